Context: an optimization exercise on an open-source flow, tuned for small area. The choices shown serve that exercise and are no tape-out recipe. At most, simulation tests tie the RTL to the original design; equivalence was not proved. Order is by start time. A run may have started before the one above it ended, and the first run may already hold edits. Not every run is shown, and edits may drop behaviour that the tests do not exercise. Only the layout flow was run in runs 4, 11 and 12; the RTL was not checked for function there. The clock port is modelled as an ideal driver; clocking choices that lean on that would not hold on a real chip.

===== config.mk =====
export PLATFORM = sky130hd
export DESIGN_NAME = layer_1
export DESIGN_NICKNAME = layer_1
export VERILOG_FILES = /design/flow/design.v
export SDC_FILE = /design/flow/constraint.sdc
export NUM_CORES = 4
export LEC_CHECK = 0
export CAP_MARGIN = 20
export CORE_MARGIN = 2
export CORE_UTILIZATION = 40
export SLEW_MARGIN = 20

===== constraint.sdc =====
create_clock -name core_clock -period 12.0 [get_ports {clk}]
set_input_delay 2.4000 -clock core_clock [delete_from_list [all_inputs] [get_ports {clk}]]
set_output_delay 2.4000 -clock core_clock [all_outputs]
set_load 0.01 [all_outputs]

===== design.v =====
module layer_1(
  input clk,
  input reset,
  input in_valid,
  input [7:0] pxl_in,
  output [8:0] pool_out,
  output out_valid
);
  reg [1063:0] sh;
  always @(posedge clk)
    if (in_valid) sh <= {sh[1055:0], pxl_in};
  reg [4:0] row, col;
  always @(posedge clk or posedge reset)
    if (reset) begin
      row <= 5'd0; col <= 5'd0;
    end else if (in_valid) begin
      col <= col + 5'd1;
      if (col == 5'd31) row <= row + 5'd1;
    end
  reg v0, v1, v2, vo;
  reg xo0, yo0, xo1, yo1, xo2, yo2;
  always @(posedge clk or posedge reset)
    if (reset) begin
      v0 <= 1'b0; v1 <= 1'b0; v2 <= 1'b0; vo <= 1'b0;
    end else begin
      v0 <= in_valid && row >= 5'd4 && col >= 5'd4;
      v1 <= v0;
      v2 <= v1;
      vo <= v2 && xo2 && yo2;
    end
  always @(posedge clk) begin
    xo0 <= col[0]; yo0 <= row[0];
    xo1 <= xo0; yo1 <= yo0;
    xo2 <= xo1; yo2 <= yo1;
  end
  wire t1 = sh[1059] ^ sh[1057] ^ sh[1050];
  wire t2 = (sh[1059] & sh[1057]) | (sh[1050] & (sh[1059] ^ sh[1057]));
  wire t3 = sh[1048] ^ ~sh[1043] ^ sh[1033];
  wire t4 = (sh[1048] & ~sh[1043]) | (sh[1033] & (sh[1048] ^ ~sh[1043]));
  wire t5 = sh[1027] ^ ~sh[1024] ^ ~sh[802];
  wire t6 = (sh[1027] & ~sh[1024]) | (~sh[802] & (sh[1027] ^ ~sh[1024]));
  wire t7 = ~sh[795] ^ sh[793];
  wire t8 = ~sh[795] & sh[793];
  wire t9 = sh[1060] ^ sh[1058] ^ sh[1051];
  wire t10 = (sh[1060] & sh[1058]) | (sh[1051] & (sh[1060] ^ sh[1058]));
  wire t11 = sh[1049] ^ ~sh[1044] ^ sh[1040];
  wire t12 = (sh[1049] & ~sh[1044]) | (sh[1040] & (sh[1049] ^ ~sh[1044]));
  wire t13 = sh[1034] ^ sh[1032] ^ sh[1028];
  wire t14 = (sh[1034] & sh[1032]) | (sh[1028] & (sh[1034] ^ sh[1032]));
  wire t15 = ~sh[1025] ^ ~sh[803] ^ ~sh[796];
  wire t16 = (~sh[1025] & ~sh[803]) | (~sh[796] & (~sh[1025] ^ ~sh[803]));
  wire t17 = sh[794] ^ sh[785] ^ sh[780];
  wire t18 = (sh[794] & sh[785]) | (sh[780] & (sh[794] ^ sh[785]));
  wire t19 = ~sh[778] ^ ~sh[776] ^ sh[772];
  wire t20 = (~sh[778] & ~sh[776]) | (sh[772] & (~sh[778] ^ ~sh[776]));
  wire t21 = sh[770] ^ ~sh[549] ^ ~sh[547];
  wire t22 = (sh[770] & ~sh[549]) | (~sh[547] & (sh[770] ^ ~sh[549]));
  wire t23 = sh[545] ^ ~sh[539] ^ sh[537];
  wire t24 = (sh[545] & ~sh[539]) | (sh[537] & (sh[545] ^ ~sh[539]));
  wire t25 = sh[533] ^ ~sh[531] ^ sh[529];
  wire t26 = (sh[533] & ~sh[531]) | (sh[529] & (sh[533] ^ ~sh[531]));
  wire t27 = sh[1061] ^ sh[1059] ^ sh[1052];
  wire t28 = (sh[1061] & sh[1059]) | (sh[1052] & (sh[1061] ^ sh[1059]));
  wire t29 = sh[1050] ^ ~sh[1045] ^ sh[1041];
  wire t30 = (sh[1050] & ~sh[1045]) | (sh[1041] & (sh[1050] ^ ~sh[1045]));
  wire t31 = sh[1035] ^ sh[1033] ^ sh[1029];
  wire t32 = (sh[1035] & sh[1033]) | (sh[1029] & (sh[1035] ^ sh[1033]));
  wire t33 = ~sh[1026] ^ sh[1024] ^ ~sh[804];
  wire t34 = (~sh[1026] & sh[1024]) | (~sh[804] & (~sh[1026] ^ sh[1024]));
  wire t35 = sh[800] ^ ~sh[797] ^ sh[795];
  wire t36 = (sh[800] & ~sh[797]) | (sh[795] & (sh[800] ^ ~sh[797]));
  wire t37 = sh[792] ^ sh[786] ^ sh[784];
  wire t38 = (sh[792] & sh[786]) | (sh[784] & (sh[792] ^ sh[786]));
  wire t39 = sh[781] ^ ~sh[779] ^ ~sh[777];
  wire t40 = (sh[781] & ~sh[779]) | (~sh[777] & (sh[781] ^ ~sh[779]));
  wire t41 = sh[773] ^ sh[771] ^ ~sh[550];
  wire t42 = (sh[773] & sh[771]) | (~sh[550] & (sh[773] ^ sh[771]));
  wire t43 = ~sh[548] ^ sh[546] ^ ~sh[540];
  wire t44 = (~sh[548] & sh[546]) | (~sh[540] & (~sh[548] ^ sh[546]));
  wire t45 = sh[538] ^ sh[534] ^ ~sh[532];
  wire t46 = (sh[538] & sh[534]) | (~sh[532] & (sh[538] ^ sh[534]));
  wire t47 = sh[530] ^ ~sh[525] ^ sh[522];
  wire t48 = (sh[530] & ~sh[525]) | (sh[522] & (sh[530] ^ ~sh[525]));
  wire t49 = ~sh[518] ^ sh[514] ^ sh[290];
  wire t50 = (~sh[518] & sh[514]) | (sh[290] & (~sh[518] ^ sh[514]));
  wire t51 = sh[286] ^ sh[282] ^ sh[277];
  wire t52 = (sh[286] & sh[282]) | (sh[277] & (sh[286] ^ sh[282]));
  wire t53 = sh[274] ^ ~sh[270];
  wire t54 = sh[274] & ~sh[270];
  wire t55 = sh[1062] ^ sh[1060] ^ sh[1053];
  wire t56 = (sh[1062] & sh[1060]) | (sh[1053] & (sh[1062] ^ sh[1060]));
  wire t57 = sh[1051] ^ ~sh[1046] ^ sh[1042];
  wire t58 = (sh[1051] & ~sh[1046]) | (sh[1042] & (sh[1051] ^ ~sh[1046]));
  wire t59 = sh[1036] ^ sh[1034] ^ sh[1030];
  wire t60 = (sh[1036] & sh[1034]) | (sh[1030] & (sh[1036] ^ sh[1034]));
  wire t61 = ~sh[1027] ^ sh[1025] ^ ~sh[805];
  wire t62 = (~sh[1027] & sh[1025]) | (~sh[805] & (~sh[1027] ^ sh[1025]));
  wire t63 = sh[801] ^ ~sh[798] ^ sh[796];
  wire t64 = (sh[801] & ~sh[798]) | (sh[796] & (sh[801] ^ ~sh[798]));
  wire t65 = sh[793] ^ sh[787] ^ sh[785];
  wire t66 = (sh[793] & sh[787]) | (sh[785] & (sh[793] ^ sh[787]));
  wire t67 = sh[782] ^ ~sh[780] ^ ~sh[778];
  wire t68 = (sh[782] & ~sh[780]) | (~sh[778] & (sh[782] ^ ~sh[780]));
  wire t69 = sh[776] ^ sh[774] ^ sh[772];
  wire t70 = (sh[776] & sh[774]) | (sh[772] & (sh[776] ^ sh[774]));
  wire t71 = ~sh[551] ^ ~sh[549] ^ sh[547];
  wire t72 = (~sh[551] & ~sh[549]) | (sh[547] & (~sh[551] ^ ~sh[549]));
  wire t73 = ~sh[541] ^ sh[539] ^ sh[535];
  wire t74 = (~sh[541] & sh[539]) | (sh[535] & (~sh[541] ^ sh[539]));
  wire t75 = ~sh[533] ^ sh[531] ^ ~sh[526];
  wire t76 = (~sh[533] & sh[531]) | (~sh[526] & (~sh[533] ^ sh[531]));
  wire t77 = sh[523] ^ ~sh[519] ^ sh[515];
  wire t78 = (sh[523] & ~sh[519]) | (sh[515] & (sh[523] ^ ~sh[519]));
  wire t79 = sh[291] ^ sh[287] ^ sh[283];
  wire t80 = (sh[291] & sh[287]) | (sh[283] & (sh[291] ^ sh[287]));
  wire t81 = sh[278] ^ sh[275] ^ ~sh[271];
  wire t82 = (sh[278] & sh[275]) | (~sh[271] & (sh[278] ^ sh[275]));
  wire t83 = sh[269] ^ sh[267] ^ sh[261];
  wire t84 = (sh[269] & sh[267]) | (sh[261] & (sh[269] ^ sh[267]));
  wire t85 = sh[259] ^ sh[39] ^ sh[37];
  wire t86 = (sh[259] & sh[39]) | (sh[37] & (sh[259] ^ sh[39]));
  wire t87 = sh[1063] ^ sh[1061] ^ sh[1054];
  wire t88 = (sh[1063] & sh[1061]) | (sh[1054] & (sh[1063] ^ sh[1061]));
  wire t89 = sh[1052] ^ ~sh[1047] ^ sh[1043];
  wire t90 = (sh[1052] & ~sh[1047]) | (sh[1043] & (sh[1052] ^ ~sh[1047]));
  wire t91 = sh[1037] ^ sh[1035] ^ sh[1031];
  wire t92 = (sh[1037] & sh[1035]) | (sh[1031] & (sh[1037] ^ sh[1035]));
  wire t93 = ~sh[1028] ^ sh[1026] ^ ~sh[806];
  wire t94 = (~sh[1028] & sh[1026]) | (~sh[806] & (~sh[1028] ^ sh[1026]));
  wire t95 = sh[802] ^ ~sh[799] ^ sh[797];
  wire t96 = (sh[802] & ~sh[799]) | (sh[797] & (sh[802] ^ ~sh[799]));
  wire t97 = sh[794] ^ sh[788] ^ sh[786];
  wire t98 = (sh[794] & sh[788]) | (sh[786] & (sh[794] ^ sh[788]));
  wire t99 = sh[783] ^ ~sh[781] ^ ~sh[779];
  wire t100 = (sh[783] & ~sh[781]) | (~sh[779] & (sh[783] ^ ~sh[781]));
  wire t101 = sh[777] ^ sh[775] ^ sh[773];
  wire t102 = (sh[777] & sh[775]) | (sh[773] & (sh[777] ^ sh[775]));
  wire t103 = ~sh[550] ^ sh[548] ^ ~sh[542];
  wire t104 = (~sh[550] & sh[548]) | (~sh[542] & (~sh[550] ^ sh[548]));
  wire t105 = sh[540] ^ ~sh[534] ^ sh[532];
  wire t106 = (sh[540] & ~sh[534]) | (sh[532] & (sh[540] ^ ~sh[534]));
  wire t107 = ~sh[527] ^ sh[524] ^ sh[516];
  wire t108 = (~sh[527] & sh[524]) | (sh[516] & (~sh[527] ^ sh[524]));
  wire t109 = sh[292] ^ sh[284] ^ sh[279];
  wire t110 = (sh[292] & sh[284]) | (sh[279] & (sh[292] ^ sh[284]));
  wire t111 = sh[276] ^ sh[270] ^ sh[268];
  wire t112 = (sh[276] & sh[270]) | (sh[268] & (sh[276] ^ sh[270]));
  wire t113 = sh[1062] ^ sh[1055] ^ sh[1053];
  wire t114 = (sh[1062] & sh[1055]) | (sh[1053] & (sh[1062] ^ sh[1055]));
  wire t115 = sh[1044] ^ sh[1038] ^ sh[1036];
  wire t116 = (sh[1044] & sh[1038]) | (sh[1036] & (sh[1044] ^ sh[1038]));
  wire t117 = ~sh[1029] ^ sh[1027] ^ ~sh[807];
  wire t118 = (~sh[1029] & sh[1027]) | (~sh[807] & (~sh[1029] ^ sh[1027]));
  wire t119 = sh[803] ^ sh[798] ^ sh[795];
  wire t120 = (sh[803] & sh[798]) | (sh[795] & (sh[803] ^ sh[798]));
  wire t121 = sh[789] ^ sh[787] ^ ~sh[782];
  wire t122 = (sh[789] & sh[787]) | (~sh[782] & (sh[789] ^ sh[787]));
  wire t123 = ~sh[780] ^ sh[778] ^ sh[774];
  wire t124 = (~sh[780] & sh[778]) | (sh[774] & (~sh[780] ^ sh[778]));
  wire t125 = ~sh[551] ^ sh[549] ^ ~sh[543];
  wire t126 = (~sh[551] & sh[549]) | (~sh[543] & (~sh[551] ^ sh[549]));
  wire t127 = sh[1063] ^ sh[1054];
  wire t128 = sh[1063] & sh[1054];
  wire t129 = sh[1058] ^ sh[1056] ^ sh[1049];
  wire t130 = (sh[1058] & sh[1056]) | (sh[1049] & (sh[1058] ^ sh[1056]));
  wire t131 = ~sh[1042] ^ sh[1032] ^ sh[1026];
  wire t132 = (~sh[1042] & sh[1032]) | (sh[1026] & (~sh[1042] ^ sh[1032]));
  wire t133 = ~sh[801] ^ ~sh[794] ^ sh[792];
  wire t134 = (~sh[801] & ~sh[794]) | (sh[792] & (~sh[801] ^ ~sh[794]));
  wire t135 = t1 ^ t3 ^ t5;
  wire t136 = (t1 & t3) | (t5 & (t1 ^ t3));
  wire t137 = t7 ^ sh[784] ^ sh[779];
  wire t138 = (t7 & sh[784]) | (sh[779] & (t7 ^ sh[784]));
  wire t139 = ~sh[777] ^ sh[771] ^ sh[769];
  wire t140 = (~sh[777] & sh[771]) | (sh[769] & (~sh[777] ^ sh[771]));
  wire t141 = ~sh[548] ^ ~sh[546] ^ sh[544];
  wire t142 = (~sh[548] & ~sh[546]) | (sh[544] & (~sh[548] ^ ~sh[546]));
  wire t143 = ~sh[538] ^ sh[536] ^ sh[532];
  wire t144 = (~sh[538] & sh[536]) | (sh[532] & (~sh[538] ^ sh[536]));
  wire t145 = ~sh[530] ^ sh[528] ^ ~sh[523];
  wire t146 = (~sh[530] & sh[528]) | (~sh[523] & (~sh[530] ^ sh[528]));
  wire t147 = sh[520] ^ ~sh[516] ^ sh[512];
  wire t148 = (sh[520] & ~sh[516]) | (sh[512] & (sh[520] ^ ~sh[516]));
  wire t149 = sh[288] ^ sh[284] ^ sh[280];
  wire t150 = (sh[288] & sh[284]) | (sh[280] & (sh[288] ^ sh[284]));
  wire t151 = sh[275] ^ sh[272];
  wire t152 = sh[275] & sh[272];
  wire t153 = t2 ^ t4 ^ t6;
  wire t154 = (t2 & t4) | (t6 & (t2 ^ t4));
  wire t155 = t8 ^ t9 ^ t11;
  wire t156 = (t8 & t9) | (t11 & (t8 ^ t9));
  wire t157 = t13 ^ t15 ^ t17;
  wire t158 = (t13 & t15) | (t17 & (t13 ^ t15));
  wire t159 = t19 ^ t21 ^ t23;
  wire t160 = (t19 & t21) | (t23 & (t19 ^ t21));
  wire t161 = t25 ^ ~sh[524] ^ sh[521];
  wire t162 = (t25 & ~sh[524]) | (sh[521] & (t25 ^ ~sh[524]));
  wire t163 = ~sh[517] ^ sh[513] ^ sh[289];
  wire t164 = (~sh[517] & sh[513]) | (sh[289] & (~sh[517] ^ sh[513]));
  wire t165 = sh[285] ^ sh[281] ^ sh[276];
  wire t166 = (sh[285] & sh[281]) | (sh[276] & (sh[285] ^ sh[281]));
  wire t167 = sh[273] ^ ~sh[269] ^ sh[267];
  wire t168 = (sh[273] & ~sh[269]) | (sh[267] & (sh[273] ^ ~sh[269]));
  wire t169 = sh[265] ^ sh[259] ^ sh[257];
  wire t170 = (sh[265] & sh[259]) | (sh[257] & (sh[265] ^ sh[259]));
  wire t171 = sh[37] ^ sh[35] ^ sh[33];
  wire t172 = (sh[37] & sh[35]) | (sh[33] & (sh[37] ^ sh[35]));
  wire t173 = ~sh[28] ^ ~sh[26] ^ sh[24];
  wire t174 = (~sh[28] & ~sh[26]) | (sh[24] & (~sh[28] ^ ~sh[26]));
  wire t175 = ~sh[21] ^ ~sh[18];
  wire t176 = ~sh[21] & ~sh[18];
  wire t177 = t10 ^ t12 ^ t14;
  wire t178 = (t10 & t12) | (t14 & (t10 ^ t12));
  wire t179 = t16 ^ t18 ^ t20;
  wire t180 = (t16 & t18) | (t20 & (t16 ^ t18));
  wire t181 = t22 ^ t24 ^ t26;
  wire t182 = (t22 & t24) | (t26 & (t22 ^ t24));
  wire t183 = t27 ^ t29 ^ t31;
  wire t184 = (t27 & t29) | (t31 & (t27 ^ t29));
  wire t185 = t33 ^ t35 ^ t37;
  wire t186 = (t33 & t35) | (t37 & (t33 ^ t35));
  wire t187 = t39 ^ t41 ^ t43;
  wire t188 = (t39 & t41) | (t43 & (t39 ^ t41));
  wire t189 = t45 ^ t47 ^ t49;
  wire t190 = (t45 & t47) | (t49 & (t45 ^ t47));
  wire t191 = t51 ^ t53 ^ sh[268];
  wire t192 = (t51 & t53) | (sh[268] & (t51 ^ t53));
  wire t193 = sh[266] ^ sh[260] ^ sh[258];
  wire t194 = (sh[266] & sh[260]) | (sh[258] & (sh[266] ^ sh[260]));
  wire t195 = sh[38] ^ sh[36] ^ sh[34];
  wire t196 = (sh[38] & sh[36]) | (sh[34] & (sh[38] ^ sh[36]));
  wire t197 = ~sh[29] ^ ~sh[27] ^ sh[25];
  wire t198 = (~sh[29] & ~sh[27]) | (sh[25] & (~sh[29] ^ ~sh[27]));
  wire t199 = ~sh[22] ^ ~sh[19] ^ sh[17];
  wire t200 = (~sh[22] & ~sh[19]) | (sh[17] & (~sh[22] ^ ~sh[19]));
  wire t201 = ~sh[11] ^ sh[9] ^ sh[6];
  wire t202 = (~sh[11] & sh[9]) | (sh[6] & (~sh[11] ^ sh[9]));
  wire t203 = t28 ^ t30 ^ t32;
  wire t204 = (t28 & t30) | (t32 & (t28 ^ t30));
  wire t205 = t34 ^ t36 ^ t38;
  wire t206 = (t34 & t36) | (t38 & (t34 ^ t36));
  wire t207 = t40 ^ t42 ^ t44;
  wire t208 = (t40 & t42) | (t44 & (t40 ^ t42));
  wire t209 = t46 ^ t48 ^ t50;
  wire t210 = (t46 & t48) | (t50 & (t46 ^ t48));
  wire t211 = t52 ^ t54 ^ t55;
  wire t212 = (t52 & t54) | (t55 & (t52 ^ t54));
  wire t213 = t57 ^ t59 ^ t61;
  wire t214 = (t57 & t59) | (t61 & (t57 ^ t59));
  wire t215 = t63 ^ t65 ^ t67;
  wire t216 = (t63 & t65) | (t67 & (t63 ^ t65));
  wire t217 = t69 ^ t71 ^ t73;
  wire t218 = (t69 & t71) | (t73 & (t69 ^ t71));
  wire t219 = t75 ^ t77 ^ t79;
  wire t220 = (t75 & t77) | (t79 & (t75 ^ t77));
  wire t221 = t81 ^ t83 ^ t85;
  wire t222 = (t81 & t83) | (t85 & (t81 ^ t83));
  wire t223 = sh[35] ^ ~sh[30] ^ ~sh[28];
  wire t224 = (sh[35] & ~sh[30]) | (~sh[28] & (sh[35] ^ ~sh[30]));
  wire t225 = sh[26] ^ ~sh[23] ^ ~sh[20];
  wire t226 = (sh[26] & ~sh[23]) | (~sh[20] & (sh[26] ^ ~sh[23]));
  wire t227 = sh[18] ^ ~sh[12] ^ sh[10];
  wire t228 = (sh[18] & ~sh[12]) | (sh[10] & (sh[18] ^ ~sh[12]));
  wire t229 = sh[7] ^ ~sh[4];
  wire t230 = sh[7] & ~sh[4];
  wire t231 = t56 ^ t58 ^ t60;
  wire t232 = (t56 & t58) | (t60 & (t56 ^ t58));
  wire t233 = t62 ^ t64 ^ t66;
  wire t234 = (t62 & t64) | (t66 & (t62 ^ t64));
  wire t235 = t68 ^ t70 ^ t72;
  wire t236 = (t68 & t70) | (t72 & (t68 ^ t70));
  wire t237 = t74 ^ t76 ^ t78;
  wire t238 = (t74 & t76) | (t78 & (t74 ^ t76));
  wire t239 = t80 ^ t82 ^ t84;
  wire t240 = (t80 & t82) | (t84 & (t80 ^ t82));
  wire t241 = t86 ^ t87 ^ t89;
  wire t242 = (t86 & t87) | (t89 & (t86 ^ t87));
  wire t243 = t91 ^ t93 ^ t95;
  wire t244 = (t91 & t93) | (t95 & (t91 ^ t93));
  wire t245 = t97 ^ t99 ^ t101;
  wire t246 = (t97 & t99) | (t101 & (t97 ^ t99));
  wire t247 = t103 ^ t105 ^ t107;
  wire t248 = (t103 & t105) | (t107 & (t103 ^ t105));
  wire t249 = t109 ^ t111 ^ sh[262];
  wire t250 = (t109 & t111) | (sh[262] & (t109 ^ t111));
  wire t251 = sh[260] ^ sh[38] ^ sh[36];
  wire t252 = (sh[260] & sh[38]) | (sh[36] & (sh[260] ^ sh[38]));
  wire t253 = ~sh[31] ^ ~sh[29] ^ sh[27];
  wire t254 = (~sh[31] & ~sh[29]) | (sh[27] & (~sh[31] ^ ~sh[29]));
  wire t255 = ~sh[21] ^ sh[19] ^ ~sh[13];
  wire t256 = (~sh[21] & sh[19]) | (~sh[13] & (~sh[21] ^ sh[19]));
  wire t257 = sh[11] ^ ~sh[5] ^ sh[3];
  wire t258 = (sh[11] & ~sh[5]) | (sh[3] & (sh[11] ^ ~sh[5]));
  wire t259 = t88 ^ t90 ^ t92;
  wire t260 = (t88 & t90) | (t92 & (t88 ^ t90));
  wire t261 = t94 ^ t96 ^ t98;
  wire t262 = (t94 & t96) | (t98 & (t94 ^ t96));
  wire t263 = t100 ^ t102 ^ t104;
  wire t264 = (t100 & t102) | (t104 & (t100 ^ t102));
  wire t265 = t106 ^ t108 ^ t110;
  wire t266 = (t106 & t108) | (t110 & (t106 ^ t108));
  wire t267 = t112 ^ t113 ^ t115;
  wire t268 = (t112 & t113) | (t115 & (t112 ^ t113));
  wire t269 = t117 ^ t119 ^ t121;
  wire t270 = (t117 & t119) | (t121 & (t117 ^ t119));
  wire t271 = t123 ^ t125 ^ sh[541];
  wire t272 = (t123 & t125) | (sh[541] & (t123 ^ t125));
  wire t273 = ~sh[535] ^ sh[533] ^ sh[525];
  wire t274 = (~sh[535] & sh[533]) | (sh[525] & (~sh[535] ^ sh[533]));
  wire t275 = sh[517] ^ sh[293] ^ sh[285];
  wire t276 = (sh[517] & sh[293]) | (sh[285] & (sh[517] ^ sh[293]));
  wire t277 = sh[277] ^ sh[271] ^ sh[269];
  wire t278 = (sh[277] & sh[271]) | (sh[269] & (sh[277] ^ sh[271]));
  wire t279 = sh[263] ^ sh[261] ^ sh[39];
  wire t280 = (sh[263] & sh[261]) | (sh[39] & (sh[263] ^ sh[261]));
  wire t281 = sh[37] ^ ~sh[30] ^ sh[28];
  wire t282 = (sh[37] & ~sh[30]) | (sh[28] & (sh[37] ^ ~sh[30]));
  wire t283 = ~sh[22] ^ sh[20] ^ ~sh[14];
  wire t284 = (~sh[22] & sh[20]) | (~sh[14] & (~sh[22] ^ sh[20]));
  wire t285 = sh[12] ^ ~sh[6] ^ sh[4];
  wire t286 = (sh[12] & ~sh[6]) | (sh[4] & (sh[12] ^ ~sh[6]));
  wire t287 = t114 ^ t116 ^ t118;
  wire t288 = (t114 & t116) | (t118 & (t114 ^ t116));
  wire t289 = t120 ^ t122 ^ t124;
  wire t290 = (t120 & t122) | (t124 & (t120 ^ t122));
  wire t291 = t126 ^ t127 ^ sh[1045];
  wire t292 = (t126 & t127) | (sh[1045] & (t126 ^ t127));
  wire t293 = sh[1039] ^ sh[1037] ^ ~sh[1030];
  wire t294 = (sh[1039] & sh[1037]) | (~sh[1030] & (sh[1039] ^ sh[1037]));
  wire t295 = sh[1028] ^ sh[804] ^ sh[799];
  wire t296 = (sh[1028] & sh[804]) | (sh[799] & (sh[1028] ^ sh[804]));
  wire t297 = sh[796] ^ sh[790] ^ sh[788];
  wire t298 = (sh[796] & sh[790]) | (sh[788] & (sh[796] ^ sh[790]));
  wire t299 = ~sh[783] ^ ~sh[781] ^ sh[779];
  wire t300 = (~sh[783] & ~sh[781]) | (sh[779] & (~sh[783] ^ ~sh[781]));
  wire t301 = sh[775] ^ sh[550] ^ sh[542];
  wire t302 = (sh[775] & sh[550]) | (sh[542] & (sh[775] ^ sh[550]));
  wire t303 = sh[534] ^ sh[526] ^ sh[518];
  wire t304 = (sh[534] & sh[526]) | (sh[518] & (sh[534] ^ sh[526]));
  wire t305 = sh[294] ^ sh[286] ^ sh[278];
  wire t306 = (sh[294] & sh[286]) | (sh[278] & (sh[294] ^ sh[286]));
  wire t307 = sh[270] ^ sh[262] ^ sh[38];
  wire t308 = (sh[270] & sh[262]) | (sh[38] & (sh[270] ^ sh[262]));
  wire t309 = ~sh[31] ^ sh[29] ^ ~sh[23];
  wire t310 = (~sh[31] & sh[29]) | (~sh[23] & (~sh[31] ^ sh[29]));
  wire t311 = sh[21] ^ ~sh[15] ^ sh[13];
  wire t312 = (sh[21] & ~sh[15]) | (sh[13] & (sh[21] ^ ~sh[15]));
  wire t313 = ~sh[7] ^ sh[5] ^ 1'b1;
  wire t314 = (~sh[7] & sh[5]) | (1'b1 & (~sh[7] ^ sh[5]));
  wire t315 = t128 ^ sh[1055] ^ sh[1046];
  wire t316 = (t128 & sh[1055]) | (sh[1046] & (t128 ^ sh[1055]));
  wire t317 = sh[1038] ^ ~sh[1031] ^ sh[1029];
  wire t318 = (sh[1038] & ~sh[1031]) | (sh[1029] & (sh[1038] ^ ~sh[1031]));
  wire t319 = sh[805] ^ sh[797] ^ sh[791];
  wire t320 = (sh[805] & sh[797]) | (sh[791] & (sh[805] ^ sh[797]));
  wire t321 = sh[789] ^ ~sh[782] ^ sh[780];
  wire t322 = (sh[789] & ~sh[782]) | (sh[780] & (sh[789] ^ ~sh[782]));
  wire t323 = sh[551] ^ sh[543] ^ sh[535];
  wire t324 = (sh[551] & sh[543]) | (sh[535] & (sh[551] ^ sh[543]));
  wire t325 = sh[527] ^ sh[519] ^ sh[295];
  wire t326 = (sh[527] & sh[519]) | (sh[295] & (sh[527] ^ sh[519]));
  wire t327 = sh[287] ^ sh[279] ^ sh[271];
  wire t328 = (sh[287] & sh[279]) | (sh[271] & (sh[287] ^ sh[279]));
  wire t329 = sh[1057] ^ sh[1048] ^ ~sh[1041];
  wire t330 = (sh[1057] & sh[1048]) | (~sh[1041] & (sh[1057] ^ sh[1048]));
  wire t331 = sh[1025] ^ ~sh[800] ^ ~sh[793];
  wire t332 = (sh[1025] & ~sh[800]) | (~sh[793] & (sh[1025] ^ ~sh[800]));
  wire t333 = sh[777] ^ sh[769] ^ ~sh[546];
  wire t334 = (sh[777] & sh[769]) | (~sh[546] & (sh[777] ^ sh[769]));
  wire t335 = ~sh[544] ^ ~sh[536];
  wire t336 = ~sh[544] & ~sh[536];
  wire t337 = t129 ^ t131 ^ t133;
  wire t338 = (t129 & t131) | (t133 & (t129 ^ t131));
  wire t339 = sh[778] ^ ~sh[776] ^ sh[770];
  wire t340 = (sh[778] & ~sh[776]) | (sh[770] & (sh[778] ^ ~sh[776]));
  wire t341 = sh[768] ^ ~sh[547] ^ ~sh[545];
  wire t342 = (sh[768] & ~sh[547]) | (~sh[545] & (sh[768] ^ ~sh[547]));
  wire t343 = ~sh[537] ^ sh[531] ^ ~sh[529];
  wire t344 = (~sh[537] & sh[531]) | (~sh[529] & (~sh[537] ^ sh[531]));
  wire t345 = ~sh[522] ^ ~sh[515] ^ sh[283];
  wire t346 = (~sh[522] & ~sh[515]) | (sh[283] & (~sh[522] ^ ~sh[515]));
  wire t347 = sh[274] ^ ~sh[267] ^ sh[265];
  wire t348 = (sh[274] & ~sh[267]) | (sh[265] & (sh[274] ^ ~sh[267]));
  wire t349 = sh[257] ^ sh[35];
  wire t350 = sh[257] & sh[35];
  wire t351 = t130 ^ t132 ^ t134;
  wire t352 = (t130 & t132) | (t134 & (t130 ^ t132));
  wire t353 = t135 ^ t137 ^ t139;
  wire t354 = (t135 & t137) | (t139 & (t135 ^ t137));
  wire t355 = t141 ^ t143 ^ t145;
  wire t356 = (t141 & t143) | (t145 & (t141 ^ t143));
  wire t357 = t147 ^ t149 ^ t151;
  wire t358 = (t147 & t149) | (t151 & (t147 ^ t149));
  wire t359 = ~sh[268] ^ sh[266] ^ sh[264];
  wire t360 = (~sh[268] & sh[266]) | (sh[264] & (~sh[268] ^ sh[266]));
  wire t361 = sh[258] ^ sh[256] ^ sh[36];
  wire t362 = (sh[258] & sh[256]) | (sh[36] & (sh[258] ^ sh[256]));
  wire t363 = sh[34] ^ sh[32] ^ ~sh[27];
  wire t364 = (sh[34] & sh[32]) | (~sh[27] & (sh[34] ^ sh[32]));
  wire t365 = ~sh[25] ^ ~sh[20] ^ ~sh[17];
  wire t366 = (~sh[25] & ~sh[20]) | (~sh[17] & (~sh[25] ^ ~sh[20]));
  wire t367 = t136 ^ t138 ^ t140;
  wire t368 = (t136 & t138) | (t140 & (t136 ^ t138));
  wire t369 = t142 ^ t144 ^ t146;
  wire t370 = (t142 & t144) | (t146 & (t142 ^ t144));
  wire t371 = t148 ^ t150 ^ t152;
  wire t372 = (t148 & t150) | (t152 & (t148 ^ t150));
  wire t373 = t153 ^ t155 ^ t157;
  wire t374 = (t153 & t155) | (t157 & (t153 ^ t155));
  wire t375 = t159 ^ t161 ^ t163;
  wire t376 = (t159 & t161) | (t163 & (t159 ^ t161));
  wire t377 = t165 ^ t167 ^ t169;
  wire t378 = (t165 & t167) | (t169 & (t165 ^ t167));
  wire t379 = t171 ^ t173 ^ t175;
  wire t380 = (t171 & t173) | (t175 & (t171 ^ t173));
  wire t381 = sh[16] ^ ~sh[10] ^ sh[8];
  wire t382 = (sh[16] & ~sh[10]) | (sh[8] & (sh[16] ^ ~sh[10]));
  wire t383 = sh[5] ^ ~sh[2];
  wire t384 = sh[5] & ~sh[2];
  wire t385 = t154 ^ t156 ^ t158;
  wire t386 = (t154 & t156) | (t158 & (t154 ^ t156));
  wire t387 = t160 ^ t162 ^ t164;
  wire t388 = (t160 & t162) | (t164 & (t160 ^ t162));
  wire t389 = t166 ^ t168 ^ t170;
  wire t390 = (t166 & t168) | (t170 & (t166 ^ t168));
  wire t391 = t172 ^ t174 ^ t176;
  wire t392 = (t172 & t174) | (t176 & (t172 ^ t174));
  wire t393 = t177 ^ t179 ^ t181;
  wire t394 = (t177 & t179) | (t181 & (t177 ^ t179));
  wire t395 = t183 ^ t185 ^ t187;
  wire t396 = (t183 & t185) | (t187 & (t183 ^ t185));
  wire t397 = t189 ^ t191 ^ t193;
  wire t398 = (t189 & t191) | (t193 & (t189 ^ t191));
  wire t399 = t195 ^ t197 ^ t199;
  wire t400 = (t195 & t197) | (t199 & (t195 ^ t197));
  wire t401 = t201 ^ ~sh[3] ^ sh[1];
  wire t402 = (t201 & ~sh[3]) | (sh[1] & (t201 ^ ~sh[3]));
  wire t403 = t178 ^ t180 ^ t182;
  wire t404 = (t178 & t180) | (t182 & (t178 ^ t180));
  wire t405 = t184 ^ t186 ^ t188;
  wire t406 = (t184 & t186) | (t188 & (t184 ^ t186));
  wire t407 = t190 ^ t192 ^ t194;
  wire t408 = (t190 & t192) | (t194 & (t190 ^ t192));
  wire t409 = t196 ^ t198 ^ t200;
  wire t410 = (t196 & t198) | (t200 & (t196 ^ t198));
  wire t411 = t202 ^ t203 ^ t205;
  wire t412 = (t202 & t203) | (t205 & (t202 ^ t203));
  wire t413 = t207 ^ t209 ^ t211;
  wire t414 = (t207 & t209) | (t211 & (t207 ^ t209));
  wire t415 = t213 ^ t215 ^ t217;
  wire t416 = (t213 & t215) | (t217 & (t213 ^ t215));
  wire t417 = t219 ^ t221 ^ t223;
  wire t418 = (t219 & t221) | (t223 & (t219 ^ t221));
  wire t419 = t225 ^ t227 ^ t229;
  wire t420 = (t225 & t227) | (t229 & (t225 ^ t227));
  wire t421 = t204 ^ t206 ^ t208;
  wire t422 = (t204 & t206) | (t208 & (t204 ^ t206));
  wire t423 = t210 ^ t212 ^ t214;
  wire t424 = (t210 & t212) | (t214 & (t210 ^ t212));
  wire t425 = t216 ^ t218 ^ t220;
  wire t426 = (t216 & t218) | (t220 & (t216 ^ t218));
  wire t427 = t222 ^ t224 ^ t226;
  wire t428 = (t222 & t224) | (t226 & (t222 ^ t224));
  wire t429 = t228 ^ t230 ^ t231;
  wire t430 = (t228 & t230) | (t231 & (t228 ^ t230));
  wire t431 = t233 ^ t235 ^ t237;
  wire t432 = (t233 & t235) | (t237 & (t233 ^ t235));
  wire t433 = t239 ^ t241 ^ t243;
  wire t434 = (t239 & t241) | (t243 & (t239 ^ t241));
  wire t435 = t245 ^ t247 ^ t249;
  wire t436 = (t245 & t247) | (t249 & (t245 ^ t247));
  wire t437 = t251 ^ t253 ^ t255;
  wire t438 = (t251 & t253) | (t255 & (t251 ^ t253));
  wire t439 = t232 ^ t234 ^ t236;
  wire t440 = (t232 & t234) | (t236 & (t232 ^ t234));
  wire t441 = t238 ^ t240 ^ t242;
  wire t442 = (t238 & t240) | (t242 & (t238 ^ t240));
  wire t443 = t244 ^ t246 ^ t248;
  wire t444 = (t244 & t246) | (t248 & (t244 ^ t246));
  wire t445 = t250 ^ t252 ^ t254;
  wire t446 = (t250 & t252) | (t254 & (t250 ^ t252));
  wire t447 = t256 ^ t258 ^ t259;
  wire t448 = (t256 & t258) | (t259 & (t256 ^ t258));
  wire t449 = t261 ^ t263 ^ t265;
  wire t450 = (t261 & t263) | (t265 & (t261 ^ t263));
  wire t451 = t267 ^ t269 ^ t271;
  wire t452 = (t267 & t269) | (t271 & (t267 ^ t269));
  wire t453 = t273 ^ t275 ^ t277;
  wire t454 = (t273 & t275) | (t277 & (t273 ^ t275));
  wire t455 = t279 ^ t281 ^ t283;
  wire t456 = (t279 & t281) | (t283 & (t279 ^ t281));
  wire t457 = t260 ^ t262 ^ t264;
  wire t458 = (t260 & t262) | (t264 & (t260 ^ t262));
  wire t459 = t266 ^ t268 ^ t270;
  wire t460 = (t266 & t268) | (t270 & (t266 ^ t268));
  wire t461 = t272 ^ t274 ^ t276;
  wire t462 = (t272 & t274) | (t276 & (t272 ^ t274));
  wire t463 = t278 ^ t280 ^ t282;
  wire t464 = (t278 & t280) | (t282 & (t278 ^ t280));
  wire t465 = t284 ^ t286 ^ t287;
  wire t466 = (t284 & t286) | (t287 & (t284 ^ t286));
  wire t467 = t289 ^ t291 ^ t293;
  wire t468 = (t289 & t291) | (t293 & (t289 ^ t291));
  wire t469 = t295 ^ t297 ^ t299;
  wire t470 = (t295 & t297) | (t299 & (t295 ^ t297));
  wire t471 = t301 ^ t303 ^ t305;
  wire t472 = (t301 & t303) | (t305 & (t301 ^ t303));
  wire t473 = t307 ^ t309 ^ t311;
  wire t474 = (t307 & t309) | (t311 & (t307 ^ t309));
  wire t475 = t288 ^ t290 ^ t292;
  wire t476 = (t288 & t290) | (t292 & (t288 ^ t290));
  wire t477 = t294 ^ t296 ^ t298;
  wire t478 = (t294 & t296) | (t298 & (t294 ^ t296));
  wire t479 = t300 ^ t302 ^ t304;
  wire t480 = (t300 & t302) | (t304 & (t300 ^ t302));
  wire t481 = t306 ^ t308 ^ t310;
  wire t482 = (t306 & t308) | (t310 & (t306 ^ t308));
  wire t483 = t312 ^ t314 ^ t315;
  wire t484 = (t312 & t314) | (t315 & (t312 ^ t314));
  wire t485 = t317 ^ t319 ^ t321;
  wire t486 = (t317 & t319) | (t321 & (t317 ^ t319));
  wire t487 = t323 ^ t325 ^ t327;
  wire t488 = (t323 & t325) | (t327 & (t323 ^ t325));
  wire t489 = sh[263] ^ sh[39] ^ sh[30];
  wire t490 = (sh[263] & sh[39]) | (sh[30] & (sh[263] ^ sh[39]));
  wire t491 = sh[22] ^ sh[14] ^ sh[6];
  wire t492 = (sh[22] & sh[14]) | (sh[6] & (sh[22] ^ sh[14]));
  wire t493 = t316 ^ t318 ^ t320;
  wire t494 = (t316 & t318) | (t320 & (t316 ^ t318));
  wire t495 = t322 ^ t324 ^ t326;
  wire t496 = (t322 & t324) | (t326 & (t322 ^ t324));
  wire t497 = t328 ^ sh[1047] ^ sh[1039];
  wire t498 = (t328 & sh[1047]) | (sh[1039] & (t328 ^ sh[1047]));
  wire t499 = sh[1030] ^ sh[806] ^ sh[798];
  wire t500 = (sh[1030] & sh[806]) | (sh[798] & (sh[1030] ^ sh[806]));
  wire t501 = sh[790] ^ ~sh[783];
  wire t502 = sh[790] & ~sh[783];
  wire t503 = sh[1056] ^ ~sh[1040] ^ sh[1024];
  wire t504 = (sh[1056] & ~sh[1040]) | (sh[1024] & (sh[1056] ^ ~sh[1040]));
  wire t505 = ~sh[792] ^ sh[776] ^ sh[768];
  wire t506 = (~sh[792] & sh[776]) | (sh[768] & (~sh[792] ^ sh[776]));
  wire t507 = t329 ^ t331 ^ t333;
  wire t508 = (t329 & t331) | (t333 & (t329 ^ t331));
  wire t509 = t335 ^ sh[530] ^ ~sh[528];
  wire t510 = (t335 & sh[530]) | (~sh[528] & (t335 ^ sh[530]));
  wire t511 = ~sh[521] ^ ~sh[514] ^ sh[282];
  wire t512 = (~sh[521] & ~sh[514]) | (sh[282] & (~sh[521] ^ ~sh[514]));
  wire t513 = sh[273] ^ ~sh[266] ^ sh[264];
  wire t514 = (sh[273] & ~sh[266]) | (sh[264] & (sh[273] ^ ~sh[266]));
  wire t515 = t330 ^ t332 ^ t334;
  wire t516 = (t330 & t332) | (t334 & (t330 ^ t332));
  wire t517 = t336 ^ t337 ^ t339;
  wire t518 = (t336 & t337) | (t339 & (t336 ^ t337));
  wire t519 = t341 ^ t343 ^ t345;
  wire t520 = (t341 & t343) | (t345 & (t341 ^ t343));
  wire t521 = t347 ^ t349 ^ sh[33];
  wire t522 = (t347 & t349) | (sh[33] & (t347 ^ t349));
  wire t523 = ~sh[26] ^ ~sh[24] ^ ~sh[19];
  wire t524 = (~sh[26] & ~sh[24]) | (~sh[19] & (~sh[26] ^ ~sh[24]));
  wire t525 = t338 ^ t340 ^ t342;
  wire t526 = (t338 & t340) | (t342 & (t338 ^ t340));
  wire t527 = t344 ^ t346 ^ t348;
  wire t528 = (t344 & t346) | (t348 & (t344 ^ t346));
  wire t529 = t350 ^ t351 ^ t353;
  wire t530 = (t350 & t351) | (t353 & (t350 ^ t351));
  wire t531 = t355 ^ t357 ^ t359;
  wire t532 = (t355 & t357) | (t359 & (t355 ^ t357));
  wire t533 = t361 ^ t363 ^ t365;
  wire t534 = (t361 & t363) | (t365 & (t361 ^ t363));
  wire t535 = ~sh[9] ^ sh[4];
  wire t536 = ~sh[9] & sh[4];
  wire t537 = t352 ^ t354 ^ t356;
  wire t538 = (t352 & t354) | (t356 & (t352 ^ t354));
  wire t539 = t358 ^ t360 ^ t362;
  wire t540 = (t358 & t360) | (t362 & (t358 ^ t360));
  wire t541 = t364 ^ t366 ^ t367;
  wire t542 = (t364 & t366) | (t367 & (t364 ^ t366));
  wire t543 = t369 ^ t371 ^ t373;
  wire t544 = (t369 & t371) | (t373 & (t369 ^ t371));
  wire t545 = t375 ^ t377 ^ t379;
  wire t546 = (t375 & t377) | (t379 & (t375 ^ t377));
  wire t547 = t381 ^ t383 ^ sh[0];
  wire t548 = (t381 & t383) | (sh[0] & (t381 ^ t383));
  wire t549 = t368 ^ t370 ^ t372;
  wire t550 = (t368 & t370) | (t372 & (t368 ^ t370));
  wire t551 = t374 ^ t376 ^ t378;
  wire t552 = (t374 & t376) | (t378 & (t374 ^ t376));
  wire t553 = t380 ^ t382 ^ t384;
  wire t554 = (t380 & t382) | (t384 & (t380 ^ t382));
  wire t555 = t385 ^ t387 ^ t389;
  wire t556 = (t385 & t387) | (t389 & (t385 ^ t387));
  wire t557 = t391 ^ t393 ^ t395;
  wire t558 = (t391 & t393) | (t395 & (t391 ^ t393));
  wire t559 = t397 ^ t399 ^ t401;
  wire t560 = (t397 & t399) | (t401 & (t397 ^ t399));
  wire t561 = t386 ^ t388 ^ t390;
  wire t562 = (t386 & t388) | (t390 & (t386 ^ t388));
  wire t563 = t392 ^ t394 ^ t396;
  wire t564 = (t392 & t394) | (t396 & (t392 ^ t394));
  wire t565 = t398 ^ t400 ^ t402;
  wire t566 = (t398 & t400) | (t402 & (t398 ^ t400));
  wire t567 = t403 ^ t405 ^ t407;
  wire t568 = (t403 & t405) | (t407 & (t403 ^ t405));
  wire t569 = t409 ^ t411 ^ t413;
  wire t570 = (t409 & t411) | (t413 & (t409 ^ t411));
  wire t571 = t415 ^ t417 ^ t419;
  wire t572 = (t415 & t417) | (t419 & (t415 ^ t417));
  wire t573 = t404 ^ t406 ^ t408;
  wire t574 = (t404 & t406) | (t408 & (t404 ^ t406));
  wire t575 = t410 ^ t412 ^ t414;
  wire t576 = (t410 & t412) | (t414 & (t410 ^ t412));
  wire t577 = t416 ^ t418 ^ t420;
  wire t578 = (t416 & t418) | (t420 & (t416 ^ t418));
  wire t579 = t421 ^ t423 ^ t425;
  wire t580 = (t421 & t423) | (t425 & (t421 ^ t423));
  wire t581 = t427 ^ t429 ^ t431;
  wire t582 = (t427 & t429) | (t431 & (t427 ^ t429));
  wire t583 = t433 ^ t435 ^ t437;
  wire t584 = (t433 & t435) | (t437 & (t433 ^ t435));
  wire t585 = t422 ^ t424 ^ t426;
  wire t586 = (t422 & t424) | (t426 & (t422 ^ t424));
  wire t587 = t428 ^ t430 ^ t432;
  wire t588 = (t428 & t430) | (t432 & (t428 ^ t430));
  wire t589 = t434 ^ t436 ^ t438;
  wire t590 = (t434 & t436) | (t438 & (t434 ^ t436));
  wire t591 = t439 ^ t441 ^ t443;
  wire t592 = (t439 & t441) | (t443 & (t439 ^ t441));
  wire t593 = t445 ^ t447 ^ t449;
  wire t594 = (t445 & t447) | (t449 & (t445 ^ t447));
  wire t595 = t451 ^ t453 ^ t455;
  wire t596 = (t451 & t453) | (t455 & (t451 ^ t453));
  wire t597 = t440 ^ t442 ^ t444;
  wire t598 = (t440 & t442) | (t444 & (t440 ^ t442));
  wire t599 = t446 ^ t448 ^ t450;
  wire t600 = (t446 & t448) | (t450 & (t446 ^ t448));
  wire t601 = t452 ^ t454 ^ t456;
  wire t602 = (t452 & t454) | (t456 & (t452 ^ t454));
  wire t603 = t457 ^ t459 ^ t461;
  wire t604 = (t457 & t459) | (t461 & (t457 ^ t459));
  wire t605 = t463 ^ t465 ^ t467;
  wire t606 = (t463 & t465) | (t467 & (t463 ^ t465));
  wire t607 = t469 ^ t471 ^ t473;
  wire t608 = (t469 & t471) | (t473 & (t469 ^ t471));
  wire t609 = t458 ^ t460 ^ t462;
  wire t610 = (t458 & t460) | (t462 & (t458 ^ t460));
  wire t611 = t464 ^ t466 ^ t468;
  wire t612 = (t464 & t466) | (t468 & (t464 ^ t466));
  wire t613 = t470 ^ t472 ^ t474;
  wire t614 = (t470 & t472) | (t474 & (t470 ^ t472));
  wire t615 = t475 ^ t477 ^ t479;
  wire t616 = (t475 & t477) | (t479 & (t475 ^ t477));
  wire t617 = t481 ^ t483 ^ t485;
  wire t618 = (t481 & t483) | (t485 & (t481 ^ t483));
  wire t619 = t487 ^ t489 ^ t491;
  wire t620 = (t487 & t489) | (t491 & (t487 ^ t489));
  wire t621 = t476 ^ t478 ^ t480;
  wire t622 = (t476 & t478) | (t480 & (t476 ^ t478));
  wire t623 = t482 ^ t484 ^ t486;
  wire t624 = (t482 & t484) | (t486 & (t482 ^ t484));
  wire t625 = t488 ^ t490 ^ t492;
  wire t626 = (t488 & t490) | (t492 & (t488 ^ t490));
  wire t627 = t493 ^ t495 ^ t497;
  wire t628 = (t493 & t495) | (t497 & (t493 ^ t495));
  wire t629 = t499 ^ t501 ^ sh[781];
  wire t630 = (t499 & t501) | (sh[781] & (t499 ^ t501));
  wire t631 = sh[31] ^ sh[23] ^ sh[15];
  wire t632 = (sh[31] & sh[23]) | (sh[15] & (sh[31] ^ sh[23]));
  wire t633 = t494 ^ t496 ^ t498;
  wire t634 = (t494 & t496) | (t498 & (t494 ^ t496));
  wire t635 = t500 ^ t502;
  wire t636 = t500 & t502;
  wire t637 = t503 ^ t505 ^ ~sh[545];
  wire t638 = (t503 & t505) | (~sh[545] & (t503 ^ t505));
  wire t639 = sh[529] ^ ~sh[520] ^ ~sh[513];
  wire t640 = (sh[529] & ~sh[520]) | (~sh[513] & (sh[529] ^ ~sh[520]));
  wire t641 = t504 ^ t506 ^ t507;
  wire t642 = (t504 & t506) | (t507 & (t504 ^ t506));
  wire t643 = t509 ^ t511 ^ t513;
  wire t644 = (t509 & t511) | (t513 & (t509 ^ t511));
  wire t645 = sh[256] ^ sh[34] ^ sh[32];
  wire t646 = (sh[256] & sh[34]) | (sh[32] & (sh[256] ^ sh[34]));
  wire t647 = t508 ^ t510 ^ t512;
  wire t648 = (t508 & t510) | (t512 & (t508 ^ t510));
  wire t649 = t514 ^ t515 ^ t517;
  wire t650 = (t514 & t515) | (t517 & (t514 ^ t515));
  wire t651 = t519 ^ t521 ^ t523;
  wire t652 = (t519 & t521) | (t523 & (t519 ^ t521));
  wire t653 = ~sh[16] ^ ~sh[8];
  wire t654 = ~sh[16] & ~sh[8];
  wire t655 = t516 ^ t518 ^ t520;
  wire t656 = (t516 & t518) | (t520 & (t516 ^ t518));
  wire t657 = t522 ^ t524 ^ t525;
  wire t658 = (t522 & t524) | (t525 & (t522 ^ t524));
  wire t659 = t527 ^ t529 ^ t531;
  wire t660 = (t527 & t529) | (t531 & (t527 ^ t529));
  wire t661 = t533 ^ t535 ^ ~sh[1];
  wire t662 = (t533 & t535) | (~sh[1] & (t533 ^ t535));
  wire t663 = t526 ^ t528 ^ t530;
  wire t664 = (t526 & t528) | (t530 & (t526 ^ t528));
  wire t665 = t532 ^ t534 ^ t536;
  wire t666 = (t532 & t534) | (t536 & (t532 ^ t534));
  wire t667 = t537 ^ t539 ^ t541;
  wire t668 = (t537 & t539) | (t541 & (t537 ^ t539));
  wire t669 = t543 ^ t545 ^ t547;
  wire t670 = (t543 & t545) | (t547 & (t543 ^ t545));
  wire t671 = t538 ^ t540 ^ t542;
  wire t672 = (t538 & t540) | (t542 & (t538 ^ t540));
  wire t673 = t544 ^ t546 ^ t548;
  wire t674 = (t544 & t546) | (t548 & (t544 ^ t546));
  wire t675 = t549 ^ t551 ^ t553;
  wire t676 = (t549 & t551) | (t553 & (t549 ^ t551));
  wire t677 = t555 ^ t557 ^ t559;
  wire t678 = (t555 & t557) | (t559 & (t555 ^ t557));
  wire t679 = t550 ^ t552 ^ t554;
  wire t680 = (t550 & t552) | (t554 & (t550 ^ t552));
  wire t681 = t556 ^ t558 ^ t560;
  wire t682 = (t556 & t558) | (t560 & (t556 ^ t558));
  wire t683 = t561 ^ t563 ^ t565;
  wire t684 = (t561 & t563) | (t565 & (t561 ^ t563));
  wire t685 = t567 ^ t569 ^ t571;
  wire t686 = (t567 & t569) | (t571 & (t567 ^ t569));
  wire t687 = t562 ^ t564 ^ t566;
  wire t688 = (t562 & t564) | (t566 & (t562 ^ t564));
  wire t689 = t568 ^ t570 ^ t572;
  wire t690 = (t568 & t570) | (t572 & (t568 ^ t570));
  wire t691 = t573 ^ t575 ^ t577;
  wire t692 = (t573 & t575) | (t577 & (t573 ^ t575));
  wire t693 = t579 ^ t581 ^ t583;
  wire t694 = (t579 & t581) | (t583 & (t579 ^ t581));
  wire t695 = t574 ^ t576 ^ t578;
  wire t696 = (t574 & t576) | (t578 & (t574 ^ t576));
  wire t697 = t580 ^ t582 ^ t584;
  wire t698 = (t580 & t582) | (t584 & (t580 ^ t582));
  wire t699 = t585 ^ t587 ^ t589;
  wire t700 = (t585 & t587) | (t589 & (t585 ^ t587));
  wire t701 = t591 ^ t593 ^ t595;
  wire t702 = (t591 & t593) | (t595 & (t591 ^ t593));
  wire t703 = t586 ^ t588 ^ t590;
  wire t704 = (t586 & t588) | (t590 & (t586 ^ t588));
  wire t705 = t592 ^ t594 ^ t596;
  wire t706 = (t592 & t594) | (t596 & (t592 ^ t594));
  wire t707 = t597 ^ t599 ^ t601;
  wire t708 = (t597 & t599) | (t601 & (t597 ^ t599));
  wire t709 = t603 ^ t605 ^ t607;
  wire t710 = (t603 & t605) | (t607 & (t603 ^ t605));
  wire t711 = t598 ^ t600 ^ t602;
  wire t712 = (t598 & t600) | (t602 & (t598 ^ t600));
  wire t713 = t604 ^ t606 ^ t608;
  wire t714 = (t604 & t606) | (t608 & (t604 ^ t606));
  wire t715 = t609 ^ t611 ^ t613;
  wire t716 = (t609 & t611) | (t613 & (t609 ^ t611));
  wire t717 = t615 ^ t617 ^ t619;
  wire t718 = (t615 & t617) | (t619 & (t615 ^ t617));
  wire t719 = t610 ^ t612 ^ t614;
  wire t720 = (t610 & t612) | (t614 & (t610 ^ t612));
  wire t721 = t616 ^ t618 ^ t620;
  wire t722 = (t616 & t618) | (t620 & (t616 ^ t618));
  wire t723 = t621 ^ t623 ^ t625;
  wire t724 = (t621 & t623) | (t625 & (t621 ^ t623));
  wire t725 = t627 ^ t629 ^ t631;
  wire t726 = (t627 & t629) | (t631 & (t627 ^ t629));
  wire t727 = t622 ^ t624 ^ t626;
  wire t728 = (t622 & t624) | (t626 & (t622 ^ t624));
  wire t729 = t628 ^ t630 ^ t632;
  wire t730 = (t628 & t630) | (t632 & (t628 ^ t630));
  wire t731 = t633 ^ t635 ^ sh[1031];
  wire t732 = (t633 & t635) | (sh[1031] & (t633 ^ t635));
  wire t733 = sh[807] ^ sh[799] ^ sh[791];
  wire t734 = (sh[807] & sh[799]) | (sh[791] & (sh[807] ^ sh[799]));
  wire t735 = ~sh[544] ^ sh[528] ^ ~sh[512];
  wire t736 = (~sh[544] & sh[528]) | (~sh[512] & (~sh[544] ^ sh[528]));
  wire t737 = t637 ^ t639 ^ sh[281];
  wire t738 = (t637 & t639) | (sh[281] & (t637 ^ t639));
  wire t739 = sh[272] ^ ~sh[265] ^ sh[33];
  wire t740 = (sh[272] & ~sh[265]) | (sh[33] & (sh[272] ^ ~sh[265]));
  wire t741 = t638 ^ t640 ^ t641;
  wire t742 = (t638 & t640) | (t641 & (t638 ^ t640));
  wire t743 = t643 ^ t645 ^ ~sh[25];
  wire t744 = (t643 & t645) | (~sh[25] & (t643 ^ t645));
  wire t745 = ~sh[18] ^ sh[2];
  wire t746 = ~sh[18] & sh[2];
  wire t747 = t642 ^ t644 ^ t646;
  wire t748 = (t642 & t644) | (t646 & (t642 ^ t644));
  wire t749 = t647 ^ t649 ^ t651;
  wire t750 = (t647 & t649) | (t651 & (t647 ^ t649));
  wire t751 = t653 ^ sh[3] ^ ~sh[0];
  wire t752 = (t653 & sh[3]) | (~sh[0] & (t653 ^ sh[3]));
  wire t753 = t648 ^ t650 ^ t652;
  wire t754 = (t648 & t650) | (t652 & (t648 ^ t650));
  wire t755 = t654 ^ t655 ^ t657;
  wire t756 = (t654 & t655) | (t657 & (t654 ^ t655));
  wire t757 = t659 ^ t661 ^ 1'b1;
  wire t758 = (t659 & t661) | (1'b1 & (t659 ^ t661));
  wire t759 = t656 ^ t658 ^ t660;
  wire t760 = (t656 & t658) | (t660 & (t656 ^ t658));
  wire t761 = t662 ^ t663 ^ t665;
  wire t762 = (t662 & t663) | (t665 & (t662 ^ t663));
  wire t763 = t667 ^ t669 ^ 1'b1;
  wire t764 = (t667 & t669) | (1'b1 & (t667 ^ t669));
  wire t765 = t664 ^ t666 ^ t668;
  wire t766 = (t664 & t666) | (t668 & (t664 ^ t666));
  wire t767 = t670 ^ t671 ^ t673;
  wire t768 = (t670 & t671) | (t673 & (t670 ^ t671));
  wire t769 = t675 ^ t677 ^ 1'b1;
  wire t770 = (t675 & t677) | (1'b1 & (t675 ^ t677));
  wire t771 = t672 ^ t674 ^ t676;
  wire t772 = (t672 & t674) | (t676 & (t672 ^ t674));
  wire t773 = t678 ^ t679 ^ t681;
  wire t774 = (t678 & t679) | (t681 & (t678 ^ t679));
  wire t775 = t683 ^ t685 ^ sh[2];
  wire t776 = (t683 & t685) | (sh[2] & (t683 ^ t685));
  wire t777 = t680 ^ t682 ^ t684;
  wire t778 = (t680 & t682) | (t684 & (t680 ^ t682));
  wire t779 = t686 ^ t687 ^ t689;
  wire t780 = (t686 & t687) | (t689 & (t686 ^ t687));
  wire t781 = t691 ^ t693 ^ t257;
  wire t782 = (t691 & t693) | (t257 & (t691 ^ t693));
  wire t783 = t688 ^ t690 ^ t692;
  wire t784 = (t688 & t690) | (t692 & (t688 ^ t690));
  wire t785 = t694 ^ t695 ^ t697;
  wire t786 = (t694 & t695) | (t697 & (t694 ^ t695));
  wire t787 = t699 ^ t701 ^ t285;
  wire t788 = (t699 & t701) | (t285 & (t699 ^ t701));
  wire t789 = t696 ^ t698 ^ t700;
  wire t790 = (t696 & t698) | (t700 & (t696 ^ t698));
  wire t791 = t702 ^ t703 ^ t705;
  wire t792 = (t702 & t703) | (t705 & (t702 ^ t703));
  wire t793 = t707 ^ t709 ^ t313;
  wire t794 = (t707 & t709) | (t313 & (t707 ^ t709));
  wire t795 = t704 ^ t706 ^ t708;
  wire t796 = (t704 & t706) | (t708 & (t704 ^ t706));
  wire t797 = t710 ^ t711 ^ t713;
  wire t798 = (t710 & t711) | (t713 & (t710 ^ t711));
  wire t799 = t715 ^ t717 ^ 1'b1;
  wire t800 = (t715 & t717) | (1'b1 & (t715 ^ t717));
  wire t801 = t712 ^ t714 ^ t716;
  wire t802 = (t712 & t714) | (t716 & (t712 ^ t714));
  wire t803 = t718 ^ t719 ^ t721;
  wire t804 = (t718 & t719) | (t721 & (t718 ^ t719));
  wire t805 = t723 ^ t725 ^ sh[7];
  wire t806 = (t723 & t725) | (sh[7] & (t723 ^ t725));
  wire t807 = t720 ^ t722 ^ t724;
  wire t808 = (t720 & t722) | (t724 & (t720 ^ t722));
  wire t809 = t726 ^ t727 ^ t729;
  wire t810 = (t726 & t727) | (t729 & (t726 ^ t727));
  wire t811 = t731 ^ t733 ^ sh[782];
  wire t812 = (t731 & t733) | (sh[782] & (t731 ^ t733));
  wire t813 = t728 ^ t730 ^ t732;
  wire t814 = (t728 & t730) | (t732 & (t728 ^ t730));
  wire t815 = t734 ^ t634 ^ t636;
  wire t816 = (t734 & t634) | (t636 & (t734 ^ t634));
  wire t817 = t735 ^ sh[280] ^ ~sh[264];
  wire t818 = (t735 & sh[280]) | (~sh[264] & (t735 ^ sh[280]));
  wire t819 = t736 ^ t737 ^ t739;
  wire t820 = (t736 & t737) | (t739 & (t736 ^ t737));
  wire t821 = ~sh[24] ^ ~sh[17];
  wire t822 = ~sh[24] & ~sh[17];
  wire t823 = t738 ^ t740 ^ t741;
  wire t824 = (t738 & t740) | (t741 & (t738 ^ t740));
  wire t825 = t743 ^ t745 ^ 1'b1;
  wire t826 = (t743 & t745) | (1'b1 & (t743 ^ t745));
  wire t827 = t742 ^ t744 ^ t746;
  wire t828 = (t742 & t744) | (t746 & (t742 ^ t744));
  wire t829 = t747 ^ t749 ^ t751;
  wire t830 = (t747 & t749) | (t751 & (t747 ^ t749));
  wire t831 = t748 ^ t750 ^ t752;
  wire t832 = (t748 & t750) | (t752 & (t748 ^ t750));
  wire t833 = t753 ^ t755 ^ t757;
  wire t834 = (t753 & t755) | (t757 & (t753 ^ t755));
  wire t835 = t754 ^ t756 ^ t758;
  wire t836 = (t754 & t756) | (t758 & (t754 ^ t756));
  wire t837 = t759 ^ t761 ^ t763;
  wire t838 = (t759 & t761) | (t763 & (t759 ^ t761));
  wire t839 = t760 ^ t762 ^ t764;
  wire t840 = (t760 & t762) | (t764 & (t760 ^ t762));
  wire t841 = t765 ^ t767 ^ t769;
  wire t842 = (t765 & t767) | (t769 & (t765 ^ t767));
  wire t843 = t766 ^ t768 ^ t770;
  wire t844 = (t766 & t768) | (t770 & (t766 ^ t768));
  wire t845 = t771 ^ t773 ^ t775;
  wire t846 = (t771 & t773) | (t775 & (t771 ^ t773));
  wire t847 = t772 ^ t774 ^ t776;
  wire t848 = (t772 & t774) | (t776 & (t772 ^ t774));
  wire t849 = t777 ^ t779 ^ t781;
  wire t850 = (t777 & t779) | (t781 & (t777 ^ t779));
  wire t851 = t778 ^ t780 ^ t782;
  wire t852 = (t778 & t780) | (t782 & (t778 ^ t780));
  wire t853 = t783 ^ t785 ^ t787;
  wire t854 = (t783 & t785) | (t787 & (t783 ^ t785));
  wire t855 = t784 ^ t786 ^ t788;
  wire t856 = (t784 & t786) | (t788 & (t784 ^ t786));
  wire t857 = t789 ^ t791 ^ t793;
  wire t858 = (t789 & t791) | (t793 & (t789 ^ t791));
  wire t859 = t790 ^ t792 ^ t794;
  wire t860 = (t790 & t792) | (t794 & (t790 ^ t792));
  wire t861 = t795 ^ t797 ^ t799;
  wire t862 = (t795 & t797) | (t799 & (t795 ^ t797));
  wire t863 = t796 ^ t798 ^ t800;
  wire t864 = (t796 & t798) | (t800 & (t796 ^ t798));
  wire t865 = t801 ^ t803 ^ t805;
  wire t866 = (t801 & t803) | (t805 & (t801 ^ t803));
  wire t867 = t802 ^ t804 ^ t806;
  wire t868 = (t802 & t804) | (t806 & (t802 ^ t804));
  wire t869 = t807 ^ t809 ^ t811;
  wire t870 = (t807 & t809) | (t811 & (t807 ^ t809));
  wire t871 = t808 ^ t810 ^ t812;
  wire t872 = (t808 & t810) | (t812 & (t808 ^ t810));
  wire t873 = t813 ^ t815 ^ sh[783];
  wire t874 = (t813 & t815) | (sh[783] & (t813 ^ t815));
  wire t875 = t814 ^ t816;
  wire t876 = t814 & t816;
  wire t877 = t817 ^ sh[32];
  wire t878 = t817 & sh[32];
  wire t879 = t818 ^ t819 ^ t821;
  wire t880 = (t818 & t819) | (t821 & (t818 ^ t819));
  wire t881 = t820 ^ t822 ^ t823;
  wire t882 = (t820 & t822) | (t823 & (t820 ^ t822));
  wire t883 = t824 ^ t826 ^ t827;
  wire t884 = (t824 & t826) | (t827 & (t824 ^ t826));
  wire t885 = t828 ^ t830 ^ t831;
  wire t886 = (t828 & t830) | (t831 & (t828 ^ t830));
  wire t887 = t832 ^ t834 ^ t835;
  wire t888 = (t832 & t834) | (t835 & (t832 ^ t834));
  wire t889 = t836 ^ t838 ^ t839;
  wire t890 = (t836 & t838) | (t839 & (t836 ^ t838));
  wire t891 = t840 ^ t842 ^ t843;
  wire t892 = (t840 & t842) | (t843 & (t840 ^ t842));
  wire t893 = t844 ^ t846 ^ t847;
  wire t894 = (t844 & t846) | (t847 & (t844 ^ t846));
  wire t895 = t848 ^ t850 ^ t851;
  wire t896 = (t848 & t850) | (t851 & (t848 ^ t850));
  wire t897 = t852 ^ t854 ^ t855;
  wire t898 = (t852 & t854) | (t855 & (t852 ^ t854));
  wire t899 = t856 ^ t858 ^ t859;
  wire t900 = (t856 & t858) | (t859 & (t856 ^ t858));
  wire t901 = t860 ^ t862 ^ t863;
  wire t902 = (t860 & t862) | (t863 & (t860 ^ t862));
  wire t903 = t864 ^ t866 ^ t867;
  wire t904 = (t864 & t866) | (t867 & (t864 ^ t866));
  wire t905 = t868 ^ t870 ^ t871;
  wire t906 = (t868 & t870) | (t871 & (t868 ^ t870));
  wire t907 = t872 ^ t874 ^ t875;
  wire t908 = (t872 & t874) | (t875 & (t872 ^ t874));
  wire t909 = t877 ^ ~sh[16];
  wire t910 = t877 & ~sh[16];
  wire t911 = t878 ^ t879 ^ sh[1];
  wire t912 = (t878 & t879) | (sh[1] & (t878 ^ t879));
  wire t913 = t880 ^ t881 ^ t825;
  wire t914 = (t880 & t881) | (t825 & (t880 ^ t881));
  wire t915 = t882 ^ t883 ^ t829;
  wire t916 = (t882 & t883) | (t829 & (t882 ^ t883));
  wire t917 = t884 ^ t885 ^ t833;
  wire t918 = (t884 & t885) | (t833 & (t884 ^ t885));
  wire t919 = t886 ^ t887 ^ t837;
  wire t920 = (t886 & t887) | (t837 & (t886 ^ t887));
  wire t921 = t888 ^ t889 ^ t841;
  wire t922 = (t888 & t889) | (t841 & (t888 ^ t889));
  wire t923 = t890 ^ t891 ^ t845;
  wire t924 = (t890 & t891) | (t845 & (t890 ^ t891));
  wire t925 = t892 ^ t893 ^ t849;
  wire t926 = (t892 & t893) | (t849 & (t892 ^ t893));
  wire t927 = t894 ^ t895 ^ t853;
  wire t928 = (t894 & t895) | (t853 & (t894 ^ t895));
  wire t929 = t896 ^ t897 ^ t857;
  wire t930 = (t896 & t897) | (t857 & (t896 ^ t897));
  wire t931 = t898 ^ t899 ^ t861;
  wire t932 = (t898 & t899) | (t861 & (t898 ^ t899));
  wire t933 = t900 ^ t901 ^ t865;
  wire t934 = (t900 & t901) | (t865 & (t900 ^ t901));
  wire t935 = t902 ^ t903 ^ t869;
  wire t936 = (t902 & t903) | (t869 & (t902 ^ t903));
  wire t937 = t904 ^ t905 ^ t873;
  wire t938 = (t904 & t905) | (t873 & (t904 ^ t905));
  wire t939 = t906 ^ t907 ^ 1'b1;
  wire t940 = (t906 & t907) | (1'b1 & (t906 ^ t907));
  wire t941 = t908 ^ t876 ^ 1'b1;
  wire t942 = (t908 & t876) | (1'b1 & (t908 ^ t876));
  wire t943 = t909 ^ sh[0];
  wire t944 = t909 & sh[0];
  wire t945 = t910 ^ t911 ^ t944;
  wire t946 = (t910 & t911) | (t944 & (t910 ^ t911));
  wire t947 = t912 ^ t913 ^ t946;
  wire t948 = (t912 & t913) | (t946 & (t912 ^ t913));
  wire t949 = t914 ^ t915 ^ t948;
  wire t950 = (t914 & t915) | (t948 & (t914 ^ t915));
  wire t951 = t916 ^ t917 ^ t950;
  wire t952 = (t916 & t917) | (t950 & (t916 ^ t917));
  wire t953 = t918 ^ t919 ^ t952;
  wire t954 = (t918 & t919) | (t952 & (t918 ^ t919));
  wire t955 = t920 ^ t921 ^ t954;
  wire t956 = (t920 & t921) | (t954 & (t920 ^ t921));
  wire t957 = t922 ^ t923 ^ t956;
  wire t958 = (t922 & t923) | (t956 & (t922 ^ t923));
  wire t959 = t924 ^ t925 ^ t958;
  wire t960 = (t924 & t925) | (t958 & (t924 ^ t925));
  wire t961 = t926 ^ t927 ^ t960;
  wire t962 = (t926 & t927) | (t960 & (t926 ^ t927));
  wire t963 = t928 ^ t929 ^ t962;
  wire t964 = (t928 & t929) | (t962 & (t928 ^ t929));
  wire t965 = t930 ^ t931 ^ t964;
  wire t966 = (t930 & t931) | (t964 & (t930 ^ t931));
  wire t967 = t932 ^ t933 ^ t966;
  wire t968 = (t932 & t933) | (t966 & (t932 ^ t933));
  wire t969 = t934 ^ t935 ^ t968;
  wire t970 = (t934 & t935) | (t968 & (t934 ^ t935));
  wire t971 = t936 ^ t937 ^ t970;
  wire t972 = (t936 & t937) | (t970 & (t936 ^ t937));
  wire t973 = t938 ^ t939 ^ t972;
  wire t974 = (t938 & t939) | (t972 & (t938 ^ t939));
  wire t975 = t940 ^ t941 ^ t974;
  wire t976 = (t940 & t941) | (t974 & (t940 ^ t941));
  wire t977 = t942 ^ 1'b1 ^ t976;
  wire [17:0] a_sum = {t977, t975, t973, t971, t969, t967, t965, t963, t961, t959, t957, t955, t953, t951, t949, t947, t945, t943};
  wire nz = (|sh[1063:1056]) | (|sh[1055:1048]) | (|sh[1047:1040]) | (|sh[1039:1032]) | (|sh[807:800]) | (|sh[799:792]) | (|sh[791:784]) | (|sh[783:776]) | (|sh[775:768]) | (|sh[551:544]) | (|sh[543:536]) | (|sh[535:528]) | (|sh[527:520]) | (|sh[519:512]) | (|sh[295:288]) | (|sh[287:280]) | (|sh[279:272]) | (|sh[271:264]) | (|sh[263:256]) | (|sh[39:32]) | (|sh[31:24]) | (|sh[23:16]) | (|sh[15:8]);
  reg [17:0] a_r;
  reg nz1;
  always @(posedge clk) begin
    a_r <= a_sum;
    nz1 <= nz;
  end
  wire d1 = ~a_r[14] ^ ~a_r[11];
  wire d2 = ~a_r[14] & ~a_r[11];
  wire d3 = ~a_r[15] ^ ~a_r[12] ^ ~a_r[10];
  wire d4 = (~a_r[15] & ~a_r[12]) | (~a_r[10] & (~a_r[15] ^ ~a_r[12]));
  wire d5 = ~a_r[16] ^ ~a_r[13] ^ ~a_r[11];
  wire d6 = (~a_r[16] & ~a_r[13]) | (~a_r[11] & (~a_r[16] ^ ~a_r[13]));
  wire d7 = a_r[6] ^ a_r[3];
  wire d8 = a_r[6] & a_r[3];
  wire d9 = ~a_r[17] ^ ~a_r[14] ^ ~a_r[12];
  wire d10 = (~a_r[17] & ~a_r[14]) | (~a_r[12] & (~a_r[17] ^ ~a_r[14]));
  wire d11 = a_r[7] ^ a_r[4] ^ a_r[2];
  wire d12 = (a_r[7] & a_r[4]) | (a_r[2] & (a_r[7] ^ a_r[4]));
  wire d13 = ~a_r[15] ^ ~a_r[13] ^ a_r[8];
  wire d14 = (~a_r[15] & ~a_r[13]) | (a_r[8] & (~a_r[15] ^ ~a_r[13]));
  wire d15 = a_r[5] ^ a_r[3] ^ 1'b1;
  wire d16 = (a_r[5] & a_r[3]) | (1'b1 & (a_r[5] ^ a_r[3]));
  wire d17 = ~a_r[16] ^ ~a_r[14] ^ a_r[9];
  wire d18 = (~a_r[16] & ~a_r[14]) | (a_r[9] & (~a_r[16] ^ ~a_r[14]));
  wire d19 = a_r[6] ^ a_r[4] ^ 1'b1;
  wire d20 = (a_r[6] & a_r[4]) | (1'b1 & (a_r[6] ^ a_r[4]));
  wire d21 = ~a_r[17] ^ ~a_r[15] ^ a_r[10];
  wire d22 = (~a_r[17] & ~a_r[15]) | (a_r[10] & (~a_r[17] ^ ~a_r[15]));
  wire d23 = a_r[7] ^ a_r[5] ^ 1'b1;
  wire d24 = (a_r[7] & a_r[5]) | (1'b1 & (a_r[7] ^ a_r[5]));
  wire d25 = ~a_r[16] ^ a_r[11] ^ a_r[8];
  wire d26 = (~a_r[16] & a_r[11]) | (a_r[8] & (~a_r[16] ^ a_r[11]));
  wire d27 = ~a_r[17] ^ a_r[12] ^ a_r[9];
  wire d28 = (~a_r[17] & a_r[12]) | (a_r[9] & (~a_r[17] ^ a_r[12]));
  wire d29 = ~a_r[11] ^ ~a_r[8];
  wire d30 = ~a_r[11] & ~a_r[8];
  wire d31 = ~a_r[12] ^ ~a_r[9] ^ ~a_r[7];
  wire d32 = (~a_r[12] & ~a_r[9]) | (~a_r[7] & (~a_r[12] ^ ~a_r[9]));
  wire d33 = ~a_r[13] ^ ~a_r[10] ^ ~a_r[8];
  wire d34 = (~a_r[13] & ~a_r[10]) | (~a_r[8] & (~a_r[13] ^ ~a_r[10]));
  wire d35 = d1 ^ ~a_r[9] ^ a_r[4];
  wire d36 = (d1 & ~a_r[9]) | (a_r[4] & (d1 ^ ~a_r[9]));
  wire d37 = d2 ^ d3 ^ a_r[5];
  wire d38 = (d2 & d3) | (a_r[5] & (d2 ^ d3));
  wire d39 = d4 ^ d5 ^ d7;
  wire d40 = (d4 & d5) | (d7 & (d4 ^ d5));
  wire d41 = d6 ^ d8 ^ d9;
  wire d42 = (d6 & d8) | (d9 & (d6 ^ d8));
  wire d43 = d10 ^ d12 ^ d13;
  wire d44 = (d10 & d12) | (d13 & (d10 ^ d12));
  wire d45 = d14 ^ d16 ^ d17;
  wire d46 = (d14 & d16) | (d17 & (d14 ^ d16));
  wire d47 = d18 ^ d20 ^ d21;
  wire d48 = (d18 & d20) | (d21 & (d18 ^ d20));
  wire d49 = d22 ^ d24 ^ d25;
  wire d50 = (d22 & d24) | (d25 & (d22 ^ d24));
  wire d51 = d26 ^ d27 ^ a_r[7];
  wire d52 = (d26 & d27) | (a_r[7] & (d26 ^ d27));
  wire d53 = d28 ^ a_r[13] ^ a_r[10];
  wire d54 = (d28 & a_r[13]) | (a_r[10] & (d28 ^ a_r[13]));
  wire d55 = a_r[14] ^ a_r[11] ^ a_r[9];
  wire d56 = (a_r[14] & a_r[11]) | (a_r[9] & (a_r[14] ^ a_r[11]));
  wire d57 = a_r[15] ^ a_r[12] ^ a_r[10];
  wire d58 = (a_r[15] & a_r[12]) | (a_r[10] & (a_r[15] ^ a_r[12]));
  wire d59 = a_r[16] ^ a_r[13] ^ a_r[11];
  wire d60 = (a_r[16] & a_r[13]) | (a_r[11] & (a_r[16] ^ a_r[13]));
  wire d61 = a_r[17] ^ a_r[14] ^ a_r[12];
  wire d62 = (a_r[17] & a_r[14]) | (a_r[12] & (a_r[17] ^ a_r[14]));
  wire d63 = a_r[15] ^ a_r[13];
  wire d64 = a_r[15] & a_r[13];
  wire d65 = a_r[16] ^ a_r[14];
  wire d66 = a_r[16] & a_r[14];
  wire d67 = a_r[17] ^ a_r[15];
  wire d68 = a_r[17] & a_r[15];
  wire d69 = ~a_r[6] ^ ~a_r[3];
  wire d70 = ~a_r[6] & ~a_r[3];
  wire d71 = ~a_r[7] ^ ~a_r[4] ^ ~a_r[2];
  wire d72 = (~a_r[7] & ~a_r[4]) | (~a_r[2] & (~a_r[7] ^ ~a_r[4]));
  wire d73 = ~a_r[8] ^ ~a_r[5] ^ ~a_r[3];
  wire d74 = (~a_r[8] & ~a_r[5]) | (~a_r[3] & (~a_r[8] ^ ~a_r[5]));
  wire d75 = ~a_r[9] ^ ~a_r[6] ^ ~a_r[4];
  wire d76 = (~a_r[9] & ~a_r[6]) | (~a_r[4] & (~a_r[9] ^ ~a_r[6]));
  wire d77 = ~a_r[10] ^ ~a_r[7] ^ ~a_r[5];
  wire d78 = (~a_r[10] & ~a_r[7]) | (~a_r[5] & (~a_r[10] ^ ~a_r[7]));
  wire d79 = d29 ^ ~a_r[6] ^ 1'b1;
  wire d80 = (d29 & ~a_r[6]) | (1'b1 & (d29 ^ ~a_r[6]));
  wire d81 = d30 ^ d31 ^ a_r[2];
  wire d82 = (d30 & d31) | (a_r[2] & (d30 ^ d31));
  wire d83 = d32 ^ d33 ^ a_r[3];
  wire d84 = (d32 & d33) | (a_r[3] & (d32 ^ d33));
  wire d85 = d34 ^ d35 ^ 1'b1;
  wire d86 = (d34 & d35) | (1'b1 & (d34 ^ d35));
  wire d87 = d36 ^ d37 ^ a_r[2];
  wire d88 = (d36 & d37) | (a_r[2] & (d36 ^ d37));
  wire d89 = d38 ^ d39 ^ 1'b1;
  wire d90 = (d38 & d39) | (1'b1 & (d38 ^ d39));
  wire d91 = d40 ^ d41 ^ d11;
  wire d92 = (d40 & d41) | (d11 & (d40 ^ d41));
  wire d93 = d42 ^ d43 ^ d15;
  wire d94 = (d42 & d43) | (d15 & (d42 ^ d43));
  wire d95 = d44 ^ d45 ^ d19;
  wire d96 = (d44 & d45) | (d19 & (d44 ^ d45));
  wire d97 = d46 ^ d47 ^ d23;
  wire d98 = (d46 & d47) | (d23 & (d46 ^ d47));
  wire d99 = d48 ^ d49 ^ a_r[6];
  wire d100 = (d48 & d49) | (a_r[6] & (d48 ^ d49));
  wire d101 = d50 ^ d51 ^ 1'b1;
  wire d102 = (d50 & d51) | (1'b1 & (d50 ^ d51));
  wire d103 = d52 ^ d53 ^ a_r[8];
  wire d104 = (d52 & d53) | (a_r[8] & (d52 ^ d53));
  wire d105 = d54 ^ d55 ^ 1'b1;
  wire d106 = (d54 & d55) | (1'b1 & (d54 ^ d55));
  wire d107 = d56 ^ d57 ^ 1'b1;
  wire d108 = (d56 & d57) | (1'b1 & (d56 ^ d57));
  wire d109 = d58 ^ d59 ^ 1'b1;
  wire d110 = (d58 & d59) | (1'b1 & (d58 ^ d59));
  wire d111 = d60 ^ d61 ^ 1'b1;
  wire d112 = (d60 & d61) | (1'b1 & (d60 ^ d61));
  wire d113 = d62 ^ d63 ^ 1'b1;
  wire d114 = (d62 & d63) | (1'b1 & (d62 ^ d63));
  wire d115 = d64 ^ d65 ^ 1'b1;
  wire d116 = (d64 & d65) | (1'b1 & (d64 ^ d65));
  wire d117 = d66 ^ d67 ^ 1'b1;
  wire d118 = (d66 & d67) | (1'b1 & (d66 ^ d67));
  wire d119 = ~a_r[4] ^ 1'b1;
  wire d120 = ~a_r[4] & 1'b1;
  wire d121 = ~a_r[5] ^ ~a_r[2] ^ d120;
  wire d122 = (~a_r[5] & ~a_r[2]) | (d120 & (~a_r[5] ^ ~a_r[2]));
  wire d123 = d69 ^ 1'b1 ^ d122;
  wire d124 = (d69 & 1'b1) | (d122 & (d69 ^ 1'b1));
  wire d125 = d70 ^ d71 ^ d124;
  wire d126 = (d70 & d71) | (d124 & (d70 ^ d71));
  wire d127 = d72 ^ d73 ^ d126;
  wire d128 = (d72 & d73) | (d126 & (d72 ^ d73));
  wire d129 = d74 ^ d75 ^ d128;
  wire d130 = (d74 & d75) | (d128 & (d74 ^ d75));
  wire d131 = d76 ^ d77 ^ d130;
  wire d132 = (d76 & d77) | (d130 & (d76 ^ d77));
  wire d133 = d78 ^ d79 ^ d132;
  wire d134 = (d78 & d79) | (d132 & (d78 ^ d79));
  wire d135 = d80 ^ d81 ^ d134;
  wire d136 = (d80 & d81) | (d134 & (d80 ^ d81));
  wire d137 = d82 ^ d83 ^ d136;
  wire d138 = (d82 & d83) | (d136 & (d82 ^ d83));
  wire d139 = d84 ^ d85 ^ d138;
  wire d140 = (d84 & d85) | (d138 & (d84 ^ d85));
  wire d141 = d86 ^ d87 ^ d140;
  wire d142 = (d86 & d87) | (d140 & (d86 ^ d87));
  wire d143 = d88 ^ d89 ^ d142;
  wire d144 = (d88 & d89) | (d142 & (d88 ^ d89));
  wire d145 = d90 ^ d91 ^ d144;
  wire d146 = (d90 & d91) | (d144 & (d90 ^ d91));
  wire d147 = d92 ^ d93 ^ d146;
  wire d148 = (d92 & d93) | (d146 & (d92 ^ d93));
  wire d149 = d94 ^ d95 ^ d148;
  wire d150 = (d94 & d95) | (d148 & (d94 ^ d95));
  wire d151 = d96 ^ d97 ^ d150;
  wire d152 = (d96 & d97) | (d150 & (d96 ^ d97));
  wire d153 = d98 ^ d99 ^ d152;
  wire d154 = (d98 & d99) | (d152 & (d98 ^ d99));
  wire d155 = d100 ^ d101 ^ d154;
  wire d156 = (d100 & d101) | (d154 & (d100 ^ d101));
  wire d157 = d102 ^ d103 ^ d156;
  wire d158 = (d102 & d103) | (d156 & (d102 ^ d103));
  wire d159 = d104 ^ d105 ^ d158;
  wire d160 = (d104 & d105) | (d158 & (d104 ^ d105));
  wire d161 = d106 ^ d107 ^ d160;
  wire d162 = (d106 & d107) | (d160 & (d106 ^ d107));
  wire d163 = d108 ^ d109 ^ d162;
  wire d164 = (d108 & d109) | (d162 & (d108 ^ d109));
  wire d165 = d110 ^ d111 ^ d164;
  wire d166 = (d110 & d111) | (d164 & (d110 ^ d111));
  wire d167 = d112 ^ d113 ^ d166;
  wire d168 = (d112 & d113) | (d166 & (d112 ^ d113));
  wire d169 = d114 ^ d115 ^ d168;
  wire d170 = (d114 & d115) | (d168 & (d114 ^ d115));
  wire d171 = d116 ^ d117 ^ d170;
  wire [28:0] prod = {d171, d169, d167, d165, d163, d161, d159, d157, d155, d153, d151, d149, d147, d145, d143, d141, d139, d137, d135, d133, d131, d129, d127, d125, d123, d121, d119, ~a_r[3], ~a_r[2]};
  reg [8:0] q_r;
  reg rz2, nz2;
  always @(posedge clk) begin
    q_r <= prod[28:20];
    rz2 <= prod[19:15] == 5'd0 && a_r[1:0] == 2'd0;
    nz2 <= nz1;
  end
  wire [8:0] c9 = q_r - {8'd0, rz2 & nz2};
  wire [7:0] f = c9[8] ? 8'd0 : c9[7:0];
  reg [7:0] hm;
  reg [111:0] pb;
  wire [7:0] up = yo2 ? pb[111:104] : 8'd0;
  wire [7:0] m0 = f > up ? f : up;
  wire [7:0] m1 = f > hm ? f : hm;
  always @(posedge clk) begin
    if (v2 && !xo2) hm <= m0;
    if (v2 && xo2) pb <= {pb[103:0], m1};
  end
  assign pool_out = {1'b0, pb[7:0]};
  assign out_valid = vo;
endmodule

===== run.sh =====
#!/bin/bash
# synth_recipe.tcl (not shown) runs the flow's synth.tcl, then flattens the netlist and writes it again
# the make line also repeats each setting of config.mk as NAME=value (left out here)
make -C /OpenROAD-flow-scripts/flow DESIGN_CONFIG=/design/flow/config.mk WORK_HOME=/design/flow/orfs CLKGATE_MAP_FILE= SYNTH_SCRIPT=/design/flow/synth_recipe.tcl finish

==> results_dict.tcl, run 1 <==
set metrics [dict create \
    outcome "no timing/DRC/antenna violations" \
    drt_pre_antenna_iters 5 \
    finClkSkew_ns 0.0341 \
    cp_slowest_stage_delay_ns 0.57 \
    cp_max_fo 5 \
    ant_nets 0 \
    hold_violations 0 \
    crit_path_end_kind "flip-flop" \
    layout_commonest_cell "edfxtp_1" \
    syn_nets 3183 \
    synthFlopType "edfxtp_1" \
    die-area_mm2 0.131 \
    layout_common_cells "edfxtp_1 (1184), inv_1 (546), fa_1 (512)" \
    max-cap-violations 0 \
    clk_latency_ns 0.77 \
    grt_use_total_pct 17.4 \
    hold_class "reg2reg" \
    port_buffers 19 \
    vias 21200 \
    clk_pin_slew_worst_paths_ns 0.06 \
    grt_pass1_wl_mm 162 \
    drv_slew 0 \
    fin_nets 3337 \
    antenna_cells 0 \
    drtIter0Drc 2037 \
    yosysSeqAreaShare_pct 71.4 \
    rsz0062_at_grt "no" \
    tightest_slew_ns 1.22 \
    synth_cell_types 43 \
    relSlewSlack_pct 18.0 \
    setup_viol 0 \
    syn_inst 2577 \
    synth_compound_area_share_pct 0.537 \
    die_h_um 362 \
    area_growth_pct 13.2 \
    max_freq_ghz 0.0972 \
    io_pins 21 \
    routed_wl_mm 110 \
    synth-adder-area-share_pct 22.0 \
    coreArea_mm2 0.127 \
    fp-row-count 131 \
    ys_seq_elements 1234 \
    cts.hold.buffers_added 0 \
    viasPerCell 4.72 \
    synth_edf_count 1184 \
    dp.final_hpwl_mm 78.7 \
    syn_avg_cell_area_um2 19.9 \
    synth_area_mm2 0.0513 \
    routabilityCongestion 0.941 \
    cts_setup_buffers 0 \
    period_share_pct 85.7 \
    initial_core_util_pct 40.3 \
    antenna_found_initial 4 \
    start_kind "flip-flop" \
    synthMuxAreaShare_pct 0.215 \
    worstPathArrival_ns 10.98 \
    critPathKind "reg2reg" \
    die_w_um 362 \
    clk_path_buf_depth 3 \
    synth-xor-area-share_pct 0.327 \
    cts.sinks 1234 \
    cpMostUsedCell "fa_1" \
    grt_max_degree 175 \
    cts_buffers 133 \
    cts_max_level 4 \
    final_util_pct 45.6 \
    yosys.area_share.simple_pct 1.31 \
    grt_pass1_vias 23300 \
    drive_gt1_share_pct 7.96 \
    setup-tns-final_ns 0 \
    synthArstFlopShare_pct 1.13 \
    cts_root_buf "clkbuf_16" \
    gr-total-overflow 0 \
    synth_top_family_by_area "adder cells" \
    drcViolationCount 0 \
    cp_slowest_cell "fa_1" \
    crit_required_ns 12.69 \
    wl_per_cell_um 24.5 \
    cts_tree "built" \
    cts_resized 0 \
    min_period_ns 10.29 \
    rrSetupSlack_ns 1.71 \
    synth_warnings 1 \
]
==> worst paths after layout <==
kind / start / to / cells after the start
max in group asynchronous: reset / row[1] / 2
worst min-delay path: nz1 / nz2 / 0
min in group asynchronous: reset / vo / 2
worst min register to register: nz1 / nz2 / 0
worst max-delay path: sh[776] / a_r[16] / 28
worst max register to register: sh[776] / a_r[16] / 28
==> area by class of cell <==
type | instances | area (um2)
fillers | 10700 | 69300
flip-flops and latches | 1234 | 36600
multi-input cells | 783 | 12500
clock buffers | 158 | 3440
well taps | 1662 | 2080
inverters | 546 | 2050
clock inverters | 86 | 951
repair buffers | 33 | 363
==> registers in the layout, summed over array words and instances, names as in the netlist <==
signal  cells
pb        112
nz2         1
xo0         1
row         5
yo1         1
sh       1064
v1          1
q_r         9
vo          1
nz1         1
yo2         1
v0          1
a_r        18
col         5
hm          8
xo2         1
xo1         1
rz2         1
yo0         1
v2          1
==> critical path, delay by kind of cell (launching register included) <==
kind	cells	cell delay, ns
fa+ha+maj	22	9.25
buf+inv	6	0.44
flops	1	0.52
==> metal layers <==
layer  global-route usage (%)  routed length (um)
met1                     24.5               50700
met2                     27.8               52700
met3                     3.25                4190
met4                     5.23                2750
met5                        0                  13
==> kinds of logic after synthesis <==
| logic type | Yosys count |
|---|---|
| flip-flops | 1234 |
| adder cells (fa/ha/maj) | 595 |
| buffers and inverters | 560 |
| AND/OR/NAND/NOR | 119 |
| AO/OA/AOI/OAI | 41 |
| XOR/XNOR | 17 |
| multiplexers | 10 |
| other | 1 |
==> synthesized netlist by cell type, drive strengths merged (2+ instances only) <==
library cell,number,area share (%)
and2,3,0.037
and3,2,0.024
a21o,4,0.059
dfrtp,14,0.68
xor2,3,0.051
clkbuf,5,0.037
nor2,14,0.10
nand3,6,0.059
a221oi,2,0.034
o21ai,5,0.049
buf,9,0.13
a31o,7,0.12
a21oi,13,0.13
nand2,16,0.12
nor4,50,0.61
edfxtp,1184,69
nand4,14,0.17
nor2b,2,0.024
fa,512,20
o21a,2,0.029
inv,546,4.0
a32oi,2,0.034
mux2i,2,0.039
xnor2,14,0.28
dfxtp,36,1.4
mux2,8,0.18
ha,83,2.0
nor3,3,0.029
nand2b,3,0.037
==> metrics by stage <==
stage          instances  hold WS, ns  setup WS (ns)  cell area, um2
4_1_cts             4501        0.325           1.60           58000
3_5_place_dp        4257        0.312           1.63           53600
3_3_place_gp        4257        0.313           1.63           53600
2_1_floorplan       2577        0.310           2.38           51300
5_1_grt             4502        0.336           1.34           58000
6_report            4502        0.324           1.71           58000
Power of run 1 is not shown: default switching activity piles up to over one toggle a cycle in this logic, so the estimate is an artifact.
==> run 2: changes to the inputs <==
--- a/config.mk
+++ b/config.mk
@@ -8,4 +8,6 @@
 export CAP_MARGIN = 20
 export CORE_MARGIN = 2
 export CORE_UTILIZATION = 40
+export CTS_BUF_LIST = sky130_fd_sc_hd__clkbuf_8
+export CTS_CLUSTER_SIZE = 30
 export SLEW_MARGIN = 20
==> run 2 against run 1 <==
  * Area after synthesis stayed put
  * Die area stayed put
  * Register-to-register slack worse by 0.02 ns
  * Non-clock buffer count is 1 higher
  * Wire length is 0.80% higher
  * Utilization is 0.19 points lower
  * Still clean
  * Setup slack worse by 0.025 ns
  * Count of clock-buffer cells in the layout is 46 higher
  * Worst hold slack worse by 0.013 ns
==> results_dict.tcl, run 2 <==
set metrics [dict create \
    outcome "no timing/DRC/antenna violations" \
    top_regs "sh: 1064 flops, pb: 112 flops, a_r: 18 flops" \
    syn_inst 2577 \
    max_freq_ghz 0.0970 \
    dp.final_hpwl_mm 78.7 \
    drt_pre_antenna_iters 5 \
    port_buffers 19 \
    critPathKind "reg2reg" \
    vias 21600 \
    setup_viol 0 \
    grt_pass1_vias 23800 \
    synth_cell_types 43 \
    synthMuxAreaShare_pct 0.215 \
    cp_max_fo 5 \
    min_period_ns 10.31 \
    synth-adder-area-share_pct 22.0 \
    drv_slew 0 \
    tightest_slew_ns 1.22 \
    grt_pass1_wl_mm 163 \
    crit_required_ns 12.84 \
    drcViolationCount 0 \
    die_w_um 362 \
    max-cap-violations 0 \
    synth_top_cells_by_count "edfxtp_1 (1184), inv_1 (546), fa_1 (512), ha_1 (83), nor4_1 (50)" \
    hold_class "reg2reg" \
    largest_register_ffs 1064 \
    multi_input_area_mm2 0.0125 \
    initial_core_util_pct 40.3 \
    fin_nets 3405 \
    area_growth_pct 12.7 \
    layout_commonest_cell "edfxtp_1" \
    crit_path_end_kind "flip-flop" \
    yosysTopAreaCell "edfxtp_1" \
    cts_max_level 4 \
    die-area_mm2 0.131 \
    wl_per_cell_um 24.0 \
    antenna_found_initial 5 \
    clk_path_buf_depth 3 \
    place_ws_ns 1.63 \
    period_share_pct 85.9 \
    die_h_um 362 \
    cts_resized 0 \
    synth_area_leaders "edfxtp_1 (69%), fa_1 (20%), inv_1 (4.0%)" \
    routed_wl_mm 111 \
    cts_root_buf "clkbuf_8" \
    yosysMostFrequentCell "edfxtp_1" \
    routabilityCongestion 0.941 \
    grt_max_degree 175 \
    syn_nets 3183 \
    cts_buffers 200 \
    coreArea_mm2 0.127 \
    synth_warnings 1 \
    synthArstFlopShare_pct 1.13 \
    ant_nets 0 \
    seqCellArea_mm2 0.0366 \
    yosysSeqAreaShare_pct 71.4 \
    drive_gt1_share_pct 9.91 \
    cts_setup_buffers 0 \
    drtIter0Drc 1856 \
    worst_slack_ns 1.69 \
    clk_latency_ns 0.92 \
    yosysTopAreaCellShare_pct 69.3 \
    cts.sinks 1234 \
    n_fill_cell 10800 \
    setup-tns-final_ns 0 \
    start_kind "flip-flop" \
    rsz0062_at_grt "no" \
    cts_tree "built" \
    top_register "sh" \
    cp_slowest_stage_delay_ns 0.58 \
    gr-total-overflow 0 \
    cp_slowest_cell "fa_1" \
    viasPerCell 4.66 \
    yosys.area_share.simple_pct 1.31 \
    ys_seq_elements 1234 \
    relSlewSlack_pct 17.9 \
    finClkSkew_ns 0.0644 \
    synth_edf_count 1184 \
    io_pins 21 \
    synth_compound_area_share_pct 0.537 \
    fp-row-count 131 \
    synthFlopType "edfxtp_1" \
    hold_violations 0 \
    worstPathArrival_ns 11.15 \
    synth_area_mm2 0.0513 \
    cts.hold.buffers_added 0 \
    synth_top_family_by_area "adder cells" \
    layout_common_cells "edfxtp_1 (1184), inv_1 (603), fa_1 (512)" \
    cpMostUsedCell "fa_1" \
    synth-xor-area-share_pct 0.327 \
    clk_pin_slew_worst_paths_ns 0.07 \
    syn_avg_cell_area_um2 19.9 \
    grt_use_total_pct 17.5 \
]
## run 2: cell count changes in the layout (fill, tap and decap cells not counted), sizes merged
cell,change
bufinv,+8
clkinvlp,-11
buf,+1
clkbuf,+46
diode,+3
inv,+60
clkinv,+22
## run 2: routing by layer
metal / routed length [um] / share of wire, % / track usage [%] / up-vias
met3: 4710 / 4.2 / 3.43 / 154
met4: 2480 / 2.2 / 5.24 / 0
met2: 53400 / 48 / 27.9 / 477
met5: 0 / 0 / 0 / -
li1: - / - / - / 9298
met1: 50600 / 45 / 24.5 / 11700
## run 2: stage by stage
stage / cells / instance area, um2 / util (%) / hold WS (ns)
3_5_place_dp: 4257 / 53600 / 42.1 / 0.312
6_report: 4631 / 57800 / 45.4 / 0.310
3_3_place_gp: 4257 / 53600 / 42.1 / 0.313
5_1_grt: 4630 / 57800 / 45.4 / 0.327
2_1_floorplan: 2577 / 51300 / - / 0.310
4_1_cts: 4626 / 57700 / 45.3 / 0.311
## run 2: path summary, 6_finish.rpt
| kind | start | depth (start not counted) | slack, ns | end |
|---|---|---|---|---|
| setup / recovery | sh[776] | 28 | 1.69 | a_r[16] |
| hold / removal | nz1 | 0 | 0.31 | nz2 |
| setup reg to reg | sh[776] | 28 | 1.69 | a_r[16] |
| hold reg to reg | nz1 | 0 | 0.31 | nz2 |
| max in group asynchronous | reset | 2 | 9.67 | col[0] |
| min in group asynchronous | reset | 2 | 1.92 | vo |
## run 2: cell type report
class / instances / share of cell area (%)
clock buffer: 204 / 4.86
inverter: 546 / 3.55
sequential: 1234 / 63.4
clock inverter: 165 / 2.27
timing repair buffer: 34 / 0.676
tap: 1662 / 3.60
antenna: 3 / 0.0130
multi-input combinational: 783 / 21.7
## run 2: cells by family after synthesis
kind of cell	count (synthesis)
buffers and inverters	560
multiplexers	10
flip-flops	1234
AO/OA/AOI/OAI	41
AND/OR/NAND/NOR	119
adder cells (fa/ha/maj)	595
XOR/XNOR	17
other	1
## run 2: worst max-delay path, delay by kind of cell, from the launching register on
family / cells / cell delay [ns]
buffers and inverters: 6 / 0.46
DFF: 1 / 0.52
adders and majority gates: 22 / 9.27
Power of run 2 is left out for the same reason.
==> run 3: changes to the inputs <==
--- a/config.mk
+++ b/config.mk
@@ -8,6 +8,6 @@
 export CAP_MARGIN = 20
 export CORE_MARGIN = 2
 export CORE_UTILIZATION = 40
-export CTS_BUF_LIST = sky130_fd_sc_hd__clkbuf_8
+export CTS_CLUSTER_DIAMETER = 100
 export CTS_CLUSTER_SIZE = 30
 export SLEW_MARGIN = 20
==> run 3 against run 2 <==
  * Wire length decreased by 3.2%
  * First-iteration DRC count decreased by 1.8%
  * Non-clock buffer count unchanged
  * Fmax increased by 0.45%
  * Cell count decreased by 6.3%
  * Largest cell class unchanged
==> results_dict.tcl, run 3 <==
set metrics [dict create \
    outcome "no timing/DRC/antenna violations" \
    syn_avg_cell_area_um2 19.9 \
    period_share_pct 85.6 \
    grt_use_total_pct 16.8 \
    cts_buffers 54 \
    top_register "sh" \
    hold_class "reg2reg" \
    cts_resized 0 \
    drive_gt1_share_pct 4.15 \
    placed_area_mm2 0.0536 \
    cpMostUsedCell "fa_1" \
    cts_tree "built" \
    crit_required_ns 12.64 \
    max-cap-violations 0 \
    top_regs "sh: 1064 flops, pb: 112 flops, a_r: 18 flops" \
    syn_inst 2577 \
    cp_slowest_cell "fa_1" \
    io_pins 21 \
    vias 20600 \
    crit_path_start "sh[776]" \
    cts_setup_buffers 0 \
    hold_violations 0 \
    r2r-start "sh[776]" \
    port_buffers 19 \
    cts.sinks 1234 \
    ant_nets 0 \
    drv_slew 0 \
    initial_core_util_pct 40.3 \
    layout_common_cells "edfxtp_1 (1184), inv_1 (546), fa_1 (512)" \
    die_w_um 362 \
    drt_pre_antenna_iters 5 \
    synth_top_cells_by_count "edfxtp_1 (1184), inv_1 (546), fa_1 (512), ha_1 (83), nor4_1 (50)" \
    ys_seq_elements 1234 \
    layout_commonest_cell "edfxtp_1" \
    fp-row-count 131 \
    worstPathArrival_ns 10.91 \
    yosysTopAreaCellShare_pct 69.3 \
    dp.final_hpwl_mm 78.7 \
    rsz0062_at_grt "no" \
    grt_pass1_wl_mm 158 \
    clk_latency_ns 0.70 \
    worst_slack_ns 1.73 \
    min_period_ns 10.27 \
    tightest_slew_ns 1.04 \
    clk_pin_slew_worst_paths_ns 0.11 \
    setup_viol 0 \
    synth_area_mm2 0.0513 \
    gr-total-overflow 0 \
    yosysTopAreaCell "edfxtp_1" \
    relSlewSlack_pct 30.2 \
    critPathKind "reg2reg" \
    coreArea_mm2 0.127 \
    viasPerCell 4.74 \
    place_ws_ns 1.63 \
    largest_register_ffs 1064 \
    grt_max_degree 175 \
    synth_warnings 1 \
    antenna_found_initial 3 \
    routabilityCongestion 0.941 \
    synthArstFlopShare_pct 1.13 \
    max_freq_ghz 0.0974 \
    yosysSeqAreaShare_pct 71.4 \
    stdcell_area_mm2 0.0554 \
    finClkSkew_ns 0.0283 \
    fin_nets 3259 \
    synth_edf_count 1184 \
    rrSetupSlack_ns 1.73 \
    cp_max_fo 5 \
    synthFlopType "edfxtp_1" \
    drcViolationCount 0 \
    routed_wl_mm 108 \
    drtIter0Drc 1823 \
    crit_path_end_kind "flip-flop" \
    die-area_mm2 0.131 \
    cts_max_level 2 \
    syn_nets 3183 \
    clk_path_buf_depth 3 \
    setup-tns-final_ns 0 \
    yosysMostFrequentCell "edfxtp_1" \
    r2r-end "a_r[16]" \
    start_kind "flip-flop" \
    r2r_cells 28 \
    cts_root_buf "clkbuf_16" \
    synth_cell_types 43 \
    grt_pass1_vias 22300 \
    die_h_um 362 \
    wl_per_cell_um 24.8 \
    synth_area_leaders "edfxtp_1 (69%), fa_1 (20%), inv_1 (4.0%)" \
    cp_slowest_stage_delay_ns 0.57 \
    cts.hold.buffers_added 0 \
    final_util_pct 43.5 \
    area_growth_pct 8.01 \
    crit_path_end "a_r[16]" \
]
-- run 3: cell count changes in the layout (fill, tap and decap cells not counted), moves of 4 or more --
cell       before  now
inv_1         603  546
clkbuf_1        0    4
clkbuf_16       0   56
bufinv_16      18    0
clkinv_2       20    0
clkinv_1       54    1
inv_6           1    5
clkbuf_8      204    0
-- run 3: how the worst min path moves through the flow --
stage,from,to,slack [ns],cells after the start
after floorplan,nz1,nz2,0.31,0
after global placement,yo1,yo2,0.31,0
after detailed placement,yo0,yo1,0.31,0
after CTS,yo0,yo1,0.34,0
after global routing,yo0,yo1,0.35,0
final,yo0,yo1,0.34,0
-- run 3: final cells by class --
cell class              count  area [um2]
diodes                      2        5.00
clock buffers              60        1420
clock inverters            20         300
fillers                 10900       72000
inverters                 546        2050
multi-input cells         783       12500
flip-flops and latches   1234       36600
well taps                1662        2080
repair buffers             34         390
-- run 3: kinds of logic (layout without fill, tap and decap cells) --
logic type / Yosys count / after routing / synth area share, %
adders and majority gates: 595 / 595 / 22.0
DFF: 1234 / 1234 / 71.4
other: 1 / 3 / 0.00731
muxes: 10 / 10 / 0.215
AOI/OAI and AO/OA: 41 / 41 / 0.537
and+or+nand+nor: 119 / 119 / 1.31
xor gates and xnor gates: 17 / 17 / 0.327
buffers and inverters: 560 / 660 / 4.17
-- run 3: worst max-delay path: cells and delay by family (launching register included) --
kind                       cells  cell delay (ns)
adders and majority gates     22             9.24
DFF                            1             0.52
buffers and inverters          6             0.44
-- run 3: through the flow --
step                      hold WS (ns)  cells
after floorplan                  0.310   2577
after global routing             0.349   4339
final                            0.337   4341
after global placement           0.313   4257
after detailed placement         0.312   4257
after CTS                        0.339   4337
-- run 3: routing by layer --
metal | up-vias | GRT usage (%) | part of all wire, % | routed length, um
met1 | 11300 | 24.1 | 46 | 49500
li1 | 8878 | - | - | -
met4 | 2 | 3.77 | 2.1 | 2290
met2 | 297 | 27.7 | 49 | 52300
met5 | - | 0 | 0.010 | 11
met3 | 97 | 2.03 | 3.4 | 3670
Power of run 3 is left out for the same reason.
==> run 4: changes to the inputs <==
==> design.v (replaced) <==
module layer_1(
  input clk,
  input reset,
  input in_valid,
  input [7:0] pxl_in,
  output [8:0] pool_out,
  output out_valid
);
  reg [7:0] pd;
  reg ivd;
  always @(posedge clk) begin
    pd <= pxl_in;
    ivd <= in_valid;
  end
  reg [1023:0] ch;
  always @(posedge clk)
    if (ivd) ch <= {ch[1015:0], pd};
  reg [4:0] row, col;
  always @(posedge clk or posedge reset)
    if (reset) begin
      row <= 5'd0; col <= 5'd0;
    end else if (in_valid) begin
      col <= col + 5'd1;
      if (col == 5'd31) row <= row + 5'd1;
    end
  reg v0, v1, v2, vo;
  reg xo0, yo0, xo1, yo1, xo2, yo2;
  always @(posedge clk or posedge reset)
    if (reset) begin
      v0 <= 1'b0; v1 <= 1'b0; v2 <= 1'b0; vo <= 1'b0;
    end else begin
      v0 <= in_valid && row >= 5'd4 && col >= 5'd4;
      v1 <= v0;
      v2 <= v1;
      vo <= v2 && xo2 && yo2;
    end
  always @(posedge clk) begin
    xo0 <= col[0]; yo0 <= row[0];
    xo1 <= xo0; yo1 <= yo0;
    xo2 <= xo1; yo2 <= yo1;
  end
  reg [14:0] a1;
  reg [16:0] a2, a3;
  reg [17:0] a4;
  reg [3:0] nzh;
  wire n1 = ch[1019] ^ ch[1017];
  wire n2 = ch[1019] & ch[1017];
  wire n3s, n3c;
  fadd un3 (ch[1020], ch[1018], ch[505], n3s, n3c);
  wire n4s, n4c;
  fadd un4 (ch[1021], ch[1019], ch[760], n4s, n4c);
  wire n5 = ch[506] ^ ch[250];
  wire n6 = ch[506] & ch[250];
  wire n7s, n7c;
  fadd un7 (ch[1022], ch[1020], ch[761], n7s, n7c);
  wire n8s, n8c;
  fadd un8 (ch[507], ch[251], pd[7], n8s, n8c);
  wire n9s, n9c;
  fadd un9 (ch[1023], ch[1021], ch[762], n9s, n9c);
  wire n10s, n10c;
  fadd un10 (ch[1022], ch[763], ch[509], n10s, n10c);
  wire n11s, n11c;
  fadd un11 (ch[1018], ch[1016], pd[3], n11s, n11c);
  wire n12s, n12c;
  fadd un12 (n1, ch[504], ch[248], n12s, n12c);
  wire n13s, n13c;
  fadd un13 (pd[4], pd[2], pd[0], n13s, n13c);
  wire n14s, n14c;
  fadd un14 (n2, n3s, ch[249], n14s, n14c);
  wire n15s, n15c;
  fadd un15 (pd[5], pd[3], pd[1], n15s, n15c);
  wire n16 = ch[763] ^ ch[509];
  wire n17 = ch[763] | ch[509];
  wire n18s, n18c;
  fadd un18 (n3c, n4s, n5, n18s, n18c);
  wire n19s, n19c;
  fadd un19 (pd[6], pd[4], pd[2], n19s, n19c);
  wire n20s, n20c;
  fadd un20 (ch[764], ch[510], ch[508], n20s, n20c);
  wire n21s, n21c;
  fadd un21 (n4c, n6, n7s, n21s, n21c);
  wire n22s, n22c;
  fadd un22 (n8s, pd[5], pd[3], n22s, n22c);
  wire n23s, n23c;
  fadd un23 (ch[765], ch[511], ch[509], n23s, n23c);
  wire n24s, n24c;
  fadd un24 (n7c, n8c, n9s, n24s, n24c);
  wire n25s, n25c;
  fadd un25 (ch[252], pd[6], pd[4], n25s, n25c);
  wire n26s, n26c;
  fadd un26 (ch[508], ch[766], ch[510], n26s, n26c);
  wire n27s, n27c;
  fadd un27 (n9c, ch[508], n10s, n27s, n27c);
  wire n28s, n28c;
  fadd un28 (ch[253], pd[7], pd[5], n28s, n28c);
  wire n29 = ch[767] ^ ch[511];
  wire n30 = ch[767] & ch[511];
  wire n31s, n31c;
  fadd un31 (n10c, ch[1023], ch[764], n31s, n31c);
  wire n32s, n32c;
  fadd un32 (ch[510], ch[254], pd[6], n32s, n32c);
  wire n33s, n33c;
  fadd un33 (ch[1017], pd[2], pd[0], n33s, n33c);
  wire n34s, n34c;
  fadd un34 (ch[761], ch[507], ch[505], n34s, n34c);
  wire n35s, n35c;
  fadd un35 (n11c, n12s, n13s, n35s, n35c);
  wire n36s, n36c;
  fadd un36 (ch[762], ch[508], ch[506], n36s, n36c);
  wire n37s, n37c;
  fadd un37 (n12c, n13c, n14s, n37s, n37c);
  wire n38s, n38c;
  fadd un38 (n15s, n16, ~ch[507], n38s, n38c);
  wire n39s, n39c;
  fadd un39 (n14c, n15c, n18s, n39s, n39c);
  wire n40s, n40c;
  fadd un40 (~n19s, n17, n20s, n40s, n40c);
  wire n41s, n41c;
  fadd un41 (n18c, n19c, n21s, n41s, n41c);
  wire n42s, n42c;
  fadd un42 (~n22s, n20c, n23s, n42s, n42c);
  wire n43s, n43c;
  fadd un43 (n21c, n22c, n24s, n43s, n43c);
  wire n44s, n44c;
  fadd un44 (~n25s, n23c, n26s, n44s, n44c);
  wire n45s, n45c;
  fadd un45 (n24c, n25c, n27s, n45s, n45c);
  wire n46s, n46c;
  fadd un46 (~n28s, n26c, n29, n46s, n46c);
  wire n47s, n47c;
  fadd un47 (n27c, n28c, n31s, n47s, n47c);
  wire n48 = n32s ^ n30;
  wire n49 = n32s | ~n30;
  wire n50s, n50c;
  fadd un50 (n31c, n32c, ch[765], n50s, n50c);
  wire n51s, n51c;
  fadd un51 (ch[511], ch[255], pd[7], n51s, n51c);
  wire n52 = ch[760] ^ ch[506];
  wire n53 = ch[760] | ch[506];
  wire n54s, n54c;
  fadd un54 (n33c, pd[1], ~n34s, n54s, n54c);
  wire n55s, n55c;
  fadd un55 (n11s, n35s, ~n34c, n55s, n55c);
  wire n56s, n56c;
  fadd un56 (n35c, n37s, n38s, n56s, n56c);
  wire n57s, n57c;
  fadd un57 (n37c, n38c, n39s, n57s, n57c);
  wire n58s, n58c;
  fadd un58 (n39c, n41s, ~n40c, n58s, n58c);
  wire n59s, n59c;
  fadd un59 (n41c, n43s, ~n42c, n59s, n59c);
  wire n60s, n60c;
  fadd un60 (n43c, n45s, ~n44c, n60s, n60c);
  wire n61s, n61c;
  fadd un61 (n45c, n47s, n48, n61s, n61c);
  wire n62s, n62c;
  fadd un62 (n47c, n49, n50s, n62s, n62c);
  wire n63s, n63c;
  fadd un63 (n50c, n51c, ch[766], n63s, n63c);
  wire n64s, n64c;
  fadd un64 (ch[1016], pd[1], ~ch[505], n64s, n64c);
  wire n65s, n65c;
  fadd un65 (n52, n33s, ~ch[504], n65s, n65c);
  wire n66s, n66c;
  fadd un66 (~n54s, n53, n11s, n66s, n66c);
  wire n67s, n67c;
  fadd un67 (n54c, n55s, ~n36s, n67s, n67c);
  wire n68s, n68c;
  fadd un68 (n55c, n56s, ~n36c, n68s, n68c);
  wire n69s, n69c;
  fadd un69 (n56c, n57s, ~n40s, n69s, n69c);
  wire n70s, n70c;
  fadd un70 (n57c, n58s, ~n42s, n70s, n70c);
  wire n71s, n71c;
  fadd un71 (n58c, n59s, ~n44s, n71s, n71c);
  wire n72s, n72c;
  fadd un72 (n59c, n60s, ~n46s, n72s, n72c);
  wire n73s, n73c;
  fadd un73 (n60c, n61s, ~n46c, n73s, n73c);
  wire n74s, n74c;
  fadd un74 (n61c, n62s, n51s, n74s, n74c);
  wire n75 = n62c ^ n63s;
  wire n76 = n62c | n63s;
  wire n77 = n63c ^ ch[767];
  wire n78 = n63c | ch[767];
  wire n79 = pd[0] ^ ch[504];
  wire n80 = pd[0] | ch[504];
  wire n81s, n81c;
  fadd un81 (pd[0], n64s, ~n80, n81s, n81c);
  wire n82s, n82c;
  fadd un82 (n64c, n65s, n81c, n82s, n82c);
  wire n83s, n83c;
  fadd un83 (n65c, ~n66s, n82c, n83s, n83c);
  wire n84s, n84c;
  fadd un84 (~n66c, n67s, n83c, n84s, n84c);
  wire n85s, n85c;
  fadd un85 (n67c, n68s, n84c, n85s, n85c);
  wire n86s, n86c;
  fadd un86 (n68c, n69s, n85c, n86s, n86c);
  wire n87s, n87c;
  fadd un87 (n69c, n70s, n86c, n87s, n87c);
  wire n88s, n88c;
  fadd un88 (n70c, n71s, n87c, n88s, n88c);
  wire n89s, n89c;
  fadd un89 (n71c, n72s, n88c, n89s, n89c);
  wire n90s, n90c;
  fadd un90 (n72c, n73s, n89c, n90s, n90c);
  wire n91s, n91c;
  fadd un91 (n73c, n74s, n90c, n91s, n91c);
  wire n92s, n92c;
  fadd un92 (n74c, ~n75, n91c, n92s, n92c);
  wire n93s, n93c;
  fadd un93 (n76, ~n77, n92c, n93s, n93c);
  wire n94 = n78 ^ n93c;
  wire [14:0] base = {n94, n93s, n92s, n91s, n90s, n89s, n88s, n87s, n86s, n85s, n84s, n83s, n82s, n81s, n79};
  wire n95 = ch[1018] ^ ch[1016];
  wire n96 = ch[1018] & ch[1016];
  wire n97s, n97c;
  fadd un97 (ch[1019], ch[1017], ch[763], n97s, n97c);
  wire n98s, n98c;
  fadd un98 (ch[1020], ch[1018], ch[764], n98s, n98c);
  wire n99s, n99c;
  fadd un99 (ch[1021], ch[1019], ch[765], n99s, n99c);
  wire n100s, n100c;
  fadd un100 (ch[1022], ch[1020], ch[766], n100s, n100c);
  wire n101 = ch[1016] ^ ch[760];
  wire n102 = ch[1016] & ch[760];
  wire n103s, n103c;
  fadd un103 (ch[1017], ch[761], ch[506], n103s, n103c);
  wire n104s, n104c;
  fadd un104 (n95, ch[762], ch[760], n104s, n104c);
  wire n105 = ch[507] ^ ch[251];
  wire n106 = ch[507] & ch[251];
  wire n107s, n107c;
  fadd un107 (n96, n97s, ch[761], n107s, n107c);
  wire n108s, n108c;
  fadd un108 (ch[508], ch[252], pd[4], n108s, n108c);
  wire n109s, n109c;
  fadd un109 (n97c, n98s, ch[762], n109s, n109c);
  wire n110s, n110c;
  fadd un110 (ch[509], ch[253], pd[5], n110s, n110c);
  wire n111s, n111c;
  fadd un111 (n98c, n99s, ch[763], n111s, n111c);
  wire n112s, n112c;
  fadd un112 (ch[510], ch[254], pd[6], n112s, n112c);
  wire n113s, n113c;
  fadd un113 (n99c, n100s, ch[764], n113s, n113c);
  wire n114s, n114c;
  fadd un114 (ch[511], ch[255], pd[7], n114s, n114c);
  wire n115s, n115c;
  fadd un115 (n100c, ch[1023], ch[1021], n115s, n115c);
  wire n116 = ch[767] ^ ch[765];
  wire n117 = ch[767] & ch[765];
  wire n118 = n101 ^ ch[505];
  wire n119 = n101 & ch[505];
  wire n120s, n120c;
  fadd un120 (n102, n103s, ch[250], n120s, n120c);
  wire n121s, n121c;
  fadd un121 (n103c, n104s, n105, n121s, n121c);
  wire n122s, n122c;
  fadd un122 (n104c, n106, n107s, n122s, n122c);
  wire n123s, n123c;
  fadd un123 (n107c, n108c, n109s, n123s, n123c);
  wire n124s, n124c;
  fadd un124 (n109c, n110c, n111s, n124s, n124c);
  wire n125s, n125c;
  fadd un125 (n111c, n112c, n113s, n125s, n125c);
  wire n126s, n126c;
  fadd un126 (n113c, n114c, n115s, n126s, n126c);
  wire n127s, n127c;
  fadd un127 (n115c, n117, ch[1022], n127s, n127c);
  wire n128 = ch[504] ^ ch[248];
  wire n129 = ch[504] & ch[248];
  wire n130s, n130c;
  fadd un130 (n118, ch[249], pd[1], n130s, n130c);
  wire n131s, n131c;
  fadd un131 (n119, n120s, pd[2], n131s, n131c);
  wire n132s, n132c;
  fadd un132 (n120c, n121s, pd[3], n132s, n132c);
  wire n133s, n133c;
  fadd un133 (n121c, n122s, n108s, n133s, n133c);
  wire n134s, n134c;
  fadd un134 (n122c, n123s, n110s, n134s, n134c);
  wire n135s, n135c;
  fadd un135 (n123c, n124s, n112s, n135s, n135c);
  wire n136s, n136c;
  fadd un136 (n124c, n125s, n114s, n136s, n136c);
  wire n137s, n137c;
  fadd un137 (n125c, n126s, n116, n137s, n137c);
  wire n138s, n138c;
  fadd un138 (n126c, n127s, ch[766], n138s, n138c);
  wire n139s, n139c;
  fadd un139 (n127c, ch[1023], ch[767], n139s, n139c);
  wire n140 = n128 ^ pd[0];
  wire n141 = n128 & pd[0];
  wire n142s, n142c;
  fadd un142 (n129, n130s, n141, n142s, n142c);
  wire n143s, n143c;
  fadd un143 (n130c, n131s, n142c, n143s, n143c);
  wire n144s, n144c;
  fadd un144 (n131c, n132s, n143c, n144s, n144c);
  wire n145s, n145c;
  fadd un145 (n132c, n133s, n144c, n145s, n145c);
  wire n146s, n146c;
  fadd un146 (n133c, n134s, n145c, n146s, n146c);
  wire n147s, n147c;
  fadd un147 (n134c, n135s, n146c, n147s, n147c);
  wire n148s, n148c;
  fadd un148 (n135c, n136s, n147c, n148s, n148c);
  wire n149s, n149c;
  fadd un149 (n136c, n137s, n148c, n149s, n149c);
  wire n150s, n150c;
  fadd un150 (n137c, n138s, n149c, n150s, n150c);
  wire n151s, n151c;
  fadd un151 (n138c, n139s, n150c, n151s, n151c);
  wire n152 = n139c ^ n151c;
  wire n153 = n139c & n151c;
  wire [12:0] dsum = {n153, n152, n151s, n150s, n149s, n148s, n147s, n146s, n145s, n144s, n143s, n142s, n140};
  wire n154 = dsum[1] ^ dsum[0];
  wire n155 = dsum[1] & dsum[0];
  wire n156s, n156c;
  fadd un156 (dsum[2], dsum[1], n155, n156s, n156c);
  wire n157s, n157c;
  fadd un157 (dsum[3], dsum[2], n156c, n157s, n157c);
  wire n158s, n158c;
  fadd un158 (dsum[4], dsum[3], n157c, n158s, n158c);
  wire n159s, n159c;
  fadd un159 (dsum[5], dsum[4], n158c, n159s, n159c);
  wire n160s, n160c;
  fadd un160 (dsum[6], dsum[5], n159c, n160s, n160c);
  wire n161s, n161c;
  fadd un161 (dsum[7], dsum[6], n160c, n161s, n161c);
  wire n162s, n162c;
  fadd un162 (dsum[8], dsum[7], n161c, n162s, n162c);
  wire n163s, n163c;
  fadd un163 (dsum[9], dsum[8], n162c, n163s, n163c);
  wire n164s, n164c;
  fadd un164 (dsum[10], dsum[9], n163c, n164s, n164c);
  wire n165s, n165c;
  fadd un165 (dsum[11], dsum[10], n164c, n165s, n165c);
  wire n166s, n166c;
  fadd un166 (dsum[12], dsum[11], n165c, n166s, n166c);
  wire n167 = dsum[12] ^ n166c;
  wire n168 = dsum[12] & n166c;
  wire [14:0] d3 = {n168, n167, n166s, n165s, n164s, n163s, n162s, n161s, n160s, n159s, n158s, n157s, n156s, n154, dsum[0]};
  wire n169 = a1[0] ^ base[0];
  wire n170 = a1[0] & base[0];
  wire n171s, n171c;
  fadd un171 (a1[1], base[1], dsum[1], n171s, n171c);
  wire n172s, n172c;
  fadd un172 (a1[2], base[2], dsum[2], n172s, n172c);
  wire n173s, n173c;
  fadd un173 (a1[3], base[3], dsum[3], n173s, n173c);
  wire n174s, n174c;
  fadd un174 (a1[4], base[4], dsum[4], n174s, n174c);
  wire n175s, n175c;
  fadd un175 (a1[5], base[5], dsum[5], n175s, n175c);
  wire n176s, n176c;
  fadd un176 (a1[6], base[6], dsum[6], n176s, n176c);
  wire n177s, n177c;
  fadd un177 (a1[7], base[7], dsum[7], n177s, n177c);
  wire n178s, n178c;
  fadd un178 (a1[8], base[8], dsum[8], n178s, n178c);
  wire n179s, n179c;
  fadd un179 (a1[9], base[9], dsum[9], n179s, n179c);
  wire n180s, n180c;
  fadd un180 (a1[10], base[10], dsum[10], n180s, n180c);
  wire n181s, n181c;
  fadd un181 (a1[11], base[11], dsum[11], n181s, n181c);
  wire n182s, n182c;
  fadd un182 (a1[12], base[12], dsum[12], n182s, n182c);
  wire n183 = a1[13] ^ base[13];
  wire n184 = a1[13] & base[13];
  wire n185 = a1[14] ^ base[14];
  wire n186 = a1[14] | base[14];
  wire n187 = n169 ^ dsum[0];
  wire n188 = n169 & dsum[0];
  wire n189s, n189c;
  fadd un189 (n170, n171s, n188, n189s, n189c);
  wire n190s, n190c;
  fadd un190 (n171c, n172s, n189c, n190s, n190c);
  wire n191s, n191c;
  fadd un191 (n172c, n173s, n190c, n191s, n191c);
  wire n192s, n192c;
  fadd un192 (n173c, n174s, n191c, n192s, n192c);
  wire n193s, n193c;
  fadd un193 (n174c, n175s, n192c, n193s, n193c);
  wire n194s, n194c;
  fadd un194 (n175c, n176s, n193c, n194s, n194c);
  wire n195s, n195c;
  fadd un195 (n176c, n177s, n194c, n195s, n195c);
  wire n196s, n196c;
  fadd un196 (n177c, n178s, n195c, n196s, n196c);
  wire n197s, n197c;
  fadd un197 (n178c, n179s, n196c, n197s, n197c);
  wire n198s, n198c;
  fadd un198 (n179c, n180s, n197c, n198s, n198c);
  wire n199s, n199c;
  fadd un199 (n180c, n181s, n198c, n199s, n199c);
  wire n200s, n200c;
  fadd un200 (n181c, n182s, n199c, n200s, n200c);
  wire n201s, n201c;
  fadd un201 (n182c, n183, n200c, n201s, n201c);
  wire n202s, n202c;
  fadd un202 (n184, n185, n201c, n202s, n202c);
  wire n203 = n186 ^ n202c;
  wire n204 = ~n186 & n202c;
  wire n205 = a2[1] ^ base[1];
  wire n206 = a2[1] & base[1];
  wire n207s, n207c;
  fadd un207 (a2[2], base[2], dsum[1], n207s, n207c);
  wire n208s, n208c;
  fadd un208 (a2[3], base[3], dsum[2], n208s, n208c);
  wire n209s, n209c;
  fadd un209 (a2[4], base[4], dsum[3], n209s, n209c);
  wire n210s, n210c;
  fadd un210 (a2[5], base[5], dsum[4], n210s, n210c);
  wire n211s, n211c;
  fadd un211 (a2[6], base[6], dsum[5], n211s, n211c);
  wire n212s, n212c;
  fadd un212 (a2[7], base[7], dsum[6], n212s, n212c);
  wire n213s, n213c;
  fadd un213 (a2[8], base[8], dsum[7], n213s, n213c);
  wire n214s, n214c;
  fadd un214 (a2[9], base[9], dsum[8], n214s, n214c);
  wire n215s, n215c;
  fadd un215 (a2[10], base[10], dsum[9], n215s, n215c);
  wire n216s, n216c;
  fadd un216 (a2[11], base[11], dsum[10], n216s, n216c);
  wire n217s, n217c;
  fadd un217 (a2[12], base[12], dsum[11], n217s, n217c);
  wire n218s, n218c;
  fadd un218 (a2[13], base[13], dsum[12], n218s, n218c);
  wire n219 = a2[14] ^ base[14];
  wire n220 = a2[14] & ~base[14];
  wire n221 = a2[0] ^ base[0];
  wire n222 = a2[0] & base[0];
  wire n223s, n223c;
  fadd un223 (n205, dsum[0], n222, n223s, n223c);
  wire n224s, n224c;
  fadd un224 (n206, n207s, n223c, n224s, n224c);
  wire n225s, n225c;
  fadd un225 (n207c, n208s, n224c, n225s, n225c);
  wire n226s, n226c;
  fadd un226 (n208c, n209s, n225c, n226s, n226c);
  wire n227s, n227c;
  fadd un227 (n209c, n210s, n226c, n227s, n227c);
  wire n228s, n228c;
  fadd un228 (n210c, n211s, n227c, n228s, n228c);
  wire n229s, n229c;
  fadd un229 (n211c, n212s, n228c, n229s, n229c);
  wire n230s, n230c;
  fadd un230 (n212c, n213s, n229c, n230s, n230c);
  wire n231s, n231c;
  fadd un231 (n213c, n214s, n230c, n231s, n231c);
  wire n232s, n232c;
  fadd un232 (n214c, n215s, n231c, n232s, n232c);
  wire n233s, n233c;
  fadd un233 (n215c, n216s, n232c, n233s, n233c);
  wire n234s, n234c;
  fadd un234 (n216c, n217s, n233c, n234s, n234c);
  wire n235s, n235c;
  fadd un235 (n217c, n218s, n234c, n235s, n235c);
  wire n236s, n236c;
  fadd un236 (n218c, ~n219, n235c, n236s, n236c);
  wire n237s, n237c;
  fadd un237 (n220, ~a2[15], n236c, n237s, n237c);
  wire n238 = a2[16] ^ n237c;
  wire n239 = a3[0] ^ base[0];
  wire n240 = a3[0] & base[0];
  wire n241s, n241c;
  fadd un241 (a3[1], base[1], d3[1], n241s, n241c);
  wire n242s, n242c;
  fadd un242 (a3[2], base[2], d3[2], n242s, n242c);
  wire n243s, n243c;
  fadd un243 (a3[3], base[3], d3[3], n243s, n243c);
  wire n244s, n244c;
  fadd un244 (a3[4], base[4], d3[4], n244s, n244c);
  wire n245s, n245c;
  fadd un245 (a3[5], base[5], d3[5], n245s, n245c);
  wire n246s, n246c;
  fadd un246 (a3[6], base[6], d3[6], n246s, n246c);
  wire n247s, n247c;
  fadd un247 (a3[7], base[7], d3[7], n247s, n247c);
  wire n248s, n248c;
  fadd un248 (a3[8], base[8], d3[8], n248s, n248c);
  wire n249s, n249c;
  fadd un249 (a3[9], base[9], d3[9], n249s, n249c);
  wire n250s, n250c;
  fadd un250 (a3[10], base[10], d3[10], n250s, n250c);
  wire n251s, n251c;
  fadd un251 (a3[11], base[11], d3[11], n251s, n251c);
  wire n252s, n252c;
  fadd un252 (a3[12], base[12], d3[12], n252s, n252c);
  wire n253s, n253c;
  fadd un253 (a3[13], base[13], d3[13], n253s, n253c);
  wire n254s, n254c;
  fadd un254 (a3[14], d3[14], ~base[14], n254s, n254c);
  wire n255 = n239 ^ d3[0];
  wire n256 = n239 & d3[0];
  wire n257s, n257c;
  fadd un257 (n240, n241s, n256, n257s, n257c);
  wire n258s, n258c;
  fadd un258 (n241c, n242s, n257c, n258s, n258c);
  wire n259s, n259c;
  fadd un259 (n242c, n243s, n258c, n259s, n259c);
  wire n260s, n260c;
  fadd un260 (n243c, n244s, n259c, n260s, n260c);
  wire n261s, n261c;
  fadd un261 (n244c, n245s, n260c, n261s, n261c);
  wire n262s, n262c;
  fadd un262 (n245c, n246s, n261c, n262s, n262c);
  wire n263s, n263c;
  fadd un263 (n246c, n247s, n262c, n263s, n263c);
  wire n264s, n264c;
  fadd un264 (n247c, n248s, n263c, n264s, n264c);
  wire n265s, n265c;
  fadd un265 (n248c, n249s, n264c, n265s, n265c);
  wire n266s, n266c;
  fadd un266 (n249c, n250s, n265c, n266s, n266c);
  wire n267s, n267c;
  fadd un267 (n250c, n251s, n266c, n267s, n267c);
  wire n268s, n268c;
  fadd un268 (n251c, n252s, n267c, n268s, n268c);
  wire n269s, n269c;
  fadd un269 (n252c, n253s, n268c, n269s, n269c);
  wire n270s, n270c;
  fadd un270 (n253c, n254s, n269c, n270s, n270c);
  wire n271s, n271c;
  fadd un271 (n254c, a3[15], n270c, n271s, n271c);
  wire n272 = a3[16] ^ n271c;
  wire n273 = a3[16] & n271c;
  wire n274s, n274c;
  fadd un274 (a4[7], base[7], dsum[5], n274s, n274c);
  wire n275s, n275c;
  fadd un275 (a4[8], base[8], dsum[6], n275s, n275c);
  wire n276s, n276c;
  fadd un276 (a4[9], base[9], dsum[7], n276s, n276c);
  wire n277s, n277c;
  fadd un277 (a4[10], base[10], dsum[8], n277s, n277c);
  wire n278 = a4[3] ^ base[3];
  wire n279 = a4[3] & base[3];
  wire n280s, n280c;
  fadd un280 (a4[4], base[4], dsum[2], n280s, n280c);
  wire n281s, n281c;
  fadd un281 (a4[5], base[5], dsum[3], n281s, n281c);
  wire n282 = ch[762] ^ ch[760];
  wire n283 = ch[762] & ch[760];
  wire n284s, n284c;
  fadd un284 (a4[6], base[6], dsum[4], n284s, n284c);
  wire n285s, n285c;
  fadd un285 (ch[763], ch[761], ~ch[765], n285s, n285c);
  wire n286s, n286c;
  fadd un286 (n274s, ch[764], ch[762], n286s, n286c);
  wire n287 = ch[766] ^ ch[760];
  wire n288 = ch[766] & ch[760];
  wire n289s, n289c;
  fadd un289 (n274c, n275s, ch[765], n289s, n289c);
  wire n290s, n290c;
  fadd un290 (~ch[763], ch[767], ch[761], n290s, n290c);
  wire n291s, n291c;
  fadd un291 (n275c, n276s, ch[766], n291s, n291c);
  wire n292 = ch[764] ^ ch[762];
  wire n293 = ch[764] | ~ch[762];
  wire n294s, n294c;
  fadd un294 (n276c, n277s, ch[767], n294s, n294c);
  wire n295 = ch[765] ^ ch[763];
  wire n296 = ch[765] | ~ch[763];
  wire n297s, n297c;
  fadd un297 (n277c, base[11], dsum[9], n297s, n297c);
  wire n298s, n298c;
  fadd un298 (~ch[766], a4[11], ch[764], n298s, n298c);
  wire n299s, n299c;
  fadd un299 (a4[11], base[12], dsum[10], n299s, n299c);
  wire n300s, n300c;
  fadd un300 (~ch[767], a4[12], ch[765], n300s, n300c);
  wire n301s, n301c;
  fadd un301 (a4[12], a4[13], base[13], n301s, n301c);
  wire n302 = dsum[11] ^ ch[766];
  wire n303 = dsum[11] | ~ch[766];
  wire n304 = a4[14] ^ dsum[12];
  wire n305 = a4[14] | dsum[12];
  wire n306 = base[14] ^ ch[767];
  wire n307 = base[14] | ch[767];
  wire n308s, n308c;
  fadd un308 (a4[2], base[2], dsum[0], n308s, n308c);
  wire n309s, n309c;
  fadd un309 (n278, dsum[1], ch[760], n309s, n309c);
  wire n310s, n310c;
  fadd un310 (n279, n280s, ch[761], n310s, n310c);
  wire n311s, n311c;
  fadd un311 (n280c, n281s, n282, n311s, n311c);
  wire n312s, n312c;
  fadd un312 (n281c, n283, n284s, n312s, n312c);
  wire n313s, n313c;
  fadd un313 (n284c, n285c, n286s, n313s, n313c);
  wire n314s, n314c;
  fadd un314 (n286c, n289s, ~n288, n314s, n314c);
  wire n315s, n315c;
  fadd un315 (n289c, n291s, n292, n315s, n315c);
  wire n316s, n316c;
  fadd un316 (n291c, n293, n294s, n316s, n316c);
  wire n317s, n317c;
  fadd un317 (n294c, n296, n297s, n317s, n317c);
  wire n318s, n318c;
  fadd un318 (n297c, n299s, ~n298c, n318s, n318c);
  wire n319s, n319c;
  fadd un319 (n299c, n301s, n302, n319s, n319c);
  wire n320s, n320c;
  fadd un320 (n301c, n303, n306, n320s, n320c);
  wire n321 = n305 ^ a4[15];
  wire n322 = n305 & a4[15];
  wire n323 = a4[1] ^ ch[760];
  wire n324 = a4[1] | ch[760];
  wire n325s, n325c;
  fadd un325 (a4[1], n308s, ~ch[761], n325s, n325c);
  wire n326s, n326c;
  fadd un326 (n308c, n309s, ~ch[762], n326s, n326c);
  wire n327s, n327c;
  fadd un327 (n309c, n310s, ~ch[763], n327s, n327c);
  wire n328s, n328c;
  fadd un328 (n310c, n311s, ~ch[764], n328s, n328c);
  wire n329s, n329c;
  fadd un329 (n311c, n312s, n285s, n329s, n329c);
  wire n330s, n330c;
  fadd un330 (n312c, n313s, ~n287, n330s, n330c);
  wire n331s, n331c;
  fadd un331 (n313c, n314s, ~n290s, n331s, n331c);
  wire n332s, n332c;
  fadd un332 (n314c, n315s, ~n290c, n332s, n332c);
  wire n333s, n333c;
  fadd un333 (n315c, n316s, n295, n333s, n333c);
  wire n334s, n334c;
  fadd un334 (n316c, n317s, ~n298s, n334s, n334c);
  wire n335s, n335c;
  fadd un335 (n317c, n318s, ~n300s, n335s, n335c);
  wire n336s, n336c;
  fadd un336 (n318c, n319s, ~n300c, n336s, n336c);
  wire n337s, n337c;
  fadd un337 (n319c, n320s, ~n304, n337s, n337c);
  wire n338s, n338c;
  fadd un338 (n320c, n321, ~n307, n338s, n338c);
  wire n339 = n322 ^ a4[16];
  wire n340 = n322 | a4[16];
  wire n341 = a4[0] ^ base[0];
  wire n342 = a4[0] & base[0];
  wire n343s, n343c;
  fadd un343 (n323, base[1], n342, n343s, n343c);
  wire n344s, n344c;
  fadd un344 (~n324, n325s, n343c, n344s, n344c);
  wire n345s, n345c;
  fadd un345 (n325c, n326s, n344c, n345s, n345c);
  wire n346s, n346c;
  fadd un346 (n326c, n327s, n345c, n346s, n346c);
  wire n347s, n347c;
  fadd un347 (n327c, n328s, n346c, n347s, n347c);
  wire n348s, n348c;
  fadd un348 (n328c, n329s, n347c, n348s, n348c);
  wire n349s, n349c;
  fadd un349 (n329c, n330s, n348c, n349s, n349c);
  wire n350s, n350c;
  fadd un350 (n330c, n331s, n349c, n350s, n350c);
  wire n351s, n351c;
  fadd un351 (n331c, n332s, n350c, n351s, n351c);
  wire n352s, n352c;
  fadd un352 (n332c, n333s, n351c, n352s, n352c);
  wire n353s, n353c;
  fadd un353 (n333c, n334s, n352c, n353s, n353c);
  wire n354s, n354c;
  fadd un354 (n334c, n335s, n353c, n354s, n354c);
  wire n355s, n355c;
  fadd un355 (n335c, n336s, n354c, n355s, n355c);
  wire n356s, n356c;
  fadd un356 (n336c, n337s, n355c, n356s, n356c);
  wire n357s, n357c;
  fadd un357 (n337c, n338s, n356c, n357s, n357c);
  wire n358s, n358c;
  fadd un358 (n338c, ~n339, n357c, n358s, n358c);
  wire n359 = n340 ^ a4[17] ^ n358c;
  wire [14:0] a1_n = {base[14], base[13], base[12], base[11], base[10], base[9], base[8], base[7], base[6], base[5], base[4], base[3], base[2], base[1], base[0]};
  wire [16:0] a2_n = {n204, n203, n202s, n201s, n200s, n199s, n198s, n197s, n196s, n195s, n194s, n193s, n192s, n191s, n190s, n189s, n187};
  wire [16:0] a3_n = {n238, n237s, n236s, n235s, n234s, n233s, n232s, n231s, n230s, n229s, n228s, n227s, n226s, n225s, n224s, n223s, n221};
  wire [17:0] a4_n = {n273, n272, n271s, n270s, n269s, n268s, n267s, n266s, n265s, n264s, n263s, n262s, n261s, n260s, n259s, n258s, n257s, n255};
  wire [17:0] a_sum = {n359, n358s, n357s, n356s, n355s, n354s, n353s, n352s, n351s, n350s, n349s, n348s, n347s, n346s, n345s, n344s, n343s, n341};
  wire n360 = a_r[5] ^ a_r[2];
  wire n361 = a_r[5] & a_r[2];
  wire n362s, n362c;
  fadd un362 (a_r[16], a_r[13], a_r[11], n362s, n362c);
  wire n363s, n363c;
  fadd un363 (a_r[7], a_r[4], a_r[2], n363s, n363c);
  wire n364 = a_r[17] ^ a_r[14];
  wire n365 = a_r[17] | a_r[14];
  wire n366s, n366c;
  fadd un366 (a_r[17], a_r[5], a_r[3], n366s, n366c);
  wire n367s, n367c;
  fadd un367 (a_r[8], a_r[15], a_r[13], n367s, n367c);
  wire n368s, n368c;
  fadd un368 (a_r[8], a_r[6], a_r[4], n368s, n368c);
  wire n369s, n369c;
  fadd un369 (a_r[9], a_r[16], a_r[14], n369s, n369c);
  wire n370s, n370c;
  fadd un370 (a_r[9], a_r[10], a_r[7], n370s, n370c);
  wire n371s, n371c;
  fadd un371 (~a_r[5], a_r[17], a_r[15], n371s, n371c);
  wire n372s, n372c;
  fadd un372 (a_r[17], a_r[11], a_r[8], n372s, n372c);
  wire n373 = a_r[6] ^ a_r[16];
  wire n374 = a_r[6] & ~a_r[16];
  wire n375s, n375c;
  fadd un375 (a_r[17], a_r[12], a_r[9], n375s, n375c);
  wire n376 = a_r[13] ^ a_r[10];
  wire n377 = a_r[13] & a_r[10];
  wire n378 = a_r[15] ^ a_r[12];
  wire n379 = a_r[15] | a_r[12];
  wire n380s, n380c;
  fadd un380 (n361, a_r[6], a_r[3], n380s, n380c);
  wire n381s, n381c;
  fadd un381 (n363s, n364, ~n362c, n381s, n381c);
  wire n382s, n382c;
  fadd un382 (n363c, n366s, ~n365, n382s, n382c);
  wire n383s, n383c;
  fadd un383 (n366c, n368s, ~n367c, n383s, n383c);
  wire n384s, n384c;
  fadd un384 (n368c, n370s, ~n369c, n384s, n384c);
  wire n385s, n385c;
  fadd un385 (n370c, n372s, ~n371c, n385s, n385c);
  wire n386s, n386c;
  fadd un386 (n372c, n374, n375s, n386s, n386c);
  wire n387s, n387c;
  fadd un387 (n375c, a_r[7], n376, n387s, n387c);
  wire n388s, n388c;
  fadd un388 (n377, a_r[11], a_r[9], n388s, n388c);
  wire n389s, n389c;
  fadd un389 (a_r[14], a_r[12], a_r[10], n389s, n389c);
  wire n390s, n390c;
  fadd un390 (a_r[15], a_r[13], a_r[11], n390s, n390c);
  wire n391s, n391c;
  fadd un391 (a_r[16], a_r[12], ~a_r[14], n391s, n391c);
  wire n392s, n392c;
  fadd un392 (a_r[14], a_r[15], a_r[13], n392s, n392c);
  wire n393 = n378 ^ n360;
  wire n394 = n378 & n360;
  wire n395s, n395c;
  fadd un395 (~n380s, n379, n362s, n395s, n395c);
  wire n396s, n396c;
  fadd un396 (n380c, n381s, ~a_r[12], n396s, n396c);
  wire n397s, n397c;
  fadd un397 (n381c, n382s, ~n367s, n397s, n397c);
  wire n398s, n398c;
  fadd un398 (n382c, n383s, ~n369s, n398s, n398c);
  wire n399s, n399c;
  fadd un399 (n383c, n384s, ~n371s, n399s, n399c);
  wire n400s, n400c;
  fadd un400 (n384c, n385s, ~n373, n400s, n400c);
  wire n401s, n401c;
  fadd un401 (n385c, n386s, ~a_r[7], n401s, n401c);
  wire n402s, n402c;
  fadd un402 (n386c, n387s, a_r[8], n402s, n402c);
  wire n403s, n403c;
  fadd un403 (n387c, n388s, ~a_r[14], n403s, n403c);
  wire n404s, n404c;
  fadd un404 (n388c, n389s, ~a_r[15], n404s, n404c);
  wire n405s, n405c;
  fadd un405 (n389c, n390s, ~a_r[16], n405s, n405c);
  wire n406s, n406c;
  fadd un406 (n390c, n391s, ~a_r[17], n406s, n406c);
  wire n407 = n391c ^ n392s;
  wire n408 = n391c | n392s;
  wire n409s, n409c;
  fadd un409 (n392c, a_r[14], ~a_r[16], n409s, n409c);
  wire n410s, n410c;
  fadd un410 (~a_r[16], a_r[15], a_r[17], n410s, n410c);
  wire n411 = n393 ^ a_r[10];
  wire n412 = n393 & ~a_r[10];
  wire n413s, n413c;
  fadd un413 (n394, ~n395s, n412, n413s, n413c);
  wire n414s, n414c;
  fadd un414 (~n395c, n396s, n413c, n414s, n414c);
  wire n415s, n415c;
  fadd un415 (n396c, n397s, n414c, n415s, n415c);
  wire n416s, n416c;
  fadd un416 (n397c, n398s, n415c, n416s, n416c);
  wire n417s, n417c;
  fadd un417 (n398c, n399s, n416c, n417s, n417c);
  wire n418s, n418c;
  fadd un418 (n399c, n400s, n417c, n418s, n418c);
  wire n419s, n419c;
  fadd un419 (n400c, n401s, n418c, n419s, n419c);
  wire n420s, n420c;
  fadd un420 (n401c, n402s, n419c, n420s, n420c);
  wire n421s, n421c;
  fadd un421 (n402c, n403s, n420c, n421s, n421c);
  wire n422s, n422c;
  fadd un422 (n403c, n404s, n421c, n422s, n422c);
  wire n423s, n423c;
  fadd un423 (n404c, n405s, n422c, n423s, n423c);
  wire n424s, n424c;
  fadd un424 (n405c, n406s, n423c, n424s, n424c);
  wire n425s, n425c;
  fadd un425 (n406c, ~n407, n424c, n425s, n425c);
  wire n426s, n426c;
  fadd un426 (n408, n409s, n425c, n426s, n426c);
  wire n427 = n409c ^ n410s ^ n426c;
  wire [28:0] prod = {n427, n426s, n425s, n424s, n423s, n422s, n421s, n420s, n419s, n418s, n417s, n416s, n415s, n414s, n413s, n411, 1'b0, 1'b0, 1'b0, 1'b0, 1'b0, 1'b0, 1'b0, 1'b0, 1'b0, 1'b0, 1'b0, 1'b0, 1'b0};
  wire nz_col = (|ch[1023:1016]) | (|ch[767:760]) | (|ch[511:504]) | (|ch[255:248]) | (|pd[7:0]);
  wire nz = (|nzh) | (|ch[767:760]) | (|ch[511:504]) | (|ch[255:248]);
  always @(posedge clk)
    if (ivd) begin
      a1 <= a1_n; a2 <= a2_n; a3 <= a3_n; a4 <= a4_n;
      nzh <= {nzh[2:0], nz_col};
    end
  reg [17:0] a_r;
  reg nz1;
  always @(posedge clk) begin
    a_r <= a_sum;
    nz1 <= nz;
  end
  reg [8:0] q_r;
  reg rz2, nz2;
  wire [28:0] prod_t = {~prod[28], prod[27], prod[26], prod[25], prod[24], prod[23], prod[22], prod[21], prod[20], prod[19], prod[18], prod[17], prod[16], prod[15], prod[14], ~prod[13], prod[12], prod[11], prod[10], prod[9], prod[8], prod[7], prod[6], prod[5], prod[4], prod[3], prod[2], prod[1], prod[0]};
  wire [1:0] a_lo = {a_r[1], a_r[0]};
  always @(posedge clk) begin
    q_r <= prod_t[28:20];
    rz2 <= prod_t[19:15] == 5'd0 && a_lo == 2'd0;
    nz2 <= nz1;
  end
  wire [8:0] c9 = q_r - {8'd0, rz2 & nz2};
  wire [7:0] f = c9[8] ? 8'd0 : c9[7:0];
  reg [7:0] hm;
  reg [111:0] pb;
  wire [7:0] up = yo2 ? pb[111:104] : 8'd0;
  wire [7:0] m0 = f > up ? f : up;
  wire [7:0] m1 = f > hm ? f : hm;
  always @(posedge clk) begin
    if (v2 && !xo2) hm <= m0;
    if (v2 && xo2) pb <= {pb[103:0], m1};
  end
  assign pool_out = {1'b0, pb[7:0]};
  assign out_valid = vo;
endmodule
module fadd(input a, input b, input c, output s, output co);
  assign s = a ^ b ^ c;
  assign co = (a & b) | (a & c) | (b & c);
endmodule
--- a/config.mk
+++ b/config.mk
@@ -11,3 +11,5 @@
 export CTS_CLUSTER_DIAMETER = 100
 export CTS_CLUSTER_SIZE = 30
 export SLEW_MARGIN = 20
+export SYNTH_HIERARCHICAL = 1
+export SYNTH_MINIMUM_KEEP_SIZE = 0
==> run 4 against run 3 <==
  * Worst hold slack gained 0.0018 ns
  * Clock skew is 0.012 ns higher
  * Global-route usage down 6.1 points
  * Design area decreased by 9.1%
  * Via count decreased by 21%
  * Wire length is 42% lower
  * Register-to-register slack got worse by 0.90 ns
==> results_dict.tcl, run 4 <==
set metrics [dict create \
    viasPerCell 4.56 \
    yosys.area_share.simple_pct 0.944 \
    synth_warnings 7 \
    wl_met3_mm 1.92 \
    cts_setup_buffers 0 \
    ant_nets 0 \
    syn_avg_cell_area_um2 24.0 \
    yosysMostFrequentCell "edfxtp_1" \
    grt_pass1_vias 17300 \
    tightest_slew_ns 1.19 \
    cts_buffers 51 \
    io_pins 21 \
    clk_latency_ns 0.69 \
    top_layer_used "met4" \
    hp-start "yo1" \
    crit_path_end_kind "flip-flop" \
    synth-xor-area-share_pct 0.357 \
    drtIter0Drc 1308 \
    clk_pin_slew_worst_paths_ns 0.11 \
    synth_top_family_by_area "adder cells" \
    setup-tns-final_ns 0 \
    routed_wl_mm 62.5 \
    crit_required_ns 12.58 \
    cts_max_level 2 \
    die_w_um 345 \
    grt_max_degree 202 \
    setup_viol 0 \
    synthArstFlopShare_pct 1.10 \
    routed-wl-met2_mm 28.2 \
    antenna_found_initial 0 \
    yosysSeqAreaShare_pct 80.9 \
    met1_length_mm 31.2 \
    r2r-end "a_r[17]" \
    drv_slew 0 \
    n_fill_cell 9657 \
    r2r-start "ch[1017]" \
    max-cap-violations 0 \
    finClkSkew_ns 0.0400 \
    critPathKind "reg2reg" \
    rsz0062_at_grt "no" \
    die-area_mm2 0.119 \
    period_share_pct 93.0 \
    cts_tree "built" \
    top_regs "ch: 1024 flops, pb: 112 flops" \
    grt_pass1_wl_mm 102 \
    vias 16300 \
    coreArea_mm2 0.116 \
    min_period_ns 11.17 \
    area_growth_pct 7.94 \
    port_buffers 19 \
    cts.sinks 1274 \
    routabilityCongestion 0.781 \
    gr-total-overflow 0 \
    synth_edf_count 1215 \
    die_h_um 345 \
    hold_depth 0 \
    synth_cell_types 49 \
    start_kind "flip-flop" \
    drcViolationCount 0 \
    largest_register_ffs 1024 \
    fin_nets 2421 \
    synth_top_cells_by_count "edfxtp_1 (1215), fa_1 (323), inv_1 (119), ha_1 (70), dfxtp_1 (45)" \
    cts_resized 0 \
    multi_input_area_mm2 0.00837 \
    synth_area_mm2 0.0466 \
    syn_nets 2347 \
    layout_commonest_cell "edfxtp_1" \
    synthMuxAreaShare_pct 0.456 \
    worstPathArrival_ns 11.75 \
    antenna_cells 0 \
    dp.final_hpwl_mm 37.5 \
    grt_use_total_pct 10.7 \
    r2r_cells 25 \
    fp-row-count 125 \
    yosysTopAreaCell "edfxtp_1" \
    drive_gt1_share_pct 4.78 \
    syn_inst 1943 \
    synth-adder-area-share_pct 15.7 \
    synth_compound_area_share_pct 0.429 \
    cp_max_fo 5 \
    yosysTopAreaCellShare_pct 78.2 \
    synth_area_leaders "edfxtp_1 (78%), fa_1 (14%), dfxtp_1 (1.9%)" \
    seqCellArea_mm2 0.0377 \
    drt_pre_antenna_iters 4 \
    wl_per_cell_um 17.5 \
    clk_path_buf_depth 3 \
    layout_common_cells "edfxtp_1 (1215), fa_1 (323), inv_1 (119)" \
    relSlewSlack_pct 20.9 \
    hold_class "reg2reg" \
    cts.hold.buffers_added 0 \
    ys_seq_elements 1274 \
    cts_root_buf "clkbuf_16" \
    initial_core_util_pct 40.2 \
    hold_violations 0 \
    top_register "ch" \
    rrSetupSlack_ns 0.83 \
    max_freq_ghz 0.0896 \
    holdPathEnd "yo2" \
    outcome "no timing/DRC/antenna violations" \
    synthFlopType "edfxtp_1" \
]
## run 4: cell types whose count changed after synthesis, sizes merged, moves of 8 or more
cell / delta
ha: -13
nand2: +8
a21oi: -8
nor4: -36
inv: -427
nand4: -11
fa: -189
dfxtp: +9
edfxtp: +31
## run 4: layout make-up
cell class	instances	share of cell area [%]
well taps	1524	3.79
clock inverters	12	0.365
multi-input cells	537	16.6
inverters	119	0.887
clock buffers	73	2.70
flip-flops and latches	1274	75.0
repair buffers	34	0.691
## run 4: worst max-delay path by stage
stage | start | end | slack (ns) | cells past startpoint
final | ch[1017] | a_r[17] | 0.83 | 25
after detailed placement | ch[1017] | a_r[17] | 0.72 | 25
after CTS | ch[1017] | a_r[17] | 0.70 | 25
after floorplan | ch[1017] | a_r[17] | 1.20 | 25
after global placement | ch[1017] | a_r[17] | 0.77 | 25
after global routing | ch[1017] | a_r[17] | 0.47 | 25
## run 4: cell families (layout without fill, tap and decap cells)
kind of cell               Yosys count  count (layout)
AOI/OAI and AO/OA                   28              28
xor gates and xnor gates            19              19
adders and majority gates          393             393
buffers and inverters              132             238
and+or+nand+nor                     80              80
other                                1               1
muxes                               16              16
DFF                               1274            1274
## run 4: Yosys stat by module, one instance, submodules excluded
module	cells	flip-flops and latches	area [um2]	copies in the design
fadd	1	0	20.0	323
layer_1	1620	1274	40200	1
## run 4: metal layers
layer / GRT usage [%] / vias up
met5: 0 / -
met2: 15.6 / 162
met1: 16.9 / 8776
met3: 1.82 / 78
met4: 2.57 / 0
li1: - / 7289
## run 4: metrics by stage
step | instances | setup slack, ns | util (%) | hold slack [ns] | area [um2]
2_1_floorplan | 1943 | 1.20 | - | 0.310 | 46600
3_3_place_gp | 3488 | 0.774 | 42.1 | 0.313 | 48800
3_5_place_dp | 3488 | 0.717 | 42.1 | 0.316 | 48800
4_1_cts | 3573 | 0.704 | 43.4 | 0.343 | 50300
5_1_grt | 3573 | 0.469 | 43.4 | 0.353 | 50400
6_report | 3573 | 0.834 | 43.4 | 0.339 | 50400
## run 4: worst max-delay path, stage by stage, from the launching register on
cell      delay (ns)
edfxtp_1        0.56
ha_1            0.39
fa_1            0.57
fa_1            0.45
fa_1            0.54
fa_1            0.44
fa_1            0.42
fa_1            0.39
fa_1            0.42
fa_1            0.42
fa_1            0.41
fa_1            0.70
fa_1            0.49
fa_1            0.51
fa_1            0.55
fa_1            0.44
fa_1            0.41
fa_1            0.39
fa_1            0.39
fa_1            0.39
fa_1            0.39
fa_1            0.38
fa_1            0.38
fa_1            0.38
xor2_1          0.16
xnor2_1         0.12
Power of run 4 is left out for the same reason.
==> run 5: changes to the inputs <==
--- a/design.v
+++ b/design.v
@@ -23,26 +23,26 @@
       col <= col + 5'd1;
       if (col == 5'd31) row <= row + 5'd1;
     end
-  reg v0, v1, v2, vo;
-  reg xo0, yo0, xo1, yo1, xo2, yo2;
+  reg v0, v1, vo;
+  reg xo0, yo0, xo1, yo1;
   always @(posedge clk or posedge reset)
     if (reset) begin
-      v0 <= 1'b0; v1 <= 1'b0; v2 <= 1'b0; vo <= 1'b0;
+      v0 <= 1'b0; v1 <= 1'b0; vo <= 1'b0;
     end else begin
       v0 <= in_valid && row >= 5'd4 && col >= 5'd4;
       v1 <= v0;
-      v2 <= v1;
-      vo <= v2 && xo2 && yo2;
+      vo <= v1 && xo1 && yo1;
     end
   always @(posedge clk) begin
     xo0 <= col[0]; yo0 <= row[0];
     xo1 <= xo0; yo1 <= yo0;
-    xo2 <= xo1; yo2 <= yo1;
   end
   reg [14:0] a1;
   reg [16:0] a2, a3;
   reg [17:0] a4;
   reg [3:0] nzh;
+  wire nz_col = (|ch[1023:1016]) | (|ch[767:760]) | (|ch[511:504]) | (|ch[255:248]) | (|pd[7:0]);
+  wire nz = (|nzh) | (|ch[767:760]) | (|ch[511:504]) | (|ch[255:248]);
   wire n1 = ch[1019] ^ ch[1017];
   wire n2 = ch[1019] & ch[1017];
   wire n3s, n3c;
@@ -582,76 +582,74 @@
   wire n305 = a4[14] | dsum[12];
   wire n306 = base[14] ^ ch[767];
   wire n307 = base[14] | ch[767];
-  wire n308s, n308c;
-  fadd un308 (a4[2], base[2], dsum[0], n308s, n308c);
-  wire n309s, n309c;
-  fadd un309 (n278, dsum[1], ch[760], n309s, n309c);
+  wire n308 = a4[1] ^ base[1];
+  wire n309 = a4[1] & base[1];
   wire n310s, n310c;
-  fadd un310 (n279, n280s, ch[761], n310s, n310c);
+  fadd un310 (a4[2], base[2], dsum[0], n310s, n310c);
   wire n311s, n311c;
-  fadd un311 (n280c, n281s, n282, n311s, n311c);
+  fadd un311 (n278, dsum[1], ch[760], n311s, n311c);
   wire n312s, n312c;
-  fadd un312 (n281c, n283, n284s, n312s, n312c);
+  fadd un312 (n279, n280s, ch[761], n312s, n312c);
   wire n313s, n313c;
-  fadd un313 (n284c, n285c, n286s, n313s, n313c);
+  fadd un313 (n280c, n281s, n282, n313s, n313c);
   wire n314s, n314c;
-  fadd un314 (n286c, n289s, ~n288, n314s, n314c);
+  fadd un314 (n281c, n283, n284s, n314s, n314c);
   wire n315s, n315c;
-  fadd un315 (n289c, n291s, n292, n315s, n315c);
+  fadd un315 (n284c, n285c, n286s, n315s, n315c);
   wire n316s, n316c;
-  fadd un316 (n291c, n293, n294s, n316s, n316c);
+  fadd un316 (n286c, n289s, ~n288, n316s, n316c);
   wire n317s, n317c;
-  fadd un317 (n294c, n296, n297s, n317s, n317c);
+  fadd un317 (n289c, n291s, n292, n317s, n317c);
   wire n318s, n318c;
-  fadd un318 (n297c, n299s, ~n298c, n318s, n318c);
+  fadd un318 (n291c, n293, n294s, n318s, n318c);
   wire n319s, n319c;
-  fadd un319 (n299c, n301s, n302, n319s, n319c);
+  fadd un319 (n294c, n296, n297s, n319s, n319c);
   wire n320s, n320c;
-  fadd un320 (n301c, n303, n306, n320s, n320c);
-  wire n321 = n305 ^ a4[15];
-  wire n322 = n305 & a4[15];
-  wire n323 = a4[1] ^ ch[760];
-  wire n324 = a4[1] | ch[760];
-  wire n325s, n325c;
-  fadd un325 (a4[1], n308s, ~ch[761], n325s, n325c);
-  wire n326s, n326c;
-  fadd un326 (n308c, n309s, ~ch[762], n326s, n326c);
+  fadd un320 (n297c, n299s, ~n298c, n320s, n320c);
+  wire n321s, n321c;
+  fadd un321 (n299c, n301s, n302, n321s, n321c);
+  wire n322s, n322c;
+  fadd un322 (n301c, n303, n306, n322s, n322c);
+  wire n323 = n305 ^ a4[15];
+  wire n324 = n305 & a4[15];
+  wire n325 = a4[0] ^ nz;
+  wire n326 = a4[0] | nz;
   wire n327s, n327c;
-  fadd un327 (n309c, n310s, ~ch[763], n327s, n327c);
+  fadd un327 (a4[0], n308, ~ch[760], n327s, n327c);
   wire n328s, n328c;
-  fadd un328 (n310c, n311s, ~ch[764], n328s, n328c);
+  fadd un328 (n309, n310s, ~ch[761], n328s, n328c);
   wire n329s, n329c;
-  fadd un329 (n311c, n312s, n285s, n329s, n329c);
+  fadd un329 (n310c, n311s, ~ch[762], n329s, n329c);
   wire n330s, n330c;
-  fadd un330 (n312c, n313s, ~n287, n330s, n330c);
+  fadd un330 (n311c, n312s, ~ch[763], n330s, n330c);
   wire n331s, n331c;
-  fadd un331 (n313c, n314s, ~n290s, n331s, n331c);
+  fadd un331 (n312c, n313s, ~ch[764], n331s, n331c);
   wire n332s, n332c;
-  fadd un332 (n314c, n315s, ~n290c, n332s, n332c);
+  fadd un332 (n313c, n314s, n285s, n332s, n332c);
   wire n333s, n333c;
-  fadd un333 (n315c, n316s, n295, n333s, n333c);
+  fadd un333 (n314c, n315s, ~n287, n333s, n333c);
   wire n334s, n334c;
-  fadd un334 (n316c, n317s, ~n298s, n334s, n334c);
+  fadd un334 (n315c, n316s, ~n290s, n334s, n334c);
   wire n335s, n335c;
-  fadd un335 (n317c, n318s, ~n300s, n335s, n335c);
+  fadd un335 (n316c, n317s, ~n290c, n335s, n335c);
   wire n336s, n336c;
-  fadd un336 (n318c, n319s, ~n300c, n336s, n336c);
+  fadd un336 (n317c, n318s, n295, n336s, n336c);
   wire n337s, n337c;
-  fadd un337 (n319c, n320s, ~n304, n337s, n337c);
+  fadd un337 (n318c, n319s, ~n298s, n337s, n337c);
   wire n338s, n338c;
-  fadd un338 (n320c, n321, ~n307, n338s, n338c);
-  wire n339 = n322 ^ a4[16];
-  wire n340 = n322 | a4[16];
-  wire n341 = a4[0] ^ base[0];
-  wire n342 = a4[0] & base[0];
-  wire n343s, n343c;
-  fadd un343 (n323, base[1], n342, n343s, n343c);
-  wire n344s, n344c;
-  fadd un344 (~n324, n325s, n343c, n344s, n344c);
-  wire n345s, n345c;
-  fadd un345 (n325c, n326s, n344c, n345s, n345c);
+  fadd un338 (n319c, n320s, ~n300s, n338s, n338c);
+  wire n339s, n339c;
+  fadd un339 (n320c, n321s, ~n300c, n339s, n339c);
+  wire n340s, n340c;
+  fadd un340 (n321c, n322s, ~n304, n340s, n340c);
+  wire n341s, n341c;
+  fadd un341 (n322c, n323, ~n307, n341s, n341c);
+  wire n342 = n324 ^ a4[16];
+  wire n343 = n324 | a4[16];
+  wire n344 = n325 ^ base[0];
+  wire n345 = n325 & base[0];
   wire n346s, n346c;
-  fadd un346 (n326c, n327s, n345c, n346s, n346c);
+  fadd un346 (~n326, n327s, n345, n346s, n346c);
   wire n347s, n347c;
   fadd un347 (n327c, n328s, n346c, n347s, n347c);
   wire n348s, n348c;
@@ -675,113 +673,113 @@
   wire n357s, n357c;
   fadd un357 (n337c, n338s, n356c, n357s, n357c);
   wire n358s, n358c;
-  fadd un358 (n338c, ~n339, n357c, n358s, n358c);
-  wire n359 = n340 ^ a4[17] ^ n358c;
+  fadd un358 (n338c, n339s, n357c, n358s, n358c);
+  wire n359s, n359c;
+  fadd un359 (n339c, n340s, n358c, n359s, n359c);
+  wire n360s, n360c;
+  fadd un360 (n340c, n341s, n359c, n360s, n360c);
+  wire n361s, n361c;
+  fadd un361 (n341c, ~n342, n360c, n361s, n361c);
+  wire n362 = n343 ^ a4[17] ^ n361c;
   wire [14:0] a1_n = {base[14], base[13], base[12], base[11], base[10], base[9], base[8], base[7], base[6], base[5], base[4], base[3], base[2], base[1], base[0]};
   wire [16:0] a2_n = {n204, n203, n202s, n201s, n200s, n199s, n198s, n197s, n196s, n195s, n194s, n193s, n192s, n191s, n190s, n189s, n187};
   wire [16:0] a3_n = {n238, n237s, n236s, n235s, n234s, n233s, n232s, n231s, n230s, n229s, n228s, n227s, n226s, n225s, n224s, n223s, n221};
   wire [17:0] a4_n = {n273, n272, n271s, n270s, n269s, n268s, n267s, n266s, n265s, n264s, n263s, n262s, n261s, n260s, n259s, n258s, n257s, n255};
-  wire [17:0] a_sum = {n359, n358s, n357s, n356s, n355s, n354s, n353s, n352s, n351s, n350s, n349s, n348s, n347s, n346s, n345s, n344s, n343s, n341};
-  wire n360 = a_r[5] ^ a_r[2];
-  wire n361 = a_r[5] & a_r[2];
-  wire n362s, n362c;
-  fadd un362 (a_r[16], a_r[13], a_r[11], n362s, n362c);
-  wire n363s, n363c;
-  fadd un363 (a_r[7], a_r[4], a_r[2], n363s, n363c);
-  wire n364 = a_r[17] ^ a_r[14];
-  wire n365 = a_r[17] | a_r[14];
+  wire [17:0] a_sum = {n362, n361s, n360s, n359s, n358s, n357s, n356s, n355s, n354s, n353s, n352s, n351s, n350s, n349s, n348s, n347s, n346s, n344};
+  wire n363 = a_r[5] ^ a_r[2];
+  wire n364 = a_r[5] & a_r[2];
+  wire n365s, n365c;
+  fadd un365 (a_r[16], a_r[13], a_r[11], n365s, n365c);
   wire n366s, n366c;
-  fadd un366 (a_r[17], a_r[5], a_r[3], n366s, n366c);
-  wire n367s, n367c;
-  fadd un367 (a_r[8], a_r[15], a_r[13], n367s, n367c);
-  wire n368s, n368c;
-  fadd un368 (a_r[8], a_r[6], a_r[4], n368s, n368c);
+  fadd un366 (a_r[7], a_r[4], a_r[2], n366s, n366c);
+  wire n367 = a_r[17] ^ a_r[14];
+  wire n368 = a_r[17] | a_r[14];
   wire n369s, n369c;
-  fadd un369 (a_r[9], a_r[16], a_r[14], n369s, n369c);
+  fadd un369 (a_r[17], a_r[5], a_r[3], n369s, n369c);
   wire n370s, n370c;
-  fadd un370 (a_r[9], a_r[10], a_r[7], n370s, n370c);
+  fadd un370 (a_r[8], a_r[15], a_r[13], n370s, n370c);
   wire n371s, n371c;
-  fadd un371 (~a_r[5], a_r[17], a_r[15], n371s, n371c);
+  fadd un371 (a_r[8], a_r[6], a_r[4], n371s, n371c);
   wire n372s, n372c;
-  fadd un372 (a_r[17], a_r[11], a_r[8], n372s, n372c);
-  wire n373 = a_r[6] ^ a_r[16];
-  wire n374 = a_r[6] & ~a_r[16];
+  fadd un372 (a_r[9], a_r[16], a_r[14], n372s, n372c);
+  wire n373s, n373c;
+  fadd un373 (a_r[9], a_r[10], a_r[7], n373s, n373c);
+  wire n374s, n374c;
+  fadd un374 (~a_r[5], a_r[17], a_r[15], n374s, n374c);
   wire n375s, n375c;
-  fadd un375 (a_r[17], a_r[12], a_r[9], n375s, n375c);
-  wire n376 = a_r[13] ^ a_r[10];
-  wire n377 = a_r[13] & a_r[10];
-  wire n378 = a_r[15] ^ a_r[12];
-  wire n379 = a_r[15] | a_r[12];
-  wire n380s, n380c;
-  fadd un380 (n361, a_r[6], a_r[3], n380s, n380c);
-  wire n381s, n381c;
-  fadd un381 (n363s, n364, ~n362c, n381s, n381c);
-  wire n382s, n382c;
-  fadd un382 (n363c, n366s, ~n365, n382s, n382c);
+  fadd un375 (a_r[17], a_r[11], a_r[8], n375s, n375c);
+  wire n376 = a_r[6] ^ a_r[16];
+  wire n377 = a_r[6] & ~a_r[16];
+  wire n378s, n378c;
+  fadd un378 (a_r[17], a_r[12], a_r[9], n378s, n378c);
+  wire n379 = a_r[13] ^ a_r[10];
+  wire n380 = a_r[13] & a_r[10];
+  wire n381 = a_r[15] ^ a_r[12];
+  wire n382 = a_r[15] | a_r[12];
   wire n383s, n383c;
-  fadd un383 (n366c, n368s, ~n367c, n383s, n383c);
+  fadd un383 (n364, a_r[6], a_r[3], n383s, n383c);
   wire n384s, n384c;
-  fadd un384 (n368c, n370s, ~n369c, n384s, n384c);
+  fadd un384 (n366s, n367, ~n365c, n384s, n384c);
   wire n385s, n385c;
-  fadd un385 (n370c, n372s, ~n371c, n385s, n385c);
+  fadd un385 (n366c, n369s, ~n368, n385s, n385c);
   wire n386s, n386c;
-  fadd un386 (n372c, n374, n375s, n386s, n386c);
+  fadd un386 (n369c, n371s, ~n370c, n386s, n386c);
   wire n387s, n387c;
-  fadd un387 (n375c, a_r[7], n376, n387s, n387c);
+  fadd un387 (n371c, n373s, ~n372c, n387s, n387c);
   wire n388s, n388c;
-  fadd un388 (n377, a_r[11], a_r[9], n388s, n388c);
+  fadd un388 (n373c, n375s, ~n374c, n388s, n388c);
   wire n389s, n389c;
-  fadd un389 (a_r[14], a_r[12], a_r[10], n389s, n389c);
+  fadd un389 (n375c, n377, n378s, n389s, n389c);
   wire n390s, n390c;
-  fadd un390 (a_r[15], a_r[13], a_r[11], n390s, n390c);
+  fadd un390 (n378c, a_r[7], n379, n390s, n390c);
   wire n391s, n391c;
-  fadd un391 (a_r[16], a_r[12], ~a_r[14], n391s, n391c);
+  fadd un391 (n380, a_r[11], a_r[9], n391s, n391c);
   wire n392s, n392c;
-  fadd un392 (a_r[14], a_r[15], a_r[13], n392s, n392c);
-  wire n393 = n378 ^ n360;
-  wire n394 = n378 & n360;
+  fadd un392 (a_r[14], a_r[12], a_r[10], n392s, n392c);
+  wire n393s, n393c;
+  fadd un393 (a_r[15], a_r[13], a_r[11], n393s, n393c);
+  wire n394s, n394c;
+  fadd un394 (a_r[16], a_r[12], ~a_r[14], n394s, n394c);
   wire n395s, n395c;
-  fadd un395 (~n380s, n379, n362s, n395s, n395c);
-  wire n396s, n396c;
-  fadd un396 (n380c, n381s, ~a_r[12], n396s, n396c);
-  wire n397s, n397c;
-  fadd un397 (n381c, n382s, ~n367s, n397s, n397c);
+  fadd un395 (a_r[14], a_r[15], a_r[13], n395s, n395c);
+  wire n396 = n381 ^ n363;
+  wire n397 = n381 & n363;
   wire n398s, n398c;
-  fadd un398 (n382c, n383s, ~n369s, n398s, n398c);
+  fadd un398 (~n383s, n382, n365s, n398s, n398c);
   wire n399s, n399c;
-  fadd un399 (n383c, n384s, ~n371s, n399s, n399c);
+  fadd un399 (n383c, n384s, ~a_r[12], n399s, n399c);
   wire n400s, n400c;
-  fadd un400 (n384c, n385s, ~n373, n400s, n400c);
+  fadd un400 (n384c, n385s, ~n370s, n400s, n400c);
   wire n401s, n401c;
-  fadd un401 (n385c, n386s, ~a_r[7], n401s, n401c);
+  fadd un401 (n385c, n386s, ~n372s, n401s, n401c);
   wire n402s, n402c;
-  fadd un402 (n386c, n387s, a_r[8], n402s, n402c);
+  fadd un402 (n386c, n387s, ~n374s, n402s, n402c);
   wire n403s, n403c;
-  fadd un403 (n387c, n388s, ~a_r[14], n403s, n403c);
+  fadd un403 (n387c, n388s, ~n376, n403s, n403c);
   wire n404s, n404c;
-  fadd un404 (n388c, n389s, ~a_r[15], n404s, n404c);
+  fadd un404 (n388c, n389s, ~a_r[7], n404s, n404c);
   wire n405s, n405c;
-  fadd un405 (n389c, n390s, ~a_r[16], n405s, n405c);
+  fadd un405 (n389c, n390s, a_r[8], n405s, n405c);
   wire n406s, n406c;
-  fadd un406 (n390c, n391s, ~a_r[17], n406s, n406c);
-  wire n407 = n391c ^ n392s;
-  wire n408 = n391c | n392s;
+  fadd un406 (n390c, n391s, ~a_r[14], n406s, n406c);
+  wire n407s, n407c;
+  fadd un407 (n391c, n392s, ~a_r[15], n407s, n407c);
+  wire n408s, n408c;
+  fadd un408 (n392c, n393s, ~a_r[16], n408s, n408c);
   wire n409s, n409c;
-  fadd un409 (n392c, a_r[14], ~a_r[16], n409s, n409c);
-  wire n410s, n410c;
-  fadd un410 (~a_r[16], a_r[15], a_r[17], n410s, n410c);
-  wire n411 = n393 ^ a_r[10];
-  wire n412 = n393 & ~a_r[10];
+  fadd un409 (n393c, n394s, ~a_r[17], n409s, n409c);
+  wire n410 = n394c ^ n395s;
+  wire n411 = n394c | n395s;
+  wire n412s, n412c;
+  fadd un412 (n395c, a_r[14], ~a_r[16], n412s, n412c);
   wire n413s, n413c;
-  fadd un413 (n394, ~n395s, n412, n413s, n413c);
-  wire n414s, n414c;
-  fadd un414 (~n395c, n396s, n413c, n414s, n414c);
-  wire n415s, n415c;
-  fadd un415 (n396c, n397s, n414c, n415s, n415c);
+  fadd un413 (~a_r[16], a_r[15], a_r[17], n413s, n413c);
+  wire n414 = n396 ^ a_r[10];
+  wire n415 = n396 & ~a_r[10];
   wire n416s, n416c;
-  fadd un416 (n397c, n398s, n415c, n416s, n416c);
+  fadd un416 (n397, ~n398s, n415, n416s, n416c);
   wire n417s, n417c;
-  fadd un417 (n398c, n399s, n416c, n417s, n417c);
+  fadd un417 (~n398c, n399s, n416c, n417s, n417c);
   wire n418s, n418c;
   fadd un418 (n399c, n400s, n417c, n418s, n418c);
   wire n419s, n419c;
@@ -797,43 +795,35 @@
   wire n424s, n424c;
   fadd un424 (n405c, n406s, n423c, n424s, n424c);
   wire n425s, n425c;
-  fadd un425 (n406c, ~n407, n424c, n425s, n425c);
+  fadd un425 (n406c, n407s, n424c, n425s, n425c);
   wire n426s, n426c;
-  fadd un426 (n408, n409s, n425c, n426s, n426c);
-  wire n427 = n409c ^ n410s ^ n426c;
-  wire [28:0] prod = {n427, n426s, n425s, n424s, n423s, n422s, n421s, n420s, n419s, n418s, n417s, n416s, n415s, n414s, n413s, n411, 1'b0, 1'b0, 1'b0, 1'b0, 1'b0, 1'b0, 1'b0, 1'b0, 1'b0, 1'b0, 1'b0, 1'b0, 1'b0};
-  wire nz_col = (|ch[1023:1016]) | (|ch[767:760]) | (|ch[511:504]) | (|ch[255:248]) | (|pd[7:0]);
-  wire nz = (|nzh) | (|ch[767:760]) | (|ch[511:504]) | (|ch[255:248]);
+  fadd un426 (n407c, n408s, n425c, n426s, n426c);
+  wire n427s, n427c;
+  fadd un427 (n408c, n409s, n426c, n427s, n427c);
+  wire n428s, n428c;
+  fadd un428 (n409c, ~n410, n427c, n428s, n428c);
+  wire n429s, n429c;
+  fadd un429 (n411, n412s, n428c, n429s, n429c);
+  wire n430 = n412c ^ n413s ^ n429c;
+  wire [28:0] prod = {n430, n429s, n428s, n427s, n426s, n425s, n424s, n423s, n422s, n421s, n420s, n419s, n418s, n417s, n416s, n414, 1'b0, 1'b0, 1'b0, 1'b0, 1'b0, 1'b0, 1'b0, 1'b0, 1'b0, 1'b0, 1'b0, 1'b0, 1'b0};
   always @(posedge clk)
     if (ivd) begin
       a1 <= a1_n; a2 <= a2_n; a3 <= a3_n; a4 <= a4_n;
       nzh <= {nzh[2:0], nz_col};
     end
   reg [17:0] a_r;
-  reg nz1;
-  always @(posedge clk) begin
+  always @(posedge clk)
     a_r <= a_sum;
-    nz1 <= nz;
-  end
-  reg [8:0] q_r;
-  reg rz2, nz2;
-  wire [28:0] prod_t = {~prod[28], prod[27], prod[26], prod[25], prod[24], prod[23], prod[22], prod[21], prod[20], prod[19], prod[18], prod[17], prod[16], prod[15], prod[14], ~prod[13], prod[12], prod[11], prod[10], prod[9], prod[8], prod[7], prod[6], prod[5], prod[4], prod[3], prod[2], prod[1], prod[0]};
-  wire [1:0] a_lo = {a_r[1], a_r[0]};
-  always @(posedge clk) begin
-    q_r <= prod_t[28:20];
-    rz2 <= prod_t[19:15] == 5'd0 && a_lo == 2'd0;
-    nz2 <= nz1;
-  end
-  wire [8:0] c9 = q_r - {8'd0, rz2 & nz2};
+  wire [8:0] c9 = {~prod[28], prod[27], prod[26], prod[25], prod[24], prod[23], prod[22], prod[21], prod[20]};
   wire [7:0] f = c9[8] ? 8'd0 : c9[7:0];
   reg [7:0] hm;
   reg [111:0] pb;
-  wire [7:0] up = yo2 ? pb[111:104] : 8'd0;
+  wire [7:0] up = yo1 ? pb[111:104] : 8'd0;
   wire [7:0] m0 = f > up ? f : up;
   wire [7:0] m1 = f > hm ? f : hm;
   always @(posedge clk) begin
-    if (v2 && !xo2) hm <= m0;
-    if (v2 && xo2) pb <= {pb[103:0], m1};
+    if (v1 && !xo1) hm <= m0;
+    if (v1 && xo1) pb <= {pb[103:0], m1};
   end
   assign pool_out = {1'b0, pb[7:0]};
   assign out_valid = vo;
==> run 5 against run 4 <==
  * Largest cell class unchanged
  * Cell count decreased by 2.2%
  * Design area fell by 1.4%
  * Utilization is essentially flat
==> results_dict.tcl, run 5 <==
set metrics [dict create \
    yosysSeqAreaShare_pct 81.3 \
    r2r-end "a_r[17]" \
    cts_resized 0 \
    setup-tns-final_ns 0 \
    cts.hold.buffers_added 0 \
    drt_pre_antenna_iters 4 \
    layout_common_cells "edfxtp_1 (1215), fa_1 (324), inv_1 (111)" \
    rsz0062_at_grt "no" \
    ant_nets 0 \
    synth_cell_types 41 \
    grt_pass1_vias 16700 \
    fp-row-count 124 \
    setup_viol 0 \
    antenna_cells 0 \
    grt_use_total_pct 10.6 \
    crit_required_ns 12.56 \
    grt_pass1_wl_mm 97.5 \
    routabilityCongestion 0.788 \
    worstPathArrival_ns 11.73 \
    layout_commonest_cell "edfxtp_1" \
    yosysMostFrequentCell "edfxtp_1" \
    synth_warnings 7 \
    seqCellArea_mm2 0.0374 \
    port_buffers 19 \
    finalNonFillerCells 3496 \
    crit_path_end "a_r[17]" \
    synth_area_leaders "edfxtp_1 (79%), fa_1 (14%), ha_1 (1.8%)" \
    fin_nets 2361 \
    yosysTopAreaCell "edfxtp_1" \
    synth_area_mm2 0.0460 \
    outcome "no timing/DRC/antenna violations" \
    viasPerCell 4.56 \
    period_share_pct 93.1 \
    cts_max_level 2 \
    io_pins 21 \
    dp_cells 3420 \
    synthFlopType "edfxtp_1" \
    synth_top_cells_by_count "edfxtp_1 (1215), fa_1 (324), inv_1 (111), ha_1 (66), dfxtp_1 (29)" \
    finClkSkew_ns 0.0292 \
    die-area_mm2 0.118 \
    syn_avg_cell_area_um2 24.4 \
    max_freq_ghz 0.0895 \
    die_w_um 343 \
    cts_tree "built" \
    drcViolationCount 0 \
    n_fill_cell 9622 \
    coreArea_mm2 0.114 \
    dp.final_hpwl_mm 35.7 \
    antenna_found_initial 7 \
    relSlewSlack_pct 26.9 \
    multi_input_area_mm2 0.00810 \
    wl_per_cell_um 17.3 \
    syn_inst 1889 \
    drtIter0Drc 1366 \
    crit_path_end_kind "flip-flop" \
    cts_setup_buffers 0 \
    cts_root_buf "clkbuf_16" \
    cts.sinks 1257 \
    cp_max_fo 5 \
    gr-total-overflow 0 \
    cts_buffers 50 \
    synth_edf_count 1215 \
    clk_pin_slew_worst_paths_ns 0.12 \
    top_regs "ch: 1024 flops, pb: 112 flops, a4: 18 flops" \
    syn_nets 2290 \
    r2r-start "ch[1017]" \
    clk_latency_ns 0.66 \
    tightest_slew_ns 1.10 \
    grt_max_degree 201 \
    initial_core_util_pct 40.3 \
    largest_register_ffs 1024 \
    synthArstFlopShare_pct 1.03 \
    drive_gt1_share_pct 4.28 \
    die_h_um 343 \
    r2r_cells 25 \
    ys_seq_elements 1257 \
    rrSetupSlack_ns 0.83 \
    start_kind "flip-flop" \
    hold_violations 0 \
    crit_path_start "ch[1017]" \
    top_register "ch" \
    area_growth_pct 7.87 \
    yosysTopAreaCellShare_pct 79.3 \
    critPathKind "reg2reg" \
    clk_path_buf_depth 3 \
    drv_slew 0 \
    min_period_ns 11.17 \
    hold_class "reg2reg" \
    vias 16000 \
    routed_wl_mm 60.5 \
    max-cap-violations 0 \
]
-- run 5: cell types whose count changed after synthesis, moves of 3 or more --
| cell | previous run | this run |
|---|---|---|
| mux2i_1 | 4 | 14 |
| xnor2_1 | 15 | 10 |
| nand2_1 | 24 | 27 |
| inv_1 | 119 | 111 |
| mux2_4 | 10 | 0 |
| nor4_1 | 13 | 10 |
| dfxtp_1 | 45 | 29 |
| a21o_1 | 4 | 0 |
| ha_1 | 70 | 66 |
| nor2_1 | 13 | 5 |
| nand4_1 | 3 | 9 |
| nand3_1 | 4 | 1 |
-- run 5: kinds of logic after synthesis --
kind of cell,after synthesis,synth area share (%)
buffers and inverters,125,1.13
AND/OR/NAND/NOR,67,0.748
flip-flops,1257,81.3
other,1,0.00815
multiplexers,16,0.353
XOR/XNOR,15,0.321
AO/OA/AOI/OAI,18,0.286
adder cells (fa/ha/maj),390,15.9
-- run 5: cell type report --
cell class,count,share of cell area [%]
flip-flops and latches,1257,75.3
clock buffers,65,2.68
multi-input cells,507,16.3
well taps,1512,3.81
clock inverters,11,0.295
repair buffers,33,0.703
inverters,111,0.839
-- run 5: per-module statistics from Yosys (local to each module, per instance) --
module	cells inside	flip-flops and latches	area, um2
fadd	1	0	20.0
layer_1	1565	1257	39500
-- run 5: metal layers --
layer	up-vias	wire length, um	track usage, %
met5	-	11	0
li1	7112	-	-
met1	8590	30300	16.9
met2	174	26700	15.1
met3	81	2250	1.91
met4	2	1190	2.57
-- run 5: critical path: stages, from the launching register on --
cell and delay (ns):
edfxtp_1 0.55, ha_1 0.38, fa_1 0.57, fa_1 0.44, fa_1 0.55, fa_1 0.44, fa_1 0.42, fa_1 0.39
fa_1 0.41, fa_1 0.40, fa_1 0.43, fa_1 0.73, fa_1 0.50, fa_1 0.54, fa_1 0.44, fa_1 0.49
fa_1 0.41, fa_1 0.39, fa_1 0.38, fa_1 0.39, fa_1 0.39, fa_1 0.39, fa_1 0.38, fa_1 0.38
xor2_1 0.16, xnor2_1 0.12
-- run 5: worst min path at each step --
stage,startpoint,endpoint,slack [ns],depth (start not counted)
floorplan,xo0,xo1,0.31,0
finish,xo0,xo1,0.34,0
global placement,yo0,yo1,0.31,0
CTS,yo0,yo1,0.34,0
detailed placement,yo0,yo1,0.31,0
global route,yo0,yo1,0.34,0
-- run 5: per-stage QoR --
stage,hold slack (ns),area (um2),setup slack (ns),util (%)
final,0.336,49600,0.829,43.5
after global routing,0.341,49600,0.406,43.5
after floorplan,0.310,46000,1.20,-
after detailed placement,0.312,48200,0.741,42.2
after CTS,0.338,49600,0.696,43.5
after global placement,0.313,48200,0.782,42.2
Power of run 5 is left out for the same reason.
==> run 6: changes to the inputs <==
--- a/config.mk
+++ b/config.mk
@@ -7,9 +7,10 @@
 export LEC_CHECK = 0
 export CAP_MARGIN = 20
 export CORE_MARGIN = 2
-export CORE_UTILIZATION = 40
+export CORE_UTILIZATION = 65
 export CTS_CLUSTER_DIAMETER = 100
 export CTS_CLUSTER_SIZE = 30
+export PLACE_DENSITY = 0.75
 export SLEW_MARGIN = 20
 export SYNTH_HIERARCHICAL = 1
 export SYNTH_MINIMUM_KEEP_SIZE = 0
==> run 6 against run 5 <==
  * Setup slack worse by 0.026 ns
  * Worst hold slack improved by 0.0016 ns
  * First-iteration DRC count fell by 6.1%
  * Critical path type unchanged
==> results_dict.tcl, run 6 <==
set metrics [dict create \
    rsz0062_at_grt "no" \
    cpMostUsedCell "fa_1" \
    synth_compound_area_share_pct 0.286 \
    synth_top_family_by_area "adder cells" \
    synth_area_mm2 0.0460 \
    top_register "ch" \
    cts_buffers 48 \
    worst_slack_ns 0.802 \
    vias 15800 \
    largest_register_ffs 1024 \
    r2r-end "a_r[17]" \
    n_fill_cell 4162 \
    layout_commonest_cell "edfxtp_1" \
    synth-adder-area-share_pct 15.9 \
    gr-total-overflow 0 \
    synth_warnings 7 \
    dp_cells 2845 \
    syn_avg_cell_area_um2 24.4 \
    drv_slew 0 \
    hold_class "reg2reg" \
    cp_slowest_cell "fa_1" \
    yosysTopAreaCell "edfxtp_1" \
    antenna_found_initial 3 \
    holdPathEnd "xo1" \
    routed_wl_mm 59.5 \
    io_pins 21 \
    fp-row-count 97 \
    clk_pin_slew_worst_paths_ns 0.11 \
    relSlewSlack_pct 30.9 \
    routabilityCongestion 0.820 \
    cp_max_fo 5 \
    die-area_mm2 0.0729 \
    min_period_ns 11.20 \
    synth_top_cells_by_count "edfxtp_1 (1215), fa_1 (324), inv_1 (111), ha_1 (66), dfxtp_1 (29)" \
    grt_max_degree 228 \
    r2r_cells 25 \
    fin_nets 2358 \
    grt_use_total_pct 17.1 \
    cts_resized 0 \
    yosysMostFrequentCell "edfxtp_1" \
    ant_nets 0 \
    period_share_pct 93.3 \
    die_h_um 270 \
    clk_latency_ns 0.63 \
    hold_violations 0 \
    place_ws_ns 0.723 \
    layout_common_cells "edfxtp_1 (1215), fa_1 (324), inv_1 (111)" \
    crit_required_ns 12.53 \
    hp-start "xo0" \
    clk_path_buf_depth 3 \
    cts_tree "built" \
    cts.hold.buffers_added 0 \
    synth_area_leaders "edfxtp_1 (79%), fa_1 (14%), ha_1 (1.8%)" \
    synth-xor-area-share_pct 0.321 \
    dp.final_hpwl_mm 35.2 \
    setup-tns-final_ns 0 \
    drcViolationCount 0 \
    max_freq_ghz 0.0893 \
    synth_cell_types 41 \
    crit_path_end_kind "flip-flop" \
    start_kind "flip-flop" \
    ys_seq_elements 1257 \
    placed_area_mm2 0.0474 \
    top_regs "ch: 1024 flops, pb: 112 flops, a4: 18 flops" \
    viasPerCell 5.37 \
    grt_pass1_vias 16300 \
    syn_inst 1889 \
    cp_slowest_stage_delay_ns 0.70 \
    hold_depth 0 \
    synth_edf_count 1215 \
    drive_gt1_share_pct 3.76 \
    max-cap-violations 0 \
    area_growth_pct 6.25 \
    worstPathArrival_ns 11.73 \
    yosysTopAreaCellShare_pct 79.3 \
    tightest_slew_ns 1.04 \
    synthFlopType "edfxtp_1" \
    syn_nets 2290 \
    cts.sinks 1257 \
    yosysSeqAreaShare_pct 81.3 \
    wl_per_cell_um 20.3 \
    initial_core_util_pct 65.7 \
    drtIter0Drc 1283 \
    yosys.area_share.simple_pct 0.748 \
    critPathKind "reg2reg" \
    grt_pass1_wl_mm 94.8 \
    synthArstFlopShare_pct 1.03 \
    stdcell_area_mm2 0.0489 \
    cts_setup_buffers 0 \
    finalNonFillerCells 2937 \
    setup_viol 0 \
    drt_pre_antenna_iters 6 \
    outcome "no timing/DRC/antenna violations" \
    r2r-start "ch[1017]" \
    synthMuxAreaShare_pct 0.354 \
    rrSetupSlack_ns 0.80 \
    port_buffers 19 \
    finClkSkew_ns 0.0307 \
    cts_max_level 2 \
    coreArea_mm2 0.0700 \
    cts_root_buf "clkbuf_16" \
    die_w_um 270 \
]
## run 6: how the worst max path moves through the flow
stage / cells after the start / to / from
final: 25 / a_r[17] / ch[1017]
after detailed placement: 25 / a_r[17] / ch[1017]
after CTS: 25 / a_r[17] / ch[1017]
after global routing: 25 / a_r[17] / ch[1017]
after global placement: 25 / a_r[17] / ch[1017]
after floorplan: 25 / a_r[17] / ch[1017]
## run 6: cells by family (layout without fill, tap and decap cells)
group / after synthesis / after routing
adders and majority gates: 390 / 390
and+or+nand+nor: 67 / 67
AOI/OAI and AO/OA: 18 / 18
DFF: 1257 / 1257
buffers and inverters: 125 / 232
other: 1 / 2
muxes: 16 / 16
xor gates and xnor gates: 15 / 15
## run 6: metrics by stage
stage,util (%),hold slack (ns)
2_1_floorplan,-,0.310
3_3_place_gp,67.7,0.313
3_5_place_dp,67.7,0.316
4_1_cts,69.7,0.338
5_1_grt,69.8,0.347
6_report,69.8,0.337
## run 6: final cells by class
class / instances / area, um2 / area share (%)
Multi-Input combinational cell: 507 / 8100 / 16.6
Sequential cell: 1257 / 37400 / 76.5
Timing Repair Buffer: 32 / 373 / 0.763
Clock inverter: 4 / 58.8 / 0.120
Inverter: 111 / 417 / 0.852
Tap cell: 940 / 1180 / 2.41
Clock buffer: 85 / 1360 / 2.78
Antenna cell: 1 / 2.50 / 0.00512
## run 6: Yosys stat by module (local to each module, per instance)
module / times used / cell area, um2 / cells inside / flops+latches
fadd: 324 / 20.0 / 1 / 0
layer_1: 1 / 39500 / 1565 / 1257
## run 6: critical path, delay by kind of cell (launching register included)
family / cells / cell delay [ns]
xor gates and xnor gates: 2 / 0.29
adders and majority gates: 23 / 10.28
DFF: 1 / 0.56
## run 6: per-layer routing
metal	vias up	global-route usage [%]	routed length [um]
met3	68	2.36	1780
li1	7110	-	-
met4	2	3.71	977
met5	-	0	13
met1	8439	28.4	29300
met2	167	24.8	27400
Power of run 6 is left out for the same reason.
==> run 7: changes to the inputs <==
==> flow/run.sh (new file) <==
#!/bin/bash
# The standard layout, with two changes: clock tree synthesis adds no dummy
# loads, and the port buffers are the smallest buffer.
set -euo pipefail
export CTS_ARGS="-sink_clustering_enable -repair_clock_nets -sink_clustering_size 30 -sink_clustering_max_diameter 100 -dont_use_dummy_load"
export BUFFER_PORTS_ARGS="-buffer_cell sky130_fd_sc_hd__buf_1"
bash ./standard.sh > standard.log 2>&1
==> standard.sh (new file) <==
#!/bin/bash
# synth_recipe.tcl (not shown) runs the flow's synth.tcl, then flattens the netlist and writes it again
# the make line also repeats each setting of config.mk as NAME=value (left out here)
make -C /OpenROAD-flow-scripts/flow DESIGN_CONFIG=/design/flow/config.mk WORK_HOME=/design/flow/orfs CLKGATE_MAP_FILE= SYNTH_SCRIPT=/design/flow/synth_recipe.tcl "${@:-finish}"
--- a/config.mk
+++ b/config.mk
@@ -7,10 +7,9 @@
 export LEC_CHECK = 0
 export CAP_MARGIN = 20
 export CORE_MARGIN = 2
-export CORE_UTILIZATION = 65
+export CORE_UTILIZATION = 40
 export CTS_CLUSTER_DIAMETER = 100
 export CTS_CLUSTER_SIZE = 30
-export PLACE_DENSITY = 0.75
 export SLEW_MARGIN = 20
 export SYNTH_HIERARCHICAL = 1
 export SYNTH_MINIMUM_KEEP_SIZE = 0
removed: run.sh
==> run 7 against run 6 <==
  * Worst hold slack worse by 0.00072 ns
  * Global-route usage is 6.3 points lower
  * Clock skew is 0.049 ns higher
  * Critical path type unchanged
  * Sequential share of layout area is 0.67 points lower
  * Wire length is 2.7% higher
  * Area after synthesis stayed put
  * Fmax hardly changed
==> results_dict.tcl, run 7 <==
set metrics [dict create \
    outcome "no timing/DRC/antenna violations" \
    cts_max_level 2 \
    synth_edf_count 1215 \
    rsz0062_at_grt "no" \
    finClkSkew_ns 0.0794 \
    hold_class "reg2reg" \
    tightest_slew_ns 1.12 \
    cts_root_buf "clkbuf_16" \
    drcViolationCount 0 \
    drive_gt1_share_pct 3.88 \
    io_pins 21 \
    crit_path_end_kind "flip-flop" \
    final_util_pct 43.2 \
    top_register "ch" \
    clk_pin_slew_worst_paths_ns 0.11 \
    synth_cell_types 41 \
    worstPathArrival_ns 11.72 \
    syn_avg_cell_area_um2 24.4 \
    synth_area_mm2 0.0460 \
    grtUsageMet1_pct 16.8 \
    layout_common_cells "edfxtp_1 (1215), fa_1 (324), inv_1 (111)" \
    max-cap-violations 0 \
    setup_viol 0 \
    yosysTopAreaCell "edfxtp_1" \
    relSlewSlack_pct 25.6 \
    die-area_mm2 0.118 \
    cts_resized 0 \
    antenna_cells 0 \
    grt.busiest_layer "met1" \
    cts_buffers 51 \
    layout_commonest_cell "edfxtp_1" \
    dp.final_hpwl_mm 36.1 \
    ys_seq_elements 1257 \
    drt_pre_antenna_iters 4 \
    start_kind "flip-flop" \
    clk_latency_ns 0.66 \
    cts_tree "built" \
    fp-row-count 124 \
    max_freq_ghz 0.0893 \
    fin_nets 2364 \
    top_regs "ch: 1024 flops, pb: 112 flops, a4: 18 flops" \
    routed_wl_mm 61.1 \
    crit_required_ns 12.51 \
    coreArea_mm2 0.114 \
    die_w_um 343 \
    wl_per_cell_um 17.6 \
    gr-total-overflow 0 \
    cts.hold.buffers_added 0 \
    n_fill_cell 9685 \
    routabilityCongestion 0.786 \
    synth_top_cells_by_count "edfxtp_1 (1215), fa_1 (324), inv_1 (111), ha_1 (66), dfxtp_1 (29)" \
    drtIter0Drc 1203 \
    gr-usage-met2_pct 15.7 \
    port_buffers 19 \
    setup-tns-final_ns 0 \
    syn_inst 1889 \
    synth_area_leaders "edfxtp_1 (79%), fa_1 (14%), ha_1 (1.8%)" \
    hold_violations 0 \
    critPathTopFamily "adder cells" \
    drv_slew 0 \
    critPathKind "reg2reg" \
    syn_nets 2290 \
    yosysSeqAreaShare_pct 81.3 \
    vias 15900 \
    area_growth_pct 7.18 \
    largest_register_ffs 1024 \
    cp_slowest_cell "fa_1" \
    grt_max_degree 211 \
    antenna_found_initial 3 \
    ant_nets 0 \
    clk_path_buf_depth 3 \
    crit_buf_inv 0 \
    viasPerCell 4.58 \
    met3_usage_pct 1.81 \
    cts.sinks 1257 \
    grt_use_total_pct 10.7 \
    initial_core_util_pct 40.3 \
    yosysTopAreaCellShare_pct 79.3 \
    cp_slowest_stage_delay_ns 0.69 \
    cpMostUsedCell "fa_1" \
    cts_setup_buffers 0 \
    yosysMostFrequentCell "edfxtp_1" \
    synth_warnings 7 \
    synthArstFlopShare_pct 1.03 \
    grt_pass1_vias 17100 \
    period_share_pct 93.4 \
    cp_max_fo 5 \
    min_period_ns 11.20 \
    synthFlopType "edfxtp_1" \
    grt_pass1_wl_mm 99.0 \
    die_h_um 343 \
]
==> run 7: layer usage <==
layer  vias up  routed length [um]
li1       7089                   -
met1      8591               30500
met2       143               27400
met3        71                1890
met4         2                1290
met5         -                   7
==> run 7: path summary, 6_finish.rpt <==
kind / start / end / slack, ns / cells past startpoint
min in group asynchronous: reset / col[2] / 1.77 / 2
worst max-delay path: ch[1017] / a_r[17] / 0.80 / 25
worst max register to register: ch[1017] / a_r[17] / 0.80 / 25
worst min register to register: yo0 / yo1 / 0.34 / 0
worst min-delay path: yo0 / yo1 / 0.34 / 0
max in group asynchronous: reset / vo / 9.88 / 2
==> run 7: logic make-up after synthesis <==
logic type / count (synthesis) / synth area share [%]
DFF: 1257 / 81.3
other: 1 / 0.00815
and+or+nand+nor: 67 / 0.748
xor gates and xnor gates: 15 / 0.321
buffers and inverters: 125 / 1.13
AOI/OAI and AO/OA: 18 / 0.286
adders and majority gates: 390 / 15.9
muxes: 16 / 0.353
==> run 7: metrics by stage <==
step                      std cells  hold WS [ns]  cell area, um2  setup slack (ns)
after floorplan                1889         0.310           46000              1.20
after global placement         3422         0.315           48000             0.785
after detailed placement       3422         0.314           48000             0.712
after CTS                      3473         0.340           49300             0.658
after global routing           3473         0.347           49300             0.368
final                          3473         0.337           49300             0.798
==> run 7: per-module statistics from Yosys, one instance, submodules excluded <==
module / copies in the design / flip-flops and latches
fadd: 324 / 0
layer_1: 1 / 1257
==> run 7: cell type report <==
| class | instances | area [um2] | share of cell area, % |
|---|---|---|---|
| multi-input combinational | 507 | 8100 | 16.4 |
| clock buffer | 51 | 1280 | 2.59 |
| inverter | 111 | 417 | 0.845 |
| sequential | 1257 | 37400 | 75.8 |
| timing repair buffer | 35 | 233 | 0.472 |
| tap | 1512 | 1890 | 3.84 |
Power of run 7 is left out for the same reason.
==> run 8: changes to the inputs <==
==> design.v (replaced) <==
module layer_1(
  input clk,
  input reset,
  input in_valid,
  input [7:0] pxl_in,
  output [8:0] pool_out,
  output out_valid
);
  reg [7:0] pd;
  reg ivd;
  always @(posedge clk) begin
    pd <= pxl_in;
    ivd <= in_valid;
  end
  reg [1023:0] ch;
  always @(posedge clk)
    if (ivd) ch <= {ch[1015:0], pd};
  reg [4:0] row, col;
  always @(posedge clk or posedge reset)
    if (reset) begin
      row <= 5'd0; col <= 5'd0;
    end else if (in_valid) begin
      col <= col + 5'd1;
      if (col == 5'd31) row <= row + 5'd1;
    end
  reg v0, v1, vo;
  reg xo0, yo0, xo1, yo1;
  always @(posedge clk or posedge reset)
    if (reset) begin
      v0 <= 1'b0; v1 <= 1'b0; vo <= 1'b0;
    end else begin
      v0 <= in_valid && row >= 5'd4 && col >= 5'd4;
      v1 <= v0;
      vo <= v1 && xo1 && yo1;
    end
  always @(posedge clk) begin
    xo0 <= col[0]; yo0 <= row[0];
    xo1 <= xo0; yo1 <= yo0;
  end
  reg [14:0] a1;
  reg [16:0] a2, a3;
  reg [17:0] a4;
  reg [3:0] nzh;
  wire nz_col = (|ch[1023:1016]) | (|ch[767:760]) | (|ch[511:504]) | (|ch[255:248]) | (|pd[7:0]);
  wire nz = (|nzh) | (|ch[767:760]) | (|ch[511:504]) | (|ch[255:248]);
  wire n1 = ~ch[760];
  wire n2 = ~ch[761];
  wire n3 = ~ch[762];
  wire n4 = ~ch[763];
  wire n5 = ~ch[764];
  wire n6 = ~ch[765];
  wire n7 = ~ch[766];
  wire n8 = ~ch[767];
  wire n9 = ~ch[504];
  wire n10 = ~ch[505];
  wire n11 = ~ch[506];
  wire n12 = ~ch[507];
  wire n13 = ~ch[508];
  wire n14 = ~ch[509];
  wire n15 = ~ch[510];
  wire n16 = ~ch[511];
  wire n17 = ch[1019] ^ ch[1017];
  wire n18 = ch[1019] & ch[1017];
  wire n19s, n19c;
  fadd un19 (ch[1020], ch[1018], n4, n19s, n19c);
  wire n20s, n20c;
  fadd un20 (ch[1021], ch[1019], n5, n20s, n20c);
  wire n21 = ch[760] ^ n15;
  wire n22 = ch[760] & n15;
  wire n23s, n23c;
  fadd un23 (ch[1022], ch[1020], n6, n23s, n23c);
  wire n24s, n24c;
  fadd un24 (ch[761], n16, n14, n24s, n24c);
  wire n25s, n25c;
  fadd un25 (ch[1023], ch[1021], n7, n25s, n25c);
  wire n26s, n26c;
  fadd un26 (ch[1022], n8, ch[763], n26s, n26c);
  wire n27s, n27c;
  fadd un27 (ch[1018], ch[1016], n2, n27s, n27c);
  wire n28s, n28c;
  fadd un28 (n17, n3, n13, n28s, n28c);
  wire n29s, n29c;
  fadd un29 (n11, ch[504], ch[248], n29s, n29c);
  wire n30s, n30c;
  fadd un30 (n18, n19s, n14, n30s, n30c);
  wire n31s, n31c;
  fadd un31 (n12, ch[505], ch[249], n31s, n31c);
  wire n32 = pd[5] ^ pd[3];
  wire n33 = pd[5] & pd[3];
  wire n34s, n34c;
  fadd un34 (n19c, n20s, n21, n34s, n34c);
  wire n35s, n35c;
  fadd un35 (n13, ch[506], ch[250], n35s, n35c);
  wire n36s, n36c;
  fadd un36 (pd[6], pd[4], pd[2], n36s, n36c);
  wire n37s, n37c;
  fadd un37 (n20c, n22, n23s, n37s, n37c);
  wire n38s, n38c;
  fadd un38 (n24s, ch[507], ch[251], n38s, n38c);
  wire n39s, n39c;
  fadd un39 (pd[7], pd[5], pd[3], n39s, n39c);
  wire n40s, n40c;
  fadd un40 (n23c, n24c, n25s, n40s, n40c);
  wire n41s, n41c;
  fadd un41 (n15, ch[508], ch[252], n41s, n41c);
  wire n42s, n42c;
  fadd un42 (pd[6], pd[4], ~ch[762], n42s, n42c);
  wire n43s, n43c;
  fadd un43 (n25c, ch[762], n26s, n43s, n43c);
  wire n44s, n44c;
  fadd un44 (n16, ch[509], ch[253], n44s, n44c);
  wire n45 = ~(pd[7] ^ pd[5]);
  wire n46 = pd[7] | pd[5];
  wire n47s, n47c;
  fadd un47 (n26c, ch[1023], ch[764], n47s, n47c);
  wire n48s, n48c;
  fadd un48 (ch[510], ch[254], pd[6], n48s, n48c);
  wire n49s, n49c;
  fadd un49 (ch[1017], n1, n11, n49s, n49c);
  wire n50s, n50c;
  fadd un50 (n27s, n12, n10, n50s, n50c);
  wire n51s, n51c;
  fadd un51 (n27c, n28s, n29s, n51s, n51c);
  wire n52s, n52c;
  fadd un52 (pd[4], pd[2], pd[0], n52s, n52c);
  wire n53s, n53c;
  fadd un53 (n28c, n29c, n30s, n53s, n53c);
  wire n54s, n54c;
  fadd un54 (n31s, n32, pd[1], n54s, n54c);
  wire n55s, n55c;
  fadd un55 (n30c, n31c, n33, n55s, n55c);
  wire n56s, n56c;
  fadd un56 (n34s, n35s, n36s, n56s, n56c);
  wire n57s, n57c;
  fadd un57 (n34c, n35c, n36c, n57s, n57c);
  wire n58s, n58c;
  fadd un58 (n37s, n38s, n39s, n58s, n58c);
  wire n59s, n59c;
  fadd un59 (n37c, n38c, n39c, n59s, n59c);
  wire n60s, n60c;
  fadd un60 (n40s, n41s, n42s, n60s, n60c);
  wire n61s, n61c;
  fadd un61 (n40c, n41c, n42c, n61s, n61c);
  wire n62s, n62c;
  fadd un62 (n43s, n44s, n45, n62s, n62c);
  wire n63s, n63c;
  fadd un63 (n43c, n44c, n46, n63s, n63c);
  wire n64 = ~(n47s ^ n48s);
  wire n65 = n47s | n48s;
  wire n66s, n66c;
  fadd un66 (n47c, n48c, ch[765], n66s, n66c);
  wire n67s, n67c;
  fadd un67 (ch[511], ch[255], pd[7], n67s, n67c);
  wire n68 = n49s ^ n9;
  wire n69 = n49s & n9;
  wire n70s, n70c;
  fadd un70 (n49c, n50s, pd[1], n70s, n70c);
  wire n71s, n71c;
  fadd un71 (n50c, pd[3], n51s, n71s, n71c);
  wire n72s, n72c;
  fadd un72 (n51c, n52c, n53s, n72s, n72c);
  wire n73s, n73c;
  fadd un73 (n53c, n54c, n55s, n73s, n73c);
  wire n74s, n74c;
  fadd un74 (n55c, n56c, n57s, n74s, n74c);
  wire n75s, n75c;
  fadd un75 (n57c, n58c, n59s, n75s, n75c);
  wire n76s, n76c;
  fadd un76 (n59c, n60c, n61s, n76s, n76c);
  wire n77s, n77c;
  fadd un77 (n61c, n62c, n63s, n77s, n77c);
  wire n78s, n78c;
  fadd un78 (n63c, n65, n66s, n78s, n78c);
  wire n79s, n79c;
  fadd un79 (n66c, n67c, ch[766], n79s, n79c);
  wire n80s, n80c;
  fadd un80 (ch[1016], n10, pd[1], n80s, n80c);
  wire n81s, n81c;
  fadd un81 (n68, pd[2], pd[0], n81s, n81c);
  wire n82s, n82c;
  fadd un82 (n69, n70s, ~pd[3], n82s, n82c);
  wire n83s, n83c;
  fadd un83 (n70c, n71s, n52s, n83s, n83c);
  wire n84s, n84c;
  fadd un84 (n71c, n72s, n54s, n84s, n84c);
  wire n85s, n85c;
  fadd un85 (n72c, n73s, n56s, n85s, n85c);
  wire n86s, n86c;
  fadd un86 (n73c, n74s, n58s, n86s, n86c);
  wire n87s, n87c;
  fadd un87 (n74c, n75s, n60s, n87s, n87c);
  wire n88s, n88c;
  fadd un88 (n75c, n76s, n62s, n88s, n88c);
  wire n89s, n89c;
  fadd un89 (n76c, n77s, n64, n89s, n89c);
  wire n90s, n90c;
  fadd un90 (n77c, n78s, n67s, n90s, n90c);
  wire n91 = ~(n78c ^ n79s);
  wire n92 = n78c | n79s;
  wire n93 = ~(n79c ^ ch[767]);
  wire n94 = n79c | ch[767];
  wire n95 = ~(n9 ^ pd[0]);
  wire n96 = ~n9 & pd[0];
  wire n97s, n97c;
  fadd un97 (n9, n80s, n96, n97s, n97c);
  wire n98s, n98c;
  fadd un98 (n80c, n81s, n97c, n98s, n98c);
  wire n99s, n99c;
  fadd un99 (n81c, n82s, n98c, n99s, n99c);
  wire n100s, n100c;
  fadd un100 (n82c, n83s, n99c, n100s, n100c);
  wire n101s, n101c;
  fadd un101 (n83c, n84s, n100c, n101s, n101c);
  wire n102s, n102c;
  fadd un102 (n84c, n85s, n101c, n102s, n102c);
  wire n103s, n103c;
  fadd un103 (n85c, n86s, n102c, n103s, n103c);
  wire n104s, n104c;
  fadd un104 (n86c, n87s, n103c, n104s, n104c);
  wire n105s, n105c;
  fadd un105 (n87c, n88s, n104c, n105s, n105c);
  wire n106s, n106c;
  fadd un106 (n88c, n89s, n105c, n106s, n106c);
  wire n107s, n107c;
  fadd un107 (n89c, n90s, n106c, n107s, n107c);
  wire n108s, n108c;
  fadd un108 (n90c, n91, n107c, n108s, n108c);
  wire n109s, n109c;
  fadd un109 (n92, n93, n108c, n109s, n109c);
  wire n110 = n94 ^ n109c;
  wire [14:0] base = {n110, n109s, n108s, n107s, n106s, n105s, n104s, n103s, n102s, n101s, n100s, n99s, n98s, n97s, n95};
  wire n111 = ch[1018] ^ ch[1016];
  wire n112 = ch[1018] & ch[1016];
  wire n113s, n113c;
  fadd un113 (ch[1019], ch[1017], ch[763], n113s, n113c);
  wire n114s, n114c;
  fadd un114 (ch[1020], ch[1018], ch[764], n114s, n114c);
  wire n115s, n115c;
  fadd un115 (ch[1021], ch[1019], ch[765], n115s, n115c);
  wire n116s, n116c;
  fadd un116 (ch[1022], ch[1020], ch[766], n116s, n116c);
  wire n117 = ch[1016] ^ ch[760];
  wire n118 = ch[1016] & ch[760];
  wire n119s, n119c;
  fadd un119 (ch[1017], ch[761], ch[506], n119s, n119c);
  wire n120s, n120c;
  fadd un120 (n111, ch[762], ch[760], n120s, n120c);
  wire n121 = ch[507] ^ ch[251];
  wire n122 = ch[507] & ch[251];
  wire n123s, n123c;
  fadd un123 (n112, n113s, ch[761], n123s, n123c);
  wire n124s, n124c;
  fadd un124 (ch[508], ch[252], pd[4], n124s, n124c);
  wire n125s, n125c;
  fadd un125 (n113c, n114s, ch[762], n125s, n125c);
  wire n126s, n126c;
  fadd un126 (ch[509], ch[253], pd[5], n126s, n126c);
  wire n127s, n127c;
  fadd un127 (n114c, n115s, ch[763], n127s, n127c);
  wire n128s, n128c;
  fadd un128 (ch[510], ch[254], pd[6], n128s, n128c);
  wire n129s, n129c;
  fadd un129 (n115c, n116s, ch[764], n129s, n129c);
  wire n130s, n130c;
  fadd un130 (ch[511], ch[255], pd[7], n130s, n130c);
  wire n131s, n131c;
  fadd un131 (n116c, ch[1023], ch[1021], n131s, n131c);
  wire n132 = ch[767] ^ ch[765];
  wire n133 = ch[767] & ch[765];
  wire n134 = n117 ^ ch[505];
  wire n135 = n117 & ch[505];
  wire n136s, n136c;
  fadd un136 (n118, n119s, ch[250], n136s, n136c);
  wire n137s, n137c;
  fadd un137 (n119c, n120s, n121, n137s, n137c);
  wire n138s, n138c;
  fadd un138 (n120c, n122, n123s, n138s, n138c);
  wire n139s, n139c;
  fadd un139 (n123c, n124c, n125s, n139s, n139c);
  wire n140s, n140c;
  fadd un140 (n125c, n126c, n127s, n140s, n140c);
  wire n141s, n141c;
  fadd un141 (n127c, n128c, n129s, n141s, n141c);
  wire n142s, n142c;
  fadd un142 (n129c, n130c, n131s, n142s, n142c);
  wire n143s, n143c;
  fadd un143 (n131c, n133, ch[1022], n143s, n143c);
  wire n144 = ch[504] ^ ch[248];
  wire n145 = ch[504] & ch[248];
  wire n146s, n146c;
  fadd un146 (n134, ch[249], pd[1], n146s, n146c);
  wire n147s, n147c;
  fadd un147 (n135, n136s, pd[2], n147s, n147c);
  wire n148s, n148c;
  fadd un148 (n136c, n137s, pd[3], n148s, n148c);
  wire n149s, n149c;
  fadd un149 (n137c, n138s, n124s, n149s, n149c);
  wire n150s, n150c;
  fadd un150 (n138c, n139s, n126s, n150s, n150c);
  wire n151s, n151c;
  fadd un151 (n139c, n140s, n128s, n151s, n151c);
  wire n152s, n152c;
  fadd un152 (n140c, n141s, n130s, n152s, n152c);
  wire n153s, n153c;
  fadd un153 (n141c, n142s, n132, n153s, n153c);
  wire n154s, n154c;
  fadd un154 (n142c, n143s, ch[766], n154s, n154c);
  wire n155s, n155c;
  fadd un155 (n143c, ch[1023], ch[767], n155s, n155c);
  wire n156 = n144 ^ pd[0];
  wire n157 = n144 & pd[0];
  wire n158s, n158c;
  fadd un158 (n145, n146s, n157, n158s, n158c);
  wire n159s, n159c;
  fadd un159 (n146c, n147s, n158c, n159s, n159c);
  wire n160s, n160c;
  fadd un160 (n147c, n148s, n159c, n160s, n160c);
  wire n161s, n161c;
  fadd un161 (n148c, n149s, n160c, n161s, n161c);
  wire n162s, n162c;
  fadd un162 (n149c, n150s, n161c, n162s, n162c);
  wire n163s, n163c;
  fadd un163 (n150c, n151s, n162c, n163s, n163c);
  wire n164s, n164c;
  fadd un164 (n151c, n152s, n163c, n164s, n164c);
  wire n165s, n165c;
  fadd un165 (n152c, n153s, n164c, n165s, n165c);
  wire n166s, n166c;
  fadd un166 (n153c, n154s, n165c, n166s, n166c);
  wire n167s, n167c;
  fadd un167 (n154c, n155s, n166c, n167s, n167c);
  wire n168 = n155c ^ n167c;
  wire n169 = n155c & n167c;
  wire [12:0] dsum = {n169, n168, n167s, n166s, n165s, n164s, n163s, n162s, n161s, n160s, n159s, n158s, n156};
  wire n170 = dsum[1] ^ dsum[0];
  wire n171 = dsum[1] & dsum[0];
  wire n172s, n172c;
  fadd un172 (dsum[2], dsum[1], n171, n172s, n172c);
  wire n173s, n173c;
  fadd un173 (dsum[3], dsum[2], n172c, n173s, n173c);
  wire n174s, n174c;
  fadd un174 (dsum[4], dsum[3], n173c, n174s, n174c);
  wire n175s, n175c;
  fadd un175 (dsum[5], dsum[4], n174c, n175s, n175c);
  wire n176s, n176c;
  fadd un176 (dsum[6], dsum[5], n175c, n176s, n176c);
  wire n177s, n177c;
  fadd un177 (dsum[7], dsum[6], n176c, n177s, n177c);
  wire n178s, n178c;
  fadd un178 (dsum[8], dsum[7], n177c, n178s, n178c);
  wire n179s, n179c;
  fadd un179 (dsum[9], dsum[8], n178c, n179s, n179c);
  wire n180s, n180c;
  fadd un180 (dsum[10], dsum[9], n179c, n180s, n180c);
  wire n181s, n181c;
  fadd un181 (dsum[11], dsum[10], n180c, n181s, n181c);
  wire n182s, n182c;
  fadd un182 (dsum[12], dsum[11], n181c, n182s, n182c);
  wire n183 = dsum[12] ^ n182c;
  wire n184 = dsum[12] & n182c;
  wire [14:0] d3 = {n184, n183, n182s, n181s, n180s, n179s, n178s, n177s, n176s, n175s, n174s, n173s, n172s, n170, dsum[0]};
  wire n185 = a1[0] ^ base[0];
  wire n186 = a1[0] & base[0];
  wire n187s, n187c;
  fadd un187 (a1[1], base[1], dsum[1], n187s, n187c);
  wire n188s, n188c;
  fadd un188 (a1[2], base[2], dsum[2], n188s, n188c);
  wire n189s, n189c;
  fadd un189 (a1[3], base[3], dsum[3], n189s, n189c);
  wire n190s, n190c;
  fadd un190 (a1[4], base[4], dsum[4], n190s, n190c);
  wire n191s, n191c;
  fadd un191 (a1[5], base[5], dsum[5], n191s, n191c);
  wire n192s, n192c;
  fadd un192 (a1[6], base[6], dsum[6], n192s, n192c);
  wire n193s, n193c;
  fadd un193 (a1[7], base[7], dsum[7], n193s, n193c);
  wire n194s, n194c;
  fadd un194 (a1[8], base[8], dsum[8], n194s, n194c);
  wire n195s, n195c;
  fadd un195 (a1[9], base[9], dsum[9], n195s, n195c);
  wire n196s, n196c;
  fadd un196 (a1[10], base[10], dsum[10], n196s, n196c);
  wire n197s, n197c;
  fadd un197 (a1[11], base[11], dsum[11], n197s, n197c);
  wire n198s, n198c;
  fadd un198 (a1[12], base[12], dsum[12], n198s, n198c);
  wire n199 = a1[13] ^ base[13];
  wire n200 = a1[13] & base[13];
  wire n201 = a1[14] ^ base[14];
  wire n202 = ~(a1[14] | base[14]);
  wire n203 = n185 ^ dsum[0];
  wire n204 = n185 & dsum[0];
  wire n205s, n205c;
  fadd un205 (n186, n187s, n204, n205s, n205c);
  wire n206s, n206c;
  fadd un206 (n187c, n188s, n205c, n206s, n206c);
  wire n207s, n207c;
  fadd un207 (n188c, n189s, n206c, n207s, n207c);
  wire n208s, n208c;
  fadd un208 (n189c, n190s, n207c, n208s, n208c);
  wire n209s, n209c;
  fadd un209 (n190c, n191s, n208c, n209s, n209c);
  wire n210s, n210c;
  fadd un210 (n191c, n192s, n209c, n210s, n210c);
  wire n211s, n211c;
  fadd un211 (n192c, n193s, n210c, n211s, n211c);
  wire n212s, n212c;
  fadd un212 (n193c, n194s, n211c, n212s, n212c);
  wire n213s, n213c;
  fadd un213 (n194c, n195s, n212c, n213s, n213c);
  wire n214s, n214c;
  fadd un214 (n195c, n196s, n213c, n214s, n214c);
  wire n215s, n215c;
  fadd un215 (n196c, n197s, n214c, n215s, n215c);
  wire n216s, n216c;
  fadd un216 (n197c, n198s, n215c, n216s, n216c);
  wire n217s, n217c;
  fadd un217 (n198c, n199, n216c, n217s, n217c);
  wire n218s, n218c;
  fadd un218 (n200, n201, n217c, n218s, n218c);
  wire n219 = n202 ^ n218c;
  wire n220 = n202 & n218c;
  wire n221 = a2[1] ^ base[1];
  wire n222 = a2[1] & base[1];
  wire n223s, n223c;
  fadd un223 (a2[2], base[2], dsum[1], n223s, n223c);
  wire n224s, n224c;
  fadd un224 (a2[3], base[3], dsum[2], n224s, n224c);
  wire n225s, n225c;
  fadd un225 (a2[4], base[4], dsum[3], n225s, n225c);
  wire n226s, n226c;
  fadd un226 (a2[5], base[5], dsum[4], n226s, n226c);
  wire n227s, n227c;
  fadd un227 (a2[6], base[6], dsum[5], n227s, n227c);
  wire n228s, n228c;
  fadd un228 (a2[7], base[7], dsum[6], n228s, n228c);
  wire n229s, n229c;
  fadd un229 (a2[8], base[8], dsum[7], n229s, n229c);
  wire n230s, n230c;
  fadd un230 (a2[9], base[9], dsum[8], n230s, n230c);
  wire n231s, n231c;
  fadd un231 (a2[10], base[10], dsum[9], n231s, n231c);
  wire n232s, n232c;
  fadd un232 (a2[11], base[11], dsum[10], n232s, n232c);
  wire n233s, n233c;
  fadd un233 (a2[12], base[12], dsum[11], n233s, n233c);
  wire n234s, n234c;
  fadd un234 (a2[13], base[13], dsum[12], n234s, n234c);
  wire n235 = ~(a2[14] ^ base[14]);
  wire n236 = a2[14] & ~base[14];
  wire n237 = a2[0] ^ base[0];
  wire n238 = a2[0] & base[0];
  wire n239s, n239c;
  fadd un239 (n221, dsum[0], n238, n239s, n239c);
  wire n240s, n240c;
  fadd un240 (n222, n223s, n239c, n240s, n240c);
  wire n241s, n241c;
  fadd un241 (n223c, n224s, n240c, n241s, n241c);
  wire n242s, n242c;
  fadd un242 (n224c, n225s, n241c, n242s, n242c);
  wire n243s, n243c;
  fadd un243 (n225c, n226s, n242c, n243s, n243c);
  wire n244s, n244c;
  fadd un244 (n226c, n227s, n243c, n244s, n244c);
  wire n245s, n245c;
  fadd un245 (n227c, n228s, n244c, n245s, n245c);
  wire n246s, n246c;
  fadd un246 (n228c, n229s, n245c, n246s, n246c);
  wire n247s, n247c;
  fadd un247 (n229c, n230s, n246c, n247s, n247c);
  wire n248s, n248c;
  fadd un248 (n230c, n231s, n247c, n248s, n248c);
  wire n249s, n249c;
  fadd un249 (n231c, n232s, n248c, n249s, n249c);
  wire n250s, n250c;
  fadd un250 (n232c, n233s, n249c, n250s, n250c);
  wire n251s, n251c;
  fadd un251 (n233c, n234s, n250c, n251s, n251c);
  wire n252s, n252c;
  fadd un252 (n234c, n235, n251c, n252s, n252c);
  wire n253s, n253c;
  fadd un253 (n236, a2[15], n252c, n253s, n253c);
  wire n254 = a2[16] ^ n253c;
  wire n255 = a3[0] ^ base[0];
  wire n256 = a3[0] & base[0];
  wire n257s, n257c;
  fadd un257 (a3[1], base[1], d3[1], n257s, n257c);
  wire n258s, n258c;
  fadd un258 (a3[2], base[2], d3[2], n258s, n258c);
  wire n259s, n259c;
  fadd un259 (a3[3], base[3], d3[3], n259s, n259c);
  wire n260s, n260c;
  fadd un260 (a3[4], base[4], d3[4], n260s, n260c);
  wire n261s, n261c;
  fadd un261 (a3[5], base[5], d3[5], n261s, n261c);
  wire n262s, n262c;
  fadd un262 (a3[6], base[6], d3[6], n262s, n262c);
  wire n263s, n263c;
  fadd un263 (a3[7], base[7], d3[7], n263s, n263c);
  wire n264s, n264c;
  fadd un264 (a3[8], base[8], d3[8], n264s, n264c);
  wire n265s, n265c;
  fadd un265 (a3[9], base[9], d3[9], n265s, n265c);
  wire n266s, n266c;
  fadd un266 (a3[10], base[10], d3[10], n266s, n266c);
  wire n267s, n267c;
  fadd un267 (a3[11], base[11], d3[11], n267s, n267c);
  wire n268s, n268c;
  fadd un268 (a3[12], base[12], d3[12], n268s, n268c);
  wire n269s, n269c;
  fadd un269 (a3[13], base[13], d3[13], n269s, n269c);
  wire n270s, n270c;
  fadd un270 (a3[14], d3[14], ~base[14], n270s, n270c);
  wire n271 = n255 ^ d3[0];
  wire n272 = n255 & d3[0];
  wire n273s, n273c;
  fadd un273 (n256, n257s, n272, n273s, n273c);
  wire n274s, n274c;
  fadd un274 (n257c, n258s, n273c, n274s, n274c);
  wire n275s, n275c;
  fadd un275 (n258c, n259s, n274c, n275s, n275c);
  wire n276s, n276c;
  fadd un276 (n259c, n260s, n275c, n276s, n276c);
  wire n277s, n277c;
  fadd un277 (n260c, n261s, n276c, n277s, n277c);
  wire n278s, n278c;
  fadd un278 (n261c, n262s, n277c, n278s, n278c);
  wire n279s, n279c;
  fadd un279 (n262c, n263s, n278c, n279s, n279c);
  wire n280s, n280c;
  fadd un280 (n263c, n264s, n279c, n280s, n280c);
  wire n281s, n281c;
  fadd un281 (n264c, n265s, n280c, n281s, n281c);
  wire n282s, n282c;
  fadd un282 (n265c, n266s, n281c, n282s, n282c);
  wire n283s, n283c;
  fadd un283 (n266c, n267s, n282c, n283s, n283c);
  wire n284s, n284c;
  fadd un284 (n267c, n268s, n283c, n284s, n284c);
  wire n285s, n285c;
  fadd un285 (n268c, n269s, n284c, n285s, n285c);
  wire n286s, n286c;
  fadd un286 (n269c, n270s, n285c, n286s, n286c);
  wire n287s, n287c;
  fadd un287 (n270c, a3[15], n286c, n287s, n287c);
  wire n288 = a3[16] ^ n287c;
  wire n289 = a3[16] & n287c;
  wire n290s, n290c;
  fadd un290 (a4[7], base[7], dsum[5], n290s, n290c);
  wire n291s, n291c;
  fadd un291 (a4[8], base[8], dsum[6], n291s, n291c);
  wire n292s, n292c;
  fadd un292 (a4[9], base[9], dsum[7], n292s, n292c);
  wire n293s, n293c;
  fadd un293 (a4[10], base[10], dsum[8], n293s, n293c);
  wire n294 = a4[3] ^ base[3];
  wire n295 = a4[3] & base[3];
  wire n296s, n296c;
  fadd un296 (a4[4], base[4], dsum[2], n296s, n296c);
  wire n297s, n297c;
  fadd un297 (a4[5], base[5], dsum[3], n297s, n297c);
  wire n298 = n5 ^ ch[762];
  wire n299 = n5 & ch[762];
  wire n300s, n300c;
  fadd un300 (a4[6], base[6], dsum[4], n300s, n300c);
  wire n301s, n301c;
  fadd un301 (n6, ch[763], ch[761], n301s, n301c);
  wire n302s, n302c;
  fadd un302 (n290s, n7, ch[764], n302s, n302c);
  wire n303 = ~(ch[762] ^ n1);
  wire n304 = ch[762] | n1;
  wire n305s, n305c;
  fadd un305 (n290c, n291s, n8, n305s, n305c);
  wire n306s, n306c;
  fadd un306 (ch[765], ch[763], n2, n306s, n306c);
  wire n307s, n307c;
  fadd un307 (n291c, n292s, ch[766], n307s, n307c);
  wire n308 = ~(ch[764] ^ n3);
  wire n309 = ch[764] | n3;
  wire n310s, n310c;
  fadd un310 (n292c, n293s, ch[767], n310s, n310c);
  wire n311 = ~(ch[765] ^ n4);
  wire n312 = ch[765] | n4;
  wire n313s, n313c;
  fadd un313 (n293c, base[11], dsum[9], n313s, n313c);
  wire n314s, n314c;
  fadd un314 (ch[766], n5, ~a4[11], n314s, n314c);
  wire n315s, n315c;
  fadd un315 (a4[11], base[12], dsum[10], n315s, n315c);
  wire n316s, n316c;
  fadd un316 (ch[767], n6, ~a4[12], n316s, n316c);
  wire n317s, n317c;
  fadd un317 (a4[12], a4[13], base[13], n317s, n317c);
  wire n318 = ~(dsum[11] ^ n7);
  wire n319 = dsum[11] | n7;
  wire n320s, n320c;
  fadd un320 (a4[14], dsum[12], n8, n320s, n320c);
  wire n321 = a4[1] ^ base[1];
  wire n322 = a4[1] & base[1];
  wire n323s, n323c;
  fadd un323 (a4[2], base[2], dsum[0], n323s, n323c);
  wire n324s, n324c;
  fadd un324 (n294, dsum[1], n3, n324s, n324c);
  wire n325s, n325c;
  fadd un325 (n295, n296s, n4, n325s, n325c);
  wire n326s, n326c;
  fadd un326 (n296c, n297s, n298, n326s, n326c);
  wire n327s, n327c;
  fadd un327 (n297c, n299, n300s, n327s, n327c);
  wire n328s, n328c;
  fadd un328 (n300c, n301c, n302s, n328s, n328c);
  wire n329s, n329c;
  fadd un329 (n302c, n304, n305s, n329s, n329c);
  wire n330s, n330c;
  fadd un330 (n305c, n306c, n307s, n330s, n330c);
  wire n331s, n331c;
  fadd un331 (n307c, n309, n310s, n331s, n331c);
  wire n332s, n332c;
  fadd un332 (n310c, n312, n313s, n332s, n332c);
  wire n333s, n333c;
  fadd un333 (n313c, n314c, n315s, n333s, n333c);
  wire n334s, n334c;
  fadd un334 (n315c, n316c, n317s, n334s, n334c);
  wire n335s, n335c;
  fadd un335 (n317c, n319, n320s, n335s, n335c);
  wire n336 = n320c ^ a4[15];
  wire n337 = n320c & a4[15];
  wire n338 = a4[0] ^ nz;
  wire n339 = ~(a4[0] | nz);
  wire n340s, n340c;
  fadd un340 (a4[0], n321, n1, n340s, n340c);
  wire n341s, n341c;
  fadd un341 (n322, n323s, n2, n341s, n341c);
  wire n342s, n342c;
  fadd un342 (n323c, n324s, ch[760], n342s, n342c);
  wire n343s, n343c;
  fadd un343 (n324c, n325s, ch[761], n343s, n343c);
  wire n344s, n344c;
  fadd un344 (n325c, n326s, ch[760], n344s, n344c);
  wire n345s, n345c;
  fadd un345 (n326c, n327s, n301s, n345s, n345c);
  wire n346s, n346c;
  fadd un346 (n327c, n328s, n303, n346s, n346c);
  wire n347s, n347c;
  fadd un347 (n328c, n329s, n306s, n347s, n347c);
  wire n348s, n348c;
  fadd un348 (n329c, n330s, n308, n348s, n348c);
  wire n349s, n349c;
  fadd un349 (n330c, n331s, n311, n349s, n349c);
  wire n350s, n350c;
  fadd un350 (n331c, n332s, n314s, n350s, n350c);
  wire n351s, n351c;
  fadd un351 (n332c, n333s, n316s, n351s, n351c);
  wire n352s, n352c;
  fadd un352 (n333c, n334s, n318, n352s, n352c);
  wire n353s, n353c;
  fadd un353 (n334c, n335s, base[14], n353s, n353c);
  wire n354s, n354c;
  fadd un354 (n335c, n336, ~base[14], n354s, n354c);
  wire n355 = ~(n337 ^ a4[16]);
  wire n356 = n337 | a4[16];
  wire n357 = n338 ^ base[0];
  wire n358 = n338 & base[0];
  wire n359s, n359c;
  fadd un359 (n339, n340s, n358, n359s, n359c);
  wire n360s, n360c;
  fadd un360 (n340c, n341s, n359c, n360s, n360c);
  wire n361s, n361c;
  fadd un361 (n341c, n342s, n360c, n361s, n361c);
  wire n362s, n362c;
  fadd un362 (n342c, n343s, n361c, n362s, n362c);
  wire n363s, n363c;
  fadd un363 (n343c, n344s, n362c, n363s, n363c);
  wire n364s, n364c;
  fadd un364 (n344c, n345s, n363c, n364s, n364c);
  wire n365s, n365c;
  fadd un365 (n345c, n346s, n364c, n365s, n365c);
  wire n366s, n366c;
  fadd un366 (n346c, n347s, n365c, n366s, n366c);
  wire n367s, n367c;
  fadd un367 (n347c, n348s, n366c, n367s, n367c);
  wire n368s, n368c;
  fadd un368 (n348c, n349s, n367c, n368s, n368c);
  wire n369s, n369c;
  fadd un369 (n349c, n350s, n368c, n369s, n369c);
  wire n370s, n370c;
  fadd un370 (n350c, n351s, n369c, n370s, n370c);
  wire n371s, n371c;
  fadd un371 (n351c, n352s, n370c, n371s, n371c);
  wire n372s, n372c;
  fadd un372 (n352c, n353s, n371c, n372s, n372c);
  wire n373s, n373c;
  fadd un373 (n353c, n354s, n372c, n373s, n373c);
  wire n374s, n374c;
  fadd un374 (n354c, n355, n373c, n374s, n374c);
  wire n375 = n356 ^ a4[17] ^ n374c;
  wire [14:0] a1_n = {base[14], base[13], base[12], base[11], base[10], base[9], base[8], base[7], base[6], base[5], base[4], base[3], base[2], base[1], base[0]};
  wire [16:0] a2_n = {n220, n219, n218s, n217s, n216s, n215s, n214s, n213s, n212s, n211s, n210s, n209s, n208s, n207s, n206s, n205s, n203};
  wire [16:0] a3_n = {n254, n253s, n252s, n251s, n250s, n249s, n248s, n247s, n246s, n245s, n244s, n243s, n242s, n241s, n240s, n239s, n237};
  wire [17:0] a4_n = {n289, n288, n287s, n286s, n285s, n284s, n283s, n282s, n281s, n280s, n279s, n278s, n277s, n276s, n275s, n274s, n273s, n271};
  wire [17:0] a_sum = {n375, n374s, n373s, n372s, n371s, n370s, n369s, n368s, n367s, n366s, n365s, n364s, n363s, n362s, n361s, n360s, n359s, n357};
  wire n376 = ~a_r[15];
  wire n377 = ~a_r[16];
  wire n378 = ~a_r[12];
  wire n379 = ~a_r[13];
  wire n380 = ~a_r[14];
  wire n381 = ~a_r[10];
  wire n382 = ~a_r[11];
  wire n383 = n376 ^ n378;
  wire n384 = n376 & n378;
  wire n385s, n385c;
  fadd un385 (n377, n379, n382, n385s, n385c);
  wire n386s, n386c;
  fadd un386 (n380, n378, a_r[7], n386s, n386c);
  wire n387 = a_r[4] ^ a_r[2];
  wire n388 = a_r[4] & a_r[2];
  wire n389s, n389c;
  fadd un389 (a_r[17], n379, a_r[8], n389s, n389c);
  wire n390s, n390c;
  fadd un390 (a_r[5], a_r[3], ~n376, n390s, n390c);
  wire n391s, n391c;
  fadd un391 (n376, n380, a_r[9], n391s, n391c);
  wire n392s, n392c;
  fadd un392 (a_r[6], a_r[4], ~n377, n392s, n392c);
  wire n393s, n393c;
  fadd un393 (n377, n376, a_r[10], n393s, n393c);
  wire n394s, n394c;
  fadd un394 (a_r[7], a_r[5], ~a_r[17], n394s, n394c);
  wire n395s, n395c;
  fadd un395 (a_r[17], n377, a_r[11], n395s, n395c);
  wire n396 = a_r[8] ^ a_r[6];
  wire n397 = a_r[8] & a_r[6];
  wire n398s, n398c;
  fadd un398 (a_r[17], a_r[12], a_r[9], n398s, n398c);
  wire n399 = a_r[13] ^ a_r[10];
  wire n400 = a_r[13] & a_r[10];
  wire n401 = n383 ^ n381;
  wire n402 = n383 & n381;
  wire n403s, n403c;
  fadd un403 (n384, n385s, a_r[6], n403s, n403c);
  wire n404s, n404c;
  fadd un404 (n385c, n386s, n387, n404s, n404c);
  wire n405s, n405c;
  fadd un405 (n386c, n388, n389s, n405s, n405c);
  wire n406s, n406c;
  fadd un406 (n389c, n390c, n391s, n406s, n406c);
  wire n407s, n407c;
  fadd un407 (n391c, n392c, n393s, n407s, n407c);
  wire n408s, n408c;
  fadd un408 (n393c, n394c, n395s, n408s, n408c);
  wire n409s, n409c;
  fadd un409 (n395c, n397, n398s, n409s, n409c);
  wire n410s, n410c;
  fadd un410 (n398c, a_r[7], n399, n410s, n410c);
  wire n411s, n411c;
  fadd un411 (n400, a_r[11], a_r[9], n411s, n411c);
  wire n412s, n412c;
  fadd un412 (a_r[14], a_r[12], a_r[10], n412s, n412c);
  wire n413s, n413c;
  fadd un413 (a_r[15], a_r[13], a_r[11], n413s, n413c);
  wire n414s, n414c;
  fadd un414 (a_r[16], a_r[12], ~a_r[14], n414s, n414c);
  wire n415s, n415c;
  fadd un415 (a_r[14], a_r[15], a_r[13], n415s, n415c);
  wire n416 = n401 ^ a_r[5];
  wire n417 = n401 & a_r[5];
  wire n418s, n418c;
  fadd un418 (n402, n403s, a_r[3], n418s, n418c);
  wire n419s, n419c;
  fadd un419 (n403c, n404s, ~a_r[17], n419s, n419c);
  wire n420s, n420c;
  fadd un420 (n404c, n405s, n390s, n420s, n420c);
  wire n421s, n421c;
  fadd un421 (n405c, n406s, n392s, n421s, n421c);
  wire n422s, n422c;
  fadd un422 (n406c, n407s, n394s, n422s, n422c);
  wire n423s, n423c;
  fadd un423 (n407c, n408s, n396, n423s, n423c);
  wire n424s, n424c;
  fadd un424 (n408c, n409s, ~a_r[7], n424s, n424c);
  wire n425s, n425c;
  fadd un425 (n409c, n410s, a_r[8], n425s, n425c);
  wire n426s, n426c;
  fadd un426 (n410c, n411s, ~a_r[14], n426s, n426c);
  wire n427s, n427c;
  fadd un427 (n411c, n412s, ~a_r[15], n427s, n427c);
  wire n428s, n428c;
  fadd un428 (n412c, n413s, ~a_r[16], n428s, n428c);
  wire n429s, n429c;
  fadd un429 (n413c, n414s, ~a_r[17], n429s, n429c);
  wire n430 = ~(n414c ^ n415s);
  wire n431 = n414c | n415s;
  wire n432s, n432c;
  fadd un432 (n415c, a_r[14], ~a_r[16], n432s, n432c);
  wire n433s, n433c;
  fadd un433 (~a_r[16], a_r[15], a_r[17], n433s, n433c);
  wire n434 = n416 ^ a_r[2];
  wire n435 = n416 & a_r[2];
  wire n436s, n436c;
  fadd un436 (n417, n418s, n435, n436s, n436c);
  wire n437s, n437c;
  fadd un437 (n418c, n419s, n436c, n437s, n437c);
  wire n438s, n438c;
  fadd un438 (n419c, n420s, n437c, n438s, n438c);
  wire n439s, n439c;
  fadd un439 (n420c, n421s, n438c, n439s, n439c);
  wire n440s, n440c;
  fadd un440 (n421c, n422s, n439c, n440s, n440c);
  wire n441s, n441c;
  fadd un441 (n422c, n423s, n440c, n441s, n441c);
  wire n442s, n442c;
  fadd un442 (n423c, n424s, n441c, n442s, n442c);
  wire n443s, n443c;
  fadd un443 (n424c, n425s, n442c, n443s, n443c);
  wire n444s, n444c;
  fadd un444 (n425c, n426s, n443c, n444s, n444c);
  wire n445s, n445c;
  fadd un445 (n426c, n427s, n444c, n445s, n445c);
  wire n446s, n446c;
  fadd un446 (n427c, n428s, n445c, n446s, n446c);
  wire n447s, n447c;
  fadd un447 (n428c, n429s, n446c, n447s, n447c);
  wire n448s, n448c;
  fadd un448 (n429c, n430, n447c, n448s, n448c);
  wire n449s, n449c;
  fadd un449 (n431, n432s, n448c, n449s, n449c);
  wire n450 = n432c ^ n433s ^ n449c;
  wire [28:0] prod = {n450, n449s, n448s, n447s, n446s, n445s, n444s, n443s, n442s, n441s, n440s, n439s, n438s, n437s, n436s, n434, 1'b0, 1'b0, 1'b0, 1'b0, 1'b0, 1'b0, 1'b0, 1'b0, 1'b0, 1'b0, 1'b0, 1'b0, 1'b0};
  always @(posedge clk)
    if (ivd) begin
      a1 <= a1_n; a2 <= a2_n; a3 <= a3_n; a4 <= a4_n;
      nzh <= {nzh[2:0], nz_col};
    end
  reg [17:0] a_r;
  always @(posedge clk)
    a_r <= a_sum;
  wire [8:0] c9 = {~prod[28], prod[27], prod[26], prod[25], prod[24], prod[23], prod[22], prod[21], prod[20]};
  reg [7:0] hm;
  reg [111:0] pb;
  wire [7:0] other = xo1 ? hm : (yo1 ? pb[111:104] : 8'd0);
  wire [7:0] res = (c9[8] || c9[7:0] < other) ? other : c9[7:0];
  always @(posedge clk) begin
    if (v1 && !xo1) hm <= res;
    if (v1 && xo1) pb <= {pb[103:0], res};
  end
  assign pool_out = {1'b0, pb[7:0]};
  assign out_valid = vo;
endmodule
module fadd(input a, input b, input c, output s, output co);
  assign s = a ^ b ^ c;
  assign co = (a & b) | (a & c) | (b & c);
endmodule
==> flow/run.sh (replaced) <==
#!/bin/bash
# The standard layout, with two changes: clock tree synthesis adds no dummy
# loads, and the port buffers are the smallest buffer.
set -euo pipefail
export CTS_ARGS="-sink_clustering_enable -repair_clock_nets -sink_clustering_size 36 -sink_clustering_max_diameter 60 -dont_use_dummy_load"
export BUFFER_PORTS_ARGS="-buffer_cell sky130_fd_sc_hd__buf_1"
bash ./standard.sh > standard.log 2>&1
--- a/config.mk
+++ b/config.mk
@@ -10,6 +10,7 @@
 export CORE_UTILIZATION = 40
 export CTS_CLUSTER_DIAMETER = 100
 export CTS_CLUSTER_SIZE = 30
+export PLACE_DENSITY = 0.85
 export SLEW_MARGIN = 20
 export SYNTH_HIERARCHICAL = 1
 export SYNTH_MINIMUM_KEEP_SIZE = 0
==> run 8 against run 7 <==
  * Count of clock-buffer cells in the layout up 19
  * Die area down 0.97%
  * Setup slack worse by 0.10 ns
  * Worst hold slack worse by 0.029 ns
  * Register-to-register slack worse by 0.10 ns
  * Utilization up 0.54 points
  * Critical endpoint unchanged
  * Largest cell class unchanged
  * Non-clock buffer count down 1
  * Global-route usage down 0.079 points
  * First-iteration DRC count up 7.1%
  * Critical path depth unchanged
  * Design area about the same
  * Area after synthesis down 0.98%
==> results_dict.tcl, run 8 <==
set metrics [dict create \
    outcome "no timing/DRC/antenna violations" \
    port_buffers 19 \
    syn_nets 2201 \
    cts_tree "built" \
    yosysSeqAreaShare_pct 82.1 \
    worstPathArrival_ns 11.76 \
    grt_use_total_pct 10.6 \
    ys_seq_elements 1257 \
    io_pins 21 \
    critPathKind "reg2reg" \
    fin_nets 2295 \
    final_util_pct 43.7 \
    grt_max_degree 182 \
    clk_pin_slew_worst_paths_ns 0.10 \
    clk_path_buf_depth 3 \
    crit_path_end_kind "flip-flop" \
    ant_nets 0 \
    synth-adder-area-share_pct 15.9 \
    drtIter0Drc 1289 \
    r2r_cells 25 \
    synthMuxAreaShare_pct 0.211 \
    syn_inst 1807 \
    setup-tns-final_ns 0 \
    r2r-start "ch[1016]" \
    cts_resized 0 \
    crit_required_ns 12.46 \
    grt_pass1_wl_mm 96.6 \
    cts_buffers 70 \
    routabilityCongestion 0.816 \
    cp_slowest_stage_delay_ns 0.70 \
    cts_root_buf "clkbuf_16" \
    largest_register_ffs 1024 \
    synth_compound_area_share_pct 0.324 \
    drt_pre_antenna_iters 5 \
    die-area_mm2 0.117 \
    yosysTopAreaCell "edfxtp_1" \
    die_w_um 341 \
    crit_buf_inv 0 \
    synth_area_mm2 0.0456 \
    worst_slack_ns 0.698 \
    layout_common_cells "edfxtp_1 (1215), fa_1 (325), inv_1 (73)" \
    period_share_pct 94.2 \
    holdPathEnd "xo1" \
    yosysMostFrequentCell "edfxtp_1" \
    tightest_slew_ns 1.07 \
    viasPerCell 4.62 \
    drive_gt1_share_pct 4.79 \
    dp.final_hpwl_mm 36.9 \
    min_period_ns 11.30 \
    start_kind "flip-flop" \
    cts.hold.buffers_added 0 \
    yosys.area_share.simple_pct 0.486 \
    grt_pass1_vias 16700 \
    rrSetupSlack_ns 0.70 \
    top_register "ch" \
    cts_max_level 3 \
    place_ws_ns 0.603 \
    yosysTopAreaCellShare_pct 80.1 \
    cp_slowest_cell "fa_1" \
    synthArstFlopShare_pct 1.03 \
    antenna_found_initial 3 \
    gr-total-overflow 0 \
    hold_violations 0 \
    synthFlopType "edfxtp_1" \
    finClkSkew_ns 0.0704 \
    cts_setup_buffers 0 \
    wl_per_cell_um 17.9 \
    max-cap-violations 0 \
    max_freq_ghz 0.0885 \
    r2r-end "a_r[17]" \
    hold_depth 0 \
    drv_slew 0 \
    setup_viol 0 \
    relSlewSlack_pct 28.4 \
    drcViolationCount 0 \
    hold_class "reg2reg" \
    critPathTopFamily "adder cells" \
    synth-xor-area-share_pct 0.250 \
    synth_top_family_by_area "adder cells" \
    top_regs "ch: 1024 flops, pb: 112 flops, a4: 18 flops" \
    area_growth_pct 8.29 \
    synth_warnings 7 \
    initial_core_util_pct 40.4 \
    hp-start "xo0" \
    clk_latency_ns 0.63 \
    vias 15700 \
    rsz0062_at_grt "no" \
    fp-row-count 123 \
    placed_area_mm2 0.0476 \
    stdcell_area_mm2 0.0493 \
    layout_commonest_cell "edfxtp_1" \
    cts.sinks 1257 \
    synth_area_leaders "edfxtp_1 (80%), fa_1 (14%), ha_1 (1.6%)" \
    coreArea_mm2 0.113 \
    routed_wl_mm 61.0 \
    die_h_um 341 \
    cpMostUsedCell "fa_1" \
    cp_max_fo 5 \
    synth_edf_count 1215 \
    synth_cell_types 36 \
    syn_avg_cell_area_um2 25.2 \
    synth_top_cells_by_count "edfxtp_1 (1215), fa_1 (325), inv_1 (73), ha_1 (58), dfxtp_1 (29)" \
]
run 8: cell types whose count changed after synthesis, moves of 2 or more:
| cell | before | now |
|---|---|---|
| inv_1 | 111 | 73 |
| nand2_1 | 27 | 7 |
| ha_1 | 66 | 58 |
| mux2i_1 | 14 | 7 |
| a22oi_1 | 0 | 6 |
| nand4_1 | 9 | 5 |
| a21oi_1 | 4 | 1 |
| buf_6 | 2 | 0 |
| nand2b_1 | 2 | 0 |
run 8: final cells by class:
cell class	instances	area, um2
antenna	1	2.50
clock buffer	70	1750
multi-input combinational	465	7820
inverter	73	274
tap	1500	1880
fill	9090	63500
sequential	1257	37400
timing repair buffer	34	216
run 8: cells by family (layout without fill, tap and decap cells):
| logic type | Yosys count | after routing |
|---|---|---|
| and+or+nand+nor | 40 | 40 |
| AOI/OAI and AO/OA | 19 | 19 |
| other | 1 | 2 |
| adders and majority gates | 383 | 383 |
| DFF | 1257 | 1257 |
| muxes | 9 | 9 |
| xor gates and xnor gates | 13 | 13 |
| buffers and inverters | 85 | 177 |
run 8: how the worst max path moves through the flow:
| stage | startpoint | end | slack [ns] | cells after the start |
|---|---|---|---|---|
| after floorplan | ch[761] | a_r[17] | 1.00 | 26 |
| after global placement | ch[1018] | a_r[17] | 0.73 | 25 |
| after detailed placement | ch[1018] | a_r[17] | 0.60 | 25 |
| after CTS | ch[1018] | a_r[17] | 0.58 | 25 |
| after global routing | ch[1018] | a_r[17] | 0.26 | 25 |
| final | ch[1016] | a_r[17] | 0.70 | 25 |
run 8: routing by layer:
| metal | vias to the layer above | GRT usage, % | wire (um) |
|---|---|---|---|
| met4 | 0 | 3.27 | 1380 |
| met3 | 101 | 1.80 | 2320 |
| met5 | - | 0 | 0 |
| met2 | 265 | 16.7 | 29100 |
| li1 | 6905 | - | - |
| met1 | 8451 | 15.4 | 28100 |
run 8: per-module statistics from Yosys (local to each module, per instance):
| module | cells inside | cell area, um2 | flops+latches | times used |
|---|---|---|---|---|
| fadd | 1 | 20.0 | 0 | 325 |
| layer_1 | 1482 | 39100 | 1257 | 1 |
run 8: through the flow:
stage               hold slack (ns)  std cells
global placement              0.318       3329
floorplan                     0.310       1807
finish                        0.307       3400
detailed placement            0.319       3329
CTS                           0.305       3399
global route                  0.312       3399
run 8: worst reg2reg max path: cells and delay by family, from the launching register on:
family	cells	cell delay, ns
XOR/XNOR	2	0.28
adder cells (fa/ha/maj)	23	10.38
flip-flops	1	0.52
Power of run 8 is left out for the same reason.
==> run 9: changes to the inputs <==
==> flow/run.sh (replaced) <==
#!/bin/bash
# The standard layout, with two changes: clock tree synthesis adds no dummy
# loads, and the port buffers are the smallest buffer.
set -euo pipefail
export CTS_ARGS="-sink_clustering_enable -repair_clock_nets -sink_clustering_size 33 -sink_clustering_max_diameter 100 -dont_use_dummy_load"
export BUFFER_PORTS_ARGS="-buffer_cell sky130_fd_sc_hd__buf_1"
bash ./standard.sh > standard.log 2>&1
--- a/config.mk
+++ b/config.mk
@@ -10,7 +10,6 @@
 export CORE_UTILIZATION = 40
 export CTS_CLUSTER_DIAMETER = 100
 export CTS_CLUSTER_SIZE = 30
-export PLACE_DENSITY = 0.85
 export SLEW_MARGIN = 20
 export SYNTH_HIERARCHICAL = 1
 export SYNTH_MINIMUM_KEEP_SIZE = 0
==> run 9 against run 8 <==
  * Global-route usage decreased by 0.083 points
  * Sequential cell count unchanged
  * Critical path depth unchanged
  * Non-clock buffer count unchanged
  * Via count decreased by 2.3%
  * Worst hold slack improved by 0.033 ns
  * Design area decreased by 1.2%
  * Setup slack improved by 0.011 ns
  * Wire length decreased by 1.9%
  * Critical path type unchanged
==> results_dict.tcl, run 9 <==
set metrics [dict create \
    tightest_slew_ns 1.09 \
    fin_nets 2271 \
    yosysMostFrequentCell "edfxtp_1" \
    start_kind "flip-flop" \
    rrSetupSlack_ns 0.71 \
    grt_pass1_vias 16300 \
    vias 15400 \
    finClkSkew_ns 0.116 \
    die_w_um 341 \
    synthFlopType "edfxtp_1" \
    setup_viol 0 \
    clk_path_buf_depth 3 \
    layout_commonest_cell "edfxtp_1" \
    period_share_pct 94.1 \
    crit_buf_inv 0 \
    io_pins 21 \
    n_fill_cell 9419 \
    holdPathEnd "yo1" \
    top_regs "ch: 1024 flops, pb: 112 flops, a4: 18 flops" \
    clk_latency_ns 0.67 \
    drive_gt1_share_pct 3.57 \
    cpMostUsedCell "fa_1" \
    min_period_ns 11.29 \
    outcome "no timing/DRC/antenna violations" \
    drcViolationCount 0 \
    ys_seq_elements 1257 \
    grt_use_total_pct 10.6 \
    initial_core_util_pct 40.4 \
    syn_nets 2201 \
    viasPerCell 4.55 \
    cp_slowest_stage_delay_ns 0.70 \
    final_util_pct 43.2 \
    grt_max_degree 225 \
    cts_root_buf "clkbuf_16" \
    antenna_cells 0 \
    synthArstFlopShare_pct 1.03 \
    die-area_mm2 0.117 \
    fp-row-count 123 \
    crit_required_ns 12.50 \
    routed_wl_mm 59.8 \
    area_growth_pct 7.02 \
    port_buffers 19 \
    cts.hold.buffers_added 0 \
    setup-tns-final_ns 0 \
    hp-start "yo0" \
    cts_tree "built" \
    drt_pre_antenna_iters 4 \
    r2r-end "a_r[17]" \
    largest_register_ffs 1024 \
    top_register "ch" \
    cts_resized 0 \
    coreArea_mm2 0.113 \
    cts_setup_buffers 0 \
    max_freq_ghz 0.0886 \
    syn_inst 1807 \
    dp.final_hpwl_mm 36.5 \
    hold_class "reg2reg" \
    max-cap-violations 0 \
    routabilityCongestion 0.795 \
    cp_slowest_cell "fa_1" \
    wl_per_cell_um 17.7 \
    cts.sinks 1257 \
    yosysTopAreaCell "edfxtp_1" \
    relSlewSlack_pct 27.4 \
    cp_max_fo 5 \
    die_h_um 341 \
    stdcell_area_mm2 0.0488 \
    seqCellArea_mm2 0.0374 \
    multi_input_area_mm2 0.00782 \
    synth_area_leaders "edfxtp_1 (80%), fa_1 (14%), ha_1 (1.6%)" \
    hold_violations 0 \
    cts_buffers 46 \
    critPathKind "reg2reg" \
    synth_warnings 7 \
    placed_area_mm2 0.0476 \
    r2r-start "ch[1018]" \
    crit_path_end_kind "flip-flop" \
    antenna_found_initial 3 \
    synth_cell_types 36 \
    synth_area_mm2 0.0456 \
    r2r_cells 25 \
    yosysSeqAreaShare_pct 82.1 \
    grt_pass1_wl_mm 96.6 \
    clk_pin_slew_worst_paths_ns 0.12 \
    worstPathArrival_ns 11.79 \
    drtIter0Drc 1295 \
    gr-total-overflow 0 \
    cts_max_level 2 \
    synth_top_cells_by_count "edfxtp_1 (1215), fa_1 (325), inv_1 (73), ha_1 (58), dfxtp_1 (29)" \
    hold_depth 0 \
    synth_edf_count 1215 \
    drv_slew 0 \
    rsz0062_at_grt "no" \
    yosysTopAreaCellShare_pct 80.1 \
    ant_nets 0 \
    syn_avg_cell_area_um2 25.2 \
    layout_common_cells "edfxtp_1 (1215), fa_1 (325), inv_1 (73)" \
    critPathTopFamily "adder cells" \
]
-- run 9: worst max-delay path by stage --
stage	depth (start not counted)	end	slack (ns)	start
2_1_floorplan	26	a_r[17]	1.00	ch[761]
3_3_place_gp	25	a_r[17]	0.70	ch[1018]
3_5_place_dp	25	a_r[17]	0.62	ch[1018]
4_1_cts	25	a_r[17]	0.56	ch[1018]
5_1_grt	25	a_r[17]	0.32	ch[1018]
6_report	25	a_r[17]	0.71	ch[1018]
-- run 9: metal layers --
metal | routed length (um) | vias to the layer above | GRT usage [%]
met2 | 27200 | 144 | 15.7
met5 | 0 | - | 0
met4 | 1100 | 0 | 2.40
met3 | 2330 | 64 | 1.94
met1 | 29100 | 8299 | 16.3
li1 | - | 6850 | -
-- run 9: metrics by stage --
stage / std cells / worst slack (ns) / hold slack [ns]
finish: 3375 / 0.709 / 0.341
global route: 3375 / 0.319 / 0.347
CTS: 3374 / 0.559 / 0.343
detailed placement: 3328 / 0.618 / 0.315
global placement: 3328 / 0.699 / 0.315
floorplan: 1807 / 1.00 / 0.310
-- run 9: worst register-to-register path: cells and delay by family (launching register included) --
kind                     cells  cell delay [ns]
XOR/XNOR                     2             0.28
adder cells (fa/ha/maj)     23            10.34
flip-flops                   1             0.56
-- run 9: modules after synthesis (local to each module, per instance) --
module / flip-flops and latches / area (um2) / times used
fadd: 0 / 20.0 / 325
layer_1: 1257 / 39100 / 1
-- run 9: kinds of logic after synthesis --
kind of cell	count (synthesis)	synth area share, %
AOI/OAI and AO/OA	19	0.324
muxes	9	0.211
adders and majority gates	383	15.9
xor gates and xnor gates	13	0.250
DFF	1257	82.1
and+or+nand+nor	40	0.486
buffers and inverters	85	0.774
other	1	0.00823
-- run 9: area by class of cell --
| cell class | count | share of cell area, % |
|---|---|---|
| Clock buffer | 46 | 2.36 |
| Inverter | 73 | 0.562 |
| Multi-Input combinational cell | 465 | 16.0 |
| Sequential cell | 1257 | 76.7 |
| Tap cell | 1500 | 3.85 |
| Timing Repair Buffer | 34 | 0.495 |
Power of run 9 is left out for the same reason.
==> run 10: changes to the inputs <==
==> flow/run.sh (replaced) <==
#!/bin/bash
# The standard layout, with two changes: clock tree synthesis adds no dummy
# loads, and the port buffers are the smallest buffer.
set -euo pipefail
export CTS_ARGS="-sink_clustering_enable -repair_clock_nets -sink_clustering_size 30 -sink_clustering_max_diameter 100 -dont_use_dummy_load"
export BUFFER_PORTS_ARGS="-buffer_cell sky130_fd_sc_hd__buf_1"
bash ./standard.sh > standard.log 2>&1
==> run 10 against run 9 <==
  * Still clean
  * Count of clock-buffer cells in the layout increased by 4
  * Utilization increased by 0.089 points
  * Fmax increased by 0.34%
  * Via count increased by 0.18%
  * Design area increased by 0.21%
  * Cell count increased by 0.12%
  * Worst hold slack got worse by 0.026 ns
  * Global-route usage increased by 0.10 points
  * Setup slack improved by 0.038 ns
  * Register-to-register slack improved by 0.04 ns
  * Largest cell class unchanged
  * Highest routed layer unchanged
==> results_dict.tcl, run 10 <==
set metrics [dict create \
    cts.hold.buffers_added 0 \
    grt_use_total_pct 10.7 \
    drtIter0Drc 1492 \
    cts_resized 0 \
    clk_path_buf_depth 3 \
    n_fill_cell 9412 \
    die_h_um 341 \
    critPathKind "reg2reg" \
    area_growth_pct 7.24 \
    syn_avg_cell_area_um2 25.2 \
    synth_top_cells_by_count "edfxtp_1 (1215), fa_1 (325), inv_1 (73), ha_1 (58), dfxtp_1 (29)" \
    relSlewSlack_pct 27.9 \
    grt_max_degree 225 \
    outcome "no timing/DRC/antenna violations" \
    fin_nets 2275 \
    gr-usage-met2_pct 15.8 \
    ant_nets 0 \
    coreArea_mm2 0.113 \
    grt.busiest_layer "met1" \
    largest_register_ffs 1024 \
    initial_core_util_pct 40.4 \
    hold_class "reg2reg" \
    met3_usage_pct 2.25 \
    hold_violations 0 \
    port_buffers 19 \
    crit_required_ns 12.57 \
    setup-tns-final_ns 0 \
    cts.sinks 1257 \
    die-area_mm2 0.117 \
    synth_area_mm2 0.0456 \
    drt_pre_antenna_iters 4 \
    setup_viol 0 \
    crit_path_end_kind "flip-flop" \
    grt_pass1_vias 16400 \
    dp.final_hpwl_mm 36.5 \
    tightest_slew_ns 1.08 \
    max-cap-violations 0 \
    syn_nets 2201 \
    cts_buffers 50 \
    top_register "ch" \
    worstPathArrival_ns 11.82 \
    routabilityCongestion 0.795 \
    drcViolationCount 0 \
    max_freq_ghz 0.0889 \
    layout_commonest_cell "edfxtp_1" \
    vias 15400 \
    seqCellArea_mm2 0.0374 \
    yosysTopAreaCell "edfxtp_1" \
    finClkSkew_ns 0.0732 \
    viasPerCell 4.55 \
    ys_seq_elements 1257 \
    start_kind "flip-flop" \
    io_pins 21 \
    syn_inst 1807 \
    gr-total-overflow 0 \
    yosysTopAreaCellShare_pct 80.1 \
    wl_per_cell_um 17.8 \
    clk_latency_ns 0.67 \
    yosysSeqAreaShare_pct 82.1 \
    cp_max_fo 5 \
    antenna_cells 0 \
    grt_pass1_wl_mm 97.0 \
    cts_root_buf "clkbuf_16" \
    fp-row-count 123 \
    synth_cell_types 36 \
    grtUsageMet1_pct 16.3 \
    cts_setup_buffers 0 \
    layout_common_cells "edfxtp_1 (1215), fa_1 (325), inv_1 (73)" \
    synth_area_leaders "edfxtp_1 (80%), fa_1 (14%), ha_1 (1.6%)" \
    synthArstFlopShare_pct 1.03 \
    period_share_pct 93.8 \
    drive_gt1_share_pct 3.78 \
    cts_max_level 2 \
    top_regs "ch: 1024 flops, pb: 112 flops, a4: 18 flops" \
    die_w_um 341 \
    yosysMostFrequentCell "edfxtp_1" \
    synthFlopType "edfxtp_1" \
    drv_slew 0 \
    clk_pin_slew_worst_paths_ns 0.12 \
    min_period_ns 11.25 \
    synth_warnings 7 \
    routed_wl_mm 60.3 \
    antenna_found_initial 3 \
    cts_tree "built" \
    rsz0062_at_grt "no" \
    synth_edf_count 1215 \
    multi_input_area_mm2 0.00782 \
]
## run 10: cell count changes in the layout (fill, tap and decap cells not counted)
cell / before / now
clkbuf_16: 46 / 50
## run 10: cell type report
cell class | count | share of cell area (%)
timing repair buffer | 34 | 0.494
clock buffer | 50 | 2.56
inverter | 73 | 0.561
tap | 1500 | 3.84
sequential | 1257 | 76.5
multi-input combinational | 465 | 16.0
## run 10: worst max-delay path: stages (launching register included)
cell and delay, ns:
edfxtp_1 0.56, fa_1 0.57, fa_1 0.58, fa_1 0.44, fa_1 0.49, fa_1 0.41, fa_1 0.40, fa_1 0.39
fa_1 0.42, fa_1 0.40, fa_1 0.41, fa_1 0.39, fa_1 0.70, fa_1 0.50, fa_1 0.54, fa_1 0.44
fa_1 0.49, fa_1 0.42, fa_1 0.39, fa_1 0.39, fa_1 0.39, fa_1 0.38, fa_1 0.39, fa_1 0.38
xor2_1 0.16, xnor2_1 0.12
## run 10: kinds of logic after synthesis
group / after synthesis / share of synthesized area (%)
DFF: 1257 / 82.1
adders and majority gates: 383 / 15.9
buffers and inverters: 85 / 0.774
and+or+nand+nor: 40 / 0.486
AOI/OAI and AO/OA: 19 / 0.324
xor gates and xnor gates: 13 / 0.250
muxes: 9 / 0.211
other: 1 / 0.00823
## run 10: metrics by stage
step / area, um2 / instances / utilization (%) / worst slack, ns / hold slack [ns]
2_1_floorplan: 45600 / 1807 / - / 1.00 / 0.310
3_3_place_gp: 47600 / 3328 / 42.2 / 0.699 / 0.315
3_5_place_dp: 47600 / 3328 / 42.2 / 0.618 / 0.315
6_report: 48900 / 3379 / 43.3 / 0.747 / 0.315
4_1_cts: 48800 / 3378 / 43.3 / 0.597 / 0.317
5_1_grt: 48900 / 3379 / 43.3 / 0.356 / 0.318
## run 10: final timing paths
check / startpoint / to / slack [ns] / cells past startpoint
hold reg to reg: xo0 / xo1 / 0.32 / 0
setup reg to reg: ch[1018] / a_r[17] / 0.75 / 25
max in group asynchronous: reset / vo / 9.82 / 2
min in group asynchronous: reset / row[2] / 1.81 / 2
hold / removal: xo0 / xo1 / 0.32 / 0
setup / recovery: ch[1018] / a_r[17] / 0.75 / 25
## run 10: modules after synthesis (local to each module, per instance)
| module | copies in the design | cell area [um2] | cells | flip-flops and latches |
|---|---|---|---|---|
| layer_1 | 1 | 39100 | 1482 | 1257 |
| fadd | 325 | 20.0 | 1 | 0 |
## run 10: metal layers
layer,vias to the layer above,wire length [um]
met5,-,0
met4,0,1100
met3,69,2480
met2,148,27300
met1,8315,29400
li1,6853,-
Power of run 10 is left out for the same reason.
==> run 11: changes to the inputs <==
==> design.v (replaced) <==
module layer_1(
  input clk,
  input reset,
  input in_valid,
  input [7:0] pxl_in,
  output [8:0] pool_out,
  output out_valid
);
  reg [1023:0] ch;
  always @(posedge clk)
    if (in_valid) ch <= {ch[1015:0], pxl_in};
  reg [4:0] row, col;
  always @(posedge clk or posedge reset)
    if (reset) begin
      row <= 5'd0; col <= 5'd0;
    end else if (in_valid) begin
      col <= col + 5'd1;
      if (col == 5'd31) row <= row + 5'd1;
    end
  reg v0, vo;
  reg xo0, yo0;
  always @(posedge clk or posedge reset)
    if (reset) begin
      v0 <= 1'b0; vo <= 1'b0;
    end else begin
      v0 <= in_valid && row >= 5'd4 && col >= 5'd4;
      vo <= v0 && xo0 && yo0;
    end
  always @(posedge clk) begin
    xo0 <= col[0]; yo0 <= row[0];
  end
  reg [14:0] a1;
  reg [16:0] a2, a3;
  reg [17:0] a4;
  reg [3:0] nzh;
  wire nz_col = (|ch[1023:1016]) | (|ch[767:760]) | (|ch[511:504]) | (|ch[255:248]) | (|pxl_in[7:0]);
  wire nz = (|nzh) | (|ch[767:760]) | (|ch[511:504]) | (|ch[255:248]);
  wire n1 = ~ch[760];
  wire n2 = ~ch[761];
  wire n3 = ~ch[762];
  wire n4 = ~ch[763];
  wire n5 = ~ch[764];
  wire n6 = ~ch[765];
  wire n7 = ~ch[766];
  wire n8 = ~ch[767];
  wire n9 = ch[1019] ^ ch[1017];
  wire n10 = ch[1019] & ch[1017];
  wire n11s, n11c;
  fadd un11 (ch[1020], ch[1018], n4, n11s, n11c);
  wire n12s, n12c;
  fadd un12 (ch[1021], ch[1019], n5, n12s, n12c);
  wire n13 = ch[760] ^ ch[510];
  wire n14 = ch[760] & ch[510];
  wire n15s, n15c;
  fadd un15 (ch[1022], ch[1020], n6, n15s, n15c);
  wire n16s, n16c;
  fadd un16 (ch[761], ch[511], ch[510], n16s, n16c);
  wire n17s, n17c;
  fadd un17 (ch[1023], ch[1021], n7, n17s, n17c);
  wire n18s, n18c;
  fadd un18 (ch[1018], ch[1016], n2, n18s, n18c);
  wire n19 = ch[507] ^ ch[506];
  wire n20 = ch[507] & ch[506];
  wire n21s, n21c;
  fadd un21 (n9, n3, ch[508], n21s, n21c);
  wire n22s, n22c;
  fadd un22 (ch[507], ch[505], ch[248], n22s, n22c);
  wire n23 = pxl_in[4] ^ pxl_in[2];
  wire n24 = pxl_in[4] & pxl_in[2];
  wire n25s, n25c;
  fadd un25 (n10, n11s, ch[509], n25s, n25c);
  wire n26s, n26c;
  fadd un26 (ch[508], ch[506], ch[249], n26s, n26c);
  wire n27s, n27c;
  fadd un27 (pxl_in[5], pxl_in[3], pxl_in[1], n27s, n27c);
  wire n28s, n28c;
  fadd un28 (n11c, n12s, n13, n28s, n28c);
  wire n29s, n29c;
  fadd un29 (ch[509], ch[507], ch[250], n29s, n29c);
  wire n30s, n30c;
  fadd un30 (pxl_in[6], pxl_in[4], pxl_in[2], n30s, n30c);
  wire n31s, n31c;
  fadd un31 (n12c, n14, n15s, n31s, n31c);
  wire n32s, n32c;
  fadd un32 (n16s, ch[508], ch[251], n32s, n32c);
  wire n33s, n33c;
  fadd un33 (pxl_in[7], pxl_in[5], pxl_in[3], n33s, n33c);
  wire n34s, n34c;
  fadd un34 (n15c, n16c, n17s, n34s, n34c);
  wire n35s, n35c;
  fadd un35 (ch[762], ch[511], ch[509], n35s, n35c);
  wire n36s, n36c;
  fadd un36 (ch[252], pxl_in[6], pxl_in[4], n36s, n36c);
  wire n37s, n37c;
  fadd un37 (n17c, ch[1022], n8, n37s, n37c);
  wire n38s, n38c;
  fadd un38 (ch[763], ch[510], ch[253], n38s, n38c);
  wire n39 = pxl_in[7] ^ pxl_in[5];
  wire n40 = pxl_in[7] & pxl_in[5];
  wire n41s, n41c;
  fadd un41 (ch[1023], ch[764], ch[511], n41s, n41c);
  wire n42s, n42c;
  fadd un42 (n1, ch[506], ch[505], n42s, n42c);
  wire n43s, n43c;
  fadd un43 (ch[1017], n18s, n19, n43s, n43c);
  wire n44 = ch[504] ^ pxl_in[3];
  wire n45 = ch[504] & pxl_in[3];
  wire n46s, n46c;
  fadd un46 (n18c, n20, n21s, n46s, n46c);
  wire n47s, n47c;
  fadd un47 (n22s, n23, pxl_in[0], n47s, n47c);
  wire n48s, n48c;
  fadd un48 (n21c, n22c, n24, n48s, n48c);
  wire n49s, n49c;
  fadd un49 (n25s, n26s, n27s, n49s, n49c);
  wire n50s, n50c;
  fadd un50 (n25c, n26c, n27c, n50s, n50c);
  wire n51s, n51c;
  fadd un51 (n28s, n29s, n30s, n51s, n51c);
  wire n52s, n52c;
  fadd un52 (n28c, n29c, n30c, n52s, n52c);
  wire n53s, n53c;
  fadd un53 (n31s, n32s, n33s, n53s, n53c);
  wire n54s, n54c;
  fadd un54 (n31c, n32c, n33c, n54s, n54c);
  wire n55s, n55c;
  fadd un55 (n34s, n35s, n36s, n55s, n55c);
  wire n56s, n56c;
  fadd un56 (n34c, n35c, n36c, n56s, n56c);
  wire n57s, n57c;
  fadd un57 (n37s, n38s, n39, n57s, n57c);
  wire n58s, n58c;
  fadd un58 (n37c, n38c, n40, n58s, n58c);
  wire n59s, n59c;
  fadd un59 (n41s, pxl_in[6], ~ch[254], n59s, n59c);
  wire n60s, n60c;
  fadd un60 (n41c, ch[254], ch[765], n60s, n60c);
  wire n61 = ~(ch[255] ^ pxl_in[7]);
  wire n62 = ch[255] | pxl_in[7];
  wire n63 = ch[1016] ^ ch[505];
  wire n64 = ch[1016] & ch[505];
  wire n65s, n65c;
  fadd un65 (n42s, pxl_in[2], pxl_in[0], n65s, n65c);
  wire n66s, n66c;
  fadd un66 (n42c, n43s, n44, n66s, n66c);
  wire n67s, n67c;
  fadd un67 (n43c, n45, n46s, n67s, n67c);
  wire n68s, n68c;
  fadd un68 (n46c, n47c, n48s, n68s, n68c);
  wire n69s, n69c;
  fadd un69 (n48c, n49c, n50s, n69s, n69c);
  wire n70s, n70c;
  fadd un70 (n50c, n51c, n52s, n70s, n70c);
  wire n71s, n71c;
  fadd un71 (n52c, n53c, n54s, n71s, n71c);
  wire n72s, n72c;
  fadd un72 (n54c, n55c, n56s, n72s, n72c);
  wire n73s, n73c;
  fadd un73 (n56c, n57c, n58s, n73s, n73c);
  wire n74s, n74c;
  fadd un74 (n58c, n59c, n60s, n74s, n74c);
  wire n75s, n75c;
  fadd un75 (n60c, n62, ch[766], n75s, n75c);
  wire n76 = n63 ^ ch[504];
  wire n77 = n63 & ch[504];
  wire n78s, n78c;
  fadd un78 (n64, n65s, ~ch[1017], n78s, n78c);
  wire n79s, n79c;
  fadd un79 (n65c, n66s, pxl_in[1], n79s, n79c);
  wire n80s, n80c;
  fadd un80 (n66c, n67s, n47s, n80s, n80c);
  wire n81s, n81c;
  fadd un81 (n67c, n68s, n49s, n81s, n81c);
  wire n82s, n82c;
  fadd un82 (n68c, n69s, n51s, n82s, n82c);
  wire n83s, n83c;
  fadd un83 (n69c, n70s, n53s, n83s, n83c);
  wire n84s, n84c;
  fadd un84 (n70c, n71s, n55s, n84s, n84c);
  wire n85s, n85c;
  fadd un85 (n71c, n72s, n57s, n85s, n85c);
  wire n86s, n86c;
  fadd un86 (n72c, n73s, n59s, n86s, n86c);
  wire n87s, n87c;
  fadd un87 (n73c, n74s, n61, n87s, n87c);
  wire n88 = ~(n74c ^ n75s);
  wire n89 = n74c | n75s;
  wire n90 = ~(n75c ^ ch[767]);
  wire n91 = n75c | ch[767];
  wire n92 = ch[504] ^ pxl_in[0];
  wire n93 = ch[504] & pxl_in[0];
  wire n94s, n94c;
  fadd un94 (n76, pxl_in[1], n93, n94s, n94c);
  wire n95s, n95c;
  fadd un95 (n77, n78s, n94c, n95s, n95c);
  wire n96s, n96c;
  fadd un96 (n78c, n79s, n95c, n96s, n96c);
  wire n97s, n97c;
  fadd un97 (n79c, n80s, n96c, n97s, n97c);
  wire n98s, n98c;
  fadd un98 (n80c, n81s, n97c, n98s, n98c);
  wire n99s, n99c;
  fadd un99 (n81c, n82s, n98c, n99s, n99c);
  wire n100s, n100c;
  fadd un100 (n82c, n83s, n99c, n100s, n100c);
  wire n101s, n101c;
  fadd un101 (n83c, n84s, n100c, n101s, n101c);
  wire n102s, n102c;
  fadd un102 (n84c, n85s, n101c, n102s, n102c);
  wire n103s, n103c;
  fadd un103 (n85c, n86s, n102c, n103s, n103c);
  wire n104s, n104c;
  fadd un104 (n86c, n87s, n103c, n104s, n104c);
  wire n105s, n105c;
  fadd un105 (n87c, n88, n104c, n105s, n105c);
  wire n106s, n106c;
  fadd un106 (n89, n90, n105c, n106s, n106c);
  wire n107 = n91 ^ n106c;
  wire [14:0] base = {n107, n106s, n105s, n104s, n103s, n102s, n101s, n100s, n99s, n98s, n97s, n96s, n95s, n94s, n92};
  wire n108 = ch[1018] ^ ch[1016];
  wire n109 = ch[1018] & ch[1016];
  wire n110s, n110c;
  fadd un110 (ch[1019], ch[1017], ch[763], n110s, n110c);
  wire n111s, n111c;
  fadd un111 (ch[1020], ch[1018], ch[764], n111s, n111c);
  wire n112s, n112c;
  fadd un112 (ch[1021], ch[1019], ch[765], n112s, n112c);
  wire n113s, n113c;
  fadd un113 (ch[1022], ch[1020], ch[766], n113s, n113c);
  wire n114 = ch[1016] ^ ch[760];
  wire n115 = ch[1016] & ch[760];
  wire n116s, n116c;
  fadd un116 (ch[1017], ch[761], ch[506], n116s, n116c);
  wire n117s, n117c;
  fadd un117 (n108, ch[762], ch[760], n117s, n117c);
  wire n118 = ch[507] ^ ch[251];
  wire n119 = ch[507] & ch[251];
  wire n120s, n120c;
  fadd un120 (n109, n110s, ch[761], n120s, n120c);
  wire n121s, n121c;
  fadd un121 (ch[508], ch[252], pxl_in[4], n121s, n121c);
  wire n122s, n122c;
  fadd un122 (n110c, n111s, ch[762], n122s, n122c);
  wire n123s, n123c;
  fadd un123 (ch[509], ch[253], pxl_in[5], n123s, n123c);
  wire n124s, n124c;
  fadd un124 (n111c, n112s, ch[763], n124s, n124c);
  wire n125s, n125c;
  fadd un125 (ch[510], ch[254], pxl_in[6], n125s, n125c);
  wire n126s, n126c;
  fadd un126 (n112c, n113s, ch[764], n126s, n126c);
  wire n127s, n127c;
  fadd un127 (ch[511], ch[255], pxl_in[7], n127s, n127c);
  wire n128s, n128c;
  fadd un128 (n113c, ch[1023], ch[1021], n128s, n128c);
  wire n129 = ch[767] ^ ch[765];
  wire n130 = ch[767] & ch[765];
  wire n131 = n114 ^ ch[505];
  wire n132 = n114 & ch[505];
  wire n133s, n133c;
  fadd un133 (n115, n116s, ch[250], n133s, n133c);
  wire n134s, n134c;
  fadd un134 (n116c, n117s, n118, n134s, n134c);
  wire n135s, n135c;
  fadd un135 (n117c, n119, n120s, n135s, n135c);
  wire n136s, n136c;
  fadd un136 (n120c, n121c, n122s, n136s, n136c);
  wire n137s, n137c;
  fadd un137 (n122c, n123c, n124s, n137s, n137c);
  wire n138s, n138c;
  fadd un138 (n124c, n125c, n126s, n138s, n138c);
  wire n139s, n139c;
  fadd un139 (n126c, n127c, n128s, n139s, n139c);
  wire n140s, n140c;
  fadd un140 (n128c, n130, ch[1022], n140s, n140c);
  wire n141 = ch[504] ^ ch[248];
  wire n142 = ch[504] & ch[248];
  wire n143s, n143c;
  fadd un143 (n131, ch[249], pxl_in[1], n143s, n143c);
  wire n144s, n144c;
  fadd un144 (n132, n133s, pxl_in[2], n144s, n144c);
  wire n145s, n145c;
  fadd un145 (n133c, n134s, pxl_in[3], n145s, n145c);
  wire n146s, n146c;
  fadd un146 (n134c, n135s, n121s, n146s, n146c);
  wire n147s, n147c;
  fadd un147 (n135c, n136s, n123s, n147s, n147c);
  wire n148s, n148c;
  fadd un148 (n136c, n137s, n125s, n148s, n148c);
  wire n149s, n149c;
  fadd un149 (n137c, n138s, n127s, n149s, n149c);
  wire n150s, n150c;
  fadd un150 (n138c, n139s, n129, n150s, n150c);
  wire n151s, n151c;
  fadd un151 (n139c, n140s, ch[766], n151s, n151c);
  wire n152s, n152c;
  fadd un152 (n140c, ch[1023], ch[767], n152s, n152c);
  wire n153 = n141 ^ pxl_in[0];
  wire n154 = n141 & pxl_in[0];
  wire n155s, n155c;
  fadd un155 (n142, n143s, n154, n155s, n155c);
  wire n156s, n156c;
  fadd un156 (n143c, n144s, n155c, n156s, n156c);
  wire n157s, n157c;
  fadd un157 (n144c, n145s, n156c, n157s, n157c);
  wire n158s, n158c;
  fadd un158 (n145c, n146s, n157c, n158s, n158c);
  wire n159s, n159c;
  fadd un159 (n146c, n147s, n158c, n159s, n159c);
  wire n160s, n160c;
  fadd un160 (n147c, n148s, n159c, n160s, n160c);
  wire n161s, n161c;
  fadd un161 (n148c, n149s, n160c, n161s, n161c);
  wire n162s, n162c;
  fadd un162 (n149c, n150s, n161c, n162s, n162c);
  wire n163s, n163c;
  fadd un163 (n150c, n151s, n162c, n163s, n163c);
  wire n164s, n164c;
  fadd un164 (n151c, n152s, n163c, n164s, n164c);
  wire n165 = n152c ^ n164c;
  wire n166 = n152c & n164c;
  wire [12:0] dsum = {n166, n165, n164s, n163s, n162s, n161s, n160s, n159s, n158s, n157s, n156s, n155s, n153};
  wire n167 = dsum[1] ^ dsum[0];
  wire n168 = dsum[1] & dsum[0];
  wire n169s, n169c;
  fadd un169 (dsum[2], dsum[1], n168, n169s, n169c);
  wire n170s, n170c;
  fadd un170 (dsum[3], dsum[2], n169c, n170s, n170c);
  wire n171s, n171c;
  fadd un171 (dsum[4], dsum[3], n170c, n171s, n171c);
  wire n172s, n172c;
  fadd un172 (dsum[5], dsum[4], n171c, n172s, n172c);
  wire n173s, n173c;
  fadd un173 (dsum[6], dsum[5], n172c, n173s, n173c);
  wire n174s, n174c;
  fadd un174 (dsum[7], dsum[6], n173c, n174s, n174c);
  wire n175s, n175c;
  fadd un175 (dsum[8], dsum[7], n174c, n175s, n175c);
  wire n176s, n176c;
  fadd un176 (dsum[9], dsum[8], n175c, n176s, n176c);
  wire n177s, n177c;
  fadd un177 (dsum[10], dsum[9], n176c, n177s, n177c);
  wire n178s, n178c;
  fadd un178 (dsum[11], dsum[10], n177c, n178s, n178c);
  wire n179s, n179c;
  fadd un179 (dsum[12], dsum[11], n178c, n179s, n179c);
  wire n180 = dsum[12] ^ n179c;
  wire n181 = dsum[12] & n179c;
  wire [14:0] d3 = {n181, n180, n179s, n178s, n177s, n176s, n175s, n174s, n173s, n172s, n171s, n170s, n169s, n167, dsum[0]};
  wire n182 = a1[0] ^ base[0];
  wire n183 = a1[0] & base[0];
  wire n184s, n184c;
  fadd un184 (a1[1], base[1], dsum[1], n184s, n184c);
  wire n185s, n185c;
  fadd un185 (a1[2], base[2], dsum[2], n185s, n185c);
  wire n186s, n186c;
  fadd un186 (a1[3], base[3], dsum[3], n186s, n186c);
  wire n187s, n187c;
  fadd un187 (a1[4], base[4], dsum[4], n187s, n187c);
  wire n188s, n188c;
  fadd un188 (a1[5], base[5], dsum[5], n188s, n188c);
  wire n189s, n189c;
  fadd un189 (a1[6], base[6], dsum[6], n189s, n189c);
  wire n190s, n190c;
  fadd un190 (a1[7], base[7], dsum[7], n190s, n190c);
  wire n191s, n191c;
  fadd un191 (a1[8], base[8], dsum[8], n191s, n191c);
  wire n192s, n192c;
  fadd un192 (a1[9], base[9], dsum[9], n192s, n192c);
  wire n193s, n193c;
  fadd un193 (a1[10], base[10], dsum[10], n193s, n193c);
  wire n194s, n194c;
  fadd un194 (a1[11], base[11], dsum[11], n194s, n194c);
  wire n195s, n195c;
  fadd un195 (a1[12], base[12], dsum[12], n195s, n195c);
  wire n196 = a1[13] ^ base[13];
  wire n197 = a1[13] & base[13];
  wire n198 = a1[14] ^ base[14];
  wire n199 = ~(a1[14] | base[14]);
  wire n200 = n182 ^ dsum[0];
  wire n201 = n182 & dsum[0];
  wire n202s, n202c;
  fadd un202 (n183, n184s, n201, n202s, n202c);
  wire n203s, n203c;
  fadd un203 (n184c, n185s, n202c, n203s, n203c);
  wire n204s, n204c;
  fadd un204 (n185c, n186s, n203c, n204s, n204c);
  wire n205s, n205c;
  fadd un205 (n186c, n187s, n204c, n205s, n205c);
  wire n206s, n206c;
  fadd un206 (n187c, n188s, n205c, n206s, n206c);
  wire n207s, n207c;
  fadd un207 (n188c, n189s, n206c, n207s, n207c);
  wire n208s, n208c;
  fadd un208 (n189c, n190s, n207c, n208s, n208c);
  wire n209s, n209c;
  fadd un209 (n190c, n191s, n208c, n209s, n209c);
  wire n210s, n210c;
  fadd un210 (n191c, n192s, n209c, n210s, n210c);
  wire n211s, n211c;
  fadd un211 (n192c, n193s, n210c, n211s, n211c);
  wire n212s, n212c;
  fadd un212 (n193c, n194s, n211c, n212s, n212c);
  wire n213s, n213c;
  fadd un213 (n194c, n195s, n212c, n213s, n213c);
  wire n214s, n214c;
  fadd un214 (n195c, n196, n213c, n214s, n214c);
  wire n215s, n215c;
  fadd un215 (n197, n198, n214c, n215s, n215c);
  wire n216 = n199 ^ n215c;
  wire n217 = n199 & n215c;
  wire n218 = a2[1] ^ base[1];
  wire n219 = a2[1] & base[1];
  wire n220s, n220c;
  fadd un220 (a2[2], base[2], dsum[1], n220s, n220c);
  wire n221s, n221c;
  fadd un221 (a2[3], base[3], dsum[2], n221s, n221c);
  wire n222s, n222c;
  fadd un222 (a2[4], base[4], dsum[3], n222s, n222c);
  wire n223s, n223c;
  fadd un223 (a2[5], base[5], dsum[4], n223s, n223c);
  wire n224s, n224c;
  fadd un224 (a2[6], base[6], dsum[5], n224s, n224c);
  wire n225s, n225c;
  fadd un225 (a2[7], base[7], dsum[6], n225s, n225c);
  wire n226s, n226c;
  fadd un226 (a2[8], base[8], dsum[7], n226s, n226c);
  wire n227s, n227c;
  fadd un227 (a2[9], base[9], dsum[8], n227s, n227c);
  wire n228s, n228c;
  fadd un228 (a2[10], base[10], dsum[9], n228s, n228c);
  wire n229s, n229c;
  fadd un229 (a2[11], base[11], dsum[10], n229s, n229c);
  wire n230s, n230c;
  fadd un230 (a2[12], base[12], dsum[11], n230s, n230c);
  wire n231s, n231c;
  fadd un231 (a2[13], base[13], dsum[12], n231s, n231c);
  wire n232 = ~(a2[14] ^ base[14]);
  wire n233 = a2[14] & ~base[14];
  wire n234 = a2[0] ^ base[0];
  wire n235 = a2[0] & base[0];
  wire n236s, n236c;
  fadd un236 (n218, dsum[0], n235, n236s, n236c);
  wire n237s, n237c;
  fadd un237 (n219, n220s, n236c, n237s, n237c);
  wire n238s, n238c;
  fadd un238 (n220c, n221s, n237c, n238s, n238c);
  wire n239s, n239c;
  fadd un239 (n221c, n222s, n238c, n239s, n239c);
  wire n240s, n240c;
  fadd un240 (n222c, n223s, n239c, n240s, n240c);
  wire n241s, n241c;
  fadd un241 (n223c, n224s, n240c, n241s, n241c);
  wire n242s, n242c;
  fadd un242 (n224c, n225s, n241c, n242s, n242c);
  wire n243s, n243c;
  fadd un243 (n225c, n226s, n242c, n243s, n243c);
  wire n244s, n244c;
  fadd un244 (n226c, n227s, n243c, n244s, n244c);
  wire n245s, n245c;
  fadd un245 (n227c, n228s, n244c, n245s, n245c);
  wire n246s, n246c;
  fadd un246 (n228c, n229s, n245c, n246s, n246c);
  wire n247s, n247c;
  fadd un247 (n229c, n230s, n246c, n247s, n247c);
  wire n248s, n248c;
  fadd un248 (n230c, n231s, n247c, n248s, n248c);
  wire n249s, n249c;
  fadd un249 (n231c, n232, n248c, n249s, n249c);
  wire n250s, n250c;
  fadd un250 (n233, a2[15], n249c, n250s, n250c);
  wire n251 = a2[16] ^ n250c;
  wire n252 = a3[0] ^ base[0];
  wire n253 = a3[0] & base[0];
  wire n254s, n254c;
  fadd un254 (a3[1], base[1], d3[1], n254s, n254c);
  wire n255s, n255c;
  fadd un255 (a3[2], base[2], d3[2], n255s, n255c);
  wire n256s, n256c;
  fadd un256 (a3[3], base[3], d3[3], n256s, n256c);
  wire n257s, n257c;
  fadd un257 (a3[4], base[4], d3[4], n257s, n257c);
  wire n258s, n258c;
  fadd un258 (a3[5], base[5], d3[5], n258s, n258c);
  wire n259s, n259c;
  fadd un259 (a3[6], base[6], d3[6], n259s, n259c);
  wire n260s, n260c;
  fadd un260 (a3[7], base[7], d3[7], n260s, n260c);
  wire n261s, n261c;
  fadd un261 (a3[8], base[8], d3[8], n261s, n261c);
  wire n262s, n262c;
  fadd un262 (a3[9], base[9], d3[9], n262s, n262c);
  wire n263s, n263c;
  fadd un263 (a3[10], base[10], d3[10], n263s, n263c);
  wire n264s, n264c;
  fadd un264 (a3[11], base[11], d3[11], n264s, n264c);
  wire n265s, n265c;
  fadd un265 (a3[12], base[12], d3[12], n265s, n265c);
  wire n266s, n266c;
  fadd un266 (a3[13], base[13], d3[13], n266s, n266c);
  wire n267s, n267c;
  fadd un267 (a3[14], d3[14], ~base[14], n267s, n267c);
  wire n268 = n252 ^ d3[0];
  wire n269 = n252 & d3[0];
  wire n270s, n270c;
  fadd un270 (n253, n254s, n269, n270s, n270c);
  wire n271s, n271c;
  fadd un271 (n254c, n255s, n270c, n271s, n271c);
  wire n272s, n272c;
  fadd un272 (n255c, n256s, n271c, n272s, n272c);
  wire n273s, n273c;
  fadd un273 (n256c, n257s, n272c, n273s, n273c);
  wire n274s, n274c;
  fadd un274 (n257c, n258s, n273c, n274s, n274c);
  wire n275s, n275c;
  fadd un275 (n258c, n259s, n274c, n275s, n275c);
  wire n276s, n276c;
  fadd un276 (n259c, n260s, n275c, n276s, n276c);
  wire n277s, n277c;
  fadd un277 (n260c, n261s, n276c, n277s, n277c);
  wire n278s, n278c;
  fadd un278 (n261c, n262s, n277c, n278s, n278c);
  wire n279s, n279c;
  fadd un279 (n262c, n263s, n278c, n279s, n279c);
  wire n280s, n280c;
  fadd un280 (n263c, n264s, n279c, n280s, n280c);
  wire n281s, n281c;
  fadd un281 (n264c, n265s, n280c, n281s, n281c);
  wire n282s, n282c;
  fadd un282 (n265c, n266s, n281c, n282s, n282c);
  wire n283s, n283c;
  fadd un283 (n266c, n267s, n282c, n283s, n283c);
  wire n284s, n284c;
  fadd un284 (n267c, a3[15], n283c, n284s, n284c);
  wire n285 = a3[16] ^ n284c;
  wire n286 = a3[16] & n284c;
  wire n287 = a4[5] ^ base[5];
  wire n288 = a4[5] & base[5];
  wire n289s, n289c;
  fadd un289 (a4[6], base[6], dsum[4], n289s, n289c);
  wire n290s, n290c;
  fadd un290 (a4[7], base[7], dsum[5], n290s, n290c);
  wire n291 = n7 ^ n5;
  wire n292 = n7 & n5;
  wire n293s, n293c;
  fadd un293 (a4[8], base[8], dsum[6], n293s, n293c);
  wire n294 = n8 ^ n6;
  wire n295 = n8 & n6;
  wire n296s, n296c;
  fadd un296 (a4[9], base[9], dsum[7], n296s, n296c);
  wire n297s, n297c;
  fadd un297 (a4[10], base[10], dsum[8], n297s, n297c);
  wire n298 = a4[11] ^ base[11];
  wire n299 = a4[11] & base[11];
  wire n300s, n300c;
  fadd un300 (a4[3], base[3], dsum[1], n300s, n300c);
  wire n301s, n301c;
  fadd un301 (base[4], dsum[2], n4, n301s, n301c);
  wire n302 = n2 ^ n1;
  wire n303 = n2 & n1;
  wire n304s, n304c;
  fadd un304 (a4[4], n287, dsum[3], n304s, n304c);
  wire n305s, n305c;
  fadd un305 (n5, n3, n2, n305s, n305c);
  wire n306s, n306c;
  fadd un306 (n288, n289s, n4, n306s, n306c);
  wire n307s, n307c;
  fadd un307 (n3, n1, ~n6, n307s, n307c);
  wire n308s, n308c;
  fadd un308 (n289c, n6, n290s, n308s, n308c);
  wire n309s, n309c;
  fadd un309 (n291, n4, n2, n309s, n309c);
  wire n310s, n310c;
  fadd un310 (n290c, n292, n293s, n310s, n310c);
  wire n311s, n311c;
  fadd un311 (n294, n5, n3, n311s, n311c);
  wire n312s, n312c;
  fadd un312 (n293c, n295, n296s, n312s, n312c);
  wire n313s, n313c;
  fadd un313 (n6, n4, ~n7, n313s, n313c);
  wire n314s, n314c;
  fadd un314 (n296c, n7, n297s, n314s, n314c);
  wire n315s, n315c;
  fadd un315 (n7, n5, ~n8, n315s, n315c);
  wire n316s, n316c;
  fadd un316 (n297c, n8, n298, n316s, n316c);
  wire n317s, n317c;
  fadd un317 (dsum[9], n8, n6, n317s, n317c);
  wire n318s, n318c;
  fadd un318 (n299, a4[12], base[12], n318s, n318c);
  wire n319 = dsum[10] ^ n7;
  wire n320 = dsum[10] & n7;
  wire n321s, n321c;
  fadd un321 (a4[13], base[13], dsum[11], n321s, n321c);
  wire n322 = a4[14] ^ dsum[12];
  wire n323 = a4[14] & dsum[12];
  wire n324 = a4[1] ^ base[1];
  wire n325 = a4[1] & base[1];
  wire n326s, n326c;
  fadd un326 (a4[2], base[2], dsum[0], n326s, n326c);
  wire n327s, n327c;
  fadd un327 (n300s, n3, n1, n327s, n327c);
  wire n328s, n328c;
  fadd un328 (n300c, n301s, n302, n328s, n328c);
  wire n329s, n329c;
  fadd un329 (n301c, n303, n304s, n329s, n329c);
  wire n330s, n330c;
  fadd un330 (n304c, n305c, n306s, n330s, n330c);
  wire n331s, n331c;
  fadd un331 (n306c, n307c, n308s, n331s, n331c);
  wire n332s, n332c;
  fadd un332 (n308c, n309c, n310s, n332s, n332c);
  wire n333s, n333c;
  fadd un333 (n310c, n311c, n312s, n333s, n333c);
  wire n334s, n334c;
  fadd un334 (n312c, n313c, n314s, n334s, n334c);
  wire n335s, n335c;
  fadd un335 (n314c, n315c, n316s, n335s, n335c);
  wire n336s, n336c;
  fadd un336 (n316c, n317c, n318s, n336s, n336c);
  wire n337s, n337c;
  fadd un337 (n318c, n320, n321s, n337s, n337c);
  wire n338s, n338c;
  fadd un338 (n321c, n8, n322, n338s, n338c);
  wire n339 = a4[0] ^ nz;
  wire n340 = ~(a4[0] | nz);
  wire n341s, n341c;
  fadd un341 (a4[0], n324, n1, n341s, n341c);
  wire n342s, n342c;
  fadd un342 (n325, n326s, n2, n342s, n342c);
  wire n343 = ~(n326c ^ n327s);
  wire n344 = n326c | n327s;
  wire n345s, n345c;
  fadd un345 (n327c, n328s, ~a4[4], n345s, n345c);
  wire n346s, n346c;
  fadd un346 (n328c, n329s, n305s, n346s, n346c);
  wire n347s, n347c;
  fadd un347 (n329c, n330s, n307s, n347s, n347c);
  wire n348s, n348c;
  fadd un348 (n330c, n331s, n309s, n348s, n348c);
  wire n349s, n349c;
  fadd un349 (n331c, n332s, n311s, n349s, n349c);
  wire n350s, n350c;
  fadd un350 (n332c, n333s, n313s, n350s, n350c);
  wire n351s, n351c;
  fadd un351 (n333c, n334s, n315s, n351s, n351c);
  wire n352s, n352c;
  fadd un352 (n334c, n335s, n317s, n352s, n352c);
  wire n353s, n353c;
  fadd un353 (n335c, n336s, n319, n353s, n353c);
  wire n354s, n354c;
  fadd un354 (n336c, n337s, ~n8, n354s, n354c);
  wire n355s, n355c;
  fadd un355 (n337c, n338s, ~base[14], n355s, n355c);
  wire n356s, n356c;
  fadd un356 (n338c, a4[15], ~n323, n356s, n356c);
  wire n357 = ~(n323 ^ a4[16]);
  wire n358 = n323 | a4[16];
  wire n359 = n339 ^ base[0];
  wire n360 = n339 & base[0];
  wire n361s, n361c;
  fadd un361 (n340, n341s, n360, n361s, n361c);
  wire n362s, n362c;
  fadd un362 (n341c, n342s, n361c, n362s, n362c);
  wire n363s, n363c;
  fadd un363 (n342c, n343, n362c, n363s, n363c);
  wire n364s, n364c;
  fadd un364 (n344, n345s, n363c, n364s, n364c);
  wire n365s, n365c;
  fadd un365 (n345c, n346s, n364c, n365s, n365c);
  wire n366s, n366c;
  fadd un366 (n346c, n347s, n365c, n366s, n366c);
  wire n367s, n367c;
  fadd un367 (n347c, n348s, n366c, n367s, n367c);
  wire n368s, n368c;
  fadd un368 (n348c, n349s, n367c, n368s, n368c);
  wire n369s, n369c;
  fadd un369 (n349c, n350s, n368c, n369s, n369c);
  wire n370s, n370c;
  fadd un370 (n350c, n351s, n369c, n370s, n370c);
  wire n371s, n371c;
  fadd un371 (n351c, n352s, n370c, n371s, n371c);
  wire n372s, n372c;
  fadd un372 (n352c, n353s, n371c, n372s, n372c);
  wire n373s, n373c;
  fadd un373 (n353c, n354s, n372c, n373s, n373c);
  wire n374s, n374c;
  fadd un374 (n354c, n355s, n373c, n374s, n374c);
  wire n375s, n375c;
  fadd un375 (n355c, n356s, n374c, n375s, n375c);
  wire n376s, n376c;
  fadd un376 (n356c, n357, n375c, n376s, n376c);
  wire n377 = n358 ^ a4[17] ^ n376c;
  wire [14:0] a1_n = {base[14], base[13], base[12], base[11], base[10], base[9], base[8], base[7], base[6], base[5], base[4], base[3], base[2], base[1], base[0]};
  wire [16:0] a2_n = {n217, n216, n215s, n214s, n213s, n212s, n211s, n210s, n209s, n208s, n207s, n206s, n205s, n204s, n203s, n202s, n200};
  wire [16:0] a3_n = {n251, n250s, n249s, n248s, n247s, n246s, n245s, n244s, n243s, n242s, n241s, n240s, n239s, n238s, n237s, n236s, n234};
  wire [17:0] a4_n = {n286, n285, n284s, n283s, n282s, n281s, n280s, n279s, n278s, n277s, n276s, n275s, n274s, n273s, n272s, n271s, n270s, n268};
  wire [17:0] a_sum = {n377, n376s, n375s, n374s, n373s, n372s, n371s, n370s, n369s, n368s, n367s, n366s, n365s, n364s, n363s, n362s, n361s, n359};
  wire n378 = ~a_r[15];
  wire n379 = ~a_r[16];
  wire n380 = ~a_r[12];
  wire n381 = ~a_r[13];
  wire n382 = ~a_r[14];
  wire n383 = ~a_r[10];
  wire n384 = ~a_r[11];
  wire n385 = n378 ^ n380;
  wire n386 = n378 & n380;
  wire n387s, n387c;
  fadd un387 (n379, n381, n384, n387s, n387c);
  wire n388s, n388c;
  fadd un388 (n382, n380, a_r[7], n388s, n388c);
  wire n389 = a_r[4] ^ a_r[2];
  wire n390 = a_r[4] & a_r[2];
  wire n391s, n391c;
  fadd un391 (a_r[17], n381, a_r[8], n391s, n391c);
  wire n392s, n392c;
  fadd un392 (a_r[5], a_r[3], ~n378, n392s, n392c);
  wire n393s, n393c;
  fadd un393 (n378, n382, a_r[9], n393s, n393c);
  wire n394s, n394c;
  fadd un394 (a_r[6], a_r[4], ~n379, n394s, n394c);
  wire n395s, n395c;
  fadd un395 (n379, n378, a_r[10], n395s, n395c);
  wire n396s, n396c;
  fadd un396 (a_r[7], a_r[5], ~a_r[17], n396s, n396c);
  wire n397s, n397c;
  fadd un397 (a_r[17], n379, a_r[11], n397s, n397c);
  wire n398 = a_r[8] ^ a_r[6];
  wire n399 = a_r[8] & a_r[6];
  wire n400s, n400c;
  fadd un400 (a_r[17], a_r[12], a_r[9], n400s, n400c);
  wire n401 = a_r[13] ^ a_r[10];
  wire n402 = a_r[13] & a_r[10];
  wire n403 = n385 ^ n383;
  wire n404 = n385 & n383;
  wire n405s, n405c;
  fadd un405 (n386, n387s, a_r[6], n405s, n405c);
  wire n406s, n406c;
  fadd un406 (n387c, n388s, n389, n406s, n406c);
  wire n407s, n407c;
  fadd un407 (n388c, n390, n391s, n407s, n407c);
  wire n408s, n408c;
  fadd un408 (n391c, n392c, n393s, n408s, n408c);
  wire n409s, n409c;
  fadd un409 (n393c, n394c, n395s, n409s, n409c);
  wire n410s, n410c;
  fadd un410 (n395c, n396c, n397s, n410s, n410c);
  wire n411s, n411c;
  fadd un411 (n397c, n399, n400s, n411s, n411c);
  wire n412s, n412c;
  fadd un412 (n400c, a_r[7], n401, n412s, n412c);
  wire n413s, n413c;
  fadd un413 (n402, a_r[11], a_r[9], n413s, n413c);
  wire n414s, n414c;
  fadd un414 (a_r[14], a_r[12], a_r[10], n414s, n414c);
  wire n415s, n415c;
  fadd un415 (a_r[15], a_r[13], a_r[11], n415s, n415c);
  wire n416s, n416c;
  fadd un416 (a_r[16], a_r[12], ~a_r[14], n416s, n416c);
  wire n417s, n417c;
  fadd un417 (a_r[14], a_r[15], a_r[13], n417s, n417c);
  wire n418 = n403 ^ a_r[5];
  wire n419 = n403 & a_r[5];
  wire n420s, n420c;
  fadd un420 (n404, n405s, a_r[3], n420s, n420c);
  wire n421s, n421c;
  fadd un421 (n405c, n406s, ~a_r[17], n421s, n421c);
  wire n422s, n422c;
  fadd un422 (n406c, n407s, n392s, n422s, n422c);
  wire n423s, n423c;
  fadd un423 (n407c, n408s, n394s, n423s, n423c);
  wire n424s, n424c;
  fadd un424 (n408c, n409s, n396s, n424s, n424c);
  wire n425s, n425c;
  fadd un425 (n409c, n410s, n398, n425s, n425c);
  wire n426s, n426c;
  fadd un426 (n410c, n411s, ~a_r[7], n426s, n426c);
  wire n427s, n427c;
  fadd un427 (n411c, n412s, a_r[8], n427s, n427c);
  wire n428s, n428c;
  fadd un428 (n412c, n413s, ~a_r[14], n428s, n428c);
  wire n429s, n429c;
  fadd un429 (n413c, n414s, ~a_r[15], n429s, n429c);
  wire n430s, n430c;
  fadd un430 (n414c, n415s, ~a_r[16], n430s, n430c);
  wire n431s, n431c;
  fadd un431 (n415c, n416s, ~a_r[17], n431s, n431c);
  wire n432 = ~(n416c ^ n417s);
  wire n433 = n416c | n417s;
  wire n434s, n434c;
  fadd un434 (n417c, a_r[14], ~a_r[16], n434s, n434c);
  wire n435s, n435c;
  fadd un435 (~a_r[16], a_r[15], a_r[17], n435s, n435c);
  wire n436 = n418 ^ a_r[2];
  wire n437 = n418 & a_r[2];
  wire n438s, n438c;
  fadd un438 (n419, n420s, n437, n438s, n438c);
  wire n439s, n439c;
  fadd un439 (n420c, n421s, n438c, n439s, n439c);
  wire n440s, n440c;
  fadd un440 (n421c, n422s, n439c, n440s, n440c);
  wire n441s, n441c;
  fadd un441 (n422c, n423s, n440c, n441s, n441c);
  wire n442s, n442c;
  fadd un442 (n423c, n424s, n441c, n442s, n442c);
  wire n443s, n443c;
  fadd un443 (n424c, n425s, n442c, n443s, n443c);
  wire n444s, n444c;
  fadd un444 (n425c, n426s, n443c, n444s, n444c);
  wire n445s, n445c;
  fadd un445 (n426c, n427s, n444c, n445s, n445c);
  wire n446s, n446c;
  fadd un446 (n427c, n428s, n445c, n446s, n446c);
  wire n447s, n447c;
  fadd un447 (n428c, n429s, n446c, n447s, n447c);
  wire n448s, n448c;
  fadd un448 (n429c, n430s, n447c, n448s, n448c);
  wire n449s, n449c;
  fadd un449 (n430c, n431s, n448c, n449s, n449c);
  wire n450s, n450c;
  fadd un450 (n431c, n432, n449c, n450s, n450c);
  wire n451s, n451c;
  fadd un451 (n433, n434s, n450c, n451s, n451c);
  wire n452 = n434c ^ n435s ^ n451c;
  wire [28:0] prod = {n452, n451s, n450s, n449s, n448s, n447s, n446s, n445s, n444s, n443s, n442s, n441s, n440s, n439s, n438s, n436, 1'b0, 1'b0, 1'b0, 1'b0, 1'b0, 1'b0, 1'b0, 1'b0, 1'b0, 1'b0, 1'b0, 1'b0, 1'b0};
  always @(posedge clk)
    if (in_valid) begin
      a1 <= a1_n; a2 <= a2_n; a3 <= a3_n; a4 <= a4_n;
      nzh <= {nzh[2:0], nz_col};
    end
  reg [17:0] a_r;
  always @(posedge clk)
    a_r <= a_sum;
  wire [8:0] c9 = {~prod[28], prod[27], prod[26], prod[25], prod[24], prod[23], prod[22], prod[21], prod[20]};
  reg [7:0] hm;
  reg [111:0] pb;
  wire [7:0] other = xo0 ? hm : (yo0 ? pb[111:104] : 8'd0);
  wire [7:0] res = (c9[8] || c9[7:0] < other) ? other : c9[7:0];
  always @(posedge clk) begin
    if (v0 && !xo0) hm <= res;
    if (v0 && xo0) pb <= {pb[103:0], res};
  end
  assign pool_out = {1'b0, pb[7:0]};
  assign out_valid = vo;
endmodule
module fadd(input a, input b, input c, output s, output co);
  assign s = a ^ b ^ c;
  assign co = (a & b) | (a & c) | (b & c);
endmodule
==> flow/run.sh (replaced) <==
#!/bin/bash
# The standard layout, with two changes: clock tree synthesis adds no dummy
# loads, and the port buffers are the smallest buffer.
set -euo pipefail
export CTS_ARGS="-sink_clustering_enable -repair_clock_nets -sink_clustering_size 33 -sink_clustering_max_diameter 100 -dont_use_dummy_load"
export BUFFER_PORTS_ARGS="-buffer_cell sky130_fd_sc_hd__buf_1"
bash ./standard.sh > standard.log 2>&1
==> run 11 against run 10 <==
  * Synthesized cell count down 1.2%
  * Design area hardly changed
  * Area after synthesis fell by 0.40%
  * Via count increased by 0.45%
  * Non-clock buffer count up 32
  * Setup slack lost 0.49 ns
  * Cell count increased by 0.30%
  * Sequential cell count fell by 12
==> results_dict.tcl, run 11 <==
set metrics [dict create \
    port_buffers 19 \
    cts_root_buf "clkbuf_16" \
    setup_viol 0 \
    max_freq_ghz 0.0852 \
    drive_gt1_share_pct 5.51 \
    synth_top_cells_by_count "edfxtp_1 (1215), fa_1 (327), ha_1 (64), inv_1 (58), dfxtp_1 (18)" \
    outcome "no timing/DRC/antenna violations" \
    synthArstFlopShare_pct 0.964 \
    top_register "ch" \
    die_w_um 341 \
    cp_max_fo 2 \
    syn_inst 1786 \
    io_pins 21 \
    synth_area_leaders "edfxtp_1 (80%), fa_1 (14%), ha_1 (1.8%)" \
    critPathTopFamily "adder cells" \
    synth_top_family_by_area "adder cells" \
    drtIter0Drc 1248 \
    cp_num_cells 25 \
    yosys.area_share.simple_pct 0.491 \
    cts_tree "built" \
    hold_class "reg2reg" \
    crit_path_end_kind "flip-flop" \
    die_h_um 341 \
    synth_area_mm2 0.0454 \
    period_share_pct 97.8 \
    n_fill_cell 9355 \
    synth-xor-area-share_pct 0.251 \
    yosysTopAreaCell "edfxtp_1" \
    synthFlopType "edfxtp_1" \
    finalNonFillerCells 3389 \
    grt_use_total_pct 10.7 \
    antenna_found_initial 5 \
    cts_setup_buffers 0 \
    routed_wl_mm 60.9 \
    r2r_cells 25 \
    whs_ns 0.351 \
    ys_seq_elements 1245 \
    hold_violations 0 \
    synthMuxAreaShare_pct 0.237 \
    critPathKind "in2reg" \
    dp.final_hpwl_mm 37.0 \
    cp_slowest_stage_delay_ns 0.59 \
    gr-total-overflow 0 \
    synth_warnings 7 \
    wl_per_cell_um 18.0 \
    synth-adder-area-share_pct 16.2 \
    cts_buffers 47 \
    syn_avg_cell_area_um2 25.4 \
    min_period_ns 11.74 \
    vias 15500 \
    die-area_mm2 0.116 \
    finClkSkew_ns 0.0684 \
    crit_required_ns 12.46 \
    max-cap-violations 0 \
    grt_pass1_vias 16400 \
    fp-row-count 123 \
    ant_nets 0 \
    grt_pass1_wl_mm 97.0 \
    start_kind "input pin" \
    yosysSeqAreaShare_pct 81.9 \
    yosysTopAreaCellShare_pct 80.4 \
    synth_compound_area_share_pct 0.314 \
    yosysMostFrequentCell "edfxtp_1" \
    rsz0062_at_grt "no" \
    worstPathArrival_ns 12.20 \
    area_growth_pct 7.67 \
    clk_path_buf_depth 3 \
    tightest_slew_ns 1.10 \
    stdcell_area_mm2 0.0489 \
    largest_register_ffs 1024 \
    hold_depth 0 \
    worst_slack_ns 0.262 \
    placed_area_mm2 0.0477 \
    grt_max_degree 192 \
    layout_common_cells "edfxtp_1 (1215), fa_1 (324), ha_1 (64)" \
    cpMostUsedCell "fa_1" \
    drcViolationCount 0 \
    relSlewSlack_pct 26.5 \
    synth_cell_types 38 \
    clk_pin_slew_worst_paths_ns 0.12 \
    cts_resized 0 \
    crit_buf_inv 1 \
    viasPerCell 4.56 \
    cts.hold.buffers_added 0 \
    cp_slowest_cell "fa_1" \
    syn_nets 2188 \
    drv_slew 0 \
    fin_nets 2292 \
    dp_cells 3341 \
    layout_commonest_cell "edfxtp_1" \
    place_ws_ns -0.408 \
    initial_core_util_pct 40.3 \
    routabilityCongestion 0.773 \
    clk_latency_ns 0.64 \
    synth_edf_count 1215 \
    cts_max_level 2 \
    drt_pre_antenna_iters 4 \
    cts.sinks 1245 \
    coreArea_mm2 0.112 \
    top_regs "ch: 1024 flops, pb: 112 flops, a4: 18 flops" \
]
run 11: changes by cell type in the layout (fill, tap and decap cells not counted), sizes merged, moves of 3 or more:
cell / change
dfxtp: -11
buf: +31
ha: +6
nand4: -3
nand3: +3
inv: -15
run 11: final cells by class:
cell class / instances / area, um2 / share of cell area, %
multi-input combinational: 472 / 7950 / 16.3
tap: 1500 / 1880 / 3.84
sequential: 1245 / 37100 / 76.0
inverter: 58 / 218 / 0.446
antenna: 1 / 2.50 / 0.00512
clock buffer: 47 / 1180 / 2.41
timing repair buffer: 66 / 490 / 1.00
run 11: kinds of logic after synthesis:
family / after synthesis
adder cells (fa/ha/maj): 391
multiplexers: 10
AND/OR/NAND/NOR: 39
flip-flops: 1245
AO/OA/AOI/OAI: 18
buffers and inverters: 69
XOR/XNOR: 13
other: 1
run 11: modules after synthesis, one instance, submodules excluded:
| module | copies in the design | cells |
|---|---|---|
| fadd | 327 | 1 |
| layer_1 | 1 | 1459 |
run 11: final timing paths:
check,start,end,slack (ns)
setup / recovery,pxl_in[2],a_r[17],0.26
hold / removal,ch[642],ch[650],0.35
setup reg to reg,ch[1018],a_r[17],0.82
hold reg to reg,ch[642],ch[650],0.35
max in group asynchronous,reset,row[2],9.85
min in group asynchronous,reset,row[0],1.79
run 11: worst register-to-register path, stage by stage (launching register included):
cell	delay, ns
edfxtp_1	0.66
fa_1	0.67
fa_1	0.45
fa_1	0.55
fa_1	0.45
fa_1	0.42
fa_1	0.40
fa_2	0.36
fa_2	0.48
fa_1	0.51
fa_1	0.53
fa_1	0.44
fa_1	0.51
fa_1	0.43
fa_1	0.39
fa_1	0.39
fa_1	0.38
fa_1	0.39
fa_1	0.39
fa_1	0.39
fa_1	0.38
fa_1	0.39
fa_1	0.39
fa_1	0.38
xor2_1	0.16
xnor2_1	0.13
run 11: per-layer routing:
layer / wire, um / up-vias / GRT usage [%]
met5: 27 / - / 0
met1: 30500 / 8369 / 17.1
li1: - / 6872 / -
met4: 1070 / 4 / 2.44
met2: 27100 / 142 / 15.5
met3: 2190 / 67 / 1.78
run 11: stage by stage:
stage	setup TNS, ns	util, %
finish	0	43.4
floorplan	0	-
global placement	-0.496	42.4
detailed placement	-0.585	42.4
CTS	0	43.4
global route	0	43.4
Power of run 11 is left out for the same reason.
==> run 12: changes to the inputs <==
==> flow/run.sh (replaced) <==
#!/bin/bash
# The standard layout, with two changes: clock tree synthesis adds no dummy
# loads, and the port buffers are the smallest buffer.
set -euo pipefail
export CTS_ARGS="-sink_clustering_enable -repair_clock_nets -sink_clustering_size 30 -sink_clustering_max_diameter 100 -dont_use_dummy_load"
export BUFFER_PORTS_ARGS="-buffer_cell sky130_fd_sc_hd__buf_1"
bash ./standard.sh > standard.log 2>&1
==> run 12 against run 11 <==
  * Still clean
  * Count of clock-buffer cells in the layout grew 3
  * Design area grew 0.15%
  * Sequential share of layout area shrank 0.11 points
  * Synthesized cell count is the same
  * Cell count is essentially flat
  * Critical path depth is the same
  * Sequential cell count is the same
  * Largest cell class unchanged
  * Die area is the same
  * Register-to-register slack lost 0.02 ns
  * Via count is essentially flat
  * Utilization grew 0.065 points
==> results_dict.tcl, run 12 <==
set metrics [dict create \
    outcome "no timing/DRC/antenna violations" \
    cts_tree "built" \
    max-cap-violations 0 \
    n_fill_cell 9337 \
    layout_common_cells "edfxtp_1 (1215), fa_1 (324), ha_1 (64)" \
    whs_ns 0.349 \
    die_w_um 341 \
    critPathTopFamily "adder cells" \
    synth_top_cells_by_count "edfxtp_1 (1215), fa_1 (327), ha_1 (64), inv_1 (58), dfxtp_1 (18)" \
    tightest_slew_ns 1.13 \
    ys_seq_elements 1245 \
    top_register "ch" \
    hold_class "reg2reg" \
    yosysTopAreaCell "edfxtp_1" \
    drt_pre_antenna_iters 6 \
    stdcell_area_mm2 0.0489 \
    cts_buffers 50 \
    synth_area_leaders "edfxtp_1 (80%), fa_1 (14%), ha_1 (1.8%)" \
    critPathKind "in2reg" \
    routed_wl_mm 60.9 \
    largest_register_ffs 1024 \
    cp_num_cells 25 \
    dp.final_hpwl_mm 37.0 \
    grt_max_degree 192 \
    crit_required_ns 12.48 \
    start_kind "input pin" \
    io_pins 21 \
    yosysTopAreaCellShare_pct 80.4 \
    top_regs "ch: 1024 flops, pb: 112 flops, a4: 18 flops" \
    yosysMostFrequentCell "edfxtp_1" \
    antenna_cells 0 \
    drv_slew 0 \
    cts.hold.buffers_added 0 \
    layout_commonest_cell "edfxtp_1" \
    clk_path_buf_depth 3 \
    initial_core_util_pct 40.3 \
    synth_warnings 7 \
    ant_nets 0 \
    syn_inst 1786 \
    drcViolationCount 0 \
    gr-total-overflow 0 \
    area_growth_pct 7.83 \
    die_h_um 341 \
    min_period_ns 11.72 \
    coreArea_mm2 0.112 \
    wl_per_cell_um 18.0 \
    hold_depth 0 \
    synth_area_mm2 0.0454 \
    cts.sinks 1245 \
    cts_root_buf "clkbuf_16" \
    synth_cell_types 38 \
    routabilityCongestion 0.773 \
    syn_avg_cell_area_um2 25.4 \
    viasPerCell 4.56 \
    drive_gt1_share_pct 5.66 \
    grt_use_total_pct 10.7 \
    rsz0062_at_grt "no" \
    crit_path_end_kind "flip-flop" \
    cpMostUsedCell "fa_1" \
    placed_area_mm2 0.0477 \
    antenna_found_initial 5 \
    synth_edf_count 1215 \
    port_buffers 19 \
    cp_slowest_cell "fa_1" \
    yosysSeqAreaShare_pct 81.9 \
    vias 15500 \
    synthFlopType "edfxtp_1" \
    clk_latency_ns 0.62 \
    period_share_pct 97.7 \
    cp_slowest_stage_delay_ns 0.59 \
    r2r_cells 25 \
    worstPathArrival_ns 12.20 \
    fin_nets 2295 \
    setup-tns-final_ns 0 \
    cts_resized 0 \
    die-area_mm2 0.116 \
    drtIter0Drc 1220 \
    grt_pass1_vias 16400 \
    cp_max_fo 2 \
    relSlewSlack_pct 24.5 \
    clk_pin_slew_worst_paths_ns 0.10 \
    cts_setup_buffers 0 \
    cts_max_level 2 \
    syn_nets 2188 \
    grt_pass1_wl_mm 97.2 \
    finClkSkew_ns 0.0585 \
    crit_buf_inv 1 \
    max_freq_ghz 0.0853 \
    setup_viol 0 \
    fp-row-count 123 \
    hold_violations 0 \
    synthArstFlopShare_pct 0.964 \
]
[run 12: path summary, 6_finish.rpt]
kind	startpoint	to	slack, ns
max	pxl_in[2]	a_r[17]	0.28
min	ch[358]	ch[366]	0.35
max reg2reg	ch[1016]	a_r[17]	0.80
min reg2reg	ch[358]	ch[366]	0.35
max in group asynchronous	reset	row[3]	9.87
min in group asynchronous	reset	col[4]	1.77
[run 12: final cells by class]
cell class                 instances  area [um2]  area share, %
clock buffer                      50        1250           2.56
inverter                          58         218          0.445
multi-input combinational        472        7950           16.2
sequential                      1245       37100           75.9
tap                             1500        1880           3.84
timing repair buffer              66         490           1.00
[run 12: cells by family after synthesis]
kind of cell / synth area share (%)
other: 0.00826
muxes: 0.237
xor gates and xnor gates: 0.251
buffers and inverters: 0.645
DFF: 81.9
AOI/OAI and AO/OA: 0.314
and+or+nand+nor: 0.491
adders and majority gates: 16.2
[run 12: modules after synthesis, one instance, submodules excluded]
module   flops+latches  area [um2]  times used  cells inside
fadd                 0        20.0         327             1
layer_1           1245       38800           1          1459
[run 12: stage by stage]
step | setup WS (ns) | util, % | std cells
2_1_floorplan | 0.0220 | - | 1786
3_3_place_gp | -0.381 | 42.4 | 3341
3_5_place_dp | -0.408 | 42.4 | 3341
4_1_cts | 0.249 | 43.5 | 3391
5_1_grt | 0.0658 | 43.5 | 3391
6_report | 0.276 | 43.5 | 3391
[run 12: per-layer routing]
metal	vias to the layer above	global-route usage, %	wire (um)
li1	6874	-	-
met1	8375	17.2	30600
met2	131	15.4	27000
met3	71	1.73	2040
met4	4	2.52	1140
met5	-	0	27
Power of run 12 is left out for the same reason.
==> run 13: changes to the inputs <==
==> design.v (replaced) <==
module layer_1(
  input clk,
  input reset,
  input in_valid,
  input [7:0] pxl_in,
  output [8:0] pool_out,
  output out_valid
);
  reg [7:0] pd;
  reg ivd;
  always @(posedge clk) begin
    pd <= pxl_in;
    ivd <= in_valid;
  end
  reg [1023:0] ch;
  always @(posedge clk)
    if (ivd) ch <= {ch[1015:0], pd};
  reg [4:0] row, col;
  always @(posedge clk or posedge reset)
    if (reset) begin
      row <= 5'd0; col <= 5'd0;
    end else if (in_valid) begin
      col <= col + 5'd1;
      if (col == 5'd31) row <= row + 5'd1;
    end
  reg v0, v1, vo;
  reg xo0, yo0, xo1, yo1;
  always @(posedge clk or posedge reset)
    if (reset) begin
      v0 <= 1'b0; v1 <= 1'b0; vo <= 1'b0;
    end else begin
      v0 <= in_valid && row >= 5'd4 && col >= 5'd4;
      v1 <= v0;
      vo <= v1 && xo1 && yo1;
    end
  always @(posedge clk) begin
    xo0 <= col[0]; yo0 <= row[0];
    xo1 <= xo0; yo1 <= yo0;
  end
  reg [14:0] a1;
  reg [16:0] a2, a3;
  reg [17:0] a4;
  reg [3:0] nzh;
  wire nz_col = (|ch[1023:1016]) | (|ch[767:760]) | (|ch[511:504]) | (|ch[255:248]) | (|pd[7:0]);
  wire nz = (|nzh) | (|ch[767:760]) | (|ch[511:504]) | (|ch[255:248]);
  wire n1 = ch[1016] ^ ch[760];
  wire n2 = ch[1016] & ch[760];
  wire n3s, n3c;
  fadd un3 (ch[1017], ch[761], n2, n3s, n3c);
  wire n4s, n4c;
  fadd un4 (ch[1018], ch[762], n3c, n4s, n4c);
  wire n5s, n5c;
  fadd un5 (ch[1019], ch[763], n4c, n5s, n5c);
  wire n6s, n6c;
  fadd un6 (ch[1020], ch[764], n5c, n6s, n6c);
  wire n7s, n7c;
  fadd un7 (ch[1021], ch[765], n6c, n7s, n7c);
  wire n8s, n8c;
  fadd un8 (ch[1022], ch[766], n7c, n8s, n8c);
  wire n9s, n9c;
  fadd un9 (ch[1023], ch[767], n8c, n9s, n9c);
  wire n10 = ch[504] ^ ch[248];
  wire n11 = ch[504] & ch[248];
  wire n12s, n12c;
  fadd un12 (ch[505], ch[249], pd[1], n12s, n12c);
  wire n13s, n13c;
  fadd un13 (ch[506], ch[250], pd[2], n13s, n13c);
  wire n14s, n14c;
  fadd un14 (ch[507], ch[251], pd[3], n14s, n14c);
  wire n15s, n15c;
  fadd un15 (ch[508], ch[252], pd[4], n15s, n15c);
  wire n16s, n16c;
  fadd un16 (ch[509], ch[253], pd[5], n16s, n16c);
  wire n17s, n17c;
  fadd un17 (ch[510], ch[254], pd[6], n17s, n17c);
  wire n18s, n18c;
  fadd un18 (ch[511], ch[255], pd[7], n18s, n18c);
  wire n19 = n10 ^ pd[0];
  wire n20 = n10 & pd[0];
  wire n21s, n21c;
  fadd un21 (n11, n12s, n20, n21s, n21c);
  wire n22s, n22c;
  fadd un22 (n12c, n13s, n21c, n22s, n22c);
  wire n23s, n23c;
  fadd un23 (n13c, n14s, n22c, n23s, n23c);
  wire n24s, n24c;
  fadd un24 (n14c, n15s, n23c, n24s, n24c);
  wire n25s, n25c;
  fadd un25 (n15c, n16s, n24c, n25s, n25c);
  wire n26s, n26c;
  fadd un26 (n16c, n17s, n25c, n26s, n26c);
  wire n27s, n27c;
  fadd un27 (n17c, n18s, n26c, n27s, n27c);
  wire n28 = n18c ^ n27c;
  wire n29 = n18c & n27c;
  wire n30 = ~ch[760];
  wire n31 = ~ch[761];
  wire n32 = ~ch[762];
  wire n33 = ~ch[763];
  wire n34 = ~ch[764];
  wire n35 = ~ch[765];
  wire n36 = ~ch[766];
  wire n37 = ~ch[767];
  wire n38 = ~ch[504];
  wire n39 = ~ch[505];
  wire n40 = ~ch[506];
  wire n41 = ~ch[507];
  wire n42 = ~ch[508];
  wire n43 = ~ch[509];
  wire n44 = ~ch[510];
  wire n45 = ~ch[511];
  wire n46s, n46c;
  fadd un46 (ch[1018], ch[1016], n31, n46s, n46c);
  wire n47s, n47c;
  fadd un47 (ch[1019], ch[1017], n32, n47s, n47c);
  wire n48 = n19 ^ pd[4];
  wire n49 = n19 & pd[4];
  wire n50s, n50c;
  fadd un50 (ch[1020], ch[1018], n33, n50s, n50c);
  wire n51s, n51c;
  fadd un51 (n21s, pd[5], pd[3], n51s, n51c);
  wire n52s, n52c;
  fadd un52 (ch[1021], ch[1019], n34, n52s, n52c);
  wire n53s, n53c;
  fadd un53 (ch[760], n22s, pd[6], n53s, n53c);
  wire n54 = pd[4] ^ n44;
  wire n55 = pd[4] & n44;
  wire n56s, n56c;
  fadd un56 (ch[1022], ch[1020], n35, n56s, n56c);
  wire n57s, n57c;
  fadd un57 (ch[761], n23s, pd[7], n57s, n57c);
  wire n58s, n58c;
  fadd un58 (pd[5], n45, n43, n58s, n58c);
  wire n59s, n59c;
  fadd un59 (ch[1023], ch[1021], n36, n59s, n59c);
  wire n60s, n60c;
  fadd un60 (ch[762], n24s, pd[6], n60s, n60c);
  wire n61s, n61c;
  fadd un61 (ch[1022], n37, ch[763], n61s, n61c);
  wire n62s, n62c;
  fadd un62 (n25s, pd[7], n45, n62s, n62c);
  wire n63s, n63c;
  fadd un63 (ch[1017], n30, pd[2], n63s, n63c);
  wire n64s, n64c;
  fadd un64 (n46s, pd[3], pd[1], n64s, n64c);
  wire n65s, n65c;
  fadd un65 (n46c, n47s, n48, n65s, n65c);
  wire n66s, n66c;
  fadd un66 (pd[2], n42, n40, n66s, n66c);
  wire n67s, n67c;
  fadd un67 (n47c, n49, n50s, n67s, n67c);
  wire n68s, n68c;
  fadd un68 (n51s, n43, n41, n68s, n68c);
  wire n69s, n69c;
  fadd un69 (n50c, n51c, n52s, n69s, n69c);
  wire n70s, n70c;
  fadd un70 (n53s, n54, n42, n70s, n70c);
  wire n71s, n71c;
  fadd un71 (n52c, n53c, n55, n71s, n71c);
  wire n72s, n72c;
  fadd un72 (n56s, n57s, n58s, n72s, n72c);
  wire n73s, n73c;
  fadd un73 (n56c, n57c, n58c, n73s, n73c);
  wire n74s, n74c;
  fadd un74 (n59s, n60s, ~n44, n74s, n74c);
  wire n75s, n75c;
  fadd un75 (n59c, n60c, n44, n75s, n75c);
  wire n76 = ~(n61s ^ n62s);
  wire n77 = n61s | n62s;
  wire n78s, n78c;
  fadd un78 (n61c, n62c, ch[1023], n78s, n78c);
  wire n79 = ~(ch[764] ^ n26s);
  wire n80 = ch[764] | n26s;
  wire n81 = n63s ^ pd[0];
  wire n82 = n63s & pd[0];
  wire n83s, n83c;
  fadd un83 (n63c, n64s, n39, n83s, n83c);
  wire n84s, n84c;
  fadd un84 (n64c, n41, n65s, n84s, n84c);
  wire n85s, n85c;
  fadd un85 (n65c, n66c, n67s, n85s, n85c);
  wire n86s, n86c;
  fadd un86 (n67c, n68c, n69s, n86s, n86c);
  wire n87s, n87c;
  fadd un87 (n69c, n70c, n71s, n87s, n87c);
  wire n88s, n88c;
  fadd un88 (n71c, n72c, n73s, n88s, n88c);
  wire n89s, n89c;
  fadd un89 (n73c, n74c, n75s, n89s, n89c);
  wire n90s, n90c;
  fadd un90 (n75c, n77, n78s, n90s, n90c);
  wire n91s, n91c;
  fadd un91 (n78c, n80, ch[765], n91s, n91c);
  wire n92s, n92c;
  fadd un92 (ch[1016], pd[1], n39, n92s, n92c);
  wire n93s, n93c;
  fadd un93 (n81, n40, n38, n93s, n93c);
  wire n94s, n94c;
  fadd un94 (n82, n83s, ~n41, n94s, n94c);
  wire n95s, n95c;
  fadd un95 (n83c, n84s, n66s, n95s, n95c);
  wire n96s, n96c;
  fadd un96 (n84c, n85s, n68s, n96s, n96c);
  wire n97s, n97c;
  fadd un97 (n85c, n86s, n70s, n97s, n97c);
  wire n98s, n98c;
  fadd un98 (n86c, n87s, n72s, n98s, n98c);
  wire n99s, n99c;
  fadd un99 (n87c, n88s, n74s, n99s, n99c);
  wire n100s, n100c;
  fadd un100 (n88c, n89s, n76, n100s, n100c);
  wire n101s, n101c;
  fadd un101 (n89c, n90s, n79, n101s, n101c);
  wire n102s, n102c;
  fadd un102 (n90c, n91s, n27s, n102s, n102c);
  wire n103s, n103c;
  fadd un103 (n91c, n28, ~ch[766], n103s, n103c);
  wire n104s, n104c;
  fadd un104 (ch[766], n29, ~ch[767], n104s, n104c);
  wire n105 = ~(pd[0] ^ n38);
  wire n106 = ~pd[0] & n38;
  wire n107s, n107c;
  fadd un107 (pd[0], n92s, n106, n107s, n107c);
  wire n108s, n108c;
  fadd un108 (n92c, n93s, n107c, n108s, n108c);
  wire n109s, n109c;
  fadd un109 (n93c, n94s, n108c, n109s, n109c);
  wire n110s, n110c;
  fadd un110 (n94c, n95s, n109c, n110s, n110c);
  wire n111s, n111c;
  fadd un111 (n95c, n96s, n110c, n111s, n111c);
  wire n112s, n112c;
  fadd un112 (n96c, n97s, n111c, n112s, n112c);
  wire n113s, n113c;
  fadd un113 (n97c, n98s, n112c, n113s, n113c);
  wire n114s, n114c;
  fadd un114 (n98c, n99s, n113c, n114s, n114c);
  wire n115s, n115c;
  fadd un115 (n99c, n100s, n114c, n115s, n115c);
  wire n116s, n116c;
  fadd un116 (n100c, n101s, n115c, n116s, n116c);
  wire n117s, n117c;
  fadd un117 (n101c, n102s, n116c, n117s, n117c);
  wire n118s, n118c;
  fadd un118 (n102c, n103s, n117c, n118s, n118c);
  wire n119s, n119c;
  fadd un119 (n103c, n104s, n118c, n119s, n119c);
  wire n120 = n104c ^ ch[767] ^ n119c;
  wire [14:0] base = {n120, n119s, n118s, n117s, n116s, n115s, n114s, n113s, n112s, n111s, n110s, n109s, n108s, n107s, n105};
  wire n121 = n4s ^ n1;
  wire n122 = n4s & n1;
  wire n123s, n123c;
  fadd un123 (n5s, n3s, n24s, n123s, n123c);
  wire n124s, n124c;
  fadd un124 (n6s, n4s, n25s, n124s, n124c);
  wire n125s, n125c;
  fadd un125 (n7s, n5s, n26s, n125s, n125c);
  wire n126s, n126c;
  fadd un126 (n8s, n6s, n27s, n126s, n126c);
  wire n127s, n127c;
  fadd un127 (n9s, n7s, n28, n127s, n127c);
  wire n128s, n128c;
  fadd un128 (n9c, n8s, n29, n128s, n128c);
  wire n129 = n1 ^ n21s;
  wire n130 = n1 & n21s;
  wire n131s, n131c;
  fadd un131 (n3s, n22s, n130, n131s, n131c);
  wire n132s, n132c;
  fadd un132 (n121, n23s, n131c, n132s, n132c);
  wire n133s, n133c;
  fadd un133 (n122, n123s, n132c, n133s, n133c);
  wire n134s, n134c;
  fadd un134 (n123c, n124s, n133c, n134s, n134c);
  wire n135s, n135c;
  fadd un135 (n124c, n125s, n134c, n135s, n135c);
  wire n136s, n136c;
  fadd un136 (n125c, n126s, n135c, n136s, n136c);
  wire n137s, n137c;
  fadd un137 (n126c, n127s, n136c, n137s, n137c);
  wire n138s, n138c;
  fadd un138 (n127c, n128s, n137c, n138s, n138c);
  wire n139s, n139c;
  fadd un139 (n128c, n9s, n138c, n139s, n139c);
  wire n140 = n9c ^ n139c;
  wire n141 = n9c & n139c;
  wire [12:0] dsum = {n141, n140, n139s, n138s, n137s, n136s, n135s, n134s, n133s, n132s, n131s, n129, n19};
  wire n142 = dsum[1] ^ dsum[0];
  wire n143 = dsum[1] & dsum[0];
  wire n144s, n144c;
  fadd un144 (dsum[2], dsum[1], n143, n144s, n144c);
  wire n145s, n145c;
  fadd un145 (dsum[3], dsum[2], n144c, n145s, n145c);
  wire n146s, n146c;
  fadd un146 (dsum[4], dsum[3], n145c, n146s, n146c);
  wire n147s, n147c;
  fadd un147 (dsum[5], dsum[4], n146c, n147s, n147c);
  wire n148s, n148c;
  fadd un148 (dsum[6], dsum[5], n147c, n148s, n148c);
  wire n149s, n149c;
  fadd un149 (dsum[7], dsum[6], n148c, n149s, n149c);
  wire n150s, n150c;
  fadd un150 (dsum[8], dsum[7], n149c, n150s, n150c);
  wire n151s, n151c;
  fadd un151 (dsum[9], dsum[8], n150c, n151s, n151c);
  wire n152s, n152c;
  fadd un152 (dsum[10], dsum[9], n151c, n152s, n152c);
  wire n153s, n153c;
  fadd un153 (dsum[11], dsum[10], n152c, n153s, n153c);
  wire n154s, n154c;
  fadd un154 (dsum[12], dsum[11], n153c, n154s, n154c);
  wire n155 = dsum[12] ^ n154c;
  wire n156 = dsum[12] & n154c;
  wire [14:0] d3 = {n156, n155, n154s, n153s, n152s, n151s, n150s, n149s, n148s, n147s, n146s, n145s, n144s, n142, dsum[0]};
  wire n157 = a1[0] ^ base[0];
  wire n158 = a1[0] & base[0];
  wire n159s, n159c;
  fadd un159 (a1[1], base[1], dsum[1], n159s, n159c);
  wire n160s, n160c;
  fadd un160 (a1[2], base[2], dsum[2], n160s, n160c);
  wire n161s, n161c;
  fadd un161 (a1[3], base[3], dsum[3], n161s, n161c);
  wire n162s, n162c;
  fadd un162 (a1[4], base[4], dsum[4], n162s, n162c);
  wire n163s, n163c;
  fadd un163 (a1[5], base[5], dsum[5], n163s, n163c);
  wire n164s, n164c;
  fadd un164 (a1[6], base[6], dsum[6], n164s, n164c);
  wire n165s, n165c;
  fadd un165 (a1[7], base[7], dsum[7], n165s, n165c);
  wire n166s, n166c;
  fadd un166 (a1[8], base[8], dsum[8], n166s, n166c);
  wire n167s, n167c;
  fadd un167 (a1[9], base[9], dsum[9], n167s, n167c);
  wire n168s, n168c;
  fadd un168 (a1[10], base[10], dsum[10], n168s, n168c);
  wire n169s, n169c;
  fadd un169 (a1[11], base[11], dsum[11], n169s, n169c);
  wire n170s, n170c;
  fadd un170 (a1[12], base[12], dsum[12], n170s, n170c);
  wire n171 = a1[13] ^ base[13];
  wire n172 = a1[13] & base[13];
  wire n173 = a1[14] ^ base[14];
  wire n174 = ~(a1[14] | base[14]);
  wire n175 = n157 ^ dsum[0];
  wire n176 = n157 & dsum[0];
  wire n177s, n177c;
  fadd un177 (n158, n159s, n176, n177s, n177c);
  wire n178s, n178c;
  fadd un178 (n159c, n160s, n177c, n178s, n178c);
  wire n179s, n179c;
  fadd un179 (n160c, n161s, n178c, n179s, n179c);
  wire n180s, n180c;
  fadd un180 (n161c, n162s, n179c, n180s, n180c);
  wire n181s, n181c;
  fadd un181 (n162c, n163s, n180c, n181s, n181c);
  wire n182s, n182c;
  fadd un182 (n163c, n164s, n181c, n182s, n182c);
  wire n183s, n183c;
  fadd un183 (n164c, n165s, n182c, n183s, n183c);
  wire n184s, n184c;
  fadd un184 (n165c, n166s, n183c, n184s, n184c);
  wire n185s, n185c;
  fadd un185 (n166c, n167s, n184c, n185s, n185c);
  wire n186s, n186c;
  fadd un186 (n167c, n168s, n185c, n186s, n186c);
  wire n187s, n187c;
  fadd un187 (n168c, n169s, n186c, n187s, n187c);
  wire n188s, n188c;
  fadd un188 (n169c, n170s, n187c, n188s, n188c);
  wire n189s, n189c;
  fadd un189 (n170c, n171, n188c, n189s, n189c);
  wire n190s, n190c;
  fadd un190 (n172, n173, n189c, n190s, n190c);
  wire n191 = n174 ^ n190c;
  wire n192 = n174 & n190c;
  wire n193 = a2[1] ^ base[1];
  wire n194 = a2[1] & base[1];
  wire n195s, n195c;
  fadd un195 (a2[2], base[2], dsum[1], n195s, n195c);
  wire n196s, n196c;
  fadd un196 (a2[3], base[3], dsum[2], n196s, n196c);
  wire n197s, n197c;
  fadd un197 (a2[4], base[4], dsum[3], n197s, n197c);
  wire n198s, n198c;
  fadd un198 (a2[5], base[5], dsum[4], n198s, n198c);
  wire n199s, n199c;
  fadd un199 (a2[6], base[6], dsum[5], n199s, n199c);
  wire n200s, n200c;
  fadd un200 (a2[7], base[7], dsum[6], n200s, n200c);
  wire n201s, n201c;
  fadd un201 (a2[8], base[8], dsum[7], n201s, n201c);
  wire n202s, n202c;
  fadd un202 (a2[9], base[9], dsum[8], n202s, n202c);
  wire n203s, n203c;
  fadd un203 (a2[10], base[10], dsum[9], n203s, n203c);
  wire n204s, n204c;
  fadd un204 (a2[11], base[11], dsum[10], n204s, n204c);
  wire n205s, n205c;
  fadd un205 (a2[12], base[12], dsum[11], n205s, n205c);
  wire n206s, n206c;
  fadd un206 (a2[13], base[13], dsum[12], n206s, n206c);
  wire n207 = ~(a2[14] ^ base[14]);
  wire n208 = a2[14] & ~base[14];
  wire n209 = a2[0] ^ base[0];
  wire n210 = a2[0] & base[0];
  wire n211s, n211c;
  fadd un211 (n193, dsum[0], n210, n211s, n211c);
  wire n212s, n212c;
  fadd un212 (n194, n195s, n211c, n212s, n212c);
  wire n213s, n213c;
  fadd un213 (n195c, n196s, n212c, n213s, n213c);
  wire n214s, n214c;
  fadd un214 (n196c, n197s, n213c, n214s, n214c);
  wire n215s, n215c;
  fadd un215 (n197c, n198s, n214c, n215s, n215c);
  wire n216s, n216c;
  fadd un216 (n198c, n199s, n215c, n216s, n216c);
  wire n217s, n217c;
  fadd un217 (n199c, n200s, n216c, n217s, n217c);
  wire n218s, n218c;
  fadd un218 (n200c, n201s, n217c, n218s, n218c);
  wire n219s, n219c;
  fadd un219 (n201c, n202s, n218c, n219s, n219c);
  wire n220s, n220c;
  fadd un220 (n202c, n203s, n219c, n220s, n220c);
  wire n221s, n221c;
  fadd un221 (n203c, n204s, n220c, n221s, n221c);
  wire n222s, n222c;
  fadd un222 (n204c, n205s, n221c, n222s, n222c);
  wire n223s, n223c;
  fadd un223 (n205c, n206s, n222c, n223s, n223c);
  wire n224s, n224c;
  fadd un224 (n206c, n207, n223c, n224s, n224c);
  wire n225s, n225c;
  fadd un225 (n208, a2[15], n224c, n225s, n225c);
  wire n226 = a2[16] ^ n225c;
  wire n227 = a3[0] ^ base[0];
  wire n228 = a3[0] & base[0];
  wire n229s, n229c;
  fadd un229 (a3[1], base[1], d3[1], n229s, n229c);
  wire n230s, n230c;
  fadd un230 (a3[2], base[2], d3[2], n230s, n230c);
  wire n231s, n231c;
  fadd un231 (a3[3], base[3], d3[3], n231s, n231c);
  wire n232s, n232c;
  fadd un232 (a3[4], base[4], d3[4], n232s, n232c);
  wire n233s, n233c;
  fadd un233 (a3[5], base[5], d3[5], n233s, n233c);
  wire n234s, n234c;
  fadd un234 (a3[6], base[6], d3[6], n234s, n234c);
  wire n235s, n235c;
  fadd un235 (a3[7], base[7], d3[7], n235s, n235c);
  wire n236s, n236c;
  fadd un236 (a3[8], base[8], d3[8], n236s, n236c);
  wire n237s, n237c;
  fadd un237 (a3[9], base[9], d3[9], n237s, n237c);
  wire n238s, n238c;
  fadd un238 (a3[10], base[10], d3[10], n238s, n238c);
  wire n239s, n239c;
  fadd un239 (a3[11], base[11], d3[11], n239s, n239c);
  wire n240s, n240c;
  fadd un240 (a3[12], base[12], d3[12], n240s, n240c);
  wire n241s, n241c;
  fadd un241 (a3[13], base[13], d3[13], n241s, n241c);
  wire n242s, n242c;
  fadd un242 (a3[14], d3[14], ~base[14], n242s, n242c);
  wire n243 = n227 ^ d3[0];
  wire n244 = n227 & d3[0];
  wire n245s, n245c;
  fadd un245 (n228, n229s, n244, n245s, n245c);
  wire n246s, n246c;
  fadd un246 (n229c, n230s, n245c, n246s, n246c);
  wire n247s, n247c;
  fadd un247 (n230c, n231s, n246c, n247s, n247c);
  wire n248s, n248c;
  fadd un248 (n231c, n232s, n247c, n248s, n248c);
  wire n249s, n249c;
  fadd un249 (n232c, n233s, n248c, n249s, n249c);
  wire n250s, n250c;
  fadd un250 (n233c, n234s, n249c, n250s, n250c);
  wire n251s, n251c;
  fadd un251 (n234c, n235s, n250c, n251s, n251c);
  wire n252s, n252c;
  fadd un252 (n235c, n236s, n251c, n252s, n252c);
  wire n253s, n253c;
  fadd un253 (n236c, n237s, n252c, n253s, n253c);
  wire n254s, n254c;
  fadd un254 (n237c, n238s, n253c, n254s, n254c);
  wire n255s, n255c;
  fadd un255 (n238c, n239s, n254c, n255s, n255c);
  wire n256s, n256c;
  fadd un256 (n239c, n240s, n255c, n256s, n256c);
  wire n257s, n257c;
  fadd un257 (n240c, n241s, n256c, n257s, n257c);
  wire n258s, n258c;
  fadd un258 (n241c, n242s, n257c, n258s, n258c);
  wire n259s, n259c;
  fadd un259 (n242c, a3[15], n258c, n259s, n259c);
  wire n260 = a3[16] ^ n259c;
  wire n261 = a3[16] & n259c;
  wire n262 = a4[5] ^ base[5];
  wire n263 = a4[5] & base[5];
  wire n264s, n264c;
  fadd un264 (a4[6], base[6], dsum[4], n264s, n264c);
  wire n265s, n265c;
  fadd un265 (a4[7], base[7], dsum[5], n265s, n265c);
  wire n266 = n36 ^ n34;
  wire n267 = n36 & n34;
  wire n268s, n268c;
  fadd un268 (a4[8], base[8], dsum[6], n268s, n268c);
  wire n269 = n37 ^ n35;
  wire n270 = n37 & n35;
  wire n271s, n271c;
  fadd un271 (a4[9], base[9], dsum[7], n271s, n271c);
  wire n272s, n272c;
  fadd un272 (a4[10], base[10], dsum[8], n272s, n272c);
  wire n273 = a4[11] ^ base[11];
  wire n274 = a4[11] & base[11];
  wire n275s, n275c;
  fadd un275 (a4[3], base[3], dsum[1], n275s, n275c);
  wire n276s, n276c;
  fadd un276 (base[4], dsum[2], n33, n276s, n276c);
  wire n277 = n31 ^ n30;
  wire n278 = n31 & n30;
  wire n279s, n279c;
  fadd un279 (a4[4], n262, dsum[3], n279s, n279c);
  wire n280s, n280c;
  fadd un280 (n34, n32, n31, n280s, n280c);
  wire n281s, n281c;
  fadd un281 (n263, n264s, n33, n281s, n281c);
  wire n282s, n282c;
  fadd un282 (n32, n30, ~n35, n282s, n282c);
  wire n283s, n283c;
  fadd un283 (n264c, n35, n265s, n283s, n283c);
  wire n284s, n284c;
  fadd un284 (n266, n33, n31, n284s, n284c);
  wire n285s, n285c;
  fadd un285 (n265c, n267, n268s, n285s, n285c);
  wire n286s, n286c;
  fadd un286 (n269, n34, n32, n286s, n286c);
  wire n287s, n287c;
  fadd un287 (n268c, n270, n271s, n287s, n287c);
  wire n288s, n288c;
  fadd un288 (n35, n33, ~n36, n288s, n288c);
  wire n289s, n289c;
  fadd un289 (n271c, n36, n272s, n289s, n289c);
  wire n290s, n290c;
  fadd un290 (n36, n34, ~n37, n290s, n290c);
  wire n291s, n291c;
  fadd un291 (n272c, n37, n273, n291s, n291c);
  wire n292s, n292c;
  fadd un292 (dsum[9], n37, n35, n292s, n292c);
  wire n293s, n293c;
  fadd un293 (n274, a4[12], base[12], n293s, n293c);
  wire n294 = dsum[10] ^ n36;
  wire n295 = dsum[10] & n36;
  wire n296s, n296c;
  fadd un296 (a4[13], base[13], dsum[11], n296s, n296c);
  wire n297 = a4[14] ^ dsum[12];
  wire n298 = a4[14] & dsum[12];
  wire n299 = a4[1] ^ base[1];
  wire n300 = a4[1] & base[1];
  wire n301s, n301c;
  fadd un301 (a4[2], base[2], dsum[0], n301s, n301c);
  wire n302s, n302c;
  fadd un302 (n275s, n32, n30, n302s, n302c);
  wire n303s, n303c;
  fadd un303 (n275c, n276s, n277, n303s, n303c);
  wire n304s, n304c;
  fadd un304 (n276c, n278, n279s, n304s, n304c);
  wire n305s, n305c;
  fadd un305 (n279c, n280c, n281s, n305s, n305c);
  wire n306s, n306c;
  fadd un306 (n281c, n282c, n283s, n306s, n306c);
  wire n307s, n307c;
  fadd un307 (n283c, n284c, n285s, n307s, n307c);
  wire n308s, n308c;
  fadd un308 (n285c, n286c, n287s, n308s, n308c);
  wire n309s, n309c;
  fadd un309 (n287c, n288c, n289s, n309s, n309c);
  wire n310s, n310c;
  fadd un310 (n289c, n290c, n291s, n310s, n310c);
  wire n311s, n311c;
  fadd un311 (n291c, n292c, n293s, n311s, n311c);
  wire n312s, n312c;
  fadd un312 (n293c, n295, n296s, n312s, n312c);
  wire n313s, n313c;
  fadd un313 (n296c, n37, n297, n313s, n313c);
  wire n314 = a4[0] ^ nz;
  wire n315 = ~(a4[0] | nz);
  wire n316s, n316c;
  fadd un316 (a4[0], n299, n30, n316s, n316c);
  wire n317s, n317c;
  fadd un317 (n300, n301s, n31, n317s, n317c);
  wire n318 = ~(n301c ^ n302s);
  wire n319 = n301c | n302s;
  wire n320s, n320c;
  fadd un320 (n302c, n303s, ~a4[4], n320s, n320c);
  wire n321s, n321c;
  fadd un321 (n303c, n304s, n280s, n321s, n321c);
  wire n322s, n322c;
  fadd un322 (n304c, n305s, n282s, n322s, n322c);
  wire n323s, n323c;
  fadd un323 (n305c, n306s, n284s, n323s, n323c);
  wire n324s, n324c;
  fadd un324 (n306c, n307s, n286s, n324s, n324c);
  wire n325s, n325c;
  fadd un325 (n307c, n308s, n288s, n325s, n325c);
  wire n326s, n326c;
  fadd un326 (n308c, n309s, n290s, n326s, n326c);
  wire n327s, n327c;
  fadd un327 (n309c, n310s, n292s, n327s, n327c);
  wire n328s, n328c;
  fadd un328 (n310c, n311s, n294, n328s, n328c);
  wire n329s, n329c;
  fadd un329 (n311c, n312s, ~n37, n329s, n329c);
  wire n330s, n330c;
  fadd un330 (n312c, n313s, ~base[14], n330s, n330c);
  wire n331s, n331c;
  fadd un331 (n313c, a4[15], ~n298, n331s, n331c);
  wire n332 = ~(n298 ^ a4[16]);
  wire n333 = n298 | a4[16];
  wire n334 = n314 ^ base[0];
  wire n335 = n314 & base[0];
  wire n336s, n336c;
  fadd un336 (n315, n316s, n335, n336s, n336c);
  wire n337s, n337c;
  fadd un337 (n316c, n317s, n336c, n337s, n337c);
  wire n338s, n338c;
  fadd un338 (n317c, n318, n337c, n338s, n338c);
  wire n339s, n339c;
  fadd un339 (n319, n320s, n338c, n339s, n339c);
  wire n340s, n340c;
  fadd un340 (n320c, n321s, n339c, n340s, n340c);
  wire n341s, n341c;
  fadd un341 (n321c, n322s, n340c, n341s, n341c);
  wire n342s, n342c;
  fadd un342 (n322c, n323s, n341c, n342s, n342c);
  wire n343s, n343c;
  fadd un343 (n323c, n324s, n342c, n343s, n343c);
  wire n344s, n344c;
  fadd un344 (n324c, n325s, n343c, n344s, n344c);
  wire n345s, n345c;
  fadd un345 (n325c, n326s, n344c, n345s, n345c);
  wire n346s, n346c;
  fadd un346 (n326c, n327s, n345c, n346s, n346c);
  wire n347s, n347c;
  fadd un347 (n327c, n328s, n346c, n347s, n347c);
  wire n348s, n348c;
  fadd un348 (n328c, n329s, n347c, n348s, n348c);
  wire n349s, n349c;
  fadd un349 (n329c, n330s, n348c, n349s, n349c);
  wire n350s, n350c;
  fadd un350 (n330c, n331s, n349c, n350s, n350c);
  wire n351s, n351c;
  fadd un351 (n331c, n332, n350c, n351s, n351c);
  wire n352 = n333 ^ a4[17] ^ n351c;
  wire [14:0] a1_n = {base[14], base[13], base[12], base[11], base[10], base[9], base[8], base[7], base[6], base[5], base[4], base[3], base[2], base[1], base[0]};
  wire [16:0] a2_n = {n192, n191, n190s, n189s, n188s, n187s, n186s, n185s, n184s, n183s, n182s, n181s, n180s, n179s, n178s, n177s, n175};
  wire [16:0] a3_n = {n226, n225s, n224s, n223s, n222s, n221s, n220s, n219s, n218s, n217s, n216s, n215s, n214s, n213s, n212s, n211s, n209};
  wire [17:0] a4_n = {n261, n260, n259s, n258s, n257s, n256s, n255s, n254s, n253s, n252s, n251s, n250s, n249s, n248s, n247s, n246s, n245s, n243};
  wire [17:0] a_sum = {n352, n351s, n350s, n349s, n348s, n347s, n346s, n345s, n344s, n343s, n342s, n341s, n340s, n339s, n338s, n337s, n336s, n334};
  wire n353 = ~a_r[15];
  wire n354 = ~a_r[16];
  wire n355 = ~a_r[12];
  wire n356 = ~a_r[13];
  wire n357 = ~a_r[14];
  wire n358 = ~a_r[10];
  wire n359 = ~a_r[11];
  wire n360 = n353 ^ n355;
  wire n361 = n353 & n355;
  wire n362s, n362c;
  fadd un362 (n354, n356, n359, n362s, n362c);
  wire n363s, n363c;
  fadd un363 (n357, n355, a_r[7], n363s, n363c);
  wire n364 = a_r[4] ^ a_r[2];
  wire n365 = a_r[4] & a_r[2];
  wire n366s, n366c;
  fadd un366 (a_r[17], n356, a_r[8], n366s, n366c);
  wire n367s, n367c;
  fadd un367 (a_r[5], a_r[3], ~n353, n367s, n367c);
  wire n368s, n368c;
  fadd un368 (n353, n357, a_r[9], n368s, n368c);
  wire n369s, n369c;
  fadd un369 (a_r[6], a_r[4], ~n354, n369s, n369c);
  wire n370s, n370c;
  fadd un370 (n354, n353, a_r[10], n370s, n370c);
  wire n371s, n371c;
  fadd un371 (a_r[7], a_r[5], ~a_r[17], n371s, n371c);
  wire n372s, n372c;
  fadd un372 (a_r[17], n354, a_r[11], n372s, n372c);
  wire n373 = a_r[8] ^ a_r[6];
  wire n374 = a_r[8] & a_r[6];
  wire n375s, n375c;
  fadd un375 (a_r[17], a_r[12], a_r[9], n375s, n375c);
  wire n376 = a_r[13] ^ a_r[10];
  wire n377 = a_r[13] & a_r[10];
  wire n378 = n360 ^ n358;
  wire n379 = n360 & n358;
  wire n380s, n380c;
  fadd un380 (n361, n362s, a_r[6], n380s, n380c);
  wire n381s, n381c;
  fadd un381 (n362c, n363s, n364, n381s, n381c);
  wire n382s, n382c;
  fadd un382 (n363c, n365, n366s, n382s, n382c);
  wire n383s, n383c;
  fadd un383 (n366c, n367c, n368s, n383s, n383c);
  wire n384s, n384c;
  fadd un384 (n368c, n369c, n370s, n384s, n384c);
  wire n385s, n385c;
  fadd un385 (n370c, n371c, n372s, n385s, n385c);
  wire n386s, n386c;
  fadd un386 (n372c, n374, n375s, n386s, n386c);
  wire n387s, n387c;
  fadd un387 (n375c, a_r[7], n376, n387s, n387c);
  wire n388s, n388c;
  fadd un388 (n377, a_r[11], a_r[9], n388s, n388c);
  wire n389s, n389c;
  fadd un389 (a_r[14], a_r[12], a_r[10], n389s, n389c);
  wire n390s, n390c;
  fadd un390 (a_r[15], a_r[13], a_r[11], n390s, n390c);
  wire n391s, n391c;
  fadd un391 (a_r[16], a_r[12], ~a_r[14], n391s, n391c);
  wire n392s, n392c;
  fadd un392 (a_r[14], a_r[15], a_r[13], n392s, n392c);
  wire n393 = n378 ^ a_r[5];
  wire n394 = n378 & a_r[5];
  wire n395s, n395c;
  fadd un395 (n379, n380s, a_r[3], n395s, n395c);
  wire n396s, n396c;
  fadd un396 (n380c, n381s, ~a_r[17], n396s, n396c);
  wire n397s, n397c;
  fadd un397 (n381c, n382s, n367s, n397s, n397c);
  wire n398s, n398c;
  fadd un398 (n382c, n383s, n369s, n398s, n398c);
  wire n399s, n399c;
  fadd un399 (n383c, n384s, n371s, n399s, n399c);
  wire n400s, n400c;
  fadd un400 (n384c, n385s, n373, n400s, n400c);
  wire n401s, n401c;
  fadd un401 (n385c, n386s, ~a_r[7], n401s, n401c);
  wire n402s, n402c;
  fadd un402 (n386c, n387s, a_r[8], n402s, n402c);
  wire n403s, n403c;
  fadd un403 (n387c, n388s, ~a_r[14], n403s, n403c);
  wire n404s, n404c;
  fadd un404 (n388c, n389s, ~a_r[15], n404s, n404c);
  wire n405s, n405c;
  fadd un405 (n389c, n390s, ~a_r[16], n405s, n405c);
  wire n406s, n406c;
  fadd un406 (n390c, n391s, ~a_r[17], n406s, n406c);
  wire n407 = ~(n391c ^ n392s);
  wire n408 = n391c | n392s;
  wire n409s, n409c;
  fadd un409 (n392c, a_r[14], ~a_r[16], n409s, n409c);
  wire n410s, n410c;
  fadd un410 (~a_r[16], a_r[15], a_r[17], n410s, n410c);
  wire n411 = n393 ^ a_r[2];
  wire n412 = n393 & a_r[2];
  wire n413s, n413c;
  fadd un413 (n394, n395s, n412, n413s, n413c);
  wire n414s, n414c;
  fadd un414 (n395c, n396s, n413c, n414s, n414c);
  wire n415s, n415c;
  fadd un415 (n396c, n397s, n414c, n415s, n415c);
  wire n416s, n416c;
  fadd un416 (n397c, n398s, n415c, n416s, n416c);
  wire n417s, n417c;
  fadd un417 (n398c, n399s, n416c, n417s, n417c);
  wire n418s, n418c;
  fadd un418 (n399c, n400s, n417c, n418s, n418c);
  wire n419s, n419c;
  fadd un419 (n400c, n401s, n418c, n419s, n419c);
  wire n420s, n420c;
  fadd un420 (n401c, n402s, n419c, n420s, n420c);
  wire n421s, n421c;
  fadd un421 (n402c, n403s, n420c, n421s, n421c);
  wire n422s, n422c;
  fadd un422 (n403c, n404s, n421c, n422s, n422c);
  wire n423s, n423c;
  fadd un423 (n404c, n405s, n422c, n423s, n423c);
  wire n424s, n424c;
  fadd un424 (n405c, n406s, n423c, n424s, n424c);
  wire n425s, n425c;
  fadd un425 (n406c, n407, n424c, n425s, n425c);
  wire n426s, n426c;
  fadd un426 (n408, n409s, n425c, n426s, n426c);
  wire n427 = n409c ^ n410s ^ n426c;
  wire [28:0] prod = {n427, n426s, n425s, n424s, n423s, n422s, n421s, n420s, n419s, n418s, n417s, n416s, n415s, n414s, n413s, n411, 1'b0, 1'b0, 1'b0, 1'b0, 1'b0, 1'b0, 1'b0, 1'b0, 1'b0, 1'b0, 1'b0, 1'b0, 1'b0};
  always @(posedge clk)
    if (ivd) begin
      a1 <= a1_n; a2 <= a2_n; a3 <= a3_n; a4 <= a4_n;
      nzh <= {nzh[2:0], nz_col};
    end
  reg [17:0] a_r;
  always @(posedge clk)
    a_r <= a_sum;
  wire [8:0] c9 = {~prod[28], prod[27], prod[26], prod[25], prod[24], prod[23], prod[22], prod[21], prod[20]};
  reg [7:0] hm;
  reg [111:0] pb;
  wire [7:0] other = xo1 ? hm : (yo1 ? pb[111:104] : 8'd0);
  wire [7:0] res = (c9[8] || c9[7:0] < other) ? other : c9[7:0];
  always @(posedge clk) begin
    if (v1 && !xo1) hm <= res;
    if (v1 && xo1) pb <= {pb[103:0], res};
  end
  assign pool_out = {1'b0, pb[7:0]};
  assign out_valid = vo;
endmodule
module fadd(input a, input b, input c, output s, output co);
  assign s = a ^ b ^ c;
  assign co = (a & b) | (a & c) | (b & c);
endmodule
==> run 13 against run 12 <==
  * Area after synthesis down 0.49%
  * First-iteration DRC count up 9.9%
  * Global-route usage down 0.50 points
  * Fmax up 2.8%
  * Synthesized cell count down 0.62%
  * Clock skew up 0.014 ns
  * Critical path type is now reg2reg
  * Critical endpoint unchanged
==> results_dict.tcl, run 13 <==
set metrics [dict create \
    routabilityCongestion 0.786 \
    clk_pin_slew_worst_paths_ns 0.11 \
    tightest_slew_ns 1.03 \
    critPathKind "reg2reg" \
    dp.final_hpwl_mm 34.8 \
    outcome "no timing/DRC/antenna violations" \
    synth_top_cells_by_count "edfxtp_1 (1215), fa_1 (308), inv_1 (60), ha_1 (56), dfxtp_1 (29)" \
    die-area_mm2 0.116 \
    syn_avg_cell_area_um2 25.4 \
    die_h_um 340 \
    initial_core_util_pct 40.2 \
    drive_gt1_share_pct 3.69 \
    top_register "ch" \
    place_ws_ns 0.491 \
    max_freq_ghz 0.0876 \
    crit_buf_inv 1 \
    cts_resized 0 \
    top_regs "ch: 1024 flops, pb: 112 flops, a4: 18 flops" \
    min_period_ns 11.41 \
    worst_slack_ns 0.590 \
    yosysMostFrequentCell "edfxtp_1" \
    synth_area_leaders "edfxtp_1 (81%), fa_1 (14%), ha_1 (1.6%)" \
    r2r-start "ch[761]" \
    drtIter0Drc 1341 \
    syn_inst 1775 \
    crit_path_end_kind "flip-flop" \
    clk_path_buf_depth 3 \
    setup-tns-final_ns 0 \
    synth_warnings 7 \
    cts_tree "built" \
    grt_max_degree 193 \
    crit_required_ns 12.50 \
    rsz0062_at_grt "no" \
    hold_class "reg2reg" \
    yosysTopAreaCellShare_pct 80.8 \
    period_share_pct 95.1 \
    coreArea_mm2 0.112 \
    vias 15200 \
    cp_max_fo 5 \
    layout_common_cells "edfxtp_1 (1215), fa_1 (308), inv_1 (60)" \
    syn_nets 2150 \
    synth_edf_count 1215 \
    fp-row-count 123 \
    synth_cell_types 38 \
    routed_wl_mm 58.2 \
    cts_setup_buffers 0 \
    io_pins 21 \
    synthArstFlopShare_pct 1.03 \
    ant_nets 0 \
    yosysTopAreaCell "edfxtp_1" \
    cp_slowest_stage_delay_ns 0.71 \
    cts.sinks 1257 \
    grt_pass1_wl_mm 93.7 \
    whs_ns 0.340 \
    critPathTopFamily "adder cells" \
    clk_latency_ns 0.65 \
    start_kind "flip-flop" \
    cts_buffers 48 \
    crit_path_start "ch[761]" \
    placed_area_mm2 0.0472 \
    die_w_um 340 \
    n_fill_cell 9391 \
    yosysSeqAreaShare_pct 82.8 \
    grt_use_total_pct 10.2 \
    hold_violations 0 \
    cp_slowest_cell "fa_1" \
    port_buffers 19 \
    finClkSkew_ns 0.0728 \
    layout_commonest_cell "edfxtp_1" \
    antenna_found_initial 4 \
    drv_slew 0 \
    hp-start "xo0" \
    ys_seq_elements 1257 \
    drt_pre_antenna_iters 5 \
    stdcell_area_mm2 0.0484 \
    gr-total-overflow 0 \
    cts_max_level 2 \
    cpMostUsedCell "fa_1" \
    grt_pass1_vias 16100 \
    worstPathArrival_ns 11.91 \
    viasPerCell 4.54 \
    cts_root_buf "clkbuf_16" \
    setup_viol 0 \
    synth_area_mm2 0.0452 \
    drcViolationCount 0 \
    area_growth_pct 7.17 \
    cts.hold.buffers_added 0 \
    largest_register_ffs 1024 \
    synthFlopType "edfxtp_1" \
    wl_per_cell_um 17.4 \
    fin_nets 2221 \
    max-cap-violations 0 \
    relSlewSlack_pct 31.0 \
]
## run 13: cell count changes after synthesis, sizes merged, moves of 2 or more
cell	delta
dfxtp	+11
fa	-19
ha	-8
inv	+2
nor3	+2
## run 13: layout make-up
| type | count | area (um2) | area share, % |
|---|---|---|---|
| Antenna cell | 1 | 2.50 | 0.00517 |
| Clock buffer | 48 | 1200 | 2.48 |
| Inverter | 60 | 225 | 0.465 |
| Multi-Input combinational cell | 447 | 7470 | 15.4 |
| Sequential cell | 1257 | 37400 | 77.3 |
| Tap cell | 1500 | 1880 | 3.88 |
| Timing Repair Buffer | 32 | 225 | 0.465 |
## run 13: cell families (layout without fill, tap and decap cells)
logic type                 count (synthesis)  count (layout)  share of synthesized area [%]
DFF                                     1257            1257                           82.8
adders and majority gates                364             364                           15.2
AOI/OAI and AO/OA                         18              18                          0.316
xor gates and xnor gates                  14              14                          0.272
and+or+nand+nor                           40              40                          0.490
other                                      1               2                        0.00830
muxes                                     10              10                          0.238
buffers and inverters                     71             140                          0.665
## run 13: stage by stage
| stage | instances | util (%) |
|---|---|---|
| final | 3345 | 43.1 |
| after global routing | 3344 | 43.1 |
| after CTS | 3344 | 43.1 |
| after detailed placement | 3296 | 42.0 |
| after global placement | 3296 | 42.0 |
| after floorplan | 1775 | - |
## run 13: worst reg2reg max path, delay by kind of cell (launching register included)
| family | cells | cell delay (ns) |
|---|---|---|
| xor gates and xnor gates | 2 | 0.29 |
| adders and majority gates | 23 | 10.20 |
| buffers and inverters | 1 | 0.29 |
| DFF | 1 | 0.52 |
## run 13: per-module statistics from Yosys (local to each module, per instance)
module,flip-flops and latches,copies in the design
fadd,0,308
layer_1,1257,1
## run 13: layer usage
| metal | track usage, % | routed length (um) | vias up |
|---|---|---|---|
| li1 | - | - | 6765 |
| met1 | 16.3 | 28900 | 8247 |
| met2 | 14.7 | 25900 | 112 |
| met3 | 1.89 | 2330 | 74 |
| met4 | 2.30 | 1010 | 4 |
| met5 | 0 | 25 | - |
## run 13: final timing paths
path / end / slack (ns) / depth (start not counted)
max: a_r[17] / 0.59 / 26
min: xo1 / 0.34 / 0
max reg2reg: a_r[17] / 0.59 / 26
min reg2reg: xo1 / 0.34 / 0
max in group asynchronous: vo / 9.86 / 2
min in group asynchronous: col[0] / 1.81 / 2
Power of run 13 is left out for the same reason.
==> run 14: changes to the inputs <==
==> flow/run.sh (replaced) <==
#!/bin/bash
# The standard layout, with two changes: clock tree synthesis adds no dummy
# loads, and the port buffers are the smallest buffer.
set -euo pipefail
export CTS_ARGS="-sink_clustering_enable -repair_clock_nets -sink_clustering_size 33 -sink_clustering_max_diameter 100 -dont_use_dummy_load"
export BUFFER_PORTS_ARGS="-buffer_cell sky130_fd_sc_hd__buf_1"
bash ./standard.sh > standard.log 2>&1
==> run 14 against run 13 <==
  * First-iteration DRC count increased by 2.8%
  * Fmax decreased by 0.34%
  * Global-route usage about the same
  * Via count decreased by 0.12%
  * Design area decreased by 0.10%
  * Sequential share of layout area increased by 0.080 points
  * Setup slack got worse by 0.039 ns
  * Area after synthesis unchanged
  * Critical path type unchanged
  * Critical endpoint unchanged
==> results_dict.tcl, run 14 <==
set metrics [dict create \
    ys_seq_elements 1257 \
    io_pins 21 \
    synthFlopType "edfxtp_1" \
    grt_pass1_wl_mm 93.4 \
    die_h_um 340 \
    cts_tree "built" \
    yosysMostFrequentCell "edfxtp_1" \
    clk_path_buf_depth 3 \
    crit_path_end_kind "flip-flop" \
    syn_nets 2150 \
    gr-total-overflow 0 \
    top_register "ch" \
    cp_slowest_cell "fa_1" \
    wl_per_cell_um 17.3 \
    r2r_cells 26 \
    grt_max_degree 193 \
    clk_pin_slew_worst_paths_ns 0.12 \
    crit_required_ns 12.50 \
    drcViolationCount 0 \
    rrSetupSlack_ns 0.55 \
    die-area_mm2 0.116 \
    ant_nets 0 \
    dp.final_hpwl_mm 34.8 \
    grt_use_total_pct 10.2 \
    worstPathArrival_ns 11.94 \
    rsz0062_at_grt "no" \
    viasPerCell 4.54 \
    synth_cell_types 38 \
    tightest_slew_ns 1.05 \
    hp-start "xo0" \
    cts.sinks 1257 \
    fin_nets 2219 \
    start_kind "flip-flop" \
    top_regs "ch: 1024 flops, pb: 112 flops, a4: 18 flops" \
    initial_core_util_pct 40.2 \
    cpMostUsedCell "fa_1" \
    cp_slowest_stage_delay_ns 0.71 \
    cp_max_fo 5 \
    cts_root_buf "clkbuf_16" \
    antenna_found_initial 4 \
    r2r-start "ch[761]" \
    synth_top_cells_by_count "edfxtp_1 (1215), fa_1 (308), inv_1 (60), ha_1 (56), dfxtp_1 (29)" \
    routabilityCongestion 0.786 \
    syn_inst 1775 \
    hold_class "reg2reg" \
    synth_area_leaders "edfxtp_1 (81%), fa_1 (14%), ha_1 (1.6%)" \
    max_freq_ghz 0.0873 \
    synth_compound_area_share_pct 0.316 \
    grt_pass1_vias 16100 \
    fp-row-count 123 \
    finClkSkew_ns 0.0740 \
    drv_slew 0 \
    layout_common_cells "edfxtp_1 (1215), fa_1 (308), inv_1 (60)" \
    cts_setup_buffers 0 \
    drt_pre_antenna_iters 4 \
    synth_area_mm2 0.0452 \
    synth-xor-area-share_pct 0.272 \
    cts_resized 0 \
    cts.hold.buffers_added 0 \
    clk_latency_ns 0.66 \
    r2r-end "a_r[17]" \
    die_w_um 340 \
    crit_buf_inv 1 \
    cts_max_level 2 \
    holdPathEnd "xo1" \
    synthMuxAreaShare_pct 0.238 \
    synth_top_family_by_area "adder cells" \
    cts_buffers 46 \
    setup-tns-final_ns 0 \
    critPathKind "reg2reg" \
    hold_depth 0 \
    syn_avg_cell_area_um2 25.4 \
    port_buffers 19 \
    synth_edf_count 1215 \
    critPathTopFamily "adder cells" \
    yosysTopAreaCellShare_pct 80.8 \
    layout_commonest_cell "edfxtp_1" \
    drive_gt1_share_pct 3.58 \
    yosysSeqAreaShare_pct 82.8 \
    yosysTopAreaCell "edfxtp_1" \
    hold_violations 0 \
    period_share_pct 95.4 \
    vias 15200 \
    synthArstFlopShare_pct 1.03 \
    yosys.area_share.simple_pct 0.490 \
    routed_wl_mm 57.9 \
    synth_warnings 7 \
    coreArea_mm2 0.112 \
    relSlewSlack_pct 30.0 \
    largest_register_ffs 1024 \
    area_growth_pct 7.06 \
    setup_viol 0 \
    max-cap-violations 0 \
    min_period_ns 11.45 \
    synth-adder-area-share_pct 15.2 \
    outcome "no timing/DRC/antenna violations" \
    drtIter0Drc 1378 \
]
==> run 14: cell count changes in the layout (fill, tap and decap cells not counted), sizes merged <==
cell,delta
clkbuf,-2
==> run 14: area by class of cell <==
type,instances,area [um2]
sequential,1257,37400
timing repair buffer,32,225
antenna,1,2.50
clock buffer,46,1150
multi-input combinational,447,7470
inverter,60,225
tap,1500,1880
fill,9398,63800
==> run 14: worst max-delay path by stage <==
stage | depth (start not counted) | endpoint | start
floorplan | 26 | a_r[17] | ch[761]
global placement | 26 | a_r[17] | ch[761]
detailed placement | 26 | a_r[17] | ch[761]
CTS | 26 | a_r[17] | ch[761]
global route | 26 | a_r[17] | ch[761]
finish | 26 | a_r[17] | ch[761]
==> run 14: kinds of logic (layout without fill, tap and decap cells) <==
| family | count (synthesis) | in the layout |
|---|---|---|
| xor+xnor | 14 | 14 |
| mux | 10 | 10 |
| fa+ha+maj | 364 | 364 |
| compound gates | 18 | 18 |
| buf+inv | 71 | 138 |
| other cells | 1 | 2 |
| simple gates | 40 | 40 |
| flops | 1257 | 1257 |
==> run 14: per-module statistics from Yosys (local to each module, per instance) <==
module / area, um2 / cells inside
fadd: 20.0 / 1
layer_1: 39000 / 1467
==> run 14: stage by stage <==
step	cell area (um2)	utilization (%)	hold slack (ns)	setup slack, ns	std cells
after floorplan	45200	-	0.310	1.09	1775
after global routing	48300	43.1	0.354	0.121	3342
after CTS	48300	43.1	0.347	0.432	3342
after global placement	47200	42.0	0.316	0.548	3296
final	48300	43.1	0.342	0.551	3343
after detailed placement	47200	42.0	0.316	0.491	3296
==> run 14: per-layer routing <==
metal | GRT usage (%) | vias up | part of all wire (%)
li1 | - | 6749 | -
met1 | 16.2 | 8248 | 50
met2 | 14.7 | 115 | 45
met3 | 1.87 | 68 | 3.9
met4 | 2.27 | 4 | 1.7
met5 | 0 | - | 0.036
Power of run 14 is left out for the same reason.
==> run 15: changes to the inputs <==
==> design.v (replaced) <==
module layer_1(
  input clk,
  input reset,
  input in_valid,
  input [7:0] pxl_in,
  output [8:0] pool_out,
  output out_valid
);
  reg [7:0] pd;
  reg ivd;
  always @(posedge clk) begin
    pd <= pxl_in;
    ivd <= in_valid;
  end
  reg [1023:0] ch;
  always @(posedge clk)
    if (ivd) ch <= {ch[1015:0], pd};
  reg [4:0] row, col;
  always @(posedge clk or posedge reset)
    if (reset) begin
      row <= 5'd0; col <= 5'd0;
    end else if (in_valid) begin
      col <= col + 5'd1;
      if (col == 5'd31) row <= row + 5'd1;
    end
  reg v0, v1, vo;
  reg xo0, yo0, xo1, yo1;
  always @(posedge clk or posedge reset)
    if (reset) begin
      v0 <= 1'b0; v1 <= 1'b0; vo <= 1'b0;
    end else begin
      v0 <= in_valid && row >= 5'd4 && col >= 5'd4;
      v1 <= v0;
      vo <= v1 && xo1 && yo1;
    end
  always @(posedge clk) begin
    xo0 <= col[0]; yo0 <= row[0];
    xo1 <= xo0; yo1 <= yo0;
  end
  reg [14:0] a1;
  reg [16:0] a2, a3;
  reg [17:0] a4;
  reg [3:0] nzh;
  wire nz_col = (|ch[1023:1016]) | (|ch[767:760]) | (|ch[511:504]) | (|ch[255:248]) | (|pd[7:0]);
  wire nz = (|nzh) | (|ch[767:760]) | (|ch[511:504]) | (|ch[255:248]);
  wire n1 = ch[1016] ^ ch[760];
  wire n2 = ch[1016] & ch[760];
  wire n3s, n3c;
  fadd un3 (ch[1017], ch[761], n2, n3s, n3c);
  wire n4s, n4c;
  fadd un4 (ch[1018], ch[762], n3c, n4s, n4c);
  wire n5s, n5c;
  fadd un5 (ch[1019], ch[763], n4c, n5s, n5c);
  wire n6s, n6c;
  fadd un6 (ch[1020], ch[764], n5c, n6s, n6c);
  wire n7s, n7c;
  fadd un7 (ch[1021], ch[765], n6c, n7s, n7c);
  wire n8s, n8c;
  fadd un8 (ch[1022], ch[766], n7c, n8s, n8c);
  wire n9s, n9c;
  fadd un9 (ch[1023], ch[767], n8c, n9s, n9c);
  wire n10 = ch[504] ^ ch[248];
  wire n11 = ch[504] & ch[248];
  wire n12s, n12c;
  fadd un12 (ch[505], ch[249], pd[1], n12s, n12c);
  wire n13s, n13c;
  fadd un13 (ch[506], ch[250], pd[2], n13s, n13c);
  wire n14s, n14c;
  fadd un14 (ch[507], ch[251], pd[3], n14s, n14c);
  wire n15s, n15c;
  fadd un15 (ch[508], ch[252], pd[4], n15s, n15c);
  wire n16s, n16c;
  fadd un16 (ch[509], ch[253], pd[5], n16s, n16c);
  wire n17s, n17c;
  fadd un17 (ch[510], ch[254], pd[6], n17s, n17c);
  wire n18s, n18c;
  fadd un18 (ch[511], ch[255], pd[7], n18s, n18c);
  wire n19 = n10 ^ pd[0];
  wire n20 = n10 & pd[0];
  wire n21s, n21c;
  fadd un21 (n11, n12s, n20, n21s, n21c);
  wire n22s, n22c;
  fadd un22 (n12c, n13s, n21c, n22s, n22c);
  wire n23s, n23c;
  fadd un23 (n13c, n14s, n22c, n23s, n23c);
  wire n24s, n24c;
  fadd un24 (n14c, n15s, n23c, n24s, n24c);
  wire n25s, n25c;
  fadd un25 (n15c, n16s, n24c, n25s, n25c);
  wire n26s, n26c;
  fadd un26 (n16c, n17s, n25c, n26s, n26c);
  wire n27s, n27c;
  fadd un27 (n17c, n18s, n26c, n27s, n27c);
  wire n28 = n18c ^ n27c;
  wire n29 = n18c & n27c;
  wire n30 = ~ch[504];
  wire n31 = ~ch[505];
  wire n32 = ~ch[506];
  wire n33 = ~ch[507];
  wire n34 = ~ch[508];
  wire n35 = ~ch[509];
  wire n36 = ~ch[510];
  wire n37 = ~ch[511];
  wire n38 = pd[1] ^ n31;
  wire n39 = pd[1] & n31;
  wire n40 = pd[2] ^ n32;
  wire n41 = pd[2] & n32;
  wire n42 = pd[3] ^ n33;
  wire n43 = pd[3] & n33;
  wire n44 = pd[4] ^ n34;
  wire n45 = pd[4] & n34;
  wire n46 = pd[5] ^ n35;
  wire n47 = pd[5] & n35;
  wire n48 = pd[6] ^ n36;
  wire n49 = pd[6] & n36;
  wire n50 = pd[7] ^ n37;
  wire n51 = pd[7] & n37;
  wire n52 = ~(pd[0] ^ n30);
  wire n53 = ~pd[0] & n30;
  wire n54s, n54c;
  fadd un54 (pd[0], n38, n53, n54s, n54c);
  wire n55s, n55c;
  fadd un55 (n39, n40, n54c, n55s, n55c);
  wire n56s, n56c;
  fadd un56 (n41, n42, n55c, n56s, n56c);
  wire n57s, n57c;
  fadd un57 (n43, n44, n56c, n57s, n57c);
  wire n58s, n58c;
  fadd un58 (n45, n46, n57c, n58s, n58c);
  wire n59s, n59c;
  fadd un59 (n47, n48, n58c, n59s, n59c);
  wire n60s, n60c;
  fadd un60 (n49, n50, n59c, n60s, n60c);
  wire n61 = n51 ^ n60c;
  wire n62 = ~ch[760];
  wire n63 = ~ch[761];
  wire n64 = ~ch[762];
  wire n65 = ~ch[763];
  wire n66 = ~ch[764];
  wire n67 = ~ch[765];
  wire n68 = ~ch[766];
  wire n69 = ~ch[767];
  wire n70 = ch[1021] ^ ch[1019];
  wire n71 = ch[1021] & ch[1019];
  wire n72s, n72c;
  fadd un72 (ch[1022], ch[1020], n67, n72s, n72c);
  wire n73s, n73c;
  fadd un73 (ch[1023], ch[1021], n68, n73s, n73c);
  wire n74s, n74c;
  fadd un74 (ch[1022], n69, ch[763], n74s, n74c);
  wire n75s, n75c;
  fadd un75 (ch[1018], ch[1016], n63, n75s, n75c);
  wire n76s, n76c;
  fadd un76 (ch[1019], ch[1017], n64, n76s, n76c);
  wire n77 = n19 ^ n57s;
  wire n78 = n19 & n57s;
  wire n79s, n79c;
  fadd un79 (ch[1020], ch[1018], n65, n79s, n79c);
  wire n80s, n80c;
  fadd un80 (n21s, n58s, n56s, n80s, n80c);
  wire n81s, n81c;
  fadd un81 (n70, n66, ch[760], n81s, n81c);
  wire n82s, n82c;
  fadd un82 (n22s, n59s, n57s, n82s, n82c);
  wire n83s, n83c;
  fadd un83 (n71, n72s, ch[761], n83s, n83c);
  wire n84s, n84c;
  fadd un84 (n23s, n60s, n58s, n84s, n84c);
  wire n85s, n85c;
  fadd un85 (n72c, n73s, n24s, n85s, n85c);
  wire n86s, n86c;
  fadd un86 (n59s, n61, ~ch[762], n86s, n86c);
  wire n87s, n87c;
  fadd un87 (n73c, ch[762], n74s, n87s, n87c);
  wire n88 = ~(n25s ^ n60s);
  wire n89 = n25s | n60s;
  wire n90s, n90c;
  fadd un90 (n74c, ch[1023], ch[764], n90s, n90c);
  wire n91 = ~(n26s ^ n61);
  wire n92 = n26s | n61;
  wire n93 = n62 ^ n55s;
  wire n94 = n62 & n55s;
  wire n95s, n95c;
  fadd un95 (ch[1017], n75s, n56s, n95s, n95c);
  wire n96s, n96c;
  fadd un96 (n75c, n76s, n77, n96s, n96c);
  wire n97s, n97c;
  fadd un97 (n76c, n78, n79s, n97s, n97c);
  wire n98s, n98c;
  fadd un98 (n79c, n80c, n81s, n98s, n98c);
  wire n99s, n99c;
  fadd un99 (n81c, n82c, n83s, n99s, n99c);
  wire n100s, n100c;
  fadd un100 (n83c, n84c, n85s, n100s, n100c);
  wire n101s, n101c;
  fadd un101 (n85c, n86c, n87s, n101s, n101c);
  wire n102s, n102c;
  fadd un102 (n87c, n89, n90s, n102s, n102c);
  wire n103s, n103c;
  fadd un103 (n90c, n92, ch[765], n103s, n103c);
  wire n104 = n93 ^ n52;
  wire n105 = n93 & n52;
  wire n106s, n106c;
  fadd un106 (n94, n95s, n54s, n106s, n106c);
  wire n107s, n107c;
  fadd un107 (n95c, n96s, n55s, n107s, n107c);
  wire n108s, n108c;
  fadd un108 (n96c, n97s, n80s, n108s, n108c);
  wire n109s, n109c;
  fadd un109 (n97c, n98s, n82s, n109s, n109c);
  wire n110s, n110c;
  fadd un110 (n98c, n99s, n84s, n110s, n110c);
  wire n111s, n111c;
  fadd un111 (n99c, n100s, n86s, n111s, n111c);
  wire n112s, n112c;
  fadd un112 (n100c, n101s, n88, n112s, n112c);
  wire n113s, n113c;
  fadd un113 (n101c, n102s, n91, n113s, n113c);
  wire n114s, n114c;
  fadd un114 (n102c, n103s, n27s, n114s, n114c);
  wire n115s, n115c;
  fadd un115 (n103c, n28, ~ch[766], n115s, n115c);
  wire n116s, n116c;
  fadd un116 (ch[766], n29, ~ch[767], n116s, n116c);
  wire n117 = ch[1016] ^ n54s;
  wire n118 = ch[1016] & n54s;
  wire n119s, n119c;
  fadd un119 (n104, ~ch[1017], n118, n119s, n119c);
  wire n120s, n120c;
  fadd un120 (n105, n106s, n119c, n120s, n120c);
  wire n121s, n121c;
  fadd un121 (n106c, n107s, n120c, n121s, n121c);
  wire n122s, n122c;
  fadd un122 (n107c, n108s, n121c, n122s, n122c);
  wire n123s, n123c;
  fadd un123 (n108c, n109s, n122c, n123s, n123c);
  wire n124s, n124c;
  fadd un124 (n109c, n110s, n123c, n124s, n124c);
  wire n125s, n125c;
  fadd un125 (n110c, n111s, n124c, n125s, n125c);
  wire n126s, n126c;
  fadd un126 (n111c, n112s, n125c, n126s, n126c);
  wire n127s, n127c;
  fadd un127 (n112c, n113s, n126c, n127s, n127c);
  wire n128s, n128c;
  fadd un128 (n113c, n114s, n127c, n128s, n128c);
  wire n129s, n129c;
  fadd un129 (n114c, n115s, n128c, n129s, n129c);
  wire n130s, n130c;
  fadd un130 (n115c, n116s, n129c, n130s, n130c);
  wire n131 = n116c ^ ch[767] ^ n130c;
  wire [14:0] base = {n131, n130s, n129s, n128s, n127s, n126s, n125s, n124s, n123s, n122s, n121s, n120s, n119s, n117, n52};
  wire n132 = n4s ^ n1;
  wire n133 = n4s & n1;
  wire n134s, n134c;
  fadd un134 (n5s, n3s, n24s, n134s, n134c);
  wire n135s, n135c;
  fadd un135 (n6s, n4s, n25s, n135s, n135c);
  wire n136s, n136c;
  fadd un136 (n7s, n5s, n26s, n136s, n136c);
  wire n137s, n137c;
  fadd un137 (n8s, n6s, n27s, n137s, n137c);
  wire n138s, n138c;
  fadd un138 (n9s, n7s, n28, n138s, n138c);
  wire n139s, n139c;
  fadd un139 (n9c, n8s, n29, n139s, n139c);
  wire n140 = n1 ^ n21s;
  wire n141 = n1 & n21s;
  wire n142s, n142c;
  fadd un142 (n3s, n22s, n141, n142s, n142c);
  wire n143s, n143c;
  fadd un143 (n132, n23s, n142c, n143s, n143c);
  wire n144s, n144c;
  fadd un144 (n133, n134s, n143c, n144s, n144c);
  wire n145s, n145c;
  fadd un145 (n134c, n135s, n144c, n145s, n145c);
  wire n146s, n146c;
  fadd un146 (n135c, n136s, n145c, n146s, n146c);
  wire n147s, n147c;
  fadd un147 (n136c, n137s, n146c, n147s, n147c);
  wire n148s, n148c;
  fadd un148 (n137c, n138s, n147c, n148s, n148c);
  wire n149s, n149c;
  fadd un149 (n138c, n139s, n148c, n149s, n149c);
  wire n150s, n150c;
  fadd un150 (n139c, n9s, n149c, n150s, n150c);
  wire n151 = n9c ^ n150c;
  wire n152 = n9c & n150c;
  wire [12:0] dsum = {n152, n151, n150s, n149s, n148s, n147s, n146s, n145s, n144s, n143s, n142s, n140, n19};
  wire n153 = dsum[1] ^ dsum[0];
  wire n154 = dsum[1] & dsum[0];
  wire n155s, n155c;
  fadd un155 (dsum[2], dsum[1], n154, n155s, n155c);
  wire n156s, n156c;
  fadd un156 (dsum[3], dsum[2], n155c, n156s, n156c);
  wire n157s, n157c;
  fadd un157 (dsum[4], dsum[3], n156c, n157s, n157c);
  wire n158s, n158c;
  fadd un158 (dsum[5], dsum[4], n157c, n158s, n158c);
  wire n159s, n159c;
  fadd un159 (dsum[6], dsum[5], n158c, n159s, n159c);
  wire n160s, n160c;
  fadd un160 (dsum[7], dsum[6], n159c, n160s, n160c);
  wire n161s, n161c;
  fadd un161 (dsum[8], dsum[7], n160c, n161s, n161c);
  wire n162s, n162c;
  fadd un162 (dsum[9], dsum[8], n161c, n162s, n162c);
  wire n163s, n163c;
  fadd un163 (dsum[10], dsum[9], n162c, n163s, n163c);
  wire n164s, n164c;
  fadd un164 (dsum[11], dsum[10], n163c, n164s, n164c);
  wire n165s, n165c;
  fadd un165 (dsum[12], dsum[11], n164c, n165s, n165c);
  wire n166 = dsum[12] ^ n165c;
  wire n167 = dsum[12] & n165c;
  wire [14:0] d3 = {n167, n166, n165s, n164s, n163s, n162s, n161s, n160s, n159s, n158s, n157s, n156s, n155s, n153, dsum[0]};
  wire n168 = a1[0] ^ base[0];
  wire n169 = a1[0] & base[0];
  wire n170s, n170c;
  fadd un170 (a1[1], base[1], dsum[1], n170s, n170c);
  wire n171s, n171c;
  fadd un171 (a1[2], base[2], dsum[2], n171s, n171c);
  wire n172s, n172c;
  fadd un172 (a1[3], base[3], dsum[3], n172s, n172c);
  wire n173s, n173c;
  fadd un173 (a1[4], base[4], dsum[4], n173s, n173c);
  wire n174s, n174c;
  fadd un174 (a1[5], base[5], dsum[5], n174s, n174c);
  wire n175s, n175c;
  fadd un175 (a1[6], base[6], dsum[6], n175s, n175c);
  wire n176s, n176c;
  fadd un176 (a1[7], base[7], dsum[7], n176s, n176c);
  wire n177s, n177c;
  fadd un177 (a1[8], base[8], dsum[8], n177s, n177c);
  wire n178s, n178c;
  fadd un178 (a1[9], base[9], dsum[9], n178s, n178c);
  wire n179s, n179c;
  fadd un179 (a1[10], base[10], dsum[10], n179s, n179c);
  wire n180s, n180c;
  fadd un180 (a1[11], base[11], dsum[11], n180s, n180c);
  wire n181s, n181c;
  fadd un181 (a1[12], base[12], dsum[12], n181s, n181c);
  wire n182 = a1[13] ^ base[13];
  wire n183 = a1[13] & base[13];
  wire n184 = a1[14] ^ base[14];
  wire n185 = ~(a1[14] | base[14]);
  wire n186 = n168 ^ dsum[0];
  wire n187 = n168 & dsum[0];
  wire n188s, n188c;
  fadd un188 (n169, n170s, n187, n188s, n188c);
  wire n189s, n189c;
  fadd un189 (n170c, n171s, n188c, n189s, n189c);
  wire n190s, n190c;
  fadd un190 (n171c, n172s, n189c, n190s, n190c);
  wire n191s, n191c;
  fadd un191 (n172c, n173s, n190c, n191s, n191c);
  wire n192s, n192c;
  fadd un192 (n173c, n174s, n191c, n192s, n192c);
  wire n193s, n193c;
  fadd un193 (n174c, n175s, n192c, n193s, n193c);
  wire n194s, n194c;
  fadd un194 (n175c, n176s, n193c, n194s, n194c);
  wire n195s, n195c;
  fadd un195 (n176c, n177s, n194c, n195s, n195c);
  wire n196s, n196c;
  fadd un196 (n177c, n178s, n195c, n196s, n196c);
  wire n197s, n197c;
  fadd un197 (n178c, n179s, n196c, n197s, n197c);
  wire n198s, n198c;
  fadd un198 (n179c, n180s, n197c, n198s, n198c);
  wire n199s, n199c;
  fadd un199 (n180c, n181s, n198c, n199s, n199c);
  wire n200s, n200c;
  fadd un200 (n181c, n182, n199c, n200s, n200c);
  wire n201s, n201c;
  fadd un201 (n183, n184, n200c, n201s, n201c);
  wire n202 = n185 ^ n201c;
  wire n203 = n185 & n201c;
  wire n204 = a2[1] ^ base[1];
  wire n205 = a2[1] & base[1];
  wire n206s, n206c;
  fadd un206 (a2[2], base[2], dsum[1], n206s, n206c);
  wire n207s, n207c;
  fadd un207 (a2[3], base[3], dsum[2], n207s, n207c);
  wire n208s, n208c;
  fadd un208 (a2[4], base[4], dsum[3], n208s, n208c);
  wire n209s, n209c;
  fadd un209 (a2[5], base[5], dsum[4], n209s, n209c);
  wire n210s, n210c;
  fadd un210 (a2[6], base[6], dsum[5], n210s, n210c);
  wire n211s, n211c;
  fadd un211 (a2[7], base[7], dsum[6], n211s, n211c);
  wire n212s, n212c;
  fadd un212 (a2[8], base[8], dsum[7], n212s, n212c);
  wire n213s, n213c;
  fadd un213 (a2[9], base[9], dsum[8], n213s, n213c);
  wire n214s, n214c;
  fadd un214 (a2[10], base[10], dsum[9], n214s, n214c);
  wire n215s, n215c;
  fadd un215 (a2[11], base[11], dsum[10], n215s, n215c);
  wire n216s, n216c;
  fadd un216 (a2[12], base[12], dsum[11], n216s, n216c);
  wire n217s, n217c;
  fadd un217 (a2[13], base[13], dsum[12], n217s, n217c);
  wire n218 = ~(a2[14] ^ base[14]);
  wire n219 = a2[14] & ~base[14];
  wire n220 = a2[0] ^ base[0];
  wire n221 = a2[0] & base[0];
  wire n222s, n222c;
  fadd un222 (n204, dsum[0], n221, n222s, n222c);
  wire n223s, n223c;
  fadd un223 (n205, n206s, n222c, n223s, n223c);
  wire n224s, n224c;
  fadd un224 (n206c, n207s, n223c, n224s, n224c);
  wire n225s, n225c;
  fadd un225 (n207c, n208s, n224c, n225s, n225c);
  wire n226s, n226c;
  fadd un226 (n208c, n209s, n225c, n226s, n226c);
  wire n227s, n227c;
  fadd un227 (n209c, n210s, n226c, n227s, n227c);
  wire n228s, n228c;
  fadd un228 (n210c, n211s, n227c, n228s, n228c);
  wire n229s, n229c;
  fadd un229 (n211c, n212s, n228c, n229s, n229c);
  wire n230s, n230c;
  fadd un230 (n212c, n213s, n229c, n230s, n230c);
  wire n231s, n231c;
  fadd un231 (n213c, n214s, n230c, n231s, n231c);
  wire n232s, n232c;
  fadd un232 (n214c, n215s, n231c, n232s, n232c);
  wire n233s, n233c;
  fadd un233 (n215c, n216s, n232c, n233s, n233c);
  wire n234s, n234c;
  fadd un234 (n216c, n217s, n233c, n234s, n234c);
  wire n235s, n235c;
  fadd un235 (n217c, n218, n234c, n235s, n235c);
  wire n236s, n236c;
  fadd un236 (n219, a2[15], n235c, n236s, n236c);
  wire n237 = a2[16] ^ n236c;
  wire n238 = a3[0] ^ base[0];
  wire n239 = a3[0] & base[0];
  wire n240s, n240c;
  fadd un240 (a3[1], base[1], d3[1], n240s, n240c);
  wire n241s, n241c;
  fadd un241 (a3[2], base[2], d3[2], n241s, n241c);
  wire n242s, n242c;
  fadd un242 (a3[3], base[3], d3[3], n242s, n242c);
  wire n243s, n243c;
  fadd un243 (a3[4], base[4], d3[4], n243s, n243c);
  wire n244s, n244c;
  fadd un244 (a3[5], base[5], d3[5], n244s, n244c);
  wire n245s, n245c;
  fadd un245 (a3[6], base[6], d3[6], n245s, n245c);
  wire n246s, n246c;
  fadd un246 (a3[7], base[7], d3[7], n246s, n246c);
  wire n247s, n247c;
  fadd un247 (a3[8], base[8], d3[8], n247s, n247c);
  wire n248s, n248c;
  fadd un248 (a3[9], base[9], d3[9], n248s, n248c);
  wire n249s, n249c;
  fadd un249 (a3[10], base[10], d3[10], n249s, n249c);
  wire n250s, n250c;
  fadd un250 (a3[11], base[11], d3[11], n250s, n250c);
  wire n251s, n251c;
  fadd un251 (a3[12], base[12], d3[12], n251s, n251c);
  wire n252s, n252c;
  fadd un252 (a3[13], base[13], d3[13], n252s, n252c);
  wire n253s, n253c;
  fadd un253 (a3[14], d3[14], ~base[14], n253s, n253c);
  wire n254 = n238 ^ d3[0];
  wire n255 = n238 & d3[0];
  wire n256s, n256c;
  fadd un256 (n239, n240s, n255, n256s, n256c);
  wire n257s, n257c;
  fadd un257 (n240c, n241s, n256c, n257s, n257c);
  wire n258s, n258c;
  fadd un258 (n241c, n242s, n257c, n258s, n258c);
  wire n259s, n259c;
  fadd un259 (n242c, n243s, n258c, n259s, n259c);
  wire n260s, n260c;
  fadd un260 (n243c, n244s, n259c, n260s, n260c);
  wire n261s, n261c;
  fadd un261 (n244c, n245s, n260c, n261s, n261c);
  wire n262s, n262c;
  fadd un262 (n245c, n246s, n261c, n262s, n262c);
  wire n263s, n263c;
  fadd un263 (n246c, n247s, n262c, n263s, n263c);
  wire n264s, n264c;
  fadd un264 (n247c, n248s, n263c, n264s, n264c);
  wire n265s, n265c;
  fadd un265 (n248c, n249s, n264c, n265s, n265c);
  wire n266s, n266c;
  fadd un266 (n249c, n250s, n265c, n266s, n266c);
  wire n267s, n267c;
  fadd un267 (n250c, n251s, n266c, n267s, n267c);
  wire n268s, n268c;
  fadd un268 (n251c, n252s, n267c, n268s, n268c);
  wire n269s, n269c;
  fadd un269 (n252c, n253s, n268c, n269s, n269c);
  wire n270s, n270c;
  fadd un270 (n253c, a3[15], n269c, n270s, n270c);
  wire n271 = a3[16] ^ n270c;
  wire n272 = a3[16] & n270c;
  wire n273 = a4[5] ^ base[5];
  wire n274 = a4[5] & base[5];
  wire n275s, n275c;
  fadd un275 (a4[6], base[6], dsum[4], n275s, n275c);
  wire n276s, n276c;
  fadd un276 (a4[7], base[7], dsum[5], n276s, n276c);
  wire n277 = n68 ^ n66;
  wire n278 = n68 & n66;
  wire n279s, n279c;
  fadd un279 (a4[8], base[8], dsum[6], n279s, n279c);
  wire n280 = n69 ^ n67;
  wire n281 = n69 & n67;
  wire n282s, n282c;
  fadd un282 (a4[9], base[9], dsum[7], n282s, n282c);
  wire n283s, n283c;
  fadd un283 (a4[10], base[10], dsum[8], n283s, n283c);
  wire n284 = a4[11] ^ base[11];
  wire n285 = a4[11] & base[11];
  wire n286s, n286c;
  fadd un286 (a4[3], base[3], dsum[1], n286s, n286c);
  wire n287s, n287c;
  fadd un287 (base[4], dsum[2], n65, n287s, n287c);
  wire n288 = n63 ^ n62;
  wire n289 = n63 & n62;
  wire n290s, n290c;
  fadd un290 (a4[4], n273, dsum[3], n290s, n290c);
  wire n291s, n291c;
  fadd un291 (n66, n64, n63, n291s, n291c);
  wire n292s, n292c;
  fadd un292 (n274, n275s, n65, n292s, n292c);
  wire n293s, n293c;
  fadd un293 (n64, n62, ~n67, n293s, n293c);
  wire n294s, n294c;
  fadd un294 (n275c, n67, n276s, n294s, n294c);
  wire n295s, n295c;
  fadd un295 (n277, n65, n63, n295s, n295c);
  wire n296s, n296c;
  fadd un296 (n276c, n278, n279s, n296s, n296c);
  wire n297s, n297c;
  fadd un297 (n280, n66, n64, n297s, n297c);
  wire n298s, n298c;
  fadd un298 (n279c, n281, n282s, n298s, n298c);
  wire n299s, n299c;
  fadd un299 (n67, n65, ~n68, n299s, n299c);
  wire n300s, n300c;
  fadd un300 (n282c, n68, n283s, n300s, n300c);
  wire n301s, n301c;
  fadd un301 (n68, n66, ~n69, n301s, n301c);
  wire n302s, n302c;
  fadd un302 (n283c, n69, n284, n302s, n302c);
  wire n303s, n303c;
  fadd un303 (dsum[9], n69, n67, n303s, n303c);
  wire n304s, n304c;
  fadd un304 (n285, a4[12], base[12], n304s, n304c);
  wire n305 = dsum[10] ^ n68;
  wire n306 = dsum[10] & n68;
  wire n307s, n307c;
  fadd un307 (a4[13], base[13], dsum[11], n307s, n307c);
  wire n308 = a4[14] ^ dsum[12];
  wire n309 = a4[14] & dsum[12];
  wire n310 = a4[1] ^ base[1];
  wire n311 = a4[1] & base[1];
  wire n312s, n312c;
  fadd un312 (a4[2], base[2], dsum[0], n312s, n312c);
  wire n313s, n313c;
  fadd un313 (n286s, n64, n62, n313s, n313c);
  wire n314s, n314c;
  fadd un314 (n286c, n287s, n288, n314s, n314c);
  wire n315s, n315c;
  fadd un315 (n287c, n289, n290s, n315s, n315c);
  wire n316s, n316c;
  fadd un316 (n290c, n291c, n292s, n316s, n316c);
  wire n317s, n317c;
  fadd un317 (n292c, n293c, n294s, n317s, n317c);
  wire n318s, n318c;
  fadd un318 (n294c, n295c, n296s, n318s, n318c);
  wire n319s, n319c;
  fadd un319 (n296c, n297c, n298s, n319s, n319c);
  wire n320s, n320c;
  fadd un320 (n298c, n299c, n300s, n320s, n320c);
  wire n321s, n321c;
  fadd un321 (n300c, n301c, n302s, n321s, n321c);
  wire n322s, n322c;
  fadd un322 (n302c, n303c, n304s, n322s, n322c);
  wire n323s, n323c;
  fadd un323 (n304c, n306, n307s, n323s, n323c);
  wire n324s, n324c;
  fadd un324 (n307c, n69, n308, n324s, n324c);
  wire n325 = a4[0] ^ nz;
  wire n326 = ~(a4[0] | nz);
  wire n327s, n327c;
  fadd un327 (a4[0], n310, n62, n327s, n327c);
  wire n328s, n328c;
  fadd un328 (n311, n312s, n63, n328s, n328c);
  wire n329 = ~(n312c ^ n313s);
  wire n330 = n312c | n313s;
  wire n331s, n331c;
  fadd un331 (n313c, n314s, ~a4[4], n331s, n331c);
  wire n332s, n332c;
  fadd un332 (n314c, n315s, n291s, n332s, n332c);
  wire n333s, n333c;
  fadd un333 (n315c, n316s, n293s, n333s, n333c);
  wire n334s, n334c;
  fadd un334 (n316c, n317s, n295s, n334s, n334c);
  wire n335s, n335c;
  fadd un335 (n317c, n318s, n297s, n335s, n335c);
  wire n336s, n336c;
  fadd un336 (n318c, n319s, n299s, n336s, n336c);
  wire n337s, n337c;
  fadd un337 (n319c, n320s, n301s, n337s, n337c);
  wire n338s, n338c;
  fadd un338 (n320c, n321s, n303s, n338s, n338c);
  wire n339s, n339c;
  fadd un339 (n321c, n322s, n305, n339s, n339c);
  wire n340s, n340c;
  fadd un340 (n322c, n323s, ~n69, n340s, n340c);
  wire n341s, n341c;
  fadd un341 (n323c, n324s, ~base[14], n341s, n341c);
  wire n342s, n342c;
  fadd un342 (n324c, a4[15], ~n309, n342s, n342c);
  wire n343 = ~(n309 ^ a4[16]);
  wire n344 = n309 | a4[16];
  wire n345 = n325 ^ base[0];
  wire n346 = n325 & base[0];
  wire n347s, n347c;
  fadd un347 (n326, n327s, n346, n347s, n347c);
  wire n348s, n348c;
  fadd un348 (n327c, n328s, n347c, n348s, n348c);
  wire n349s, n349c;
  fadd un349 (n328c, n329, n348c, n349s, n349c);
  wire n350s, n350c;
  fadd un350 (n330, n331s, n349c, n350s, n350c);
  wire n351s, n351c;
  fadd un351 (n331c, n332s, n350c, n351s, n351c);
  wire n352s, n352c;
  fadd un352 (n332c, n333s, n351c, n352s, n352c);
  wire n353s, n353c;
  fadd un353 (n333c, n334s, n352c, n353s, n353c);
  wire n354s, n354c;
  fadd un354 (n334c, n335s, n353c, n354s, n354c);
  wire n355s, n355c;
  fadd un355 (n335c, n336s, n354c, n355s, n355c);
  wire n356s, n356c;
  fadd un356 (n336c, n337s, n355c, n356s, n356c);
  wire n357s, n357c;
  fadd un357 (n337c, n338s, n356c, n357s, n357c);
  wire n358s, n358c;
  fadd un358 (n338c, n339s, n357c, n358s, n358c);
  wire n359s, n359c;
  fadd un359 (n339c, n340s, n358c, n359s, n359c);
  wire n360s, n360c;
  fadd un360 (n340c, n341s, n359c, n360s, n360c);
  wire n361s, n361c;
  fadd un361 (n341c, n342s, n360c, n361s, n361c);
  wire n362s, n362c;
  fadd un362 (n342c, n343, n361c, n362s, n362c);
  wire n363 = n344 ^ a4[17] ^ n362c;
  wire [14:0] a1_n = {base[14], base[13], base[12], base[11], base[10], base[9], base[8], base[7], base[6], base[5], base[4], base[3], base[2], base[1], base[0]};
  wire [16:0] a2_n = {n203, n202, n201s, n200s, n199s, n198s, n197s, n196s, n195s, n194s, n193s, n192s, n191s, n190s, n189s, n188s, n186};
  wire [16:0] a3_n = {n237, n236s, n235s, n234s, n233s, n232s, n231s, n230s, n229s, n228s, n227s, n226s, n225s, n224s, n223s, n222s, n220};
  wire [17:0] a4_n = {n272, n271, n270s, n269s, n268s, n267s, n266s, n265s, n264s, n263s, n262s, n261s, n260s, n259s, n258s, n257s, n256s, n254};
  wire [17:0] a_sum = {n363, n362s, n361s, n360s, n359s, n358s, n357s, n356s, n355s, n354s, n353s, n352s, n351s, n350s, n349s, n348s, n347s, n345};
  wire n364 = ~a_r[15];
  wire n365 = ~a_r[16];
  wire n366 = ~a_r[12];
  wire n367 = ~a_r[13];
  wire n368 = ~a_r[14];
  wire n369 = ~a_r[10];
  wire n370 = ~a_r[11];
  wire n371 = n364 ^ n366;
  wire n372 = n364 & n366;
  wire n373s, n373c;
  fadd un373 (n365, n367, n370, n373s, n373c);
  wire n374s, n374c;
  fadd un374 (n368, n366, a_r[7], n374s, n374c);
  wire n375 = a_r[4] ^ a_r[2];
  wire n376 = a_r[4] & a_r[2];
  wire n377s, n377c;
  fadd un377 (a_r[17], n367, a_r[8], n377s, n377c);
  wire n378s, n378c;
  fadd un378 (a_r[5], a_r[3], ~n364, n378s, n378c);
  wire n379s, n379c;
  fadd un379 (n364, n368, a_r[9], n379s, n379c);
  wire n380s, n380c;
  fadd un380 (a_r[6], a_r[4], ~n365, n380s, n380c);
  wire n381s, n381c;
  fadd un381 (n365, n364, a_r[10], n381s, n381c);
  wire n382s, n382c;
  fadd un382 (a_r[7], a_r[5], ~a_r[17], n382s, n382c);
  wire n383s, n383c;
  fadd un383 (a_r[17], n365, a_r[11], n383s, n383c);
  wire n384 = a_r[8] ^ a_r[6];
  wire n385 = a_r[8] & a_r[6];
  wire n386s, n386c;
  fadd un386 (a_r[17], a_r[12], a_r[9], n386s, n386c);
  wire n387 = a_r[13] ^ a_r[10];
  wire n388 = a_r[13] & a_r[10];
  wire n389 = n371 ^ n369;
  wire n390 = n371 & n369;
  wire n391s, n391c;
  fadd un391 (n372, n373s, a_r[6], n391s, n391c);
  wire n392s, n392c;
  fadd un392 (n373c, n374s, n375, n392s, n392c);
  wire n393s, n393c;
  fadd un393 (n374c, n376, n377s, n393s, n393c);
  wire n394s, n394c;
  fadd un394 (n377c, n378c, n379s, n394s, n394c);
  wire n395s, n395c;
  fadd un395 (n379c, n380c, n381s, n395s, n395c);
  wire n396s, n396c;
  fadd un396 (n381c, n382c, n383s, n396s, n396c);
  wire n397s, n397c;
  fadd un397 (n383c, n385, n386s, n397s, n397c);
  wire n398s, n398c;
  fadd un398 (n386c, a_r[7], n387, n398s, n398c);
  wire n399s, n399c;
  fadd un399 (n388, a_r[11], a_r[9], n399s, n399c);
  wire n400s, n400c;
  fadd un400 (a_r[14], a_r[12], a_r[10], n400s, n400c);
  wire n401s, n401c;
  fadd un401 (a_r[15], a_r[13], a_r[11], n401s, n401c);
  wire n402s, n402c;
  fadd un402 (a_r[16], a_r[12], ~a_r[14], n402s, n402c);
  wire n403s, n403c;
  fadd un403 (a_r[14], a_r[15], a_r[13], n403s, n403c);
  wire n404 = n389 ^ a_r[5];
  wire n405 = n389 & a_r[5];
  wire n406s, n406c;
  fadd un406 (n390, n391s, a_r[3], n406s, n406c);
  wire n407s, n407c;
  fadd un407 (n391c, n392s, ~a_r[17], n407s, n407c);
  wire n408s, n408c;
  fadd un408 (n392c, n393s, n378s, n408s, n408c);
  wire n409s, n409c;
  fadd un409 (n393c, n394s, n380s, n409s, n409c);
  wire n410s, n410c;
  fadd un410 (n394c, n395s, n382s, n410s, n410c);
  wire n411s, n411c;
  fadd un411 (n395c, n396s, n384, n411s, n411c);
  wire n412s, n412c;
  fadd un412 (n396c, n397s, ~a_r[7], n412s, n412c);
  wire n413s, n413c;
  fadd un413 (n397c, n398s, a_r[8], n413s, n413c);
  wire n414s, n414c;
  fadd un414 (n398c, n399s, ~a_r[14], n414s, n414c);
  wire n415s, n415c;
  fadd un415 (n399c, n400s, ~a_r[15], n415s, n415c);
  wire n416s, n416c;
  fadd un416 (n400c, n401s, ~a_r[16], n416s, n416c);
  wire n417s, n417c;
  fadd un417 (n401c, n402s, ~a_r[17], n417s, n417c);
  wire n418 = ~(n402c ^ n403s);
  wire n419 = n402c | n403s;
  wire n420s, n420c;
  fadd un420 (n403c, a_r[14], ~a_r[16], n420s, n420c);
  wire n421s, n421c;
  fadd un421 (~a_r[16], a_r[15], a_r[17], n421s, n421c);
  wire n422 = n404 ^ a_r[2];
  wire n423 = n404 & a_r[2];
  wire n424s, n424c;
  fadd un424 (n405, n406s, n423, n424s, n424c);
  wire n425s, n425c;
  fadd un425 (n406c, n407s, n424c, n425s, n425c);
  wire n426s, n426c;
  fadd un426 (n407c, n408s, n425c, n426s, n426c);
  wire n427s, n427c;
  fadd un427 (n408c, n409s, n426c, n427s, n427c);
  wire n428s, n428c;
  fadd un428 (n409c, n410s, n427c, n428s, n428c);
  wire n429s, n429c;
  fadd un429 (n410c, n411s, n428c, n429s, n429c);
  wire n430s, n430c;
  fadd un430 (n411c, n412s, n429c, n430s, n430c);
  wire n431s, n431c;
  fadd un431 (n412c, n413s, n430c, n431s, n431c);
  wire n432s, n432c;
  fadd un432 (n413c, n414s, n431c, n432s, n432c);
  wire n433s, n433c;
  fadd un433 (n414c, n415s, n432c, n433s, n433c);
  wire n434s, n434c;
  fadd un434 (n415c, n416s, n433c, n434s, n434c);
  wire n435s, n435c;
  fadd un435 (n416c, n417s, n434c, n435s, n435c);
  wire n436s, n436c;
  fadd un436 (n417c, n418, n435c, n436s, n436c);
  wire n437s, n437c;
  fadd un437 (n419, n420s, n436c, n437s, n437c);
  wire n438 = n420c ^ n421s ^ n437c;
  wire [28:0] prod = {n438, n437s, n436s, n435s, n434s, n433s, n432s, n431s, n430s, n429s, n428s, n427s, n426s, n425s, n424s, n422, 1'b0, 1'b0, 1'b0, 1'b0, 1'b0, 1'b0, 1'b0, 1'b0, 1'b0, 1'b0, 1'b0, 1'b0, 1'b0};
  always @(posedge clk)
    if (ivd) begin
      a1 <= a1_n; a2 <= a2_n; a3 <= a3_n; a4 <= a4_n;
      nzh <= {nzh[2:0], nz_col};
    end
  reg [17:0] a_r;
  always @(posedge clk)
    a_r <= a_sum;
  wire [8:0] c9 = {~prod[28], prod[27], prod[26], prod[25], prod[24], prod[23], prod[22], prod[21], prod[20]};
  reg [7:0] hm;
  reg [111:0] pb;
  wire [7:0] other = xo1 ? hm : (yo1 ? pb[111:104] : 8'd0);
  wire [7:0] res = (c9[8] || c9[7:0] < other) ? other : c9[7:0];
  always @(posedge clk) begin
    if (v1 && !xo1) hm <= res;
    if (v1 && xo1) pb <= {pb[103:0], res};
  end
  assign pool_out = {1'b0, pb[7:0]};
  assign out_valid = vo;
endmodule
module fadd(input a, input b, input c, output s, output co);
  assign s = a ^ b ^ c;
  assign co = (a & b) | (a & c) | (b & c);
endmodule
==> run 15 against run 14 <==
  * Setup slack worse by 0.16 ns
  * Still clean
  * Largest cell class unchanged
  * Via count is 0.18% higher
  * First-iteration DRC count is 5.7% lower
  * Synthesized cell count is 0.23% higher
  * Non-clock buffer count is 7 higher
  * Area after synthesis hardly changed
==> results_dict.tcl, run 15 <==
set metrics [dict create \
    cp_slowest_stage_delay_ns 0.58 \
    grt_pass1_wl_mm 92.8 \
    crit_path_end_kind "flip-flop" \
    critPathKind "reg2reg" \
    synthArstFlopShare_pct 1.03 \
    clk_path_buf_depth 3 \
    fp-row-count 123 \
    viasPerCell 4.53 \
    ys_seq_elements 1257 \
    clk_pin_slew_worst_paths_ns 0.12 \
    cts.sinks 1257 \
    drcViolationCount 0 \
    seqCellArea_mm2 0.0374 \
    wl_per_cell_um 17.2 \
    synth_area_mm2 0.0451 \
    rrSetupSlack_ns 0.39 \
    coreArea_mm2 0.112 \
    cp_max_fo 2 \
    n_fill_cell 9380 \
    max-cap-violations 0 \
    top_regs "ch: 1024 flops, pb: 112 flops, a4: 18 flops" \
    drive_gt1_share_pct 4.21 \
    setup_viol 0 \
    synth_top_cells_by_count "edfxtp_1 (1215), fa_1 (300), ha_1 (65), inv_1 (62), dfxtp_1 (29)" \
    synthFlopType "edfxtp_1" \
    yosysSeqAreaShare_pct 82.9 \
    stdcell_area_mm2 0.0484 \
    dp.final_hpwl_mm 34.6 \
    synth_warnings 7 \
    crit_required_ns 12.52 \
    yosysMostFrequentCell "edfxtp_1" \
    ant_nets 0 \
    area_growth_pct 7.29 \
    relSlewSlack_pct 30.1 \
    syn_inst 1779 \
    largest_register_ffs 1024 \
    multi_input_area_mm2 0.00745 \
    drtIter0Drc 1300 \
    drv_slew 0 \
    start_kind "flip-flop" \
    layout_common_cells "edfxtp_1 (1215), fa_1 (298), ha_1 (64)" \
    min_period_ns 11.61 \
    drt_pre_antenna_iters 4 \
    routabilityCongestion 0.765 \
    syn_avg_cell_area_um2 25.4 \
    synth_area_leaders "edfxtp_1 (81%), fa_1 (13%), ha_1 (1.8%)" \
    top_register "ch" \
    vias 15200 \
    cpMostUsedCell "fa_1" \
    yosysTopAreaCell "edfxtp_1" \
    layout_commonest_cell "edfxtp_1" \
    gr-total-overflow 0 \
    grt_pass1_vias 15900 \
    synth_edf_count 1215 \
    die_w_um 340 \
    cts_max_level 2 \
    hold_violations 0 \
    period_share_pct 96.8 \
    cts_buffers 47 \
    hold_class "reg2reg" \
    clk_latency_ns 0.67 \
    outcome "no timing/DRC/antenna violations" \
    synth_cell_types 38 \
    syn_nets 2155 \
    grt_use_total_pct 10.2 \
    critPathTopFamily "adder cells" \
    cts_tree "built" \
    cts_root_buf "clkbuf_16" \
    fin_nets 2232 \
    worstPathArrival_ns 12.13 \
    port_buffers 19 \
    place_ws_ns 0.219 \
    max_freq_ghz 0.0861 \
    placed_area_mm2 0.0472 \
    routed_wl_mm 57.8 \
    crit_buf_inv 1 \
    antenna_found_initial 5 \
    die_h_um 340 \
    initial_core_util_pct 40.2 \
    grt_max_degree 234 \
    io_pins 21 \
    tightest_slew_ns 1.05 \
    worst_slack_ns 0.389 \
    cp_slowest_cell "fa_1" \
    cts.hold.buffers_added 0 \
    die-area_mm2 0.116 \
    yosysTopAreaCellShare_pct 80.9 \
    finClkSkew_ns 0.108 \
]
==> run 15: through the flow <==
| step | hold WS [ns] | std cells | TNS, ns | utilization (%) |
|---|---|---|---|---|
| after floorplan | 0.310 | 1779 | 0 | - |
| after global placement | 0.315 | 3305 | 0 | 42.1 |
| after detailed placement | 0.315 | 3305 | 0 | 42.1 |
| after CTS | 0.343 | 3352 | 0 | 43.1 |
| after global routing | 0.350 | 3354 | -0.0262 | 43.1 |
| final | 0.340 | 3355 | 0 | 43.2 |
==> run 15: routing by layer <==
layer | vias up | share of wire, % | GRT usage, %
li1 | 6804 | - | -
met1 | 8220 | 51 | 16.4
met2 | 120 | 44 | 14.5
met3 | 66 | 3.0 | 1.54
met4 | 2 | 1.9 | 2.73
met5 | - | 0.021 | 0
==> run 15: area by class of cell <==
class	count	share of cell area [%]
Timing Repair Buffer	39	0.584
Inverter	62	0.481
Clock buffer	47	2.43
Sequential cell	1257	77.2
Tap cell	1500	3.88
Multi-Input combinational cell	449	15.4
Antenna cell	1	0.00517
==> run 15: cell families after synthesis <==
family | synth area share, %
buffers and inverters | 0.682
flip-flops | 82.9
other | 0.00831
XOR/XNOR | 0.291
adder cells (fa/ha/maj) | 15.1
AND/OR/NAND/NOR | 0.491
multiplexers | 0.238
AO/OA/AOI/OAI | 0.316
==> run 15: final timing paths <==
kind	startpoint	end	cells after the start
max reg2reg	ch[505]	a_r[17]	29
min in group asynchronous	reset	v0	2
min reg2reg	yo0	yo1	0
max in group asynchronous	reset	col[1]	2
min	yo0	yo1	0
max	ch[505]	a_r[17]	29
==> run 15: what timing repair did <==
action                                  4_1_cts  5_1_grt
setup buffers                                 0        1
gates resized for setup                       0        4
endpoints found under the hold margin         0        0
endpoints found under the setup margin        0        1
==> run 15: Yosys stat by module, one instance, submodules excluded <==
module	area, um2	times used	flops+latches	cells
layer_1	39100	1	1257	1479
fadd	20.0	300	0	1
==> run 15: worst register-to-register path, delay by kind of cell (launching register included) <==
kind,cells,cell delay [ns]
fa+ha+maj,26,10.73
xor+xnor,2,0.30
flops,1,0.41
buf+inv,1,0.07
Power of run 15 is left out for the same reason.
==> run 16: changes to the inputs <==
==> design.v (replaced) <==
module layer_1(
  input clk,
  input reset,
  input in_valid,
  input [7:0] pxl_in,
  output [8:0] pool_out,
  output out_valid
);
  reg [7:0] pd;
  reg ivd;
  always @(posedge clk) begin
    pd <= pxl_in;
    ivd <= in_valid;
  end
  reg [1023:0] ch;
  always @(posedge clk)
    if (ivd) ch <= {ch[1015:0], pd};
  reg [4:0] row, col;
  always @(posedge clk or posedge reset)
    if (reset) begin
      row <= 5'd0; col <= 5'd0;
    end else if (in_valid) begin
      col <= col + 5'd1;
      if (col == 5'd31) row <= row + 5'd1;
    end
  reg v0, v1, vo;
  reg xo0, yo0, xo1, yo1;
  always @(posedge clk or posedge reset)
    if (reset) begin
      v0 <= 1'b0; v1 <= 1'b0; vo <= 1'b0;
    end else begin
      v0 <= in_valid && row >= 5'd4 && col >= 5'd4;
      v1 <= v0;
      vo <= v1 && xo1 && yo1;
    end
  always @(posedge clk) begin
    xo0 <= col[0]; yo0 <= row[0];
    xo1 <= xo0; yo1 <= yo0;
  end
  reg [14:0] a1;
  reg [16:0] a2, a3;
  reg [17:0] a4;
  reg [3:0] nzh;
  wire nz_col = (|ch[1023:1016]) | (|ch[767:760]) | (|ch[511:504]) | (|ch[255:248]) | (|pd[7:0]);
  wire nz = (|nzh) | (|ch[767:760]) | (|ch[511:504]) | (|ch[255:248]);
  wire n1 = ch[1016] ^ ch[760];
  wire n2 = ch[1016] & ch[760];
  wire n3s, n3c;
  fadd un3 (ch[1017], ch[761], n2, n3s, n3c);
  wire n4s, n4c;
  fadd un4 (ch[1018], ch[762], n3c, n4s, n4c);
  wire n5s, n5c;
  fadd un5 (ch[1019], ch[763], n4c, n5s, n5c);
  wire n6s, n6c;
  fadd un6 (ch[1020], ch[764], n5c, n6s, n6c);
  wire n7s, n7c;
  fadd un7 (ch[1021], ch[765], n6c, n7s, n7c);
  wire n8s, n8c;
  fadd un8 (ch[1022], ch[766], n7c, n8s, n8c);
  wire n9s, n9c;
  fadd un9 (ch[1023], ch[767], n8c, n9s, n9c);
  wire n10 = ch[504] ^ ch[248];
  wire n11 = ch[504] & ch[248];
  wire n12s, n12c;
  fadd un12 (ch[505], ch[249], pd[1], n12s, n12c);
  wire n13s, n13c;
  fadd un13 (ch[506], ch[250], pd[2], n13s, n13c);
  wire n14s, n14c;
  fadd un14 (ch[507], ch[251], pd[3], n14s, n14c);
  wire n15s, n15c;
  fadd un15 (ch[508], ch[252], pd[4], n15s, n15c);
  wire n16s, n16c;
  fadd un16 (ch[509], ch[253], pd[5], n16s, n16c);
  wire n17s, n17c;
  fadd un17 (ch[510], ch[254], pd[6], n17s, n17c);
  wire n18s, n18c;
  fadd un18 (ch[511], ch[255], pd[7], n18s, n18c);
  wire n19 = n10 ^ pd[0];
  wire n20 = n10 & pd[0];
  wire n21s, n21c;
  fadd un21 (n11, n12s, n20, n21s, n21c);
  wire n22s, n22c;
  fadd un22 (n12c, n13s, n21c, n22s, n22c);
  wire n23s, n23c;
  fadd un23 (n13c, n14s, n22c, n23s, n23c);
  wire n24s, n24c;
  fadd un24 (n14c, n15s, n23c, n24s, n24c);
  wire n25s, n25c;
  fadd un25 (n15c, n16s, n24c, n25s, n25c);
  wire n26s, n26c;
  fadd un26 (n16c, n17s, n25c, n26s, n26c);
  wire n27s, n27c;
  fadd un27 (n17c, n18s, n26c, n27s, n27c);
  wire n28 = n18c ^ n27c;
  wire n29 = n18c & n27c;
  wire n30 = ~ch[504];
  wire n31 = ~ch[505];
  wire n32 = ~ch[506];
  wire n33 = ~ch[507];
  wire n34 = ~ch[508];
  wire n35 = ~ch[509];
  wire n36 = ~ch[510];
  wire n37 = ~ch[511];
  wire n38 = pd[1] ^ n31;
  wire n39 = pd[1] & n31;
  wire n40 = pd[2] ^ n32;
  wire n41 = pd[2] & n32;
  wire n42 = pd[3] ^ n33;
  wire n43 = pd[3] & n33;
  wire n44 = pd[4] ^ n34;
  wire n45 = pd[4] & n34;
  wire n46 = pd[5] ^ n35;
  wire n47 = pd[5] & n35;
  wire n48 = pd[6] ^ n36;
  wire n49 = pd[6] & n36;
  wire n50 = pd[7] ^ n37;
  wire n51 = pd[7] & n37;
  wire n52 = ~(pd[0] ^ n30);
  wire n53 = ~pd[0] & n30;
  wire n54s, n54c;
  fadd un54 (pd[0], n38, n53, n54s, n54c);
  wire n55s, n55c;
  fadd un55 (n39, n40, n54c, n55s, n55c);
  wire n56s, n56c;
  fadd un56 (n41, n42, n55c, n56s, n56c);
  wire n57s, n57c;
  fadd un57 (n43, n44, n56c, n57s, n57c);
  wire n58s, n58c;
  fadd un58 (n45, n46, n57c, n58s, n58c);
  wire n59s, n59c;
  fadd un59 (n47, n48, n58c, n59s, n59c);
  wire n60s, n60c;
  fadd un60 (n49, n50, n59c, n60s, n60c);
  wire n61 = n51 ^ n60c;
  wire n62 = ~ch[760];
  wire n63 = ~ch[761];
  wire n64 = ~ch[762];
  wire n65 = ~ch[763];
  wire n66 = ~ch[764];
  wire n67 = ~ch[765];
  wire n68 = ~ch[766];
  wire n69 = ~ch[767];
  wire n70 = ch[1021] ^ ch[1019];
  wire n71 = ch[1021] & ch[1019];
  wire n72s, n72c;
  fadd un72 (ch[1022], ch[1020], n67, n72s, n72c);
  wire n73s, n73c;
  fadd un73 (ch[1023], ch[1021], n68, n73s, n73c);
  wire n74s, n74c;
  fadd un74 (ch[1022], n69, ch[763], n74s, n74c);
  wire n75s, n75c;
  fadd un75 (ch[1018], ch[1016], n63, n75s, n75c);
  wire n76s, n76c;
  fadd un76 (ch[1019], ch[1017], n64, n76s, n76c);
  wire n77 = n19 ^ n57s;
  wire n78 = n19 & n57s;
  wire n79s, n79c;
  fadd un79 (ch[1020], ch[1018], n65, n79s, n79c);
  wire n80s, n80c;
  fadd un80 (n21s, n58s, n56s, n80s, n80c);
  wire n81s, n81c;
  fadd un81 (n70, n66, ch[760], n81s, n81c);
  wire n82s, n82c;
  fadd un82 (n22s, n59s, n57s, n82s, n82c);
  wire n83s, n83c;
  fadd un83 (n71, n72s, ch[761], n83s, n83c);
  wire n84s, n84c;
  fadd un84 (n23s, n60s, n58s, n84s, n84c);
  wire n85s, n85c;
  fadd un85 (n72c, n73s, n24s, n85s, n85c);
  wire n86s, n86c;
  fadd un86 (n59s, n61, ~ch[762], n86s, n86c);
  wire n87s, n87c;
  fadd un87 (n73c, ch[762], n74s, n87s, n87c);
  wire n88 = ~(n25s ^ n60s);
  wire n89 = n25s | n60s;
  wire n90s, n90c;
  fadd un90 (n74c, ch[1023], ch[764], n90s, n90c);
  wire n91 = ~(n26s ^ n61);
  wire n92 = n26s | n61;
  wire n93 = n62 ^ n55s;
  wire n94 = n62 & n55s;
  wire n95s, n95c;
  fadd un95 (ch[1017], n75s, n56s, n95s, n95c);
  wire n96s, n96c;
  fadd un96 (n75c, n76s, n77, n96s, n96c);
  wire n97s, n97c;
  fadd un97 (n76c, n78, n79s, n97s, n97c);
  wire n98s, n98c;
  fadd un98 (n79c, n80c, n81s, n98s, n98c);
  wire n99s, n99c;
  fadd un99 (n81c, n82c, n83s, n99s, n99c);
  wire n100s, n100c;
  fadd un100 (n83c, n84c, n85s, n100s, n100c);
  wire n101s, n101c;
  fadd un101 (n85c, n86c, n87s, n101s, n101c);
  wire n102s, n102c;
  fadd un102 (n87c, n89, n90s, n102s, n102c);
  wire n103s, n103c;
  fadd un103 (n90c, n92, ch[765], n103s, n103c);
  wire n104 = n93 ^ n52;
  wire n105 = n93 & n52;
  wire n106s, n106c;
  fadd un106 (n94, n95s, n54s, n106s, n106c);
  wire n107s, n107c;
  fadd un107 (n95c, n96s, n55s, n107s, n107c);
  wire n108s, n108c;
  fadd un108 (n96c, n97s, n80s, n108s, n108c);
  wire n109s, n109c;
  fadd un109 (n97c, n98s, n82s, n109s, n109c);
  wire n110s, n110c;
  fadd un110 (n98c, n99s, n84s, n110s, n110c);
  wire n111s, n111c;
  fadd un111 (n99c, n100s, n86s, n111s, n111c);
  wire n112s, n112c;
  fadd un112 (n100c, n101s, n88, n112s, n112c);
  wire n113s, n113c;
  fadd un113 (n101c, n102s, n91, n113s, n113c);
  wire n114s, n114c;
  fadd un114 (n102c, n103s, n27s, n114s, n114c);
  wire n115s, n115c;
  fadd un115 (n103c, n28, ~ch[766], n115s, n115c);
  wire n116s, n116c;
  fadd un116 (ch[766], n29, ~ch[767], n116s, n116c);
  wire n117 = ch[1016] ^ n54s;
  wire n118 = ch[1016] & n54s;
  wire n119s, n119c;
  fadd un119 (n104, ~ch[1017], n118, n119s, n119c);
  wire n120s, n120c;
  fadd un120 (n105, n106s, n119c, n120s, n120c);
  wire n121s, n121c;
  fadd un121 (n106c, n107s, n120c, n121s, n121c);
  wire n122s, n122c;
  fadd un122 (n107c, n108s, n121c, n122s, n122c);
  wire n123s, n123c;
  fadd un123 (n108c, n109s, n122c, n123s, n123c);
  wire n124s, n124c;
  fadd un124 (n109c, n110s, n123c, n124s, n124c);
  wire n125s, n125c;
  fadd un125 (n110c, n111s, n124c, n125s, n125c);
  wire n126s, n126c;
  fadd un126 (n111c, n112s, n125c, n126s, n126c);
  wire n127s, n127c;
  fadd un127 (n112c, n113s, n126c, n127s, n127c);
  wire n128s, n128c;
  fadd un128 (n113c, n114s, n127c, n128s, n128c);
  wire n129s, n129c;
  fadd un129 (n114c, n115s, n128c, n129s, n129c);
  wire n130s, n130c;
  fadd un130 (n115c, n116s, n129c, n130s, n130c);
  wire n131 = n116c ^ ch[767] ^ n130c;
  wire [14:0] base = {n131, n130s, n129s, n128s, n127s, n126s, n125s, n124s, n123s, n122s, n121s, n120s, n119s, n117, n52};
  wire n132 = n4s ^ n1;
  wire n133 = n4s & n1;
  wire n134s, n134c;
  fadd un134 (n5s, n3s, n24s, n134s, n134c);
  wire n135s, n135c;
  fadd un135 (n6s, n4s, n25s, n135s, n135c);
  wire n136s, n136c;
  fadd un136 (n7s, n5s, n26s, n136s, n136c);
  wire n137s, n137c;
  fadd un137 (n8s, n6s, n27s, n137s, n137c);
  wire n138s, n138c;
  fadd un138 (n9s, n7s, n28, n138s, n138c);
  wire n139s, n139c;
  fadd un139 (n9c, n8s, n29, n139s, n139c);
  wire n140 = n1 ^ n21s;
  wire n141 = n1 & n21s;
  wire n142s, n142c;
  fadd un142 (n3s, n22s, n141, n142s, n142c);
  wire n143s, n143c;
  fadd un143 (n132, n23s, n142c, n143s, n143c);
  wire n144s, n144c;
  fadd un144 (n133, n134s, n143c, n144s, n144c);
  wire n145s, n145c;
  fadd un145 (n134c, n135s, n144c, n145s, n145c);
  wire n146s, n146c;
  fadd un146 (n135c, n136s, n145c, n146s, n146c);
  wire n147s, n147c;
  fadd un147 (n136c, n137s, n146c, n147s, n147c);
  wire n148s, n148c;
  fadd un148 (n137c, n138s, n147c, n148s, n148c);
  wire n149s, n149c;
  fadd un149 (n138c, n139s, n148c, n149s, n149c);
  wire n150s, n150c;
  fadd un150 (n139c, n9s, n149c, n150s, n150c);
  wire n151 = n9c ^ n150c;
  wire n152 = n9c & n150c;
  wire [12:0] dsum = {n152, n151, n150s, n149s, n148s, n147s, n146s, n145s, n144s, n143s, n142s, n140, n19};
  wire n153 = base[0] ^ dsum[0];
  wire n154 = base[0] & dsum[0];
  wire n155s, n155c;
  fadd un155 (base[1], dsum[1], n154, n155s, n155c);
  wire n156s, n156c;
  fadd un156 (base[2], dsum[2], n155c, n156s, n156c);
  wire n157s, n157c;
  fadd un157 (base[3], dsum[3], n156c, n157s, n157c);
  wire n158s, n158c;
  fadd un158 (base[4], dsum[4], n157c, n158s, n158c);
  wire n159s, n159c;
  fadd un159 (base[5], dsum[5], n158c, n159s, n159c);
  wire n160s, n160c;
  fadd un160 (base[6], dsum[6], n159c, n160s, n160c);
  wire n161s, n161c;
  fadd un161 (base[7], dsum[7], n160c, n161s, n161c);
  wire n162s, n162c;
  fadd un162 (base[8], dsum[8], n161c, n162s, n162c);
  wire n163s, n163c;
  fadd un163 (base[9], dsum[9], n162c, n163s, n163c);
  wire n164s, n164c;
  fadd un164 (base[10], dsum[10], n163c, n164s, n164c);
  wire n165s, n165c;
  fadd un165 (base[11], dsum[11], n164c, n165s, n165c);
  wire n166s, n166c;
  fadd un166 (base[12], dsum[12], n165c, n166s, n166c);
  wire n167 = base[13] ^ n166c;
  wire n168 = base[13] & n166c;
  wire n169 = ~(base[14] ^ n168);
  wire n170 = ~base[14] & n168;
  wire [15:0] e1 = {n170, n169, n167, n166s, n165s, n164s, n163s, n162s, n161s, n160s, n159s, n158s, n157s, n156s, n155s, n153};
  wire n171 = base[1] ^ dsum[0];
  wire n172 = base[1] & dsum[0];
  wire n173s, n173c;
  fadd un173 (base[2], dsum[1], n172, n173s, n173c);
  wire n174s, n174c;
  fadd un174 (base[3], dsum[2], n173c, n174s, n174c);
  wire n175s, n175c;
  fadd un175 (base[4], dsum[3], n174c, n175s, n175c);
  wire n176s, n176c;
  fadd un176 (base[5], dsum[4], n175c, n176s, n176c);
  wire n177s, n177c;
  fadd un177 (base[6], dsum[5], n176c, n177s, n177c);
  wire n178s, n178c;
  fadd un178 (base[7], dsum[6], n177c, n178s, n178c);
  wire n179s, n179c;
  fadd un179 (base[8], dsum[7], n178c, n179s, n179c);
  wire n180s, n180c;
  fadd un180 (base[9], dsum[8], n179c, n180s, n180c);
  wire n181s, n181c;
  fadd un181 (base[10], dsum[9], n180c, n181s, n181c);
  wire n182s, n182c;
  fadd un182 (base[11], dsum[10], n181c, n182s, n182c);
  wire n183s, n183c;
  fadd un183 (base[12], dsum[11], n182c, n183s, n183c);
  wire n184s, n184c;
  fadd un184 (base[13], dsum[12], n183c, n184s, n184c);
  wire n185 = ~(base[14] ^ n184c);
  wire n186 = ~base[14] & n184c;
  wire [15:0] e2 = {n186, n185, n184s, n183s, n182s, n181s, n180s, n179s, n178s, n177s, n176s, n175s, n174s, n173s, n171, base[0]};
  wire n187 = e1[1] ^ dsum[0];
  wire n188 = e1[1] & dsum[0];
  wire n189s, n189c;
  fadd un189 (e1[2], dsum[1], n188, n189s, n189c);
  wire n190s, n190c;
  fadd un190 (e1[3], dsum[2], n189c, n190s, n190c);
  wire n191s, n191c;
  fadd un191 (e1[4], dsum[3], n190c, n191s, n191c);
  wire n192s, n192c;
  fadd un192 (e1[5], dsum[4], n191c, n192s, n192c);
  wire n193s, n193c;
  fadd un193 (e1[6], dsum[5], n192c, n193s, n193c);
  wire n194s, n194c;
  fadd un194 (e1[7], dsum[6], n193c, n194s, n194c);
  wire n195s, n195c;
  fadd un195 (e1[8], dsum[7], n194c, n195s, n195c);
  wire n196s, n196c;
  fadd un196 (e1[9], dsum[8], n195c, n196s, n196c);
  wire n197s, n197c;
  fadd un197 (e1[10], dsum[9], n196c, n197s, n197c);
  wire n198s, n198c;
  fadd un198 (e1[11], dsum[10], n197c, n198s, n198c);
  wire n199s, n199c;
  fadd un199 (e1[12], dsum[11], n198c, n199s, n199c);
  wire n200s, n200c;
  fadd un200 (e1[13], dsum[12], n199c, n200s, n200c);
  wire n201 = e1[14] ^ n200c;
  wire n202 = e1[14] & n200c;
  wire n203 = e1[15] ^ n202;
  wire [15:0] e3 = {n203, n201, n200s, n199s, n198s, n197s, n196s, n195s, n194s, n193s, n192s, n191s, n190s, n189s, n187, e1[0]};
  wire n204 = a1[0] ^ e1[0];
  wire n205 = a1[0] & e1[0];
  wire n206s, n206c;
  fadd un206 (a1[1], e1[1], n205, n206s, n206c);
  wire n207s, n207c;
  fadd un207 (a1[2], e1[2], n206c, n207s, n207c);
  wire n208s, n208c;
  fadd un208 (a1[3], e1[3], n207c, n208s, n208c);
  wire n209s, n209c;
  fadd un209 (a1[4], e1[4], n208c, n209s, n209c);
  wire n210s, n210c;
  fadd un210 (a1[5], e1[5], n209c, n210s, n210c);
  wire n211s, n211c;
  fadd un211 (a1[6], e1[6], n210c, n211s, n211c);
  wire n212s, n212c;
  fadd un212 (a1[7], e1[7], n211c, n212s, n212c);
  wire n213s, n213c;
  fadd un213 (a1[8], e1[8], n212c, n213s, n213c);
  wire n214s, n214c;
  fadd un214 (a1[9], e1[9], n213c, n214s, n214c);
  wire n215s, n215c;
  fadd un215 (a1[10], e1[10], n214c, n215s, n215c);
  wire n216s, n216c;
  fadd un216 (a1[11], e1[11], n215c, n216s, n216c);
  wire n217s, n217c;
  fadd un217 (a1[12], e1[12], n216c, n217s, n217c);
  wire n218s, n218c;
  fadd un218 (a1[13], e1[13], n217c, n218s, n218c);
  wire n219s, n219c;
  fadd un219 (~a1[14], e1[14], n218c, n219s, n219c);
  wire n220 = e1[15] ^ n219c;
  wire n221 = e1[15] & n219c;
  wire n222 = a2[0] ^ e2[0];
  wire n223 = a2[0] & e2[0];
  wire n224s, n224c;
  fadd un224 (a2[1], e2[1], n223, n224s, n224c);
  wire n225s, n225c;
  fadd un225 (a2[2], e2[2], n224c, n225s, n225c);
  wire n226s, n226c;
  fadd un226 (a2[3], e2[3], n225c, n226s, n226c);
  wire n227s, n227c;
  fadd un227 (a2[4], e2[4], n226c, n227s, n227c);
  wire n228s, n228c;
  fadd un228 (a2[5], e2[5], n227c, n228s, n228c);
  wire n229s, n229c;
  fadd un229 (a2[6], e2[6], n228c, n229s, n229c);
  wire n230s, n230c;
  fadd un230 (a2[7], e2[7], n229c, n230s, n230c);
  wire n231s, n231c;
  fadd un231 (a2[8], e2[8], n230c, n231s, n231c);
  wire n232s, n232c;
  fadd un232 (a2[9], e2[9], n231c, n232s, n232c);
  wire n233s, n233c;
  fadd un233 (a2[10], e2[10], n232c, n233s, n233c);
  wire n234s, n234c;
  fadd un234 (a2[11], e2[11], n233c, n234s, n234c);
  wire n235s, n235c;
  fadd un235 (a2[12], e2[12], n234c, n235s, n235c);
  wire n236s, n236c;
  fadd un236 (a2[13], e2[13], n235c, n236s, n236c);
  wire n237s, n237c;
  fadd un237 (a2[14], e2[14], n236c, n237s, n237c);
  wire n238s, n238c;
  fadd un238 (a2[15], e2[15], n237c, n238s, n238c);
  wire n239 = a2[16] ^ n238c;
  wire n240 = a3[0] ^ e3[0];
  wire n241 = a3[0] & e3[0];
  wire n242s, n242c;
  fadd un242 (a3[1], e3[1], n241, n242s, n242c);
  wire n243s, n243c;
  fadd un243 (a3[2], e3[2], n242c, n243s, n243c);
  wire n244s, n244c;
  fadd un244 (a3[3], e3[3], n243c, n244s, n244c);
  wire n245s, n245c;
  fadd un245 (a3[4], e3[4], n244c, n245s, n245c);
  wire n246s, n246c;
  fadd un246 (a3[5], e3[5], n245c, n246s, n246c);
  wire n247s, n247c;
  fadd un247 (a3[6], e3[6], n246c, n247s, n247c);
  wire n248s, n248c;
  fadd un248 (a3[7], e3[7], n247c, n248s, n248c);
  wire n249s, n249c;
  fadd un249 (a3[8], e3[8], n248c, n249s, n249c);
  wire n250s, n250c;
  fadd un250 (a3[9], e3[9], n249c, n250s, n250c);
  wire n251s, n251c;
  fadd un251 (a3[10], e3[10], n250c, n251s, n251c);
  wire n252s, n252c;
  fadd un252 (a3[11], e3[11], n251c, n252s, n252c);
  wire n253s, n253c;
  fadd un253 (a3[12], e3[12], n252c, n253s, n253c);
  wire n254s, n254c;
  fadd un254 (a3[13], e3[13], n253c, n254s, n254c);
  wire n255s, n255c;
  fadd un255 (a3[14], e3[14], n254c, n255s, n255c);
  wire n256s, n256c;
  fadd un256 (a3[15], e3[15], n255c, n256s, n256c);
  wire n257 = a3[16] ^ n256c;
  wire n258 = a3[16] & n256c;
  wire n259 = a4[5] ^ base[5];
  wire n260 = a4[5] & base[5];
  wire n261s, n261c;
  fadd un261 (a4[6], base[6], dsum[4], n261s, n261c);
  wire n262s, n262c;
  fadd un262 (a4[7], base[7], dsum[5], n262s, n262c);
  wire n263 = n68 ^ n66;
  wire n264 = n68 & n66;
  wire n265s, n265c;
  fadd un265 (a4[8], base[8], dsum[6], n265s, n265c);
  wire n266 = n69 ^ n67;
  wire n267 = n69 & n67;
  wire n268s, n268c;
  fadd un268 (a4[9], base[9], dsum[7], n268s, n268c);
  wire n269s, n269c;
  fadd un269 (a4[10], base[10], dsum[8], n269s, n269c);
  wire n270 = a4[11] ^ base[11];
  wire n271 = a4[11] & base[11];
  wire n272s, n272c;
  fadd un272 (a4[3], base[3], dsum[1], n272s, n272c);
  wire n273s, n273c;
  fadd un273 (base[4], dsum[2], n65, n273s, n273c);
  wire n274 = n63 ^ n62;
  wire n275 = n63 & n62;
  wire n276s, n276c;
  fadd un276 (a4[4], n259, dsum[3], n276s, n276c);
  wire n277s, n277c;
  fadd un277 (n66, n64, n63, n277s, n277c);
  wire n278s, n278c;
  fadd un278 (n260, n261s, n65, n278s, n278c);
  wire n279s, n279c;
  fadd un279 (n64, n62, ~n67, n279s, n279c);
  wire n280s, n280c;
  fadd un280 (n261c, n67, n262s, n280s, n280c);
  wire n281s, n281c;
  fadd un281 (n263, n65, n63, n281s, n281c);
  wire n282s, n282c;
  fadd un282 (n262c, n264, n265s, n282s, n282c);
  wire n283s, n283c;
  fadd un283 (n266, n66, n64, n283s, n283c);
  wire n284s, n284c;
  fadd un284 (n265c, n267, n268s, n284s, n284c);
  wire n285s, n285c;
  fadd un285 (n67, n65, ~n68, n285s, n285c);
  wire n286s, n286c;
  fadd un286 (n268c, n68, n269s, n286s, n286c);
  wire n287s, n287c;
  fadd un287 (n68, n66, ~n69, n287s, n287c);
  wire n288s, n288c;
  fadd un288 (n269c, n69, n270, n288s, n288c);
  wire n289s, n289c;
  fadd un289 (dsum[9], n69, n67, n289s, n289c);
  wire n290s, n290c;
  fadd un290 (n271, a4[12], base[12], n290s, n290c);
  wire n291 = dsum[10] ^ n68;
  wire n292 = dsum[10] & n68;
  wire n293s, n293c;
  fadd un293 (a4[13], base[13], dsum[11], n293s, n293c);
  wire n294 = a4[14] ^ dsum[12];
  wire n295 = a4[14] & dsum[12];
  wire n296 = a4[1] ^ base[1];
  wire n297 = a4[1] & base[1];
  wire n298s, n298c;
  fadd un298 (a4[2], base[2], dsum[0], n298s, n298c);
  wire n299s, n299c;
  fadd un299 (n272s, n64, n62, n299s, n299c);
  wire n300s, n300c;
  fadd un300 (n272c, n273s, n274, n300s, n300c);
  wire n301s, n301c;
  fadd un301 (n273c, n275, n276s, n301s, n301c);
  wire n302s, n302c;
  fadd un302 (n276c, n277c, n278s, n302s, n302c);
  wire n303s, n303c;
  fadd un303 (n278c, n279c, n280s, n303s, n303c);
  wire n304s, n304c;
  fadd un304 (n280c, n281c, n282s, n304s, n304c);
  wire n305s, n305c;
  fadd un305 (n282c, n283c, n284s, n305s, n305c);
  wire n306s, n306c;
  fadd un306 (n284c, n285c, n286s, n306s, n306c);
  wire n307s, n307c;
  fadd un307 (n286c, n287c, n288s, n307s, n307c);
  wire n308s, n308c;
  fadd un308 (n288c, n289c, n290s, n308s, n308c);
  wire n309s, n309c;
  fadd un309 (n290c, n292, n293s, n309s, n309c);
  wire n310s, n310c;
  fadd un310 (n293c, n69, n294, n310s, n310c);
  wire n311 = a4[0] ^ nz;
  wire n312 = ~(a4[0] | nz);
  wire n313s, n313c;
  fadd un313 (a4[0], n296, n62, n313s, n313c);
  wire n314s, n314c;
  fadd un314 (n297, n298s, n63, n314s, n314c);
  wire n315 = ~(n298c ^ n299s);
  wire n316 = n298c | n299s;
  wire n317s, n317c;
  fadd un317 (n299c, n300s, ~a4[4], n317s, n317c);
  wire n318s, n318c;
  fadd un318 (n300c, n301s, n277s, n318s, n318c);
  wire n319s, n319c;
  fadd un319 (n301c, n302s, n279s, n319s, n319c);
  wire n320s, n320c;
  fadd un320 (n302c, n303s, n281s, n320s, n320c);
  wire n321s, n321c;
  fadd un321 (n303c, n304s, n283s, n321s, n321c);
  wire n322s, n322c;
  fadd un322 (n304c, n305s, n285s, n322s, n322c);
  wire n323s, n323c;
  fadd un323 (n305c, n306s, n287s, n323s, n323c);
  wire n324s, n324c;
  fadd un324 (n306c, n307s, n289s, n324s, n324c);
  wire n325s, n325c;
  fadd un325 (n307c, n308s, n291, n325s, n325c);
  wire n326s, n326c;
  fadd un326 (n308c, n309s, ~n69, n326s, n326c);
  wire n327s, n327c;
  fadd un327 (n309c, n310s, ~base[14], n327s, n327c);
  wire n328s, n328c;
  fadd un328 (n310c, a4[15], ~n295, n328s, n328c);
  wire n329 = ~(n295 ^ a4[16]);
  wire n330 = n295 | a4[16];
  wire n331 = n311 ^ base[0];
  wire n332 = n311 & base[0];
  wire n333s, n333c;
  fadd un333 (n312, n313s, n332, n333s, n333c);
  wire n334s, n334c;
  fadd un334 (n313c, n314s, n333c, n334s, n334c);
  wire n335s, n335c;
  fadd un335 (n314c, n315, n334c, n335s, n335c);
  wire n336s, n336c;
  fadd un336 (n316, n317s, n335c, n336s, n336c);
  wire n337s, n337c;
  fadd un337 (n317c, n318s, n336c, n337s, n337c);
  wire n338s, n338c;
  fadd un338 (n318c, n319s, n337c, n338s, n338c);
  wire n339s, n339c;
  fadd un339 (n319c, n320s, n338c, n339s, n339c);
  wire n340s, n340c;
  fadd un340 (n320c, n321s, n339c, n340s, n340c);
  wire n341s, n341c;
  fadd un341 (n321c, n322s, n340c, n341s, n341c);
  wire n342s, n342c;
  fadd un342 (n322c, n323s, n341c, n342s, n342c);
  wire n343s, n343c;
  fadd un343 (n323c, n324s, n342c, n343s, n343c);
  wire n344s, n344c;
  fadd un344 (n324c, n325s, n343c, n344s, n344c);
  wire n345s, n345c;
  fadd un345 (n325c, n326s, n344c, n345s, n345c);
  wire n346s, n346c;
  fadd un346 (n326c, n327s, n345c, n346s, n346c);
  wire n347s, n347c;
  fadd un347 (n327c, n328s, n346c, n347s, n347c);
  wire n348s, n348c;
  fadd un348 (n328c, n329, n347c, n348s, n348c);
  wire n349 = n330 ^ a4[17] ^ n348c;
  wire [14:0] a1_n = {base[14], base[13], base[12], base[11], base[10], base[9], base[8], base[7], base[6], base[5], base[4], base[3], base[2], base[1], base[0]};
  wire [16:0] a2_n = {n221, n220, n219s, n218s, n217s, n216s, n215s, n214s, n213s, n212s, n211s, n210s, n209s, n208s, n207s, n206s, n204};
  wire [16:0] a3_n = {n239, n238s, n237s, n236s, n235s, n234s, n233s, n232s, n231s, n230s, n229s, n228s, n227s, n226s, n225s, n224s, n222};
  wire [17:0] a4_n = {n258, n257, n256s, n255s, n254s, n253s, n252s, n251s, n250s, n249s, n248s, n247s, n246s, n245s, n244s, n243s, n242s, n240};
  wire [17:0] a_sum = {n349, n348s, n347s, n346s, n345s, n344s, n343s, n342s, n341s, n340s, n339s, n338s, n337s, n336s, n335s, n334s, n333s, n331};
  wire n350 = ~a_r[15];
  wire n351 = ~a_r[16];
  wire n352 = ~a_r[12];
  wire n353 = ~a_r[13];
  wire n354 = ~a_r[14];
  wire n355 = ~a_r[10];
  wire n356 = ~a_r[11];
  wire n357 = n350 ^ n352;
  wire n358 = n350 & n352;
  wire n359s, n359c;
  fadd un359 (n351, n353, n356, n359s, n359c);
  wire n360s, n360c;
  fadd un360 (n354, n352, a_r[7], n360s, n360c);
  wire n361 = a_r[4] ^ a_r[2];
  wire n362 = a_r[4] & a_r[2];
  wire n363s, n363c;
  fadd un363 (a_r[17], n353, a_r[8], n363s, n363c);
  wire n364s, n364c;
  fadd un364 (a_r[5], a_r[3], ~n350, n364s, n364c);
  wire n365s, n365c;
  fadd un365 (n350, n354, a_r[9], n365s, n365c);
  wire n366s, n366c;
  fadd un366 (a_r[6], a_r[4], ~n351, n366s, n366c);
  wire n367s, n367c;
  fadd un367 (n351, n350, a_r[10], n367s, n367c);
  wire n368s, n368c;
  fadd un368 (a_r[7], a_r[5], ~a_r[17], n368s, n368c);
  wire n369s, n369c;
  fadd un369 (a_r[17], n351, a_r[11], n369s, n369c);
  wire n370 = a_r[8] ^ a_r[6];
  wire n371 = a_r[8] & a_r[6];
  wire n372s, n372c;
  fadd un372 (a_r[17], a_r[12], a_r[9], n372s, n372c);
  wire n373 = a_r[13] ^ a_r[10];
  wire n374 = a_r[13] & a_r[10];
  wire n375 = n357 ^ n355;
  wire n376 = n357 & n355;
  wire n377s, n377c;
  fadd un377 (n358, n359s, a_r[6], n377s, n377c);
  wire n378s, n378c;
  fadd un378 (n359c, n360s, n361, n378s, n378c);
  wire n379s, n379c;
  fadd un379 (n360c, n362, n363s, n379s, n379c);
  wire n380s, n380c;
  fadd un380 (n363c, n364c, n365s, n380s, n380c);
  wire n381s, n381c;
  fadd un381 (n365c, n366c, n367s, n381s, n381c);
  wire n382s, n382c;
  fadd un382 (n367c, n368c, n369s, n382s, n382c);
  wire n383s, n383c;
  fadd un383 (n369c, n371, n372s, n383s, n383c);
  wire n384s, n384c;
  fadd un384 (n372c, a_r[7], n373, n384s, n384c);
  wire n385s, n385c;
  fadd un385 (n374, a_r[11], a_r[9], n385s, n385c);
  wire n386s, n386c;
  fadd un386 (a_r[14], a_r[12], a_r[10], n386s, n386c);
  wire n387s, n387c;
  fadd un387 (a_r[15], a_r[13], a_r[11], n387s, n387c);
  wire n388s, n388c;
  fadd un388 (a_r[16], a_r[12], ~a_r[14], n388s, n388c);
  wire n389s, n389c;
  fadd un389 (a_r[14], a_r[15], a_r[13], n389s, n389c);
  wire n390 = n375 ^ a_r[5];
  wire n391 = n375 & a_r[5];
  wire n392s, n392c;
  fadd un392 (n376, n377s, a_r[3], n392s, n392c);
  wire n393s, n393c;
  fadd un393 (n377c, n378s, ~a_r[17], n393s, n393c);
  wire n394s, n394c;
  fadd un394 (n378c, n379s, n364s, n394s, n394c);
  wire n395s, n395c;
  fadd un395 (n379c, n380s, n366s, n395s, n395c);
  wire n396s, n396c;
  fadd un396 (n380c, n381s, n368s, n396s, n396c);
  wire n397s, n397c;
  fadd un397 (n381c, n382s, n370, n397s, n397c);
  wire n398s, n398c;
  fadd un398 (n382c, n383s, ~a_r[7], n398s, n398c);
  wire n399s, n399c;
  fadd un399 (n383c, n384s, a_r[8], n399s, n399c);
  wire n400s, n400c;
  fadd un400 (n384c, n385s, ~a_r[14], n400s, n400c);
  wire n401s, n401c;
  fadd un401 (n385c, n386s, ~a_r[15], n401s, n401c);
  wire n402s, n402c;
  fadd un402 (n386c, n387s, ~a_r[16], n402s, n402c);
  wire n403s, n403c;
  fadd un403 (n387c, n388s, ~a_r[17], n403s, n403c);
  wire n404 = ~(n388c ^ n389s);
  wire n405 = n388c | n389s;
  wire n406s, n406c;
  fadd un406 (n389c, a_r[14], ~a_r[16], n406s, n406c);
  wire n407s, n407c;
  fadd un407 (~a_r[16], a_r[15], a_r[17], n407s, n407c);
  wire n408 = n390 ^ a_r[2];
  wire n409 = n390 & a_r[2];
  wire n410s, n410c;
  fadd un410 (n391, n392s, n409, n410s, n410c);
  wire n411s, n411c;
  fadd un411 (n392c, n393s, n410c, n411s, n411c);
  wire n412s, n412c;
  fadd un412 (n393c, n394s, n411c, n412s, n412c);
  wire n413s, n413c;
  fadd un413 (n394c, n395s, n412c, n413s, n413c);
  wire n414s, n414c;
  fadd un414 (n395c, n396s, n413c, n414s, n414c);
  wire n415s, n415c;
  fadd un415 (n396c, n397s, n414c, n415s, n415c);
  wire n416s, n416c;
  fadd un416 (n397c, n398s, n415c, n416s, n416c);
  wire n417s, n417c;
  fadd un417 (n398c, n399s, n416c, n417s, n417c);
  wire n418s, n418c;
  fadd un418 (n399c, n400s, n417c, n418s, n418c);
  wire n419s, n419c;
  fadd un419 (n400c, n401s, n418c, n419s, n419c);
  wire n420s, n420c;
  fadd un420 (n401c, n402s, n419c, n420s, n420c);
  wire n421s, n421c;
  fadd un421 (n402c, n403s, n420c, n421s, n421c);
  wire n422s, n422c;
  fadd un422 (n403c, n404, n421c, n422s, n422c);
  wire n423s, n423c;
  fadd un423 (n405, n406s, n422c, n423s, n423c);
  wire n424 = n406c ^ n407s ^ n423c;
  wire [28:0] prod = {n424, n423s, n422s, n421s, n420s, n419s, n418s, n417s, n416s, n415s, n414s, n413s, n412s, n411s, n410s, n408, 1'b0, 1'b0, 1'b0, 1'b0, 1'b0, 1'b0, 1'b0, 1'b0, 1'b0, 1'b0, 1'b0, 1'b0, 1'b0};
  always @(posedge clk)
    if (ivd) begin
      a1 <= a1_n; a2 <= a2_n; a3 <= a3_n; a4 <= a4_n;
      nzh <= {nzh[2:0], nz_col};
    end
  reg [17:0] a_r;
  always @(posedge clk)
    a_r <= a_sum;
  wire [8:0] c9 = {~prod[28], prod[27], prod[26], prod[25], prod[24], prod[23], prod[22], prod[21], prod[20]};
  reg [7:0] hm;
  reg [111:0] pb;
  wire [7:0] other = xo1 ? hm : (yo1 ? pb[111:104] : 8'd0);
  wire [7:0] res = (c9[8] || c9[7:0] < other) ? other : c9[7:0];
  always @(posedge clk) begin
    if (v1 && !xo1) hm <= res;
    if (v1 && xo1) pb <= {pb[103:0], res};
  end
  assign pool_out = {1'b0, pb[7:0]};
  assign out_valid = vo;
endmodule
module fadd(input a, input b, input c, output s, output co);
  assign s = a ^ b ^ c;
  assign co = (a & b) | (a & c) | (b & c);
endmodule
==> flow/run.sh (replaced) <==
#!/bin/bash
# The standard layout, with two changes: clock tree synthesis adds no dummy
# loads, and the port buffers are the smallest buffer.
set -euo pipefail
export CTS_ARGS="-sink_clustering_enable -repair_clock_nets -sink_clustering_size 30 -sink_clustering_max_diameter 100 -dont_use_dummy_load"
export BUFFER_PORTS_ARGS="-buffer_cell sky130_fd_sc_hd__buf_1"
bash ./standard.sh > standard.log 2>&1
==> run 16 against run 15 <==
  * Critical path depth stayed put
  * Via count is 0.28% higher
  * Wire length is 0.37% lower
  * Sequential share of layout area is 0.36 points higher
  * Synthesized cell count is 0.73% lower
  * Cell count is 0.69% lower
  * Count of clock-buffer cells in the layout is 4 higher
  * Utilization is 0.27 points higher
==> results_dict.tcl, run 16 <==
set metrics [dict create \
    yosysTopAreaCell "edfxtp_1" \
    critPathTopFamily "adder cells" \
    start_kind "flip-flop" \
    synth-xor-area-share_pct 0.293 \
    syn_nets 2128 \
    drv_slew 0 \
    synth_area_mm2 0.0449 \
    place_ws_ns 0.254 \
    rsz0062_at_grt "no" \
    max-cap-violations 0 \
    crit_path_end_kind "flip-flop" \
    synth_edf_count 1215 \
    ys_seq_elements 1257 \
    vias 15300 \
    period_share_pct 97.2 \
    dp.final_hpwl_mm 34.4 \
    hold_depth 0 \
    final_util_pct 43.4 \
    max_freq_ghz 0.0857 \
    gr-total-overflow 0 \
    drt_pre_antenna_iters 5 \
    critPathKind "reg2reg" \
    drive_gt1_share_pct 4.45 \
    clk_pin_slew_worst_paths_ns 0.11 \
    fin_nets 2208 \
    relSlewSlack_pct 20.4 \
    tightest_slew_ns 1.19 \
    yosysMostFrequentCell "edfxtp_1" \
    synth-adder-area-share_pct 14.6 \
    antenna_found_initial 3 \
    cts_max_level 2 \
    port_buffers 19 \
    hp-start "xo0" \
    placed_area_mm2 0.0469 \
    grt_use_total_pct 10.2 \
    routabilityCongestion 0.753 \
    die-area_mm2 0.115 \
    die_w_um 339 \
    r2r-end "a_r[17]" \
    setup_viol 0 \
    crit_path_start "ch[505]" \
    min_period_ns 11.67 \
    r2r-start "ch[505]" \
    drcViolationCount 0 \
    largest_register_ffs 1024 \
    coreArea_mm2 0.111 \
    cp_max_fo 2 \
    top_register "ch" \
    cts_buffers 51 \
    top_regs "ch: 1024 flops, pb: 112 flops, a4: 18 flops" \
    crit_buf_inv 1 \
    drtIter0Drc 1325 \
    worstPathArrival_ns 12.19 \
    stdcell_area_mm2 0.0482 \
    clk_latency_ns 0.66 \
    layout_commonest_cell "edfxtp_1" \
    synth_top_family_by_area "adder cells" \
    wl_per_cell_um 17.3 \
    fp-row-count 122 \
    cts_tree "built" \
    grt_pass1_wl_mm 92.9 \
    synth_warnings 7 \
    viasPerCell 4.58 \
    io_pins 21 \
    finClkSkew_ns 0.0600 \
    hold_violations 0 \
    cts.hold.buffers_added 0 \
    setup-tns-final_ns 0 \
    die_h_um 339 \
    synth_top_cells_by_count "edfxtp_1 (1215), fa_1 (288), ha_1 (63), inv_1 (62), dfxtp_1 (29)" \
    synthArstFlopShare_pct 1.03 \
    worst_slack_ns 0.335 \
    routed_wl_mm 57.6 \
    grt_max_degree 201 \
    cpMostUsedCell "fa_1" \
    clk_path_buf_depth 3 \
    synthFlopType "edfxtp_1" \
    synthMuxAreaShare_pct 0.215 \
    synth_cell_types 37 \
    outcome "no timing/DRC/antenna violations" \
    cts_root_buf "clkbuf_16" \
    crit_required_ns 12.52 \
    syn_inst 1766 \
    rrSetupSlack_ns 0.33 \
    holdPathEnd "xo1" \
    yosysSeqAreaShare_pct 83.4 \
    ant_nets 0 \
    yosysTopAreaCellShare_pct 81.3 \
    cts.sinks 1257 \
    cp_slowest_stage_delay_ns 0.59 \
    area_growth_pct 7.42 \
    synth_compound_area_share_pct 0.329 \
    antenna_cells 0 \
    hold_class "reg2reg" \
    layout_common_cells "edfxtp_1 (1215), fa_1 (283), ha_1 (63)" \
    grt_pass1_vias 16000 \
    r2r_cells 29 \
    initial_core_util_pct 40.4 \
    cp_slowest_cell "fa_2" \
    syn_avg_cell_area_um2 25.4 \
    yosys.area_share.simple_pct 0.496 \
    synth_area_leaders "edfxtp_1 (81%), fa_1 (13%), ha_1 (1.8%)" \
]
[run 16: cell types whose count changed after synthesis]
cell | previous run | this run
fa_1 | 300 | 288
nand3_1 | 3 | 0
ha_1 | 65 | 63
nand4_1 | 3 | 5
and2_1 | 3 | 4
and3_1 | 3 | 2
clkbuf_1 | 2 | 3
mux2_2 | 2 | 1
nand2_1 | 6 | 7
o21ai_0 | 3 | 4
[run 16: per-stage QoR]
stage | hold WS [ns] | std cells
floorplan | 0.310 | 1766
global placement | 0.313 | 3280
detailed placement | 0.312 | 3280
CTS | 0.333 | 3331
global route | 0.341 | 3332
finish | 0.332 | 3332
[run 16: kinds of logic after synthesis]
| kind of cell | Yosys count |
|---|---|
| xor gates and xnor gates | 15 |
| other | 1 |
| buffers and inverters | 74 |
| muxes | 9 |
| DFF | 1257 |
| AOI/OAI and AO/OA | 19 |
| adders and majority gates | 351 |
| and+or+nand+nor | 40 |
[run 16: per-layer routing]
layer / GRT usage, % / routed length (um) / vias up
li1: - / - / 6774
met1: 16.2 / 29000 / 8260
met2: 14.5 / 25300 / 138
met3: 1.61 / 1910 / 78
met4: 2.99 / 1340 / 4
met5: 0 / 30 / -
[run 16: area by class of cell]
type                    count  area [um2]
repair buffers             39         250
flip-flops and latches   1257       37400
clock buffers              51        1280
well taps                1488        1860
fillers                  9267       62800
inverters                  62         233
multi-input cells         435        7170
[run 16: worst max path at each step]
stage | to | depth (start not counted)
CTS | a_r[17] | 29
global route | a_r[17] | 29
detailed placement | a_r[17] | 29
global placement | a_r[17] | 29
finish | a_r[17] | 29
floorplan | a_r[17] | 29
[run 16: repair_timing]
item	CTS	global route
buffers inserted	0	1
setup endpoints to repair	0	1
gates resized for setup	0	5
[run 16: Yosys stat by module, one instance, submodules excluded]
module   copies in the design  flops+latches  area (um2)
fadd                      287              0        20.0
layer_1                     1           1257       39100
Power of run 16 is left out for the same reason.
==> run 17: changes to the inputs <==
--- a/config.mk
+++ b/config.mk
@@ -10,6 +10,7 @@
 export CORE_UTILIZATION = 40
 export CTS_CLUSTER_DIAMETER = 100
 export CTS_CLUSTER_SIZE = 30
+export GPL_TIMING_DRIVEN = 0
 export SLEW_MARGIN = 20
 export SYNTH_HIERARCHICAL = 1
 export SYNTH_MINIMUM_KEEP_SIZE = 0
==> run 17 against run 16 <==
  * Still clean on timing, DRC and antenna
  * Die area unchanged
  * Highest routed layer is now met4
  * Clock skew is 0.0064 ns higher
  * Utilization increased by 0.44 points
  * Cell count up 0.66%
==> results_dict.tcl, run 17 <==
set metrics [dict create \
    clk_path_buf_depth 3 \
    synth_warnings 7 \
    crit_required_ns 12.53 \
    clk_latency_ns 0.65 \
    wl_per_cell_um 16.8 \
    cp_slowest_stage_delay_ns 0.59 \
    start_kind "flip-flop" \
    clk_pin_slew_worst_paths_ns 0.11 \
    cp_max_fo 2 \
    relSlewSlack_pct 43.8 \
    finClkSkew_ns 0.0664 \
    yosysTopAreaCellShare_pct 81.3 \
    layout_commonest_cell "edfxtp_1" \
    rsz0062_at_grt "no" \
    critPathKind "reg2reg" \
    worstPathArrival_ns 12.22 \
    outcome "no timing/DRC/antenna violations" \
    cpMostUsedCell "fa_1" \
    cts.sinks 1257 \
    ys_seq_elements 1257 \
    fin_nets 2229 \
    cts_buffers 49 \
    drtIter0Drc 1223 \
    yosysSeqAreaShare_pct 83.4 \
    tightest_slew_ns 0.841 \
    synth_area_mm2 0.0449 \
    dp.final_hpwl_mm 35.0 \
    die_w_um 339 \
    min_period_ns 11.70 \
    setup-tns-final_ns 0 \
    viasPerCell 4.55 \
    grt_pass1_wl_mm 91.4 \
    drv_slew 0 \
    grt_max_degree 68 \
    die_h_um 339 \
    whs_ns 0.344 \
    synthArstFlopShare_pct 1.03 \
    syn_inst 1766 \
    grt_pass1_vias 16100 \
    cts_max_level 2 \
    max_freq_ghz 0.0855 \
    yosysTopAreaCell "edfxtp_1" \
    synth_edf_count 1215 \
    coreArea_mm2 0.111 \
    cts_tree "built" \
    synth_area_leaders "edfxtp_1 (81%), fa_1 (13%), ha_1 (1.8%)" \
    synth_top_cells_by_count "edfxtp_1 (1215), fa_1 (288), ha_1 (63), inv_1 (62), dfxtp_1 (29)" \
    cp_slowest_cell "fa_2" \
    crit_path_end_kind "flip-flop" \
    period_share_pct 97.5 \
    yosysMostFrequentCell "edfxtp_1" \
    routed_wl_mm 56.3 \
    top_regs "ch: 1024 flops, pb: 112 flops, a4: 18 flops" \
    gr-total-overflow 0 \
    initial_core_util_pct 40.4 \
    grt_use_total_pct 9.94 \
    ant_nets 0 \
    top_register "ch" \
    antenna_found_initial 4 \
    area_growth_pct 8.50 \
    drcViolationCount 0 \
    final_util_pct 43.9 \
    routabilityCongestion 0.762 \
    hold_violations 0 \
    drive_gt1_share_pct 5.68 \
    max-cap-violations 0 \
    setup_viol 0 \
    cts_root_buf "clkbuf_16" \
    io_pins 21 \
    port_buffers 19 \
    fp-row-count 122 \
    die-area_mm2 0.115 \
    syn_avg_cell_area_um2 25.4 \
    layout_common_cells "edfxtp_1 (1215), fa_1 (279), ha_1 (63)" \
    vias 15300 \
    synth_cell_types 37 \
    drt_pre_antenna_iters 4 \
    hold_class "reg2reg" \
    syn_nets 2128 \
    synthFlopType "edfxtp_1" \
    largest_register_ffs 1024 \
]
## run 17: cell count changes in the layout (fill, tap and decap cells not counted), sizes merged
cell	previous run	this run
buf	39	59
diode	0	1
clkbuf	51	52
## run 17: cell families (layout without fill, tap and decap cells)
kind of cell / count (synthesis) / after routing / synth area share (%)
simple gates: 40 / 40 / 0.496
xor+xnor: 15 / 15 / 0.293
fa+ha+maj: 351 / 351 / 14.6
compound gates: 19 / 19 / 0.329
buf+inv: 74 / 173 / 0.695
other cells: 1 / 2 / 0.00836
mux: 9 / 9 / 0.215
flops: 1257 / 1257 / 83.4
## run 17: worst paths after layout
check | from | end | slack (ns) | cells after the start
max in group asynchronous | reset | vo | 9.87 | 2
max | ch[505] | a_r[17] | 0.30 | 29
min in group asynchronous | reset | v0 | 1.78 | 2
min reg2reg | xo0 | xo1 | 0.34 | 0
max reg2reg | ch[505] | a_r[17] | 0.30 | 29
min | xo0 | xo1 | 0.34 | 0
## run 17: area by class of cell
type                            instances  area [um2]
Fill cell                            9265       62300
Sequential cell                      1257       37400
Multi-Input combinational cell        435        7180
Tap cell                             1488        1860
Clock buffer                           49        1230
Timing Repair Buffer                   50         689
Inverter                               62         233
Buffer                                 12        78.8
Antenna cell                            1        2.50
## run 17: modules after synthesis, one instance, submodules excluded
module	times used	cells	area [um2]
fadd	287	1	20.0
layer_1	1	1479	39100
## run 17: worst max-delay path, delay by kind of cell, from the launching register on
family | cells | cell delay [ns]
flops | 1 | 0.47
fa+ha+maj | 26 | 10.74
buf+inv | 1 | 0.08
xor+xnor | 2 | 0.28
## run 17: per-layer routing
layer | GRT usage [%] | routed length (um)
met1 | 15.7 | 28400
met2 | 14.4 | 24900
met3 | 1.59 | 1940
met4 | 2.49 | 1080
met5 | 0 | 0
## run 17: what timing repair did
| item | CTS | global route |
|---|---|---|
| setup endpoints to repair | 2 | 1 |
| resized for setup | 8 | 3 |
| pin swaps | 2 | 7 |
| buffers inserted | 3 | 8 |
| hold buffers | 0 | 0 |
## run 17: through the flow
step	area [um2]	cells	setup slack [ns]
floorplan	44900	1766	0.476
global placement	46800	3273	-0.211
detailed placement	47300	3293	-0.273
CTS	48600	3345	0.0401
global route	48700	3353	0.00292
finish	48700	3354	0.304
Power of run 17 is left out for the same reason.
==> run 18: changes to the inputs <==
==> flow/run.sh (replaced) <==
#!/bin/bash
# The standard layout, with two changes: clock tree synthesis adds no dummy
# loads, and the port buffers are the smallest buffer.
set -euo pipefail
export CTS_ARGS="-sink_clustering_enable -repair_clock_nets -sink_clustering_size 35 -sink_clustering_max_diameter 70 -dont_use_dummy_load"
export BUFFER_PORTS_ARGS="-buffer_cell sky130_fd_sc_hd__buf_1"
bash ./standard.sh > standard.log 2>&1
--- a/config.mk
+++ b/config.mk
@@ -7,10 +7,10 @@
 export LEC_CHECK = 0
 export CAP_MARGIN = 20
 export CORE_MARGIN = 2
-export CORE_UTILIZATION = 40
+export CORE_UTILIZATION = 60
 export CTS_CLUSTER_DIAMETER = 100
 export CTS_CLUSTER_SIZE = 30
-export GPL_TIMING_DRIVEN = 0
+export PLACE_DENSITY = 0.7
 export SLEW_MARGIN = 20
 export SYNTH_HIERARCHICAL = 1
 export SYNTH_MINIMUM_KEEP_SIZE = 0
==> run 18 against run 17 <==
  * Global-route usage increased by 5.1 points
  * Critical path depth is the same
  * Die area is 33% lower
  * Sequential share of layout area up 1.8 points
  * Utilization rose by 20 points
  * Cell count shrank 16%
  * Sequential cell count stayed put
  * Via count fell by 0.81%
  * Setup slack better by 0.074 ns
  * Count of clock-buffer cells in the layout up 2
==> results_dict.tcl, run 18 <==
set metrics [dict create \
    final_util_pct 64.1 \
    fin_nets 2208 \
    wl_per_cell_um 19.9 \
    critPathKind "reg2reg" \
    largest_register_ffs 1024 \
    synth_warnings 7 \
    synth-adder-area-share_pct 14.6 \
    drtIter0Drc 1086 \
    layout_commonest_cell "edfxtp_1" \
    synth_edf_count 1215 \
    die-area_mm2 0.0770 \
    gr-total-overflow 0 \
    drt_pre_antenna_iters 4 \
    start_kind "flip-flop" \
    finClkSkew_ns 0.0923 \
    synth_cell_types 37 \
    rrSetupSlack_ns 0.38 \
    synthArstFlopShare_pct 1.03 \
    stdcell_area_mm2 0.0476 \
    outcome "no timing/DRC/antenna violations" \
    cts_root_buf "clkbuf_16" \
    synthMuxAreaShare_pct 0.215 \
    max_freq_ghz 0.0860 \
    grt_pass1_vias 15800 \
    yosysTopAreaCellShare_pct 81.3 \
    die_h_um 277 \
    hold_violations 0 \
    cts_max_level 2 \
    max-cap-violations 0 \
    clk_path_buf_depth 3 \
    antenna_cells 0 \
    top_regs "ch: 1024 flops, pb: 112 flops, a4: 18 flops" \
    relSlewSlack_pct 24.4 \
    initial_core_util_pct 60.5 \
    synth_area_leaders "edfxtp_1 (81%), fa_1 (13%), ha_1 (1.8%)" \
    hold_class "reg2reg" \
    dp.final_hpwl_mm 33.1 \
    synth_top_family_by_area "adder cells" \
    area_growth_pct 6.07 \
    period_share_pct 96.8 \
    cpMostUsedCell "fa_1" \
    ant_nets 0 \
    top_register "ch" \
    coreArea_mm2 0.0742 \
    ys_seq_elements 1257 \
    drive_gt1_share_pct 4.50 \
    die_w_um 277 \
    syn_inst 1766 \
    synth-xor-area-share_pct 0.293 \
    yosysSeqAreaShare_pct 83.4 \
    syn_nets 2128 \
    vias 15100 \
    drcViolationCount 0 \
    crit_path_end_kind "flip-flop" \
    drv_slew 0 \
    synth_compound_area_share_pct 0.329 \
    placed_area_mm2 0.0462 \
    viasPerCell 5.38 \
    grt_max_degree 215 \
    clk_latency_ns 0.67 \
    setup_viol 0 \
    worstPathArrival_ns 12.23 \
    cts.hold.buffers_added 0 \
    routabilityCongestion 0.815 \
    cp_max_fo 2 \
    synth_top_cells_by_count "edfxtp_1 (1215), fa_1 (288), ha_1 (63), inv_1 (62), dfxtp_1 (29)" \
    synth_area_mm2 0.0449 \
    yosysTopAreaCell "edfxtp_1" \
    port_buffers 19 \
    yosysMostFrequentCell "edfxtp_1" \
    synthFlopType "edfxtp_1" \
    cts_tree "built" \
    fp-row-count 100 \
    cts_buffers 51 \
    yosys.area_share.simple_pct 0.496 \
    routed_wl_mm 55.9 \
    grt_use_total_pct 15.1 \
    cp_slowest_cell "fa_2" \
    antenna_found_initial 4 \
    tightest_slew_ns 1.13 \
    layout_common_cells "edfxtp_1 (1215), fa_1 (282), ha_1 (63)" \
    cts.sinks 1257 \
    grt_pass1_wl_mm 89.6 \
    cp_slowest_stage_delay_ns 0.58 \
    io_pins 21 \
    min_period_ns 11.62 \
    syn_avg_cell_area_um2 25.4 \
    crit_required_ns 12.61 \
    clk_pin_slew_worst_paths_ns 0.12 \
]
-- run 18: cell count changes in the layout (fill, tap and decap cells not counted), moves of 2 or more --
cell and change:
clkbuf_16 +2, clkbuf_1 -3, fa_1 +3, dfxtp_2 -2, fa_2 -3, buf_4 -5, dfxtp_1 +2, buf_12 +2
buf_16 -17
-- run 18: cells by family (layout without fill, tap and decap cells) --
logic type | Yosys count | in the layout
simple gates | 40 | 40
other cells | 1 | 1
flops | 1257 | 1257
buf+inv | 74 | 152
fa+ha+maj | 351 | 351
xor+xnor | 15 | 15
compound gates | 19 | 19
mux | 9 | 9
-- run 18: through the flow --
step	cells	TNS (ns)	worst slack [ns]	hold slack [ns]
global placement	2753	0	0.226	0.313
finish	2813	0	0.378	0.335
detailed placement	2753	0	0.116	0.312
CTS	2804	0	0.0781	0.337
global route	2813	-0.00304	-0.00304	0.334
floorplan	1766	0	0.476	0.310
-- run 18: cell type report --
class	instances	area [um2]
Timing Repair Buffer	39	292
Multi-Input combinational cell	435	7170
Clock buffer	51	1280
Tap cell	969	1210
Sequential cell	1257	37400
Inverter	62	233
Fill cell	4740	26600
-- run 18: path summary, 6_finish.rpt --
kind,from,endpoint,depth (start not counted)
max in group asynchronous,reset,row[0],2
max,ch[505],a_r[17],29
min reg2reg,yo0,yo1,0
min in group asynchronous,reset,v0,2
min,yo0,yo1,0
max reg2reg,ch[505],a_r[17],29
-- run 18: repair_timing --
item / CTS / global route
buffers inserted: 0 / 8
gates resized for setup: 0 / 6
setup endpoints to repair: 0 / 1
-- run 18: Yosys stat by module (local to each module, per instance) --
module / area, um2 / flops+latches
layer_1: 39100 / 1257
fadd: 20.0 / 0
-- run 18: worst max-delay path: cells and delay by family, from the launching register on --
family	cells	cell delay, ns
adders and majority gates	26	10.77
DFF	1	0.42
xor gates and xnor gates	2	0.33
buffers and inverters	1	0.08
-- run 18: layer usage --
layer,vias to the layer above,global-route usage [%],wire (um)
met5,-,0,0
met2,149,21.6,25100
met4,0,4.00,1170
li1,6766,-,-
met1,8155,24.7,27500
met3,71,2.49,2120
Power of run 18 is left out for the same reason.
==> run 19: changes to the inputs <==
==> flow/run.sh (replaced) <==
#!/bin/bash
# The standard layout, with two changes: clock tree synthesis adds no dummy
# loads, and the port buffers are the smallest buffer.
set -euo pipefail
export CTS_ARGS="-sink_clustering_enable -repair_clock_nets -sink_clustering_size 34 -sink_clustering_max_diameter 100 -dont_use_dummy_load"
export BUFFER_PORTS_ARGS="-buffer_cell sky130_fd_sc_hd__buf_1"
bash ./standard.sh > standard.log 2>&1
==> run 19 against run 18 <==
  * Setup slack better by 0.030 ns
  * Sequential share of layout area is 0.29 points higher
  * Design area down 0.36%
  * Still clean
  * Global-route usage down 0.21 points
  * Fmax rose by 0.26%
  * Cell count is 0.25% lower
  * Via count down 0.29%
  * Sequential cell count stayed put
==> results_dict.tcl, run 19 <==
set metrics [dict create \
    yosysTopAreaCellShare_pct 81.3 \
    synth_warnings 7 \
    drcViolationCount 0 \
    area_growth_pct 5.68 \
    n_fill_cell 4750 \
    top_register "ch" \
    fin_nets 2201 \
    grt_pass1_vias 15700 \
    io_pins 21 \
    wl_per_cell_um 19.7 \
    viasPerCell 5.38 \
    syn_nets 2128 \
    ant_nets 0 \
    gr-total-overflow 0 \
    setup-tns-final_ns 0 \
    whs_ns 0.339 \
    routed_wl_mm 55.3 \
    min_period_ns 11.59 \
    die_w_um 277 \
    dp_cells 2753 \
    clk_pin_slew_worst_paths_ns 0.12 \
    cts.hold.buffers_added 0 \
    cts_max_level 2 \
    cts_tree "built" \
    port_buffers 19 \
    synth_area_mm2 0.0449 \
    final_util_pct 63.9 \
    yosysMostFrequentCell "edfxtp_1" \
    antenna_cells 0 \
    tightest_slew_ns 1.11 \
    clk_path_buf_depth 3 \
    finClkSkew_ns 0.0683 \
    cpMostUsedCell "fa_1" \
    hold_class "reg2reg" \
    drv_slew 0 \
    period_share_pct 96.6 \
    crit_path_end_kind "flip-flop" \
    synth_edf_count 1215 \
    grt_use_total_pct 14.9 \
    yosysSeqAreaShare_pct 83.4 \
    hold_depth 0 \
    drive_gt1_share_pct 4.19 \
    critPathKind "reg2reg" \
    finalNonFillerCells 2806 \
    initial_core_util_pct 60.5 \
    clk_latency_ns 0.64 \
    fp-row-count 100 \
    cts_root_buf "clkbuf_16" \
    setup_viol 0 \
    dp.final_hpwl_mm 33.1 \
    die_h_um 277 \
    seqCellArea_mm2 0.0374 \
    synth_top_cells_by_count "edfxtp_1 (1215), fa_1 (288), ha_1 (63), inv_1 (62), dfxtp_1 (29)" \
    syn_avg_cell_area_um2 25.4 \
    r2r_cells 29 \
    cp_slowest_cell "fa_2" \
    grt_max_degree 215 \
    grt_pass1_wl_mm 88.9 \
    cts_buffers 44 \
    largest_register_ffs 1024 \
    cp_max_fo 2 \
    routabilityCongestion 0.815 \
    antenna_found_initial 3 \
    synth_area_leaders "edfxtp_1 (81%), fa_1 (13%), ha_1 (1.8%)" \
    cts.sinks 1257 \
    ys_seq_elements 1257 \
    multi_input_area_mm2 0.00718 \
    yosysTopAreaCell "edfxtp_1" \
    die-area_mm2 0.0770 \
    synthFlopType "edfxtp_1" \
    synth_cell_types 37 \
    start_kind "flip-flop" \
    crit_required_ns 12.54 \
    layout_commonest_cell "edfxtp_1" \
    hold_violations 0 \
    outcome "no timing/DRC/antenna violations" \
    synthArstFlopShare_pct 1.03 \
    vias 15100 \
    cp_slowest_stage_delay_ns 0.58 \
    top_regs "ch: 1024 flops, pb: 112 flops, a4: 18 flops" \
    max_freq_ghz 0.0863 \
    drtIter0Drc 1199 \
    worstPathArrival_ns 12.13 \
    coreArea_mm2 0.0742 \
    relSlewSlack_pct 25.9 \
    syn_inst 1766 \
    layout_common_cells "edfxtp_1 (1215), fa_1 (281), ha_1 (63)" \
    drt_pre_antenna_iters 5 \
    rsz0062_at_grt "no" \
    max-cap-violations 0 \
]
run 19: kinds of logic after synthesis:
logic type	share of synthesized area (%)
compound gates	0.329
mux	0.215
xor+xnor	0.293
buf+inv	0.695
simple gates	0.496
fa+ha+maj	14.6
other cells	0.00836
flops	83.4
run 19: final cells by class:
cell class | instances | area share, %
inverters | 62 | 0.491
clock buffers | 44 | 2.32
flip-flops and latches | 1257 | 78.9
repair buffers | 39 | 0.615
multi-input cells | 435 | 15.1
well taps | 969 | 2.56
run 19: worst max-delay path: cells and delay by family (launching register included):
| kind | cells | cell delay, ns |
|---|---|---|
| xor+xnor | 2 | 0.28 |
| fa+ha+maj | 26 | 10.71 |
| buf+inv | 1 | 0.08 |
| flops | 1 | 0.41 |
run 19: stage by stage:
step / setup slack, ns / cell area [um2]
2_1_floorplan: 0.476 / 44900
3_3_place_gp: 0.226 / 46200
3_5_place_dp: 0.116 / 46200
4_1_cts: 0.0629 / 47300
5_1_grt: 0.0383 / 47400
6_report: 0.408 / 47400
run 19: routing by layer:
metal	vias up	part of all wire [%]	track usage (%)
met5	-	0	0
met4	0	1.8	3.22
met3	64	3.8	2.32
met2	149	45	21.4
met1	8139	50	24.7
li1	6745	-	-
run 19: worst paths after layout:
check	from	to	slack, ns
worst max register to register	ch[505]	a_r[17]	0.41
min in group asynchronous	reset	v0	1.79
max in group asynchronous	reset	row[0]	9.85
worst min register to register	yo0	yo1	0.34
worst max-delay path	ch[505]	a_r[17]	0.41
worst min-delay path	yo0	yo1	0.34
run 19: timing repair:
item	in CTS	in global routing
resized for setup	0	7
setup endpoints to repair	0	2
buffers inserted	0	8
run 19: modules after synthesis (local to each module, per instance):
module,flops+latches,area (um2),copies in the design,cells
layer_1,1257,39100,1,1479
fadd,0,20.0,287,1
Power of run 19 is left out for the same reason.

## afterwards: timing with drivers on the ports
The results above use ideal ports. As a check the final layouts listed here were re-extracted and re-timed, cells and wires unchanged.
Step 1, drivers: a clkbuf_16 drives clk and a buf_2 each remaining input, both assumed.
Step 2 also shifts input and output timing later by t, the mid clock arrival at the registers, as if the neighbouring blocks saw the same clock.
a / b / c = ideal / step 1 / step 2; a / b = the first two.
run | shift t [ns] | setup slack, ns | worst setup path at the end | latest minus earliest clock arrival (ns)
run 1 | 0.829 | 1.712 / 1.712 / 1.712 | register to register | 0.036 / 0.035
run 2 | 0.959 | 1.687 / 1.687 / 1.687 | register to register | 0.075 / 0.076
run 3 | 0.756 | 1.734 / 1.734 / 1.734 | register to register | 0.043 / 0.043
run 4 | 0.738 | 0.834 / 0.834 / 0.834 | register to register | 0.043 / 0.043
run 5 | 0.710 | 0.829 / 0.829 / 0.829 | register to register | 0.030 / 0.030
run 6 | 0.687 | 0.802 / 0.802 / 0.802 | register to register | 0.040 / 0.040
run 7 | 0.681 | 0.798 / 0.798 / 0.798 | register to register | 0.095 / 0.094
run 8 | 0.666 | 0.698 / 0.698 / 0.698 | register to register | 0.073 / 0.073
run 9 | 0.678 | 0.709 / 0.709 / 0.709 | register to register | 0.117 / 0.117
run 10 | 0.696 | 0.747 / 0.747 / 0.747 | register to register | 0.075 / 0.075
run 11 | 0.667 | 0.262 / 0.250 / -0.417 | input to register | 0.078 / 0.078
run 12 | 0.667 | 0.276 / 0.270 / -0.397 | input to register | 0.086 / 0.086
run 13 | 0.679 | 0.590 / 0.590 / 0.590 | register to register | 0.073 / 0.073
run 14 | 0.683 | 0.551 / 0.551 / 0.551 | register to register | 0.080 / 0.081
run 15 | 0.679 | 0.389 / 0.389 / 0.389 | register to register | 0.108 / 0.108
run 16 | 0.689 | 0.335 / 0.335 / 0.335 | register to register | 0.074 / 0.075
run 17 | 0.680 | 0.304 / 0.304 / 0.304 | register to register | 0.069 / 0.069
run 18 | 0.683 | 0.378 / 0.378 / 0.378 | register to register | 0.104 / 0.103
run 19 | 0.671 | 0.408 / 0.408 / 0.408 | register to register | 0.070 / 0.070
With both steps, setup timing fails in run 11 and run 12, where it was met with ideal ports. The setup slack of run 11, which loses most, moves by -0.012 ns with the drivers and by -0.679 ns with both steps.
